Source: an optimization exercise on an open RTL-to-GDS flow (aim: small area, a short achievable clock period and few clock cycles). Production flows keep margins and buffers that such runs may drop.
RTL that was checked went through simulation tests only; none was proved equivalent to the original.
Runs are listed by start time; runs that overlapped did not see each other's results, and the first one shown may already differ from the original design.
Not every run is shown, and edits may drop behaviour that the tests do not exercise.
No functional check of the RTL was part of runs 2 to 9, 13, 14, 18, 21, 22, 26, 29, 31 and 37.

==> config.mk <==
export PLATFORM = sky130hd
export DESIGN_NAME = stupid_NN_layer1
export DESIGN_NICKNAME = stupid_NN_layer1
export VERILOG_FILES = /design/flow/design.v
export SDC_FILE = /design/flow/constraint.sdc
export NUM_CORES = 4
export LEC_CHECK = 0
export CAP_MARGIN = 20
export CORE_MARGIN = 2
export CORE_UTILIZATION = 40
export SLEW_MARGIN = 20
==> run.sh <==
#!/bin/bash
# synth_recipe.tcl (not shown) runs the flow's synth.tcl, then flattens the netlist and writes it again
# the make line also repeats each setting of config.mk as NAME=value (left out here)
make -C /OpenROAD-flow-scripts/flow DESIGN_CONFIG=/design/flow/config.mk WORK_HOME=/design/flow/orfs CLKGATE_MAP_FILE= SYNTH_SCRIPT=/design/flow/synth_recipe.tcl finish
==> constraint.sdc <==
create_clock -name core_clock -period 5.0 [get_ports {clk}]
set_input_delay 1.0000 -clock core_clock [delete_from_list [all_inputs] [get_ports {clk}]]
set_output_delay 1.0000 -clock core_clock [all_outputs]
set_load 0.01 [all_outputs]
==> design.v <==
module stupid_NN_layer1(
input clk,
input reset_n,
input waitrequest,
input ready,
input readdatavalid,
input [15:0] readdata,
output chipselect,
output [1:0] byteenable,
output reg done,
output reg read_n,
output reg write_n,
output reg [15:0] writedata,
output reg [31:0] address
);
localparam WAIT_READY_ST    = 4'd0;
localparam READY_ST         = 4'd1;
localparam READ_WEIGHT_ST   = 4'd2;
localparam WAIT_WEIGHT_ST   = 4'd3;
localparam READ_PIX_ST      = 4'd4;
localparam WAIT_PIX_ST      = 4'd5;
localparam CALC_ST          = 4'd6;
localparam WRITE_NODE_ST    = 4'd7;
localparam IDLE_ST          = 4'd8;
localparam RESET_ST         = 4'd9;
localparam CONTINUE_ST      = 4'd10;
localparam BASE_ADDR_WEIGHT = 32'hF1C492;
localparam BASE_ADDR_PIX = 32'h28292;
localparam BASE_ADDR_NODE = 32'h132A2;
reg [31:0] address_weight;
reg [31:0] address_pix;
reg [31:0] address_node;
reg [3:0] State;
reg [10:0] count_pix;
reg [8:0] count_node;
assign chipselect = 1;
assign byteenable = 2'b11;
reg signed [31:0] sum;
reg signed [15:0] weight;
reg signed [15:0] pix;
reg signed [3:0] psum0;
reg signed [3:0] psum1;
reg signed [3:0] psum2;
reg signed [3:0] psum3;
reg [16:0]  Timer;
localparam MAX_COUNT_TIMER          = 17'd100000;
always @(posedge clk) begin
  if (!reset_n || State == RESET_ST) begin State <= WAIT_READY_ST; end
  else begin
    case(State)
      WAIT_READY_ST:  begin State <= (Timer > MAX_COUNT_TIMER)   ? READY_ST : WAIT_READY_ST; end
      READY_ST:       begin State <= (ready)                     ? READ_WEIGHT_ST : READY_ST; end
      READ_WEIGHT_ST: begin State <= (!waitrequest)              ? WAIT_WEIGHT_ST : READ_WEIGHT_ST; end
      WAIT_WEIGHT_ST: begin State <= (readdatavalid)             ? READ_PIX_ST : WAIT_WEIGHT_ST; end
      READ_PIX_ST:    begin State <= (!waitrequest)              ? WAIT_PIX_ST : READ_PIX_ST; end
      WAIT_PIX_ST:    begin State <= (readdatavalid)             ? CALC_ST : WAIT_PIX_ST; end
      CALC_ST:        begin State <= (count_pix < 196)           ? READ_WEIGHT_ST : WRITE_NODE_ST; end
      WRITE_NODE_ST:  begin State <= (!waitrequest)              ? CONTINUE_ST : WRITE_NODE_ST; end
      CONTINUE_ST:    begin State <= (count_node < 200)          ? READ_WEIGHT_ST : IDLE_ST; end
      IDLE_ST:        begin State <= (!ready) ? READY_ST : IDLE_ST; end
      RESET_ST:       begin State <= IDLE_ST; end
      default:        begin State <= RESET_ST; end
    endcase
  end
end
always @ (posedge clk) begin
    if (!reset_n || State == RESET_ST || State == IDLE_ST)  begin
        Timer <= 0;
        address_weight  <= BASE_ADDR_WEIGHT;
        address_pix     <= BASE_ADDR_PIX;
        address_node    <= BASE_ADDR_NODE;
        count_pix       <= 0;
        count_node      <= 0;
        sum             <= 0;
        weight          <= 0;
        pix             <= 0;
    end
    else begin
        Timer <= (State == WAIT_READY_ST) ? Timer + 17'd1 : 17'b0;
        if      (State == IDLE_ST)                              begin address_weight <= BASE_ADDR_WEIGHT; end
        else if (State == WAIT_WEIGHT_ST && readdatavalid)      begin address_weight <= address_weight + 32'h2; end
        else                                                    begin address_weight <= address_weight; end
        if      (State == CONTINUE_ST)                          begin address_pix <= BASE_ADDR_PIX; end
        else if (State == WAIT_PIX_ST && readdatavalid)         begin address_pix <= address_pix + 32'h2; end
        else                                                    begin address_pix <= address_pix; end
        if      (State == IDLE_ST)                              begin address_node <= BASE_ADDR_NODE; end
        else if (State == WRITE_NODE_ST && !waitrequest)        begin address_node <= address_node + 32'h2; end
        else                                                    begin address_node <= address_node; end
        if      (State == WAIT_PIX_ST && readdatavalid) begin count_pix <= count_pix + 11'd1; end
        else if (State == WRITE_NODE_ST)                begin count_pix <= 0; end
        else                                            begin count_pix <= count_pix; end
        if      (State == IDLE_ST)                              begin count_node <= 0; end
        else if (State == WRITE_NODE_ST && !waitrequest)        begin count_node <= count_node + 9'd1; end
        else                                                    begin count_node <= count_node; end
        if      (State == CALC_ST) begin
            sum <= sum + {{28{psum3[3]}}, psum3} + {{28{psum2[3]}}, psum2} + {{28{psum1[3]}}, psum1} + {{28{psum0[3]}}, psum0};
        end
        else if   (State == CONTINUE_ST)            begin sum <= 0; end
        else                                        begin sum <= sum; end
        weight  <= (State == WAIT_WEIGHT_ST && readdatavalid)   ? readdata : weight;
        pix     <= (State == WAIT_PIX_ST && readdatavalid)      ? readdata : pix;
    end  
end
always @ (*) begin
    done    = (State == IDLE_ST)                                     ? 1'b1 : 1'b0;
    read_n  = (State == READ_WEIGHT_ST || State == READ_PIX_ST)      ? 1'b0 : 1'b1;
    write_n = (State == WRITE_NODE_ST)                               ? 1'b0 : 1'b1;
    if        (State == READ_WEIGHT_ST || State == WAIT_WEIGHT_ST)   begin address = address_weight; end
    else if   (State == READ_PIX_ST || State == WAIT_PIX_ST)         begin address = address_pix; end
    else                                                             begin address = address_node; end
    psum0 = (State == CALC_ST && (pix[15] == 1'b1 || pix[14] == 1'b1 || pix[13] == 1'b1 || pix[12] == 1'b1)) ? weight[15:12] : 4'd0;
    psum1 = (State == CALC_ST && (pix[11] == 1'b1 || pix[10] == 1'b1 || pix[9] == 1'b1 || pix[8] == 1'b1)) ? weight[11:8] : 4'd0;
    psum2 = (State == CALC_ST && (pix[7] == 1'b1 || pix[6] == 1'b1 || pix[5] == 1'b1 || pix[4] == 1'b1)) ? weight[7:4] : 4'd0;
    psum3 = (State == CALC_ST && (pix[3] == 1'b1 || pix[2] == 1'b1 || pix[1] == 1'b1 || pix[0] == 1'b1)) ? weight[3:0] : 4'd0;
    writedata = sum[15:0];
end
endmodule
==> results.txt, run 1 <==
CP Max Fanout=4; leading cell types in the layout, fill and taps excluded=nand2_1, dfxtp_1, nor2_1; Initial Util=0.403; Hold Path End=pix[3]; Worst Path Required=5.33 ns; Setup crit start kind=flip-flop; fin cells=1664; sequential area share after synthesis=0.350; Distinct cells, synth=65; relative slew slack=0.328; Synth Register Bits=182; Bufs on Longest Clock Path=2; Worst Tran Pin Value=1.01 ns; Routed WL per cell=14.4 um; share of cells above drive strength 1=0.0557; initial DRC count=534; post_cts resized=0; vias per cell=5.06; CTS Sinks=182; final wirelength=24000 um; synthesis warning total=1; PortBufs=70; endpoints failing setup=0; TritonCTS clock tree=built; cell area after synthesis=0.0104 mm^2; DRT Pass-1 Iters=5; area delta synth->final=15.6%; # IOs=75; Crit. End Element=flip-flop; pin count of the biggest net entering global routing=66; Clock Tree Root=clkbuf_16; die width=165 um; RSZ-0062 raised after global routing=false; maxcap violations=0; first-pass GRT wire length=39400 um; worst hold path class=reg -> reg; DP Wirelength=17300 um; Post-Syn Area per Cell=8.25 um^2; Post-route DRC=0; Setup CP Type=reg -> reg; hold_sp=pix[3]; Hold Slack=0.453 ns; FF-to-FF path depth=16; Die H=165 um; detailed-route via count=8423; Post-synth EDFFs=0; dpl cells=1631; final worst path period need=4.68 ns; Reg clk slew, reported paths=0.07 ns; antenna-violating nets left=0; die area=0.0273 mm^2; initial antenna violation count=2; CTS Buf Count=17; Final TNS setup=0 ns; status=no timing/DRC/antenna violations; final net count=1403; GR Overflow Total=0; hold depth=2; H-Tree Depth=4; postcts setup bufs=0; vias in the first global route=7875; Setup Skew=0.00935 ns; fillers=2565; FF-to-FF Start=pix[8]; Final period util=0.937; fmax=0.214 GHz; number of placement rows=59; R2R setup slack=0.32 ns; routability cong.=0.838; ys flop type=dfxtp_1; Slew Limit Fails=0; clock latency on the worst-skew pair=0.43 ns; Gate Count Post-Synth=1262; Worst EP arrival=5.01 ns; Total GRT Usage=0.182; Core Area=0.0258 mm^2; cts hold-fix bufs=0; Hold Violations, Final=0; Worst R2R End=sum[13]; ys async rst share=0; most common cell after layout, fill and taps aside=nand2_1
## synthesized netlist by cell type, drive strengths merged, types with 5 or more instances
| cell type | n | area [um^2] |
|---|---|---|
| ha | 35 | 438 |
| nand4 | 24 | 180 |
| mux2i | 32 | 320 |
| a31oi | 5 | 31.3 |
| nor2 | 134 | 505 |
| nor2b | 7 | 43.8 |
| a22o | 8 | 70.1 |
| and2 | 13 | 81.3 |
| dfxtp | 182 | 3640 |
| nand2 | 186 | 698 |
| fa | 32 | 641 |
| and3 | 31 | 199 |
| nand3 | 53 | 280 |
| buf | 20 | 105 |
| xor2 | 65 | 569 |
| nor3 | 11 | 55.1 |
| inv | 77 | 289 |
| a21o | 18 | 135 |
| xnor2 | 55 | 482 |
| and4 | 11 | 100 |
| or3 | 19 | 119 |
| o21ai | 67 | 335 |
| clkbuf | 34 | 128 |
| nor4 | 8 | 95.1 |
| a21oi | 77 | 385 |
| a22oi | 9 | 67.6 |
## logic make-up after synthesis
logic type / share of synthesized area
flip-flops: 0.350
XOR/XNOR: 0.103
adder cells (fa/ha/maj): 0.104
AO/OA/AOI/OAI: 0.117
multiplexers: 0.0329
buffers and inverters: 0.0501
AND/OR/NAND/NOR: 0.243
other: 0.000721
## worst max path at each step
stage	depth (start not counted)	from	slack, ns	endpoint
final	16	pix[8]	0.32	sum[13]
after global routing	17	State[3]	0.05	sum[14]
after CTS	16	pix[8]	0.20	sum[13]
after detailed placement	16	pix[8]	0.20	sum[13]
after global placement	16	pix[8]	0.27	sum[13]
after floorplan	19	State[0]	0.30	sum[14]
## layout make-up
class	instances	area, um^2	area share
clock buffers	18	439	0.0365
clock inverters	14	151	0.0126
inverters	77	289	0.0240
flip-flops and latches	182	3640	0.303
diodes	1	2.50	0.000208
multi-input cells	951	6280	0.521
well taps	335	419	0.0348
repair buffers	86	821	0.0682
## flip-flops by register name, summed over array words and instances, names as in the netlist
name,cells
address_node,31
address_pix,31
address_weight,31
Timer,17
pix,16
sum,16
weight,16
count_pix,11
count_node,9
State,4
## critical path, stage by stage, from the launching register on
cell	delay (ns)
dfxtp_1	0.31
or4_1	0.56
and2_1	0.19
nand2_1	0.08
fa_1	0.44
fa_1	0.52
fa_1	0.54
inv_1	0.04
ha_1	0.22
fa_1	0.43
a211oi_1	0.28
nor2_1	0.13
o22ai_2	0.27
o21ai_0	0.12
a21oi_1	0.18
xnor2_1	0.08
a22o_1	0.19
## through the flow
step | cell area, um^2 | setup slack (ns) | util
after CTS | 12000 | 0.196 | 0.466
after global routing | 12000 | 0.0505 | 0.466
after global placement | 11400 | 0.268 | 0.443
final | 12000 | 0.317 | 0.466
after floorplan | 10400 | 0.298 | -
after detailed placement | 11400 | 0.203 | 0.443
## routing by layer
metal / GRT usage / wire length [um]
met1: 0.245 / 11900
met2: 0.305 / 11200
met3: 0.0357 / 785
met4: 0.0396 / 159
met5: 0 / 7
Testbench counts, summed over its fixed seeds: cycles 6,135,301.
Power of run 1 is not shown: the default activity estimate is doubtful for this run.
==> run 2: changes to the inputs <==
==> design.v (replaced) <==
module stupid_NN_layer1(
input clk,
input reset_n,
input waitrequest,
input ready,
input readdatavalid,
input [15:0] readdata,
output chipselect,
output [1:0] byteenable,
output reg done,
output reg read_n,
output reg write_n,
output reg [15:0] writedata,
output reg [31:0] address
);
localparam integer K  = 4;              
localparam integer KW = (K > 1) ? $clog2(K) : 1;
localparam integer RW = $clog2(K + 1);
localparam [22:0] WB = 23'h78E249;      
localparam [9:0]  PB = 10'h149;         
localparam [9:0]  PE = 10'h149 + 10'd196;
localparam [9:0]  NB = 10'h151;         
localparam [9:0]  NE = 10'h151 + 10'd199;
localparam [22:0] STEP_K = 23'd196;                        
localparam [22:0] STEP_J = 23'd1 - 23'd196 * (K - 1);      
assign chipselect = 1'b1;
assign byteenable = 2'b11;
reg st_boot, st_idle, st_p, st_w, st_wr, st_done;
reg rq, wq;
reg [22:0] wa;         
reg [9:0]  pa;         
reg [9:0]  na;         
reg [KW-1:0] kc;       
reg [RW-1:0] ret;      
reg [2:0]  out;        
reg [3:0]  msk;        
reg signed [5:0]  term;
reg tv;
reg signed [13:0] acc [0:K-1];
wire acc_r = rq & ~waitrequest;
wire acc_w = wq & ~waitrequest;
wire rdv   = readdatavalid;
wire k_last = (kc == K-1);
wire timer_end = wa[16] & wa[15] & wa[10] & wa[9] & wa[7] & wa[5];  
wire start = st_idle & ready;
wire node_end = (pa == PE);
wire last_grp = (na == NE);
wire n_p = start | (st_p & ~acc_r) | (st_w & acc_r & k_last & ~node_end)
         | (st_wr & acc_w & k_last & ~last_grp);
wire n_w = (st_w & ~(acc_r & k_last)) | (st_p & acc_r);
wire n_wr = (st_wr & ~(acc_w & k_last)) | (st_w & acc_r & k_last & node_end);
wire n_done = (st_done & ready) | (st_wr & acc_w & k_last & last_grp);
wire n_idle = (st_idle & ~ready) | (st_done & ~ready) | (st_boot & timer_end);
always @(posedge clk) begin
  if (!reset_n) begin
    st_boot <= 1'b1; st_idle <= 1'b0; st_p <= 1'b0; st_w <= 1'b0;
    st_wr <= 1'b0; st_done <= 1'b0; rq <= 1'b0; wq <= 1'b0;
  end else begin
    st_boot <= st_boot & ~timer_end;
    st_idle <= n_idle;
    st_p <= n_p; st_w <= n_w; st_wr <= n_wr; st_done <= n_done;
    rq <= (n_p | n_w) & ~(out[2] & out[1]);
    wq <= st_wr & ~(acc_w & k_last) & (out == 3'd0);
  end
end
wire [22:0] wstep = st_boot ? 23'd1 : ~k_last ? STEP_K : node_end ? 23'd1 : STEP_J;
always @(posedge clk) begin
  if (!reset_n) wa <= 23'd0;
  else if (st_idle) wa <= WB;
  else if (st_boot | (st_w & acc_r)) wa <= wa + wstep;
  if (st_idle | (st_wr & acc_w & k_last)) pa <= PB;
  else if (st_p & acc_r) pa <= pa + 10'd1;
  if (st_idle) na <= NB;
  else if (acc_w) na <= na + 10'd1;
  if (st_idle) kc <= 0;
  else if ((st_w & acc_r) | acc_w) kc <= k_last ? {KW{1'b0}} : kc + 1'b1;
  if (st_idle) ret <= 0;
  else if (rdv) ret <= (ret == K) ? {RW{1'b0}} : ret + 1'b1;
  if (st_boot | st_idle) out <= 3'd0;
  else out <= out + {2'b0, acc_r} - {2'b0, rdv};
end
always @(posedge clk) if (rdv && ret == 0)
  msk <= {|readdata[15:12], |readdata[11:8], |readdata[7:4], |readdata[3:0]};
wire signed [5:0] l0 = msk[0] ? {{2{readdata[3]}},  readdata[3:0]}   : 6'sd0;
wire signed [5:0] l1 = msk[1] ? {{2{readdata[7]}},  readdata[7:4]}   : 6'sd0;
wire signed [5:0] l2 = msk[2] ? {{2{readdata[11]}}, readdata[11:8]}  : 6'sd0;
wire signed [5:0] l3 = msk[3] ? {{2{readdata[15]}}, readdata[15:12]} : 6'sd0;
always @(posedge clk) begin
  tv <= rdv & (ret != 0);
  term <= (l0 + l1) + (l2 + l3);
end
wire signed [13:0] tail = tv ? acc[0] + {{8{term[5]}}, term} : 14'sd0;
integer i;
always @(posedge clk) if (tv | acc_w | st_boot) begin
  for (i = 0; i < K-1; i = i + 1) acc[i] <= acc[i+1];
  acc[K-1] <= tail;
end
always @(*) begin
  done = st_done;
  read_n = ~rq;
  write_n = ~wq;
  writedata = {{2{acc[0][13]}}, acc[0]};
  address = 32'd0;
  if (st_w)      address[23:1] = wa;
  else if (st_p) address[23:1] = {13'h0050 , pa};
  else           address[23:1] = {13'h0026 , na};
end
endmodule
==> run 2 against run 1 <==
- wire length is 34% lower
- synthesized cell count down 43%
- global-route usage is 0.20 points lower
- sequential share of layout area up 7.5 points
==> results.txt, run 2 <==
Initial Util=0.406 (+0.00246); Bufs on Longest Clock Path=2 (unchanged); DP Wirelength=11300 um (-34%); status=no timing/DRC/antenna violations; most common cell after layout, fill and taps aside=dfxtp_1; Synth Register Bits=126 (-31%); synth cell count leaders=dfxtp_1, nand2_1, edfxtp_1; fmax=0.244 GHz (+14%); worst hold path class=reg -> reg; antenna-violating nets left=0 (unchanged); post-layout util=0.483 (+0.0172); Post-route DRC=0 (unchanged); ys async rst share=0 (unchanged); final wirelength=15900 um (-34%); PortBufs=62 (-11%); die area=0.0184 mm^2 (-33%); Worst EP arrival=4.39 ns (-0.62 ns); Routed WL per cell=15.8 um (+9.4%); CP max stage delay=0.69 ns (+0.13 ns); CP Max Fanout=8 (+4); cts hold-fix bufs=0 (unchanged); sequential area share after synthesis=0.450 (+0.100); share of cells above drive strength 1=0.0754 (+0.0197); cell taking the most area after synthesis=edfxtp_1; Largest regs=acc x56, wa x23; CTS Sinks=126 (-31%); die width=136 um (-18%); number of flip-flops in the largest register=56; H-Tree Depth=4 (unchanged); Worst Tran Pin Value=0.894 ns (-0.114 ns); maxcap violations=0 (unchanged); main area contributors after synthesis=edfxtp_1, dfxtp_1, ha_1, nand2_1, a21oi_1; Clock Tree Root=clkbuf_16; most common cell in the netlist=dfxtp_1; CP cell instances=ha_1, or4b_4, nor3_1, a21oi_1, ha_1, a21o_1, a21oi_1, nor3_1, o211ai_1, or4b_2, a21oi_1, xnor2_1, nor2_1; synthesis warning total=2 (+1); pin count of the biggest net entering global routing=57 (-14%); vias in the first global route=5226 (-34%); Core Area=0.0171 mm^2 (-34%); Final TNS setup=0 ns (unchanged); fillers=1639 (-36%); Slew Limit Fails=0 (unchanged); Distinct cells, synth=68 (+4.6%); # IOs=75 (unchanged); Hold Slack=0.417 ns (-0.0360 ns); Worst Path Required=5.28 ns (-0.05 ns); Reg clk slew, reported paths=0.06 ns (about the same); Total GRT Usage=0.180 (-0.00199); area taken by flip-flops and latches=0.00312 mm^2 (-14%); slowest CP cell=or4b_2; final net count=834 (-41%); Post-synth EDFFs=60 (+60); area share of the largest cell type after synthesis=0.260 (-0.0903); Setup CP Type=reg -> reg; TritonCTS clock tree=built; vias per cell=5.33 (+5.2%); worst setup margin=0.894 ns (+0.577 ns); Final period util=0.821 (-0.115); cell area after synthesis=0.00694 mm^2 (-33%); R2R setup slack=0.89 ns (+0.58 ns); endpoints failing setup=0 (unchanged); multi-input logic area=0.00349 mm^2 (-44%); pre-CTS setup slack=0.999 ns (+0.796 ns); RSZ-0062 raised after global routing=false; final worst path period need=4.11 ns (-0.577 ns); # diodes=0 (-1); Die H=136 um (-18%); initial DRC count=423 (-21%); Hold Violations, Final=0 (unchanged); postcts setup bufs=0 (unchanged); clock latency on the worst-skew pair=0.42 ns (about the same); Setup crit start kind=flip-flop; first-pass GRT wire length=25900 um (-34%); GR Overflow Total=0 (unchanged); Crit. End Element=flip-flop; detailed-route via count=5363 (-36%); initial antenna violation count=0 (-2); Gate Count Post-Synth=720 (-43%); leading cell types in the layout, fill and taps excluded=dfxtp_1, clkdlybuf4s50_1, nand2_1; Setup Skew=0.0106 ns (+0.00123 ns); area delta synth->final=19.2%; relative slew slack=0.403 (+0.0755); Most flops, register=acc; DRT Pass-1 Iters=6 (+1); CP most frequent cell=a21oi_1; Post-Syn Area per Cell=9.64 um^2 (+17%); routability cong.=0.909 (+8.5%); post_cts resized=0 (unchanged); CTS Buf Count=17 (unchanged); ys flop type=dfxtp_1; number of placement rows=48 (-19%)
[run 2: final cells by class]
type,count,area share
tap,225,0.0340
multi-input combinational,518,0.421
timing repair buffer,68,0.0805
sequential,126,0.377
inverter,38,0.0172
clock inverter,15,0.0180
clock buffer,17,0.0514
[run 2: worst paths after layout]
kind,cells past startpoint,endpoint,startpoint
max,13,wa[16],pa[0]
min,0,acc[1][12],acc[2][12]
max reg2reg,13,wa[16],pa[0]
min reg2reg,0,acc[1][12],acc[2][12]
[run 2: kinds of logic after synthesis]
group                      after synthesis  share of synthesized area
DFF                                    126                      0.450
and+or+nand+nor                        269                      0.202
adders and majority gates               45                     0.0928
buffers and inverters                   86                     0.0543
AOI/OAI and AO/OA                      133                      0.121
other                                    2                    0.00108
muxes                                   19                     0.0283
xor gates and xnor gates                40                     0.0505
[run 2: worst max-delay path, delay by kind of cell, from the launching register on]
family / cells / cell delay, ns
simple gates: 5 / 1.84
compound gates: 5 / 0.86
fa+ha+maj: 2 / 0.70
flops: 1 / 0.44
xor+xnor: 1 / 0.13
[run 2: per-stage QoR]
stage	instances	instance area, um^2
after detailed placement	975	7700
after global placement	975	7700
after CTS	1007	8270
after global routing	1007	8270
after floorplan	730	6980
final	1007	8270
[run 2: layer usage]
metal,global-route usage,share of wire
met1,0.237,0.46
met4,0.0544,0.015
met5,0,0
met3,0.0483,0.064
met2,0.292,0.46
Power of run 2 is not shown: the default activity estimate is doubtful for this run.
==> run 3: changes to the inputs <==
--- a/design.v
+++ b/design.v
@@ -13,7 +13,7 @@
 output reg [15:0] writedata,
 output reg [31:0] address
 );
-localparam integer K  = 4;              
+localparam integer K  = 1;              
 localparam integer KW = (K > 1) ? $clog2(K) : 1;
 localparam integer RW = $clog2(K + 1);
 localparam [22:0] WB = 23'h78E249;      
==> run 3 against run 2 <==
- critical path depth down 2
- sequential share of layout area down 6.9 points
- fmax up 21%
- non-clock buffer count down 3
- setup slack better by 0.71 ns
- critical path type is now in -> reg
- largest cell class unchanged
==> results.txt, run 3 <==
status=no timing/DRC/antenna violations; Routed WL per cell=14.1 um (-11%); fmax=0.295 GHz (+21%); DRT Pass-1 Iters=4 (-2); final wirelength=10300 um (-35%); CTS Buf Count=9 (-8); vias in the first global route=3547 (-32%); share of cells above drive strength 1=0.0412 (-0.0343); initial DRC count=204 (-52%); Clock Tree Root=clkbuf_16; synthesis warning total=2 (unchanged); maxcap violations=0 (unchanged); number of placement rows=40 (-17%); sequential area share after synthesis=0.370 (-0.0797); PortBufs=62 (unchanged); slowest CP cell=fa_1; die area=0.0129 mm^2 (-30%); CTS Sinks=80 (-37%); pin count of the biggest net entering global routing=30 (-47%); Setup Skew=0.00738 ns (-0.00321 ns); Setup crit start kind=input pin; Most flops, register=wa; Post-route DRC=0 (unchanged); Final TNS setup=0 ns (unchanged); area share of the largest cell type after synthesis=0.258 (-0.00169); detailed-route via count=3713 (-31%); final net count=636 (-24%); # diodes=0 (unchanged); CP most frequent cell=fa_1; Post-Syn Area per Cell=9.20 um^2 (-4.5%); Worst Path Required=5.23 ns (-0.05 ns); final worst path period need=3.39 ns (-0.715 ns); ys async rst share=0 (unchanged); Final period util=0.678 (-0.143); endpoints failing setup=0 (unchanged); Largest regs=wa x23, acc x14; TritonCTS clock tree=built; fillers=1134 (-31%); Gate Count Post-Synth=523 (-27%); Crit. End Element=flip-flop; Total GRT Usage=0.169 (-0.0112); number of flip-flops in the largest register=23 (-59%); Setup CP Type=in -> reg; ys flop type=dfxtp_1; leading cell types in the layout, fill and taps excluded=clkdlybuf4s50_1, dfxtp_1, nand2_1; Reg clk slew, reported paths=0.06 ns (about the same); H-Tree Depth=3 (-1); Distinct cells, synth=51 (-25%); Bufs on Longest Clock Path=2 (unchanged); Die H=114 um (-16%); relative slew slack=0.470 (+0.0667); clock latency on the worst-skew pair=0.34 ns (-0.08 ns); GR Overflow Total=0 (unchanged); Initial Util=0.406 (about the same); cell family with most CP delay=adder cells; CP Max Fanout=2 (-6); initial antenna violation count=0 (unchanged); main area contributors after synthesis=dfxtp_1, edfxtp_1, ha_1, xnor2_1, fa_1; vias per cell=5.09 (-4.5%); Worst EP arrival=3.62 ns (-0.77 ns); cts hold-fix bufs=0 (unchanged); DP Wirelength=7670 um (-32%); routability cong.=0.831 (-8.6%); cell area after synthesis=0.00481 mm^2 (-31%); most common cell in the netlist=dfxtp_1; synth cell count leaders=dfxtp_1, nand2_1, nor2_1; cell taking the most area after synthesis=dfxtp_1; Worst Tran Pin Value=0.793 ns (-0.101 ns); CP bufs+invs=3 (+3); Hold Violations, Final=0 (unchanged); Slew Limit Fails=0 (unchanged); antenna-violating nets left=0 (unchanged); RSZ-0062 raised after global routing=false; area delta synth->final=20.1%; Core Area=0.0119 mm^2 (-31%); postcts setup bufs=0 (unchanged); CP max stage delay=0.55 ns (-0.14 ns); Post-synth EDFFs=18 (-70%); Synth Register Bits=80 (-37%); first-pass GRT wire length=17300 um (-33%); worst hold path class=reg -> reg; CP cell instances=clkdlybuf4s50_1, and2_1, fa_1, fa_1, ha_1, inv_1, fa_1, inv_1, a21o_1, a21oi_1, xnor2_1; # IOs=75 (unchanged); post_cts resized=0 (unchanged); die width=114 um (-16%)
## run 3: cell types whose count changed after synthesis, sizes merged, moves of 10 or more
cell and delta:
edfxtp -42, a31oi -10, nand2 -15, a21oi -24, o21ai -14, and3 -10
nor2 -19, clkbuf -18
## run 3: area by class of cell
type                            count  area, um^2  area share
Clock buffer                       10         229      0.0396
Clock inverter                      6        60.1      0.0104
Inverter                           34         128      0.0221
Multi-Input combinational cell    388        2760       0.477
Sequential cell                    80        1780       0.308
Tap cell                          147         184      0.0318
Timing Repair Buffer               65         643       0.111
## run 3: per-layer routing
metal	up-vias	share of wire	global-route usage
li1	1869	-	-
met1	1748	0.47	0.224
met2	86	0.47	0.275
met3	10	0.054	0.0505
met4	0	0.0084	0.0366
met5	-	0	0
## run 3: final timing paths
kind                                  start       to  slack [ns]  depth (start not counted)
worst max-delay path            readdata[1]  term[5]        1.61                         11
worst min register to register       out[2]       wq        0.42                          1
worst min-delay path                 out[2]       wq        0.42                          1
worst max register to register       msk[0]  term[5]        2.26                         10
## run 3: cells by family after synthesis
logic type	after synthesis	share of synthesized area
xor gates and xnor gates	52	0.0946
other	2	0.00156
and+or+nand+nor	198	0.223
adders and majority gates	37	0.113
muxes	15	0.0312
buffers and inverters	65	0.0647
DFF	80	0.370
AOI/OAI and AO/OA	74	0.101
## run 3: stage by stage
stage,hold WS [ns],utilization,cell area (um^2),std cells,setup WS [ns]
floorplan,0.401,-,4850,533,1.76
global placement,0.415,0.463,5490,714,1.26
detailed placement,0.414,0.463,5490,714,1.25
CTS,0.426,0.488,5780,730,1.61
global route,0.452,0.488,5780,730,1.48
finish,0.422,0.488,5780,730,1.61
Power of run 3 is not shown: the default activity estimate is doubtful for this run.
==> run 4: changes to the inputs <==
==> design.v (replaced) <==
module stupid_NN_layer1(
input clk,
input reset_n,
input waitrequest,
input ready,
input readdatavalid,
input [15:0] readdata,
output chipselect,
output [1:0] byteenable,
output reg done,
output reg read_n,
output reg write_n,
output reg [15:0] writedata,
output reg [31:0] address
);
localparam [16:0] WB  = 17'h0E249;      
localparam [7:0]  PBH = 8'h52;          
localparam [7:0]  PLH = 8'h83;          
localparam [9:0]  NB  = 10'h151;        
localparam [9:0]  NE  = 10'h151 + 10'd199;
assign chipselect = 1'b1;
assign byteenable = 2'b11;
reg st_boot, st_idle, st_p, st_w, st_wr, st_done;
reg rq, wq, dr;
reg [16:0] wa;         
reg [7:0]  ph;         
reg [9:0]  na;         
reg        ret;        
reg [2:0]  out;        
reg [3:0]  msk;        
reg [15:0] ml;         
reg signed [5:0]  term;
reg signed [13:0] acc;
wire acc_r = rq & ~waitrequest;
wire acc_w = wq & ~waitrequest;
wire rdv   = readdatavalid;
wire timer_end = wa[16] & wa[15] & wa[10] & wa[9] & wa[7] & wa[5];  
wire start = st_idle & ready;
wire node_end = (ph == PLH) & (wa[1:0] == 2'd0);
wire last_node = (na == NE);
wire n_p = start | (st_p & ~acc_r) | (st_w & acc_r & ~node_end) | (st_wr & acc_w & ~last_node);
wire n_w = (st_w & ~acc_r) | (st_p & acc_r);
wire n_wr = (st_wr & ~acc_w) | (st_w & acc_r & node_end);
wire n_done = (st_done & ready) | (st_wr & acc_w & last_node);
wire n_idle = (st_idle & ~ready) | (st_done & ~ready) | (st_boot & timer_end);
always @(posedge clk) begin
  if (!reset_n) begin
    st_boot <= 1'b1; st_idle <= 1'b0; st_p <= 1'b0; st_w <= 1'b0;
    st_wr <= 1'b0; st_done <= 1'b0; rq <= 1'b0; wq <= 1'b0; dr <= 1'b0;
  end else begin
    st_boot <= st_boot & ~timer_end;
    st_idle <= n_idle;
    st_p <= n_p; st_w <= n_w; st_wr <= n_wr; st_done <= n_done;
    rq <= (n_p | n_w) & ~(out[2] & out[1]);
    dr <= st_wr & ~acc_w & (out == 3'd0);
    wq <= st_wr & ~acc_w & dr;
  end
end
always @(posedge clk) begin
  if (!reset_n) wa <= 17'd0;
  else if (st_idle) wa <= WB;
  else if (st_boot | (st_w & acc_r)) wa <= wa + 17'd1;
  if (st_idle | (st_w & acc_r & node_end)) ph <= PBH;
  else if (st_w & acc_r & (wa[1:0] == 2'd3)) ph <= ph + 8'd1;
  if (st_idle) na <= NB;
  else if (acc_w) na <= na + 10'd1;
  if (st_idle) ret <= 1'b0;
  else if (rdv) ret <= ~ret;
  if (st_boot | st_idle) out <= 3'd0;
  else out <= out + {2'b0, acc_r} - {2'b0, rdv};
end
always @(posedge clk) if (rdv & ~ret)
  msk <= {|readdata[15:12], |readdata[11:8], |readdata[7:4], |readdata[3:0]};
wire wv = rdv & ret;
always @(posedge clk) begin
  ml <= readdata & {{4{wv & msk[3]}}, {4{wv & msk[2]}}, {4{wv & msk[1]}}, {4{wv & msk[0]}}};
  term <= ($signed(ml[3:0]) + $signed(ml[7:4])) + ($signed(ml[11:8]) + $signed(ml[15:12]));
  if (start | acc_w) acc <= 14'sd0;
  else acc <= acc + term;
end
always @(*) begin
  done = st_done;
  read_n = ~rq;
  write_n = ~wq;
  writedata = {{2{acc[13]}}, acc};
  address = 32'd0;
  if (st_w)      address[23:1] = {6'h3C, wa};
  else if (st_p) address[23:1] = {13'h0050, ph, wa[1:0]};
  else           address[23:1] = {13'h0026, na};
end
endmodule
--- a/config.mk
+++ b/config.mk
@@ -5,7 +5,8 @@
 export SDC_FILE = /design/flow/constraint.sdc
 export NUM_CORES = 4
 export LEC_CHECK = 0
+export ABC_CLOCK_PERIOD_IN_PS = 2000
 export CAP_MARGIN = 20
 export CORE_MARGIN = 2
-export CORE_UTILIZATION = 40
+export CORE_UTILIZATION = 60
 export SLEW_MARGIN = 20
==> run 4 against run 3 <==
- first-iteration DRC count shrank 39%
- cell count shrank 7.8%
- worst hold slack lost 0.0096 ns
- wire length shrank 6.8%
- setup slack gained 0.22 ns
- non-clock buffer count shrank 4
- area after synthesis shrank 2.3%
- cell area shrank 5.5%
- critical path depth shrank 8
- utilization grew 23 points
- clock-buffer cell count grew 2
- synthesized cell count shrank 1.5%
- critical endpoint is now address[15]
==> results.txt, run 4 <==
Final TNS setup=0 ns (unchanged); cts hold-fix bufs=0 (unchanged); R2R setup slack=2.52 ns (+0.26 ns); first-pass GRT wire length=16300 um (-5.9%); ys async rst share=0 (unchanged); relative slew slack=0.563 (+0.0937); pin count of the biggest net entering global routing=34 (+13%); ys flop type=dfxtp_1; cell area after synthesis=0.00470 mm^2 (-2.3%); crit path to=address[15]; endpoints failing setup=0 (unchanged); Reg clk slew, reported paths=0.08 ns (+0.02 ns); number of placement rows=32 (-20%); synth cell count leaders=dfxtp_1, nand2_1, inv_1; Synth Register Bits=88 (+10%); FF-to-FF Start=ml[1]; final worst path period need=3.17 ns (-0.218 ns); final net count=625 (-1.7%); synthesis warning total=1 (-1); postcts setup bufs=0 (unchanged); detailed-route via count=3607 (-2.9%); Die H=92.5 um (-19%); share of cells above drive strength 1=0.0420 (+0.000865); DP Wirelength=7100 um (-7.4%); Post-Syn Area per Cell=9.13 um^2 (-0.82%); Worst Path Required=4.00 ns (-1.23 ns); leading cell types in the layout, fill and taps excluded=dfxtp_1, clkdlybuf4s50_1, nand2_1; Setup crit start kind=flip-flop; number of flip-flops in the largest register=17 (-26%); post-layout util=0.715 (+0.227); Crit. End Element=output port; Post-synth EDFFs=4 (-14); vias per cell=5.36 (+5.4%); Cell Area, Placed=0.00526 mm^2 (-4.2%); Most flops, register=wa; Largest regs=wa x17, ml x16, acc x14; FF-to-FF path depth=11 (+1); CTS Buf Count=9 (unchanged); sequential area share after synthesis=0.383 (+0.0131); Final period util=0.635 (-0.0436); Hold Violations, Final=0 (unchanged); post_cts resized=0 (unchanged); M3 GR Usage=0.0488 (-0.00166); main area contributors after synthesis=dfxtp_1, ha_1, fa_1, xor2_1, nand2_1; initial antenna violation count=0 (unchanged); clock latency on the worst-skew pair=0.36 ns (+0.02 ns); Initial Util=0.615 (+0.209); most common cell in the netlist=dfxtp_1; Total GRT Usage=0.239 (+0.0704); CP Launch Point=st_p; Slew Limit Fails=0 (unchanged); Gate Count Post-Synth=515 (-1.5%); Worst R2R End=term[5]; vias in the first global route=3482 (-1.8%); GR Overflow Total=0 (unchanged); die area=0.00856 mm^2 (-34%); maxcap violations=0 (unchanged); Core Area=0.00765 mm^2 (-36%); Setup CP Type=reg -> out; antenna-violating nets left=0 (unchanged); cell taking the most area after synthesis=dfxtp_1; CP Max Fanout=12 (+10); fin area=0.00547 mm^2 (-5.5%); Clock Tree Root=clkbuf_8; Routed WL per cell=14.3 um (+1.0%); global routing's busiest layer=met2; RSZ-0062 raised after global routing=false; final wirelength=9600 um (-6.8%); PortBufs=60 (-3.2%); # diodes=0 (unchanged); Bufs on Longest Clock Path=2 (unchanged); TritonCTS clock tree=built; most common cell after layout, fill and taps aside=dfxtp_1; GR Util met2=0.377 (+0.102); worst hold path class=reg -> reg; area share of the largest cell type after synthesis=0.358 (+0.0999); Worst Tran Pin Value=0.654 ns (-0.139 ns); area delta synth->final=16.3%; die width=92.5 um (-19%); Distinct cells, synth=52 (+2.0%); status=no timing/DRC/antenna violations; CTS Sinks=88 (+10%); initial DRC count=124 (-39%); fmax=0.315 GHz (+6.9%); Post-route DRC=0 (unchanged); GRT met1 Usage=0.325 (+0.101); Setup Skew=0.00754 ns (+0.000156 ns); Worst EP arrival=2.17 ns (-1.45 ns); H-Tree Depth=3 (unchanged); # IOs=75 (unchanged); DRT Pass-1 Iters=4 (unchanged); routability cong.=0.851 (+2.3%)
[run 4: area by class of cell]
| class | instances | area [um^2] |
|---|---|---|
| clock buffers | 12 | 145 |
| multi-input cells | 367 | 2580 |
| clock inverters | 3 | 42.5 |
| inverters | 40 | 150 |
| fillers | 653 | 2180 |
| flip-flops and latches | 88 | 1800 |
| well taps | 102 | 128 |
| repair buffers | 61 | 616 |
[run 4: critical path, stage by stage (launching register included)]
cell and delay, ns:
dfxtp_1 0.75, nor2b_1 0.42, a21o_1 0.13, clkdlybuf4s50_1 0.53
[run 4: kinds of logic after synthesis]
kind of cell,after synthesis,synth area share
xor+xnor,43,0.0801
fa+ha+maj,37,0.116
other cells,2,0.00160
compound gates,78,0.112
buf+inv,72,0.0767
simple gates,184,0.207
mux,11,0.0234
flops,88,0.383
[run 4: stage by stage]
stage               cells  worst slack (ns)  hold WS, ns
floorplan             527              2.56        0.394
global route          673              1.70        0.453
detailed placement    657              1.95        0.404
finish                673              1.83        0.413
global placement      657              2.02        0.400
CTS                   672              1.55        0.417
[run 4: layer usage]
layer  vias to the layer above  routed length [um]
met2                       108                4460
met1                      1678                4520
met3                        14                 448
met4                         0                 169
met5                         -                   0
li1                       1807                   -
[run 4: worst min-delay path by stage]
stage,startpoint,end,slack [ns],depth (start not counted)
after CTS,dr,wq,0.42,2
after global routing,dr,wq,0.45,2
final,dr,wq,0.41,2
after floorplan,dr,wq,0.39,2
after detailed placement,dr,wq,0.40,2
after global placement,dr,wq,0.40,2
Power of run 4 is not shown: the default activity estimate is doubtful for this run.
==> run 5: changes to the inputs <==
--- a/config.mk
+++ b/config.mk
@@ -5,8 +5,7 @@
 export SDC_FILE = /design/flow/constraint.sdc
 export NUM_CORES = 4
 export LEC_CHECK = 0
-export ABC_CLOCK_PERIOD_IN_PS = 2000
 export CAP_MARGIN = 20
 export CORE_MARGIN = 2
-export CORE_UTILIZATION = 60
+export CORE_UTILIZATION = 40
 export SLEW_MARGIN = 20
==> run 5 against run 4 <==
- global-route usage decreased by 7.6 points
- fmax decreased by 1.8%
- sequential cell count unchanged
- first-iteration DRC count decreased by 13%
- wire length increased by 2.6%
- clock-buffer cell count unchanged
- register-to-register slack got worse by 0.02 ns
- die area increased by 48%
- critical endpoint is now address[16]
- largest cell class unchanged
==> results.txt, run 5 <==
status=no timing/DRC/antenna violations; FF-to-FF path depth=11 (unchanged); Hold Slack=0.416 ns (+0.00307 ns); ys flop type=dfxtp_1; area share of the largest cell type after synthesis=0.358 (unchanged); Distinct cells, synth=52 (unchanged); Hold Path End=wq; Post-route DRC=0 (unchanged); RSZ-0062 raised after global routing=false; vias per cell=5.09 (-5.1%); Setup crit start kind=flip-flop; Hold Violations, Final=0 (unchanged); first-pass GRT wire length=16500 um (+1.0%); cell area after synthesis=0.00470 mm^2 (unchanged); Gate Count Post-Synth=515 (unchanged); Most flops, register=wa; area delta synth->final=20.3%; Crit. End Element=output port; Total GRT Usage=0.163 (-0.0764); initial DRC count=108 (-13%); postcts setup bufs=0 (unchanged); Post-Syn Area per Cell=9.13 um^2 (unchanged); H-Tree Depth=3 (unchanged); Worst R2R End=term[5]; R2R setup slack=2.50 ns (-0.02 ns); final net count=625 (unchanged); DP Wirelength=7500 um (+5.6%); synth cell count leaders=dfxtp_1, nand2_1, inv_1; Clock Tree Root=clkbuf_16; dpl cells=699 (+6.4%); share of cells above drive strength 1=0.0455 (+0.00342); CP Max Fanout=23 (+11); routability cong.=0.848 (-0.32%); DRT Pass-1 Iters=6 (+2); cell taking the most area after synthesis=dfxtp_1; synthesis warning total=1 (unchanged); die area=0.0126 mm^2 (+48%); FF-to-FF Start=ml[1]; most common cell in the netlist=dfxtp_1; Bufs on Longest Clock Path=2 (unchanged); Worst Tran Pin Value=0.810 ns (+0.157 ns); Routed WL per cell=13.8 um (-3.4%); CP Launch Point=st_w; endpoints failing setup=0 (unchanged); initial antenna violation count=0 (unchanged); post_cts resized=0 (unchanged); final worst path period need=3.23 ns (+0.0593 ns); CTS Sinks=88 (unchanged); Synth Register Bits=88 (unchanged); Core Area=0.0115 mm^2 (+50%); PortBufs=60 (unchanged); GR Overflow Total=0 (unchanged); fin cells=715 (+6.2%); hold depth=2 (unchanged); Cell Area, Placed=0.00532 mm^2 (+1.1%); number of placement rows=39 (+22%); clock latency on the worst-skew pair=0.34 ns (-0.02 ns); sequential area share after synthesis=0.383 (unchanged); Slew Limit Fails=0 (unchanged); Largest regs=wa x17, ml x16, acc x14; die width=112 um (+21%); pin count of the biggest net entering global routing=24 (-29%); Setup Skew=0.00807 ns (+0.000533 ns); fmax=0.309 GHz (-1.8%); fin area=0.00566 mm^2 (+3.5%); Initial Util=0.410 (-0.205); final wirelength=9860 um (+2.6%); Worst EP arrival=2.23 ns (+0.06 ns); number of flip-flops in the largest register=17 (unchanged); worst hold path class=reg -> reg; main area contributors after synthesis=dfxtp_1, ha_1, fa_1, xor2_1, nand2_1; Worst Path Required=4.00 ns (about the same); maxcap violations=0 (unchanged); ys async rst share=0 (unchanged); Final period util=0.646 (+0.0119); leading cell types in the layout, fill and taps excluded=dfxtp_1, clkdlybuf4s50_1, nand2_1; Final TNS setup=0 ns (unchanged); Die H=112 um (+21%); TritonCTS clock tree=built; relative slew slack=0.459 (-0.104); # diodes=0 (unchanged); fillers=1084 (+66%); vias in the first global route=3491 (+0.26%); antenna-violating nets left=0 (unchanged); Post-synth EDFFs=4 (unchanged); most common cell after layout, fill and taps aside=dfxtp_1; Reg clk slew, reported paths=0.07 ns (about the same); hold_sp=dr; # IOs=75 (unchanged); cts hold-fix bufs=0 (unchanged); Setup CP Type=reg -> out; detailed-route via count=3636 (+0.80%); CTS Buf Count=9 (unchanged)
run 5: cell counts after synthesis:
Identical to the previous run, type by type.
run 5: per-stage QoR:
step | setup slack [ns] | utilization
after floorplan | 2.56 | -
after global placement | 2.01 | 0.464
after detailed placement | 1.96 | 0.464
after CTS | 1.74 | 0.493
after global routing | 1.63 | 0.493
final | 1.77 | 0.493
run 5: routing by layer:
layer | wire (um) | vias up | track usage
met5 | 0 | - | 0
met4 | 181 | 0 | 0.0764
met3 | 371 | 11 | 0.0259
met2 | 4670 | 82 | 0.262
met1 | 4630 | 1720 | 0.216
li1 | - | 1823 | -
run 5: kinds of logic after synthesis:
group                    share of synthesized area
AO/OA/AOI/OAI                                0.112
XOR/XNOR                                    0.0801
adder cells (fa/ha/maj)                      0.116
buffers and inverters                       0.0767
flip-flops                                   0.383
multiplexers                                0.0234
other                                      0.00160
AND/OR/NAND/NOR                              0.207
run 5: worst max-delay path by stage:
stage / to
global route: address[13]
floorplan: out[2]
detailed placement: out[2]
global placement: out[2]
CTS: address[12]
finish: address[16]
run 5: layout make-up:
| type | instances | area [um^2] | area share |
|---|---|---|---|
| multi-input combinational | 367 | 2580 | 0.457 |
| sequential | 88 | 1800 | 0.319 |
| timing repair buffer | 61 | 608 | 0.107 |
| clock buffer | 12 | 256 | 0.0453 |
| tap | 143 | 179 | 0.0316 |
| inverter | 40 | 150 | 0.0265 |
| clock inverter | 4 | 77.6 | 0.0137 |
run 5: worst max-delay path, stage by stage (launching register included):
cell,delay [ns]
dfxtp_1,0.84
nor2b_1,0.29
a21oi_1,0.20
clkdlybuf4s50_1,0.55
Power of run 5 is not shown: the default activity estimate is doubtful for this run.
==> run 6: changes to the inputs <==
--- a/config.mk
+++ b/config.mk
@@ -5,7 +5,9 @@
 export SDC_FILE = /design/flow/constraint.sdc
 export NUM_CORES = 4
 export LEC_CHECK = 0
+export ABC_CLOCK_PERIOD_IN_PS = 2000
 export CAP_MARGIN = 20
 export CORE_MARGIN = 2
 export CORE_UTILIZATION = 40
+export SETUP_SLACK_MARGIN = 3.0
 export SLEW_MARGIN = 20
==> run 6 against run 5 <==
- worst hold slack got worse by 0.0088 ns
- highest routed layer unchanged
- cell area rose by 8.3%
- clock skew fell by 0.0038 ns
- still clean on timing, DRC and antenna
- wire length rose by 9.1%
- critical path depth rose by 1
- non-clock buffer count rose by 36
- sequential cell count did not move
- global-route usage rose by 0.88 points
==> results.txt, run 6 <==
area delta synth->final=30.3%; maxcap violations=0 (unchanged); area share of the largest cell type after synthesis=0.358 (unchanged); TritonCTS clock tree=built; Post-Syn Area per Cell=9.13 um^2 (unchanged); Gate Count Post-Synth=515 (unchanged); Final period util=0.489 (-0.157); worst hold path class=reg -> reg; mux cell area share after synthesis=0.0234 (unchanged); compound-cell area share of the yosys netlist=0.112 (unchanged); DP Wirelength=7310 um (-2.5%); relative slew slack=0.623 (+0.164); die width=112 um (unchanged); initial antenna violation count=0 (unchanged); # IOs=75 (unchanged); Worst R2R End=term[5]; fin cells=751 (+5.0%); CTS Buf Count=9 (unchanged); vias in the first global route=3522 (+0.89%); Clock Tree Root=clkbuf_16; fmax=0.409 GHz (+32%); clock latency on the worst-skew pair=0.34 ns (about the same); Routed WL per cell=14.3 um (+3.9%); cts hold-fix bufs=0 (unchanged); M1 WL=5090 um (+9.9%); Core Area=0.0115 mm^2 (unchanged); synthesis warning total=1 (unchanged); Hold Violations, Final=0 (unchanged); PortBufs=60 (unchanged); Worst Tran Pin Value=0.564 ns (-0.246 ns); area taken by flip-flops and latches=0.00183 mm^2 (+1.5%); DRT Pass-1 Iters=4 (-2); largest family of logic cells by synthesized area=simple AND/OR/NAND/NOR gates; Setup crit start kind=flip-flop; Final TNS setup=0 ns (unchanged); adder-cell share of the synthesized area=0.116 (unchanged); final wirelength=10800 um (+9.1%); detailed-route via count=3739 (+2.8%); Post-synth EDFFs=4 (unchanged); Hold Path End=wq; Distinct cells, synth=52 (unchanged); initial DRC count=152 (+41%); cell area after synthesis=0.00470 mm^2 (unchanged); FF-to-FF Start=ml[1]; Die H=112 um (unchanged); Simple-Gate Fraction of Synth Area=0.207 (unchanged); CTS Sinks=88 (unchanged); Synth Register Bits=88 (unchanged); xor and xnor fraction of the mapped netlist area=0.0801 (unchanged); share of cells above drive strength 1=0.230 (+0.185); most common cell in the netlist=dfxtp_1; RSZ-0062 raised after global routing=true; hold depth=2 (unchanged); Setup CP Type=reg -> out; ys flop type=dfxtp_1; Largest regs=wa x17, ml x16, acc x14; cell taking the most area after synthesis=dfxtp_1; synth cell count leaders=dfxtp_1, nand2_1, inv_1; multi-input logic area=0.00278 mm^2 (+7.6%); WL met2=5120 um (+9.7%); leading cell types in the layout, fill and taps excluded=dfxtp_1, nand2_1, inv_1, nor2_1, a21oi_1; Worst EP arrival=1.45 ns (-0.78 ns); vias per cell=4.98 (-2.1%); sequential area share after synthesis=0.383 (unchanged); Bufs on Longest Clock Path=2 (unchanged); # diodes=0 (unchanged); met3 WL=402 um (+8.4%); antenna-violating nets left=0 (unchanged); Initial Util=0.410 (unchanged); number of placement rows=39 (unchanged); top layer in use=met4; die area=0.0126 mm^2 (unchanged); final net count=662 (+5.9%); endpoints failing setup=0 (unchanged); Worst Path Required=4.00 ns (about the same); routability cong.=0.870 (+2.6%); FF-to-FF path depth=11 (unchanged); Total GRT Usage=0.172 (+0.00884); R2R setup slack=2.62 ns (+0.12 ns); first-pass GRT wire length=17400 um (+5.6%); final worst path period need=2.45 ns (-0.787 ns); Reg clk slew, reported paths=0.06 ns (about the same); H-Tree Depth=3 (unchanged); ys async rst share=0 (unchanged); Most flops, register=wa; most common cell after layout, fill and taps aside=dfxtp_1; Setup Skew=0.00423 ns (-0.00383 ns); CP Max Fanout=4 (-83%); dpl cells=698 (-0.14%); Slew Limit Fails=0 (unchanged); Crit. End Element=output port; status=no timing/DRC/antenna violations; GR Overflow Total=0 (unchanged); Post-route DRC=0 (unchanged); fillers=1034 (-4.6%); hold_sp=dr; main area contributors after synthesis=dfxtp_1, ha_1, fa_1, xor2_1, nand2_1; pin count of the biggest net entering global routing=15 (-38%); number of flip-flops in the largest register=17 (unchanged)
[run 6: cell counts after synthesis]
No cell type changed its count.
[run 6: kinds of logic (layout without fill, tap and decap cells)]
group	count (synthesis)	in the layout
adders and majority gates	37	37
buffers and inverters	72	152
other	2	14
xor gates and xnor gates	43	43
muxes	11	11
AOI/OAI and AO/OA	78	79
DFF	88	88
and+or+nand+nor	184	184
[run 6: final cells by class]
cell class / instances / share of cell area
Clock buffer: 11 / 0.0396
Clock inverter: 4 / 0.00736
Inverter: 40 / 0.0245
Multi-Input combinational cell: 368 / 0.454
Sequential cell: 88 / 0.299
Tap cell: 143 / 0.0292
Timing Repair Buffer: 97 / 0.147
[run 6: worst max-delay path by stage]
| stage | start | end | slack (ns) | depth (start not counted) |
|---|---|---|---|---|
| 5_1_grt | st_p | address[4] | 2.51 | 5 |
| 3_3_place_gp | waitrequest | out[2] | 2.02 | 9 |
| 3_5_place_dp | waitrequest | out[2] | 1.96 | 9 |
| 6_report | st_p | address[8] | 2.55 | 4 |
| 2_1_floorplan | waitrequest | out[2] | 2.58 | 8 |
| 4_1_cts | st_p | address[8] | 2.56 | 4 |
[run 6: per-stage QoR]
step,util,setup slack [ns],area [um^2],hold slack (ns)
CTS,0.523,2.56,6000,0.412
finish,0.534,2.55,6120,0.407
detailed placement,0.465,1.96,5340,0.408
floorplan,-,2.58,4770,0.394
global route,0.534,2.51,6120,0.415
global placement,0.465,2.02,5340,0.396
[run 6: critical path, stage by stage (launching register included)]
cell	delay (ns)
dfxtp_4	0.40
buf_6	0.14
mux2i_2	0.25
o21ai_1	0.09
clkdlybuf4s15_2	0.22
[run 6: what timing repair did]
action                     in CTS  in global routing
cloned                          2                  0
setup endpoints to repair      94                 51
pin swaps                      12                  9
setup buffers                  31                  5
resized for setup             188                 32
[run 6: metal layers]
layer	up-vias	GRT usage
met5	-	0
met1	1747	0.232
met2	90	0.279
met4	0	0.0545
met3	10	0.0335
li1	1892	-
Power of run 6 is not shown: the default activity estimate is doubtful for this run.
==> run 7: changes to the inputs <==
==> design.v (replaced) <==
module stupid_NN_layer1(
input clk,
input reset_n,
input waitrequest,
input ready,
input readdatavalid,
input [15:0] readdata,
output chipselect,
output [1:0] byteenable,
output reg done,
output reg read_n,
output reg write_n,
output reg [15:0] writedata,
output reg [31:0] address
);
localparam integer K  = 2;              
localparam integer KW = (K > 1) ? $clog2(K) : 1;
localparam integer RW = $clog2(K + 1);
localparam [16:0] WB  = 17'h0E249;      
localparam [16:0] STEP_K = 17'd196;                     
localparam [16:0] STEP_J = 17'd1 - 17'd196 * (K - 1);   
localparam [7:0]  PBH = 8'h52;          
localparam [7:0]  PLH = 8'h83;          
localparam [9:0]  NB  = 10'h151;        
localparam [9:0]  NE  = 10'h151 + 10'd199;
assign chipselect = 1'b1;
assign byteenable = 2'b11;
reg st_boot, st_idle, st_p, st_w, st_wr, st_done;
reg rq, wq, dr;
reg [16:0] wa;         
reg [7:0]  ph;         
reg [9:0]  na;         
reg [KW-1:0] kc;       
reg [RW-1:0] ret;      
reg [2:0]  out;        
reg [3:0]  msk;        
reg [15:0] ml;         
reg        mv, tv;     
reg signed [5:0]  term;
reg signed [13:0] acc [0:K-1];
wire acc_r = rq & ~waitrequest;
wire acc_w = wq & ~waitrequest;
wire rdv   = readdatavalid;
wire k_last = (kc == K-1);
wire timer_end = wa[16] & wa[15] & wa[10] & wa[9] & wa[7] & wa[5];  
wire start = st_idle & ready;
wire node_end = (ph == PLH) & (wa[1:0] == 2'd0);
wire last_node = (na == NE);
wire wlast = st_w & acc_r & k_last;
wire n_p = start | (st_p & ~acc_r) | (wlast & ~node_end) | (st_wr & acc_w & k_last & ~last_node);
wire n_w = (st_w & ~(acc_r & k_last)) | (st_p & acc_r);
wire n_wr = (st_wr & ~(acc_w & k_last)) | (wlast & node_end);
wire n_done = (st_done & ready) | (st_wr & acc_w & k_last & last_node);
wire n_idle = (st_idle & ~ready) | (st_done & ~ready) | (st_boot & timer_end);
always @(posedge clk) begin
  if (!reset_n) begin
    st_boot <= 1'b1; st_idle <= 1'b0; st_p <= 1'b0; st_w <= 1'b0;
    st_wr <= 1'b0; st_done <= 1'b0; rq <= 1'b0; wq <= 1'b0; dr <= 1'b0;
  end else begin
    st_boot <= st_boot & ~timer_end;
    st_idle <= n_idle;
    st_p <= n_p; st_w <= n_w; st_wr <= n_wr; st_done <= n_done;
    rq <= (n_p | n_w) & ~(out[2] & out[1]);
    dr <= st_wr & (out == 3'd0);
    wq <= n_wr & dr;
  end
end
wire [16:0] wstep = st_boot ? 17'd1 : ~k_last ? STEP_K : node_end ? 17'd1 : STEP_J;
always @(posedge clk) begin
  if (!reset_n) wa <= 17'd0;
  else if (st_idle) wa <= WB;
  else if (st_boot | (st_w & acc_r)) wa <= wa + wstep;
  if (st_idle | (wlast & node_end)) ph <= PBH;
  else if (wlast & (wa[1:0] == 2'd3)) ph <= ph + 8'd1;
  if (st_idle) na <= NB;
  else if (acc_w) na <= na + 10'd1;
  if (st_idle) kc <= 0;
  else if ((st_w & acc_r) | acc_w) kc <= k_last ? {KW{1'b0}} : kc + 1'b1;
  if (st_idle) ret <= 0;
  else if (rdv) ret <= (ret == K) ? {RW{1'b0}} : ret + 1'b1;
  if (st_boot | st_idle) out <= 3'd0;
  else out <= out + {2'b0, acc_r} - {2'b0, rdv};
end
always @(posedge clk) if (rdv && ret == 0)
  msk <= {|readdata[15:12], |readdata[11:8], |readdata[7:4], |readdata[3:0]};
wire wv = rdv & (ret != 0);
always @(posedge clk) begin
  ml <= readdata & {{4{msk[3]}}, {4{msk[2]}}, {4{msk[1]}}, {4{msk[0]}}};
  mv <= wv;
  tv <= mv;
  term <= ($signed(ml[3:0]) + $signed(ml[7:4])) + ($signed(ml[11:8]) + $signed(ml[15:12]));
end
wire signed [13:0] tail = tv ? acc[0] + {{8{term[5]}}, term} : 14'sd0;
integer i;
always @(posedge clk) if (tv | acc_w | st_boot) begin
  for (i = 0; i < K-1; i = i + 1) acc[i] <= acc[i+1];
  acc[K-1] <= tail;
end
always @(*) begin
  done = st_done;
  read_n = ~rq;
  write_n = ~wq;
  writedata = {{2{acc[0][13]}}, acc[0]};
  address = 32'd0;
  if (st_w)      address[23:1] = {6'h3C, wa};
  else if (st_p) address[23:1] = {13'h0050, ph, wa[1:0]};
  else           address[23:1] = {13'h0026, na};
end
endmodule
==> run 7 against run 6 <==
- still clean
- register-to-register slack worse by 0.23 ns
- sequential cell count up 18
- critical path depth up 8
- sequential share of layout area up 1.9 points
- cell area up 27%
- critical path type is now reg -> reg
- highest routed layer unchanged
==> results.txt, run 7 <==
status=no timing/DRC/antenna violations; vias per cell=5.24 (+5.2%); Core Area=0.0139 mm^2 (+22%); endpoints failing setup=0 (unchanged); most common cell after layout, fill and taps aside=dfxtp_1; Die H=124 um (+10%); number of placement rows=43 (+10%); final worst path period need=2.61 ns (+0.162 ns); Setup crit start kind=flip-flop; cell area after synthesis=0.00573 mm^2 (+22%); hold depth=0 (-2); final net count=782 (+18%); share of cells above drive strength 1=0.326 (+0.0953); Total GRT Usage=0.192 (+0.0198); number of flip-flops in the largest register=28 (+11); dpl cells=811 (+16%); synthesis warning total=2 (+1); TritonCTS clock tree=built; antenna-violating nets left=0 (unchanged); first-pass GRT wire length=22600 um (+30%); Gate Count Post-Synth=603 (+17%); # IOs=75 (unchanged); CP Launch Point=ph[0]; ys async rst share=0 (unchanged); area delta synth->final=36.0%; most common cell in the netlist=dfxtp_1; FF-to-FF path depth=12 (+1); relative slew slack=0.541 (-0.0825); clock latency on the worst-skew pair=0.35 ns (about the same); Worst EP arrival=2.85 ns (+1.40 ns); leading cell types in the layout, fill and taps excluded=dfxtp_1, nand2_1, buf_4; Largest regs=acc x28, wa x17, ml x16; pre-CTS setup slack=1.48 ns (-0.481 ns); initial DRC count=320 (+110%); fin cells=905 (+21%); Final TNS setup=0 ns (unchanged); area share of the largest cell type after synthesis=0.259 (-0.0990); GR Overflow Total=0 (unchanged); Clock Tree Root=clkbuf_16; Worst Tran Pin Value=0.688 ns (+0.124 ns); Most flops, register=acc; Setup CP Type=reg -> reg; cell taking the most area after synthesis=dfxtp_1; Distinct cells, synth=61 (+17%); Reg clk slew, reported paths=0.07 ns (about the same); FF-to-FF Start=ph[0]; PortBufs=60 (unchanged); vias in the first global route=4675 (+33%); synth cell count leaders=dfxtp_1, nand2_1, nor2_1; sequential area share after synthesis=0.427 (+0.0433); die area=0.0153 mm^2 (+21%); CP Max Fanout=5 (+1); die width=124 um (+10%); Final period util=0.521 (+0.0323); maxcap violations=0 (unchanged); Setup Skew=0.00696 ns (+0.00273 ns); hold_sp=mv; DP Wirelength=9370 um (+28%); Hold Violations, Final=0 (unchanged); Synth Register Bits=106 (+20%); ys flop type=dfxtp_1; pin count of the biggest net entering global routing=29 (+14); detailed-route via count=4739 (+27%); fillers=1189 (+15%); CTS Buf Count=9 (unchanged); Post-synth EDFFs=32 (+28); CTS Sinks=106 (+20%); worst hold path class=reg -> reg; initial antenna violation count=0 (unchanged); # diodes=0 (unchanged); Crit. End Element=flip-flop; Hold Slack=0.330 ns (-0.0769 ns); RSZ-0062 raised after global routing=true; Routed WL per cell=16.1 um (+12%); final wirelength=14500 um (+35%); main area contributors after synthesis=dfxtp_1, edfxtp_1, ha_1, fa_1, xnor2_1; routability cong.=0.864 (-0.66%); Worst Path Required=5.24 ns (+1.24 ns); Slew Limit Fails=0 (unchanged); fmax=0.384 GHz (-6.2%); Initial Util=0.411 (+0.000954); DRT Pass-1 Iters=5 (+1); Bufs on Longest Clock Path=2 (unchanged); H-Tree Depth=3 (unchanged); Post-Syn Area per Cell=9.50 um^2 (+4.0%); worst setup margin=2.39 ns (-0.162 ns); Post-route DRC=0 (unchanged)
run 7: cell count changes after synthesis, moves of 8 or more:
| cell | previous run | this run |
|---|---|---|
| nor2_1 | 39 | 51 |
| dfxtp_1 | 84 | 74 |
| edfxtp_1 | 4 | 32 |
| xor2_1 | 25 | 17 |
| inv_1 | 40 | 28 |
run 7: through the flow:
| stage | area [um^2] | util |
|---|---|---|
| final | 7790 | 0.559 |
| after global routing | 7790 | 0.559 |
| after CTS | 7480 | 0.537 |
| after detailed placement | 6500 | 0.467 |
| after global placement | 6500 | 0.467 |
| after floorplan | 5950 | - |
run 7: worst max-delay path, stage by stage, from the launching register on:
cell      delay (ns)
dfxtp_4         0.36
ha_4            0.16
nor4bb_4        0.15
and3_4          0.20
a21oi_4         0.18
ha_4            0.24
a31oi_4         0.23
a211oi_2        0.10
mux2i_1         0.19
nand2_1         0.14
or3_1           0.32
a31oi_1         0.14
a211oi_1        0.09
run 7: cell families after synthesis:
| family | after synthesis | share of synthesized area |
|---|---|---|
| compound gates | 98 | 0.109 |
| xor+xnor | 41 | 0.0627 |
| fa+ha+maj | 41 | 0.104 |
| buf+inv | 73 | 0.0638 |
| flops | 106 | 0.427 |
| mux | 20 | 0.0354 |
| other cells | 2 | 0.00131 |
| simple gates | 222 | 0.197 |
run 7: what timing repair did:
item                                    CTS  global route
pin swaps                                29            29
gates resized for setup                 239            59
buffers inserted                         54            21
cloned                                    2             1
endpoints found under the setup margin  125            71
hold buffers                              0             0
run 7: per-layer routing:
metal / track usage / routed length, um / up-vias
met5: 0 / 0 / -
met4: 0.0568 / 265 / 0
met3: 0.0353 / 626 / 25
met2: 0.338 / 7320 / 148
met1: 0.239 / 6330 / 2260
li1: - / - / 2306
run 7: path summary, 6_finish.rpt:
| path | end | slack (ns) |
|---|---|---|
| worst max-delay path | wa[9] | 2.39 |
| worst min-delay path | tv | 0.33 |
| worst min register to register | tv | 0.33 |
| worst max register to register | wa[9] | 2.39 |
run 7: area by class of cell:
cell class / count / area (um^2) / share of cell area
Tap cell: 180 / 225 / 0.0289
Timing Repair Buffer: 138 / 1250 / 0.161
Clock inverter: 6 / 78.8 / 0.0101
Multi-Input combinational cell: 437 / 3410 / 0.437
Inverter: 28 / 113 / 0.0145
Clock buffer: 10 / 239 / 0.0307
Sequential cell: 106 / 2470 / 0.318
Power of run 7 is not shown: the default activity estimate is doubtful for this run.
==> run 8: changes to the inputs <==
--- a/design.v
+++ b/design.v
@@ -13,7 +13,7 @@
 output reg [15:0] writedata,
 output reg [31:0] address
 );
-localparam integer K  = 2;              
+localparam integer K  = 4;              
 localparam integer KW = (K > 1) ? $clog2(K) : 1;
 localparam integer RW = $clog2(K + 1);
 localparam [16:0] WB  = 17'h0E249;      
==> run 8 against run 7 <==
- still clean
- wire length increased by 4.4%
- utilization increased by 0.86 points
- sequential share of layout area increased by 5.1 points
- sequential cell count increased by 30
==> results.txt, run 8 <==
status=no timing/DRC/antenna violations; Setup crit start kind=flip-flop; CTS Buf Count=17 (+8); cts hold-fix bufs=0 (unchanged); main area contributors after synthesis=edfxtp_1, dfxtp_1, ha_1, fa_1, xnor2_1; Die H=132 um (+7.0%); cell area after synthesis=0.00658 mm^2 (+15%); Worst Path Required=5.31 ns (+0.07 ns); GR Overflow Total=0 (unchanged); CP Launch Point=wa[0]; most common cell after layout, fill and taps aside=dfxtp_1; Final period util=0.671 (+0.149); M3 GR Usage=0.0488 (+0.0136); maxcap violations=0 (unchanged); detailed-route via count=4881 (+3.0%); number of placement rows=46 (+7.0%); fin cells=962 (+6.3%); die width=132 um (+7.0%); first-pass GRT wire length=24100 um (+6.4%); CP most frequent cell=a31o_4; Reg clk slew, reported paths=0.06 ns (about the same); Synth Register Bits=136 (+28%); CP Max Fanout=3 (-2); clock latency on the worst-skew pair=0.42 ns (+0.07 ns); Core Area=0.0160 mm^2 (+15%); most common cell in the netlist=dfxtp_1; Distinct cells, synth=59 (-3.3%); synthesis warning total=2 (unchanged); Setup CP Type=reg -> reg; final net count=799 (+2.2%); crit path to=wa[13]; Setup Skew=0.0132 ns (+0.00622 ns); Routed WL per cell=15.8 um (-1.8%); CP cell instances=or4_4, nor3_4, a21oi_2, ha_4, a31o_4, a31o_4, a22o_4, o31a_1, or3_4, o22ai_2, xor2_1, o21a_1; final wirelength=15200 um (+4.4%); fmax=0.298 GHz (-22%); share of cells above drive strength 1=0.359 (+0.0337); synth cell count leaders=dfxtp_1, edfxtp_1, nor2_1; global routing's busiest layer=met2; fillers=1344 (+13%); Most flops, register=acc; vias per cell=5.07 (-3.1%); DP Wirelength=9160 um (-2.2%); Total GRT Usage=0.173 (-0.0185); CTS Sinks=136 (+28%); Final TNS setup=0 ns (unchanged); Post-Syn Area per Cell=10.9 um^2 (+14%); cell taking the most area after synthesis=edfxtp_1; vias in the first global route=4857 (+3.9%); Worst Tran Pin Value=0.668 ns (-0.0195 ns); dpl cells=858 (+5.8%); initial antenna violation count=0 (unchanged); worst hold path class=reg -> reg; # IOs=75 (unchanged); antenna-violating nets left=0 (unchanged); relative slew slack=0.554 (+0.0136); Slew Limit Fails=0 (unchanged); Initial Util=0.411 (about the same); GRT met1 Usage=0.217 (-0.0220); number of flip-flops in the largest register=56 (+100%); GR Util met2=0.281 (-0.0567); endpoints failing setup=0 (unchanged); Largest regs=acc x56, wa x17, ml x16; TritonCTS clock tree=built; routability cong.=0.855 (-1.1%); leading cell types in the layout, fill and taps excluded=dfxtp_1, edfxtp_1, buf_4; slowest CP cell=or4_4; final worst path period need=3.35 ns (+0.746 ns); area delta synth->final=38.0%; H-Tree Depth=4 (+1); hold depth=0 (unchanged); Gate Count Post-Synth=606 (+0.50%); Crit. End Element=flip-flop; area share of the largest cell type after synthesis=0.274 (+0.0152); # diodes=0 (unchanged); R2R setup slack=1.65 ns (-0.75 ns); Hold Violations, Final=0 (unchanged); DRT Pass-1 Iters=4 (-1); die area=0.0175 mm^2 (+14%); FF-to-FF Start=wa[0]; RSZ-0062 raised after global routing=true; CP max stage delay=0.54 ns (+0.18 ns); Post-route DRC=0 (unchanged); Worst R2R End=wa[13]; FF-to-FF path depth=12 (unchanged); PortBufs=60 (unchanged); ys async rst share=0 (unchanged); Worst EP arrival=3.67 ns (+0.82 ns); Bufs on Longest Clock Path=2 (unchanged); ys flop type=dfxtp_1; sequential area share after synthesis=0.505 (+0.0787); post-layout util=0.567 (+0.00863); Post-synth EDFFs=60 (+88%); Clock Tree Root=clkbuf_16; pin count of the biggest net entering global routing=40 (+38%); initial DRC count=299 (-6.6%)
[run 8: per-layer routing]
metal | part of all wire | vias to the layer above
met2 | 0.49 | 127
met3 | 0.042 | 31
met5 | 0 | -
met1 | 0.45 | 2366
met4 | 0.025 | 0
li1 | - | 2357
[run 8: how the worst min path moves through the flow]
| stage | start | end | slack, ns |
|---|---|---|---|
| CTS | mv | tv | 0.33 |
| floorplan | mv | tv | 0.31 |
| global placement | mv | tv | 0.31 |
| detailed placement | mv | tv | 0.32 |
| global route | mv | tv | 0.34 |
| finish | mv | tv | 0.33 |
[run 8: stage by stage]
stage / setup WS [ns] / area (um^2) / hold WS (ns)
4_1_cts: 1.63 / 8560 / 0.333
3_3_place_gp: 1.34 / 7400 / 0.312
3_5_place_dp: 1.30 / 7400 / 0.319
2_1_floorplan: 1.63 / 6750 / 0.310
5_1_grt: 1.59 / 9080 / 0.340
6_report: 1.65 / 9080 / 0.330
[run 8: final cells by class]
| cell class | count | area, um^2 | area share |
|---|---|---|---|
| Sequential cell | 136 | 3340 | 0.368 |
| Tap cell | 216 | 270 | 0.0298 |
| Clock inverter | 14 | 195 | 0.0215 |
| Clock buffer | 18 | 429 | 0.0473 |
| Timing Repair Buffer | 135 | 1190 | 0.131 |
| Multi-Input combinational cell | 413 | 3540 | 0.390 |
| Inverter | 30 | 118 | 0.0130 |
[run 8: kinds of logic (layout without fill, tap and decap cells)]
family	after synthesis	in the layout	synth area share
mux	16	16	0.0249
simple gates	190	190	0.152
buf+inv	69	197	0.0540
fa+ha+maj	47	47	0.101
xor+xnor	39	39	0.0519
flops	136	136	0.505
compound gates	107	107	0.109
other cells	2	14	0.00114
[run 8: timing repair]
item                       in CTS  in global routing
setup buffers                  44                 27
cloned                          0                  1
gates resized for setup       263                 64
setup endpoints to repair     148                114
pin swaps                      48                 46
[run 8: worst max-delay path: cells and delay by family (launching register included)]
family | cells | cell delay [ns]
AND/OR/NAND/NOR | 3 | 1.06
AO/OA/AOI/OAI | 7 | 1.50
flip-flops | 1 | 0.32
adder cells (fa/ha/maj) | 1 | 0.28
XOR/XNOR | 1 | 0.08
Power of run 8 is not shown: the default activity estimate is doubtful for this run.
==> run 9: changes to the inputs <==
==> design.v (replaced) <==
module stupid_NN_layer1(
input clk,
input reset_n,
input waitrequest,
input ready,
input readdatavalid,
input [15:0] readdata,
output chipselect,
output [1:0] byteenable,
output reg done,
output reg read_n,
output reg write_n,
output reg [15:0] writedata,
output reg [31:0] address
);
localparam [16:0] WB  = 17'h0E249;      
localparam [7:0]  PBH = 8'h52;          
localparam [7:0]  PLH = 8'h83;          
localparam [9:0]  NB  = 10'h151;        
localparam [9:0]  NE  = 10'h151 + 10'd199;
assign chipselect = 1'b1;
assign byteenable = 2'b11;
reg st_boot, st_idle, st_p, st_w, st_wr, st_done;
reg rq, wq, dr, dr2;
reg [16:0] wa;         
reg [7:0]  ph;         
reg [9:0]  na;         
reg        ret;        
reg [2:0]  out;        
reg [3:0]  msk;        
reg [15:0] ml;         
reg signed [4:0]  p0, p1;
reg signed [5:0]  term;
reg signed [13:0] acc;
wire acc_r = rq & ~waitrequest;
wire acc_w = wq & ~waitrequest;
wire rdv   = readdatavalid;
wire timer_end = wa[16] & wa[15] & wa[10] & wa[9] & wa[7] & wa[5];  
wire start = st_idle & ready;
wire node_end = (ph == PLH) & (wa[1:0] == 2'd0);
wire last_node = (na == NE);
wire n_p = start | (st_p & ~acc_r) | (st_w & acc_r & ~node_end) | (st_wr & acc_w & ~last_node);
wire n_w = (st_w & ~acc_r) | (st_p & acc_r);
wire n_wr = (st_wr & ~acc_w) | (st_w & acc_r & node_end);
wire n_done = (st_done & ready) | (st_wr & acc_w & last_node);
wire n_idle = (st_idle & ~ready) | (st_done & ~ready) | (st_boot & timer_end);
always @(posedge clk) begin
  if (!reset_n) begin
    st_boot <= 1'b1; st_idle <= 1'b0; st_p <= 1'b0; st_w <= 1'b0;
    st_wr <= 1'b0; st_done <= 1'b0; rq <= 1'b0; wq <= 1'b0; dr <= 1'b0; dr2 <= 1'b0;
  end else begin
    st_boot <= st_boot & ~timer_end;
    st_idle <= n_idle;
    st_p <= n_p; st_w <= n_w; st_wr <= n_wr; st_done <= n_done;
    rq <= (n_p | n_w) & ~(out[2] & out[1]);
    dr <= st_wr & (out == 3'd0);
    dr2 <= st_wr & dr;
    wq <= n_wr & dr2;
  end
end
wire [2:0] out_inc = out + 3'd1;
wire [2:0] out_dec = out - 3'd1;
always @(posedge clk) begin
  if (!reset_n) wa <= 17'd0;
  else if (st_idle) wa <= WB;
  else if (st_boot | (st_w & acc_r)) wa <= wa + 17'd1;
  if (st_idle | (st_w & acc_r & node_end)) ph <= PBH;
  else if (st_w & acc_r & (wa[1:0] == 2'd3)) ph <= ph + 8'd1;
  if (st_idle) na <= NB;
  else if (acc_w) na <= na + 10'd1;
  if (st_idle) ret <= 1'b0;
  else if (rdv) ret <= ~ret;
  if (st_boot | st_idle) out <= 3'd0;
  else if (acc_r & ~rdv) out <= out_inc;
  else if (rdv & ~acc_r) out <= out_dec;
end
always @(posedge clk) if (rdv & ~ret)
  msk <= {|readdata[15:12], |readdata[11:8], |readdata[7:4], |readdata[3:0]};
wire wv = rdv & ret;
always @(posedge clk) begin
  ml <= readdata & {{4{wv & msk[3]}}, {4{wv & msk[2]}}, {4{wv & msk[1]}}, {4{wv & msk[0]}}};
  p0 <= $signed(ml[3:0]) + $signed(ml[7:4]);
  p1 <= $signed(ml[11:8]) + $signed(ml[15:12]);
  term <= p0 + p1;
  if (start | acc_w) acc <= 14'sd0;
  else acc <= acc + term;
end
always @(*) begin
  done = st_done;
  read_n = ~rq;
  write_n = ~wq;
  writedata = {{2{acc[13]}}, acc};
  address = 32'd0;
  if (st_w)      address[23:1] = {6'h3C, wa};
  else if (st_p) address[23:1] = {13'h0050, ph, wa[1:0]};
  else           address[23:1] = {13'h0026, na};
end
endmodule
==> run 9 against run 8 <==
- non-clock buffer count down 48
- area after synthesis decreased by 25%
- wire length fell by 30%
- die area down 24%
- sequential share of layout area is 4.7 points lower
- cell area fell by 30%
- utilization fell by 4.1 points
- critical endpoint is now address[10]
- register-to-register slack gained 1.4 ns
- synthesized cell count is 12% lower
- fmax increased by 41%
- sequential cell count is 37 lower
- setup slack gained 0.98 ns
- critical path type is now reg -> out
==> results.txt, run 9 <==
initial antenna violation count=0 (unchanged); CP cell instances=buf_8, mux2i_4, o21ai_1, buf_2; dpl cells=745 (-13%); Clock Tree Root=clkbuf_16; cell area after synthesis=0.00494 mm^2 (-25%); vias per cell=4.89 (-3.6%); CTS Buf Count=9 (-8); die width=115 um (-13%); Reg clk slew, reported paths=0.07 ns (about the same); TritonCTS clock tree=built; cts hold-fix bufs=0 (unchanged); Slew Limit Fails=0 (unchanged); number of placement rows=40 (-13%); die area=0.0133 mm^2 (-24%); synth cell count leaders=dfxtp_1, nor2_1, nand2_1; CTS Sinks=99 (-27%); Initial Util=0.410 (-0.00113); CP Max Fanout=6 (+3); Bufs on Longest Clock Path=2 (unchanged); Total GRT Usage=0.165 (-0.00792); PortBufs=60 (unchanged); # diodes=0 (unchanged); status=no timing/DRC/antenna violations; number of flip-flops in the largest register=17 (-70%); area delta synth->final=28.4%; Post-synth EDFFs=4 (-93%); fin cells=787 (-18%); Core Area=0.0121 mm^2 (-25%); Setup crit start kind=flip-flop; most common cell after layout, fill and taps aside=dfxtp_1; synthesis warning total=1 (-1); detailed-route via count=3851 (-21%); initial DRC count=171 (-43%); Largest regs=wa x17, ml x16, acc x14; Crit. End Element=output port; RSZ-0062 raised after global routing=true; endpoints failing setup=0 (unchanged); first-pass GRT wire length=17400 um (-28%); final wirelength=10600 um (-30%); main area contributors after synthesis=dfxtp_1, ha_1, xor2_1, xnor2_1, nor2_1; # IOs=75 (unchanged); Worst Path Required=4.00 ns (-1.31 ns); pin count of the biggest net entering global routing=26 (-35%); share of cells above drive strength 1=0.213 (-0.146); Most flops, register=wa; ys async rst share=0 (unchanged); leading cell types in the layout, fill and taps excluded=dfxtp_1, nor2_1, nand2_1; Final TNS setup=0 ns (unchanged); routability cong.=0.821 (-4.0%); area share of the largest cell type after synthesis=0.385 (+0.111); vias in the first global route=3695 (-24%); Setup Skew=0.00783 ns (-0.00536 ns); H-Tree Depth=3 (-1); Die H=115 um (-13%); CP max stage delay=0.42 ns (-0.12 ns); Hold Violations, Final=0 (unchanged); sequential area share after synthesis=0.409 (-0.0963); Final period util=0.475 (-0.196); post-layout util=0.526 (-0.0410); worst hold path class=reg -> reg; final worst path period need=2.37 ns (-0.979 ns); GR Overflow Total=0 (unchanged); Routed WL per cell=13.5 um (-14%); Synth Register Bits=99 (-27%); Distinct cells, synth=54 (-8.5%); DRT Pass-1 Iters=5 (+1); most common cell in the netlist=dfxtp_1; ys flop type=dfxtp_1; DP Wirelength=7530 um (-18%); Gate Count Post-Synth=536 (-12%); slowest CP cell=dfxtp_4; Post-Syn Area per Cell=9.23 um^2 (-15%); cell taking the most area after synthesis=dfxtp_1; final net count=672 (-16%); fmax=0.421 GHz (+41%); maxcap violations=0 (unchanged); antenna-violating nets left=0 (unchanged); Setup CP Type=reg -> out; Worst EP arrival=1.37 ns (-2.30 ns); Post-route DRC=0 (unchanged); clock latency on the worst-skew pair=0.34 ns (-0.08 ns)
-- run 9: cell types whose count changed after synthesis, moves of 6 or more --
cell / before / now
o21a_1: 10 / 4
nand3_1: 7 / 19
xor2_1: 16 / 24
fa_1: 11 / 5
and2_1: 28 / 20
dfxtp_1: 76 / 95
edfxtp_1: 60 / 4
-- run 9: final timing paths --
path	end	depth (start not counted)	from	slack [ns]
worst min-delay path	wq	1	dr2	0.44
worst min register to register	wq	1	dr2	0.44
worst max-delay path	address[10]	4	st_p	2.63
worst max register to register	acc[10]	8	acc[0]	3.06
-- run 9: kinds of logic after synthesis --
| kind of cell | after synthesis | share of synthesized area |
|---|---|---|
| xor+xnor | 46 | 0.0815 |
| compound gates | 79 | 0.105 |
| simple gates | 195 | 0.208 |
| fa+ha+maj | 37 | 0.101 |
| mux | 13 | 0.0268 |
| other cells | 2 | 0.00152 |
| buf+inv | 65 | 0.0671 |
| flops | 99 | 0.409 |
-- run 9: per-layer routing --
layer  vias to the layer above  GRT usage  wire, um
li1                       1968          -         -
met1                      1812      0.216      5040
met2                        66      0.277      5230
met3                         5     0.0206       268
met4                         0     0.0699       113
met5                         -          0         0
-- run 9: timing repair --
item,CTS,global route
setup endpoints to repair,93,43
pin swaps,13,15
gates resized for setup,183,40
buffers inserted,15,10
cloned,1,0
-- run 9: stage by stage --
stage / hold WS (ns) / instance area (um^2) / worst slack (ns)
floorplan: 0.412 / 5030 / 2.80
global placement: 0.418 / 5640 / 2.10
detailed placement: 0.419 / 5640 / 2.02
CTS: 0.438 / 6160 / 2.61
global route: 0.465 / 6350 / 2.59
finish: 0.441 / 6350 / 2.63
-- run 9: layout make-up --
class,count,area [um^2]
inverter,33,126
fill,1103,5710
timing repair buffer,87,800
clock buffer,9,225
sequential,99,2040
clock inverter,7,70.1
tap,168,210
multi-input combinational,384,2880
-- run 9: worst max-delay path: cells and delay by family (launching register included) --
family / cells / cell delay (ns)
AOI/OAI and AO/OA: 1 / 0.10
muxes: 1 / 0.23
DFF: 1 / 0.42
buffers and inverters: 2 / 0.29
Power of run 9 is not shown: the default activity estimate is doubtful for this run.
==> run 10: changes to the inputs <==
--- a/design.v
+++ b/design.v
@@ -29,9 +29,9 @@
 reg [2:0]  out;        
 reg [3:0]  msk;        
 reg [15:0] ml;         
-reg signed [4:0]  p0, p1;
-reg signed [5:0]  term;
-reg signed [13:0] acc;
+reg [4:0]  p0, p1;     
+reg [5:0]  term;
+reg [13:0] acc;
 wire acc_r = rq & ~waitrequest;
 wire acc_w = wq & ~waitrequest;
 wire rdv   = readdatavalid;
@@ -79,11 +79,11 @@
 wire wv = rdv & ret;
 always @(posedge clk) begin
   ml <= readdata & {{4{wv & msk[3]}}, {4{wv & msk[2]}}, {4{wv & msk[1]}}, {4{wv & msk[0]}}};
-  p0 <= $signed(ml[3:0]) + $signed(ml[7:4]);
-  p1 <= $signed(ml[11:8]) + $signed(ml[15:12]);
-  term <= p0 + p1;
-  if (start | acc_w) acc <= 14'sd0;
-  else acc <= acc + term;
+  p0 <= {ml[3], ml[3:0]} + {ml[7], ml[7:4]};
+  p1 <= {ml[11], ml[11:8]} + {ml[15], ml[15:12]};
+  term <= {p0[4], p0} + {p1[4], p1};
+  if (start | acc_w) acc <= 14'd0;
+  else acc <= acc + {{8{term[5]}}, term};
 end
 always @(*) begin
   done = st_done;
==> run 10 against run 9 <==
- synthesized cell count unchanged
- critical path depth unchanged
- die area unchanged
- critical path type unchanged
- wire length unchanged
- setup slack unchanged
- cell area unchanged
- largest cell class unchanged
- first-iteration DRC count unchanged
- sequential cell count unchanged
==> results.txt, run 10 <==
status=no timing/DRC/antenna violations; sequential area share after synthesis=0.409 (unchanged); final worst path period need=2.37 ns (unchanged); antenna-violating nets left=0 (unchanged); Die H=115 um (unchanged); pin count of the biggest net entering global routing=26 (unchanged); most common cell after layout, fill and taps aside=dfxtp_1; area delta synth->final=28.4% (unchanged); # IOs=75 (unchanged); R2R setup slack=3.06 ns (about the same); area taken by flip-flops and latches=0.00204 mm^2 (unchanged); Setup CP Type=reg -> out; die area=0.0133 mm^2 (unchanged); synth cell count leaders=dfxtp_1, nor2_1, nand2_1; area share of the largest cell type after synthesis=0.385 (unchanged); # diodes=0 (unchanged); DRT Pass-1 Iters=5 (unchanged); Post-synth EDFFs=4 (unchanged); fmax=0.421 GHz (unchanged); Hold Violations, Final=0 (unchanged); die width=115 um (unchanged); Final TNS setup=0 ns (unchanged); PortBufs=60 (unchanged); endpoints failing setup=0 (unchanged); Total GRT Usage=0.165 (unchanged); ys flop type=dfxtp_1; leading cell types in the layout, fill and taps excluded=dfxtp_1, nor2_1, nand2_1; GR Overflow Total=0 (unchanged); Reg clk slew, reported paths=0.07 ns (about the same); TritonCTS clock tree=built; vias per cell=4.89 (unchanged); Final period util=0.475 (unchanged); vias in the first global route=3695 (unchanged); Hold Path End=wq; hold depth=1 (unchanged); main area contributors after synthesis=dfxtp_1, ha_1, xor2_1, xnor2_1, nor2_1; FF-to-FF Start=acc[0]; Setup Skew=0.00783 ns (unchanged); Largest regs=wa x17, ml x16, acc x14; detailed-route via count=3851 (unchanged); fillers=1103 (unchanged); Gate Count Post-Synth=536 (unchanged); final net count=672 (unchanged); Post-route DRC=0 (unchanged); cell taking the most area after synthesis=dfxtp_1; CTS Buf Count=9 (unchanged); cts hold-fix bufs=0 (unchanged); multi-input logic area=0.00288 mm^2 (unchanged); Worst EP arrival=1.37 ns (about the same); share of cells above drive strength 1=0.213 (unchanged); cell area after synthesis=0.00494 mm^2 (unchanged); number of flip-flops in the largest register=17 (unchanged); Clock Tree Root=clkbuf_16; hold_sp=dr2; Worst Path Required=4.00 ns (about the same); CTS Sinks=99 (unchanged); Post-Syn Area per Cell=9.23 um^2 (unchanged); Slew Limit Fails=0 (unchanged); maxcap violations=0 (unchanged); H-Tree Depth=3 (unchanged); Synth Register Bits=99 (unchanged); first-pass GRT wire length=17400 um (unchanged); ys async rst share=0 (unchanged); Bufs on Longest Clock Path=2 (unchanged); most common cell in the netlist=dfxtp_1; CP Max Fanout=6 (unchanged); Crit. End Element=output port; routability cong.=0.821 (unchanged); number of placement rows=40 (unchanged); Routed WL per cell=13.5 um (unchanged); Worst R2R End=acc[10]; Initial Util=0.410 (unchanged); RSZ-0062 raised after global routing=true; Setup crit start kind=flip-flop; final wirelength=10600 um (unchanged); DP Wirelength=7530 um (unchanged); FF-to-FF path depth=8 (unchanged); clock latency on the worst-skew pair=0.34 ns (about the same); initial antenna violation count=0 (unchanged); initial DRC count=171 (unchanged); synthesis warning total=1 (unchanged); Most flops, register=wa; Distinct cells, synth=54 (unchanged); worst hold path class=reg -> reg; Core Area=0.0121 mm^2 (unchanged)
## run 10: cell counts in the layout (fill, tap and decap cells not counted)
Identical to the previous run, type by type.
## run 10: how the worst max path moves through the flow
stage | startpoint | endpoint | slack (ns) | cells after the start
6_report | st_p | address[10] | 2.63 | 4
5_1_grt | st_p | address[8] | 2.59 | 4
3_5_place_dp | waitrequest | acc[11] | 2.02 | 5
4_1_cts | st_p | address[10] | 2.61 | 4
2_1_floorplan | waitrequest | out[2] | 2.80 | 8
3_3_place_gp | waitrequest | acc[11] | 2.10 | 5
## run 10: stage by stage
step           instance area (um^2)  utilization  worst slack [ns]  hold WS [ns]  instances
2_1_floorplan                  5030            -              2.80         0.412        548
3_3_place_gp                   5640        0.468              2.10         0.418        745
3_5_place_dp                   5640        0.468              2.02         0.419        745
4_1_cts                        6160        0.510              2.61         0.438        777
5_1_grt                        6350        0.526              2.59         0.465        787
6_report                       6350        0.526              2.63         0.441        787
## run 10: layout make-up
cell class              instances  share of cell area
flip-flops and latches         99               0.322
repair buffers                 87               0.126
well taps                     168              0.0331
inverters                      33              0.0199
clock buffers                   9              0.0355
clock inverters                 7              0.0110
multi-input cells             384               0.453
## run 10: worst max-delay path, stage by stage, from the launching register on
cell and delay (ns):
dfxtp_4 0.42, buf_8 0.15, mux2i_4 0.23, o21ai_1 0.10
buf_2 0.14
## run 10: cell families (layout without fill, tap and decap cells)
| family | count (synthesis) | in the layout | synth area share |
|---|---|---|---|
| adders and majority gates | 37 | 37 | 0.101 |
| buffers and inverters | 65 | 136 | 0.0671 |
| AOI/OAI and AO/OA | 79 | 79 | 0.105 |
| muxes | 13 | 13 | 0.0268 |
| xor gates and xnor gates | 46 | 46 | 0.0815 |
| and+or+nand+nor | 195 | 195 | 0.208 |
| other | 2 | 14 | 0.00152 |
| DFF | 99 | 99 | 0.409 |
## run 10: repair_timing
| item | 4_1_cts | 5_1_grt |
|---|---|---|
| buffers inserted | 15 | 10 |
| resized for setup | 183 | 40 |
| cloned | 1 | 0 |
| setup endpoints to repair | 93 | 43 |
| pin swaps | 13 | 15 |
## run 10: metal layers
layer,vias up,global-route usage,wire length (um)
li1,1968,-,-
met1,1812,0.216,5040
met2,66,0.277,5230
met3,5,0.0206,268
met4,0,0.0699,113
met5,-,0,0
Testbench counts for the RTL of run 10, summed over its fixed seeds: cycles 1,917,822.
Power of run 10 is not shown: the default activity estimate is doubtful for this run.
==> run 11: changes to the inputs <==
--- a/design.v
+++ b/design.v
@@ -11,7 +11,7 @@
 output reg read_n,
 output reg write_n,
 output reg [15:0] writedata,
-output reg [31:0] address
+output [31:0] address
 );
 localparam [16:0] WB  = 17'h0E249;      
 localparam [7:0]  PBH = 8'h52;          
@@ -32,6 +32,7 @@
 reg [4:0]  p0, p1;     
 reg [5:0]  term;
 reg [13:0] acc;
+reg [23:1] ad;         
 wire acc_r = rq & ~waitrequest;
 wire acc_w = wq & ~waitrequest;
 wire rdv   = readdatavalid;
@@ -58,14 +59,16 @@
     wq <= n_wr & dr2;
   end
 end
+wire [16:0] wa_inc = wa + 17'd1;
+wire [7:0]  ph_inc = ph + 8'd1;
 wire [2:0] out_inc = out + 3'd1;
 wire [2:0] out_dec = out - 3'd1;
 always @(posedge clk) begin
   if (!reset_n) wa <= 17'd0;
   else if (st_idle) wa <= WB;
-  else if (st_boot | (st_w & acc_r)) wa <= wa + 17'd1;
+  else if (st_boot | (st_w & acc_r)) wa <= wa_inc;
   if (st_idle | (st_w & acc_r & node_end)) ph <= PBH;
-  else if (st_w & acc_r & (wa[1:0] == 2'd3)) ph <= ph + 8'd1;
+  else if (st_w & acc_r & (wa[1:0] == 2'd3)) ph <= ph_inc;
   if (st_idle) na <= NB;
   else if (acc_w) na <= na + 10'd1;
   if (st_idle) ret <= 1'b0;
@@ -73,6 +76,12 @@
   if (st_boot | st_idle) out <= 3'd0;
   else if (acc_r & ~rdv) out <= out_inc;
   else if (rdv & ~acc_r) out <= out_dec;
+end
+always @(posedge clk) begin
+  if (start | (st_wr & acc_w))      ad <= {13'h0050, PBH, 2'b01};
+  else if (st_p & acc_r)            ad <= {6'h3C, wa};
+  else if (st_w & acc_r & node_end) ad <= {13'h0026, na};
+  else if (st_w & acc_r)            ad <= {13'h0050, (wa[1:0] == 2'd3) ? ph_inc : ph, wa_inc[1:0]};
 end
 always @(posedge clk) if (rdv & ~ret)
   msk <= {|readdata[15:12], |readdata[11:8], |readdata[7:4], |readdata[3:0]};
@@ -90,9 +99,6 @@
   read_n = ~rq;
   write_n = ~wq;
   writedata = {{2{acc[13]}}, acc};
-  address = 32'd0;
-  if (st_w)      address[23:1] = {6'h3C, wa};
-  else if (st_p) address[23:1] = {13'h0050, ph, wa[1:0]};
-  else           address[23:1] = {13'h0026, na};
 end
+assign address = {8'd0, ad, 1'b0};
 endmodule
==> run 11 against run 10 <==
- still clean
- wire length is 19% higher
- clock-buffer cell count increased by 14
- clock skew fell by 0.00080 ns
- via count grew 17%
- global-route usage is 1.1 points higher
- synthesized cell count up 11%
- sequential cell count is 18 higher
- fmax increased by 18%
- non-clock buffer count is 1 higher
- register-to-register slack better by 0.03 ns
- first-iteration DRC count increased by 18%
- setup slack better by 0.36 ns
- critical path type is now in -> reg
- largest cell class unchanged
- highest routed layer unchanged
==> results.txt, run 11 <==
fillers=1306 (+18%); main area contributors after synthesis=dfxtp_1, ha_1, xnor2_1, xor2_1, nor2_1; CP Max Fanout=4 (-2); leading cell types in the layout, fill and taps excluded=dfxtp_1, nor2_1, nand2_1; CTS Buf Count=17 (+8); Final TNS setup=0 ns (unchanged); fin area=0.00702 mm^2 (+11%); maxcap violations=0 (unchanged); Gate Count Post-Synth=596 (+11%); DP Wirelength=8840 um (+17%); worst hold path class=reg -> reg; Setup CP Type=in -> reg; multi-input logic area=0.00312 mm^2 (+8.5%); GR Util met2=0.271 (-0.00568); Worst Tran Pin Value=0.569 ns; number of placement rows=43 (+7.5%); # diodes=0 (unchanged); die width=122 um (+6.3%); detailed-route via count=4513 (+17%); synthesis warning total=1 (unchanged); Slew Limit Fails=0 (unchanged); H-Tree Depth=4 (+1); Final period util=0.403 (-0.0717); vias per cell=5.18 (+5.8%); PortBufs=60 (unchanged); TritonCTS clock tree=built; CTS Sinks=117 (+18%); clock latency on the worst-skew pair=0.42 ns (+0.08 ns); area taken by flip-flops and latches=0.00241 mm^2 (+18%); Core Area=0.0138 mm^2 (+14%); Reg clk slew, reported paths=0.05 ns (-0.02 ns); final net count=737 (+9.7%); M3 GR Usage=0.0558 (+0.0352); CP cell instances=buf_8, nand2b_4, clkinv_4, ha_4, inv_2, fa_2, xor2_1, nor2_1, xnor2_1, nor3_1; fmax=0.496 GHz (+18%); CP bufs+invs=3 (+1); first-pass GRT wire length=20500 um (+18%); Cell Area, Placed=0.00629 mm^2 (+12%); Routed WL per cell=14.6 um (+7.6%); final wirelength=12700 um (+19%); Worst EP arrival=2.31 ns (+0.94 ns); most common cell after layout, fill and taps aside=dfxtp_1; Die H=122 um (+6.3%); ys async rst share=0 (unchanged); Total GRT Usage=0.176 (+0.0110); Clock Tree Root=clkbuf_16; cell taking the most area after synthesis=dfxtp_1; RSZ-0062 raised after global routing=true; synth cell count leaders=dfxtp_1, nor2_1, nand2_1; slowest CP cell=fa_2; die area=0.0150 mm^2 (+13%); Hold Violations, Final=0 (unchanged); most common cell in the netlist=dfxtp_1; # IOs=75 (unchanged); area delta synth->final=25.0%; endpoints failing setup=0 (unchanged); GR Overflow Total=0 (unchanged); Post-Syn Area per Cell=9.42 um^2 (+2.1%); pin count of the biggest net entering global routing=28 (+7.7%); global routing's busiest layer=met2; Bufs on Longest Clock Path=2 (unchanged); sequential area share after synthesis=0.424 (+0.0154); routability cong.=0.861 (+5.0%); Synth Register Bits=117 (+18%); Setup Skew=0.00703 ns (-0.000795 ns); relative slew slack=0.619; Most flops, register=ad; vias in the first global route=4295 (+16%); Hold Slack=0.424 ns (-0.0167 ns); GRT met1 Usage=0.226 (+0.00984); DRT Pass-1 Iters=4 (-1); Post-route DRC=0 (unchanged); cell family with most CP delay=adder cells; Setup crit start kind=input pin; number of flip-flops in the largest register=18 (+1); Worst Path Required=5.29 ns (+1.29 ns); cts hold-fix bufs=0 (unchanged); antenna-violating nets left=0 (unchanged); Post-synth EDFFs=4 (unchanged); share of cells above drive strength 1=0.236 (+0.0223); Distinct cells, synth=66 (+22%); status=no timing/DRC/antenna violations; Largest regs=ad x18, wa x17, ml x16; area share of the largest cell type after synthesis=0.403 (+0.0183); CP max stage delay=0.33 ns (-0.09 ns); Crit. End Element=flip-flop; initial DRC count=202 (+18%); Initial Util=0.408 (-0.00235); initial antenna violation count=0 (unchanged); cell area after synthesis=0.00561 mm^2 (+14%); final worst path period need=2.02 ns (-0.358 ns); ys flop type=dfxtp_1
## run 11: changes by cell type in the layout (fill, tap and decap cells not counted), sizes merged, moves of 6 or more
cell,change
a221oi,+8
dfxtp,+18
inv,-21
dlygate4sd2,-10
clkbuf,+14
nor2,+8
mux2i,-9
o21a,+6
o21ai,+7
buf,+15
## run 11: routing by layer
layer	routed length, um	vias up
met5	0	-
met4	299	0
met1	6120	2130
li1	-	2257
met3	597	23
met2	5670	103
## run 11: logic make-up after synthesis
kind of cell	count (synthesis)	share of synthesized area
compound gates	118	0.140
flops	117	0.424
mux	6	0.0116
buf+inv	53	0.0530
fa+ha+maj	37	0.0891
xor+xnor	53	0.0827
simple gates	210	0.198
other cells	2	0.00134
## run 11: final timing paths
kind                from  slack (ns)  endpoint  cells past startpoint
max          waitrequest        2.98    out[2]                     10
min                  dr2        0.42        wq                      1
max reg2reg        ph[2]        3.09     ad[5]                      5
min reg2reg          dr2        0.42        wq                      1
## run 11: cell type report
type,count,area share
multi-input combinational,438,0.445
sequential,117,0.344
timing repair buffer,88,0.0902
clock buffer,23,0.0681
tap,180,0.0321
clock inverter,9,0.0111
inverter,17,0.00981
## run 11: what timing repair did
item / 4_1_cts / 5_1_grt
setup buffers: 18 / 9
resized for setup: 176 / 45
setup endpoints to repair: 108 / 48
pin swaps: 10 / 11
## run 11: per-stage QoR
step | utilization | worst slack, ns | cells
finish | 0.509 | 2.98 | 872
global route | 0.509 | 2.96 | 872
CTS | 0.506 | 2.87 | 863
detailed placement | 0.457 | 1.88 | 813
global placement | 0.457 | 1.88 | 813
floorplan | - | 2.73 | 608
Testbench counts for the RTL of run 11, summed over its fixed seeds: cycles 1,917,822.
Power of run 11 is not shown: the default activity estimate is doubtful for this run.
==> run 12: changes to the inputs <==
--- a/config.mk
+++ b/config.mk
@@ -9,5 +9,8 @@
 export CAP_MARGIN = 20
 export CORE_MARGIN = 2
 export CORE_UTILIZATION = 40
+export CTS_BUF_LIST = sky130_fd_sc_hd__clkbuf_4 sky130_fd_sc_hd__clkbuf_8
+export CTS_CLUSTER_DIAMETER = 100
+export CTS_CLUSTER_SIZE = 30
 export SETUP_SLACK_MARGIN = 3.0
 export SLEW_MARGIN = 20
==> run 12 against run 11 <==
- cell area fell by 2.6%
- first-iteration DRC count rose by 25%
- still clean on timing, DRC and antenna
- synthesized cell count did not move
- critical path type unchanged
- sequential share of layout area rose by 1.1 points
- highest routed layer unchanged
- sequential cell count did not move
- register-to-register slack barely moved
- critical endpoint unchanged
==> results.txt, run 12 <==
status=no timing/DRC/antenna violations; slowest CP cell=fa_2; # IOs=75 (unchanged); vias in the first global route=4260 (-0.81%); GR Overflow Total=0 (unchanged); leading cell types in the layout, fill and taps excluded=dfxtp_1, nor2_1, buf_2; Routed WL per cell=14.3 um (-1.5%); area share of the largest cell type after synthesis=0.403 (unchanged); TritonCTS clock tree=built; fin cells=872 (unchanged); # diodes=0 (unchanged); die area=0.0150 mm^2 (unchanged); PortBufs=60 (unchanged); CP cell instances=buf_8, nand2b_4, clkinv_4, ha_4, inv_2, fa_2, xor2_1, nor2_1, xnor2_1, nor3_1; area delta synth->final=21.7%; pin count of the biggest net entering global routing=28 (unchanged); Reg clk slew, reported paths=0.07 ns (+0.02 ns); most common cell after layout, fill and taps aside=dfxtp_1; initial antenna violation count=0 (unchanged); Final TNS setup=0 ns (unchanged); Core Area=0.0138 mm^2 (unchanged); ys async rst share=0 (unchanged); Gate Count Post-Synth=596 (unchanged); fmax=0.502 GHz (+1.2%); main area contributors after synthesis=dfxtp_1, ha_1, xnor2_1, xor2_1, nor2_1; ys flop type=dfxtp_1; Largest regs=ad x18, wa x17, ml x16; Post-route DRC=0 (unchanged); CTS Sinks=117 (unchanged); global routing's busiest layer=met2; Crit. End Element=flip-flop; GR Util met2=0.268 (-0.00347); Hold Violations, Final=0 (unchanged); cell taking the most area after synthesis=dfxtp_1; Worst EP arrival=2.31 ns (about the same); first-pass GRT wire length=20400 um (-0.27%); most common cell in the netlist=dfxtp_1; routability cong.=0.861 (unchanged); Setup Skew=0.0110 ns (+0.00396 ns); number of placement rows=43 (unchanged); detailed-route via count=4542 (+0.64%); M3 GR Usage=0.0409 (-0.0149); number of flip-flops in the largest register=18 (unchanged); Final period util=0.398 (-0.00474); relative slew slack=0.567 (-0.0520); CP max stage delay=0.33 ns (about the same); Distinct cells, synth=66 (unchanged); cell family with most CP delay=adder cells; share of cells above drive strength 1=0.256 (+0.0202); Setup crit start kind=input pin; synthesis warning total=1 (unchanged); Worst Tran Pin Value=0.650 ns (+0.0805 ns); final worst path period need=1.99 ns (-0.0237 ns); vias per cell=5.21 (+0.64%); Die H=122 um (unchanged); Bufs on Longest Clock Path=2 (unchanged); initial DRC count=252 (+25%); CTS Buf Count=17 (unchanged); CP bufs+invs=3 (unchanged); Most flops, register=ad; cell area after synthesis=0.00561 mm^2 (unchanged); Post-Syn Area per Cell=9.42 um^2 (unchanged); Worst Path Required=5.32 ns (+0.03 ns); RSZ-0062 raised after global routing=true; final net count=737 (unchanged); clock latency on the worst-skew pair=0.45 ns (+0.03 ns); cts hold-fix bufs=0 (unchanged); pre-CTS setup slack=1.88 ns (unchanged); DP Wirelength=8840 um (unchanged); maxcap violations=0 (unchanged); worst hold path class=reg -> reg; Initial Util=0.408 (unchanged); endpoints failing setup=0 (unchanged); fillers=1331 (+1.9%); dpl cells=813 (unchanged); GRT met1 Usage=0.228 (+0.00203); CP Max Fanout=4 (unchanged); DRT Pass-1 Iters=4 (unchanged); Total GRT Usage=0.176 (-0.000885); Slew Limit Fails=0 (unchanged); antenna-violating nets left=0 (unchanged); worst setup margin=3.01 ns (+0.0237 ns); Hold Slack=0.427 ns (+0.00308 ns); Clock Tree Root=clkbuf_8; die width=122 um (unchanged); sequential area share after synthesis=0.424 (unchanged); Post-synth EDFFs=4 (unchanged); final wirelength=12500 um (-1.5%); H-Tree Depth=4 (unchanged); synth cell count leaders=dfxtp_1, nor2_1, nand2_1; Synth Register Bits=117 (unchanged); Setup CP Type=in -> reg
==> run 12: cell counts after synthesis <==
Identical to the previous run, type by type.
==> run 12: worst paths after layout <==
| kind | startpoint | slack [ns] | endpoint | cells past startpoint |
|---|---|---|---|---|
| worst min-delay path | dr2 | 0.43 | wq | 1 |
| worst min register to register | dr2 | 0.43 | wq | 1 |
| worst max register to register | ph[2] | 3.09 | ad[8] | 5 |
| worst max-delay path | waitrequest | 3.01 | out[2] | 10 |
==> run 12: logic make-up after synthesis <==
| family | count (synthesis) | share of synthesized area |
|---|---|---|
| simple gates | 210 | 0.198 |
| compound gates | 118 | 0.140 |
| flops | 117 | 0.424 |
| xor+xnor | 53 | 0.0827 |
| buf+inv | 53 | 0.0530 |
| fa+ha+maj | 37 | 0.0891 |
| mux | 6 | 0.0116 |
| other cells | 2 | 0.00134 |
==> run 12: what timing repair did <==
action                                  in CTS  in global routing
resized for setup                          213                 26
buffers inserted                            20                  7
endpoints found under the setup margin     102                 28
pin swaps                                    9                 10
==> run 12: per-stage QoR <==
step,area (um^2),utilization
floorplan,5700,-
global placement,6290,0.457
detailed placement,6290,0.457
CTS,6690,0.486
global route,6830,0.496
finish,6830,0.496
==> run 12: metal layers <==
metal  part of all wire  wire, um
met5                  0         0
met2               0.44      5560
met3              0.052       646
met4              0.025       317
met1               0.48      5980
==> run 12: final cells by class <==
type	count	area [um^2]	area share
Multi-Input combinational cell	438	3110	0.455
Sequential cell	117	2430	0.355
Timing Repair Buffer	88	626	0.0915
Clock buffer	23	298	0.0436
Tap cell	180	225	0.0330
Clock inverter	9	77.6	0.0114
Inverter	17	68.8	0.0101
Power of run 12 is not shown: the default activity estimate is doubtful for this run.
==> run 13: changes to the inputs <==
--- a/design.v
+++ b/design.v
@@ -21,14 +21,13 @@
 assign chipselect = 1'b1;
 assign byteenable = 2'b11;
 reg st_boot, st_idle, st_p, st_w, st_wr, st_done;
-reg rq, wq, dr, dr2;
+reg rq, wq, dr;
 reg [16:0] wa;         
 reg [7:0]  ph;         
 reg [9:0]  na;         
 reg        ret;        
 reg [2:0]  out;        
 reg [3:0]  msk;        
-reg [15:0] ml;         
 reg [4:0]  p0, p1;     
 reg [5:0]  term;
 reg [13:0] acc;
@@ -48,15 +47,14 @@
 always @(posedge clk) begin
   if (!reset_n) begin
     st_boot <= 1'b1; st_idle <= 1'b0; st_p <= 1'b0; st_w <= 1'b0;
-    st_wr <= 1'b0; st_done <= 1'b0; rq <= 1'b0; wq <= 1'b0; dr <= 1'b0; dr2 <= 1'b0;
+    st_wr <= 1'b0; st_done <= 1'b0; rq <= 1'b0; wq <= 1'b0; dr <= 1'b0;
   end else begin
     st_boot <= st_boot & ~timer_end;
     st_idle <= n_idle;
     st_p <= n_p; st_w <= n_w; st_wr <= n_wr; st_done <= n_done;
     rq <= (n_p | n_w) & ~(out[2] & out[1]);
     dr <= st_wr & (out == 3'd0);
-    dr2 <= st_wr & dr;
-    wq <= n_wr & dr2;
+    wq <= n_wr & dr;
   end
 end
 wire [16:0] wa_inc = wa + 17'd1;
@@ -86,8 +84,8 @@
 always @(posedge clk) if (rdv & ~ret)
   msk <= {|readdata[15:12], |readdata[11:8], |readdata[7:4], |readdata[3:0]};
 wire wv = rdv & ret;
+wire [15:0] ml = readdata & {{4{wv & msk[3]}}, {4{wv & msk[2]}}, {4{wv & msk[1]}}, {4{wv & msk[0]}}};
 always @(posedge clk) begin
-  ml <= readdata & {{4{wv & msk[3]}}, {4{wv & msk[2]}}, {4{wv & msk[1]}}, {4{wv & msk[0]}}};
   p0 <= {ml[3], ml[3:0]} + {ml[7], ml[7:4]};
   p1 <= {ml[11], ml[11:8]} + {ml[15], ml[15:12]};
   term <= {p0[4], p0} + {p1[4], p1};
--- a/config.mk
+++ b/config.mk
@@ -9,8 +9,5 @@
 export CAP_MARGIN = 20
 export CORE_MARGIN = 2
 export CORE_UTILIZATION = 40
-export CTS_BUF_LIST = sky130_fd_sc_hd__clkbuf_4 sky130_fd_sc_hd__clkbuf_8
-export CTS_CLUSTER_DIAMETER = 100
-export CTS_CLUSTER_SIZE = 30
 export SETUP_SLACK_MARGIN = 3.0
 export SLEW_MARGIN = 20
==> run 13 against run 12 <==
- still clean
- cell count down 4.0%
- area after synthesis down 4.2%
- utilization up 1.5 points
- global-route usage up 0.082 points
- synthesized cell count down 1.5%
- die area down 4.1%
- wire length down 1.3%
- sequential cell count down 17
- first-iteration DRC count down 0.40%
- critical endpoint is now p0[4]
==> results.txt, run 13 <==
final wirelength=12300 um (-1.3%); die area=0.0144 mm^2 (-4.1%); Hold Violations, Final=0 (unchanged); Post-route DRC=0 (unchanged); adder-cell share of the synthesized area=0.0930 (+0.00390); CP bufs+invs=2 (-1); die width=120 um (-2.0%); leading cell types in the layout, fill and taps excluded=dfxtp_1, nor2_1, nand2_1; Setup Skew=0.00605 ns (-0.00493 ns); Reg clk slew, reported paths=0.07 ns (about the same); Post-Syn Area per Cell=9.16 um^2 (-2.7%); Worst EP arrival=2.39 ns (+0.08 ns); # IOs=75 (unchanged); initial DRC count=251 (-0.40%); Distinct cells, synth=72 (+9.1%); CP max stage delay=0.33 ns (about the same); Total GRT Usage=0.176 (+0.000820); R2R setup slack=3.02 ns (-0.07 ns); # diodes=0 (unchanged); Worst Tran Pin Value=0.519 ns (-0.131 ns); relative slew slack=0.653 (+0.0860); most common cell in the netlist=dfxtp_1; Setup crit start kind=input pin; RSZ-0062 raised after global routing=true; H-Tree Depth=3 (-1); cell taking the most area after synthesis=dfxtp_1; Hold Slack=0.444 ns (+0.0166 ns); first-pass GRT wire length=20300 um (-0.77%); maxcap violations=0 (unchanged); area share of the largest cell type after synthesis=0.357 (-0.0456); CP Max Fanout=6 (+2); compound-cell area share of the yosys netlist=0.144 (+0.00494); initial antenna violation count=0 (unchanged); CP Depth=9 (-1); vias per cell=5.11 (-1.9%); largest family of logic cells by synthesized area=simple AND/OR/NAND/NOR gates; CTS Buf Count=9 (-8); FF-to-FF path depth=7 (+2); xor and xnor fraction of the mapped netlist area=0.0879 (+0.00524); Simple-Gate Fraction of Synth Area=0.210 (+0.0115); status=no timing/DRC/antenna violations; DP Wirelength=8870 um (+0.38%); Largest regs=ad x18, wa x17, acc x14; Crit. End Element=flip-flop; Core Area=0.0132 mm^2 (-4.2%); CP Launch Point=readdatavalid; DRT Pass-1 Iters=4 (unchanged); final net count=714 (-3.1%); Bufs on Longest Clock Path=2 (unchanged); Slew Limit Fails=0 (unchanged); cell family with most CP delay=simple AND/OR/NAND/NOR gates; Worst R2R End=acc[12]; main area contributors after synthesis=dfxtp_1, ha_1, xnor2_1, xor2_1, nor2_1; Routed WL per cell=14.7 um (+2.8%); Gate Count Post-Synth=587 (-1.5%); antenna-violating nets left=0 (unchanged); Synth Register Bits=100 (-15%); CTS Sinks=100 (-15%); CP cell instances=buf_8, and3_4, and2_4, ha_4, inv_2, fa_2, nor2b_1, nor3_1, mux2_4; ys async rst share=0 (unchanged); endpoints failing setup=0 (unchanged); Setup CP Type=in -> reg; hold_sp=dr; FF-to-FF Start=acc[0]; Most flops, register=ad; pre-CTS setup slack=1.93 ns (+0.0579 ns); Initial Util=0.408 (about the same); mux cell area share after synthesis=0.0202 (+0.00865); share of cells above drive strength 1=0.198 (-0.0576); area delta synth->final=25.4%; crit path to=p0[4]; synthesis warning total=1 (unchanged); Worst Path Required=5.24 ns (-0.08 ns); number of placement rows=42 (-2.3%); routability cong.=0.886 (+2.9%); cell area after synthesis=0.00538 mm^2 (-4.2%); vias in the first global route=4131 (-3.0%); most common cell after layout, fill and taps aside=dfxtp_1; Final TNS setup=0 ns (unchanged); synth cell count leaders=dfxtp_1, nor2_1, nand2_1; PortBufs=60 (unchanged); fmax=0.465 GHz (-7.4%); Die H=120 um (-2.0%); GR Overflow Total=0 (unchanged); fin area=0.00675 mm^2 (-1.3%); final worst path period need=2.15 ns (+0.159 ns); sequential area share after synthesis=0.380 (-0.0447); Post-synth EDFFs=4 (unchanged); detailed-route via count=4277 (-5.8%); clock latency on the worst-skew pair=0.35 ns (-0.10 ns); pin count of the biggest net entering global routing=27 (-3.6%); Clock Tree Root=clkbuf_16; ys flop type=dfxtp_1; number of flip-flops in the largest register=18 (unchanged); slowest CP cell=fa_2; worst setup margin=2.85 ns (-0.159 ns); Cell Area, Placed=0.00613 mm^2 (-2.5%); TritonCTS clock tree=built; Final period util=0.430 (+0.0318); worst hold path class=reg -> reg
-- run 13: cell types whose count changed in the layout (fill, tap and decap cells not counted), moves of 6 or more --
cell and change:
dfxtp_1 +6, buf_2 -39, dfxtp_2 -23, clkdlybuf4s50_1 -8
and2_1 -7, clkdlybuf4s15_1 +23, nor3_1 -8, clkbuf_8 -19
clkbuf_2 +7, clkbuf_16 +10, ha_1 -7, o21ai_0 -7
dlygate4sd2_1 +18
-- run 13: cell type report --
| type | count | area (um^2) |
|---|---|---|
| multi-input combinational | 439 | 3350 |
| tap | 176 | 220 |
| clock inverter | 5 | 33.8 |
| fill | 1223 | 6440 |
| timing repair buffer | 84 | 734 |
| sequential | 100 | 2060 |
| clock buffer | 11 | 264 |
| inverter | 22 | 85.1 |
-- run 13: kinds of logic (layout without fill, tap and decap cells) --
group	Yosys count	in the layout
multiplexers	10	10
buffers and inverters	60	122
other	2	14
adder cells (fa/ha/maj)	37	37
AND/OR/NAND/NOR	210	210
AO/OA/AOI/OAI	114	114
XOR/XNOR	54	54
flip-flops	100	100
-- run 13: metal layers --
| metal | track usage | vias to the layer above | wire (um) |
|---|---|---|---|
| met4 | 0.0706 | 0 | 204 |
| met1 | 0.233 | 1990 | 5820 |
| met2 | 0.291 | 90 | 5800 |
| met5 | 0 | - | 0 |
| li1 | - | 2185 | - |
| met3 | 0.0238 | 12 | 507 |
-- run 13: worst min path at each step --
stage | to | slack [ns] | cells past startpoint
2_1_floorplan | wq | 0.41 | 1
3_3_place_gp | wq | 0.41 | 1
3_5_place_dp | wq | 0.42 | 1
4_1_cts | wq | 0.46 | 1
5_1_grt | wq | 0.46 | 1
6_report | wq | 0.44 | 1
-- run 13: through the flow --
step,util,std cells
detailed placement,0.465,798
global route,0.511,837
finish,0.511,837
CTS,0.497,826
floorplan,-,599
global placement,0.465,798
-- run 13: worst register-to-register path, stage by stage, from the launching register on --
cell,delay (ns)
dfxtp_2,0.34
ha_4,0.16
fa_2,0.35
a211oi_2,0.24
o21ai_1,0.12
a221oi_2,0.29
nor4_1,0.07
or3_1,0.30
-- run 13: timing repair --
item,4_1_cts,5_1_grt
endpoints found under the hold margin,0,0
hold buffers,0,0
buffers inserted,12,11
endpoints found under the setup margin,121,51
gates resized for setup,106,47
pin swaps,20,16
Power of run 13 is not shown: the default activity estimate is doubtful for this run.
==> run 14: changes to the inputs <==
==> design.v (replaced) <==
module stupid_NN_layer1(
input clk,
input reset_n,
input waitrequest,
input ready,
input readdatavalid,
input [15:0] readdata,
output chipselect,
output [1:0] byteenable,
output reg done,
output reg read_n,
output reg write_n,
output reg [15:0] writedata,
output [31:0] address
);
localparam [16:0] WB  = 17'h0E249;      
localparam [7:0]  PBH = 8'h52;          
localparam [7:0]  PLH = 8'h83;          
localparam [9:0]  NB  = 10'h151;        
localparam [9:0]  NE  = 10'h151 + 10'd199;
assign chipselect = 1'b1;
assign byteenable = 2'b11;
reg st_boot, st_idle, st_p, st_w, st_wr, st_done;
reg rq, wq, dr;
reg        kc;         
reg [16:0] wa;         
reg [7:0]  ph;         
reg [9:0]  na;         
reg [1:0]  ret;        
reg [2:0]  out;        
reg [3:0]  msk;        
reg [4:0]  p0, p1;     
reg        pv, tv;     
reg [5:0]  term;
reg [13:0] acc0, acc1;  
reg [23:1] ad;         
wire acc_r = rq & ~waitrequest;
wire acc_w = wq & ~waitrequest;
wire rdv   = readdatavalid;
wire timer_end = wa[16] & wa[15] & wa[10] & wa[9] & wa[7] & wa[5];  
wire start = st_idle & ready;
wire node_end = (ph == PLH) & (wa[1:0] == 2'd0);
wire last_node = (na == NE);
wire wlast = st_w & acc_r & kc;
wire n_p = start | (st_p & ~acc_r) | (wlast & ~node_end) | (st_wr & acc_w & kc & ~last_node);
wire n_w = (st_w & ~wlast) | (st_p & acc_r);
wire n_wr = (st_wr & ~(acc_w & kc)) | (wlast & node_end);
wire n_done = (st_done & ready) | (st_wr & acc_w & kc & last_node);
wire n_idle = (st_idle & ~ready) | (st_done & ~ready) | (st_boot & timer_end);
always @(posedge clk) begin
  if (!reset_n) begin
    st_boot <= 1'b1; st_idle <= 1'b0; st_p <= 1'b0; st_w <= 1'b0;
    st_wr <= 1'b0; st_done <= 1'b0; rq <= 1'b0; wq <= 1'b0; dr <= 1'b0;
  end else begin
    st_boot <= st_boot & ~timer_end;
    st_idle <= n_idle;
    st_p <= n_p; st_w <= n_w; st_wr <= n_wr; st_done <= n_done;
    rq <= (n_p | n_w) & ~(out[2] & out[1]);
    dr <= st_wr & (out == 3'd0);
    wq <= n_wr & dr;
  end
end
wire [16:0] wa_inc = wa + 17'd1;
wire [16:0] wa_nx  = wa + 17'd196;      
wire [7:0]  ph_inc = ph + 8'd1;
wire [9:0]  na_inc = na + 10'd1;
wire [2:0]  out_inc = out + 3'd1;
wire [2:0]  out_dec = out - 3'd1;
always @(posedge clk) begin
  if (!reset_n) wa <= 17'd0;
  else if (st_idle) wa <= WB;
  else if (st_boot | wlast) wa <= wa_inc;
  else if (st_wr & acc_w & ~kc) wa <= wa_nx;
  if (st_idle | (wlast & node_end)) ph <= PBH;
  else if (wlast & (wa[1:0] == 2'd3)) ph <= ph_inc;
  if (st_idle) na <= NB;
  else if (acc_w) na <= na_inc;
  if (st_idle) kc <= 1'b0;
  else if ((st_w & acc_r) | acc_w) kc <= ~kc;
  if (st_idle) ret <= 2'd0;
  else if (rdv) ret <= {ret == 2'd1, ret == 2'd0};
  if (st_boot | st_idle) out <= 3'd0;
  else if (acc_r & ~rdv) out <= out_inc;
  else if (rdv & ~acc_r) out <= out_dec;
end
always @(posedge clk) begin
  if (start | (st_wr & acc_w & kc))       ad <= {13'h0050, PBH, 2'b01};
  else if (st_p & acc_r)                  ad <= {6'h3C, wa};
  else if (st_w & acc_r & ~kc)            ad <= {6'h3C, wa_nx};
  else if (wlast & node_end)              ad <= {13'h0026, na};
  else if (wlast)                         ad <= {13'h0050, (wa[1:0] == 2'd3) ? ph_inc : ph, wa_inc[1:0]};
  else if (st_wr & acc_w)                 ad <= {13'h0026, na_inc};
end
always @(posedge clk) if (rdv && ret == 2'd0)
  msk <= {|readdata[15:12], |readdata[11:8], |readdata[7:4], |readdata[3:0]};
wire wv = rdv & (ret != 2'd0);
wire [15:0] ml = readdata & {{4{msk[3]}}, {4{msk[2]}}, {4{msk[1]}}, {4{msk[0]}}};
always @(posedge clk) begin
  pv <= wv;
  tv <= pv;
  p0 <= {ml[3], ml[3:0]} + {ml[7], ml[7:4]};
  p1 <= {ml[11], ml[11:8]} + {ml[15], ml[15:12]};
  term <= {p0[4], p0} + {p1[4], p1};
end
always @(posedge clk) if (tv | acc_w | st_boot) begin
  acc0 <= acc1;
  acc1 <= tv ? acc0 + {{8{term[5]}}, term} : 14'd0;
end
always @(*) begin
  done = st_done;
  read_n = ~rq;
  write_n = ~wq;
  writedata = {{2{acc0[13]}}, acc0};
end
assign address = {8'd0, ad, 1'b0};
endmodule
--- a/config.mk
+++ b/config.mk
@@ -9,5 +9,8 @@
 export CAP_MARGIN = 20
 export CORE_MARGIN = 2
 export CORE_UTILIZATION = 40
+export CTS_BUF_LIST = sky130_fd_sc_hd__clkbuf_4 sky130_fd_sc_hd__clkbuf_8
+export CTS_CLUSTER_DIAMETER = 100
+export CTS_CLUSTER_SIZE = 30
 export SETUP_SLACK_MARGIN = 3.0
 export SLEW_MARGIN = 20
==> run 14 against run 13 <==
- first-iteration DRC count is 120% higher
- wire length rose by 58%
- sequential cell count is 18 higher
- area after synthesis rose by 30%
- global-route usage is 3.7 points higher
==> results.txt, run 14 <==
Die H=136 um (+14%); Cell Area, Placed=0.00780 mm^2 (+27%); initial DRC count=563 (+120%); H-Tree Depth=4 (+1); number of placement rows=48 (+14%); cell taking the most area after synthesis=dfxtp_1; area delta synth->final=30.2%; Worst Tran Pin Value=0.761 ns (+0.243 ns); Worst EP arrival=2.52 ns (+0.13 ns); initial antenna violation count=0 (unchanged); ys flop type=dfxtp_1; Bufs on Longest Clock Path=2 (unchanged); Reg clk slew, reported paths=0.08 ns (about the same); die width=136 um (+14%); Distinct cells, synth=87 (+21%); ys async rst share=0 (unchanged); fin area=0.00909 mm^2 (+35%); Setup CP Type=reg -> reg; relative slew slack=0.489 (-0.164); maxcap violations=0 (unchanged); Total GRT Usage=0.213 (+0.0371); fmax=0.436 GHz (-6.2%); Core Area=0.0172 mm^2 (+30%); DP Wirelength=13200 um (+49%); pin count of the biggest net entering global routing=30 (+11%); # IOs=75 (unchanged); final wirelength=19500 um (+58%); pre-CTS setup slack=1.55 ns (-0.382 ns); Setup crit start kind=flip-flop; synth cell count leaders=dfxtp_1, nand2_1, nor2_1; GRT met1 Usage=0.280 (+0.0472); vias in the first global route=6080 (+47%); cell area after synthesis=0.00699 mm^2 (+30%); cts hold-fix bufs=0 (unchanged); leading cell types in the layout, fill and taps excluded=nand2_1, nor2_1, buf_4; Hold Violations, Final=0 (unchanged); final net count=932 (+31%); Gate Count Post-Synth=771 (+31%); Post-Syn Area per Cell=9.06 um^2 (-1.1%); clock latency on the worst-skew pair=0.47 ns (+0.12 ns); sequential area share after synthesis=0.384 (+0.00433); CTS Buf Count=17 (+8); Clock Tree Root=clkbuf_8; main area contributors after synthesis=dfxtp_1, edfxtp_1, ha_1, xnor2_1, nand2_1; Hold Slack=0.328 ns (-0.115 ns); area share of the largest cell type after synthesis=0.246 (-0.111); Crit. End Element=flip-flop; final worst path period need=2.29 ns (+0.143 ns); Routed WL per cell=17.5 um (+19%); GR Overflow Total=0 (unchanged); Slew Limit Fails=0 (unchanged); Worst Path Required=5.22 ns (-0.02 ns); Final period util=0.459 (+0.0285); TritonCTS clock tree=built; worst hold path class=reg -> reg; first-pass GRT wire length=31000 um (+53%); Initial Util=0.407 (-0.00104); antenna-violating nets left=0 (unchanged); PortBufs=60 (unchanged); number of flip-flops in the largest register=18 (unchanged); share of cells above drive strength 1=0.328 (+0.130); Largest regs=ad x18, wa x16; CP Max Fanout=2 (-4); Final TNS setup=0 ns (unchanged); vias per cell=5.62 (+10%); Most flops, register=ad; die area=0.0185 mm^2 (+29%); CTS Sinks=118 (+18%); most common cell in the netlist=dfxtp_1; status=no timing/DRC/antenna violations; Post-route DRC=0 (unchanged); worst setup margin=2.71 ns (-0.143 ns); endpoints failing setup=0 (unchanged); DRT Pass-1 Iters=5 (+1); RSZ-0062 raised after global routing=true; Setup Skew=0.0118 ns (+0.00574 ns); synthesis warning total=1 (unchanged); detailed-route via count=6246 (+46%); most common cell after layout, fill and taps aside=nand2_1; Synth Register Bits=118 (+18%); Post-synth EDFFs=32 (+28); M3 GR Usage=0.0406 (+0.0169); global routing's busiest layer=met2; routability cong.=0.953 (+7.5%); GR Util met2=0.348 (+0.0570); R2R setup slack=2.71 ns (-0.31 ns); # diodes=0 (unchanged)
[run 14: cell count changes after synthesis, moves of 8 or more]
cell and delta:
edfxtp_1 +28, nand2_1 +19, o21ai_0 +17, nand3_1 +15, a21oi_1 +14, buf_2 +14, inv_1 +13, nor2_1 +13
nor3_1 +12, dfxtp_1 -10, and3_1 -9, a211oi_1 +8, xor2_1 -8
[run 14: layout make-up]
cell class	instances	area, um^2
Clock buffer	21	283
Clock inverter	11	171
Fill cell	1569	8080
Inverter	36	146
Multi-Input combinational cell	574	4470
Sequential cell	118	2730
Tap cell	225	282
Timing Repair Buffer	126	1010
[run 14: routing by layer]
metal | vias up | part of all wire
li1 | 2967 | -
met4 | 0 | 0.021
met2 | 220 | 0.48
met1 | 3018 | 0.44
met5 | - | 0
met3 | 41 | 0.062
[run 14: through the flow]
step                      cells  utilization
after global routing       1111        0.529
after CTS                  1091        0.509
after global placement     1013        0.454
final                      1111        0.529
after floorplan             783            -
after detailed placement   1013        0.454
[run 14: final timing paths]
path         endpoint  startpoint  cells after the start
max           acc1[8]     acc0[1]                      7
min reg2reg        tv          pv                      0
max reg2reg   acc1[8]     acc0[1]                      7
min                tv          pv                      0
[run 14: logic make-up (layout without fill, tap and decap cells)]
| group | Yosys count | count (layout) | share of synthesized area |
|---|---|---|---|
| muxes | 8 | 8 | 0.0122 |
| and+or+nand+nor | 279 | 279 | 0.220 |
| AOI/OAI and AO/OA | 186 | 187 | 0.182 |
| buffers and inverters | 92 | 194 | 0.0673 |
| adders and majority gates | 38 | 38 | 0.0734 |
| DFF | 118 | 118 | 0.384 |
| xor gates and xnor gates | 48 | 48 | 0.0602 |
| other | 2 | 14 | 0.00107 |
[run 14: worst max-delay path, stage by stage, from the launching register on]
cell and delay, ns:
edfxtp_1 0.43, buf_6 0.15, fa_2 0.41, a211oi_4 0.26, o21bai_1 0.15, a2111oi_2 0.39, o21ai_1 0.11, nor3b_1 0.14
[run 14: what timing repair did]
action	CTS	global route
endpoints found under the setup margin	143	92
gates resized for setup	264	47
setup buffers	45	18
gates cloned	1	2
pin swaps	22	23
Power of run 14 is not shown: the default activity estimate is doubtful for this run.
==> run 15: changes to the inputs <==
==> design.v: back to that of run 11 <==
==> flow/run.sh (new file) <==
#!/bin/bash
set -e
cp standard.sh standard_copy.sh.log
export BUFFER_PORTS_ARGS="-buffer_cell sky130_fd_sc_hd__buf_2"
bash standard.sh > standard.log 2>&1
==> standard.sh (new file) <==
#!/bin/bash
# synth_recipe.tcl (not shown) runs the flow's synth.tcl, then flattens the netlist and writes it again
# the make line also repeats each setting of config.mk as NAME=value (left out here)
make -C /OpenROAD-flow-scripts/flow DESIGN_CONFIG=/design/flow/config.mk WORK_HOME=/design/flow/orfs CLKGATE_MAP_FILE= SYNTH_SCRIPT=/design/flow/synth_recipe.tcl "${@:-finish}"
removed: run.sh
==> run 15 against run 14 <==
- still clean on timing, DRC and antenna
- die area down 19%
- worst hold slack better by 0.097 ns
- register-to-register slack better by 0.32 ns
- non-clock buffer count down 50
- cell area down 27%
==> results.txt, run 15 <==
vias per cell=5.10 (-9.4%); share of cells above drive strength 1=0.226 (-0.102); Gate Count Post-Synth=596 (-23%); synth cell count leaders=dfxtp_1, nor2_1, nand2_1; most common cell after layout, fill and taps aside=dfxtp_1; cell area after synthesis=0.00561 mm^2 (-20%); CP Max Fanout=5 (+3); maxcap violations=0 (unchanged); Largest regs=ad x18, wa x17, ml x16; # diodes=0 (unchanged); CTS Buf Count=17 (unchanged); # IOs=75 (unchanged); fmax=0.497 GHz (+14%); sequential area share after synthesis=0.424 (+0.0404); GR Overflow Total=0 (unchanged); leading cell types in the layout, fill and taps excluded=dfxtp_1, buf_2, nor2_1; clock latency on the worst-skew pair=0.43 ns (-0.04 ns); ys flop type=dfxtp_1; area delta synth->final=17.6%; die area=0.0150 mm^2 (-19%); number of flip-flops in the largest register=18 (unchanged); Slew Limit Fails=0 (unchanged); ys async rst share=0 (unchanged); worst hold path class=reg -> reg; most common cell in the netlist=dfxtp_1; Hold Violations, Final=0 (unchanged); antenna-violating nets left=0 (unchanged); Post-synth EDFFs=4 (-88%); Worst Tran Pin Value=0.583 ns (-0.178 ns); Post-route DRC=0 (unchanged); PortBufs=60 (unchanged); Distinct cells, synth=66 (-24%); Bufs on Longest Clock Path=2 (unchanged); Post-Syn Area per Cell=9.42 um^2 (+3.9%); CTS Sinks=117 (-0.85%); main area contributors after synthesis=dfxtp_1, ha_1, xnor2_1, xor2_1, nor2_1; cell taking the most area after synthesis=dfxtp_1; final net count=726 (-22%); Initial Util=0.408 (+0.000853); die width=122 um (-10%); Final TNS setup=0 ns (unchanged); synthesis warning total=1 (unchanged); number of placement rows=43 (-10%); final wirelength=12600 um (-35%); TritonCTS clock tree=built; DP Wirelength=8860 um (-33%); status=no timing/DRC/antenna violations; area share of the largest cell type after synthesis=0.403 (+0.157); Synth Register Bits=117 (-0.85%); routability cong.=0.879 (-7.7%); Routed WL per cell=14.6 um (-16%); final worst path period need=2.01 ns (-0.281 ns); DRT Pass-1 Iters=4 (-1); pin count of the biggest net entering global routing=28 (-6.7%); Reg clk slew, reported paths=0.06 ns (-0.02 ns); Worst Path Required=5.30 ns (+0.08 ns); first-pass GRT wire length=20300 um (-35%); Final period util=0.402 (-0.0562); detailed-route via count=4387 (-30%); H-Tree Depth=4 (unchanged); Crit. End Element=flip-flop; initial antenna violation count=0 (unchanged); Setup CP Type=in -> reg; vias in the first global route=4105 (-32%); Most flops, register=ad; Total GRT Usage=0.172 (-0.0413); cts hold-fix bufs=0 (unchanged); Die H=122 um (-10%); Clock Tree Root=clkbuf_8; fillers=1323 (-16%); RSZ-0062 raised after global routing=true; initial DRC count=318 (-44%); Worst EP arrival=2.31 ns (-0.21 ns); Core Area=0.0138 mm^2 (-20%); Setup Skew=0.0139 ns (+0.00208 ns); Setup crit start kind=input pin; relative slew slack=0.610 (+0.121); endpoints failing setup=0 (unchanged)
run 15: changes by cell type after synthesis, moves of 11 or more:
| cell | previous run | this run |
|---|---|---|
| dfxtp_1 | 86 | 113 |
| nand2_1 | 65 | 43 |
| a21oi_1 | 43 | 26 |
| nand3_1 | 27 | 14 |
| inv_1 | 34 | 16 |
| edfxtp_1 | 32 | 4 |
| buf_2 | 15 | 4 |
| o21ai_0 | 37 | 22 |
run 15: kinds of logic after synthesis:
kind of cell,after synthesis,share of synthesized area
and+or+nand+nor,210,0.198
AOI/OAI and AO/OA,118,0.140
DFF,117,0.424
xor gates and xnor gates,53,0.0827
buffers and inverters,53,0.0530
adders and majority gates,37,0.0891
muxes,6,0.0116
other,2,0.00134
run 15: per-layer routing:
metal	global-route usage	part of all wire	vias up	wire, um
met5	0	0	-	0
met4	0.0647	0.015	0	184
met3	0.0372	0.052	12	659
met2	0.274	0.46	103	5800
met1	0.229	0.47	2049	5970
li1	-	-	2223	-
run 15: path summary, 6_finish.rpt:
kind	from	to	slack (ns)	cells past startpoint
max reg2reg	ph[2]	ad[10]	3.03	5
min reg2reg	dr2	wq	0.43	1
max	waitrequest	ad[10]	2.99	8
min	dr2	wq	0.43	1
run 15: what timing repair did:
action | CTS | global route
buffers inserted | 5 | 10
setup endpoints to repair | 34 | 51
resized for setup | 8 | 22
pin swaps | 3 | 9
gates cloned | 0 | 1
run 15: layout make-up:
class	instances	area, um^2	share of cell area
clock inverters	10	108	0.0163
inverters	17	68.8	0.0104
multi-input cells	439	3110	0.471
well taps	180	225	0.0341
clock buffers	22	272	0.0411
flip-flops and latches	117	2390	0.362
repair buffers	76	427	0.0646
run 15: worst max-delay path, cell delays in order:
cell      delay (ns)
buf_6           0.09
nand2b_4        0.17
clkinv_4        0.09
nand2_1         0.24
nor4_4          0.06
buf_4           0.17
a221oi_1        0.38
nor2_1          0.09
run 15: stage by stage:
stage | std cells | instance area [um^2] | util | worst slack (ns) | hold slack, ns
global route | 861 | 6600 | 0.479 | 2.91 | 0.453
detailed placement | 813 | 5990 | 0.435 | 2.23 | 0.412
floorplan | 608 | 5700 | - | 2.73 | 0.406
CTS | 850 | 6430 | 0.467 | 2.96 | 0.427
global placement | 813 | 5990 | 0.435 | 2.27 | 0.417
finish | 861 | 6600 | 0.479 | 2.99 | 0.426
Testbench counts for the RTL of run 15, summed over its fixed seeds: cycles 1,917,822.
Power of run 15 is not shown: the default activity estimate is doubtful for this run.
==> run 16: changes to the inputs <==
==> run.sh (new file) <==
#!/bin/bash
# synth_recipe.tcl (not shown) runs the flow's synth.tcl, then flattens the netlist and writes it again
# the make line also repeats each setting of config.mk as NAME=value (left out here)
make -C /OpenROAD-flow-scripts/flow DESIGN_CONFIG=/design/flow/config.mk WORK_HOME=/design/flow/orfs CLKGATE_MAP_FILE= SYNTH_SCRIPT=/design/flow/synth_recipe.tcl finish
--- a/config.mk
+++ b/config.mk
@@ -9,8 +9,8 @@
 export CAP_MARGIN = 20
 export CORE_MARGIN = 2
 export CORE_UTILIZATION = 40
-export CTS_BUF_LIST = sky130_fd_sc_hd__clkbuf_4 sky130_fd_sc_hd__clkbuf_8
-export CTS_CLUSTER_DIAMETER = 100
-export CTS_CLUSTER_SIZE = 30
+export CTS_BUF_LIST = sky130_fd_sc_hd__clkbuf_4
+export CTS_CLUSTER_DIAMETER = 200
+export CTS_CLUSTER_SIZE = 50
 export SETUP_SLACK_MARGIN = 3.0
 export SLEW_MARGIN = 20
removed: flow/run.sh
removed: standard.sh
==> run 16 against run 15 <==
- critical path depth fell by 6
- worst hold slack better by 0.0089 ns
- non-clock buffer count up 15
- sequential share of layout area fell by 1.3 points
- wire length decreased by 0.58%
- setup slack lost 0.037 ns
- cell area rose by 5.8%
- utilization is 2.8 points higher
- area after synthesis did not move
- cell count is 1.7% higher
==> results.txt, run 16 <==
dpl cells=813 (unchanged); cell taking the most area after synthesis=dfxtp_1; main area contributors after synthesis=dfxtp_1, ha_1, xnor2_1, xor2_1, nor2_1; CTS Buf Count=17 (unchanged); final wirelength=12500 um (-0.58%); synthesis warning total=1 (unchanged); antenna-violating nets left=0 (unchanged); Worst EP arrival=1.05 ns (-1.26 ns); ys flop type=dfxtp_1; Setup crit start kind=flip-flop; Slew Limit Fails=0 (unchanged); Post-Syn Area per Cell=9.42 um^2 (unchanged); clock latency on the worst-skew pair=0.55 ns (+0.12 ns); Gate Count Post-Synth=596 (unchanged); fillers=1302 (-1.6%); leading cell types in the layout, fill and taps excluded=dfxtp_1, nor2_1, buf_6; Core Area=0.0138 mm^2 (unchanged); ys async rst share=0 (unchanged); worst hold path class=reg -> reg; Bufs on Longest Clock Path=2 (unchanged); final worst path period need=2.05 ns (+0.0371 ns); Crit. End Element=output port; pre-CTS setup slack=1.88 ns (-0.356 ns); fin cells=876 (+1.7%); Hold Violations, Final=0 (unchanged); detailed-route via count=4514 (+2.9%); CP Max Fanout=2 (-3); initial antenna violation count=1 (+1); die width=122 um (unchanged); Distinct cells, synth=66 (unchanged); maxcap violations=0 (unchanged); sequential area share after synthesis=0.424 (unchanged); Routed WL per cell=14.3 um (-2.3%); Synth Register Bits=117 (unchanged); Most flops, register=ad; first-pass GRT wire length=20400 um (+0.82%); vias per cell=5.15 (+1.1%); relative slew slack=0.560 (-0.0497); Setup CP Type=reg -> out; DP Wirelength=8840 um (-0.17%); number of placement rows=43 (unchanged); Initial Util=0.408 (unchanged); vias in the first global route=4286 (+4.4%); CTS Sinks=117 (unchanged); H-Tree Depth=4 (unchanged); Total GRT Usage=0.175 (+0.00302); most common cell after layout, fill and taps aside=dfxtp_1; most common cell in the netlist=dfxtp_1; worst setup margin=2.95 ns (-0.0371 ns); Largest regs=ad x18, wa x17, ml x16; Hold Slack=0.435 ns (+0.00894 ns); DRT Pass-1 Iters=4 (unchanged); RSZ-0062 raised after global routing=true; Worst Tran Pin Value=0.659 ns (+0.0760 ns); fmax=0.488 GHz (-1.8%); synth cell count leaders=dfxtp_1, nor2_1, nand2_1; Setup Skew=0.0174 ns (+0.00354 ns); area delta synth->final=24.4%; pin count of the biggest net entering global routing=28 (unchanged); endpoints failing setup=0 (unchanged); final net count=740 (+1.9%); Reg clk slew, reported paths=0.10 ns (+0.04 ns); share of cells above drive strength 1=0.265 (+0.0386); number of flip-flops in the largest register=18 (unchanged); TritonCTS clock tree=built; status=no timing/DRC/antenna violations; PortBufs=60 (unchanged); Post-synth EDFFs=4 (unchanged); Die H=122 um (unchanged); cell area after synthesis=0.00561 mm^2 (unchanged); # IOs=75 (unchanged); Post-route DRC=0 (unchanged); Final period util=0.410 (+0.00741); initial DRC count=237 (-25%); Final TNS setup=0 ns (unchanged); die area=0.0150 mm^2 (unchanged); area share of the largest cell type after synthesis=0.403 (unchanged); GR Overflow Total=0 (unchanged); Clock Tree Root=clkbuf_4; routability cong.=0.861 (-2.0%); Worst Path Required=4.00 ns (-1.30 ns)
==> run 16: cell count changes in the layout (fill, tap and decap cells not counted), moves of 14 or more <==
cell,before,now
clkdlybuf4s50_1,0,17
buf_2,59,0
clkbuf_8,17,0
dfxtp_1,106,75
dfxtp_2,7,33
buf_6,1,40
buf_4,16,30
clkbuf_4,5,20
==> run 16: path summary, 6_finish.rpt <==
kind              endpoint  cells after the start  slack, ns   start
setup / recovery    read_n                      2       2.95      rq
hold / removal          wq                      1       0.43     dr2
setup reg to reg    acc[9]                      7       3.06  acc[1]
hold reg to reg         wq                      1       0.43     dr2
==> run 16: logic make-up after synthesis <==
group,after synthesis,synth area share
XOR/XNOR,53,0.0827
other,2,0.00134
multiplexers,6,0.0116
buffers and inverters,53,0.0530
flip-flops,117,0.424
AND/OR/NAND/NOR,210,0.198
adder cells (fa/ha/maj),37,0.0891
AO/OA/AOI/OAI,118,0.140
==> run 16: final cells by class <==
cell class | instances | area [um^2] | area share
Inverter | 17 | 68.8 | 0.00985
Tap cell | 180 | 225 | 0.0322
Multi-Input combinational cell | 438 | 3120 | 0.446
Timing Repair Buffer | 91 | 888 | 0.127
Sequential cell | 117 | 2440 | 0.350
Antenna cell | 1 | 2.50 | 0.000358
Clock buffer | 20 | 150 | 0.0215
Clock inverter | 12 | 88.8 | 0.0127
==> run 16: critical path, cell delays in order (launching register included) <==
cell,delay (ns)
dfxtp_4,0.36
inv_2,0.04
buf_6,0.11
==> run 16: metal layers <==
| layer | global-route usage | up-vias | part of all wire |
|---|---|---|---|
| met5 | 0 | - | 0 |
| met4 | 0.0812 | 0 | 0.022 |
| met3 | 0.0502 | 27 | 0.055 |
| met2 | 0.273 | 127 | 0.45 |
| met1 | 0.224 | 2100 | 0.47 |
| li1 | - | 2260 | - |
==> run 16: through the flow <==
| step | instance area (um^2) | utilization |
|---|---|---|
| floorplan | 5700 | - |
| global placement | 6290 | 0.457 |
| detailed placement | 6290 | 0.457 |
| CTS | 6860 | 0.498 |
| global route | 6980 | 0.507 |
| finish | 6980 | 0.507 |
==> run 16: repair_timing <==
| item | 4_1_cts | 5_1_grt |
|---|---|---|
| hold endpoints to repair | 0 | 0 |
| gates resized for setup | 253 | 26 |
| pin swaps | 6 | 3 |
| hold buffers | 0 | 0 |
| endpoints found under the setup margin | 97 | 74 |
| setup buffers | 26 | 4 |
Power of run 16 is not shown: the default activity estimate is doubtful for this run.
==> run 17: changes to the inputs <==
--- a/config.mk
+++ b/config.mk
@@ -8,9 +8,9 @@
 export ABC_CLOCK_PERIOD_IN_PS = 2000
 export CAP_MARGIN = 20
 export CORE_MARGIN = 2
-export CORE_UTILIZATION = 40
-export CTS_BUF_LIST = sky130_fd_sc_hd__clkbuf_4
-export CTS_CLUSTER_DIAMETER = 200
-export CTS_CLUSTER_SIZE = 50
+export CORE_UTILIZATION = 55
+export CTS_BUF_LIST = sky130_fd_sc_hd__clkbuf_8
+export CTS_CLUSTER_DIAMETER = 150
+export CTS_CLUSTER_SIZE = 40
 export SETUP_SLACK_MARGIN = 3.0
 export SLEW_MARGIN = 20
==> run 17 against run 16 <==
- cell count fell by 6.1%
- sequential cell count did not move
- first-iteration DRC count fell by 19%
- non-clock buffer count fell by 5
- clock-buffer cell count rose by 1
- critical path type is now in -> reg
==> results.txt, run 17 <==
status=no timing/DRC/antenna violations; met3 WL=728 um (+4.7%); fmax=0.497 GHz (+1.8%); CP bufs+invs=3 (+1); ys async rst share=0 (unchanged); final wirelength=12200 um (-3.0%); Worst EP arrival=2.33 ns (+1.28 ns); pin count of the biggest net entering global routing=28 (unchanged); Reg clk slew, reported paths=0.07 ns (-0.03 ns); cell family with most CP delay=adder cells; H-Tree Depth=4 (unchanged); cell area after synthesis=0.00561 mm^2 (unchanged); cts hold-fix bufs=0 (unchanged); final net count=735 (-0.68%); GR Overflow Total=0 (unchanged); ys flop type=dfxtp_1; cell taking the most area after synthesis=dfxtp_1; Final TNS setup=0 ns (unchanged); most common cell after layout, fill and taps aside=dfxtp_1; relative slew slack=0.559 (-0.00125); multi-input logic area=0.00310 mm^2 (-0.64%); routability cong.=0.891 (+3.5%); CP max stage delay=0.32 ns (-0.04 ns); RSZ-0062 raised after global routing=true; Distinct cells, synth=66 (unchanged); PortBufs=60 (unchanged); TritonCTS clock tree=built; vias per cell=5.51 (+6.9%); worst hold path class=reg -> reg; first-pass GRT wire length=20300 um (-0.54%); CTS Buf Count=17 (unchanged); WL met2=5450 um (-4.3%); top layer in use=met4; CTS Sinks=117 (unchanged); die width=105 um (-14%); Final period util=0.402 (-0.00741); initial antenna violation count=0 (-1); leading cell types in the layout, fill and taps excluded=dfxtp_1, nor2_1, nand2_1, buf_2, ha_1; synth cell count leaders=dfxtp_1, nor2_1, nand2_1; Post-Syn Area per Cell=9.42 um^2 (unchanged); Hold Violations, Final=0 (unchanged); Post-synth EDFFs=4 (unchanged); CP Max Fanout=5 (+3); Die H=105 um (-14%); sequential area share after synthesis=0.424 (unchanged); number of placement rows=36 (-16%); Gate Count Post-Synth=596 (unchanged); DP Wirelength=8450 um (-4.5%); Clock Tree Root=clkbuf_8; # diodes=0 (-1); final worst path period need=2.01 ns (-0.0371 ns); Most flops, register=ad; initial DRC count=193 (-19%); share of cells above drive strength 1=0.238 (-0.0271); M1 WL=5800 um (-1.1%); antenna-violating nets left=0 (unchanged); slowest CP cell=fa_2; Core Area=0.00982 mm^2 (-29%); Setup Skew=0.00834 ns (-0.00908 ns); Worst Path Required=5.32 ns (+1.32 ns); Slew Limit Fails=0 (unchanged); Total GRT Usage=0.231 (+0.0563); die area=0.0110 mm^2 (-26%); Bufs on Longest Clock Path=2 (unchanged); vias in the first global route=4283 (-0.070%); endpoints failing setup=0 (unchanged); Setup crit start kind=input pin; area taken by flip-flops and latches=0.00243 mm^2 (-0.67%); area delta synth->final=20.9%; Crit. End Element=flip-flop; DRT Pass-1 Iters=4 (unchanged); CP cell instances=buf_2, nand2b_4, clkinv_4, ha_4, inv_2, fa_2, xor2_1, nor2_1, xnor2_1, nor3_1; area share of the largest cell type after synthesis=0.403 (unchanged); most common cell in the netlist=dfxtp_1; post-layout util=0.691 (+0.184); Initial Util=0.572 (+0.164); Post-route DRC=0 (unchanged); # IOs=75 (unchanged); Routed WL per cell=14.8 um (+3.3%); number of flip-flops in the largest register=18 (unchanged); maxcap violations=0 (unchanged); fillers=810 (-38%); detailed-route via count=4532 (+0.40%); main area contributors after synthesis=dfxtp_1, ha_1, xnor2_1, xor2_1, nor2_1; Synth Register Bits=117 (unchanged); Largest regs=ad x18, wa x17, ml x16; clock latency on the worst-skew pair=0.45 ns (-0.10 ns); Setup CP Type=in -> reg; Worst Tran Pin Value=0.662 ns (+0.00295 ns); synthesis warning total=1 (unchanged)
## run 17: cell count changes in the layout (fill, tap and decap cells not counted), sizes merged
cell / before / now
clkdlybuf4s50: 17 / 16
inv: 16 / 20
clkinv: 9 / 3
bufinv: 1 / 3
dlygate4sd2: 0 / 1
buf: 71 / 68
diode: 1 / 0
clkbuf: 22 / 21
clkinvlp: 3 / 2
## run 17: cell families after synthesis
| kind of cell | share of synthesized area |
|---|---|
| muxes | 0.0116 |
| DFF | 0.424 |
| buffers and inverters | 0.0530 |
| AOI/OAI and AO/OA | 0.140 |
| adders and majority gates | 0.0891 |
| xor gates and xnor gates | 0.0827 |
| and+or+nand+nor | 0.198 |
| other | 0.00134 |
## run 17: through the flow
stage / setup WS [ns] / cell area, um^2 / hold WS, ns / instances
final: 2.99 / 6790 / 0.434 / 823
after global routing: 2.93 / 6790 / 0.476 / 823
after CTS: 2.95 / 6640 / 0.435 / 814
after detailed placement: 1.90 / 6230 / 0.420 / 766
after global placement: 1.92 / 6230 / 0.416 / 766
after floorplan: 2.73 / 5700 / 0.406 / 608
## run 17: metal layers
metal | global-route usage | vias to the layer above
met5 | 0 | -
li1 | - | 2246
met2 | 0.346 | 145
met3 | 0.0686 | 17
met1 | 0.312 | 2124
met4 | 0.0962 | 0
## run 17: area by class of cell
| type | instances | share of cell area |
|---|---|---|
| well taps | 133 | 0.0245 |
| inverters | 17 | 0.0101 |
| repair buffers | 86 | 0.0889 |
| clock inverters | 11 | 0.0197 |
| flip-flops and latches | 117 | 0.358 |
| multi-input cells | 438 | 0.457 |
| clock buffers | 21 | 0.0426 |
## run 17: what timing repair did
action / in CTS / in global routing
setup endpoints to repair: 105 / 26
resized for setup: 207 / 25
gates cloned: 0 / 0
hold endpoints to repair: 0 / 0
pin swaps: 5 / 8
setup buffers: 16 / 9
## run 17: path summary, 6_finish.rpt
path | start | slack [ns] | endpoint | cells past startpoint
setup / recovery | waitrequest | 2.99 | out[2] | 10
hold / removal | dr2 | 0.43 | wq | 1
setup reg to reg | na[1] | 3.06 | rq | 7
hold reg to reg | dr2 | 0.43 | wq | 1
Power of run 17 is not shown: the default activity estimate is doubtful for this run.
==> run 18: changes to the inputs <==
--- a/design.v
+++ b/design.v
@@ -21,14 +21,13 @@
 assign chipselect = 1'b1;
 assign byteenable = 2'b11;
 reg st_boot, st_idle, st_p, st_w, st_wr, st_done;
-reg rq, wq, dr, dr2;
+reg rq, wq, dr;
 reg [16:0] wa;         
 reg [7:0]  ph;         
 reg [9:0]  na;         
 reg        ret;        
 reg [2:0]  out;        
 reg [3:0]  msk;        
-reg [15:0] ml;         
 reg [4:0]  p0, p1;     
 reg [5:0]  term;
 reg [13:0] acc;
@@ -48,15 +47,14 @@
 always @(posedge clk) begin
   if (!reset_n) begin
     st_boot <= 1'b1; st_idle <= 1'b0; st_p <= 1'b0; st_w <= 1'b0;
-    st_wr <= 1'b0; st_done <= 1'b0; rq <= 1'b0; wq <= 1'b0; dr <= 1'b0; dr2 <= 1'b0;
+    st_wr <= 1'b0; st_done <= 1'b0; rq <= 1'b0; wq <= 1'b0; dr <= 1'b0;
   end else begin
     st_boot <= st_boot & ~timer_end;
     st_idle <= n_idle;
     st_p <= n_p; st_w <= n_w; st_wr <= n_wr; st_done <= n_done;
     rq <= (n_p | n_w) & ~(out[2] & out[1]);
     dr <= st_wr & (out == 3'd0);
-    dr2 <= st_wr & dr;
-    wq <= n_wr & dr2;
+    wq <= n_wr & dr;
   end
 end
 wire [16:0] wa_inc = wa + 17'd1;
@@ -86,8 +84,8 @@
 always @(posedge clk) if (rdv & ~ret)
   msk <= {|readdata[15:12], |readdata[11:8], |readdata[7:4], |readdata[3:0]};
 wire wv = rdv & ret;
+wire [15:0] ml = readdata & {{4{wv & msk[3]}}, {4{wv & msk[2]}}, {4{wv & msk[1]}}, {4{wv & msk[0]}}};
 always @(posedge clk) begin
-  ml <= readdata & {{4{wv & msk[3]}}, {4{wv & msk[2]}}, {4{wv & msk[1]}}, {4{wv & msk[0]}}};
   p0 <= {ml[3], ml[3:0]} + {ml[7], ml[7:4]};
   p1 <= {ml[11], ml[11:8]} + {ml[15], ml[15:12]};
   term <= {p0[4], p0} + {p1[4], p1};
==> flow/run.sh (new file) <==
#!/bin/bash
set -e
export BUFFER_PORTS_ARGS="-buffer_cell sky130_fd_sc_hd__buf_2"
bash standard.sh > standard.log 2>&1
==> standard.sh (new file) <==
#!/bin/bash
# synth_recipe.tcl (not shown) runs the flow's synth.tcl, then flattens the netlist and writes it again
# the make line also repeats each setting of config.mk as NAME=value (left out here)
make -C /OpenROAD-flow-scripts/flow DESIGN_CONFIG=/design/flow/config.mk WORK_HOME=/design/flow/orfs CLKGATE_MAP_FILE= SYNTH_SCRIPT=/design/flow/synth_recipe.tcl "${@:-finish}"
--- a/config.mk
+++ b/config.mk
@@ -8,9 +8,9 @@
 export ABC_CLOCK_PERIOD_IN_PS = 2000
 export CAP_MARGIN = 20
 export CORE_MARGIN = 2
-export CORE_UTILIZATION = 55
-export CTS_BUF_LIST = sky130_fd_sc_hd__clkbuf_8
-export CTS_CLUSTER_DIAMETER = 150
-export CTS_CLUSTER_SIZE = 40
+export CORE_UTILIZATION = 40
+export CTS_BUF_LIST = sky130_fd_sc_hd__clkbuf_4 sky130_fd_sc_hd__clkbuf_8
+export CTS_CLUSTER_DIAMETER = 100
+export CTS_CLUSTER_SIZE = 30
 export SETUP_SLACK_MARGIN = 3.0
 export SLEW_MARGIN = 20
removed: run.sh
==> run 18 against run 17 <==
- via count decreased by 5.7%
- utilization fell by 21 points
- sequential cell count decreased by 17
- critical path depth is 1 lower
- critical endpoint is now p1[4]
- highest routed layer unchanged
==> results.txt, run 18 <==
fmax=0.474 GHz (-4.6%); CP bufs+invs=2 (-1); area delta synth->final=17.6%; leading cell types in the layout, fill and taps excluded=dfxtp_1, buf_2, nor2_1; most common cell in the netlist=dfxtp_1; RSZ-0062 raised after global routing=true; status=no timing/DRC/antenna violations; cts hold-fix bufs=0 (unchanged); detailed-route via count=4272 (-5.7%); CTS Buf Count=9 (-8); Largest regs=ad x18, wa x17, acc x14; Core Area=0.0132 mm^2 (+34%); clock latency on the worst-skew pair=0.39 ns (-0.06 ns); Initial Util=0.408 (-0.164); Worst EP arrival=2.40 ns (+0.07 ns); Final period util=0.422 (+0.0195); slowest CP cell=fa_2; antenna-violating nets left=0 (unchanged); Bufs on Longest Clock Path=2 (unchanged); main area contributors after synthesis=dfxtp_1, ha_1, xnor2_1, xor2_1, nor2_1; cell family with most CP delay=simple AND/OR/NAND/NOR gates; CTS Sinks=100 (-15%); Die H=120 um (+14%); Setup Skew=0.0109 ns (+0.00255 ns); number of placement rows=42 (+17%); worst setup margin=2.89 ns (-0.0977 ns); first-pass GRT wire length=19800 um (-2.6%); Hold Violations, Final=0 (unchanged); Crit. End Element=flip-flop; Setup crit start kind=input pin; final net count=711 (-3.3%); PortBufs=60 (unchanged); area share of the largest cell type after synthesis=0.357 (-0.0456); ys async rst share=0 (unchanged); Synth Register Bits=100 (-15%); cell area after synthesis=0.00538 mm^2 (-4.2%); number of flip-flops in the largest register=18 (unchanged); final wirelength=12000 um (-1.2%); CP Max Fanout=6 (+1); Total GRT Usage=0.173 (-0.0585); maxcap violations=0 (unchanged); # diodes=0 (unchanged); DP Wirelength=8810 um (+4.3%); GR Overflow Total=0 (unchanged); Final TNS setup=0 ns (unchanged); # IOs=75 (unchanged); sequential area share after synthesis=0.380 (-0.0447); Distinct cells, synth=72 (+9.1%); vias per cell=5.12 (-7.0%); endpoints failing setup=0 (unchanged); final worst path period need=2.11 ns (+0.0977 ns); Slew Limit Fails=0 (unchanged); CP cell instances=buf_8, and3_4, and2_4, ha_4, inv_2, fa_2, nor2b_2, nor3_2, mux2_4; share of cells above drive strength 1=0.252 (+0.0146); pin count of the biggest net entering global routing=27 (-3.6%); worst hold path class=reg -> reg; Most flops, register=ad; initial antenna violation count=0 (unchanged); routability cong.=0.878 (-1.5%); pre-CTS setup slack=2.41 ns (+0.509 ns); Post-route DRC=0 (unchanged); DRT Pass-1 Iters=5 (+1); Post-synth EDFFs=4 (unchanged); synthesis warning total=1 (unchanged); TritonCTS clock tree=built; die area=0.0144 mm^2 (+30%); Post-Syn Area per Cell=9.16 um^2 (-2.7%); Gate Count Post-Synth=587 (-1.5%); Routed WL per cell=14.4 um (-2.5%); fin cells=834 (+1.3%); ys flop type=dfxtp_1; Clock Tree Root=clkbuf_8; Reg clk slew, reported paths=0.10 ns (+0.03 ns); initial DRC count=213 (+10%); Worst Path Required=5.29 ns (-0.03 ns); most common cell after layout, fill and taps aside=dfxtp_1; post-layout util=0.480 (-0.211); H-Tree Depth=3 (-1); vias in the first global route=4021 (-6.1%); die width=120 um (+14%); synth cell count leaders=dfxtp_1, nor2_1, nand2_1; CP max stage delay=0.36 ns (+0.04 ns); Setup CP Type=in -> reg; dpl cells=798 (+4.2%); cell taking the most area after synthesis=dfxtp_1
run 18: changes by cell type after synthesis, moves of 4 or more:
cell,before,now
and2_1,20,16
dfxtp_1,113,96
inv_1,16,21
mux2i_1,2,6
nor3_1,16,11
run 18: worst register-to-register path, cell delays in order, from the launching register on:
cell      delay (ns)
dfxtp_4         0.39
ha_1            0.35
and3_1          0.26
and3_1          0.20
a221oi_2        0.07
buf_4           0.14
and4_1          0.18
or3_1           0.33
run 18: area by class of cell:
type / instances / area (um^2)
fill: 1287 / 6860
multi-input combinational: 439 / 3290
sequential: 100 / 2060
timing repair buffer: 81 / 484
tap: 176 / 220
clock buffer: 10 / 131
inverter: 22 / 85.1
clock inverter: 6 / 62.6
run 18: stage by stage:
stage	hold slack [ns]	instance area (um^2)
after floorplan	0.406	5590
after global placement	0.409	5830
after detailed placement	0.417	5830
after CTS	0.443	6160
after global routing	0.458	6330
final	0.440	6330
run 18: layer usage:
metal | track usage | up-vias | part of all wire
met4 | 0.0750 | 0 | 0.020
met5 | 0 | - | 0
met1 | 0.235 | 2022 | 0.48
li1 | - | 2164 | -
met2 | 0.273 | 68 | 0.48
met3 | 0.0257 | 18 | 0.026
run 18: cells by family after synthesis:
| logic type | synth area share |
|---|---|
| AO/OA/AOI/OAI | 0.144 |
| XOR/XNOR | 0.0879 |
| adder cells (fa/ha/maj) | 0.0930 |
| buffers and inverters | 0.0635 |
| flip-flops | 0.380 |
| multiplexers | 0.0202 |
| other | 0.00140 |
| AND/OR/NAND/NOR | 0.210 |
run 18: what timing repair did:
| item | in CTS | in global routing |
|---|---|---|
| setup buffers | 11 | 9 |
| gates resized for setup | 17 | 23 |
| endpoints found under the setup margin | 24 | 31 |
| pin swaps | 17 | 16 |
| cloned | 0 | 0 |
run 18: worst paths after layout:
check,start,endpoint,slack (ns),cells past startpoint
worst max-delay path,readdatavalid,p1[4],2.89,9
worst max register to register,term[5],acc[12],2.97,7
worst min register to register,dr,wq,0.44,1
worst min-delay path,dr,wq,0.44,1
Power of run 18 is not shown: the default activity estimate is doubtful for this run.
==> run 19: changes to the inputs <==
--- a/design.v
+++ b/design.v
@@ -21,13 +21,14 @@
 assign chipselect = 1'b1;
 assign byteenable = 2'b11;
 reg st_boot, st_idle, st_p, st_w, st_wr, st_done;
-reg rq, wq, dr;
+reg rq, wq, dr, dr2;
 reg [16:0] wa;         
 reg [7:0]  ph;         
 reg [9:0]  na;         
 reg        ret;        
 reg [2:0]  out;        
 reg [3:0]  msk;        
+reg [15:0] ml;         
 reg [4:0]  p0, p1;     
 reg [5:0]  term;
 reg [13:0] acc;
@@ -47,14 +48,15 @@
 always @(posedge clk) begin
   if (!reset_n) begin
     st_boot <= 1'b1; st_idle <= 1'b0; st_p <= 1'b0; st_w <= 1'b0;
-    st_wr <= 1'b0; st_done <= 1'b0; rq <= 1'b0; wq <= 1'b0; dr <= 1'b0;
+    st_wr <= 1'b0; st_done <= 1'b0; rq <= 1'b0; wq <= 1'b0; dr <= 1'b0; dr2 <= 1'b0;
   end else begin
     st_boot <= st_boot & ~timer_end;
     st_idle <= n_idle;
     st_p <= n_p; st_w <= n_w; st_wr <= n_wr; st_done <= n_done;
     rq <= (n_p | n_w) & ~(out[2] & out[1]);
     dr <= st_wr & (out == 3'd0);
-    wq <= n_wr & dr;
+    dr2 <= st_wr & dr;
+    wq <= n_wr & dr2;
   end
 end
 wire [16:0] wa_inc = wa + 17'd1;
@@ -84,8 +86,8 @@
 always @(posedge clk) if (rdv & ~ret)
   msk <= {|readdata[15:12], |readdata[11:8], |readdata[7:4], |readdata[3:0]};
 wire wv = rdv & ret;
-wire [15:0] ml = readdata & {{4{wv & msk[3]}}, {4{wv & msk[2]}}, {4{wv & msk[1]}}, {4{wv & msk[0]}}};
 always @(posedge clk) begin
+  ml <= readdata & {{4{wv & msk[3]}}, {4{wv & msk[2]}}, {4{wv & msk[1]}}, {4{wv & msk[0]}}};
   p0 <= {ml[3], ml[3:0]} + {ml[7], ml[7:4]};
   p1 <= {ml[11], ml[11:8]} + {ml[15], ml[15:12]};
   term <= {p0[4], p0} + {p1[4], p1};
--- a/config.mk
+++ b/config.mk
@@ -5,6 +5,7 @@
 export SDC_FILE = /design/flow/constraint.sdc
 export NUM_CORES = 4
 export LEC_CHECK = 0
+export ABC_AREA = 1
 export ABC_CLOCK_PERIOD_IN_PS = 2000
 export CAP_MARGIN = 20
 export CORE_MARGIN = 2
==> run 19 against run 18 <==
- synthesized cell count up 41%
- setup slack improved by 0.14 ns
- wire length is 11% higher
- global-route usage grew 0.16 points
==> results.txt, run 19 <==
M3 GR Usage=0.0436 (+0.0179); TritonCTS clock tree=built; most common cell in the netlist=nand2_1; synth cell count leaders=nand2_1, dfxtp_1, nor2_1; Hold Violations, Final=0 (unchanged); pin count of the biggest net entering global routing=18 (-33%); PortBufs=60 (unchanged); Post-synth EDFFs=4 (unchanged); Setup crit start kind=flip-flop; RSZ-0062 raised after global routing=true; final wirelength=13400 um (+11%); R2R setup slack=3.15 ns (+0.18 ns); status=no timing/DRC/antenna violations; detailed-route via count=5186 (+21%); cell area after synthesis=0.00609 mm^2 (+13%); hold depth=2 (+1); GR Overflow Total=0 (unchanged); Setup Skew=0.00984 ns (-0.00105 ns); endpoints failing setup=0 (unchanged); area share of the largest cell type after synthesis=0.371 (+0.0141); DP Wirelength=10200 um (+15%); first-pass GRT wire length=22600 um (+14%); synthesis warning total=1 (unchanged); global routing's busiest layer=met2; initial DRC count=335 (+57%); Worst R2R End=acc[6]; Clock Tree Root=clkbuf_8; ys async rst share=0 (unchanged); Post-Syn Area per Cell=7.37 um^2 (-20%); number of placement rows=45 (+7.1%); die area=0.0162 mm^2 (+13%); Worst Tran Pin Value=0.572 ns; Hold Slack=0.413 ns (-0.0272 ns); Slew Limit Fails=0 (unchanged); cell taking the most area after synthesis=dfxtp_1; GRT met1 Usage=0.219 (-0.0156); Hold Path End=dr2; fin area=0.00695 mm^2 (+9.8%); CTS Sinks=117 (+17%); CP Max Fanout=2 (-4); Setup CP Type=reg -> out; Synth Register Bits=117 (+17%); Post-route DRC=0 (unchanged); worst hold path class=reg -> reg; Routed WL per cell=12.3 um (-15%); hold_sp=dr; vias per cell=4.75 (-7.2%); antenna-violating nets left=0 (unchanged); Final TNS setup=0 ns (unchanged); most common cell after layout, fill and taps aside=nand2_1; Largest regs=ad x18, wa x17, ml x16; Die H=127 um (+6.2%); Crit. End Element=output port; # diodes=0 (unchanged); GR Util met2=0.288 (+0.0148); share of cells above drive strength 1=0.162 (-0.0906); relative slew slack=0.618; Total GRT Usage=0.175 (+0.00160); # IOs=75 (unchanged); initial antenna violation count=0 (unchanged); die width=127 um (+6.2%); Cell Area, Placed=0.00646 mm^2 (+11%); clock latency on the worst-skew pair=0.46 ns (+0.07 ns); sequential area share after synthesis=0.391 (+0.0115); Final period util=0.395 (-0.0274); vias in the first global route=4833 (+20%); CTS Buf Count=17 (+8); Reg clk slew, reported paths=0.07 ns (-0.03 ns); routability cong.=0.840 (-4.3%); Core Area=0.0150 mm^2 (+14%); FF-to-FF Start=acc[0]; area delta synth->final=14.1%; CP Launch Point=rq; DRT Pass-1 Iters=5 (unchanged); leading cell types in the layout, fill and taps excluded=nand2_1, nor2_1, dfxtp_1; Bufs on Longest Clock Path=2 (unchanged); number of flip-flops in the largest register=18 (unchanged); Most flops, register=ad; final net count=948 (+33%); Initial Util=0.405 (-0.00264); FF-to-FF path depth=7 (unchanged); final worst path period need=1.97 ns (-0.137 ns); fin cells=1091 (+31%); fmax=0.507 GHz (+6.9%); Worst EP arrival=0.97 ns (-1.43 ns); ys flop type=dfxtp_1; Gate Count Post-Synth=826 (+41%); Distinct cells, synth=45 (-38%); main area contributors after synthesis=dfxtp_1, nand2_1, nor2_1, ha_1, inv_1; Worst Path Required=4.00 ns (-1.29 ns); H-Tree Depth=4 (+1); maxcap violations=0 (unchanged); dpl cells=1056 (+32%)
[run 19: cell types whose count changed in the layout (fill, tap and decap cells not counted), moves of 17 or more]
cell	before	now
o21ai_0	15	48
buf_4	20	3
xnor2_1	30	3
nor2_1	50	110
dfxtp_1	87	104
inv_1	18	101
nand3_1	12	48
nand2_1	45	175
a21oi_1	28	53
[run 19: per-stage QoR]
step                utilization  setup WS [ns]
floorplan                     -           2.99
global placement          0.430           2.72
detailed placement        0.430           2.71
CTS                       0.460           2.99
global route              0.462           2.98
finish                    0.462           3.03
[run 19: worst max path at each step]
| stage | end | slack (ns) | cells past startpoint |
|---|---|---|---|
| final | read_n | 3.03 | 2 |
| after global routing | read_n | 2.98 | 2 |
| after CTS | write_n | 2.99 | 2 |
| after detailed placement | ad[7] | 2.71 | 11 |
| after global placement | ad[4] | 2.72 | 11 |
| after floorplan | out[1] | 2.99 | 6 |
[run 19: kinds of logic (layout without fill, tap and decap cells)]
group,after synthesis,after routing,synth area share
xor+xnor,16,16,0.0230
flops,117,117,0.391
simple gates,386,386,0.283
other cells,2,14,0.00123
buf+inv,145,210,0.108
compound gates,123,123,0.111
fa+ha+maj,37,37,0.0822
[run 19: layout make-up]
class / instances / area (um^2)
Clock buffer: 18 / 241
Clock inverter: 14 / 174
Fill cell: 1552 / 8090
Inverter: 115 / 437
Multi-Input combinational cell: 576 / 3120
Sequential cell: 117 / 2400
Tap cell: 188 / 235
Timing Repair Buffer: 63 / 342
[run 19: worst max-delay path: stages, from the launching register on]
cell	delay [ns]
dfxtp_4	0.37
inv_4	0.04
buf_6	0.11
[run 19: repair_timing]
action,in CTS,in global routing
buffers inserted,2,1
hold endpoints to repair,0,0
resized for setup,9,9
hold buffers,0,0
endpoints found under the setup margin,9,17
pin swaps,0,0
[run 19: per-layer routing]
layer / vias up / part of all wire / wire [um]
li1: 2767 / - / -
met1: 2304 / 0.47 / 6350
met2: 98 / 0.47 / 6280
met3: 17 / 0.041 / 543
met4: 0 / 0.015 / 206
met5: - / 0 / 0
Testbench counts for the RTL of run 19, summed over its fixed seeds: cycles 1,917,822.
Power of run 19 is not shown: the default activity estimate is doubtful for this run.
==> run 20: changes to the inputs <==
--- a/config.mk
+++ b/config.mk
@@ -5,7 +5,6 @@
 export SDC_FILE = /design/flow/constraint.sdc
 export NUM_CORES = 4
 export LEC_CHECK = 0
-export ABC_AREA = 1
 export ABC_CLOCK_PERIOD_IN_PS = 2000
 export CAP_MARGIN = 20
 export CORE_MARGIN = 2
==> run 20 against run 19 <==
- via count decreased by 15%
- sequential cell count unchanged
- worst hold slack improved by 0.013 ns
- critical path depth increased by 6
- synthesized cell count decreased by 28%
- still clean
- sequential share of layout area increased by 1.7 points
- clock-buffer cell count increased by 4
- register-to-register slack got worse by 0.12 ns
- wire length decreased by 5.7%
- non-clock buffer count increased by 13
- clock skew increased by 0.0040 ns
==> results.txt, run 20 <==
status=no timing/DRC/antenna violations; number of flip-flops in the largest register=18 (unchanged); area share of the largest cell type after synthesis=0.403 (+0.0315); vias in the first global route=4105 (-15%); Clock Tree Root=clkbuf_8; clock latency on the worst-skew pair=0.43 ns (-0.03 ns); worst hold path class=reg -> reg; Reg clk slew, reported paths=0.06 ns (about the same); number of placement rows=43 (-4.4%); relative slew slack=0.610 (-0.00866); FF-to-FF Start=ph[2]; synth cell count leaders=dfxtp_1, nor2_1, nand2_1; Core Area=0.0138 mm^2 (-8.4%); Gate Count Post-Synth=596 (-28%); leading cell types in the layout, fill and taps excluded=dfxtp_1, buf_2, nor2_1; fillers=1323 (-15%); vias per cell=5.10 (+7.2%); GR Overflow Total=0 (unchanged); final wirelength=12600 um (-5.7%); Worst EP arrival=2.31 ns (+1.34 ns); Setup CP Type=in -> reg; hold depth=1 (-1); antenna-violating nets left=0 (unchanged); CTS Buf Count=17 (unchanged); Synth Register Bits=117 (unchanged); Largest regs=ad x18, wa x17, ml x16; # IOs=75 (unchanged); most common cell after layout, fill and taps aside=dfxtp_1; R2R setup slack=3.03 ns (-0.12 ns); endpoints failing setup=0 (unchanged); routability cong.=0.879 (+4.7%); main area contributors after synthesis=dfxtp_1, ha_1, xnor2_1, xor2_1, nor2_1; Worst Tran Pin Value=0.583 ns (+0.0110 ns); Worst R2R End=ad[10]; DP Wirelength=8860 um (-13%); FF-to-FF path depth=5 (-2); cell taking the most area after synthesis=dfxtp_1; Routed WL per cell=14.6 um (+19%); Slew Limit Fails=0 (unchanged); Setup crit start kind=input pin; share of cells above drive strength 1=0.226 (+0.0645); Final TNS setup=0 ns (unchanged); cts hold-fix bufs=0 (unchanged); Total GRT Usage=0.172 (-0.00236); RSZ-0062 raised after global routing=true; # diodes=0 (unchanged); CP Max Fanout=5 (+3); dpl cells=813 (-23%); fmax=0.497 GHz (-1.9%); Crit. End Element=flip-flop; Bufs on Longest Clock Path=2 (unchanged); cell area after synthesis=0.00561 mm^2 (-7.8%); Die H=122 um (-3.9%); sequential area share after synthesis=0.424 (+0.0332); synthesis warning total=1 (unchanged); Initial Util=0.408 (+0.00245); die width=122 um (-3.9%); H-Tree Depth=4 (unchanged); PortBufs=60 (unchanged); Post-Syn Area per Cell=9.42 um^2 (+28%); ys async rst share=0 (unchanged); DRT Pass-1 Iters=4 (-1); Hold Violations, Final=0 (unchanged); Setup Skew=0.0139 ns (+0.00403 ns); Hold Path End=wq; detailed-route via count=4387 (-15%); maxcap violations=0 (unchanged); die area=0.0150 mm^2 (-7.6%); Distinct cells, synth=66 (+47%); ys flop type=dfxtp_1; Post-synth EDFFs=4 (unchanged); first-pass GRT wire length=20300 um (-10%); CTS Sinks=117 (unchanged); pin count of the biggest net entering global routing=28 (+10); initial antenna violation count=0 (unchanged); Most flops, register=ad; area delta synth->final=17.6%; initial DRC count=318 (-5.1%); most common cell in the netlist=dfxtp_1; fin cells=861 (-21%); Worst Path Required=5.30 ns (+1.30 ns); Final period util=0.402 (+0.00783); final net count=726 (-23%); TritonCTS clock tree=built; Post-route DRC=0 (unchanged); final worst path period need=2.01 ns (+0.0391 ns); hold_sp=dr2
-- run 20: cell count changes after synthesis, moves of 10 or more --
cell	change
nor2_1	-57
nand3_1	-34
and3_1	+14
o21a_1	+10
nand2_1	-132
a21oi_1	-27
and2_1	+19
o21ai_0	-26
inv_2	-12
xnor2_1	+24
inv_1	-86
xor2_1	+13
-- run 20: worst max-delay path by stage --
| stage | startpoint | cells past startpoint | endpoint |
|---|---|---|---|
| floorplan | waitrequest | 9 | out[2] |
| global placement | waitrequest | 6 | wa[13] |
| detailed placement | waitrequest | 6 | wa[13] |
| CTS | waitrequest | 6 | wa[13] |
| global route | na[0] | 7 | rq |
| finish | waitrequest | 8 | ad[10] |
-- run 20: cell type report --
class / instances / area, um^2 / share of cell area
multi-input combinational: 439 / 3110 / 0.471
inverter: 17 / 68.8 / 0.0104
timing repair buffer: 76 / 427 / 0.0646
clock inverter: 10 / 108 / 0.0163
clock buffer: 22 / 272 / 0.0411
sequential: 117 / 2390 / 0.362
tap: 180 / 225 / 0.0341
-- run 20: per-layer routing --
layer	GRT usage	part of all wire	routed length [um]	up-vias
met5	0	0	0	-
met4	0.0647	0.015	184	0
met3	0.0372	0.052	659	12
met2	0.274	0.46	5800	103
met1	0.229	0.47	5970	2049
li1	-	-	-	2223
-- run 20: stage by stage --
| stage | hold slack, ns | setup slack (ns) | util | cell area (um^2) |
|---|---|---|---|---|
| 6_report | 0.426 | 2.99 | 0.479 | 6600 |
| 3_5_place_dp | 0.412 | 2.23 | 0.435 | 5990 |
| 5_1_grt | 0.453 | 2.91 | 0.479 | 6600 |
| 3_3_place_gp | 0.417 | 2.27 | 0.435 | 5990 |
| 2_1_floorplan | 0.406 | 2.73 | - | 5700 |
| 4_1_cts | 0.427 | 2.96 | 0.467 | 6430 |
-- run 20: cell families after synthesis --
logic type,Yosys count,share of synthesized area
AOI/OAI and AO/OA,118,0.140
xor gates and xnor gates,53,0.0827
adders and majority gates,37,0.0891
buffers and inverters,53,0.0530
DFF,117,0.424
muxes,6,0.0116
other,2,0.00134
and+or+nand+nor,210,0.198
-- run 20: worst max-delay path, cell delays in order --
cell,delay (ns)
buf_6,0.09
nand2b_4,0.17
clkinv_4,0.09
nand2_1,0.24
nor4_4,0.06
buf_4,0.17
a221oi_1,0.38
nor2_1,0.09
-- run 20: repair_timing --
action                     CTS  global route
buffers inserted             5            10
gates resized for setup      8            22
pin swaps                    3             9
cloned                       0             1
setup endpoints to repair   34            51
Power of run 20 is not shown: the default activity estimate is doubtful for this run.
==> run 21: changes to the inputs <==
==> design.v (replaced) <==
module stupid_NN_layer1(
input clk,
input reset_n,
input waitrequest,
input ready,
input readdatavalid,
input [15:0] readdata,
output chipselect,
output [1:0] byteenable,
output reg done,
output reg read_n,
output reg write_n,
output reg [15:0] writedata,
output [31:0] address
);
localparam [16:0] WB  = 17'h0E249;      
localparam [7:0]  PBH = 8'h52;          
localparam [7:0]  PLH = 8'h83;          
localparam [9:0]  NB  = 10'h151;        
localparam [9:0]  NE  = 10'h151 + 10'd199;
assign chipselect = 1'b1;
assign byteenable = 2'b11;
reg st_boot, st_idle, st_p, st_w, st_wr, st_done;
reg rq, wq, dr, dr2;
reg [16:0] wa;         
reg [7:0]  ph;         
reg [9:0]  na;         
reg        ret;        
reg [2:0]  out;        
reg [3:0]  msk;        
reg [15:0] ml;         
reg [4:0]  p0, p1;     
reg [5:0]  term;
reg [13:0] acc;
reg [23:1] ad;         
wire acc_r = rq & ~waitrequest;
wire acc_w = wq & ~waitrequest;
wire adv   = (rq | wq) & ~waitrequest;    
wire rdv   = readdatavalid;
wire timer_end = wa[16] & wa[15] & wa[10] & wa[9] & wa[7] & wa[5];  
wire start = st_idle & ready;
wire node_end = (ph == PLH) & (wa[1:0] == 2'd0);
wire last_node = (na == NE);
wire cap = out[2] & out[1];
wire a_p  = (st_w & ~node_end) | (st_wr & ~last_node);
wire a_w  = st_p;
wire a_wr = st_w & node_end;
wire a_done = st_wr & last_node;
wire [16:0] wa_inc = wa + 17'd1;
wire [7:0]  ph_inc = ph + 8'd1;
wire [23:1] ad_nx = st_p ? {6'h3C, wa} :
                    (st_w & ~node_end) ? {13'h0050, (wa[1:0] == 2'd3) ? ph_inc : ph, wa_inc[1:0]} :
                    st_w ? {13'h0026, na} : {13'h0050, PBH, 2'b01};
always @(posedge clk) begin
  if (!reset_n) begin
    st_boot <= 1'b1; st_idle <= 1'b0; st_p <= 1'b0; st_w <= 1'b0;
    st_wr <= 1'b0; st_done <= 1'b0; rq <= 1'b0; wq <= 1'b0; dr <= 1'b0; dr2 <= 1'b0;
  end else begin
    st_boot <= st_boot & ~timer_end;
    st_idle <= (st_idle & ~ready) | (st_done & ~ready) | (st_boot & timer_end);
    st_done <= ready & (adv ? a_done : st_done);
    st_p  <= start | (adv ? a_p : st_p);
    st_w  <= adv ? a_w : st_w;
    st_wr <= adv ? a_wr : st_wr;
    rq <= start | (adv ? (a_p | a_w) & ~cap : (st_p | st_w) & ~cap);
    dr <= st_wr & (out == 3'd0);
    dr2 <= st_wr & dr;
    wq <= adv ? 1'b0 : st_wr & dr2;
  end
end
always @(posedge clk) begin
  if (!reset_n) wa <= 17'd0;
  else if (st_idle) wa <= WB;
  else if (st_boot) wa <= wa_inc;
  else wa <= (adv & st_w) ? wa_inc : wa;
  if (st_idle) ph <= PBH;
  else ph <= (adv & st_w) ? (node_end ? PBH : (wa[1:0] == 2'd3) ? ph_inc : ph) : ph;
  if (st_idle) na <= NB;
  else na <= (adv & st_wr) ? na + 10'd1 : na;
  if (st_idle) ad <= {13'h0050, PBH, 2'b01};
  else ad <= adv ? ad_nx : ad;
  if (st_idle) ret <= 1'b0;
  else if (rdv) ret <= ~ret;
  if (st_boot | st_idle) out <= 3'd0;
  else if (rdv) out <= acc_r ? out : out - 3'd1;
  else out <= acc_r ? out + 3'd1 : out;
end
always @(posedge clk) if (rdv & ~ret)
  msk <= {|readdata[15:12], |readdata[11:8], |readdata[7:4], |readdata[3:0]};
wire wv = rdv & ret;
always @(posedge clk) begin
  ml <= readdata & {{4{wv & msk[3]}}, {4{wv & msk[2]}}, {4{wv & msk[1]}}, {4{wv & msk[0]}}};
  p0 <= {ml[3], ml[3:0]} + {ml[7], ml[7:4]};
  p1 <= {ml[11], ml[11:8]} + {ml[15], ml[15:12]};
  term <= {p0[4], p0} + {p1[4], p1};
  if (start | acc_w) acc <= 14'd0;
  else acc <= acc + {{8{term[5]}}, term};
end
always @(*) begin
  done = st_done;
  read_n = ~rq;
  write_n = ~wq;
  writedata = {{2{acc[13]}}, acc};
end
assign address = {8'd0, ad, 1'b0};
endmodule
==> run 21 against run 20 <==
- area after synthesis rose by 1.7%
- sequential cell count did not move
- critical path depth decreased by 1
- highest routed layer unchanged
- sequential share of layout area shrank 0.37 points
- critical endpoint is now acc[10]
- wire length is 0.53% higher
- non-clock buffer count fell by 2
- critical path type is now reg -> reg
- fmax increased by 1.0%
- global-route usage up 0.40 points
- via count up 4.1%
==> results.txt, run 21 <==
CTS Sinks=117 (unchanged); antenna-violating nets left=0 (unchanged); fmax=0.502 GHz (+1.0%); first-pass GRT wire length=20900 um (+3.2%); initial DRC count=356 (+12%); synth cell count leaders=dfxtp_1, nand2_1, nor2_1; detailed-route via count=4569 (+4.1%); initial antenna violation count=0 (unchanged); worst hold path class=reg -> reg; final net count=738 (+1.7%); fin area=0.00670 mm^2 (+1.5%); ys async rst share=0 (unchanged); PortBufs=60 (unchanged); endpoints failing setup=0 (unchanged); DP Wirelength=8540 um (-3.6%); CP bufs+invs=0 (-3); Post-route DRC=0 (unchanged); # IOs=75 (unchanged); cts hold-fix bufs=0 (unchanged); Setup crit start kind=flip-flop; CP Max Fanout=4 (-1); Cell Area, Placed=0.00610 mm^2 (+1.8%); Post-Syn Area per Cell=9.23 um^2 (-2.0%); H-Tree Depth=4 (unchanged); GR Overflow Total=0 (unchanged); status=no timing/DRC/antenna violations; CP max stage delay=0.39 ns (about the same); RSZ-0062 raised after global routing=true; routability cong.=0.838 (-4.7%); sequential area share after synthesis=0.417 (-0.00725); Post-synth EDFFs=4 (unchanged); DRT Pass-1 Iters=5 (+1); TritonCTS clock tree=built; clock latency on the worst-skew pair=0.46 ns (+0.03 ns); main area contributors after synthesis=dfxtp_1, ha_1, xnor2_1, a21oi_1, and2_1; Distinct cells, synth=59 (-11%); number of flip-flops in the largest register=18 (unchanged); Setup Skew=0.0170 ns (+0.00317 ns); maxcap violations=0 (unchanged); Core Area=0.0139 mm^2 (+1.2%); cell family with most CP delay=compound AO/OA/AOI/OAI gates; Worst EP arrival=2.38 ns (+0.07 ns); Slew Limit Fails=0 (unchanged); dpl cells=828 (+1.8%); Total GRT Usage=0.176 (+0.00404); Worst Tran Pin Value=0.976 ns (+0.394 ns); fin cells=874 (+1.5%); die area=0.0153 mm^2 (+1.7%); Reg clk slew, reported paths=0.09 ns (+0.03 ns); Gate Count Post-Synth=619 (+3.9%); Synth Register Bits=117 (unchanged); pin count of the biggest net entering global routing=52 (+86%); cell taking the most area after synthesis=dfxtp_1; ys flop type=dfxtp_1; Largest regs=ad x18, wa x17, ml x16; area delta synth->final=17.3%; Die H=123 um (+0.84%); leading cell types in the layout, fill and taps excluded=dfxtp_1, buf_2, nand2_1; vias in the first global route=4387 (+6.9%); Final TNS setup=0 ns (unchanged); cell area after synthesis=0.00571 mm^2 (+1.7%); synthesis warning total=1 (unchanged); vias per cell=5.23 (+2.6%); final worst path period need=1.99 ns (-0.0201 ns); CTS Buf Count=17 (unchanged); Clock Tree Root=clkbuf_8; die width=123 um (+0.84%); post-layout util=0.481 (+0.00136); most common cell in the netlist=dfxtp_1; share of cells above drive strength 1=0.219 (-0.00712); Final period util=0.398 (-0.00402); Most flops, register=ad; area share of the largest cell type after synthesis=0.396 (-0.00688); final wirelength=12700 um (+0.53%); Hold Violations, Final=0 (unchanged); relative slew slack=0.345 (-0.265); most common cell after layout, fill and taps aside=dfxtp_1; Worst Path Required=5.38 ns (+0.08 ns); slowest CP cell=fa_2; Bufs on Longest Clock Path=2 (unchanged); Routed WL per cell=14.5 um (-0.96%); number of placement rows=43 (unchanged); Initial Util=0.410 (+0.00228); # diodes=0 (unchanged); Crit. End Element=flip-flop; Setup CP Type=reg -> reg; CP cell instances=ha_4, fa_2, a21o_1, a221oi_4, a211oi_2, o21a_1, nor3_1
==> run 21: cell types whose count changed after synthesis, sizes merged, moves of 4 or more <==
cell	previous run	this run
nand4	8	14
a41o	0	4
and2	20	29
a211oi	5	10
clkbuf	9	19
inv	16	21
a21o	9	17
nand3	14	18
nor2	54	41
o21ai	26	21
a21oi	27	38
xor2	26	19
a221oi	9	1
==> run 21: metrics by stage <==
stage	setup WS [ns]	hold WS [ns]
detailed placement	2.44	0.441
global route	2.91	0.480
global placement	2.46	0.436
floorplan	2.81	0.420
finish	3.01	0.454
CTS	2.99	0.456
==> run 21: path summary, 6_finish.rpt <==
path / start / endpoint / slack (ns) / depth (start not counted)
setup reg to reg: acc[0] / acc[10] / 3.01 / 7
setup / recovery: acc[0] / acc[10] / 3.01 / 7
hold / removal: dr2 / wq / 0.45 / 1
hold reg to reg: dr2 / wq / 0.45 / 1
==> run 21: final cells by class <==
class | instances | area, um^2
clock buffers | 17 | 234
flip-flops and latches | 117 | 2400
repair buffers | 74 | 424
inverters | 21 | 83.8
fillers | 1319 | 7240
clock inverters | 15 | 144
multi-input cells | 450 | 3190
well taps | 180 | 225
==> run 21: routing by layer <==
layer  vias to the layer above  global-route usage  share of wire
met5                         -                   0              0
met2                       109               0.267           0.45
met1                      2156               0.234           0.48
li1                       2283                   -              -
met4                         0              0.0824          0.021
met3                        21              0.0457          0.044
==> run 21: worst register-to-register path, stage by stage (launching register included) <==
cell and delay, ns:
dfxtp_2 0.34, ha_4 0.17, fa_2 0.39, a21o_1 0.21, a221oi_4 0.35, a211oi_2 0.14
o21a_1 0.19, nor3_1 0.15
==> run 21: kinds of logic after synthesis <==
family          share of synthesized area
fa+ha+maj                          0.0854
simple gates                        0.198
xor+xnor                           0.0721
compound gates                      0.151
flops                               0.417
buf+inv                            0.0598
mux                                0.0147
other cells                       0.00131
==> run 21: what timing repair did <==
action | CTS | global route
setup endpoints to repair | 26 | 18
cloned | 1 | 1
setup buffers | 3 | 9
gates resized for setup | 17 | 17
pin swaps | 3 | 13
hold endpoints to repair | 0 | 0
Power of run 21 is not shown: the default activity estimate is doubtful for this run.
==> run 22: changes to the inputs <==
==> design.v (replaced) <==
module stupid_NN_layer1(
input clk,
input reset_n,
input waitrequest,
input ready,
input readdatavalid,
input [15:0] readdata,
output chipselect,
output [1:0] byteenable,
output reg done,
output reg read_n,
output reg write_n,
output reg [15:0] writedata,
output [31:0] address
);
localparam [16:0] WB  = 17'h0E249;      
localparam [7:0]  PBH = 8'h52;          
localparam [7:0]  PLH = 8'h83;          
localparam [9:0]  NB  = 10'h151;        
localparam [9:0]  NE  = 10'h151 + 10'd198;
assign chipselect = 1'b1;
assign byteenable = 2'b11;
reg st_boot, st_idle, st_p, st_w, st_wr, st_done;
reg kc;                
reg rq, wq, dr, dr2, dr3;
reg wa_done, wb_done;  
reg [16:0] wa;         
reg [7:0]  ph;         
reg [9:0]  na;         
reg [1:0]  ret;        
reg [2:0]  out;        
reg [3:0]  msk;        
reg [15:0] ml;         
reg [4:0]  p0, p1;     
reg [5:0]  term;
reg mv, pv, tv;        
reg mn, pn, tn;        
reg hd;                
reg [13:0] r0, r1;     
reg [5:0]  sk;         
reg        skv;
reg [23:1] ad;         
wire adv   = (rq | wq) & ~waitrequest;    
wire acc_r = rq & ~waitrequest;
wire rdv   = readdatavalid;
wire timer_end = wa[16] & wa[15] & wa[10] & wa[9] & wa[7] & wa[5];  
wire start = st_idle & ready;
wire node_end = (ph == PLH) & (wa[1:0] == 2'd0);
wire last_pair = (na == NE);
wire cap = out[2] & out[1];
wire pair_done = st_wr & (hd ? wa_done : wb_done);   
wire a_p  = (st_w & kc & ~node_end) | (pair_done & ~last_pair);
wire a_w  = st_p | (st_w & ~kc);
wire a_wr = (st_w & kc & node_end) | (st_wr & ~pair_done);
wire a_done = pair_done & last_pair;
wire [16:0] wa_inc = wa + 17'd1;
wire [16:0] wa_nx  = wa + 17'd196;
wire [7:0]  ph_inc = ph + 8'd1;
wire [9:0]  na_inc = na + 10'd1;
wire [23:1] ad_nx = st_p ? {6'h3C, wa} :
                    (st_w & ~kc) ? {6'h3C, wa_nx} :
                    {13'h0050, (wa[1:0] == 2'd3) ? ph_inc : ph, wa_inc[1:0]};
always @(posedge clk) begin
  if (!reset_n) begin
    st_boot <= 1'b1; st_idle <= 1'b0; st_p <= 1'b0; st_w <= 1'b0; kc <= 1'b0;
    st_wr <= 1'b0; st_done <= 1'b0; rq <= 1'b0; wq <= 1'b0;
    dr <= 1'b0; dr2 <= 1'b0; dr3 <= 1'b0; wa_done <= 1'b0; wb_done <= 1'b0;
  end else begin
    st_boot <= st_boot & ~timer_end;
    st_idle <= (st_idle & ~ready) | (st_done & ~ready) | (st_boot & timer_end);
    st_done <= ready & (adv ? a_done : st_done);
    st_p  <= start | (adv ? a_p : st_p);
    st_w  <= adv ? a_w : st_w;
    kc    <= adv ? st_w & ~kc : kc;
    st_wr <= adv ? a_wr : st_wr;
    rq <= start | (adv ? (a_p | a_w) & ~cap : (st_p | st_w) & ~cap);
    dr <= st_wr & (out == 3'd0);
    dr2 <= st_wr & dr;
    dr3 <= st_wr & dr2;
    wq <= (adv ? a_wr : st_wr) & dr3 & (hd ? ~wa_done : ~wb_done) & ~(adv & pair_done);
    if (adv & st_wr & ~pair_done) begin
      if (hd) wb_done <= 1'b1; else wa_done <= 1'b1;
    end else if (adv & pair_done) begin
      wa_done <= 1'b0; wb_done <= 1'b0;
    end
  end
end
always @(posedge clk) begin
  if (!reset_n) wa <= 17'd0;
  else if (st_idle) wa <= WB;
  else if (st_boot | (adv & st_w & kc)) wa <= wa_inc;
  else if (adv & pair_done) wa <= wa_nx;
  if (st_idle | (adv & st_w & kc & node_end)) ph <= PBH;
  else if (adv & st_w & kc & (wa[1:0] == 2'd3)) ph <= ph_inc;
  if (st_idle) na <= NB;
  else if (adv & pair_done) na <= na + 10'd2;
  if (st_idle | (adv & pair_done)) ad <= {13'h0050, PBH, 2'b01};
  else if (st_wr) ad <= {13'h0026, hd ? na : na_inc};
  else if (adv) ad <= ad_nx;
  if (st_idle) ret <= 2'd0;
  else if (rdv) ret <= {ret == 2'd1, ret == 2'd0};
  if (st_boot | st_idle) out <= 3'd0;
  else if (rdv) out <= acc_r ? out : out - 3'd1;
  else out <= acc_r ? out + 3'd1 : out;
end
always @(posedge clk) if (rdv && ret == 2'd0)
  msk <= {|readdata[15:12], |readdata[11:8], |readdata[7:4], |readdata[3:0]};
always @(posedge clk) begin
  ml <= readdata & {{4{msk[3]}}, {4{msk[2]}}, {4{msk[1]}}, {4{msk[0]}}};
  mv <= rdv & (ret != 2'd0);
  mn <= ret[1];
  p0 <= {ml[3], ml[3:0]} + {ml[7], ml[7:4]};
  p1 <= {ml[11], ml[11:8]} + {ml[15], ml[15:12]};
  pv <= mv; pn <= mn;
  term <= {p0[4], p0} + {p1[4], p1};
  tv <= pv; tn <= pn;
end
wire now = tv & (tn == hd);
wire [5:0] addend = skv ? sk : now ? term : 6'd0;
always @(posedge clk) begin
  if (!reset_n) begin hd <= 1'b0; skv <= 1'b0; end
  else begin hd <= ~hd; skv <= tv & ~now; end
  sk <= term;
  r0 <= r1;
  r1 <= (st_boot | (st_wr & adv)) ? 14'd0 : r0 + {{8{addend[5]}}, addend};
end
always @(*) begin
  done = st_done;
  read_n = ~rq;
  write_n = ~wq;
  writedata = {{2{r0[13]}}, r0};
end
assign address = {8'd0, ad, 1'b0};
endmodule
==> run 22 against run 21 <==
- still clean
- cell area rose by 28%
- utilization increased by 1.3 points
- non-clock buffer count grew 21
- clock skew down 0.0049 ns
- sequential cell count up 32
- wire length up 35%
- synthesized cell count up 29%
- fmax down 14%
- via count increased by 28%
- sequential share of layout area increased by 0.18 points
- global-route usage is 1.4 points higher
- critical endpoint is now r1[13]
==> results.txt, run 22 <==
status=no timing/DRC/antenna violations; Setup CP Type=reg -> reg; endpoints failing setup=0 (unchanged); initial antenna violation count=0 (unchanged); # diodes=0 (unchanged); vias per cell=5.29 (+1.1%); CP Launch Point=hd; ys async rst share=0 (unchanged); Die H=137 um (+11%); CTS Sinks=149 (+27%); RSZ-0062 raised after global routing=true; cell family with most CP delay=compound AO/OA/AOI/OAI gates; number of placement rows=48 (+12%); TritonCTS clock tree=built; CP Depth=10 (+3); slowest CP cell=a2111o_1; share of cells above drive strength 1=0.266 (+0.0469); GR Util met2=0.299 (+0.0325); leading cell types in the layout, fill and taps excluded=dfxtp_1, nor2_1, nand2_1; most common cell after layout, fill and taps aside=dfxtp_1; initial DRC count=378 (+6.2%); Core Area=0.0173 mm^2 (+24%); # IOs=75 (unchanged); number of flip-flops in the largest register=18 (unchanged); most common cell in the netlist=dfxtp_1; Bufs on Longest Clock Path=2 (unchanged); DRT Pass-1 Iters=5 (unchanged); Worst EP arrival=2.71 ns (+0.33 ns); Clock Tree Root=clkbuf_8; vias in the first global route=5324 (+21%); fmax=0.430 GHz (-14%); maxcap violations=0 (unchanged); area taken by flip-flops and latches=0.00308 mm^2 (+28%); detailed-route via count=5841 (+28%); final net count=924 (+25%); relative slew slack=0.547 (+0.203); Total GRT Usage=0.190 (+0.0138); Largest regs=ad x18, ml x16, wa x16; R2R setup slack=2.68 ns (-0.33 ns); CP max stage delay=0.42 ns (+0.03 ns); Worst Path Required=5.38 ns (about the same); GRT met1 Usage=0.259 (+0.0249); die area=0.0188 mm^2 (+23%); CTS Buf Count=17 (unchanged); synth cell count leaders=dfxtp_1, nor2_1, nand2_1; M3 GR Usage=0.0442 (-0.00151); ys flop type=dfxtp_1; Worst Tran Pin Value=0.674 ns (-0.302 ns); global routing's busiest layer=met2; Final TNS setup=0 ns (unchanged); Most flops, register=ad; DP Wirelength=11700 um (+37%); Post-Syn Area per Cell=8.90 um^2 (-3.5%); FF-to-FF path depth=10 (+3); CP Max Fanout=5 (+1); die width=137 um (+11%); worst hold path class=reg -> reg; Hold Violations, Final=0 (unchanged); multi-input logic area=0.00403 mm^2 (+27%); FF-to-FF Start=hd; Post-route DRC=0 (unchanged); routability cong.=0.862 (+2.9%); synthesis warning total=1 (unchanged); Slew Limit Fails=0 (unchanged); Reg clk slew, reported paths=0.09 ns (about the same); Distinct cells, synth=72 (+22%); cell area after synthesis=0.00710 mm^2 (+24%); Gate Count Post-Synth=797 (+29%); Setup Skew=0.0122 ns (-0.00488 ns); CP cell instances=xnor2_4, and2_4, nand2_2, o21ai_2, ha_1, a21oi_2, a2bb2oi_2, o211ai_1, a2111o_1, o21ai_1; final worst path period need=2.32 ns (+0.331 ns); crit path to=r1[13]; final wirelength=17100 um (+35%); fillers=1657 (+26%); sequential area share after synthesis=0.426 (+0.00887); Synth Register Bits=149 (+27%); cell taking the most area after synthesis=dfxtp_1; Crit. End Element=flip-flop; clock latency on the worst-skew pair=0.46 ns (about the same); Initial Util=0.410 (about the same); first-pass GRT wire length=27900 um (+33%); Final period util=0.465 (+0.0663); H-Tree Depth=4 (unchanged); PortBufs=60 (unchanged); main area contributors after synthesis=dfxtp_1, ha_1, a21oi_1, xnor2_1, nor2_1; Setup crit start kind=flip-flop; area share of the largest cell type after synthesis=0.409 (+0.0130); Routed WL per cell=15.5 um (+6.7%); antenna-violating nets left=0 (unchanged); pin count of the biggest net entering global routing=25 (-52%); area delta synth->final=20.4%; CP bufs+invs=0 (unchanged); Post-synth EDFFs=4 (unchanged); GR Overflow Total=0 (unchanged); cts hold-fix bufs=0 (unchanged); Worst R2R End=r1[13]
run 22: layer usage:
| layer | wire, um | part of all wire | vias to the layer above |
|---|---|---|---|
| li1 | - | - | 2927 |
| met1 | 8010 | 0.47 | 2703 |
| met2 | 7770 | 0.45 | 184 |
| met3 | 1080 | 0.063 | 27 |
| met4 | 245 | 0.014 | 0 |
| met5 | 0 | 0 | - |
run 22: worst min-delay path by stage:
stage | from | to | slack [ns] | cells past startpoint
finish | r1[1] | r0[1] | 0.33 | 0
global route | r1[13] | r0[13] | 0.33 | 0
CTS | r1[1] | r0[1] | 0.33 | 0
detailed placement | r1[13] | r0[13] | 0.31 | 0
global placement | r1[11] | r0[11] | 0.31 | 0
floorplan | mn | pn | 0.31 | 0
run 22: cell type report:
cell class | count | area share
multi-input combinational | 571 | 0.472
clock buffer | 18 | 0.0283
clock inverter | 14 | 0.0163
inverter | 33 | 0.0165
sequential | 149 | 0.360
timing repair buffer | 95 | 0.0737
tap | 225 | 0.0330
run 22: per-stage QoR:
step                hold WS, ns  setup slack, ns  utilization  instances  area (um^2)
floorplan                 0.310             2.75            -        809         7340
global placement          0.311             2.11        0.440       1039         7610
detailed placement        0.314             2.09        0.440       1039         7610
CTS                       0.326             2.66        0.483       1096         8350
global route              0.326             2.48        0.494       1105         8540
finish                    0.326             2.68        0.494       1105         8540
run 22: cells by family after synthesis:
logic type | share of synthesized area
buf+inv | 0.0640
simple gates | 0.193
flops | 0.426
compound gates | 0.165
xor+xnor | 0.0642
fa+ha+maj | 0.0688
mux | 0.0178
other cells | 0.00106
run 22: timing repair:
item	CTS	global route
pin swaps	23	9
gates cloned	2	1
setup buffers	23	8
resized for setup	48	48
endpoints found under the setup margin	59	52
run 22: worst reg2reg max path, cell delays in order, from the launching register on:
cell	delay (ns)
dfxtp_4	0.37
xnor2_4	0.20
and2_4	0.21
nand2_2	0.06
o21ai_2	0.15
ha_1	0.26
a21oi_2	0.20
a2bb2oi_2	0.18
o211ai_1	0.13
a2111o_1	0.42
o21ai_1	0.09
Power of run 22 is not shown: the default activity estimate is doubtful for this run.
==> run 23: changes to the inputs <==
--- a/design.v
+++ b/design.v
@@ -32,11 +32,11 @@
 reg [3:0]  msk;        
 reg [15:0] ml;         
 reg [4:0]  p0, p1;     
-reg [5:0]  term;
-reg mv, pv, tv;        
-reg mn, pn, tn;        
+reg mv, pv;            
+reg mn, pn;            
 reg hd;                
 reg [13:0] r0, r1;     
+reg [5:0]  ta;         
 reg [5:0]  sk;         
 reg        skv;
 reg [23:1] ad;         
@@ -88,8 +88,8 @@
 always @(posedge clk) begin
   if (!reset_n) wa <= 17'd0;
   else if (st_idle) wa <= WB;
-  else if (st_boot | (adv & st_w & kc)) wa <= wa_inc;
-  else if (adv & pair_done) wa <= wa_nx;
+  else if (st_boot) wa <= wa_inc;
+  else wa <= adv ? ((st_w & kc) ? wa_inc : pair_done ? wa_nx : wa) : wa;
   if (st_idle | (adv & st_w & kc & node_end)) ph <= PBH;
   else if (adv & st_w & kc & (wa[1:0] == 2'd3)) ph <= ph_inc;
   if (st_idle) na <= NB;
@@ -112,17 +112,15 @@
   p0 <= {ml[3], ml[3:0]} + {ml[7], ml[7:4]};
   p1 <= {ml[11], ml[11:8]} + {ml[15], ml[15:12]};
   pv <= mv; pn <= mn;
-  term <= {p0[4], p0} + {p1[4], p1};
-  tv <= pv; tn <= pn;
 end
-wire now = tv & (tn == hd);
-wire [5:0] addend = skv ? sk : now ? term : 6'd0;
+wire [5:0] term = {p0[4], p0} + {p1[4], p1};
 always @(posedge clk) begin
   if (!reset_n) begin hd <= 1'b0; skv <= 1'b0; end
-  else begin hd <= ~hd; skv <= tv & ~now; end
+  else begin hd <= ~hd; skv <= pv & (skv | (pn == hd)); end
   sk <= term;
+  ta <= skv ? sk : (pv & (pn != hd)) ? term : 6'd0;
   r0 <= r1;
-  r1 <= (st_boot | (st_wr & adv)) ? 14'd0 : r0 + {{8{addend[5]}}, addend};
+  r1 <= (st_boot | (st_wr & adv)) ? 14'd0 : r0 + {{8{ta[5]}}, ta};
 end
 always @(*) begin
   done = st_done;
==> run 23 against run 22 <==
- first-iteration DRC count increased by 22%
- clock skew is essentially flat
- setup slack better by 0.26 ns
- cell count is 2.6% lower
- global-route usage down 0.81 points
- via count shrank 1.1%
- utilization down 0.66 points
- non-clock buffer count is 2 lower
- wire length hardly changed
- critical path depth shrank 3
- clock-buffer cell count is 1 lower
- die area is 2.1% lower
- critical path type unchanged
==> results.txt, run 23 <==
Distinct cells, synth=71 (-1.4%); share of cells above drive strength 1=0.254 (-0.0121); synth cell count leaders=dfxtp_1, nor2_1, a21oi_1; final net count=895 (-3.1%); number of placement rows=48 (unchanged); die area=0.0184 mm^2 (-2.1%); final wirelength=17100 um (about the same); # diodes=0 (unchanged); leading cell types in the layout, fill and taps excluded=dfxtp_1, nor2_1, a21oi_1; DRT Pass-1 Iters=5 (unchanged); vias in the first global route=5208 (-2.2%); endpoints failing setup=0 (unchanged); cell taking the most area after synthesis=dfxtp_1; Synth Register Bits=147 (-1.3%); Routed WL per cell=15.9 um (+2.7%); main area contributors after synthesis=dfxtp_1, ha_1, xnor2_1, nor2_1, a21oi_1; maxcap violations=0 (unchanged); Slew Limit Fails=0 (unchanged); DP Wirelength=11500 um (-2.0%); Post-route DRC=0 (unchanged); Final period util=0.413 (-0.0521); Largest regs=ad x18, ml x16, wa x16; sequential area share after synthesis=0.430 (+0.00367); ys async rst share=0 (unchanged); Reg clk slew, reported paths=0.09 ns (about the same); Total GRT Usage=0.182 (-0.00808); Post-Syn Area per Cell=9.05 um^2 (+1.7%); vias per cell=5.37 (+1.6%); pin count of the biggest net entering global routing=38 (+52%); GR Overflow Total=0 (unchanged); area share of the largest cell type after synthesis=0.412 (+0.00330); cell area after synthesis=0.00694 mm^2 (-2.2%); Worst Path Required=5.39 ns (about the same); ys flop type=dfxtp_1; detailed-route via count=5776 (-1.1%); Clock Tree Root=clkbuf_8; CP Max Fanout=2 (-3); synthesis warning total=1 (unchanged); first-pass GRT wire length=26400 um (-5.3%); Setup CP Type=reg -> reg; PortBufs=60 (unchanged); Core Area=0.0171 mm^2 (-1.0%); status=no timing/DRC/antenna violations; number of flip-flops in the largest register=18 (unchanged); CP cell instances=ha_4, fa_2, a21o_1, a221oi_4, a21oi_2, o41ai_2, mux2i_1; Worst EP arrival=2.45 ns (-0.26 ns); H-Tree Depth=4 (unchanged); slowest CP cell=dfxtp_4; Post-synth EDFFs=4 (unchanged); Setup Skew=0.0124 ns (+0.000260 ns); initial DRC count=462 (+22%); Hold Violations, Final=0 (unchanged); Crit. End Element=flip-flop; Worst Tran Pin Value=0.740 ns (+0.0657 ns); final worst path period need=2.06 ns (-0.260 ns); die width=136 um (-1.1%); CP max stage delay=0.36 ns (-0.06 ns); cts hold-fix bufs=0 (unchanged); worst hold path class=reg -> reg; Bufs on Longest Clock Path=2 (unchanged); clock latency on the worst-skew pair=0.46 ns (about the same); most common cell after layout, fill and taps aside=dfxtp_1; CTS Buf Count=17 (unchanged); area delta synth->final=20.1%; RSZ-0062 raised after global routing=true; Most flops, register=ad; initial antenna violation count=0 (unchanged); antenna-violating nets left=0 (unchanged); # IOs=75 (unchanged); routability cong.=0.869 (+0.78%); Gate Count Post-Synth=767 (-3.8%); Setup crit start kind=flip-flop; Final TNS setup=0 ns (unchanged); Initial Util=0.406 (-0.00467); TritonCTS clock tree=built; fmax=0.485 GHz (+13%); CTS Sinks=147 (-1.3%); relative slew slack=0.505 (-0.0421); most common cell in the netlist=dfxtp_1; Die H=136 um (-1.1%)
run 23: changes by cell type after synthesis, moves of 5 or more:
cell / change
o21ai_0: -17
nand2_1: -14
nor2_1: +13
inv_1: -9
nand4_1: -9
a22o_1: +6
buf_2: -6
clkbuf_1: +5
nand2b_1: +5
o31a_1: +5
run 23: final cells by class:
| class | count | area, um^2 |
|---|---|---|
| Clock buffer | 17 | 234 |
| Clock inverter | 15 | 183 |
| Fill cell | 1622 | 8770 |
| Inverter | 25 | 93.8 |
| Multi-Input combinational cell | 554 | 3880 |
| Sequential cell | 147 | 3040 |
| Tap cell | 225 | 282 |
| Timing Repair Buffer | 93 | 627 |
run 23: worst max-delay path, delay by kind of cell, from the launching register on:
kind                     cells  cell delay [ns]
multiplexers                 1             0.23
adder cells (fa/ha/maj)      2             0.52
AO/OA/AOI/OAI                4             0.88
flip-flops                   1             0.36
run 23: path summary, 6_finish.rpt:
path,start,to,slack [ns],depth (start not counted)
worst max-delay path,r0[0],r1[12],2.94,7
worst min-delay path,r1[0],r0[0],0.33,0
worst max register to register,r0[0],r1[12],2.94,7
worst min register to register,r1[0],r0[0],0.33,0
run 23: kinds of logic after synthesis:
kind of cell,synth area share
multiplexers,0.0182
flip-flops,0.430
adder cells (fa/ha/maj),0.0703
buffers and inverters,0.0571
XOR/XNOR,0.0681
other,0.00108
AND/OR/NAND/NOR,0.194
AO/OA/AOI/OAI,0.161
run 23: layer usage:
metal	up-vias	share of wire	global-route usage	routed length, um
met5	-	0	0	0
met4	0	0.023	0.0700	393
met3	34	0.061	0.0426	1040
met2	207	0.43	0.277	7410
met1	2695	0.48	0.249	8250
li1	2840	-	-	-
run 23: metrics by stage:
step	area (um^2)	instances	worst slack [ns]	hold slack, ns	util
6_report	8340	1076	2.94	0.330	0.487
3_3_place_gp	7360	1011	1.95	0.310	0.430
2_1_floorplan	7080	779	2.64	0.310	-
3_5_place_dp	7360	1011	1.95	0.312	0.430
5_1_grt	8340	1076	2.82	0.334	0.487
4_1_cts	7980	1049	2.80	0.331	0.466
run 23: what timing repair did:
action	4_1_cts	5_1_grt
setup buffers	6	23
pin swaps	7	16
gates cloned	0	4
gates resized for setup	51	41
endpoints found under the setup margin	72	61
Testbench counts for the RTL of run 23, summed over its fixed seeds: cycles 1,436,315.
Power of run 23 is not shown: the default activity estimate is doubtful for this run.
==> run 24: changes to the inputs <==
--- a/config.mk
+++ b/config.mk
@@ -12,5 +12,5 @@
 export CTS_BUF_LIST = sky130_fd_sc_hd__clkbuf_4 sky130_fd_sc_hd__clkbuf_8
 export CTS_CLUSTER_DIAMETER = 100
 export CTS_CLUSTER_SIZE = 30
-export SETUP_SLACK_MARGIN = 3.0
+export SETUP_SLACK_MARGIN = 2.7
 export SLEW_MARGIN = 20
==> run 24 against run 23 <==
- sequential cell count stayed put
- still clean on timing, DRC and antenna
- area after synthesis stayed put
- clock skew is 0.0047 ns higher
==> results.txt, run 24 <==
Worst EP arrival=2.59 ns (+0.14 ns); xor and xnor fraction of the mapped netlist area=0.0681 (unchanged); Hold Violations, Final=0 (unchanged); Core Area=0.0171 mm^2 (unchanged); initial DRC count=299 (-35%); Synth Register Bits=147 (unchanged); vias per cell=5.28 (-1.6%); Hold Slack=0.315 ns (-0.0153 ns); Distinct cells, synth=71 (unchanged); maxcap violations=0 (unchanged); cell area after synthesis=0.00694 mm^2 (unchanged); routability cong.=0.869 (about the same); Simple-Gate Fraction of Synth Area=0.194 (unchanged); Post-Syn Area per Cell=9.05 um^2 (unchanged); cell family with most CP delay=compound AO/OA/AOI/OAI gates; Clock Tree Root=clkbuf_8; area delta synth->final=13.8%; CTS Sinks=147 (unchanged); CP cell instances=buf_2, o21ba_4, nand3_4, a21o_1, o31a_1, o31a_1; first-pass GRT wire length=26500 um (+0.58%); area share of the largest cell type after synthesis=0.412 (unchanged); most common cell after layout, fill and taps aside=dfxtp_1; Setup CP Type=in -> reg; CTS Buf Count=17 (unchanged); synthesis warning total=1 (unchanged); number of flip-flops in the largest register=18 (unchanged); largest family of logic cells by synthesized area=simple AND/OR/NAND/NOR gates; GR Overflow Total=0 (unchanged); die area=0.0184 mm^2 (unchanged); ys async rst share=0 (unchanged); CP most frequent cell=o31a_1; # IOs=75 (unchanged); fmax=0.445 GHz (-8.1%); Cell Area, Placed=0.00731 mm^2 (-0.65%); main area contributors after synthesis=dfxtp_1, ha_1, xnor2_1, nor2_1, a21oi_1; fin area=0.00790 mm^2 (-5.3%); slowest CP cell=o21ba_4; synth cell count leaders=dfxtp_1, nor2_1, a21oi_1; adder-cell share of the synthesized area=0.0703 (unchanged); Setup crit start kind=input pin; PortBufs=60 (unchanged); Final TNS setup=0 ns (unchanged); die width=136 um (unchanged); Die H=136 um (unchanged); cell taking the most area after synthesis=dfxtp_1; CP max stage delay=0.42 ns (+0.06 ns); Worst Tran Pin Value=0.681 ns (-0.0583 ns); R2R setup slack=2.79 ns (-0.15 ns); Total GRT Usage=0.184 (+0.00172); final wirelength=15900 um (-6.8%); Post-synth EDFFs=4 (unchanged); H-Tree Depth=4 (unchanged); Routed WL per cell=15.2 um (-4.4%); # diodes=0 (unchanged); ys flop type=dfxtp_1; cts hold-fix bufs=0 (unchanged); number of placement rows=48 (unchanged); most common cell in the netlist=dfxtp_1; share of cells above drive strength 1=0.166 (-0.0876); Most flops, register=ad; Largest regs=ad x18, ml x16, wa x16; pin count of the biggest net entering global routing=26 (-32%); TritonCTS clock tree=built; Post-route DRC=0 (unchanged); vias in the first global route=5232 (+0.46%); Slew Limit Fails=0 (unchanged); worst hold path class=reg -> reg; Reg clk slew, reported paths=0.09 ns (about the same); initial antenna violation count=0 (unchanged); detailed-route via count=5543 (-4.0%); Final period util=0.449 (+0.0365); DRT Pass-1 Iters=4 (-1); CP Max Fanout=24 (+22); Bufs on Longest Clock Path=2 (unchanged); antenna-violating nets left=0 (unchanged); final worst path period need=2.25 ns (+0.182 ns); final net count=868 (-3.0%); Setup Skew=0.0171 ns (+0.00466 ns); CP bufs+invs=1 (+1); RSZ-0062 raised after global routing=true; Initial Util=0.406 (unchanged); clock latency on the worst-skew pair=0.46 ns (about the same); worst setup margin=2.75 ns (-0.182 ns); mux cell area share after synthesis=0.0182 (unchanged); compound-cell area share of the yosys netlist=0.161 (unchanged); Worst Path Required=5.34 ns (-0.05 ns); Gate Count Post-Synth=767 (unchanged); endpoints failing setup=0 (unchanged); leading cell types in the layout, fill and taps excluded=dfxtp_1, nor2_1, buf_2; status=no timing/DRC/antenna violations; pre-CTS setup slack=1.77 ns (-0.176 ns); DP Wirelength=11500 um (about the same); sequential area share after synthesis=0.430 (unchanged); Crit. End Element=flip-flop; relative slew slack=0.542 (+0.0372)
## run 24: cell counts after synthesis
No cell type changed its count.
## run 24: layout make-up
class	count	area, um^2
fill	1664	9220
multi-input combinational	550	3710
sequential	147	2990
timing repair buffer	70	375
tap	225	282
clock buffer	18	241
clock inverter	14	201
inverter	25	93.8
## run 24: repair_timing
action	CTS	global route
buffers inserted	0	6
resized for setup	8	16
pin swaps	0	5
endpoints found under the setup margin	32	23
## run 24: per-stage QoR
step | util | std cells
3_3_place_gp | 0.427 | 1011
5_1_grt | 0.461 | 1049
4_1_cts | 0.456 | 1043
3_5_place_dp | 0.427 | 1011
6_report | 0.461 | 1049
2_1_floorplan | - | 779
## run 24: path summary, 6_finish.rpt
path,cells past startpoint,startpoint,to
max,6,waitrequest,wa[13]
min,0,r1[4],r0[4]
max reg2reg,7,r0[0],r1[12]
min reg2reg,0,r1[4],r0[4]
## run 24: logic make-up after synthesis
kind of cell             count (synthesis)
flip-flops                             147
AND/OR/NAND/NOR                        266
other                                    2
adder cells (fa/ha/maj)                 36
AO/OA/AOI/OAI                          168
multiplexers                            12
XOR/XNOR                                54
buffers and inverters                   82
## run 24: routing by layer
| metal | part of all wire | global-route usage | vias to the layer above | wire, um |
|---|---|---|---|---|
| met3 | 0.051 | 0.0408 | 29 | 819 |
| met5 | 0 | 0 | - | 0 |
| met2 | 0.45 | 0.279 | 163 | 7090 |
| met1 | 0.48 | 0.254 | 2582 | 7690 |
| li1 | - | - | 2769 | - |
| met4 | 0.021 | 0.0712 | 0 | 328 |
## run 24: worst reg2reg max path: stages, from the launching register on
cell and delay (ns):
dfxtp_2 0.34, ha_2 0.19, fa_2 0.35, a21o_1 0.23, a221oi_4 0.34, a21oi_2 0.12, o41ai_2 0.35, mux2i_1 0.23
Power of run 24 is not shown: the default activity estimate is doubtful for this run.
==> run 25: changes to the inputs <==
==> flow/run.sh (replaced) <==
#!/bin/bash
set -e
export BUFFER_PORTS_ARGS="-buffer_cell sky130_fd_sc_hd__buf_2"
export CTS_ARGS="-sink_clustering_enable -repair_clock_nets -sink_clustering_size 30 -sink_clustering_max_diameter 100 -buf_list {sky130_fd_sc_hd__clkbuf_4 sky130_fd_sc_hd__clkbuf_8} -dont_use_dummy_load"
bash standard.sh > standard.log 2>&1
--- a/config.mk
+++ b/config.mk
@@ -12,5 +12,5 @@
 export CTS_BUF_LIST = sky130_fd_sc_hd__clkbuf_4 sky130_fd_sc_hd__clkbuf_8
 export CTS_CLUSTER_DIAMETER = 100
 export CTS_CLUSTER_SIZE = 30
-export SETUP_SLACK_MARGIN = 2.7
+export SETUP_SLACK_MARGIN = 3.3
 export SLEW_MARGIN = 20
==> run 25 against run 24 <==
- wire length is 15% higher
- clock-buffer cell count is 1 lower
- non-clock buffer count rose by 80
- fmax up 11%
- cell area grew 20%
- setup slack improved by 0.22 ns
- worst hold slack worse by 0.017 ns
- utilization rose by 9.3 points
- register-to-register slack better by 0.20 ns
- via count rose by 9.7%
==> results.txt, run 25 <==
status=no timing/DRC/antenna violations; antenna-violating nets left=0 (unchanged); Setup Skew=0.0248 ns (+0.00775 ns); # diodes=0 (unchanged); Final TNS setup=0 ns (unchanged); maxcap violations=0 (unchanged); Slew Limit Fails=0 (unchanged); area share of the largest cell type after synthesis=0.412 (unchanged); Final period util=0.406 (-0.0433); slowest CP cell=dfxtp_4; fin area=0.00949 mm^2 (+20%); PortBufs=60 (unchanged); Worst Path Required=4.00 ns (-1.34 ns); Initial Util=0.406 (unchanged); ys flop type=dfxtp_1; routability cong.=0.885 (+1.9%); pin count of the biggest net entering global routing=38 (+46%); CP cell instances=buf_4, buf_6; sequential area share after synthesis=0.430 (unchanged); most common cell in the netlist=dfxtp_1; Post-Syn Area per Cell=9.05 um^2 (unchanged); TritonCTS clock tree=built; CP Max Fanout=2 (-92%); Routed WL per cell=16.4 um (+8.0%); cell taking the most area after synthesis=dfxtp_1; CP Launch Point=r0[0]; DRT Pass-1 Iters=6 (+2); cts hold-fix bufs=0 (unchanged); most common cell after layout, fill and taps aside=dfxtp_1; Setup CP Type=reg -> out; Worst EP arrival=1.03 ns (-1.56 ns); Cell Area, Placed=0.00746 mm^2 (+2.1%); clock latency on the worst-skew pair=0.46 ns (about the same); area delta synth->final=36.7%; fmax=0.493 GHz (+11%); synth cell count leaders=dfxtp_1, nor2_1, a21oi_1; endpoints failing setup=0 (unchanged); Hold Violations, Final=0 (unchanged); Most flops, register=ad; RSZ-0062 raised after global routing=true; Distinct cells, synth=71 (unchanged); hold_sp=r1[9]; Synth Register Bits=147 (unchanged); Gate Count Post-Synth=767 (unchanged); first-pass GRT wire length=28900 um (+8.9%); leading cell types in the layout, fill and taps excluded=dfxtp_1, buf_4, nor2_1; vias per cell=5.46 (+3.2%); DP Wirelength=11400 um (-0.77%); cell family with most CP delay=flip-flops; Post-route DRC=0 (unchanged); worst hold path class=reg -> reg; cell area after synthesis=0.00694 mm^2 (unchanged); Post-synth EDFFs=4 (unchanged); final worst path period need=2.03 ns (-0.216 ns); vias in the first global route=5739 (+9.7%); die width=136 um (unchanged); CTS Buf Count=17 (unchanged); initial DRC count=450 (+51%); Reg clk slew, reported paths=0.08 ns (about the same); CP max stage delay=0.35 ns (-0.07 ns); Setup crit start kind=flip-flop; Largest regs=ad x18, ml x16, wa x16; share of cells above drive strength 1=0.392 (+0.226); # IOs=75 (unchanged); FF-to-FF Start=r0[1]; synthesis warning total=1 (unchanged); number of placement rows=48 (unchanged); CP bufs+invs=2 (+1); detailed-route via count=6083 (+9.7%); ys async rst share=0 (unchanged); Bufs on Longest Clock Path=2 (unchanged); final net count=949 (+9.3%); Crit. End Element=output port; H-Tree Depth=4 (unchanged); final wirelength=18300 um (+15%); CTS Sinks=147 (unchanged); number of flip-flops in the largest register=18 (unchanged); Die H=136 um (unchanged); initial antenna violation count=0 (unchanged); GR Overflow Total=0 (unchanged); Core Area=0.0171 mm^2 (unchanged); Total GRT Usage=0.199 (+0.0155); main area contributors after synthesis=dfxtp_1, ha_1, xnor2_1, nor2_1, a21oi_1; die area=0.0184 mm^2 (unchanged); Clock Tree Root=clkbuf_8
-- run 25: cell count changes in the layout (fill, tap and decap cells not counted), sizes merged --
cell / before / now
buf: 70 / 150
bufinv: 4 / 0
clkbuf: 18 / 17
clkinv: 6 / 0
inv: 29 / 25
o21ba: 1 / 2
-- run 25: final cells by class --
cell class	instances	area, um^2
timing repair buffer	150	1380
clock buffer	17	234
fill	1488	7630
inverter	25	115
sequential	147	3090
tap	225	282
multi-input combinational	551	4390
-- run 25: stage by stage --
stage,util,cells,setup WS [ns],hold WS (ns)
6_report,0.554,1115,2.97,0.298
5_1_grt,0.554,1115,2.83,0.296
4_1_cts,0.524,1091,3.01,0.299
3_5_place_dp,0.436,1012,2.16,0.312
3_3_place_gp,0.436,1012,2.18,0.311
2_1_floorplan,-,779,2.65,0.310
-- run 25: path summary, 6_finish.rpt --
path | to | slack [ns] | cells after the start
hold / removal | r0[9] | 0.30 | 0
setup / recovery | writedata[0] | 2.97 | 2
hold reg to reg | r0[9] | 0.30 | 0
setup reg to reg | r1[11] | 2.99 | 7
-- run 25: worst register-to-register path: stages, from the launching register on --
cell and delay [ns]:
dfxtp_4 0.36, buf_4 0.14, ha_4 0.25, a21oi_1 0.06, nand4b_1 0.28, a211o_4 0.42, a2111o_1 0.39, nand3_1 0.07
-- run 25: kinds of logic (layout without fill, tap and decap cells) --
group           Yosys count  count (layout)  share of synthesized area
compound gates          168             169                      0.161
xor+xnor                 54              54                     0.0681
other cells               2              14                    0.00108
simple gates            266             266                      0.194
fa+ha+maj                36              36                     0.0703
mux                      12              12                     0.0182
flops                   147             147                      0.430
buf+inv                  82             192                     0.0571
-- run 25: repair_timing --
action / CTS / global route
setup buffers: 61 / 24
pin swaps: 56 / 36
gates resized for setup: 195 / 83
endpoints found under the hold margin: 0 / 0
cloned: 1 / 0
setup endpoints to repair: 105 / 98
-- run 25: per-layer routing --
layer	track usage	share of wire	vias up
li1	-	-	2922
met1	0.266	0.45	2816
met2	0.312	0.45	282
met3	0.0408	0.069	63
met4	0.0851	0.035	0
met5	0	0	-
Power of run 25 is not shown: the default activity estimate is doubtful for this run.
==> run 26: changes to the inputs <==
--- a/design.v
+++ b/design.v
@@ -17,13 +17,13 @@
 localparam [7:0]  PBH = 8'h52;          
 localparam [7:0]  PLH = 8'h83;          
 localparam [9:0]  NB  = 10'h151;        
-localparam [9:0]  NE  = 10'h151 + 10'd198;
+localparam [9:0]  NE  = 10'h151 + 10'd199;
 assign chipselect = 1'b1;
 assign byteenable = 2'b11;
 reg st_boot, st_idle, st_p, st_w, st_wr, st_done;
 reg kc;                
 reg rq, wq, dr, dr2, dr3;
-reg wa_done, wb_done;  
+reg wdn;               
 reg [16:0] wa;         
 reg [7:0]  ph;         
 reg [9:0]  na;         
@@ -48,7 +48,7 @@
 wire node_end = (ph == PLH) & (wa[1:0] == 2'd0);
 wire last_pair = (na == NE);
 wire cap = out[2] & out[1];
-wire pair_done = st_wr & (hd ? wa_done : wb_done);   
+wire pair_done = st_wr & wdn;    
 wire a_p  = (st_w & kc & ~node_end) | (pair_done & ~last_pair);
 wire a_w  = st_p | (st_w & ~kc);
 wire a_wr = (st_w & kc & node_end) | (st_wr & ~pair_done);
@@ -64,7 +64,7 @@
   if (!reset_n) begin
     st_boot <= 1'b1; st_idle <= 1'b0; st_p <= 1'b0; st_w <= 1'b0; kc <= 1'b0;
     st_wr <= 1'b0; st_done <= 1'b0; rq <= 1'b0; wq <= 1'b0;
-    dr <= 1'b0; dr2 <= 1'b0; dr3 <= 1'b0; wa_done <= 1'b0; wb_done <= 1'b0;
+    dr <= 1'b0; dr2 <= 1'b0; dr3 <= 1'b0; wdn <= 1'b0;
   end else begin
     st_boot <= st_boot & ~timer_end;
     st_idle <= (st_idle & ~ready) | (st_done & ~ready) | (st_boot & timer_end);
@@ -77,12 +77,8 @@
     dr <= st_wr & (out == 3'd0);
     dr2 <= st_wr & dr;
     dr3 <= st_wr & dr2;
-    wq <= (adv ? a_wr : st_wr) & dr3 & (hd ? ~wa_done : ~wb_done) & ~(adv & pair_done);
-    if (adv & st_wr & ~pair_done) begin
-      if (hd) wb_done <= 1'b1; else wa_done <= 1'b1;
-    end else if (adv & pair_done) begin
-      wa_done <= 1'b0; wb_done <= 1'b0;
-    end
+    wq <= (adv ? a_wr : st_wr) & dr3 & (~hd == (adv ? st_wr & ~wdn : wdn));
+    if (adv & st_wr) wdn <= ~wdn;
   end
 end
 always @(posedge clk) begin
@@ -93,9 +89,9 @@
   if (st_idle | (adv & st_w & kc & node_end)) ph <= PBH;
   else if (adv & st_w & kc & (wa[1:0] == 2'd3)) ph <= ph_inc;
   if (st_idle) na <= NB;
-  else if (adv & pair_done) na <= na + 10'd2;
+  else if (adv & st_wr) na <= na_inc;
   if (st_idle | (adv & pair_done)) ad <= {13'h0050, PBH, 2'b01};
-  else if (st_wr) ad <= {13'h0026, hd ? na : na_inc};
+  else if (st_wr) ad <= {13'h0026, adv ? na_inc : na};
   else if (adv) ad <= ad_nx;
   if (st_idle) ret <= 2'd0;
   else if (rdv) ret <= {ret == 2'd1, ret == 2'd0};
--- a/config.mk
+++ b/config.mk
@@ -12,5 +12,5 @@
 export CTS_BUF_LIST = sky130_fd_sc_hd__clkbuf_4 sky130_fd_sc_hd__clkbuf_8
 export CTS_CLUSTER_DIAMETER = 100
 export CTS_CLUSTER_SIZE = 30
-export SETUP_SLACK_MARGIN = 3.3
+export SETUP_SLACK_MARGIN = 3.0
 export SLEW_MARGIN = 20
==> run 26 against run 25 <==
- non-clock buffer count is 69 lower
- register-to-register slack improved by 0.04 ns
- sequential share of layout area increased by 4.1 points
- worst hold slack improved by 0.014 ns
- via count down 6.8%
- critical path type is now in -> reg
- critical endpoint is now wa[15]
==> results.txt, run 26 <==
Slew Limit Fails=0 (unchanged); met3 WL=919 um (-27%); initial antenna violation count=0 (unchanged); cell taking the most area after synthesis=dfxtp_1; Final period util=0.404 (-0.00180); maxcap violations=0 (unchanged); Final TNS setup=0 ns (unchanged); number of placement rows=48 (unchanged); Total GRT Usage=0.182 (-0.0169); # IOs=75 (unchanged); Setup crit start kind=input pin; CP bufs+invs=1 (-1); Post-Syn Area per Cell=9.33 um^2 (+3.0%); Post-route DRC=0 (unchanged); Worst Tran Pin Value=0.745 ns; Setup CP Type=in -> reg; PortBufs=60 (unchanged); area taken by flip-flops and latches=0.00302 mm^2 (-2.5%); routability cong.=0.827 (-6.6%); Most flops, register=ad; Clock Tree Root=clkbuf_8; antenna-violating nets left=0 (unchanged); Synth Register Bits=147 (unchanged); DP Wirelength=11100 um (-2.4%); die width=138 um (+1.7%); initial DRC count=374 (-17%); CP max stage delay=0.41 ns (+0.06 ns); detailed-route via count=5671 (-6.8%); most common cell in the netlist=dfxtp_1; hold depth=0 (unchanged); top layer in use=met4; slowest CP cell=a2111oi_4; first-pass GRT wire length=27100 um (-6.4%); ys async rst share=0 (unchanged); share of cells above drive strength 1=0.224 (-0.168); Gate Count Post-Synth=770 (+0.39%); TritonCTS clock tree=built; ys flop type=dfxtp_1; Worst Path Required=5.33 ns (+1.33 ns); dpl cells=1012 (unchanged); Largest regs=ad x18, ml x16, wa x16; synth cell count leaders=dfxtp_1, nor2_1, nand2_1; CTS Sinks=147 (unchanged); Die H=138 um (+1.7%); Reg clk slew, reported paths=0.07 ns (about the same); Hold Violations, Final=0 (unchanged); area share of the largest cell type after synthesis=0.399 (-0.0137); fillers=1671 (+12%); clock latency on the worst-skew pair=0.45 ns (about the same); fmax=0.495 GHz (+0.45%); GR Overflow Total=0 (unchanged); cell family with most CP delay=compound AO/OA/AOI/OAI gates; CP cell instances=buf_8, o21ba_4, a31oi_4, a2111oi_4, xor2_1, o21a_1; R2R setup slack=3.03 ns (+0.04 ns); Initial Util=0.412 (+0.00666); H-Tree Depth=4 (unchanged); FF-to-FF Start=wa[0]; Worst EP arrival=2.35 ns (+1.32 ns); area delta synth->final=14.4%; Core Area=0.0174 mm^2 (+1.8%); multi-input logic area=0.00408 mm^2 (-7.1%); # diodes=0 (unchanged); Routed WL per cell=15.6 um (-4.8%); Bufs on Longest Clock Path=2 (unchanged); Setup Skew=0.0319 ns (+0.00707 ns); hold_sp=r1[7]; Worst R2R End=ad[10]; DRT Pass-1 Iters=5 (-1); cell area after synthesis=0.00718 mm^2 (+3.4%); relative slew slack=0.499; main area contributors after synthesis=dfxtp_1, ha_1, xnor2_1, nor2_1, xor2_1; CP Max Fanout=6 (+4); final wirelength=16400 um (-10%); WL met2=7270 um (-12%); synthesis warning total=1 (unchanged); post-layout util=0.471 (-0.0830); final worst path period need=2.02 ns (-0.00900 ns); Crit. End Element=flip-flop; sequential area share after synthesis=0.415 (-0.0142); M1 WL=7940 um (-2.6%); status=no timing/DRC/antenna violations; die area=0.0190 mm^2 (+3.3%); vias in the first global route=5449 (-5.1%); Post-synth EDFFs=4 (unchanged); endpoints failing setup=0 (unchanged); Hold Path End=r0[7]; fin cells=1050 (-5.8%); number of flip-flops in the largest register=18 (unchanged); CTS Buf Count=17 (unchanged); vias per cell=5.40 (-1.0%); Distinct cells, synth=84 (+18%); FF-to-FF path depth=6 (-1); leading cell types in the layout, fill and taps excluded=dfxtp_1, nor2_1, buf_2; final net count=885 (-6.7%); RSZ-0062 raised after global routing=true; most common cell after layout, fill and taps aside=dfxtp_1; pin count of the biggest net entering global routing=32 (-16%); worst hold path class=reg -> reg
[run 26: timing repair]
action,4_1_cts,5_1_grt
hold buffers,0,0
resized for setup,38,25
pin swaps,5,9
gates cloned,3,0
setup endpoints to repair,58,37
buffers inserted,11,7
[run 26: logic make-up after synthesis]
| logic type | share of synthesized area |
|---|---|
| AOI/OAI and AO/OA | 0.180 |
| DFF | 0.415 |
| and+or+nand+nor | 0.185 |
| buffers and inverters | 0.0613 |
| muxes | 0.0118 |
| other | 0.00105 |
| xor gates and xnor gates | 0.0756 |
| adders and majority gates | 0.0697 |
[run 26: stage by stage]
| step | area (um^2) | setup WS, ns | hold slack (ns) |
|---|---|---|---|
| after floorplan | 7330 | 2.76 | 0.310 |
| after global placement | 7580 | 2.12 | 0.310 |
| after detailed placement | 7580 | 2.10 | 0.312 |
| after CTS | 8070 | 2.97 | 0.313 |
| after global routing | 8210 | 2.93 | 0.307 |
| final | 8210 | 2.98 | 0.312 |
[run 26: worst max path at each step]
stage	startpoint	endpoint	slack (ns)	cells after the start
after floorplan	waitrequest	wa[13]	2.76	6
after global placement	waitrequest	wa[9]	2.12	6
after detailed placement	waitrequest	wa[9]	2.10	6
after CTS	wa[0]	ad[10]	2.97	6
after global routing	waitrequest	wa[14]	2.93	6
final	waitrequest	wa[15]	2.98	6
[run 26: layout make-up]
cell class                      instances  share of cell area
Multi-Input combinational cell        550               0.497
Inverter                               30              0.0137
Timing Repair Buffer                   81              0.0594
Tap cell                              225              0.0343
Sequential cell                       147               0.368
Clock buffer                           17              0.0285
[run 26: metal layers]
metal	vias to the layer above	track usage
met1	2671	0.249
met3	19	0.0457
met5	-	0
met2	175	0.278
li1	2806	-
met4	0	0.0680
Power of run 26 is not shown: the default activity estimate is doubtful for this run.
==> run 27: changes to the inputs <==
--- a/design.v
+++ b/design.v
@@ -17,13 +17,13 @@
 localparam [7:0]  PBH = 8'h52;          
 localparam [7:0]  PLH = 8'h83;          
 localparam [9:0]  NB  = 10'h151;        
-localparam [9:0]  NE  = 10'h151 + 10'd199;
+localparam [9:0]  NE  = 10'h151 + 10'd198;
 assign chipselect = 1'b1;
 assign byteenable = 2'b11;
 reg st_boot, st_idle, st_p, st_w, st_wr, st_done;
 reg kc;                
 reg rq, wq, dr, dr2, dr3;
-reg wdn;               
+reg wa_done, wb_done;  
 reg [16:0] wa;         
 reg [7:0]  ph;         
 reg [9:0]  na;         
@@ -48,7 +48,7 @@
 wire node_end = (ph == PLH) & (wa[1:0] == 2'd0);
 wire last_pair = (na == NE);
 wire cap = out[2] & out[1];
-wire pair_done = st_wr & wdn;    
+wire pair_done = st_wr & (hd ? wa_done : wb_done);   
 wire a_p  = (st_w & kc & ~node_end) | (pair_done & ~last_pair);
 wire a_w  = st_p | (st_w & ~kc);
 wire a_wr = (st_w & kc & node_end) | (st_wr & ~pair_done);
@@ -64,7 +64,7 @@
   if (!reset_n) begin
     st_boot <= 1'b1; st_idle <= 1'b0; st_p <= 1'b0; st_w <= 1'b0; kc <= 1'b0;
     st_wr <= 1'b0; st_done <= 1'b0; rq <= 1'b0; wq <= 1'b0;
-    dr <= 1'b0; dr2 <= 1'b0; dr3 <= 1'b0; wdn <= 1'b0;
+    dr <= 1'b0; dr2 <= 1'b0; dr3 <= 1'b0; wa_done <= 1'b0; wb_done <= 1'b0;
   end else begin
     st_boot <= st_boot & ~timer_end;
     st_idle <= (st_idle & ~ready) | (st_done & ~ready) | (st_boot & timer_end);
@@ -77,8 +77,12 @@
     dr <= st_wr & (out == 3'd0);
     dr2 <= st_wr & dr;
     dr3 <= st_wr & dr2;
-    wq <= (adv ? a_wr : st_wr) & dr3 & (~hd == (adv ? st_wr & ~wdn : wdn));
-    if (adv & st_wr) wdn <= ~wdn;
+    wq <= (adv ? a_wr : st_wr) & dr3 & (hd ? ~wa_done : ~wb_done) & ~(adv & pair_done);
+    if (adv & st_wr & ~pair_done) begin
+      if (hd) wb_done <= 1'b1; else wa_done <= 1'b1;
+    end else if (adv & pair_done) begin
+      wa_done <= 1'b0; wb_done <= 1'b0;
+    end
   end
 end
 always @(posedge clk) begin
@@ -89,9 +93,9 @@
   if (st_idle | (adv & st_w & kc & node_end)) ph <= PBH;
   else if (adv & st_w & kc & (wa[1:0] == 2'd3)) ph <= ph_inc;
   if (st_idle) na <= NB;
-  else if (adv & st_wr) na <= na_inc;
+  else if (adv & pair_done) na <= na + 10'd2;
   if (st_idle | (adv & pair_done)) ad <= {13'h0050, PBH, 2'b01};
-  else if (st_wr) ad <= {13'h0026, adv ? na_inc : na};
+  else if (st_wr) ad <= {13'h0026, hd ? na : na_inc};
   else if (adv) ad <= ad_nx;
   if (st_idle) ret <= 2'd0;
   else if (rdv) ret <= {ret == 2'd1, ret == 2'd0};
==> run 27 against run 26 <==
- critical endpoint is now writedata[0]
- critical path depth is 4 lower
- cell area is 1.9% lower
- global-route usage is 0.30 points higher
- worst hold slack better by 0.015 ns
- register-to-register slack worse by 0.04 ns
- still clean on timing, DRC and antenna
==> results.txt, run 27 <==
most common cell in the netlist=dfxtp_1; Bufs on Longest Clock Path=2 (unchanged); synthesis warning total=1 (unchanged); sequential area share after synthesis=0.430 (+0.0142); most common cell after layout, fill and taps aside=dfxtp_1; Reg clk slew, reported paths=0.06 ns (about the same); vias in the first global route=5227 (-4.1%); GR Overflow Total=0 (unchanged); first-pass GRT wire length=26700 um (-1.4%); detailed-route via count=5700 (+0.51%); main area contributors after synthesis=dfxtp_1, ha_1, xnor2_1, nor2_1, a21oi_1; fmax=0.494 GHz (-0.27%); PortBufs=60 (unchanged); Crit. End Element=output port; Post-Syn Area per Cell=9.05 um^2 (-2.9%); Core Area=0.0171 mm^2 (-1.7%); Worst Tran Pin Value=0.746 ns (+0.000189 ns); Routed WL per cell=16.1 um (+2.9%); vias per cell=5.39 (-0.15%); RSZ-0062 raised after global routing=true; ys flop type=dfxtp_1; Total GRT Usage=0.185 (+0.00296); area delta synth->final=16.0%; initial antenna violation count=0 (unchanged); Most flops, register=ad; Final period util=0.405 (+0.00110); Largest regs=ad x18, ml x16, wa x16; DRT Pass-1 Iters=5 (unchanged); cell taking the most area after synthesis=dfxtp_1; TritonCTS clock tree=built; Distinct cells, synth=71 (-15%); relative slew slack=0.501 (+0.00186); cts hold-fix bufs=0 (unchanged); number of flip-flops in the largest register=18 (unchanged); fillers=1655 (-0.96%); share of cells above drive strength 1=0.221 (-0.00309); R2R setup slack=2.99 ns (-0.04 ns); Die H=136 um (-1.6%); Worst Path Required=4.00 ns (-1.33 ns); synth cell count leaders=dfxtp_1, nor2_1, a21oi_1; worst hold path class=reg -> reg; Synth Register Bits=147 (unchanged); CP Max Fanout=2 (-4); Setup crit start kind=flip-flop; maxcap violations=0 (unchanged); Setup CP Type=reg -> out; initial DRC count=408 (+9.1%); ys async rst share=0 (unchanged); Initial Util=0.406 (-0.00666); routability cong.=0.869 (+5.2%); cell area after synthesis=0.00694 mm^2 (-3.3%); Slew Limit Fails=0 (unchanged); number of placement rows=48 (unchanged); H-Tree Depth=4 (unchanged); Worst EP arrival=1.03 ns (-1.32 ns); Post-route DRC=0 (unchanged); Gate Count Post-Synth=767 (-0.39%); Hold Violations, Final=0 (unchanged); DP Wirelength=11500 um (+3.3%); die area=0.0184 mm^2 (-3.2%); CTS Sinks=147 (unchanged); final wirelength=17000 um (+3.6%); multi-input logic area=0.00387 mm^2 (-5.0%); pin count of the biggest net entering global routing=38 (+19%); # IOs=75 (unchanged); CTS Buf Count=17 (unchanged); final worst path period need=2.03 ns (+0.00550 ns); # diodes=0 (unchanged); antenna-violating nets left=0 (unchanged); Final TNS setup=0 ns (unchanged); final net count=891 (+0.68%); endpoints failing setup=0 (unchanged); Setup Skew=0.0284 ns (-0.00352 ns); leading cell types in the layout, fill and taps excluded=dfxtp_1, nor2_1, buf_2; area taken by flip-flops and latches=0.00303 mm^2 (+0.46%); Post-synth EDFFs=4 (unchanged); clock latency on the worst-skew pair=0.46 ns (about the same); area share of the largest cell type after synthesis=0.412 (+0.0137); Clock Tree Root=clkbuf_8; die width=136 um (-1.6%); status=no timing/DRC/antenna violations
[run 27: changes by cell type in the layout (fill, tap and decap cells not counted), moves of 6 or more]
cell,change
nor2_1,+19
a21oi_1,+16
nor4_1,+6
xor2_1,-7
o21ai_0,+9
buf_4,+12
o21ai_1,-12
[run 27: cells by family (layout without fill, tap and decap cells)]
kind of cell	Yosys count	count (layout)	share of synthesized area
flops	147	147	0.430
buf+inv	82	132	0.0571
fa+ha+maj	36	36	0.0703
other cells	2	14	0.00108
mux	12	12	0.0182
xor+xnor	54	54	0.0681
simple gates	266	268	0.194
compound gates	168	169	0.161
[run 27: cell type report]
class	instances	share of cell area
timing repair buffer	90	0.0671
multi-input combinational	553	0.481
clock buffer	17	0.0290
sequential	147	0.376
tap	225	0.0349
inverter	25	0.0116
[run 27: worst paths after layout]
path,from,end,depth (start not counted)
setup / recovery,r0[0],writedata[0],2
hold / removal,r1[0],r0[0],0
setup reg to reg,r0[0],r1[12],7
hold reg to reg,r1[0],r0[0],0
[run 27: worst max-delay path: stages, from the launching register on]
cell and delay, ns:
dfxtp_4 0.35, buf_4 0.14, buf_6 0.11
[run 27: metrics by stage]
| step | setup slack, ns | hold WS (ns) | cells | cell area [um^2] | util |
|---|---|---|---|---|---|
| floorplan | 2.64 | 0.310 | 779 | 7080 | - |
| global placement | 1.95 | 0.310 | 1011 | 7360 | 0.430 |
| detailed placement | 1.95 | 0.312 | 1011 | 7360 | 0.430 |
| CTS | 2.91 | 0.327 | 1044 | 7860 | 0.459 |
| global route | 2.86 | 0.329 | 1057 | 8060 | 0.471 |
| finish | 2.97 | 0.327 | 1057 | 8060 | 0.471 |
[run 27: layer usage]
metal,track usage,vias up,wire length (um)
met2,0.285,221,7520
met1,0.254,2650,8150
met5,0,-,0
met3,0.0456,20,1110
li1,-,2809,-
met4,0.0613,0,216
[run 27: repair_timing]
item / CTS / global route
endpoints found under the hold margin: 0 / 0
setup endpoints to repair: 65 / 46
cloned: 1 / 2
buffers inserted: 15 / 11
pin swaps: 8 / 12
gates resized for setup: 43 / 26
Testbench counts for the RTL of run 27, summed over its fixed seeds: cycles 1,436,315.
Power of run 27 is not shown: the default activity estimate is doubtful for this run.
==> run 28: changes to the inputs <==
--- a/config.mk
+++ b/config.mk
@@ -8,7 +8,7 @@
 export ABC_CLOCK_PERIOD_IN_PS = 2000
 export CAP_MARGIN = 20
 export CORE_MARGIN = 2
-export CORE_UTILIZATION = 40
+export CORE_UTILIZATION = 60
 export CTS_BUF_LIST = sky130_fd_sc_hd__clkbuf_4 sky130_fd_sc_hd__clkbuf_8
 export CTS_CLUSTER_DIAMETER = 100
 export CTS_CLUSTER_SIZE = 30
==> run 28 against run 27 <==
- still clean on timing, DRC and antenna
- non-clock buffer count increased by 5
- setup slack got worse by 0.030 ns
- utilization increased by 23 points
- die area decreased by 32%
- sequential share of layout area increased by 0.18 points
- clock skew increased by 0.0049 ns
- synthesized cell count unchanged
- sequential cell count unchanged
- cell count decreased by 7.4%
- global-route usage increased by 8.0 points
==> results.txt, run 28 <==
synth cell count leaders=dfxtp_1, nor2_1, a21oi_1; Worst Path Required=5.33 ns (+1.33 ns); die area=0.0124 mm^2 (-32%); ys flop type=dfxtp_1; R2R setup slack=3.00 ns (about the same); Setup CP Type=in -> reg; Crit. End Element=flip-flop; share of cells above drive strength 1=0.233 (+0.0121); Simple-Gate Fraction of Synth Area=0.194 (unchanged); Hold Violations, Final=0 (unchanged); vias per cell=5.96 (+11%); vias in the first global route=5427 (+3.8%); initial DRC count=432 (+5.9%); Gate Count Post-Synth=767 (unchanged); worst setup margin=2.94 ns (-0.0297 ns); CP Max Fanout=8 (+6); FF-to-FF Start=ta[0]; Worst R2R End=r1[12]; compound-cell area share of the yosys netlist=0.161 (unchanged); dpl cells=926 (-8.4%); Synth Register Bits=147 (unchanged); TritonCTS clock tree=built; ys async rst share=0 (unchanged); Routed WL per cell=16.9 um (+5.2%); top layer in use=met4; first-pass GRT wire length=26500 um (-0.83%); Post-synth EDFFs=4 (unchanged); pre-CTS setup slack=1.89 ns (-0.0600 ns); Setup Skew=0.0332 ns (+0.00486 ns); main area contributors after synthesis=dfxtp_1, ha_1, xnor2_1, nor2_1, a21oi_1; final wirelength=16600 um (-2.5%); Post-Syn Area per Cell=9.05 um^2 (unchanged); status=no timing/DRC/antenna violations; leading cell types in the layout, fill and taps excluded=dfxtp_1, nor2_1, buf_2; Final period util=0.411 (+0.00593); # diodes=0 (unchanged); Clock Tree Root=clkbuf_8; crit path to=wa[13]; M1 WL=7370 um (-9.6%); Worst Tran Pin Value=0.716 ns (-0.0299 ns); final worst path period need=2.06 ns (+0.0297 ns); xor and xnor fraction of the mapped netlist area=0.0681 (unchanged); Most flops, register=ad; initial antenna violation count=0 (unchanged); mux cell area share after synthesis=0.0182 (unchanged); adder-cell share of the synthesized area=0.0703 (unchanged); CTS Buf Count=17 (unchanged); Largest regs=ad x18, ml x16, wa x16; fmax=0.487 GHz (-1.4%); sequential area share after synthesis=0.430 (unchanged); GR Overflow Total=0 (unchanged); most common cell after layout, fill and taps aside=dfxtp_1; worst hold path class=reg -> reg; number of placement rows=39 (-19%); largest family of logic cells by synthesized area=simple AND/OR/NAND/NOR gates; Worst EP arrival=2.38 ns (+1.35 ns); CP Launch Point=waitrequest; Setup crit start kind=input pin; maxcap violations=0 (unchanged); cell taking the most area after synthesis=dfxtp_1; post-layout util=0.705 (+0.235); die width=112 um (-18%); Post-route DRC=0 (unchanged); relative slew slack=0.519 (+0.0181); clock latency on the worst-skew pair=0.45 ns (about the same); cell area after synthesis=0.00694 mm^2 (unchanged); Final TNS setup=0 ns (unchanged); most common cell in the netlist=dfxtp_1; H-Tree Depth=4 (unchanged); RSZ-0062 raised after global routing=true; final net count=895 (+0.45%); CTS Sinks=147 (unchanged); Bufs on Longest Clock Path=2 (unchanged); Total GRT Usage=0.265 (+0.0800); DP Wirelength=11400 um (-1.0%); Initial Util=0.611 (+0.205); Die H=112 um (-18%); Slew Limit Fails=0 (unchanged); synthesis warning total=1 (unchanged); detailed-route via count=5834 (+2.4%); met3 WL=1370 um (+23%); Reg clk slew, reported paths=0.06 ns (about the same); Core Area=0.0114 mm^2 (-34%); area share of the largest cell type after synthesis=0.412 (unchanged); pin count of the biggest net entering global routing=37 (-2.6%); PortBufs=60 (unchanged); DRT Pass-1 Iters=5 (unchanged); fin cells=979 (-7.4%); number of flip-flops in the largest register=18 (unchanged); Distinct cells, synth=71 (unchanged); FF-to-FF path depth=7 (unchanged); cts hold-fix bufs=0 (unchanged); endpoints failing setup=0 (unchanged); area delta synth->final=15.5%; # IOs=75 (unchanged); routability cong.=0.919 (+5.8%); antenna-violating nets left=0 (unchanged); WL met2=7610 um (+1.1%)
## run 28: cell families after synthesis
logic type	after synthesis
AOI/OAI and AO/OA	168
xor gates and xnor gates	54
adders and majority gates	36
buffers and inverters	82
DFF	147
muxes	12
other	2
and+or+nand+nor	266
## run 28: critical path, cell delays in order
cell and delay (ns):
buf_8 0.10, o21ba_4 0.31, a21oi_4 0.13, a21o_1 0.25
o31a_1 0.31, o31a_1 0.27
## run 28: worst min-delay path by stage
stage          startpoint      to  slack (ns)  depth (start not counted)
6_report           r1[10]  r0[10]        0.33                          0
5_1_grt                mn      pn        0.34                          0
4_1_cts            r1[12]  r0[12]        0.33                          0
3_5_place_dp        r1[3]   r0[3]        0.31                          0
3_3_place_gp        r1[7]   r0[7]        0.31                          0
2_1_floorplan          mn      pn        0.31                          0
## run 28: timing repair
action,4_1_cts,5_1_grt
resized for setup,40,36
endpoints found under the setup margin,65,48
cloned,1,1
pin swaps,9,18
buffers inserted,15,19
## run 28: per-layer routing
layer,vias up,GRT usage
met3,26,0.0811
met4,0,0.0765
met2,250,0.419
met1,2742,0.354
li1,2816,-
met5,-,0
## run 28: final cells by class
cell class                 instances  area (um^2)
fill                             916         3350
inverter                          25         93.8
multi-input combinational        552         3890
timing repair buffer              95          592
sequential                       147         3030
clock buffer                      17          234
tap                              143          179
## run 28: metrics by stage
| stage | hold WS [ns] | area [um^2] |
|---|---|---|
| after global routing | 0.335 | 8020 |
| after global placement | 0.310 | 7240 |
| final | 0.326 | 8020 |
| after floorplan | 0.310 | 7080 |
| after detailed placement | 0.312 | 7240 |
| after CTS | 0.327 | 7750 |
Power of run 28 is not shown: the default activity estimate is doubtful for this run.
==> run 29: changes to the inputs <==
--- a/design.v
+++ b/design.v
@@ -22,7 +22,7 @@
 assign byteenable = 2'b11;
 reg st_boot, st_idle, st_p, st_w, st_wr, st_done;
 reg kc;                
-reg rq, wq, dr, dr2, dr3;
+reg rq, wq, dr, dr3;
 reg wa_done, wb_done;  
 reg [16:0] wa;         
 reg [7:0]  ph;         
@@ -30,10 +30,9 @@
 reg [1:0]  ret;        
 reg [2:0]  out;        
 reg [3:0]  msk;        
-reg [15:0] ml;         
 reg [4:0]  p0, p1;     
-reg mv, pv;            
-reg mn, pn;            
+reg pv;                
+reg pn;                
 reg hd;                
 reg [13:0] r0, r1;     
 reg [5:0]  ta;         
@@ -64,7 +63,7 @@
   if (!reset_n) begin
     st_boot <= 1'b1; st_idle <= 1'b0; st_p <= 1'b0; st_w <= 1'b0; kc <= 1'b0;
     st_wr <= 1'b0; st_done <= 1'b0; rq <= 1'b0; wq <= 1'b0;
-    dr <= 1'b0; dr2 <= 1'b0; dr3 <= 1'b0; wa_done <= 1'b0; wb_done <= 1'b0;
+    dr <= 1'b0; dr3 <= 1'b0; wa_done <= 1'b0; wb_done <= 1'b0;
   end else begin
     st_boot <= st_boot & ~timer_end;
     st_idle <= (st_idle & ~ready) | (st_done & ~ready) | (st_boot & timer_end);
@@ -75,8 +74,7 @@
     st_wr <= adv ? a_wr : st_wr;
     rq <= start | (adv ? (a_p | a_w) & ~cap : (st_p | st_w) & ~cap);
     dr <= st_wr & (out == 3'd0);
-    dr2 <= st_wr & dr;
-    dr3 <= st_wr & dr2;
+    dr3 <= st_wr & dr;
     wq <= (adv ? a_wr : st_wr) & dr3 & (hd ? ~wa_done : ~wb_done) & ~(adv & pair_done);
     if (adv & st_wr & ~pair_done) begin
       if (hd) wb_done <= 1'b1; else wa_done <= 1'b1;
@@ -103,15 +101,14 @@
   else if (rdv) out <= acc_r ? out : out - 3'd1;
   else out <= acc_r ? out + 3'd1 : out;
 end
+wire [15:0] ml = readdata & {{4{msk[3]}}, {4{msk[2]}}, {4{msk[1]}}, {4{msk[0]}}};
 always @(posedge clk) if (rdv && ret == 2'd0)
   msk <= {|readdata[15:12], |readdata[11:8], |readdata[7:4], |readdata[3:0]};
 always @(posedge clk) begin
-  ml <= readdata & {{4{msk[3]}}, {4{msk[2]}}, {4{msk[1]}}, {4{msk[0]}}};
-  mv <= rdv & (ret != 2'd0);
-  mn <= ret[1];
   p0 <= {ml[3], ml[3:0]} + {ml[7], ml[7:4]};
   p1 <= {ml[11], ml[11:8]} + {ml[15], ml[15:12]};
-  pv <= mv; pn <= mn;
+  pv <= rdv & (ret != 2'd0);
+  pn <= ret[1];
 end
 wire [5:0] term = {p0[4], p0} + {p1[4], p1};
 always @(posedge clk) begin
--- a/config.mk
+++ b/config.mk
@@ -8,7 +8,7 @@
 export ABC_CLOCK_PERIOD_IN_PS = 2000
 export CAP_MARGIN = 20
 export CORE_MARGIN = 2
-export CORE_UTILIZATION = 60
+export CORE_UTILIZATION = 40
 export CTS_BUF_LIST = sky130_fd_sc_hd__clkbuf_4 sky130_fd_sc_hd__clkbuf_8
 export CTS_CLUSTER_DIAMETER = 100
 export CTS_CLUSTER_SIZE = 30
==> run 29 against run 28 <==
- still clean
- clock skew is 0.011 ns lower
- via count is 3.7% lower
- critical path depth stayed put
- first-iteration DRC count is 4.4% lower
- sequential cell count is 19 lower
- wire length is 0.36% lower
- area after synthesis is 4.3% lower
- highest routed layer unchanged
==> results.txt, run 29 <==
Setup Skew=0.0220 ns (-0.0113 ns); Most flops, register=ad; hold depth=0 (unchanged); area share of the largest cell type after synthesis=0.374 (-0.0386); Gate Count Post-Synth=761 (-0.78%); relative slew slack=0.524 (+0.00440); endpoints failing setup=0 (unchanged); adder-cell share of the synthesized area=0.0735 (+0.00318); worst hold path class=reg -> reg; Final period util=0.441 (+0.0300); antenna-violating nets left=0 (unchanged); synthesis warning total=1 (unchanged); FF-to-FF Start=hd; most common cell after layout, fill and taps aside=dfxtp_1; Bufs on Longest Clock Path=2 (unchanged); Slew Limit Fails=0 (unchanged); mux cell area share after synthesis=0.0138 (-0.00445); ys flop type=dfxtp_1; Worst EP arrival=2.54 ns (+0.16 ns); first-pass GRT wire length=27200 um (+2.7%); hold_sp=r1[0]; # diodes=0 (unchanged); die area=0.0177 mm^2 (+42%); most common cell in the netlist=dfxtp_1; initial DRC count=413 (-4.4%); # IOs=75 (unchanged); Worst Tran Pin Value=0.709 ns (-0.00656 ns); initial antenna violation count=0 (unchanged); R2R setup slack=2.96 ns (-0.04 ns); Die H=133 um (+19%); Core Area=0.0164 mm^2 (+44%); area delta synth->final=17.6%; ys async rst share=0 (unchanged); Simple-Gate Fraction of Synth Area=0.205 (+0.0109); share of cells above drive strength 1=0.225 (-0.00792); CP max stage delay=0.48 ns (+0.17 ns); CTS Buf Count=17 (unchanged); RSZ-0062 raised after global routing=true; synth cell count leaders=dfxtp_1, nor2_1, nand2_1; DRT Pass-1 Iters=5 (unchanged); Post-Syn Area per Cell=8.73 um^2 (-3.6%); main area contributors after synthesis=dfxtp_1, ha_1, nor2_1, xnor2_1, a21oi_1; fillers=1588 (+73%); final worst path period need=2.21 ns (+0.150 ns); status=no timing/DRC/antenna violations; vias in the first global route=5266 (-3.0%); leading cell types in the layout, fill and taps excluded=dfxtp_1, nor2_1, buf_2; Hold Violations, Final=0 (unchanged); fmax=0.453 GHz (-6.8%); xor and xnor fraction of the mapped netlist area=0.0686 (+0.000442); H-Tree Depth=4 (unchanged); Synth Register Bits=128 (-13%); final wirelength=16500 um (-0.36%); Worst Path Required=5.33 ns (about the same); final net count=880 (-1.7%); Worst R2R End=wa[14]; sequential area share after synthesis=0.392 (-0.0378); Total GRT Usage=0.194 (-0.0714); routability cong.=0.890 (-3.3%); PortBufs=60 (unchanged); CP cell instances=buf_8, o21bai_4, or3_4, a2111oi_4, a21boi_1, o31a_1; Largest regs=ad x18, wa x16; maxcap violations=0 (unchanged); clock latency on the worst-skew pair=0.44 ns (about the same); fin cells=1041 (+6.3%); Initial Util=0.405 (-0.206); CP Max Fanout=5 (-3); cts hold-fix bufs=0 (unchanged); number of placement rows=47 (+21%); Post-route DRC=0 (unchanged); cell family with most CP delay=compound AO/OA/AOI/OAI gates; Setup crit start kind=input pin; CP bufs+invs=1 (unchanged); GR Overflow Total=0 (unchanged); dpl cells=998 (+7.8%); number of flip-flops in the largest register=18 (unchanged); Hold Path End=r0[0]; Distinct cells, synth=72 (+1.4%); cell area after synthesis=0.00664 mm^2 (-4.3%); FF-to-FF path depth=5 (-2); Reg clk slew, reported paths=0.07 ns (about the same); CTS Sinks=128 (-13%); slowest CP cell=a2111oi_4; Setup CP Type=in -> reg; Clock Tree Root=clkbuf_8; Final TNS setup=0 ns (unchanged); Crit. End Element=flip-flop; Routed WL per cell=15.9 um (-6.3%); Post-synth EDFFs=4 (unchanged); TritonCTS clock tree=built; die width=133 um (+19%); detailed-route via count=5619 (-3.7%); largest family of logic cells by synthesized area=simple AND/OR/NAND/NOR gates; cell taking the most area after synthesis=dfxtp_1; pin count of the biggest net entering global routing=25 (-32%); compound-cell area share of the yosys netlist=0.189 (+0.0276); DP Wirelength=11400 um (about the same); vias per cell=5.40 (-9.4%)
## run 29: timing repair
item	CTS	global route
cloned	1	0
setup buffers	20	5
endpoints found under the setup margin	72	52
pin swaps	17	17
gates resized for setup	45	33
hold endpoints to repair	0	0
## run 29: worst reg2reg max path, cell delays in order, from the launching register on
cell	delay [ns]
dfxtp_2	0.50
mux2i_2	0.19
or3_4	0.42
a2111oi_4	0.48
a21boi_1	0.11
o31a_1	0.24
## run 29: layer usage
layer	share of wire	GRT usage	vias to the layer above
met4	0.018	0.0651	0
met2	0.44	0.285	164
met1	0.50	0.281	2622
li1	-	-	2808
met3	0.049	0.0414	25
met5	0	0	-
## run 29: worst max path at each step
stage               cells after the start        start  endpoint
global placement                        6  waitrequest    wa[14]
floorplan                               6  waitrequest    wa[14]
finish                                  6  waitrequest    wa[14]
global route                            7  waitrequest    wa[16]
detailed placement                      6  waitrequest    wa[14]
CTS                                     6  waitrequest    wa[14]
## run 29: cell families after synthesis
group	Yosys count
multiplexers	9
adder cells (fa/ha/maj)	36
buffers and inverters	80
other	2
AND/OR/NAND/NOR	271
XOR/XNOR	52
flip-flops	128
AO/OA/AOI/OAI	183
## run 29: metrics by stage
stage          setup WS [ns]  cell area [um^2]  utilization  hold slack (ns)
4_1_cts                 2.81              7650        0.466            0.315
3_3_place_gp            1.73              7100        0.433            0.311
5_1_grt                 2.76              7810        0.476            0.324
3_5_place_dp            1.69              7100        0.433            0.312
6_report                2.79              7810        0.476            0.313
2_1_floorplan           2.39              6830            -            0.310
## run 29: final cells by class
cell class | count | area [um^2] | area share
multi-input combinational | 566 | 4040 | 0.517
sequential | 128 | 2630 | 0.337
timing repair buffer | 88 | 551 | 0.0705
tap | 220 | 275 | 0.0352
clock buffer | 17 | 234 | 0.0299
inverter | 22 | 82.6 | 0.0106
Power of run 29 is not shown: the default activity estimate is doubtful for this run.
==> run 30: changes to the inputs <==
--- a/design.v
+++ b/design.v
@@ -22,7 +22,7 @@
 assign byteenable = 2'b11;
 reg st_boot, st_idle, st_p, st_w, st_wr, st_done;
 reg kc;                
-reg rq, wq, dr, dr3;
+reg rq, wq, dr, dr2, dr3;
 reg wa_done, wb_done;  
 reg [16:0] wa;         
 reg [7:0]  ph;         
@@ -30,9 +30,10 @@
 reg [1:0]  ret;        
 reg [2:0]  out;        
 reg [3:0]  msk;        
+reg [15:0] ml;         
 reg [4:0]  p0, p1;     
-reg pv;                
-reg pn;                
+reg mv, pv;            
+reg mn, pn;            
 reg hd;                
 reg [13:0] r0, r1;     
 reg [5:0]  ta;         
@@ -63,7 +64,7 @@
   if (!reset_n) begin
     st_boot <= 1'b1; st_idle <= 1'b0; st_p <= 1'b0; st_w <= 1'b0; kc <= 1'b0;
     st_wr <= 1'b0; st_done <= 1'b0; rq <= 1'b0; wq <= 1'b0;
-    dr <= 1'b0; dr3 <= 1'b0; wa_done <= 1'b0; wb_done <= 1'b0;
+    dr <= 1'b0; dr2 <= 1'b0; dr3 <= 1'b0; wa_done <= 1'b0; wb_done <= 1'b0;
   end else begin
     st_boot <= st_boot & ~timer_end;
     st_idle <= (st_idle & ~ready) | (st_done & ~ready) | (st_boot & timer_end);
@@ -74,7 +75,8 @@
     st_wr <= adv ? a_wr : st_wr;
     rq <= start | (adv ? (a_p | a_w) & ~cap : (st_p | st_w) & ~cap);
     dr <= st_wr & (out == 3'd0);
-    dr3 <= st_wr & dr;
+    dr2 <= st_wr & dr;
+    dr3 <= st_wr & dr2;
     wq <= (adv ? a_wr : st_wr) & dr3 & (hd ? ~wa_done : ~wb_done) & ~(adv & pair_done);
     if (adv & st_wr & ~pair_done) begin
       if (hd) wb_done <= 1'b1; else wa_done <= 1'b1;
@@ -101,14 +103,15 @@
   else if (rdv) out <= acc_r ? out : out - 3'd1;
   else out <= acc_r ? out + 3'd1 : out;
 end
-wire [15:0] ml = readdata & {{4{msk[3]}}, {4{msk[2]}}, {4{msk[1]}}, {4{msk[0]}}};
 always @(posedge clk) if (rdv && ret == 2'd0)
   msk <= {|readdata[15:12], |readdata[11:8], |readdata[7:4], |readdata[3:0]};
 always @(posedge clk) begin
+  ml <= readdata & {{4{msk[3]}}, {4{msk[2]}}, {4{msk[1]}}, {4{msk[0]}}};
+  mv <= rdv & (ret != 2'd0);
+  mn <= ret[1];
   p0 <= {ml[3], ml[3:0]} + {ml[7], ml[7:4]};
   p1 <= {ml[11], ml[11:8]} + {ml[15], ml[15:12]};
-  pv <= rdv & (ret != 2'd0);
-  pn <= ret[1];
+  pv <= mv; pn <= mn;
 end
 wire [5:0] term = {p0[4], p0} + {p1[4], p1};
 always @(posedge clk) begin
--- a/config.mk
+++ b/config.mk
@@ -12,5 +12,5 @@
 export CTS_BUF_LIST = sky130_fd_sc_hd__clkbuf_4 sky130_fd_sc_hd__clkbuf_8
 export CTS_CLUSTER_DIAMETER = 100
 export CTS_CLUSTER_SIZE = 30
-export SETUP_SLACK_MARGIN = 3.0
+export SETUP_SLACK_MARGIN = 2.9
 export SLEW_MARGIN = 20
==> run 30 against run 29 <==
- synthesized cell count rose by 0.79%
- clock-buffer cell count did not move
- sequential cell count rose by 19
- critical endpoint is now wa[13]
- non-clock buffer count fell by 4
- register-to-register slack got worse by 0.02 ns
==> results.txt, run 30 <==
xor and xnor fraction of the mapped netlist area=0.0681 (-0.000442); RSZ-0062 raised after global routing=true; Slew Limit Fails=0 (unchanged); CP Max Fanout=12 (+7); TritonCTS clock tree=built; compound-cell area share of the yosys netlist=0.161 (-0.0276); vias per cell=5.29 (-1.9%); mux cell area share after synthesis=0.0182 (+0.00445); Setup Skew=0.0230 ns (+0.00101 ns); Total GRT Usage=0.180 (-0.0141); number of placement rows=48 (+2.1%); synth cell count leaders=dfxtp_1, nor2_1, a21oi_1; Crit. End Element=flip-flop; first-pass GRT wire length=25700 um (-5.4%); fmax=0.470 GHz (+3.7%); PortBufs=60 (unchanged); DP Wirelength=11600 um (+2.0%); worst hold path class=reg -> reg; dpl cells=1011 (+1.3%); area share of the largest cell type after synthesis=0.412 (+0.0386); maxcap violations=0 (unchanged); vias in the first global route=5062 (-3.9%); clock latency on the worst-skew pair=0.46 ns (+0.02 ns); ys flop type=dfxtp_1; main area contributors after synthesis=dfxtp_1, ha_1, xnor2_1, nor2_1, a21oi_1; Clock Tree Root=clkbuf_8; Post-Syn Area per Cell=9.05 um^2 (+3.7%); M1 WL=7740 um (-5.5%); endpoints failing setup=0 (unchanged); Worst EP arrival=2.45 ns (-0.09 ns); die area=0.0184 mm^2 (+4.4%); GR Overflow Total=0 (unchanged); Bufs on Longest Clock Path=2 (unchanged); most common cell after layout, fill and taps aside=dfxtp_1; Worst Path Required=5.33 ns (about the same); synthesis warning total=1 (unchanged); Final TNS setup=0 ns (unchanged); Hold Slack=0.328 ns (+0.0149 ns); leading cell types in the layout, fill and taps excluded=dfxtp_1, nor2_1, buf_2; CTS Sinks=147 (+15%); Most flops, register=ad; area taken by flip-flops and latches=0.00300 mm^2 (+14%); cell area after synthesis=0.00694 mm^2 (+4.5%); Routed WL per cell=15.8 um (-0.17%); H-Tree Depth=4 (unchanged); final worst path period need=2.13 ns (-0.0796 ns); share of cells above drive strength 1=0.190 (-0.0350); # diodes=0 (unchanged); WL met2=7530 um (+4.6%); final net count=884 (+0.45%); initial DRC count=315 (-24%); Hold Violations, Final=0 (unchanged); Synth Register Bits=147 (+15%); Gate Count Post-Synth=767 (+0.79%); Simple-Gate Fraction of Synth Area=0.194 (-0.0109); top layer in use=met4; Setup crit start kind=input pin; fin area=0.00789 mm^2 (+1.0%); sequential area share after synthesis=0.430 (+0.0378); fillers=1702 (+7.2%); multi-input logic area=0.00380 mm^2 (-5.9%); cell taking the most area after synthesis=dfxtp_1; ys async rst share=0 (unchanged); final wirelength=16600 um (+0.70%); met3 WL=1100 um (+35%); largest family of logic cells by synthesized area=simple AND/OR/NAND/NOR gates; Worst Tran Pin Value=0.773 ns (+0.0644 ns); Largest regs=ad x18, ml x16, wa x16; Core Area=0.0171 mm^2 (+4.3%); initial antenna violation count=0 (unchanged); routability cong.=0.928 (+4.3%); Reg clk slew, reported paths=0.07 ns (about the same); adder-cell share of the synthesized area=0.0703 (-0.00318); antenna-violating nets left=0 (unchanged); Post-route DRC=0 (unchanged); Final period util=0.425 (-0.0159); most common cell in the netlist=dfxtp_1; Post-synth EDFFs=4 (unchanged); # IOs=75 (unchanged); DRT Pass-1 Iters=5 (unchanged); Cell Area, Placed=0.00734 mm^2 (+3.4%); CTS Buf Count=17 (unchanged); Setup CP Type=in -> reg; area delta synth->final=13.7%; Initial Util=0.406 (+0.000763); Die H=136 um (+2.2%); relative slew slack=0.480 (-0.0433); die width=136 um (+2.2%); status=no timing/DRC/antenna violations; detailed-route via count=5558 (-1.1%); fin cells=1050 (+0.86%); Distinct cells, synth=71 (-1.4%); pin count of the biggest net entering global routing=38 (+52%); number of flip-flops in the largest register=18 (unchanged)
run 30: metrics by stage:
stage	util	setup slack [ns]
after floorplan	-	2.64
after global routing	0.461	2.82
after CTS	0.451	2.78
after global placement	0.429	1.78
after detailed placement	0.429	1.77
final	0.461	2.87
run 30: final timing paths:
kind | start | endpoint | slack, ns | depth (start not counted)
worst max register to register | wa[2] | wa[10] | 2.94 | 6
worst max-delay path | waitrequest | wa[13] | 2.87 | 6
worst min-delay path | r1[13] | r0[13] | 0.33 | 0
worst min register to register | r1[13] | r0[13] | 0.33 | 0
run 30: metal layers:
| layer | global-route usage | vias up |
|---|---|---|
| met5 | 0 | - |
| met4 | 0.0544 | 0 |
| met3 | 0.0486 | 22 |
| met2 | 0.278 | 177 |
| met1 | 0.245 | 2573 |
| li1 | - | 2786 |
run 30: cell families after synthesis:
group / after synthesis
AOI/OAI and AO/OA: 168
DFF: 147
and+or+nand+nor: 266
other: 2
buffers and inverters: 82
muxes: 12
xor gates and xnor gates: 54
adders and majority gates: 36
run 30: area by class of cell:
cell class / count / share of cell area
Sequential cell: 147 / 0.380
Tap cell: 225 / 0.0357
Timing Repair Buffer: 84 / 0.0609
Multi-Input combinational cell: 552 / 0.482
Clock buffer: 17 / 0.0296
Inverter: 25 / 0.0119
run 30: worst max-delay path: stages:
cell and delay, ns:
buf_2 0.13, o21ba_4 0.36, a21oi_2 0.19, a21o_4 0.28, o31a_1 0.27, o31a_1 0.22
run 30: timing repair:
item                                    in CTS  in global routing
endpoints found under the setup margin      47                 32
pin swaps                                    7                  7
hold buffers                                 0                  0
resized for setup                           23                 17
cloned                                       0                  2
buffers inserted                             5                 15
endpoints found under the hold margin        0                  0
Testbench counts for the RTL of run 30, summed over its fixed seeds: cycles 1,436,315.
Power of run 30 is not shown: the default activity estimate is doubtful for this run.
==> run 31: changes to the inputs <==
--- a/design.v
+++ b/design.v
@@ -40,6 +40,7 @@
 reg [5:0]  sk;         
 reg        skv;
 reg [23:1] ad;         
+reg wi_q, wn_q;        
 wire adv   = (rq | wq) & ~waitrequest;    
 wire acc_r = rq & ~waitrequest;
 wire rdv   = readdatavalid;
@@ -57,7 +58,7 @@
 wire [16:0] wa_nx  = wa + 17'd196;
 wire [7:0]  ph_inc = ph + 8'd1;
 wire [9:0]  na_inc = na + 10'd1;
-wire [23:1] ad_nx = st_p ? {6'h3C, wa} :
+wire [23:1] ad_nx = st_p ? {6'h3C, wi_q ? wa_inc : wn_q ? wa_nx : wa} :
                     (st_w & ~kc) ? {6'h3C, wa_nx} :
                     {13'h0050, (wa[1:0] == 2'd3) ? ph_inc : ph, wa_inc[1:0]};
 always @(posedge clk) begin
@@ -65,8 +66,11 @@
     st_boot <= 1'b1; st_idle <= 1'b0; st_p <= 1'b0; st_w <= 1'b0; kc <= 1'b0;
     st_wr <= 1'b0; st_done <= 1'b0; rq <= 1'b0; wq <= 1'b0;
     dr <= 1'b0; dr2 <= 1'b0; dr3 <= 1'b0; wa_done <= 1'b0; wb_done <= 1'b0;
+    wi_q <= 1'b0; wn_q <= 1'b0;
   end else begin
     st_boot <= st_boot & ~timer_end;
+    wi_q <= adv & st_w & kc;
+    wn_q <= adv & pair_done;
     st_idle <= (st_idle & ~ready) | (st_done & ~ready) | (st_boot & timer_end);
     st_done <= ready & (adv ? a_done : st_done);
     st_p  <= start | (adv ? a_p : st_p);
@@ -88,12 +92,12 @@
 always @(posedge clk) begin
   if (!reset_n) wa <= 17'd0;
   else if (st_idle) wa <= WB;
-  else if (st_boot) wa <= wa_inc;
-  else wa <= adv ? ((st_w & kc) ? wa_inc : pair_done ? wa_nx : wa) : wa;
-  if (st_idle | (adv & st_w & kc & node_end)) ph <= PBH;
-  else if (adv & st_w & kc & (wa[1:0] == 2'd3)) ph <= ph_inc;
+  else if (st_boot | wi_q) wa <= wa_inc;
+  else if (wn_q) wa <= wa_nx;
+  if (st_idle | (wi_q & node_end)) ph <= PBH;
+  else if (wi_q & (wa[1:0] == 2'd3)) ph <= ph_inc;
   if (st_idle) na <= NB;
-  else if (adv & pair_done) na <= na + 10'd2;
+  else if (wn_q) na <= na + 10'd2;
   if (st_idle | (adv & pair_done)) ad <= {13'h0050, PBH, 2'b01};
   else if (st_wr) ad <= {13'h0026, hd ? na : na_inc};
   else if (adv) ad <= ad_nx;
--- a/config.mk
+++ b/config.mk
@@ -12,5 +12,5 @@
 export CTS_BUF_LIST = sky130_fd_sc_hd__clkbuf_4 sky130_fd_sc_hd__clkbuf_8
 export CTS_CLUSTER_DIAMETER = 100
 export CTS_CLUSTER_SIZE = 30
-export SETUP_SLACK_MARGIN = 2.9
+export SETUP_SLACK_MARGIN = 3.0
 export SLEW_MARGIN = 20
==> run 31 against run 30 <==
- still clean on timing, DRC and antenna
- global-route usage shrank 0.54 points
- synthesized cell count up 6.5%
- sequential share of layout area shrank 0.81 points
- critical path depth down 4
- area after synthesis rose by 4.3%
- register-to-register slack gained 0.14 ns
- critical path type is now reg -> out
- non-clock buffer count increased by 4
==> results.txt, run 31 <==
status=no timing/DRC/antenna violations; Initial Util=0.406 (about the same); pin count of the biggest net entering global routing=26 (-32%); vias per cell=5.41 (+2.2%); pre-CTS setup slack=2.47 ns (+0.705 ns); Distinct cells, synth=72 (+1.4%); vias in the first global route=5401 (+6.7%); clock latency on the worst-skew pair=0.44 ns (-0.02 ns); CP Max Fanout=3 (-9); Hold Violations, Final=0 (unchanged); worst setup margin=3.05 ns (+0.173 ns); die width=139 um (+2.0%); synth cell count leaders=dfxtp_1, nor2_1, nand2_1; CTS Buf Count=17 (unchanged); area delta synth->final=14.5%; Most flops, register=ad; Clock Tree Root=clkbuf_8; cell taking the most area after synthesis=dfxtp_1; TritonCTS clock tree=built; CP cell instances=inv_2, buf_6; Worst Tran Pin Value=0.721 ns (-0.0526 ns); final worst path period need=1.95 ns (-0.173 ns); Synth Register Bits=149 (+1.4%); initial DRC count=804 (+160%); Total GRT Usage=0.174 (-0.00544); dpl cells=1061 (+4.9%); maxcap violations=0 (unchanged); ys async rst share=0 (unchanged); Worst Path Required=4.00 ns (-1.33 ns); Post-Syn Area per Cell=8.86 um^2 (-2.1%); sequential area share after synthesis=0.418 (-0.0120); CTS Sinks=149 (+1.4%); CP bufs+invs=2 (+1); # diodes=0 (unchanged); Reg clk slew, reported paths=0.07 ns (about the same); most common cell in the netlist=dfxtp_1; final wirelength=17200 um (+3.3%); worst hold path class=reg -> reg; most common cell after layout, fill and taps aside=dfxtp_1; Final TNS setup=0 ns (unchanged); Setup Skew=0.0199 ns (-0.00310 ns); main area contributors after synthesis=dfxtp_1, ha_1, xnor2_1, nor2_1, a21oi_1; endpoints failing setup=0 (unchanged); top layer in use=met4; fmax=0.512 GHz (+8.9%); routability cong.=0.899 (-3.2%); DRT Pass-1 Iters=7 (+2); antenna-violating nets left=0 (unchanged); Post-route DRC=0 (unchanged); M1 WL=7810 um (+0.98%); cts hold-fix bufs=0 (unchanged); Slew Limit Fails=0 (unchanged); cell family with most CP delay=flip-flops; DP Wirelength=12200 um (+5.2%); Hold Slack=0.311 ns (-0.0166 ns); initial antenna violation count=0 (unchanged); ys flop type=dfxtp_1; WL met2=7780 um (+3.4%); final net count=932 (+5.4%); Largest regs=ad x18, ml x16, wa x16; Bufs on Longest Clock Path=2 (unchanged); Core Area=0.0178 mm^2 (+4.2%); synthesis warning total=1 (unchanged); first-pass GRT wire length=27100 um (+5.4%); met3 WL=1140 um (+4.0%); number of placement rows=49 (+2.1%); Gate Count Post-Synth=817 (+6.5%); slowest CP cell=dfxtp_2; cell area after synthesis=0.00724 mm^2 (+4.3%); Routed WL per cell=15.6 um (-1.6%); detailed-route via count=5964 (+7.3%); Post-synth EDFFs=4 (unchanged); Die H=139 um (+2.0%); leading cell types in the layout, fill and taps excluded=dfxtp_1, nor2_1, nand2_1; CP max stage delay=0.35 ns (about the same); relative slew slack=0.516 (+0.0353); Setup crit start kind=flip-flop; share of cells above drive strength 1=0.206 (+0.0159); die area=0.0192 mm^2 (+4.1%); # IOs=75 (unchanged); H-Tree Depth=4 (unchanged); area share of the largest cell type after synthesis=0.401 (-0.0113); RSZ-0062 raised after global routing=true; Final period util=0.391 (-0.0346); Crit. End Element=output port; fin cells=1102 (+5.0%); GR Overflow Total=0 (unchanged); Worst EP arrival=0.95 ns (-1.50 ns); number of flip-flops in the largest register=18 (unchanged); PortBufs=60 (unchanged); Setup CP Type=reg -> out
[run 31: cell types whose count changed after synthesis, sizes merged, moves of 5 or more]
cell   before  now
and3       11    6
nand2      51   76
nor2       80   85
o31a        7    0
xnor2      36   43
xor2       18   32
[run 31: area by class of cell]
class / instances / area, um^2
fillers: 1719 / 9550
repair buffers: 88 / 551
multi-input cells: 598 / 4040
flip-flops and latches: 149 / 3090
well taps: 229 / 287
inverters: 21 / 97.6
clock buffers: 17 / 234
[run 31: final timing paths]
path,start,end,slack [ns],cells past startpoint
max,rq,read_n,3.05,2
min,r1[1],r0[1],0.31,0
max reg2reg,r0[0],r1[10],3.08,8
min reg2reg,r1[1],r0[1],0.31,0
[run 31: kinds of logic (layout without fill, tap and decap cells)]
group | count (synthesis) | in the layout | synth area share
multiplexers | 8 | 8 | 0.0116
AND/OR/NAND/NOR | 297 | 297 | 0.202
AO/OA/AOI/OAI | 168 | 168 | 0.153
adder cells (fa/ha/maj) | 36 | 36 | 0.0674
other | 2 | 14 | 0.00104
flip-flops | 149 | 149 | 0.418
XOR/XNOR | 75 | 75 | 0.0908
buffers and inverters | 82 | 126 | 0.0572
[run 31: what timing repair did]
action,4_1_cts,5_1_grt
resized for setup,47,41
setup buffers,6,18
cloned,0,0
pin swaps,2,19
setup endpoints to repair,49,31
[run 31: per-stage QoR]
stage | cell area, um^2 | utilization
final | 8290 | 0.465
after global routing | 8290 | 0.465
after CTS | 8010 | 0.449
after detailed placement | 7590 | 0.426
after global placement | 7590 | 0.426
after floorplan | 7310 | -
[run 31: routing by layer]
layer,track usage,vias to the layer above
li1,-,2942
met1,0.231,2740
met2,0.274,252
met3,0.0353,30
met4,0.0816,0
met5,0,-
Power of run 31 is not shown: the default activity estimate is doubtful for this run.
==> run 32: changes to the inputs <==
--- a/design.v
+++ b/design.v
@@ -22,7 +22,7 @@
 assign byteenable = 2'b11;
 reg st_boot, st_idle, st_p, st_w, st_wr, st_done;
 reg kc;                
-reg rq, wq, dr, dr2, dr3;
+reg rq, wq, dr, dr3;
 reg wa_done, wb_done;  
 reg [16:0] wa;         
 reg [7:0]  ph;         
@@ -30,10 +30,9 @@
 reg [1:0]  ret;        
 reg [2:0]  out;        
 reg [3:0]  msk;        
-reg [15:0] ml;         
 reg [4:0]  p0, p1;     
-reg mv, pv;            
-reg mn, pn;            
+reg pv;                
+reg pn;                
 reg hd;                
 reg [13:0] r0, r1;     
 reg [5:0]  ta;         
@@ -65,7 +64,7 @@
   if (!reset_n) begin
     st_boot <= 1'b1; st_idle <= 1'b0; st_p <= 1'b0; st_w <= 1'b0; kc <= 1'b0;
     st_wr <= 1'b0; st_done <= 1'b0; rq <= 1'b0; wq <= 1'b0;
-    dr <= 1'b0; dr2 <= 1'b0; dr3 <= 1'b0; wa_done <= 1'b0; wb_done <= 1'b0;
+    dr <= 1'b0; dr3 <= 1'b0; wa_done <= 1'b0; wb_done <= 1'b0;
     wi_q <= 1'b0; wn_q <= 1'b0;
   end else begin
     st_boot <= st_boot & ~timer_end;
@@ -79,8 +78,7 @@
     st_wr <= adv ? a_wr : st_wr;
     rq <= start | (adv ? (a_p | a_w) & ~cap : (st_p | st_w) & ~cap);
     dr <= st_wr & (out == 3'd0);
-    dr2 <= st_wr & dr;
-    dr3 <= st_wr & dr2;
+    dr3 <= st_wr & dr;
     wq <= (adv ? a_wr : st_wr) & dr3 & (hd ? ~wa_done : ~wb_done) & ~(adv & pair_done);
     if (adv & st_wr & ~pair_done) begin
       if (hd) wb_done <= 1'b1; else wa_done <= 1'b1;
@@ -107,15 +105,14 @@
   else if (rdv) out <= acc_r ? out : out - 3'd1;
   else out <= acc_r ? out + 3'd1 : out;
 end
+wire [15:0] ml = readdata & {{4{msk[3]}}, {4{msk[2]}}, {4{msk[1]}}, {4{msk[0]}}};
 always @(posedge clk) if (rdv && ret == 2'd0)
   msk <= {|readdata[15:12], |readdata[11:8], |readdata[7:4], |readdata[3:0]};
 always @(posedge clk) begin
-  ml <= readdata & {{4{msk[3]}}, {4{msk[2]}}, {4{msk[1]}}, {4{msk[0]}}};
-  mv <= rdv & (ret != 2'd0);
-  mn <= ret[1];
   p0 <= {ml[3], ml[3:0]} + {ml[7], ml[7:4]};
   p1 <= {ml[11], ml[11:8]} + {ml[15], ml[15:12]};
-  pv <= mv; pn <= mn;
+  pv <= rdv & (ret != 2'd0);
+  pn <= ret[1];
 end
 wire [5:0] term = {p0[4], p0} + {p1[4], p1};
 always @(posedge clk) begin
==> run 32 against run 31 <==
- still clean
- wire length up 3.4%
- die area down 1.3%
- clock skew up 0.0025 ns
- clock-buffer cell count unchanged
- cell area down 4.4%
- via count down 1.4%
- setup slack worse by 0.052 ns
- global-route usage up 2.0 points
- utilization down 0.82 points
- critical path type is now reg -> reg
- highest routed layer unchanged
==> results.txt, run 32 <==
status=no timing/DRC/antenna violations; Setup CP Type=reg -> reg; endpoints failing setup=0 (unchanged); H-Tree Depth=4 (unchanged); most common cell after layout, fill and taps aside=dfxtp_1; cell area after synthesis=0.00714 mm^2 (-1.3%); die area=0.0189 mm^2 (-1.3%); Reg clk slew, reported paths=0.07 ns (about the same); Synth Register Bits=130 (-13%); Die H=138 um (-0.63%); Final TNS setup=0 ns (unchanged); Cell Area, Placed=0.00742 mm^2 (-2.4%); final wirelength=17700 um (+3.4%); synth cell count leaders=dfxtp_1, nor2_1, nand2_1; Total GRT Usage=0.194 (+0.0199); initial antenna violation count=0 (unchanged); ys async rst share=0 (unchanged); Worst Path Required=5.32 ns (+1.32 ns); Gate Count Post-Synth=822 (+0.61%); area share of the largest cell type after synthesis=0.353 (-0.0480); antenna-violating nets left=0 (unchanged); FF-to-FF Start=r0[0]; DRT Pass-1 Iters=5 (-2); most common cell in the netlist=dfxtp_1; synthesis warning total=1 (unchanged); leading cell types in the layout, fill and taps excluded=dfxtp_1, nor2_1, nand2_1; Slew Limit Fails=0 (unchanged); DP Wirelength=12500 um (+2.3%); compound-cell area share of the yosys netlist=0.180 (+0.0271); fin area=0.00792 mm^2 (-4.4%); Worst EP arrival=2.32 ns (+1.37 ns); R2R setup slack=3.00 ns (-0.08 ns); Post-route DRC=0 (unchanged); fmax=0.499 GHz (-2.6%); PortBufs=60 (unchanged); Simple-Gate Fraction of Synth Area=0.209 (+0.00755); first-pass GRT wire length=28400 um (+4.8%); cell taking the most area after synthesis=dfxtp_1; pin count of the biggest net entering global routing=32 (+23%); Worst R2R End=r1[12]; Hold Violations, Final=0 (unchanged); Crit. End Element=flip-flop; Distinct cells, synth=74 (+2.8%); Bufs on Longest Clock Path=2 (unchanged); area delta synth->final=10.9%; CTS Sinks=130 (-13%); sequential area share after synthesis=0.370 (-0.0478); clock latency on the worst-skew pair=0.43 ns (about the same); die width=138 um (-0.63%); number of placement rows=48 (-2.0%); # diodes=0 (unchanged); largest family of logic cells by synthesized area=simple AND/OR/NAND/NOR gates; Setup Skew=0.0224 ns (+0.00251 ns); Worst Tran Pin Value=0.778 ns (+0.0568 ns); CP Max Fanout=3 (unchanged); detailed-route via count=5883 (-1.4%); Clock Tree Root=clkbuf_8; hold depth=0 (unchanged); vias per cell=5.40 (-0.27%); final worst path period need=2.00 ns (+0.0517 ns); ys flop type=dfxtp_1; Initial Util=0.412 (+0.00591); xor and xnor fraction of the mapped netlist area=0.0883 (-0.00249); relative slew slack=0.477 (-0.0382); Core Area=0.0174 mm^2 (-2.7%); # IOs=75 (unchanged); worst hold path class=reg -> reg; Routed WL per cell=16.3 um (+4.5%); final net count=924 (-0.86%); RSZ-0062 raised after global routing=true; Largest regs=ad x18, wa x16; Most flops, register=ad; hold_sp=r1[9]; adder-cell share of the synthesized area=0.0683 (+0.000885); FF-to-FF path depth=7 (-1); dpl cells=1063 (+0.19%); vias in the first global route=5453 (+0.96%); TritonCTS clock tree=built; GR Overflow Total=0 (unchanged); Post-Syn Area per Cell=8.69 um^2 (-1.9%); mux cell area share after synthesis=0.0131 (+0.00155); Hold Path End=r0[9]; Post-synth EDFFs=4 (unchanged); Final period util=0.401 (+0.0103); share of cells above drive strength 1=0.183 (-0.0235); fin cells=1090 (-1.1%); number of flip-flops in the largest register=18 (unchanged); initial DRC count=402 (-50%); CTS Buf Count=17 (unchanged); maxcap violations=0 (unchanged); routability cong.=0.881 (-1.9%); fillers=1721 (+0.12%); Setup crit start kind=flip-flop; main area contributors after synthesis=dfxtp_1, ha_1, xnor2_1, nor2_1, nand2_1; Hold Slack=0.316 ns (+0.00437 ns)
## run 32: cells by family after synthesis
family	Yosys count
flops	130
mux	9
compound gates	187
other cells	2
fa+ha+maj	36
xor+xnor	72
buf+inv	87
simple gates	299
## run 32: repair_timing
item | 4_1_cts | 5_1_grt
pin swaps | 6 | 12
hold buffers | 0 | 0
setup buffers | 2 | 8
gates resized for setup | 31 | 30
endpoints found under the setup margin | 43 | 34
## run 32: critical path, stage by stage (launching register included)
cell,delay (ns)
dfxtp_2,0.34
ha_4,0.16
fa_2,0.38
a211oi_4,0.26
o211ai_1,0.18
a31oi_2,0.29
nor3_1,0.10
o21a_1,0.19
## run 32: stage by stage
step	util	setup slack (ns)
finish	0.457	3.00
global route	0.457	2.90
CTS	0.448	2.99
detailed placement	0.427	2.23
global placement	0.427	2.26
floorplan	-	2.84
## run 32: area by class of cell
cell class | count | area, um^2 | area share
Sequential cell | 130 | 2680 | 0.338
Tap cell | 225 | 282 | 0.0355
Multi-Input combinational cell | 617 | 4220 | 0.533
Timing Repair Buffer | 74 | 405 | 0.0512
Inverter | 27 | 101 | 0.0128
Clock buffer | 17 | 234 | 0.0295
## run 32: worst max path at each step
stage                start      end  slack [ns]  depth (start not counted)
6_report             r0[0]   r1[12]        3.00                          7
5_1_grt              r0[0]   r1[10]        2.90                          8
4_1_cts                 wq  write_n        2.99                          2
3_5_place_dp   waitrequest    ad[8]        2.23                          6
3_3_place_gp   waitrequest    ad[8]        2.26                          6
2_1_floorplan  readdata[8]    p1[4]        2.84                          7
## run 32: per-layer routing
layer  wire (um)  up-vias  part of all wire  track usage
met5           0        -                 0            0
met4         222        0             0.013       0.0567
met3         952       15             0.054       0.0423
met2        7910      151              0.45        0.300
met1        8650     2773              0.49        0.272
li1            -     2944                 -            -
Testbench counts for the RTL of run 32, summed over its fixed seeds: cycles 1,434,329.
Power of run 32 is not shown: the default activity estimate is doubtful for this run.
==> run 33: changes to the inputs <==
--- a/design.v
+++ b/design.v
@@ -38,6 +38,7 @@
 reg [5:0]  ta;         
 reg [5:0]  sk;         
 reg        skv;
+reg        wclr;       
 reg [23:1] ad;         
 reg wi_q, wn_q;        
 wire adv   = (rq | wq) & ~waitrequest;    
@@ -116,12 +117,12 @@
 end
 wire [5:0] term = {p0[4], p0} + {p1[4], p1};
 always @(posedge clk) begin
-  if (!reset_n) begin hd <= 1'b0; skv <= 1'b0; end
-  else begin hd <= ~hd; skv <= pv & (skv | (pn == hd)); end
+  if (!reset_n) begin hd <= 1'b0; skv <= 1'b0; wclr <= 1'b0; end
+  else begin hd <= ~hd; skv <= pv & (skv | (pn == hd)); wclr <= st_wr & adv; end
   sk <= term;
   ta <= skv ? sk : (pv & (pn != hd)) ? term : 6'd0;
-  r0 <= r1;
-  r1 <= (st_boot | (st_wr & adv)) ? 14'd0 : r0 + {{8{ta[5]}}, ta};
+  r0 <= wclr ? 14'd0 : r1;
+  r1 <= st_boot ? 14'd0 : r0 + {{8{ta[5]}}, ta};
 end
 always @(*) begin
   done = st_done;
==> run 33 against run 32 <==
- still clean on timing, DRC and antenna
- first-iteration DRC count down 4.0%
- utilization up 0.55 points
- clock skew down 0.00092 ns
- highest routed layer unchanged
==> results.txt, run 33 <==
status=no timing/DRC/antenna violations; H-Tree Depth=4 (unchanged); TritonCTS clock tree=built; initial DRC count=386 (-4.0%); Setup crit start kind=flip-flop; area delta synth->final=13.2%; Setup Skew=0.0215 ns (-0.000922 ns); cell area after synthesis=0.00703 mm^2 (-1.5%); Gate Count Post-Synth=798 (-2.9%); # diodes=0 (unchanged); cell taking the most area after synthesis=dfxtp_1; final wirelength=16200 um (-8.5%); ys async rst share=0 (unchanged); Clock Tree Root=clkbuf_8; Most flops, register=ad; number of placement rows=48 (unchanged); Hold Violations, Final=0 (unchanged); Total GRT Usage=0.177 (-0.0171); Routed WL per cell=15.1 um (-7.1%); Slew Limit Fails=0 (unchanged); initial antenna violation count=0 (unchanged); hold depth=0 (unchanged); endpoints failing setup=0 (unchanged); Reg clk slew, reported paths=0.07 ns (about the same); antenna-violating nets left=0 (unchanged); detailed-route via count=5691 (-3.3%); vias in the first global route=5184 (-4.9%); top layer in use=met4; share of cells above drive strength 1=0.222 (+0.0390); Final period util=0.398 (-0.00272); final net count=907 (-1.8%); Post-route DRC=0 (unchanged); Core Area=0.0172 mm^2 (-0.69%); Distinct cells, synth=76 (+2.7%); number of flip-flops in the largest register=18 (unchanged); # IOs=75 (unchanged); Worst Path Required=5.32 ns (about the same); maxcap violations=0 (unchanged); vias per cell=5.30 (-1.7%); DP Wirelength=11500 um (-7.9%); Setup CP Type=reg -> reg; ys flop type=dfxtp_1; synth cell count leaders=dfxtp_1, nor2_1, nand2_1; M1 WL=7710 um (-11%); CTS Sinks=131 (+0.77%); met3 WL=955 um (+0.32%); CP Max Fanout=7 (+4); pin count of the biggest net entering global routing=34 (+6.3%); Worst Tran Pin Value=0.704 ns (-0.0736 ns); Initial Util=0.408 (-0.00352); die width=137 um (-0.75%); Worst EP arrival=2.31 ns (about the same); fmax=0.502 GHz (+0.68%); routability cong.=0.932 (+5.7%); relative slew slack=0.527 (+0.0494); DRT Pass-1 Iters=5 (unchanged); Crit. End Element=flip-flop; most common cell after layout, fill and taps aside=dfxtp_1; sequential area share after synthesis=0.379 (+0.00864); Hold Slack=0.407 ns (+0.0912 ns); RSZ-0062 raised after global routing=true; WL met2=7220 um (-8.8%); first-pass GRT wire length=26000 um (-8.6%); Bufs on Longest Clock Path=2 (unchanged); Synth Register Bits=131 (+0.77%); main area contributors after synthesis=dfxtp_1, ha_1, xnor2_1, xor2_1, nor2_1; die area=0.0187 mm^2 (-1.5%); CTS Buf Count=17 (unchanged); most common cell in the netlist=dfxtp_1; GR Overflow Total=0 (unchanged); Largest regs=ad x18, wa x16; PortBufs=60 (unchanged); Post-synth EDFFs=4 (unchanged); final worst path period need=1.99 ns (-0.0136 ns); Post-Syn Area per Cell=8.81 um^2 (+1.4%); worst hold path class=reg -> reg; area share of the largest cell type after synthesis=0.361 (+0.00837); FF-to-FF path depth=7 (unchanged); Die H=137 um (-0.75%); leading cell types in the layout, fill and taps excluded=dfxtp_1, nor2_1, nand2_1; Final TNS setup=0 ns (unchanged); synthesis warning total=1 (unchanged); clock latency on the worst-skew pair=0.44 ns (about the same)
-- run 33: cell count changes after synthesis, sizes merged, moves of 6 or more --
| cell | previous run | this run |
|---|---|---|
| nor2b | 6 | 27 |
| a21boi | 8 | 2 |
| clkbuf | 26 | 20 |
| and3 | 15 | 8 |
| nor3 | 29 | 23 |
| a221oi | 0 | 7 |
| nand3 | 17 | 23 |
| nand2 | 70 | 63 |
| o211ai | 9 | 2 |
| xor2 | 28 | 37 |
| o21ai | 32 | 26 |
| a211oi | 7 | 1 |
-- run 33: worst max-delay path: stages (launching register included) --
cell and delay, ns:
dfxtp_4 0.37, ha_4 0.19, a311o_2 0.43, and3_4 0.20
o21ai_2 0.11, xor2_1 0.21, a221oi_2 0.11, a211o_1 0.25
-- run 33: stage by stage --
stage                     utilization  area [um^2]  setup WS (ns)  instances
after CTS                       0.449         7740           2.99       1059
after detailed placement        0.427         7370           2.52       1039
after global placement          0.427         7370           2.52       1039
final                           0.462         7960           3.01       1073
after global routing            0.462         7960           2.93       1073
after floorplan                     -         7110           2.84        810
-- run 33: path summary, 6_finish.rpt --
path	startpoint	endpoint	slack, ns
min reg2reg	ret[1]	pn	0.41
min	ret[1]	pn	0.41
max reg2reg	wa[2]	ad[15]	3.01
max	wa[2]	ad[15]	3.01
-- run 33: cells by family (layout without fill, tap and decap cells) --
group                    count (synthesis)  in the layout  share of synthesized area
XOR/XNOR                                79             79                     0.0984
AND/OR/NAND/NOR                        294            294                      0.214
flip-flops                             131            131                      0.379
multiplexers                            15             15                     0.0226
buffers and inverters                   85            123                     0.0631
other                                    2             14                    0.00107
adder cells (fa/ha/maj)                 36             36                     0.0694
AO/OA/AOI/OAI                          156            156                      0.153
-- run 33: repair_timing --
action                                 CTS  global route
endpoints found under the hold margin    0             0
pin swaps                                4             9
hold buffers                             0             0
setup endpoints to repair               39            42
gates resized for setup                 37            40
setup buffers                            3            14
-- run 33: final cells by class --
cell class	instances	area (um^2)
Multi-Input combinational cell	594	4160
Sequential cell	131	2720
Tap cell	225	282
Fill cell	1700	9270
Inverter	26	98.8
Timing Repair Buffer	80	467
Clock buffer	17	234
-- run 33: metal layers --
| layer | track usage | up-vias |
|---|---|---|
| met5 | 0 | - |
| met4 | 0.0613 | 0 |
| met3 | 0.0422 | 28 |
| met2 | 0.267 | 180 |
| met1 | 0.247 | 2653 |
| li1 | - | 2830 |
Testbench counts for the RTL of run 33, summed over its fixed seeds: cycles 1,434,329.
Power of run 33 is not shown: the default activity estimate is doubtful for this run.
==> run 34: changes to the inputs <==
==> flow/run.sh (replaced) <==
#!/bin/bash
set -e
export BUFFER_PORTS_ARGS="-buffer_cell sky130_fd_sc_hd__buf_2"
export CTS_ARGS="-sink_clustering_enable -repair_clock_nets -sink_clustering_size 30 -sink_clustering_max_diameter 100 -buf_list {sky130_fd_sc_hd__clkbuf_4} -dont_use_dummy_load"
bash standard.sh > standard.log 2>&1
==> run 34 against run 33 <==
- fmax decreased by 3.7%
- sequential cell count unchanged
- clock skew increased by 0.016 ns
- wire length decreased by 0.30%
- largest cell class unchanged
- critical path depth decreased by 5
==> results.txt, run 34 <==
Crit. End Element=output port; pin count of the biggest net entering global routing=34 (unchanged); CP cell instances=inv_2, buf_6; DP Wirelength=11500 um (unchanged); Post-route DRC=0 (unchanged); Total GRT Usage=0.178 (+0.000955); Core Area=0.0172 mm^2 (unchanged); number of placement rows=48 (unchanged); detailed-route via count=5668 (-0.40%); TritonCTS clock tree=built; Final TNS setup=0 ns (unchanged); final net count=914 (+0.77%); final wirelength=16200 um (-0.30%); share of cells above drive strength 1=0.254 (+0.0321); first-pass GRT wire length=26200 um (+0.99%); ys flop type=dfxtp_1; status=no timing/DRC/antenna violations; Initial Util=0.408 (unchanged); initial DRC count=398 (+3.1%); # IOs=75 (unchanged); Worst Tran Pin Value=0.949 ns (+0.245 ns); most common cell in the netlist=dfxtp_1; Worst Path Required=4.00 ns (-1.32 ns); endpoints failing setup=0 (unchanged); die area=0.0187 mm^2 (unchanged); vias per cell=5.24 (-1.1%); area share of the largest cell type after synthesis=0.361 (unchanged); number of flip-flops in the largest register=18 (unchanged); Die H=137 um (unchanged); FF-to-FF path depth=7 (unchanged); synthesis warning total=1 (unchanged); DRT Pass-1 Iters=5 (unchanged); clock latency on the worst-skew pair=0.54 ns (+0.10 ns); GR Overflow Total=0 (unchanged); most common cell after layout, fill and taps aside=nor2_1; CP Max Fanout=4 (-3); final worst path period need=2.07 ns (+0.0770 ns); antenna-violating nets left=0 (unchanged); hold depth=0 (unchanged); cell family with most CP delay=flip-flops; Reg clk slew, reported paths=0.10 ns (+0.03 ns); Worst EP arrival=1.07 ns (-1.24 ns); die width=137 um (unchanged); Clock Tree Root=clkbuf_4; worst hold path class=reg -> reg; Setup CP Type=reg -> out; area delta synth->final=15.6%; maxcap violations=0 (unchanged); Routed WL per cell=15.0 um (-1.0%); initial antenna violation count=1 (+1); Largest regs=ad x18, wa x16; CTS Sinks=131 (unchanged); main area contributors after synthesis=dfxtp_1, ha_1, xnor2_1, xor2_1, nor2_1; H-Tree Depth=4 (unchanged); routability cong.=0.932 (unchanged); Slew Limit Fails=0 (unchanged); Post-synth EDFFs=4 (unchanged); Final period util=0.414 (+0.0154); CP max stage delay=0.39 ns (-0.04 ns); synth cell count leaders=dfxtp_1, nor2_1, nand2_1; CP Depth=2 (-5); slowest CP cell=dfxtp_4; ys async rst share=0 (unchanged); Bufs on Longest Clock Path=2 (unchanged); PortBufs=60 (unchanged); CTS Buf Count=17 (unchanged); leading cell types in the layout, fill and taps excluded=nor2_1, dfxtp_1, nand2_1; Setup crit start kind=flip-flop; vias in the first global route=5259 (+1.4%); RSZ-0062 raised after global routing=true; CP bufs+invs=2 (+2); Synth Register Bits=131 (unchanged); Distinct cells, synth=76 (unchanged); Setup Skew=0.0370 ns (+0.0155 ns); Hold Violations, Final=0 (unchanged); cell taking the most area after synthesis=dfxtp_1; fillers=1684 (-0.94%); sequential area share after synthesis=0.379 (unchanged); Most flops, register=ad; cell area after synthesis=0.00703 mm^2 (unchanged); relative slew slack=0.367 (-0.160); Post-Syn Area per Cell=8.81 um^2 (unchanged); fmax=0.484 GHz (-3.7%); Gate Count Post-Synth=798 (unchanged)
-- run 34: cell counts after synthesis --
No cell type changed its count.
-- run 34: layout make-up --
cell class,instances,area [um^2],share of cell area
multi-input combinational,594,4110,0.505
inverter,26,98.8,0.0122
antenna,1,2.50,0.000308
timing repair buffer,87,757,0.0931
sequential,131,2760,0.339
clock buffer,17,128,0.0157
tap,225,282,0.0346
-- run 34: logic make-up after synthesis --
family	share of synthesized area
simple gates	0.214
compound gates	0.153
flops	0.379
buf+inv	0.0631
xor+xnor	0.0984
fa+ha+maj	0.0694
mux	0.0226
other cells	0.00107
-- run 34: repair_timing --
item / CTS / global route
pin swaps: 3 / 3
gates cloned: 0 / 0
hold buffers: 0 / 0
gates resized for setup: 108 / 27
buffers inserted: 17 / 7
endpoints found under the setup margin: 70 / 68
-- run 34: per-stage QoR --
stage,std cells,util,hold slack [ns],setup slack (ns),area [um^2]
finish,1081,0.472,0.412,2.93,8130
global route,1081,0.472,0.428,2.84,8130
CTS,1073,0.464,0.410,2.90,7990
detailed placement,1039,0.427,0.396,2.52,7370
global placement,1039,0.427,0.393,2.52,7370
floorplan,810,-,0.377,2.84,7110
-- run 34: worst paths after layout --
| kind | startpoint | to | slack, ns |
|---|---|---|---|
| hold reg to reg | ret[1] | pn | 0.41 |
| setup reg to reg | wa[2] | ad[15] | 3.01 |
| setup / recovery | rq | read_n | 2.93 |
| hold / removal | ret[1] | pn | 0.41 |
-- run 34: worst reg2reg max path: stages (launching register included) --
cell      delay (ns)
dfxtp_4         0.40
ha_4            0.20
a311o_2         0.38
and3_4          0.21
o21ai_2         0.11
xor2_1          0.17
a221oi_1        0.12
a211o_1         0.30
-- run 34: routing by layer --
layer  global-route usage  wire length [um]
met3               0.0378               795
met4               0.0642               333
met1                0.246              7830
met5                    0                 0
met2                0.273              7230
Power of run 34 is not shown: the default activity estimate is doubtful for this run.
==> run 35: changes to the inputs <==
==> flow/run.sh (replaced) <==
#!/bin/bash
set -e
export BUFFER_PORTS_ARGS="-buffer_cell sky130_fd_sc_hd__buf_2"
export CTS_ARGS="-sink_clustering_enable -repair_clock_nets -sink_clustering_size 30 -sink_clustering_max_diameter 100 -buf_list {sky130_fd_sc_hd__clkbuf_4 sky130_fd_sc_hd__clkbuf_8} -dont_use_dummy_load"
bash standard.sh > standard.log 2>&1
--- a/config.mk
+++ b/config.mk
@@ -12,5 +12,6 @@
 export CTS_BUF_LIST = sky130_fd_sc_hd__clkbuf_4 sky130_fd_sc_hd__clkbuf_8
 export CTS_CLUSTER_DIAMETER = 100
 export CTS_CLUSTER_SIZE = 30
+export PLACE_DENSITY = 0.75
 export SETUP_SLACK_MARGIN = 3.0
 export SLEW_MARGIN = 20
==> run 35 against run 34 <==
- sequential share of layout area up 0.52 points
- still clean
- via count up 0.25%
- critical path depth up 6
- critical endpoint is now r1[12]
- highest routed layer unchanged
- sequential cell count unchanged
==> results.txt, run 35 <==
pin count of the biggest net entering global routing=36 (+5.9%); Worst R2R End=r1[12]; CP Max Fanout=2 (-2); synth cell count leaders=dfxtp_1, nor2_1, nand2_1; worst setup margin=3.02 ns (+0.0845 ns); Reg clk slew, reported paths=0.07 ns (-0.03 ns); first-pass GRT wire length=26300 um (+0.47%); status=no timing/DRC/antenna violations; Largest regs=ad x18, wa x16; Slew Limit Fails=0 (unchanged); die width=137 um (unchanged); DRT Pass-1 Iters=5 (unchanged); CTS Buf Count=17 (unchanged); fillers=1644 (-2.4%); # IOs=75 (unchanged); PortBufs=60 (unchanged); cell area after synthesis=0.00703 mm^2 (unchanged); RSZ-0062 raised after global routing=true; main area contributors after synthesis=dfxtp_1, ha_1, xnor2_1, xor2_1, nor2_1; sequential area share after synthesis=0.379 (unchanged); vias in the first global route=5329 (+1.3%); area delta synth->final=12.0%; Clock Tree Root=clkbuf_8; Hold Slack=0.390 ns (-0.0224 ns); initial antenna violation count=0 (-1); Hold Violations, Final=0 (unchanged); Total GRT Usage=0.178 (about the same); ys flop type=dfxtp_1; Synth Register Bits=131 (unchanged); final worst path period need=1.98 ns (-0.0845 ns); worst hold path class=reg -> reg; CP Depth=8 (+6); Post-synth EDFFs=4 (unchanged); Die H=137 um (unchanged); Gate Count Post-Synth=798 (unchanged); vias per cell=5.30 (+1.1%); Core Area=0.0172 mm^2 (unchanged); cell taking the most area after synthesis=dfxtp_1; Setup CP Type=reg -> reg; Crit. End Element=flip-flop; CP Launch Point=r0[0]; cts hold-fix bufs=0 (unchanged); Final period util=0.397 (-0.0169); CP bufs+invs=0 (-2); area share of the largest cell type after synthesis=0.361 (unchanged); Bufs on Longest Clock Path=2 (unchanged); most common cell in the netlist=dfxtp_1; CP cell instances=ha_2, fa_2, a21o_1, a41oi_2, nand3_2, nand4_1, a21oi_1, mux2_2; Worst EP arrival=2.30 ns (+1.23 ns); initial DRC count=362 (-9.0%); Worst Tran Pin Value=0.654 ns (-0.296 ns); detailed-route via count=5682 (+0.25%); clock latency on the worst-skew pair=0.43 ns (-0.11 ns); antenna-violating nets left=0 (unchanged); Most flops, register=ad; Final TNS setup=0 ns (unchanged); final wirelength=16400 um (+1.4%); number of placement rows=48 (unchanged); FF-to-FF Start=r0[0]; DP Wirelength=11800 um (+2.8%); CP max stage delay=0.34 ns (-0.05 ns); Post-route DRC=0 (unchanged); TritonCTS clock tree=built; cell family with most CP delay=adder cells; crit path to=r1[12]; synthesis warning total=1 (unchanged); Routed WL per cell=15.3 um (+2.3%); Distinct cells, synth=76 (unchanged); pre-CTS setup slack=2.54 ns (+0.0180 ns); Setup crit start kind=flip-flop; leading cell types in the layout, fill and taps excluded=dfxtp_1, nor2_1, nand2_1; fmax=0.504 GHz (+4.3%); hold_sp=ret[1]; R2R setup slack=3.02 ns (about the same); endpoints failing setup=0 (unchanged); Post-Syn Area per Cell=8.81 um^2 (unchanged); most common cell after layout, fill and taps aside=dfxtp_1; number of flip-flops in the largest register=18 (unchanged); slowest CP cell=dfxtp_2; Initial Util=0.408 (unchanged); maxcap violations=0 (unchanged); Setup Skew=0.0184 ns (-0.0185 ns); H-Tree Depth=4 (unchanged); FF-to-FF path depth=8 (+1); final net count=906 (-0.88%); GR Overflow Total=0 (unchanged); CTS Sinks=131 (unchanged); share of cells above drive strength 1=0.209 (-0.0448); die area=0.0187 mm^2 (unchanged); Worst Path Required=5.32 ns (+1.32 ns); routability cong.=1.01 (+8.6%); # diodes=0 (-1); ys async rst share=0 (unchanged); relative slew slack=0.561 (+0.194)
## run 35: cell count changes in the layout (fill, tap and decap cells not counted), moves of 17 or more
| cell | previous run | this run |
|---|---|---|
| buf_6 | 41 | 1 |
| buf_2 | 20 | 59 |
| clkbuf_8 | 0 | 17 |
| dfxtp_1 | 72 | 101 |
| dfxtp_2 | 45 | 19 |
| clkbuf_4 | 17 | 0 |
## run 35: metrics by stage
step	cells	utilization	cell area [um^2]
floorplan	810	-	7110
global placement	1040	0.428	7380
detailed placement	1040	0.428	7380
CTS	1063	0.449	7740
global route	1072	0.457	7880
finish	1072	0.457	7880
## run 35: final cells by class
type | count | area, um^2 | area share
clock buffers | 17 | 234 | 0.0297
well taps | 225 | 282 | 0.0357
repair buffers | 79 | 449 | 0.0570
multi-input cells | 594 | 4110 | 0.521
inverters | 26 | 98.8 | 0.0125
flip-flops and latches | 131 | 2710 | 0.344
## run 35: how the worst min path moves through the flow
stage	to	slack, ns	cells past startpoint
floorplan	pn	0.38	0
global placement	pn	0.39	0
detailed placement	pn	0.39	0
CTS	pn	0.39	0
global route	pn	0.40	0
finish	pn	0.39	0
## run 35: timing repair
item                       CTS  global route
gates resized for setup     33            25
buffers inserted             6             9
setup endpoints to repair   37            30
pin swaps                    3             7
## run 35: routing by layer
layer  global-route usage  wire (um)  up-vias  part of all wire
met1                0.231       7480     2656              0.46
met4               0.0677        329        0             0.020
met3               0.0370        925       26             0.056
li1                     -          -     2835                 -
met2                0.291       7680      165              0.47
met5                    0          0        -                 0
## run 35: cell families after synthesis
group / Yosys count / share of synthesized area
AND/OR/NAND/NOR: 294 / 0.214
XOR/XNOR: 79 / 0.0984
multiplexers: 15 / 0.0226
flip-flops: 131 / 0.379
AO/OA/AOI/OAI: 156 / 0.153
buffers and inverters: 85 / 0.0631
adder cells (fa/ha/maj): 36 / 0.0694
other: 2 / 0.00107
Power of run 35 is not shown: the default activity estimate is doubtful for this run.
==> run 36: changes to the inputs <==
--- a/config.mk
+++ b/config.mk
@@ -12,6 +12,6 @@
 export CTS_BUF_LIST = sky130_fd_sc_hd__clkbuf_4 sky130_fd_sc_hd__clkbuf_8
 export CTS_CLUSTER_DIAMETER = 100
 export CTS_CLUSTER_SIZE = 30
-export PLACE_DENSITY = 0.75
+export PLACE_DENSITY = 0.85
 export SETUP_SLACK_MARGIN = 3.0
 export SLEW_MARGIN = 20
==> run 36 against run 35 <==
- still clean on timing, DRC and antenna
- wire length increased by 3.6%
- non-clock buffer count increased by 2
- fmax decreased by 1.3%
- critical path depth decreased by 7
- synthesized cell count unchanged
- area after synthesis unchanged
- global-route usage increased by 0.33 points
- sequential cell count unchanged
- sequential share of layout area decreased by 0.12 points
- largest cell class unchanged
==> results.txt, run 36 <==
RSZ-0062 raised after global routing=true; CTS Sinks=131 (unchanged); leading cell types in the layout, fill and taps excluded=dfxtp_1, nor2_1, nand2_1; worst hold path class=reg -> reg; FF-to-FF path depth=8 (unchanged); status=no timing/DRC/antenna violations; multi-input logic area=0.00413 mm^2 (+0.58%); Worst Tran Pin Value=0.716 ns (+0.0619 ns); initial antenna violation count=0 (unchanged); detailed-route via count=5958 (+4.9%); CP cell instances=buf_2; Post-route DRC=0 (unchanged); FF-to-FF Start=r0[0]; CTS Buf Count=17 (unchanged); R2R setup slack=3.04 ns (+0.02 ns); CP max stage delay=0.40 ns (+0.06 ns); cell family with most CP delay=flip-flops; Post-synth EDFFs=4 (unchanged); post-layout util=0.460 (+0.00283); Hold Path End=pn; Worst R2R End=r1[12]; Clock Tree Root=clkbuf_8; synthesis warning total=1 (unchanged); share of cells above drive strength 1=0.211 (+0.00186); hold depth=0 (unchanged); Setup CP Type=reg -> out; Worst EP arrival=1.01 ns (-1.29 ns); worst setup margin=2.99 ns (-0.0271 ns); Reg clk slew, reported paths=0.09 ns (+0.02 ns); TritonCTS clock tree=built; number of placement rows=48 (unchanged); Core Area=0.0172 mm^2 (unchanged); synth cell count leaders=dfxtp_1, nor2_1, nand2_1; ys async rst share=0 (unchanged); first-pass GRT wire length=27000 um (+2.4%); number of flip-flops in the largest register=18 (unchanged); most common cell in the netlist=dfxtp_1; H-Tree Depth=4 (unchanged); relative slew slack=0.519 (-0.0416); Hold Violations, Final=0 (unchanged); vias in the first global route=5622 (+5.5%); DRT Pass-1 Iters=6 (+1); Worst Path Required=4.00 ns (-1.32 ns); Most flops, register=ad; final worst path period need=2.01 ns (+0.0271 ns); cts hold-fix bufs=0 (unchanged); CP Max Fanout=2 (unchanged); maxcap violations=0 (unchanged); final wirelength=17000 um (+3.6%); main area contributors after synthesis=dfxtp_1, ha_1, xnor2_1, xor2_1, nor2_1; Distinct cells, synth=76 (unchanged); endpoints failing setup=0 (unchanged); antenna-violating nets left=0 (unchanged); Largest regs=ad x18, wa x16; final net count=908 (+0.22%); Setup crit start kind=flip-flop; hold_sp=ret[1]; Post-Syn Area per Cell=8.81 um^2 (unchanged); Initial Util=0.408 (unchanged); area share of the largest cell type after synthesis=0.361 (unchanged); routability cong.=1.06 (+4.3%); most common cell after layout, fill and taps aside=dfxtp_1; slowest CP cell=dfxtp_1; initial DRC count=472 (+30%); GR Overflow Total=0 (unchanged); sequential area share after synthesis=0.379 (unchanged); fillers=1591 (-3.2%); ys flop type=dfxtp_1; cell area after synthesis=0.00703 mm^2 (unchanged); pin count of the biggest net entering global routing=35 (-2.8%); area delta synth->final=12.7%; Final period util=0.402 (+0.00543); Routed WL per cell=15.8 um (+3.3%); Bufs on Longest Clock Path=2 (unchanged); Final TNS setup=0 ns (unchanged); clock latency on the worst-skew pair=0.45 ns (+0.02 ns); DP Wirelength=11900 um (+0.65%); # IOs=75 (unchanged); vias per cell=5.54 (+4.6%); die area=0.0187 mm^2 (unchanged); Total GRT Usage=0.181 (+0.00327); Gate Count Post-Synth=798 (unchanged); die width=137 um (unchanged); Slew Limit Fails=0 (unchanged); cell taking the most area after synthesis=dfxtp_1; Crit. End Element=output port; Synth Register Bits=131 (unchanged); pre-CTS setup slack=2.56 ns (+0.0190 ns); CP bufs+invs=1 (+1); PortBufs=60 (unchanged); fmax=0.497 GHz (-1.3%); Setup Skew=0.0221 ns (+0.00362 ns); area taken by flip-flops and latches=0.00272 mm^2 (+0.28%); Die H=137 um (unchanged)
==> run 36: cell types whose count changed in the layout (fill, tap and decap cells not counted), sizes merged <==
cell | before | now
buf | 79 | 81
diode | 0 | 1
==> run 36: cell families (layout without fill, tap and decap cells) <==
kind of cell,count (synthesis),in the layout,synth area share
muxes,15,15,0.0226
buffers and inverters,85,124,0.0631
other,2,15,0.00107
xor gates and xnor gates,79,79,0.0984
and+or+nand+nor,294,294,0.214
AOI/OAI and AO/OA,156,156,0.153
DFF,131,131,0.379
adders and majority gates,36,36,0.0694
==> run 36: final cells by class <==
| type | instances | share of cell area |
|---|---|---|
| inverters | 26 | 0.0125 |
| diodes | 1 | 0.000316 |
| well taps | 225 | 0.0355 |
| repair buffers | 81 | 0.0585 |
| multi-input cells | 594 | 0.521 |
| clock buffers | 17 | 0.0295 |
| flip-flops and latches | 131 | 0.343 |
==> run 36: metal layers <==
metal	up-vias	share of wire	global-route usage
met3	57	0.064	0.0356
met4	0	0.032	0.0810
met5	-	0	0
li1	2846	-	-
met1	2791	0.42	0.229
met2	264	0.49	0.300
==> run 36: worst max-delay path by stage <==
| stage | startpoint | to | slack (ns) | depth (start not counted) |
|---|---|---|---|---|
| global placement | waitrequest | ad[12] | 2.57 | 7 |
| floorplan | readdata[0] | p0[4] | 2.84 | 7 |
| CTS | wq | write_n | 3.00 | 2 |
| global route | r0[7] | writedata[7] | 2.94 | 1 |
| finish | r0[7] | writedata[7] | 2.99 | 1 |
| detailed placement | waitrequest | ad[6] | 2.56 | 6 |
==> run 36: through the flow <==
stage,area [um^2],std cells,hold slack (ns)
floorplan,7110,810,0.377
global placement,7370,1040,0.389
detailed placement,7370,1040,0.401
CTS,7730,1062,0.406
global route,7930,1074,0.422
finish,7930,1075,0.410
==> run 36: repair_timing <==
| action | in CTS | in global routing |
|---|---|---|
| setup endpoints to repair | 36 | 22 |
| pin swaps | 3 | 10 |
| gates cloned | 0 | 0 |
| gates resized for setup | 35 | 33 |
| setup buffers | 5 | 12 |
Power of run 36 is not shown: the default activity estimate is doubtful for this run.
==> run 37: changes to the inputs <==
==> design.v (replaced) <==
module stupid_NN_layer1(
input clk,
input reset_n,
input waitrequest,
input ready,
input readdatavalid,
input [15:0] readdata,
output chipselect,
output [1:0] byteenable,
output reg done,
output reg read_n,
output reg write_n,
output reg [15:0] writedata,
output [31:0] address
);
localparam [16:0] WB  = 17'h0E249;      
localparam [7:0]  PBH = 8'h52;          
localparam [7:0]  PLH = 8'h83;          
localparam [9:0]  NB  = 10'h151;        
localparam [9:0]  NE  = 10'h151 + 10'd199;
assign chipselect = 1'b1;
assign byteenable = 2'b11;
reg st_boot, st_idle, st_p, st_w, st_wr, st_done;
reg [1:0] kc;          
reg [1:0] wn;          
reg rq, wq, dr, dr2, dr3, dr4;
reg [16:0] wa;         
reg [7:0]  ph;         
reg [9:0]  na;         
reg [2:0]  ret;        
reg [2:0]  out;        
reg [3:0]  msk;        
reg [4:0]  p0, p1;     
reg        pv;         
reg [1:0]  pn;         
reg [1:0]  hd;         
reg [13:0] r0, r1, r2, r3;  
reg [5:0]  ta;         
reg [5:0]  s1, s2, s3;  
reg        wclr;       
reg [23:1] ad;         
reg wi_q, wn_q;        
wire adv   = (rq | wq) & ~waitrequest;    
wire acc_r = rq & ~waitrequest;
wire rdv   = readdatavalid;
wire timer_end = wa[16] & wa[15] & wa[10] & wa[9] & wa[7] & wa[5];  
wire start = st_idle & ready;
wire node_end = (ph == PLH) & (wa[1:0] == 2'd0);
wire last_grp = (na == NE);
wire cap = out[2] & out[1];
wire k_last = (kc == 2'd3);
wire grp_done = st_wr & (wn == 2'd3);    
wire a_p  = (st_w & k_last & ~node_end) | (grp_done & ~last_grp);
wire a_w  = st_p | (st_w & ~k_last);
wire a_wr = (st_w & k_last & node_end) | (st_wr & ~grp_done);
wire a_done = grp_done & last_grp;
wire [1:0]  ksel   = wn_q ? 2'd3 : kc + 2'd1;
wire [16:0] wadd   = wa + (ksel == 2'd1 ? 17'd196 : ksel == 2'd2 ? 17'd392 : 17'd588);
wire [16:0] wa_inc = wa + 17'd1;
wire [7:0]  ph_inc = ph + 8'd1;
wire [9:0]  na_inc = na + 10'd1;
wire [23:1] ad_nx = st_p ? {6'h3C, wi_q ? wa_inc : wn_q ? wadd : wa} :
                    (st_w & ~k_last) ? {6'h3C, wadd} :
                    {13'h0050, (wa[1:0] == 2'd3) ? ph_inc : ph, wa_inc[1:0]};
always @(posedge clk) begin
  if (!reset_n) begin
    st_boot <= 1'b1; st_idle <= 1'b0; st_p <= 1'b0; st_w <= 1'b0; kc <= 2'd0;
    st_wr <= 1'b0; st_done <= 1'b0; rq <= 1'b0; wq <= 1'b0; wn <= 2'd0;
    dr <= 1'b0; dr2 <= 1'b0; dr3 <= 1'b0; dr4 <= 1'b0;
    wi_q <= 1'b0; wn_q <= 1'b0;
  end else begin
    st_boot <= st_boot & ~timer_end;
    wi_q <= adv & st_w & k_last;
    wn_q <= adv & grp_done;
    st_idle <= (st_idle & ~ready) | (st_done & ~ready) | (st_boot & timer_end);
    st_done <= ready & (adv ? a_done : st_done);
    st_p  <= start | (adv ? a_p : st_p);
    st_w  <= adv ? a_w : st_w;
    kc    <= adv & st_w ? kc + 2'd1 : kc;
    st_wr <= adv ? a_wr : st_wr;
    rq <= start | (adv ? (a_p | a_w) & ~cap : (st_p | st_w) & ~cap);
    dr <= st_wr & (out == 3'd0);
    dr2 <= st_wr & dr;
    dr3 <= st_wr & dr2;
    dr4 <= st_wr & dr3;
    wn <= adv & st_wr ? wn + 2'd1 : wn;
    wq <= (adv ? a_wr : st_wr) & dr4 & (hd + 2'd1 == (adv & st_wr ? wn + 2'd1 : wn));
  end
end
always @(posedge clk) begin
  if (!reset_n) wa <= 17'd0;
  else if (st_idle) wa <= WB;
  else if (st_boot | wi_q) wa <= wa_inc;
  else if (wn_q) wa <= wadd;
  if (st_idle | (wi_q & node_end)) ph <= PBH;
  else if (wi_q & (wa[1:0] == 2'd3)) ph <= ph_inc;
  if (st_idle) na <= NB;
  else if (adv & st_wr) na <= na_inc;
  if (st_idle | (adv & grp_done)) ad <= {13'h0050, PBH, 2'b01};
  else if (st_wr) ad <= {13'h0026, adv ? na_inc : na};
  else if (adv) ad <= ad_nx;
  if (st_idle) ret <= 3'd0;
  else if (rdv) ret <= (ret == 3'd4) ? 3'd0 : ret + 3'd1;
  if (st_boot | st_idle) out <= 3'd0;
  else if (rdv) out <= acc_r ? out : out - 3'd1;
  else out <= acc_r ? out + 3'd1 : out;
end
wire [15:0] ml = readdata & {{4{msk[3]}}, {4{msk[2]}}, {4{msk[1]}}, {4{msk[0]}}};
always @(posedge clk) if (rdv && ret == 3'd0)
  msk <= {|readdata[15:12], |readdata[11:8], |readdata[7:4], |readdata[3:0]};
always @(posedge clk) begin
  p0 <= {ml[3], ml[3:0]} + {ml[7], ml[7:4]};
  p1 <= {ml[11], ml[11:8]} + {ml[15], ml[15:12]};
  pv <= rdv & (ret != 3'd0);
  pn <= ret[1:0] - 2'd1;
end
wire [5:0] term = {p0[4], p0} + {p1[4], p1};
wire [1:0] d = pn - hd - 2'd1;
always @(posedge clk) begin
  if (!reset_n) begin hd <= 2'd0; wclr <= 1'b0; end
  else begin hd <= hd + 2'd1; wclr <= st_wr & adv; end
  ta <= (pv & d == 2'd0) ? term : s1;
  s1 <= (pv & d == 2'd1) ? term : s2;
  s2 <= (pv & d == 2'd2) ? term : s3;
  s3 <= (pv & d == 2'd3) ? term : 6'd0;
  r0 <= r1;
  r1 <= r2;
  r2 <= wclr ? 14'd0 : r3;
  r3 <= st_boot ? 14'd0 : r0 + {{8{ta[5]}}, ta};
end
always @(*) begin
  done = st_done;
  read_n = ~rq;
  write_n = ~wq;
  writedata = {{2{r0[13]}}, r0};
end
assign address = {8'd0, ad, 1'b0};
endmodule
--- a/config.mk
+++ b/config.mk
@@ -12,6 +12,6 @@
 export CTS_BUF_LIST = sky130_fd_sc_hd__clkbuf_4 sky130_fd_sc_hd__clkbuf_8
 export CTS_CLUSTER_DIAMETER = 100
 export CTS_CLUSTER_SIZE = 30
-export PLACE_DENSITY = 0.85
+export PLACE_DENSITY = 0.75
 export SETUP_SLACK_MARGIN = 3.0
 export SLEW_MARGIN = 20
==> run 37 against run 36 <==
- still clean on timing, DRC and antenna
- sequential cell count grew 46
- fmax is 28% lower
- area after synthesis is 24% higher
- critical path depth increased by 13
- largest cell class unchanged
==> results.txt, run 37 <==
status=no timing/DRC/antenna violations; Worst EP arrival=3.15 ns (+2.14 ns); FF-to-FF path depth=14 (+6); Bufs on Longest Clock Path=2 (unchanged); Clock Tree Root=clkbuf_8; synth cell count leaders=dfxtp_1, nor2_1, nand2_1; TritonCTS clock tree=built; first-pass GRT wire length=35400 um (+31%); most common cell after layout, fill and taps aside=dfxtp_1; ys async rst share=0 (unchanged); relative slew slack=0.463 (-0.0563); Core Area=0.0216 mm^2 (+25%); H-Tree Depth=4 (unchanged); Synth Register Bits=177 (+35%); vias per cell=5.55 (+0.13%); sequential area share after synthesis=0.410 (+0.0320); Total GRT Usage=0.197 (+0.0156); die area=0.0230 mm^2 (+23%); most common cell in the netlist=dfxtp_1; number of flip-flops in the largest register=18 (unchanged); Reg clk slew, reported paths=0.10 ns (about the same); routability cong.=0.940 (-11%); Setup crit start kind=flip-flop; Distinct cells, synth=68 (-11%); Post-synth EDFFs=4 (unchanged); leading cell types in the layout, fill and taps excluded=dfxtp_1, nor2_1, nand2_1; Gate Count Post-Synth=1002 (+26%); share of cells above drive strength 1=0.236 (+0.0252); antenna-violating nets left=0 (unchanged); final worst path period need=2.81 ns (+0.801 ns); Most flops, register=ad; maxcap violations=0 (unchanged); area share of the largest cell type after synthesis=0.397 (+0.0353); cell area after synthesis=0.00873 mm^2 (+24%); main area contributors after synthesis=dfxtp_1, ha_1, nor2_1, xnor2_1, a21oi_1; fmax=0.356 GHz (-28%); number of placement rows=54 (+13%); Largest regs=ad x18, wa x16; Post-route DRC=0 (unchanged); CP Max Fanout=2 (unchanged); CTS Sinks=177 (+35%); area delta synth->final=18.2%; hold depth=0 (unchanged); Crit. End Element=flip-flop; Hold Violations, Final=0 (unchanged); DP Wirelength=15000 um (+26%); GR Overflow Total=0 (unchanged); Setup CP Type=reg -> reg; CTS Buf Count=17 (unchanged); final wirelength=23000 um (+35%); Final period util=0.562 (+0.160); cell taking the most area after synthesis=dfxtp_1; detailed-route via count=7531 (+26%); Worst Path Required=5.33 ns (+1.33 ns); Routed WL per cell=16.9 um (+7.1%); PortBufs=60 (unchanged); Slew Limit Fails=0 (unchanged); initial DRC count=692 (+47%); DRT Pass-1 Iters=5 (-1); Hold Slack=0.291 ns (-0.119 ns); Die H=152 um (+11%); Final TNS setup=0 ns (unchanged); final net count=1149 (+27%); Post-Syn Area per Cell=8.71 um^2 (-1.2%); initial antenna violation count=1 (+1); die width=152 um (+11%); clock latency on the worst-skew pair=0.47 ns (+0.02 ns); endpoints failing setup=0 (unchanged); synthesis warning total=1 (unchanged); Setup Skew=0.0351 ns (+0.0130 ns); Initial Util=0.404 (-0.00434); ys flop type=dfxtp_1; pin count of the biggest net entering global routing=33 (-5.7%); vias in the first global route=7026 (+25%); Worst Tran Pin Value=0.804 ns (+0.0883 ns); # IOs=75 (unchanged); RSZ-0062 raised after global routing=true; worst hold path class=reg -> reg
==> run 37: kinds of logic (layout without fill, tap and decap cells) <==
logic type                 after synthesis  in the layout  synth area share
adders and majority gates               50             50            0.0768
buffers and inverters                  113            173            0.0585
muxes                                   22             22            0.0268
DFF                                    177            177             0.410
AOI/OAI and AO/OA                      210            212             0.154
xor gates and xnor gates                70             70            0.0702
and+or+nand+nor                        358            358             0.202
other                                    2             15          0.000860
==> run 37: metal layers <==
metal  vias to the layer above  part of all wire  track usage
met5                         -                 0            0
met1                      3495              0.41        0.246
met2                       348              0.47        0.322
met3                       104             0.073       0.0398
met4                         0             0.052        0.102
li1                       3584                 -            -
==> run 37: repair_timing <==
action,4_1_cts,5_1_grt
setup buffers,30,12
cloned,1,1
hold buffers,0,0
pin swaps,37,31
gates resized for setup,82,59
setup endpoints to repair,51,85
==> run 37: path summary, 6_finish.rpt <==
| path | from | to | slack (ns) |
|---|---|---|---|
| max | kc[0] | ad[9] | 2.19 |
| min | r1[1] | r0[1] | 0.29 |
| max reg2reg | kc[0] | ad[9] | 2.19 |
| min reg2reg | r1[1] | r0[1] | 0.29 |
==> run 37: through the flow <==
step           area, um^2  cells  utilization  setup slack [ns]
2_1_floorplan        8930   1014            -              2.25
3_3_place_gp         9230   1295        0.427              2.08
3_5_place_dp         9230   1295        0.427              2.04
4_1_cts              9990   1343        0.462              2.24
5_1_grt             10300   1357        0.477              2.13
6_report            10300   1357        0.477              2.19
==> run 37: worst max-delay path, stage by stage, from the launching register on <==
cell and delay, ns:
dfxtp_2 0.35, ha_4 0.20, or2_4 0.24, ha_4 0.18, inv_4 0.07, ha_4 0.13, inv_2 0.03, fa_2 0.33
and4b_2 0.33, buf_4 0.13, o21a_1 0.13, nor2_2 0.06, mux2i_1 0.16, o32ai_1 0.25, o21ai_1 0.11
==> run 37: final cells by class <==
cell class                 instances  area [um^2]
fill                            1989        11300
sequential                       177         3630
tap                              280          350
clock buffer                      17          234
timing repair buffer             106          714
antenna                            1         2.50
multi-input combinational        726         5190
inverter                          50          200
Power of run 37 is not shown: the default activity estimate is doubtful for this run.
==> run 38: changes to the inputs <==
==> design.v: back to that of run 33 <==
--- a/config.mk
+++ b/config.mk
@@ -5,6 +5,7 @@
 export SDC_FILE = /design/flow/constraint.sdc
 export NUM_CORES = 4
 export LEC_CHECK = 0
+export ABC_AREA = 1
 export ABC_CLOCK_PERIOD_IN_PS = 2000
 export CAP_MARGIN = 20
 export CORE_MARGIN = 2
==> run 38 against run 37 <==
- register-to-register slack better by 0.88 ns
- clock skew down 0.0094 ns
- global-route usage down 0.54 points
- first-iteration DRC count up 11%
- still clean on timing, DRC and antenna
- sequential share of layout area down 1.2 points
- critical path depth down 13
- cell count down 5.4%
- cell area down 23%
- non-clock buffer count down 42
- clock-buffer cell count unchanged
- worst hold slack better by 0.092 ns
- setup slack better by 0.83 ns
- highest routed layer unchanged
==> results.txt, run 38 <==
Synth Register Bits=131 (-26%); first-pass GRT wire length=30000 um (-15%); leading cell types in the layout, fill and taps excluded=nand2_1, inv_1, dfxtp_1; CP Depth=1 (-13); cell area after synthesis=0.00719 mm^2 (-18%); H-Tree Depth=4 (unchanged); fmax=0.505 GHz (+42%); R2R setup slack=3.07 ns (+0.88 ns); Slew Limit Fails=0 (unchanged); Core Area=0.0178 mm^2 (-18%); vias per cell=5.26 (-5.2%); FF-to-FF path depth=7 (-7); cts hold-fix bufs=0 (unchanged); CP Max Fanout=5 (+3); worst hold path class=reg -> reg; Total GRT Usage=0.192 (-0.00542); antenna-violating nets left=0 (unchanged); Largest regs=ad x18, wa x16; Most flops, register=ad; number of flip-flops in the largest register=18 (unchanged); maxcap violations=0 (unchanged); routability cong.=0.953 (+1.4%); DP Wirelength=13800 um (-7.6%); most common cell after layout, fill and taps aside=nand2_1; Initial Util=0.404 (+0.000461); ys async rst share=0 (unchanged); ys flop type=dfxtp_1; Reg clk slew, reported paths=0.08 ns (-0.02 ns); most common cell in the netlist=nand2_1; Hold Violations, Final=0 (unchanged); DRT Pass-1 Iters=6 (+1); Setup Skew=0.0257 ns (-0.00941 ns); met3 WL=1870 um (+12%); relative slew slack=0.497 (+0.0337); Post-Syn Area per Cell=7.14 um^2 (-18%); top layer in use=met4; cell taking the most area after synthesis=dfxtp_1; synth cell count leaders=nand2_1, inv_1, dfxtp_1; final wirelength=18600 um (-19%); sequential area share after synthesis=0.370 (-0.0400); Final period util=0.396 (-0.166); crit path to=address[22]; slowest CP cell=dfxtp_4; Crit. End Element=output port; Gate Count Post-Synth=1006 (+0.40%); main area contributors after synthesis=dfxtp_1, nand2_1, inv_1, a21oi_1, nand3_1; final worst path period need=1.98 ns (-0.830 ns); Clock Tree Root=clkbuf_8; Setup CP Type=reg -> out; Worst EP arrival=0.98 ns (-2.17 ns); CTS Sinks=131 (-26%); PortBufs=60 (unchanged); area delta synth->final=10.1%; Die H=138 um (-9.0%); vias in the first global route=6231 (-11%); share of cells above drive strength 1=0.119 (-0.117); FF-to-FF Start=wn_q; Final TNS setup=0 ns (unchanged); fillers=1830 (-8.0%); Worst Path Required=4.00 ns (-1.33 ns); endpoints failing setup=0 (unchanged); initial DRC count=767 (+11%); status=no timing/DRC/antenna violations; die area=0.0191 mm^2 (-17%); CP max stage delay=0.42 ns (+0.07 ns); # diodes=0 (-1); GR Overflow Total=0 (unchanged); WL met2=8060 um (-25%); clock latency on the worst-skew pair=0.44 ns (-0.03 ns); Bufs on Longest Clock Path=2 (unchanged); CTS Buf Count=17 (unchanged); RSZ-0062 raised after global routing=true; cell family with most CP delay=flip-flops; # IOs=75 (unchanged); CP bufs+invs=1 (-2); die width=138 um (-9.0%); Post-route DRC=0 (unchanged); number of placement rows=49 (-9.3%); Post-synth EDFFs=4 (unchanged); Worst Tran Pin Value=0.748 ns (-0.0558 ns); CP cell instances=buf_6; final net count=1114 (-3.0%); pin count of the biggest net entering global routing=27 (-18%); detailed-route via count=6757 (-10%); M1 WL=8180 um (-13%); synthesis warning total=1 (unchanged); CP Launch Point=ad[22]; Routed WL per cell=14.5 um (-15%); area share of the largest cell type after synthesis=0.354 (-0.0430); Worst R2R End=ad[4]; initial antenna violation count=0 (-1); TritonCTS clock tree=built; Setup crit start kind=flip-flop; Distinct cells, synth=45 (-34%)
==> run 38: changes by cell type after synthesis, sizes merged, moves of 13 or more <==
cell | previous run | this run
nand3 | 33 | 79
a21oi | 58 | 85
nor3 | 19 | 6
inv | 50 | 130
xnor2 | 39 | 8
o21ai | 53 | 78
nand2 | 73 | 198
dfxtp | 173 | 127
and2 | 17 | 0
ha | 44 | 31
clkbuf | 32 | 12
nor2b | 33 | 0
==> run 38: metrics by stage <==
step | hold WS (ns) | worst slack [ns] | instance area [um^2] | utilization | cells
after floorplan | 0.377 | 3.01 | 7240 | - | 1018
after CTS | 0.388 | 2.97 | 7830 | 0.441 | 1281
after detailed placement | 0.395 | 1.92 | 7560 | 0.425 | 1264
after global routing | 0.398 | 2.93 | 7920 | 0.445 | 1284
after global placement | 0.390 | 2.01 | 7560 | 0.425 | 1264
final | 0.383 | 3.02 | 7920 | 0.445 | 1284
==> run 38: cell type report <==
| class | count | area [um^2] | share of cell area |
|---|---|---|---|
| Inverter | 132 | 507 | 0.0640 |
| Sequential cell | 131 | 2690 | 0.340 |
| Multi-Input combinational cell | 710 | 3840 | 0.485 |
| Clock buffer | 17 | 234 | 0.0296 |
| Tap cell | 229 | 287 | 0.0362 |
| Timing Repair Buffer | 64 | 355 | 0.0449 |
| Timing Repair inverter | 1 | 5.00 | 0.000632 |
==> run 38: worst min-delay path by stage <==
stage / from / end / slack, ns / cells past startpoint
after floorplan: ret[1] / pn / 0.38 / 0
after global placement: r1[10] / r0[10] / 0.39 / 2
after detailed placement: r1[13] / r0[13] / 0.40 / 2
after CTS: r1[11] / r0[11] / 0.39 / 2
after global routing: r1[11] / r0[11] / 0.40 / 2
final: r1[11] / r0[11] / 0.38 / 2
==> run 38: what timing repair did <==
action	CTS	global route
hold endpoints to repair	0	0
gates resized for setup	17	22
buffers inserted	0	2
gates cloned	0	1
endpoints found under the setup margin	46	28
==> run 38: logic make-up after synthesis <==
logic type | share of synthesized area
AO/OA/AOI/OAI | 0.164
flip-flops | 0.370
buffers and inverters | 0.108
adder cells (fa/ha/maj) | 0.0679
other | 0.00104
AND/OR/NAND/NOR | 0.253
XOR/XNOR | 0.0353
==> run 38: worst min-delay path: stages, from the launching register on <==
cell     delay [ns]
dfxtp_1        0.30
inv_1          0.04
nor2_1         0.03
==> run 38: routing by layer <==
metal  global-route usage  up-vias
met1                0.251     3032
met4               0.0714        0
met2                0.296      293
li1                     -     3388
met5                    0        -
met3               0.0613       44
Testbench counts for the RTL of run 38, summed over its fixed seeds: cycles 1,434,329.
Power of run 38 is not shown: the default activity estimate is doubtful for this run.
==> run 39: changes to the inputs <==
--- a/config.mk
+++ b/config.mk
@@ -5,7 +5,6 @@
 export SDC_FILE = /design/flow/constraint.sdc
 export NUM_CORES = 4
 export LEC_CHECK = 0
-export ABC_AREA = 1
 export ABC_CLOCK_PERIOD_IN_PS = 2000
 export CAP_MARGIN = 20
 export CORE_MARGIN = 2
@@ -14,5 +13,5 @@
 export CTS_CLUSTER_DIAMETER = 100
 export CTS_CLUSTER_SIZE = 30
 export PLACE_DENSITY = 0.75
-export SETUP_SLACK_MARGIN = 3.0
+export SETUP_SLACK_MARGIN = 3.1
 export SLEW_MARGIN = 20
==> run 39 against run 38 <==
- die area down 2.1%
- critical endpoint is now r1[12]
- via count shrank 12%
- worst hold slack better by 0.026 ns
- critical path depth grew 6
- cell area grew 8.7%
- cell count down 14%
- critical path type is now reg -> reg
- area after synthesis decreased by 2.1%
- non-clock buffer count up 40
- still clean on timing, DRC and antenna
- setup slack got worse by 0.0082 ns
- largest cell class unchanged
==> results.txt, run 39 <==
status=no timing/DRC/antenna violations; GR Overflow Total=0 (unchanged); final net count=932 (-16%); H-Tree Depth=4 (unchanged); Slew Limit Fails=0 (unchanged); Gate Count Post-Synth=798 (-21%); Routed WL per cell=16.2 um (+12%); fin cells=1098 (-14%); number of placement rows=48 (-2.0%); final wirelength=17800 um (-4.1%); DP Wirelength=12000 um (-13%); Bufs on Longest Clock Path=2 (unchanged); first-pass GRT wire length=27300 um (-9.0%); synthesis warning total=1 (unchanged); RSZ-0062 raised after global routing=true; clock latency on the worst-skew pair=0.43 ns (about the same); ys async rst share=0 (unchanged); Cell Area, Placed=0.00747 mm^2 (-1.2%); Worst EP arrival=2.30 ns (+1.32 ns); Final period util=0.398 (+0.00163); routability cong.=1.03 (+8.0%); area delta synth->final=22.3%; CTS Buf Count=17 (unchanged); Final TNS setup=0 ns (unchanged); Total GRT Usage=0.186 (-0.00518); cts hold-fix bufs=0 (unchanged); endpoints failing setup=0 (unchanged); sequential area share after synthesis=0.379 (+0.00804); ys flop type=dfxtp_1; die width=137 um (-1.0%); Post-synth EDFFs=4 (unchanged); fin area=0.00860 mm^2 (+8.7%); main area contributors after synthesis=dfxtp_1, ha_1, xnor2_1, xor2_1, nor2_1; CTS Sinks=131 (unchanged); initial DRC count=421 (-45%); area share of the largest cell type after synthesis=0.361 (+0.00768); TritonCTS clock tree=built; fmax=0.503 GHz (-0.41%); Setup crit start kind=flip-flop; Most flops, register=ad; initial antenna violation count=0 (unchanged); share of cells above drive strength 1=0.302 (+0.183); Setup Skew=0.0220 ns (-0.00370 ns); vias per cell=5.40 (+2.7%); Post-route DRC=0 (unchanged); die area=0.0187 mm^2 (-2.1%); relative slew slack=0.531 (+0.0342); final worst path period need=1.99 ns (+0.00815 ns); synth cell count leaders=dfxtp_1, nor2_1, nand2_1; Crit. End Element=flip-flop; Distinct cells, synth=76 (+69%); pin count of the biggest net entering global routing=33 (+22%); Clock Tree Root=clkbuf_8; dpl cells=1039 (-18%); Largest regs=ad x18, wa x16; CP Max Fanout=5 (unchanged); Die H=137 um (-1.0%); antenna-violating nets left=0 (unchanged); Setup CP Type=reg -> reg; Worst Path Required=5.31 ns (+1.31 ns); Core Area=0.0172 mm^2 (-3.1%); PortBufs=60 (unchanged); Initial Util=0.408 (+0.00388); # IOs=75 (unchanged); detailed-route via count=5933 (-12%); Post-Syn Area per Cell=8.81 um^2 (+23%); Synth Register Bits=131 (unchanged); Worst Tran Pin Value=0.699 ns (-0.0497 ns); cell taking the most area after synthesis=dfxtp_1; Reg clk slew, reported paths=0.07 ns (about the same); worst hold path class=reg -> reg; vias in the first global route=5444 (-13%); most common cell in the netlist=dfxtp_1; maxcap violations=0 (unchanged); DRT Pass-1 Iters=5 (-1); number of flip-flops in the largest register=18 (unchanged); Hold Slack=0.409 ns (+0.0261 ns); Hold Violations, Final=0 (unchanged); # diodes=0 (unchanged); leading cell types in the layout, fill and taps excluded=nor2_1, dfxtp_1, nand2_1; cell area after synthesis=0.00703 mm^2 (-2.1%)
run 39: cell types whose count changed after synthesis, sizes merged, moves of 17 or more:
cell	before	now
o21ai	78	26
nand3	79	23
nor3	6	23
inv	130	25
nor2b	0	27
a21oi	85	51
nor2	110	77
xnor2	8	42
nand2	198	63
run 39: per-layer routing:
layer,up-vias,track usage,wire length [um]
li1,2891,-,-
met1,2777,0.243,7710
met2,228,0.294,8430
met3,37,0.0444,1200
met4,0,0.0793,464
met5,-,0,0
run 39: final timing paths:
path,from,endpoint,slack [ns],cells after the start
max,r0[4],r1[12],3.01,7
min,ret[1],pn,0.41,0
max reg2reg,r0[4],r1[12],3.01,7
min reg2reg,ret[1],pn,0.41,0
run 39: worst max-delay path: stages, from the launching register on:
cell and delay, ns:
dfxtp_2 0.33, ha_1 0.38, nand2_1 0.15, a21bo_2 0.26, nand3_2 0.09, nand4_1 0.12
a21oi_1 0.21, mux2_2 0.34
run 39: metrics by stage:
stage	setup slack, ns	util
finish	3.01	0.499
global route	2.94	0.499
CTS	2.99	0.478
detailed placement	2.53	0.433
global placement	2.55	0.433
floorplan	2.87	-
run 39: area by class of cell:
cell class | count | area, um^2
fillers | 1550 | 8640
flip-flops and latches | 131 | 2770
inverters | 26 | 104
well taps | 225 | 282
repair buffers | 104 | 881
multi-input cells | 595 | 4330
clock buffers | 17 | 234
run 39: what timing repair did:
action | 4_1_cts | 5_1_grt
cloned | 0 | 1
resized for setup | 113 | 49
setup buffers | 19 | 22
pin swaps | 7 | 8
endpoints found under the setup margin | 76 | 74
run 39: cells by family after synthesis:
kind of cell | synth area share
fa+ha+maj | 0.0694
other cells | 0.00107
buf+inv | 0.0631
mux | 0.0226
flops | 0.379
compound gates | 0.153
xor+xnor | 0.0984
simple gates | 0.214
Power of run 39 is not shown: the default activity estimate is doubtful for this run.
==> run 40: changes to the inputs <==
--- a/config.mk
+++ b/config.mk
@@ -8,10 +8,10 @@
 export ABC_CLOCK_PERIOD_IN_PS = 2000
 export CAP_MARGIN = 20
 export CORE_MARGIN = 2
-export CORE_UTILIZATION = 40
+export CORE_UTILIZATION = 45
 export CTS_BUF_LIST = sky130_fd_sc_hd__clkbuf_4 sky130_fd_sc_hd__clkbuf_8
 export CTS_CLUSTER_DIAMETER = 100
 export CTS_CLUSTER_SIZE = 30
-export PLACE_DENSITY = 0.75
-export SETUP_SLACK_MARGIN = 3.1
+export PLACE_DENSITY = 0.7
+export SETUP_SLACK_MARGIN = 3.0
 export SLEW_MARGIN = 20
==> run 40 against run 39 <==
- critical path depth rose by 1
- sequential cell count did not move
- register-to-register slack barely moved
- non-clock buffer count fell by 26
- synthesized cell count did not move
- global-route usage rose by 1.0 points
- utilization rose by 2.0 points
- setup slack improved by 0.0064 ns
- critical path type unchanged
==> results.txt, run 40 <==
vias per cell=5.29 (-2.0%); hold_sp=ret[1]; DP Wirelength=11300 um (-6.0%); synthesis warning total=1 (unchanged); final worst path period need=1.98 ns (-0.00639 ns); DRT Pass-1 Iters=5 (unchanged); number of placement rows=45 (-6.3%); Worst Tran Pin Value=0.641 ns (-0.0578 ns); synth cell count leaders=dfxtp_1, nor2_1, nand2_1; initial antenna violation count=0 (unchanged); relative slew slack=0.570 (+0.0388); worst hold path class=reg -> reg; Initial Util=0.461 (+0.0529); share of cells above drive strength 1=0.213 (-0.0896); fmax=0.504 GHz (+0.32%); GR Overflow Total=0 (unchanged); Slew Limit Fails=0 (unchanged); area delta synth->final=12.5%; Final period util=0.397 (-0.00128); die width=129 um (-5.6%); Routed WL per cell=15.0 um (-7.4%); Cell Area, Placed=0.00734 mm^2 (-1.6%); CTS Buf Count=17 (unchanged); area share of the largest cell type after synthesis=0.361 (unchanged); maxcap violations=0 (unchanged); vias in the first global route=5265 (-3.3%); initial DRC count=347 (-18%); CTS Sinks=131 (unchanged); FF-to-FF Start=r0[0]; fin area=0.00791 mm^2 (-8.0%); PortBufs=60 (unchanged); Hold Slack=0.411 ns (+0.00168 ns); Setup CP Type=reg -> reg; endpoints failing setup=0 (unchanged); Reg clk slew, reported paths=0.08 ns (about the same); Setup Skew=0.0216 ns (-0.000319 ns); first-pass GRT wire length=25900 um (-5.3%); # IOs=75 (unchanged); cell taking the most area after synthesis=dfxtp_1; Distinct cells, synth=76 (unchanged); Worst EP arrival=2.32 ns (+0.02 ns); die area=0.0166 mm^2 (-11%); Worst Path Required=5.34 ns (+0.03 ns); ys async rst share=0 (unchanged); CP Launch Point=r0[0]; Post-Syn Area per Cell=8.81 um^2 (unchanged); Post-route DRC=0 (unchanged); clock latency on the worst-skew pair=0.45 ns (+0.02 ns); main area contributors after synthesis=dfxtp_1, ha_1, xnor2_1, xor2_1, nor2_1; Post-synth EDFFs=4 (unchanged); Hold Violations, Final=0 (unchanged); CP Max Fanout=3 (-2); TritonCTS clock tree=built; Core Area=0.0153 mm^2 (-11%); Crit. End Element=flip-flop; Synth Register Bits=131 (unchanged); most common cell in the netlist=dfxtp_1; Most flops, register=ad; most common cell after layout, fill and taps aside=dfxtp_1; H-Tree Depth=4 (unchanged); detailed-route via count=5596 (-5.7%); ys flop type=dfxtp_1; final wirelength=15900 um (-11%); leading cell types in the layout, fill and taps excluded=dfxtp_1, nor2_1, nand2_1; GRT met1 Usage=0.264 (+0.0210); routability cong.=0.962 (-6.6%); Total GRT Usage=0.197 (+0.0103); number of flip-flops in the largest register=18 (unchanged); Largest regs=ad x18, wa x16; final net count=905 (-2.9%); Setup crit start kind=flip-flop; post-layout util=0.519 (+0.0196); GR Util met2=0.305 (+0.0112); sequential area share after synthesis=0.379 (unchanged); Gate Count Post-Synth=798 (unchanged); M3 GR Usage=0.0450 (+0.000560); status=no timing/DRC/antenna violations; Bufs on Longest Clock Path=2 (unchanged); global routing's busiest layer=met2; cell area after synthesis=0.00703 mm^2 (unchanged); Final TNS setup=0 ns (unchanged); RSZ-0062 raised after global routing=true; Clock Tree Root=clkbuf_8; Die H=129 um (-5.6%); antenna-violating nets left=0 (unchanged); # diodes=0 (unchanged); pin count of the biggest net entering global routing=36 (+9.1%)
[run 40: cells by family (layout without fill, tap and decap cells)]
logic type                 Yosys count  count (layout)  share of synthesized area
other                                2              14                    0.00107
AOI/OAI and AO/OA                  156             156                      0.153
DFF                                131             131                      0.379
xor gates and xnor gates            79              79                     0.0984
and+or+nand+nor                    294             294                      0.214
muxes                               15              15                     0.0226
adders and majority gates           36              36                     0.0694
buffers and inverters               85             121                     0.0631
[run 40: critical path, cell delays in order (launching register included)]
cell and delay, ns:
dfxtp_2 0.34, ha_4 0.16, fa_2 0.35, a21o_1 0.20, a41oi_2 0.23, nand3_2 0.12
nand4_1 0.12, a21oi_1 0.09, mux2_2 0.27
[run 40: what timing repair did]
item	CTS	global route
setup buffers	3	13
setup endpoints to repair	40	29
gates cloned	0	0
hold buffers	0	0
pin swaps	3	8
gates resized for setup	42	28
[run 40: layout make-up]
type                            instances  area (um^2)
Tap cell                              211          264
Sequential cell                       131         2720
Clock buffer                           17          234
Inverter                               26         98.8
Timing Repair Buffer                   78          448
Fill cell                            1414         7350
Multi-Input combinational cell        594         4150
[run 40: stage by stage]
| stage | cells | setup slack (ns) |
|---|---|---|
| 6_report | 1057 | 3.02 |
| 2_1_floorplan | 810 | 2.84 |
| 5_1_grt | 1057 | 2.92 |
| 3_5_place_dp | 1024 | 2.50 |
| 3_3_place_gp | 1024 | 2.52 |
| 4_1_cts | 1044 | 2.98 |
[run 40: worst paths after layout]
check                           endpoint  slack, ns  cells after the start
worst min register to register        pn       0.41                      0
worst max register to register    r1[12]       3.02                      8
worst min-delay path                  pn       0.41                      0
worst max-delay path              r1[12]       3.02                      8
[run 40: layer usage]
metal  wire length, um  vias to the layer above  part of all wire
met1              7400                     2542              0.47
met2              7160                      184              0.45
met4               367                        0             0.023
met3               953                       38             0.060
met5                 0                        -                 0
li1                  -                     2832                 -
Power of run 40 is not shown: the default activity estimate is doubtful for this run.
==> run 41: changes to the inputs <==
==> flow/run.sh (replaced) <==
#!/bin/bash
set -e
export BUFFER_PORTS_ARGS="-buffer_cell sky130_fd_sc_hd__buf_2"
export CTS_ARGS="-sink_clustering_enable -repair_clock_nets -sink_clustering_size 30 -sink_clustering_max_diameter 100 -buf_list {sky130_fd_sc_hd__clkbuf_8 sky130_fd_sc_hd__clkbuf_16} -dont_use_dummy_load"
bash standard.sh > standard.log 2>&1
--- a/config.mk
+++ b/config.mk
@@ -8,10 +8,10 @@
 export ABC_CLOCK_PERIOD_IN_PS = 2000
 export CAP_MARGIN = 20
 export CORE_MARGIN = 2
-export CORE_UTILIZATION = 45
+export CORE_UTILIZATION = 40
 export CTS_BUF_LIST = sky130_fd_sc_hd__clkbuf_4 sky130_fd_sc_hd__clkbuf_8
 export CTS_CLUSTER_DIAMETER = 100
 export CTS_CLUSTER_SIZE = 30
-export PLACE_DENSITY = 0.7
+export PLACE_DENSITY = 0.75
 export SETUP_SLACK_MARGIN = 3.0
 export SLEW_MARGIN = 20
==> run 41 against run 40 <==
- largest cell class unchanged
- register-to-register slack got worse by 0.04 ns
- via count rose by 2.9%
- critical path depth fell by 1
- die area rose by 12%
==> results.txt, run 41 <==
final net count=907 (+0.22%); fin area=0.00810 mm^2 (+2.3%); Reg clk slew, reported paths=0.06 ns (-0.02 ns); DRT Pass-1 Iters=5 (unchanged); Crit. End Element=flip-flop; Most flops, register=ad; share of cells above drive strength 1=0.206 (-0.00640); # diodes=0 (unchanged); Worst Path Required=5.29 ns (-0.05 ns); antenna-violating nets left=0 (unchanged); # IOs=75 (unchanged); CTS Buf Count=17 (unchanged); H-Tree Depth=4 (unchanged); Die H=137 um (+5.9%); GR Overflow Total=0 (unchanged); Hold Violations, Final=0 (unchanged); final worst path period need=2.03 ns (+0.0443 ns); worst hold path class=reg -> reg; RSZ-0062 raised after global routing=true; multi-input logic area=0.00415 mm^2 (-0.18%); most common cell after layout, fill and taps aside=dfxtp_1; leading cell types in the layout, fill and taps excluded=dfxtp_1, nor2_1, nand2_1; area taken by flip-flops and latches=0.00270 mm^2 (-0.46%); dpl cells=1040 (+1.6%); synth cell count leaders=dfxtp_1, nor2_1, nand2_1; hold_sp=ret[1]; endpoints failing setup=0 (unchanged); vias per cell=5.37 (+1.4%); number of flip-flops in the largest register=18 (unchanged); Bufs on Longest Clock Path=2 (unchanged); Setup Skew=0.0134 ns (-0.00822 ns); final wirelength=16800 um (+5.9%); area delta synth->final=15.1%; cell taking the most area after synthesis=dfxtp_1; Setup CP Type=reg -> reg; initial DRC count=437 (+26%); fmax=0.493 GHz (-2.2%); Total GRT Usage=0.181 (-0.0155); Worst Tran Pin Value=0.665 ns (+0.0246 ns); die area=0.0187 mm^2 (+12%); Core Area=0.0172 mm^2 (+13%); area share of the largest cell type after synthesis=0.361 (unchanged); TritonCTS clock tree=built; die width=137 um (+5.9%); status=no timing/DRC/antenna violations; main area contributors after synthesis=dfxtp_1, ha_1, xnor2_1, xor2_1, nor2_1; Final TNS setup=0 ns (unchanged); first-pass GRT wire length=26700 um (+3.1%); PortBufs=60 (unchanged); fin cells=1073 (+1.5%); pin count of the biggest net entering global routing=36 (unchanged); routability cong.=1.01 (+5.2%); ys flop type=dfxtp_1; Post-route DRC=0 (unchanged); Routed WL per cell=15.7 um (+4.3%); ys async rst share=0 (unchanged); initial antenna violation count=0 (unchanged); Final period util=0.405 (+0.00886); Post-synth EDFFs=4 (unchanged); synthesis warning total=1 (unchanged); clock latency on the worst-skew pair=0.42 ns (-0.03 ns); Cell Area, Placed=0.00738 mm^2 (+0.44%); maxcap violations=0 (unchanged); vias in the first global route=5396 (+2.5%); CTS Sinks=131 (unchanged); fillers=1627 (+15%); relative slew slack=0.553 (-0.0166); Clock Tree Root=clkbuf_16; Distinct cells, synth=76 (unchanged); CP Launch Point=wa[3]; Largest regs=ad x18, wa x16; Setup crit start kind=flip-flop; sequential area share after synthesis=0.379 (unchanged); detailed-route via count=5760 (+2.9%); Synth Register Bits=131 (unchanged); DP Wirelength=11800 um (+4.9%); Gate Count Post-Synth=798 (unchanged); Slew Limit Fails=0 (unchanged); Initial Util=0.408 (-0.0529); Worst EP arrival=2.32 ns (about the same); number of placement rows=48 (+6.7%); FF-to-FF Start=wa[3]; CP Max Fanout=7 (+4); cell area after synthesis=0.00703 mm^2 (unchanged); Post-Syn Area per Cell=8.81 um^2 (unchanged); most common cell in the netlist=dfxtp_1
[run 41: cell counts after synthesis]
No cell type changed its count.
[run 41: path summary, 6_finish.rpt]
check | to | slack (ns) | cells after the start
hold reg to reg | pn | 0.39 | 0
setup reg to reg | ad[15] | 2.97 | 7
setup / recovery | ad[15] | 2.97 | 7
hold / removal | pn | 0.39 | 0
[run 41: worst max-delay path, stage by stage, from the launching register on]
cell and delay (ns):
dfxtp_2 0.36, ha_4 0.19, a311o_2 0.44, and3_4 0.21
o21ai_2 0.11, xor2_1 0.21, a221oi_2 0.10, a211o_1 0.28
[run 41: final cells by class]
type,instances,area share
inverters,26,0.0122
flip-flops and latches,131,0.334
multi-input cells,595,0.512
well taps,225,0.0348
repair buffers,79,0.0547
clock buffers,17,0.0525
[run 41: timing repair]
action | 4_1_cts | 5_1_grt
hold buffers | 0 | 0
setup buffers | 6 | 9
endpoints found under the setup margin | 36 | 29
pin swaps | 5 | 6
cloned | 0 | 1
gates resized for setup | 31 | 23
[run 41: stage by stage]
stage	setup WS [ns]	hold WS [ns]	util
3_3_place_gp	2.55	0.390	0.428
6_report	2.97	0.393	0.470
2_1_floorplan	2.84	0.377	-
4_1_cts	2.95	0.393	0.460
3_5_place_dp	2.54	0.395	0.428
5_1_grt	2.93	0.402	0.470
[run 41: cells by family (layout without fill, tap and decap cells)]
family | Yosys count | in the layout | share of synthesized area
flip-flops | 131 | 131 | 0.379
XOR/XNOR | 79 | 79 | 0.0984
AND/OR/NAND/NOR | 294 | 294 | 0.214
AO/OA/AOI/OAI | 156 | 157 | 0.153
multiplexers | 15 | 15 | 0.0226
adder cells (fa/ha/maj) | 36 | 36 | 0.0694
other | 2 | 14 | 0.00107
buffers and inverters | 85 | 122 | 0.0631
[run 41: layer usage]
metal  vias to the layer above  track usage  wire, um
li1                       2832            -         -
met1                      2713        0.231      7570
met2                       186        0.297      7900
met3                        29       0.0404       960
met4                         0       0.0735       395
met5                         -            0         0
Power of run 41 is not shown: the default activity estimate is doubtful for this run.
==> run 42: changes to the inputs <==
--- a/design.v
+++ b/design.v
@@ -72,7 +72,7 @@
     wi_q <= adv & st_w & kc;
     wn_q <= adv & pair_done;
     st_idle <= (st_idle & ~ready) | (st_done & ~ready) | (st_boot & timer_end);
-    st_done <= ready & (adv ? a_done : st_done);
+    st_done <= adv ? a_done : st_done & ready;
     st_p  <= start | (adv ? a_p : st_p);
     st_w  <= adv ? a_w : st_w;
     kc    <= adv ? st_w & ~kc : kc;
==> flow/run.sh (replaced) <==
#!/bin/bash
set -e
export BUFFER_PORTS_ARGS="-buffer_cell sky130_fd_sc_hd__buf_2"
export CTS_ARGS="-sink_clustering_enable -repair_clock_nets -sink_clustering_size 30 -sink_clustering_max_diameter 100 -buf_list {sky130_fd_sc_hd__clkbuf_4 sky130_fd_sc_hd__clkbuf_8} -dont_use_dummy_load"
bash standard.sh > standard.log 2>&1
==> run 42 against run 41 <==
- clock skew increased by 0.010 ns
- critical path type unchanged
- synthesized cell count increased by 2.1%
- utilization decreased by 0.75 points
- worst hold slack improved by 0.0097 ns
- clock-buffer cell count unchanged
- still clean
- critical path depth increased by 1
- area after synthesis about the same
- largest cell class unchanged
==> results.txt, run 42 <==
pin count of the biggest net entering global routing=32 (-11%); FF-to-FF path depth=8 (+1); Worst Tran Pin Value=0.929 ns (+0.264 ns); number of flip-flops in the largest register=18 (unchanged); final worst path period need=2.14 ns (+0.113 ns); Clock Tree Root=clkbuf_8; Routed WL per cell=15.5 um (-0.86%); status=no timing/DRC/antenna violations; Worst Path Required=5.33 ns (+0.04 ns); first-pass GRT wire length=26800 um (+0.41%); maxcap violations=0 (unchanged); CP Max Fanout=2 (-5); Final TNS setup=0 ns (unchanged); worst hold path class=reg -> reg; GR Util met2=0.271 (-0.0258); R2R setup slack=2.86 ns (-0.11 ns); Setup crit start kind=flip-flop; sequential area share after synthesis=0.378 (about the same); number of placement rows=48 (unchanged); Worst EP arrival=2.47 ns (+0.15 ns); fin cells=1081 (+0.75%); ys flop type=dfxtp_1; Final period util=0.428 (+0.0227); share of cells above drive strength 1=0.216 (+0.00975); hold depth=0 (unchanged); area share of the largest cell type after synthesis=0.361 (about the same); FF-to-FF Start=r0[0]; Initial Util=0.408 (about the same); clock latency on the worst-skew pair=0.44 ns (+0.02 ns); Distinct cells, synth=74 (-2.6%); die area=0.0187 mm^2 (about the same); M3 GR Usage=0.0330 (-0.00741); antenna-violating nets left=0 (unchanged); leading cell types in the layout, fill and taps excluded=dfxtp_1, nor2_1, nand2_1; CP cell instances=ha_4, fa_2, a21o_1, a41oi_2, nand3_2, a221oi_4, a21boi_1, mux2_2; CP bufs+invs=0 (unchanged); cts hold-fix bufs=0 (unchanged); Synth Register Bits=131 (unchanged); Die H=137 um (about the same); slowest CP cell=dfxtp_2; ys async rst share=0 (unchanged); most common cell in the netlist=dfxtp_1; worst setup margin=2.86 ns (-0.113 ns); Reg clk slew, reported paths=0.07 ns (about the same); initial antenna violation count=0 (unchanged); # IOs=75 (unchanged); GRT met1 Usage=0.251 (+0.0200); main area contributors after synthesis=dfxtp_1, xnor2_1, ha_1, xor2_1, nor2_1; RSZ-0062 raised after global routing=true; global routing's busiest layer=met2; Total GRT Usage=0.181 (-0.000692); die width=137 um (about the same); endpoints failing setup=0 (unchanged); Setup Skew=0.0238 ns (+0.0103 ns); final wirelength=16800 um (-0.12%); detailed-route via count=5903 (+2.5%); DRT Pass-1 Iters=5 (unchanged); synth cell count leaders=dfxtp_1, nor2_1, nand2_1; area delta synth->final=13.2%; fmax=0.467 GHz (-5.3%); most common cell after layout, fill and taps aside=dfxtp_1; relative slew slack=0.376 (-0.177); Core Area=0.0172 mm^2 (unchanged); CTS Buf Count=17 (unchanged); Setup CP Type=reg -> reg; Bufs on Longest Clock Path=2 (unchanged); Hold Violations, Final=0 (unchanged); Most flops, register=ad; Worst R2R End=r1[12]; pre-CTS setup slack=1.97 ns (-0.577 ns); vias in the first global route=5360 (-0.67%); final net count=915 (+0.88%); post-layout util=0.462 (-0.00755); vias per cell=5.46 (+1.7%); Post-Syn Area per Cell=8.63 um^2 (-2.1%); # diodes=0 (unchanged); routability cong.=0.912 (-9.9%); Gate Count Post-Synth=815 (+2.1%); DP Wirelength=11700 um (-1.6%); PortBufs=60 (unchanged); Largest regs=ad x18, wa x16; cell area after synthesis=0.00704 mm^2 (about the same); TritonCTS clock tree=built; CP max stage delay=0.34 ns (-0.10 ns); Post-synth EDFFs=4 (unchanged); Crit. End Element=flip-flop; hold_sp=ret[1]; Slew Limit Fails=0 (unchanged); Post-route DRC=0 (unchanged); Hold Path End=pn; dpl cells=1049 (+0.87%); initial DRC count=464 (+6.2%); H-Tree Depth=4 (unchanged); CTS Sinks=131 (unchanged); cell taking the most area after synthesis=dfxtp_1; cell family with most CP delay=compound AO/OA/AOI/OAI gates; synthesis warning total=1 (unchanged); GR Overflow Total=0 (unchanged)
==> run 42: cell count changes in the layout (fill, tap and decap cells not counted), moves of 6 or more <==
cell and delta:
dfxtp_1 -15, nand2_1 +7, a211oi_1 +6, nand4_1 -7, inv_1 -7, clkbuf_16 -17
clkbuf_8 +17, o21ai_0 +8, dfxtp_2 +14
==> run 42: stage by stage <==
stage / area (um^2) / hold WS, ns
finish: 7970 / 0.402
floorplan: 7120 / 0.377
global placement: 7370 / 0.387
global route: 7970 / 0.427
CTS: 7770 / 0.403
detailed placement: 7370 / 0.389
==> run 42: logic make-up after synthesis <==
logic type / after synthesis / share of synthesized area
AOI/OAI and AO/OA: 168 / 0.159
DFF: 131 / 0.378
and+or+nand+nor: 303 / 0.217
buffers and inverters: 85 / 0.0608
adders and majority gates: 36 / 0.0693
muxes: 10 / 0.0153
other: 2 / 0.00107
xor gates and xnor gates: 80 / 0.0996
==> run 42: cell type report <==
cell class	count	area (um^2)
Multi-Input combinational cell	612	4230
Inverter	21	78.8
Timing Repair Buffer	75	418
Tap cell	225	282
Fill cell	1612	9270
Sequential cell	131	2720
Clock buffer	17	234
==> run 42: what timing repair did <==
item,CTS,global route
gates resized for setup,44,35
endpoints found under the hold margin,0,0
gates cloned,0,1
endpoints found under the setup margin,41,42
pin swaps,5,4
setup buffers,3,11
==> run 42: worst max path at each step <==
stage | endpoint | start | cells past startpoint
2_1_floorplan | p1[4] | readdata[8] | 7
3_5_place_dp | ad[10] | waitrequest | 5
6_report | r1[12] | r0[0] | 8
4_1_cts | r1[12] | r0[0] | 8
5_1_grt | r1[12] | r0[0] | 8
3_3_place_gp | ad[10] | waitrequest | 5
==> run 42: routing by layer <==
metal	vias up	share of wire
met5	-	0
met4	0	0.020
met3	30	0.059
met2	222	0.46
met1	2774	0.46
li1	2877	-
Testbench counts for the RTL of run 42, summed over its fixed seeds: cycles 1,434,329.
Power of run 42 is not shown: the default activity estimate is doubtful for this run.
==> run 43: changes to the inputs <==
==> flow/run.sh (replaced) <==
#!/bin/bash
set -e
export BUFFER_PORTS_ARGS="-buffer_cell sky130_fd_sc_hd__buf_1"
export CTS_ARGS="-sink_clustering_enable -repair_clock_nets -sink_clustering_size 30 -sink_clustering_max_diameter 100 -buf_list {sky130_fd_sc_hd__clkbuf_4 sky130_fd_sc_hd__clkbuf_8} -dont_use_dummy_load"
bash standard.sh > standard.log 2>&1
==> run 43 against run 42 <==
- still clean on timing, DRC and antenna
- register-to-register slack about the same
- area after synthesis unchanged
- non-clock buffer count down 1
- highest routed layer unchanged
==> results.txt, run 43 <==
CTS Buf Count=17 (unchanged); GR Overflow Total=0 (unchanged); Most flops, register=ad; Post-Syn Area per Cell=8.63 um^2 (unchanged); cell area after synthesis=0.00704 mm^2 (unchanged); final net count=913 (-0.22%); Setup crit start kind=flip-flop; relative slew slack=0.499 (+0.123); PortBufs=60 (unchanged); worst hold path class=reg -> reg; Core Area=0.0172 mm^2 (unchanged); most common cell in the netlist=dfxtp_1; Hold Slack=0.411 ns (+0.00903 ns); TritonCTS clock tree=built; number of placement rows=48 (unchanged); Die H=137 um (unchanged); Post-route DRC=0 (unchanged); DRT Pass-1 Iters=5 (unchanged); CTS Sinks=131 (unchanged); Largest regs=ad x18, wa x16; share of cells above drive strength 1=0.197 (-0.0194); cell taking the most area after synthesis=dfxtp_1; final wirelength=16200 um (-3.9%); maxcap violations=0 (unchanged); die width=137 um (unchanged); status=no timing/DRC/antenna violations; FF-to-FF path depth=8 (unchanged); die area=0.0187 mm^2 (unchanged); H-Tree Depth=4 (unchanged); Worst Path Required=5.34 ns (about the same); cts hold-fix bufs=0 (unchanged); Clock Tree Root=clkbuf_8; RSZ-0062 raised after global routing=true; Worst R2R End=r1[12]; sequential area share after synthesis=0.378 (unchanged); synth cell count leaders=dfxtp_1, nor2_1, nand2_1; Total GRT Usage=0.175 (-0.00518); Setup CP Type=reg -> reg; Routed WL per cell=15.0 um (-3.7%); most common cell after layout, fill and taps aside=dfxtp_1; antenna-violating nets left=0 (unchanged); CP Max Fanout=2 (unchanged); Worst EP arrival=2.48 ns (about the same); Final period util=0.429 (+0.00120); main area contributors after synthesis=dfxtp_1, xnor2_1, ha_1, xor2_1, nor2_1; routability cong.=0.913 (+0.15%); vias per cell=5.35 (-2.0%); final worst path period need=2.15 ns (+0.00601 ns); initial DRC count=450 (-3.0%); area share of the largest cell type after synthesis=0.361 (unchanged); Initial Util=0.408 (unchanged); first-pass GRT wire length=25600 um (-4.6%); synthesis warning total=1 (unchanged); Reg clk slew, reported paths=0.07 ns (about the same); Worst Tran Pin Value=0.745 ns (-0.184 ns); initial antenna violation count=0 (unchanged); endpoints failing setup=0 (unchanged); Distinct cells, synth=74 (unchanged); number of flip-flops in the largest register=18 (unchanged); R2R setup slack=2.85 ns (about the same); Gate Count Post-Synth=815 (unchanged); Synth Register Bits=131 (unchanged); hold depth=0 (unchanged); vias in the first global route=5184 (-3.3%); DP Wirelength=11500 um (-1.2%); Hold Violations, Final=0 (unchanged); Final TNS setup=0 ns (unchanged); leading cell types in the layout, fill and taps excluded=dfxtp_1, nor2_1, nand2_1; Post-synth EDFFs=4 (unchanged); fmax=0.466 GHz (-0.28%); Setup Skew=0.0218 ns (-0.00191 ns); detailed-route via count=5776 (-2.2%); # IOs=75 (unchanged); Bufs on Longest Clock Path=2 (unchanged); FF-to-FF Start=r0[0]; Slew Limit Fails=0 (unchanged); Hold Path End=pn; hold_sp=ret[1]; # diodes=0 (unchanged); pin count of the biggest net entering global routing=32 (unchanged); Crit. End Element=flip-flop; area delta synth->final=12.5%; ys async rst share=0 (unchanged); fillers=1592 (-1.2%); clock latency on the worst-skew pair=0.47 ns (+0.03 ns); ys flop type=dfxtp_1
## run 43: cell types whose count changed in the layout (fill, tap and decap cells not counted), moves of 3 or more
cell	before	now
clkbuf_2	0	19
dfxtp_2	31	38
buf_1	0	21
buf_2	58	18
dfxtp_1	90	84
buf_4	17	14
## run 43: through the flow
stage	instance area (um^2)	cells	utilization	setup WS (ns)
floorplan	7120	827	-	2.84
global placement	7300	1050	0.423	2.01
detailed placement	7300	1050	0.423	1.95
CTS	7740	1071	0.449	2.85
global route	7920	1079	0.459	2.78
finish	7920	1079	0.459	2.85
## run 43: kinds of logic (layout without fill, tap and decap cells)
group	after synthesis	in the layout	synth area share
simple gates	303	303	0.217
flops	131	131	0.378
buf+inv	85	112	0.0608
mux	10	10	0.0153
compound gates	168	168	0.159
fa+ha+maj	36	36	0.0693
xor+xnor	80	80	0.0996
other cells	2	14	0.00107
## run 43: worst max-delay path, stage by stage, from the launching register on
cell      delay (ns)
dfxtp_2         0.34
ha_4            0.16
fa_2            0.35
a21o_1          0.19
a41oi_2         0.19
nand3_2         0.13
a221oi_2        0.27
a21boi_1        0.12
mux2_2          0.28
## run 43: worst max path at each step
stage,startpoint,endpoint,slack [ns]
2_1_floorplan,readdata[8],p1[4],2.84
3_3_place_gp,waitrequest,ad[10],2.01
3_5_place_dp,waitrequest,ad[10],1.95
4_1_cts,r0[0],r1[12],2.85
5_1_grt,r0[0],r1[12],2.78
6_report,r0[0],r1[12],2.85
## run 43: final cells by class
class	instances	area [um^2]	area share
sequential	131	2730	0.345
multi-input combinational	611	4200	0.531
timing repair buffer	74	392	0.0495
tap	225	282	0.0356
inverter	21	78.8	0.00996
clock buffer	17	234	0.0296
## run 43: what timing repair did
item | 4_1_cts | 5_1_grt
gates resized for setup | 65 | 59
setup endpoints to repair | 53 | 74
pin swaps | 5 | 1
setup buffers | 4 | 8
hold endpoints to repair | 0 | 0
## run 43: layer usage
metal	GRT usage	up-vias	routed length [um]
met5	0	-	0
met4	0.0781	0	387
met3	0.0448	32	1020
met2	0.270	204	7370
met1	0.231	2670	7370
li1	-	2870	-
Power of run 43 is not shown: the default activity estimate is doubtful for this run.
==> run 44: changes to the inputs <==
==> flow/run.sh (replaced) <==
#!/bin/bash
set -e
export BUFFER_PORTS_ARGS="-buffer_cell sky130_fd_sc_hd__buf_2"
export CTS_ARGS="-sink_clustering_enable -repair_clock_nets -sink_clustering_size 30 -sink_clustering_max_diameter 100 -buf_list {sky130_fd_sc_hd__clkbuf_4 sky130_fd_sc_hd__clkbuf_8} -dont_use_dummy_load"
bash standard.sh > standard.log 2>&1
--- a/config.mk
+++ b/config.mk
@@ -12,6 +12,6 @@
 export CTS_BUF_LIST = sky130_fd_sc_hd__clkbuf_4 sky130_fd_sc_hd__clkbuf_8
 export CTS_CLUSTER_DIAMETER = 100
 export CTS_CLUSTER_SIZE = 30
-export PLACE_DENSITY = 0.75
+export PLACE_DENSITY = 0.8
 export SETUP_SLACK_MARGIN = 3.0
 export SLEW_MARGIN = 20
==> run 44 against run 43 <==
- sequential share of layout area shrank 0.25 points
- clock-buffer cell count is the same
- setup slack gained 0.012 ns
- cell area grew 0.41%
- register-to-register slack is essentially flat
- critical path type unchanged
==> results.txt, run 44 <==
detailed-route via count=5905 (+2.2%); most common cell in the netlist=dfxtp_1; Worst R2R End=r1[12]; met3 WL=1020 um (-0.49%); pin count of the biggest net entering global routing=32 (unchanged); main area contributors after synthesis=dfxtp_1, xnor2_1, ha_1, xor2_1, nor2_1; Total GRT Usage=0.183 (+0.00789); H-Tree Depth=4 (unchanged); GR Overflow Total=0 (unchanged); routability cong.=0.933 (+2.2%); number of flip-flops in the largest register=18 (unchanged); ys flop type=dfxtp_1; PortBufs=60 (unchanged); fin area=0.00795 mm^2 (+0.41%); top layer in use=met4; initial DRC count=573 (+27%); Distinct cells, synth=74 (unchanged); Post-synth EDFFs=4 (unchanged); Largest regs=ad x18, wa x16; Reg clk slew, reported paths=0.08 ns (about the same); Worst EP arrival=2.47 ns (about the same); CP cell instances=ha_4, fa_2, a21o_1, a41oi_2, nand3_2, a221oi_2, a21boi_1, mux2_2; Setup Skew=0.0286 ns (+0.00676 ns); Worst Tran Pin Value=0.919 ns (+0.174 ns); cell family with most CP delay=compound AO/OA/AOI/OAI gates; Bufs on Longest Clock Path=2 (unchanged); sequential area share after synthesis=0.378 (unchanged); FF-to-FF Start=r0[0]; share of cells above drive strength 1=0.208 (+0.0117); antenna-violating nets left=0 (unchanged); CP bufs+invs=0 (unchanged); area delta synth->final=13.0%; maxcap violations=0 (unchanged); WL met2=7590 um (+2.9%); Post-Syn Area per Cell=8.63 um^2 (unchanged); Post-route DRC=0 (unchanged); Cell Area, Placed=0.00737 mm^2 (+1.0%); Final period util=0.427 (-0.00239); hold_sp=ret[1]; final net count=913 (unchanged); leading cell types in the layout, fill and taps excluded=dfxtp_1, nor2_1, nand2_1; R2R setup slack=2.87 ns (about the same); FF-to-FF path depth=8 (unchanged); CP Max Fanout=2 (unchanged); DRT Pass-1 Iters=5 (unchanged); cts hold-fix bufs=0 (unchanged); most common cell after layout, fill and taps aside=dfxtp_1; CTS Sinks=131 (unchanged); die width=137 um (unchanged); vias per cell=5.47 (+2.2%); Worst Path Required=5.33 ns (about the same); Core Area=0.0172 mm^2 (unchanged); vias in the first global route=5424 (+4.6%); # IOs=75 (unchanged); slowest CP cell=dfxtp_2; endpoints failing setup=0 (unchanged); Clock Tree Root=clkbuf_8; CP Depth=8 (unchanged); area share of the largest cell type after synthesis=0.361 (unchanged); relative slew slack=0.383 (-0.117); CTS Buf Count=17 (unchanged); RSZ-0062 raised after global routing=true; number of placement rows=48 (unchanged); DP Wirelength=12100 um (+4.7%); status=no timing/DRC/antenna violations; die area=0.0187 mm^2 (unchanged); synthesis warning total=1 (unchanged); Setup CP Type=reg -> reg; cell taking the most area after synthesis=dfxtp_1; Crit. End Element=flip-flop; Synth Register Bits=131 (unchanged); CP max stage delay=0.34 ns (about the same); fin cells=1079 (unchanged); Die H=137 um (unchanged); Initial Util=0.408 (unchanged); final worst path period need=2.13 ns (-0.0120 ns); Routed WL per cell=15.7 um (+4.8%); # diodes=0 (unchanged); Slew Limit Fails=0 (unchanged); ys async rst share=0 (unchanged); fmax=0.469 GHz (+0.56%); crit path to=r1[12]; cell area after synthesis=0.00704 mm^2 (unchanged); M1 WL=7610 um (+3.2%); dpl cells=1050 (unchanged); CP Launch Point=r0[0]; TritonCTS clock tree=built; first-pass GRT wire length=26600 um (+4.2%); clock latency on the worst-skew pair=0.45 ns (-0.02 ns); synth cell count leaders=dfxtp_1, nor2_1, nand2_1; Setup crit start kind=flip-flop; Gate Count Post-Synth=815 (unchanged); final wirelength=16900 um (+4.8%); Most flops, register=ad; initial antenna violation count=0 (unchanged); Final TNS setup=0 ns (unchanged); Hold Violations, Final=0 (unchanged); worst hold path class=reg -> reg
==> run 44: cell count changes in the layout (fill, tap and decap cells not counted), sizes merged <==
cell	before	now
clkbuf	36	17
buf	55	74
==> run 44: worst min-delay path by stage <==
| stage | to | slack, ns | cells past startpoint |
|---|---|---|---|
| final | pn | 0.40 | 0 |
| after global routing | pn | 0.42 | 0 |
| after CTS | pn | 0.40 | 0 |
| after detailed placement | pn | 0.40 | 0 |
| after global placement | pn | 0.39 | 0 |
| after floorplan | pn | 0.38 | 0 |
==> run 44: timing repair <==
action,4_1_cts,5_1_grt
setup endpoints to repair,46,37
pin swaps,6,2
setup buffers,6,6
resized for setup,52,26
==> run 44: cell families after synthesis <==
logic type / count (synthesis) / synth area share
and+or+nand+nor: 303 / 0.217
AOI/OAI and AO/OA: 168 / 0.159
adders and majority gates: 36 / 0.0693
DFF: 131 / 0.378
muxes: 10 / 0.0153
buffers and inverters: 85 / 0.0608
xor gates and xnor gates: 80 / 0.0996
other: 2 / 0.00107
==> run 44: metal layers <==
metal  global-route usage  vias to the layer above
met2                0.277                      232
met4                0.105                        0
met3               0.0359                       60
li1                     -                     2874
met1                0.243                     2739
met5                    0                        -
==> run 44: metrics by stage <==
step                      setup slack, ns  utilization  hold WS, ns
final                                2.87        0.461        0.400
after global routing                 2.81        0.461        0.416
after CTS                            2.89        0.454        0.401
after detailed placement             2.08        0.428        0.395
after global placement               2.11        0.428        0.385
after floorplan                      2.84            -        0.377
==> run 44: final cells by class <==
class                      instances  area (um^2)
tap                              225          282
timing repair buffer              74          418
clock buffer                      17          234
sequential                       131         2720
inverter                          21         78.8
multi-input combinational        611         4220
fill                            1604         9290
Power of run 44 is not shown: the default activity estimate is doubtful for this run.
==> run 45: changes to the inputs <==
--- a/config.mk
+++ b/config.mk
@@ -12,6 +12,5 @@
 export CTS_BUF_LIST = sky130_fd_sc_hd__clkbuf_4 sky130_fd_sc_hd__clkbuf_8
 export CTS_CLUSTER_DIAMETER = 100
 export CTS_CLUSTER_SIZE = 30
-export PLACE_DENSITY = 0.8
 export SETUP_SLACK_MARGIN = 3.0
 export SLEW_MARGIN = 20
==> run 45 against run 44 <==
- critical endpoint unchanged
- utilization increased by 0.25 points
- die area unchanged
- worst hold slack about the same
- fmax decreased by 0.88%
- area after synthesis unchanged
- non-clock buffer count increased by 3
- critical path depth unchanged
- largest cell class unchanged
- cell area increased by 0.54%
- sequential cell count unchanged
- synthesized cell count unchanged
- via count decreased by 3.1%
- critical path type unchanged
- global-route usage increased by 0.57 points
==> results.txt, run 45 <==
status=no timing/DRC/antenna violations; hold_sp=ret[1]; Core Area=0.0172 mm^2 (unchanged); fin area=0.00799 mm^2 (+0.54%); pre-CTS setup slack=1.94 ns (-0.131 ns); # IOs=75 (unchanged); Setup CP Type=reg -> reg; share of cells above drive strength 1=0.216 (+0.00744); Total GRT Usage=0.189 (+0.00571); CTS Sinks=131 (unchanged); Worst EP arrival=2.48 ns (about the same); area share of the largest cell type after synthesis=0.361 (unchanged); Worst Tran Pin Value=0.673 ns (-0.246 ns); ys async rst share=0 (unchanged); Setup Skew=0.0235 ns (-0.00513 ns); PortBufs=60 (unchanged); # diodes=0 (unchanged); Distinct cells, synth=74 (unchanged); Worst Path Required=5.32 ns (about the same); vias in the first global route=5250 (-3.2%); endpoints failing setup=0 (unchanged); number of placement rows=48 (unchanged); most common cell after layout, fill and taps aside=dfxtp_1; Bufs on Longest Clock Path=2 (unchanged); Largest regs=ad x18, wa x16; H-Tree Depth=4 (unchanged); ys flop type=dfxtp_1; Die H=137 um (unchanged); fmax=0.464 GHz (-0.88%); area taken by flip-flops and latches=0.00272 mm^2 (-0.18%); Cell Area, Placed=0.00738 mm^2 (+0.10%); routability cong.=0.933 (about the same); leading cell types in the layout, fill and taps excluded=dfxtp_1, nor2_1, nand2_1; sequential area share after synthesis=0.378 (unchanged); Gate Count Post-Synth=815 (unchanged); fillers=1648 (+2.7%); dpl cells=1051 (+0.095%); hold depth=0 (unchanged); initial antenna violation count=0 (unchanged); Synth Register Bits=131 (unchanged); worst hold path class=reg -> reg; relative slew slack=0.548 (+0.165); Most flops, register=ad; Setup crit start kind=flip-flop; Hold Path End=pn; final worst path period need=2.15 ns (+0.0189 ns); DP Wirelength=11900 um (-1.2%); Worst R2R End=r1[12]; DRT Pass-1 Iters=5 (unchanged); antenna-violating nets left=0 (unchanged); cell taking the most area after synthesis=dfxtp_1; FF-to-FF path depth=8 (unchanged); multi-input logic area=0.00422 mm^2 (+0.12%); Hold Violations, Final=0 (unchanged); vias per cell=5.29 (-3.3%); number of flip-flops in the largest register=18 (unchanged); TritonCTS clock tree=built; die area=0.0187 mm^2 (unchanged); detailed-route via count=5724 (-3.1%); cell area after synthesis=0.00704 mm^2 (unchanged); Crit. End Element=flip-flop; Post-synth EDFFs=4 (unchanged); clock latency on the worst-skew pair=0.44 ns (about the same); worst setup margin=2.85 ns (-0.0189 ns); die width=137 um (unchanged); Final TNS setup=0 ns (unchanged); Final period util=0.431 (+0.00379); Clock Tree Root=clkbuf_8; final net count=916 (+0.33%); FF-to-FF Start=r0[0]; CTS Buf Count=17 (unchanged); synthesis warning total=1 (unchanged); Post-route DRC=0 (unchanged); RSZ-0062 raised after global routing=true; final wirelength=16900 um (about the same); area delta synth->final=13.6%; Initial Util=0.408 (unchanged); synth cell count leaders=dfxtp_1, nor2_1, nand2_1; initial DRC count=299 (-48%); fin cells=1082 (+0.28%); Routed WL per cell=15.7 um (-0.22%); Reg clk slew, reported paths=0.07 ns (about the same); first-pass GRT wire length=27600 um (+3.5%); main area contributors after synthesis=dfxtp_1, xnor2_1, ha_1, xor2_1, nor2_1; maxcap violations=0 (unchanged); Post-Syn Area per Cell=8.63 um^2 (unchanged); pin count of the biggest net entering global routing=32 (unchanged); CP Max Fanout=2 (unchanged); most common cell in the netlist=dfxtp_1; R2R setup slack=2.85 ns (-0.02 ns); GR Overflow Total=0 (unchanged); Slew Limit Fails=0 (unchanged)
[run 45: kinds of logic (layout without fill, tap and decap cells)]
family,after synthesis,after routing,share of synthesized area
fa+ha+maj,36,36,0.0693
other cells,2,14,0.00107
simple gates,303,303,0.217
xor+xnor,80,80,0.0996
mux,10,10,0.0153
compound gates,168,168,0.159
flops,131,131,0.378
buf+inv,85,115,0.0608
[run 45: critical path: stages (launching register included)]
cell and delay, ns:
dfxtp_2 0.34, ha_4 0.16, fa_2 0.35, a21o_1 0.21, a41oi_2 0.19, nand3_2 0.13
a221oi_2 0.27, a21boi_1 0.11, mux2_2 0.28
[run 45: per-stage QoR]
step,hold slack (ns),util
floorplan,0.377,-
global placement,0.387,0.428
detailed placement,0.396,0.428
CTS,0.404,0.454
global route,0.428,0.464
finish,0.400,0.464
[run 45: repair_timing]
item	CTS	global route
gates cloned	0	0
resized for setup	48	33
pin swaps	9	3
endpoints found under the setup margin	46	42
hold buffers	0	0
buffers inserted	5	9
[run 45: cell type report]
type                       count  share of cell area
multi-input combinational    611               0.528
sequential                   131               0.340
timing repair buffer          77              0.0576
tap                          225              0.0352
clock buffer                  17              0.0293
inverter                      21             0.00986
[run 45: metal layers]
layer	vias up	track usage	routed length, um	part of all wire
met2	182	0.269	7150	0.42
met5	-	0	0	0
met1	2647	0.276	8400	0.50
met4	0	0.0613	299	0.018
met3	26	0.0481	1090	0.064
li1	2869	-	-	-
[run 45: how the worst max path moves through the flow]
stage | from | endpoint
floorplan | readdata[8] | p1[4]
global placement | waitrequest | ad[10]
detailed placement | waitrequest | ad[10]
CTS | r0[0] | r1[12]
global route | r0[0] | r1[12]
finish | r0[0] | r1[12]
Power of run 45 is not shown: the default activity estimate is doubtful for this run.
==> run 46: changes to the inputs <==
--- a/design.v
+++ b/design.v
@@ -121,8 +121,8 @@
   else begin hd <= ~hd; skv <= pv & (skv | (pn == hd)); wclr <= st_wr & adv; end
   sk <= term;
   ta <= skv ? sk : (pv & (pn != hd)) ? term : 6'd0;
-  r0 <= wclr ? 14'd0 : r1;
-  r1 <= st_boot ? 14'd0 : r0 + {{8{ta[5]}}, ta};
+  r0 <= (wclr | st_boot | st_idle) ? 14'd0 : r1;
+  r1 <= r0 + {{8{ta[5]}}, ta};
 end
 always @(*) begin
   done = st_done;
--- a/config.mk
+++ b/config.mk
@@ -12,5 +12,6 @@
 export CTS_BUF_LIST = sky130_fd_sc_hd__clkbuf_4 sky130_fd_sc_hd__clkbuf_8
 export CTS_CLUSTER_DIAMETER = 100
 export CTS_CLUSTER_SIZE = 30
+export PLACE_DENSITY = 0.75
 export SETUP_SLACK_MARGIN = 3.0
 export SLEW_MARGIN = 20
==> run 46 against run 45 <==
- setup slack better by 0.18 ns
- sequential cell count stayed put
- wire length is 4.2% lower
- utilization is 2.0 points lower
- synthesized cell count stayed put
- clock-buffer cell count stayed put
- die area is 2.0% higher
- via count is 3.3% higher
- cell area is 1.3% lower
- largest cell class unchanged
==> results.txt, run 46 <==
maxcap violations=0 (unchanged); sequential area share after synthesis=0.371 (-0.00771); met3 WL=804 um (-26%); synth cell count leaders=dfxtp_1, nor2_1, nand2_1; # IOs=75 (unchanged); R2R setup slack=3.07 ns (+0.22 ns); CTS Buf Count=17 (unchanged); PortBufs=60 (unchanged); Most flops, register=ad; Final TNS setup=0 ns (unchanged); Post-synth EDFFs=4 (unchanged); Synth Register Bits=131 (unchanged); DP Wirelength=11900 um (+0.14%); area share of the largest cell type after synthesis=0.354 (-0.00736); status=no timing/DRC/antenna violations; fillers=1740 (+5.6%); cell taking the most area after synthesis=dfxtp_1; worst hold path class=reg -> reg; most common cell in the netlist=dfxtp_1; die width=138 um (+1.0%); Post-Syn Area per Cell=8.81 um^2 (+2.1%); CP Max Fanout=2 (unchanged); leading cell types in the layout, fill and taps excluded=dfxtp_1, nor2_1, nand2_1; Worst EP arrival=0.97 ns (-1.51 ns); endpoints failing setup=0 (unchanged); initial antenna violation count=0 (unchanged); area delta synth->final=9.86%; share of cells above drive strength 1=0.184 (-0.0320); Final period util=0.394 (-0.0363); synthesis warning total=1 (unchanged); GR Overflow Total=0 (unchanged); Setup Skew=0.0284 ns (+0.00490 ns); Worst Path Required=4.00 ns (-1.32 ns); fmax=0.507 GHz (+9.2%); multi-input logic area=0.00418 mm^2 (-0.92%); Slew Limit Fails=0 (unchanged); CTS Sinks=131 (unchanged); CP bufs+invs=1 (+1); Routed WL per cell=15.0 um (-4.3%); CP cell instances=buf_2; main area contributors after synthesis=dfxtp_1, xnor2_1, ha_1, nor2_1, xor2_1; die area=0.0190 mm^2 (+2.0%); H-Tree Depth=4 (unchanged); final worst path period need=1.97 ns (-0.181 ns); Initial Util=0.404 (-0.00423); # diodes=0 (unchanged); slowest CP cell=dfxtp_1; top layer in use=met4; DRT Pass-1 Iters=5 (unchanged); dpl cells=1058 (+0.67%); ys async rst share=0 (unchanged); Clock Tree Root=clkbuf_8; area taken by flip-flops and latches=0.00270 mm^2 (-0.41%); routability cong.=0.894 (-4.2%); vias in the first global route=5347 (+1.8%); Core Area=0.0178 mm^2 (+3.2%); number of placement rows=49 (+2.1%); initial DRC count=471 (+58%); cts hold-fix bufs=0 (unchanged); Largest regs=ad x18, wa x16; vias per cell=5.46 (+3.2%); clock latency on the worst-skew pair=0.44 ns (about the same); Crit. End Element=output port; pin count of the biggest net entering global routing=30 (-6.3%); Die H=138 um (+1.0%); Post-route DRC=0 (unchanged); TritonCTS clock tree=built; CP max stage delay=0.38 ns (+0.03 ns); final wirelength=16200 um (-4.2%); Distinct cells, synth=82 (+11%); antenna-violating nets left=0 (unchanged); fin cells=1083 (+0.092%); Bufs on Longest Clock Path=2 (unchanged); relative slew slack=0.484 (-0.0641); Setup crit start kind=flip-flop; Total GRT Usage=0.168 (-0.0211); first-pass GRT wire length=26100 um (-5.2%); Setup CP Type=reg -> out; WL met2=7270 um (+1.6%); Reg clk slew, reported paths=0.07 ns (about the same); detailed-route via count=5914 (+3.3%); M1 WL=7800 um (-7.1%); number of flip-flops in the largest register=18 (unchanged); most common cell after layout, fill and taps aside=dfxtp_1; final net count=913 (-0.33%); cell area after synthesis=0.00718 mm^2 (+2.1%); Hold Violations, Final=0 (unchanged); Gate Count Post-Synth=815 (unchanged); ys flop type=dfxtp_1; cell family with most CP delay=flip-flops; Worst Tran Pin Value=0.773 ns (+0.100 ns); RSZ-0062 raised after global routing=true
[run 46: cell types whose count changed after synthesis, sizes merged, moves of 5 or more]
cell / before / now
nor2b: 30 / 5
inv: 21 / 26
buf: 37 / 45
and2: 17 / 31
xnor2: 45 / 50
nand2b: 15 / 9
clkbuf: 27 / 16
a211oi: 8 / 2
[run 46: layout make-up]
class	count	area share
inverter	27	0.0128
multi-input combinational	608	0.530
timing repair buffer	71	0.0485
sequential	131	0.343
clock buffer	17	0.0296
tap	229	0.0363
[run 46: timing repair]
item                                    4_1_cts  5_1_grt
endpoints found under the setup margin       35       37
pin swaps                                     2        4
buffers inserted                              2        6
resized for setup                            14       30
endpoints found under the hold margin         0        0
[run 46: cell families after synthesis]
group / after synthesis / share of synthesized area
AO/OA/AOI/OAI: 176 / 0.175
XOR/XNOR: 81 / 0.0988
adder cells (fa/ha/maj): 36 / 0.0679
buffers and inverters: 88 / 0.0665
flip-flops: 131 / 0.371
multiplexers: 10 / 0.0152
other: 2 / 0.00105
AND/OR/NAND/NOR: 291 / 0.205
[run 46: worst paths after layout]
kind              startpoint          end  depth (start not counted)
setup / recovery      ad[16]  address[16]                          1
hold / removal        ret[1]           pn                          0
hold reg to reg       ret[1]           pn                          0
setup reg to reg       wa[5]       wa[14]                          5
[run 46: per-stage QoR]
step                      utilization  instance area (um^2)  setup slack (ns)  hold slack, ns
after floorplan                     -                  7260              2.84           0.371
after global routing            0.444                  7890              2.99           0.439
after CTS                       0.438                  7780              2.96           0.418
after detailed placement        0.421                  7490              2.59           0.396
after global placement          0.421                  7490              2.59           0.383
final                           0.444                  7890              3.03           0.420
[run 46: metal layers]
layer,track usage,vias to the layer above
li1,-,2903
met1,0.231,2792
met2,0.258,190
met3,0.0364,29
met4,0.0644,0
met5,0,-
Testbench counts for the RTL of run 46, summed over its fixed seeds: cycles 1,434,329.
Power of run 46 is not shown: the default activity estimate is doubtful for this run.
==> run 47: changes to the inputs <==
--- a/config.mk
+++ b/config.mk
@@ -12,6 +12,5 @@
 export CTS_BUF_LIST = sky130_fd_sc_hd__clkbuf_4 sky130_fd_sc_hd__clkbuf_8
 export CTS_CLUSTER_DIAMETER = 100
 export CTS_CLUSTER_SIZE = 30
-export PLACE_DENSITY = 0.75
 export SETUP_SLACK_MARGIN = 3.0
 export SLEW_MARGIN = 20
==> run 47 against run 46 <==
- clock-buffer cell count unchanged
- setup slack worse by 0.0079 ns
- worst hold slack worse by 0.027 ns
- critical endpoint is now ad[5]
- area after synthesis unchanged
==> results.txt, run 47 <==
most common cell in the netlist=dfxtp_1; TritonCTS clock tree=built; Final period util=0.396 (+0.00158); Gate Count Post-Synth=815 (unchanged); sequential area share after synthesis=0.371 (unchanged); Worst Path Required=5.32 ns (+1.32 ns); CTS Buf Count=17 (unchanged); area share of the largest cell type after synthesis=0.354 (unchanged); Post-route DRC=0 (unchanged); Total GRT Usage=0.175 (+0.00737); dpl cells=1058 (unchanged); clock latency on the worst-skew pair=0.44 ns (about the same); Setup Skew=0.0267 ns (-0.00167 ns); ys flop type=dfxtp_1; Crit. End Element=flip-flop; Core Area=0.0178 mm^2 (unchanged); main area contributors after synthesis=dfxtp_1, xnor2_1, ha_1, nor2_1, xor2_1; Worst EP arrival=2.30 ns (+1.33 ns); worst hold path class=reg -> reg; die area=0.0190 mm^2 (unchanged); Largest regs=ad x18, wa x16; endpoints failing setup=0 (unchanged); Slew Limit Fails=0 (unchanged); Worst Tran Pin Value=0.810 ns (+0.0370 ns); Post-Syn Area per Cell=8.81 um^2 (unchanged); final worst path period need=1.98 ns (+0.00789 ns); maxcap violations=0 (unchanged); final wirelength=16400 um (+1.3%); status=no timing/DRC/antenna violations; cell area after synthesis=0.00718 mm^2 (unchanged); Setup crit start kind=input pin; ys async rst share=0 (unchanged); relative slew slack=0.457 (-0.0269); most common cell after layout, fill and taps aside=dfxtp_1; share of cells above drive strength 1=0.177 (-0.00695); area delta synth->final=9.60%; post-layout util=0.443 (-0.00106); Clock Tree Root=clkbuf_8; routability cong.=0.852 (-4.7%); # diodes=0 (unchanged); number of flip-flops in the largest register=18 (unchanged); vias per cell=5.29 (-3.1%); PortBufs=60 (unchanged); vias in the first global route=5237 (-2.1%); CP cell instances=buf_2, o21ba_2, nor2_1, a22o_1, o21a_1; slowest CP cell=o21ba_2; first-pass GRT wire length=27400 um (+4.7%); GR Overflow Total=0 (unchanged); initial antenna violation count=0 (unchanged); cts hold-fix bufs=0 (unchanged); Die H=138 um (unchanged); Post-synth EDFFs=4 (unchanged); RSZ-0062 raised after global routing=true; CTS Sinks=131 (unchanged); cell family with most CP delay=compound AO/OA/AOI/OAI gates; pin count of the biggest net entering global routing=30 (unchanged); CP Max Fanout=18 (+16); Synth Register Bits=131 (unchanged); detailed-route via count=5699 (-3.6%); Routed WL per cell=15.3 um (+1.9%); DRT Pass-1 Iters=5 (unchanged); Bufs on Longest Clock Path=2 (unchanged); synthesis warning total=1 (unchanged); synth cell count leaders=dfxtp_1, nor2_1, nand2_1; CP max stage delay=0.48 ns (+0.10 ns); Hold Violations, Final=0 (unchanged); H-Tree Depth=4 (unchanged); Initial Util=0.404 (unchanged); Setup CP Type=in -> reg; leading cell types in the layout, fill and taps excluded=dfxtp_1, nor2_1, nand2_1; Most flops, register=ad; # IOs=75 (unchanged); CP bufs+invs=1 (unchanged); cell taking the most area after synthesis=dfxtp_1; DP Wirelength=12000 um (+0.53%); number of placement rows=49 (unchanged); antenna-violating nets left=0 (unchanged); die width=138 um (unchanged); final net count=907 (-0.66%); fin cells=1077 (-0.55%); initial DRC count=396 (-16%); fmax=0.505 GHz (-0.40%); Distinct cells, synth=82 (unchanged); Reg clk slew, reported paths=0.08 ns (about the same); Final TNS setup=0 ns (unchanged)
## run 47: cell types whose count changed in the layout (fill, tap and decap cells not counted), moves of 2 or more
cell | previous run | this run
buf_4 | 11 | 6
a211oi_1 | 2 | 0
dfxtp_1 | 102 | 105
a211oi_2 | 0 | 2
dfxtp_2 | 21 | 19
ha_2 | 2 | 0
## run 47: metal layers
metal | GRT usage | vias to the layer above | share of wire
li1 | - | 2893 | -
met1 | 0.263 | 2629 | 0.51
met2 | 0.246 | 153 | 0.42
met3 | 0.0343 | 24 | 0.041
met4 | 0.0677 | 0 | 0.023
met5 | 0 | - | 0
## run 47: worst reg2reg max path: stages, from the launching register on
cell	delay (ns)
dfxtp_2	0.34
ha_4	0.17
fa_2	0.43
a21oi_4	0.20
o2111ai_2	0.14
a31o_2	0.28
a21oi_2	0.15
xnor2_1	0.14
## run 47: cells by family after synthesis
group | count (synthesis) | share of synthesized area
flops | 131 | 0.371
xor+xnor | 81 | 0.0988
mux | 10 | 0.0152
compound gates | 176 | 0.175
other cells | 2 | 0.00105
simple gates | 291 | 0.205
buf+inv | 88 | 0.0665
fa+ha+maj | 36 | 0.0679
## run 47: cell type report
class	instances	area, um^2
tap	229	287
multi-input combinational	608	4210
clock buffer	17	234
inverter	27	101
timing repair buffer	65	340
sequential	131	2700
fill	1749	9910
## run 47: per-stage QoR
| stage | cell area, um^2 | worst slack (ns) | hold WS, ns |
|---|---|---|---|
| after floorplan | 7260 | 2.84 | 0.371 |
| after global placement | 7490 | 2.58 | 0.385 |
| after detailed placement | 7490 | 2.54 | 0.387 |
| after CTS | 7760 | 2.98 | 0.389 |
| after global routing | 7870 | 2.98 | 0.413 |
| final | 7870 | 3.02 | 0.393 |
## run 47: path summary, 6_finish.rpt
check                            startpoint  endpoint  slack, ns  cells after the start
worst min-delay path                 ret[1]        pn       0.39                      0
worst max-delay path            waitrequest     ad[5]       3.02                      5
worst max register to register        r0[0]    r1[10]       3.09                      7
worst min register to register       ret[1]        pn       0.39                      0
## run 47: repair_timing
action | 4_1_cts | 5_1_grt
setup endpoints to repair | 30 | 35
pin swaps | 0 | 8
gates resized for setup | 14 | 29
buffers inserted | 0 | 2
Power of run 47 is not shown: the default activity estimate is doubtful for this run.

-- port drivers added, routing unchanged --
The results above use ideal ports. As a check the final layouts listed here were re-extracted and re-timed, cells and wires unchanged.
Step 1, drivers: a clkbuf_16 drives clk and a buf_2 each remaining input, both assumed.
Step 2 also shifts input and output timing later by t, the mid clock arrival at the registers, as if the neighbouring blocks saw the same clock.
a / b / c = no drivers / after step 1 / after step 2; a / b = the first two.
| run | shift t [ns] | slack for setup (ns) | pins driven straight from the clock port |
|---|---|---|---|
| run 1 | 0.480 | 0.317 / 0.317 / 0.317 | 1 |
| run 2 | 0.457 | 0.894 / 0.894 / 0.894 | 1 |
| run 3 | 0.378 | 1.609 / 1.596 / 1.248 | 1 |
| run 4 | 0.387 | 1.827 / 1.792 / 1.948 | 1 |
| run 5 | 0.373 | 1.768 / 1.729 / 1.941 | 1 |
| run 6 | 0.368 | 2.555 / 2.520 / 2.397 | 1 |
| run 7 | 0.386 | 2.393 / 2.393 / 2.393 | 1 |
| run 8 | 0.460 | 1.647 / 1.647 / 1.647 | 1 |
| run 9 | 0.378 | 2.626 / 2.588 / 2.593 | 1 |
| run 10 | 0.378 | 2.626 / 2.588 / 2.593 | 1 |
| run 11 | 0.454 | 2.985 / 2.967 / 2.513 | 1 |
| run 12 | 0.481 | 3.008 / 2.987 / 2.506 | 1 |
| run 13 | 0.385 | 2.849 / 2.832 / 2.447 | 1 |
| run 14 | 0.503 | 2.707 / 2.689 / 2.456 | 1 |
| run 15 | 0.457 | 2.988 / 2.950 / 2.493 | 1 |
| run 16 | 0.576 | 2.951 / 2.915 / 2.476 | 1 |
| run 17 | 0.479 | 2.988 / 2.968 / 2.506 | 1 |
| run 18 | 0.418 | 2.890 / 2.868 / 2.450 | 1 |
| run 19 | 0.485 | 3.027 / 2.990 / 2.686 | 1 |
| run 20 | 0.457 | 2.988 / 2.950 / 2.493 | 1 |
| run 21 | 0.487 | 3.008 / 3.001 / 2.605 | 1 |
| run 22 | 0.494 | 2.676 / 2.676 / 2.508 | 1 |
| run 23 | 0.489 | 2.937 / 2.925 / 2.480 | 1 |
| run 24 | 0.491 | 2.754 / 2.769 / 2.278 | 1 |
| run 25 | 0.480 | 2.971 / 2.933 / 2.527 | 1 |
| run 26 | 0.468 | 2.980 / 2.976 / 2.508 | 1 |
| run 27 | 0.480 | 2.974 / 2.935 / 2.513 | 1 |
| run 28 | 0.469 | 2.945 / 2.941 / 2.472 | 1 |
| run 29 | 0.465 | 2.795 / 2.793 / 2.328 | 1 |
| run 30 | 0.481 | 2.874 / 2.876 / 2.395 | 1 |
| run 31 | 0.473 | 3.047 / 3.011 / 2.668 | 1 |
| run 32 | 0.457 | 2.996 / 2.996 / 2.610 | 1 |
| run 33 | 0.471 | 3.009 / 2.998 / 2.684 | 1 |
| run 34 | 0.559 | 2.932 / 2.897 / 2.501 | 1 |
| run 35 | 0.465 | 3.017 / 3.011 / 2.622 | 1 |
| run 36 | 0.467 | 2.990 / 2.958 / 2.653 | 1 |
| run 37 | 0.494 | 2.189 / 2.189 / 2.189 | 1 |
| run 38 | 0.468 | 3.019 / 2.985 / 2.591 | 1 |
| run 39 | 0.461 | 3.011 / 3.009 / 2.678 | 1 |
| run 40 | 0.479 | 3.017 / 3.000 / 2.668 | 1 |
| run 41 | 0.452 | 2.973 / 2.961 / 2.614 | 1 |
| run 42 | 0.466 | 2.860 / 2.860 / 2.609 | 1 |
| run 43 | 0.490 | 2.854 / 2.854 / 2.589 | 1 |
| run 44 | 0.473 | 2.866 / 2.866 / 2.620 | 1 |
| run 45 | 0.467 | 2.847 / 2.847 / 2.625 | 1 |
| run 46 | 0.466 | 3.028 / 2.993 / 2.623 | 1 |
| run 47 | 0.458 | 3.020 / 3.010 / 2.580 | 1 |
After both steps setup and hold are still met in every run listed. For run 12, which loses most, drivers alone change the setup slack by -0.021 ns; drivers and shift together by -0.502 ns.
